Source: an optimization exercise on an open RTL-to-GDS flow (aim: small area). Production flows keep margins and buffers that such runs may drop. RTL that was checked went through simulation tests only; none was proved equivalent to the original. Order is by start time. A run may have started before the one above it ended, and the first run may already hold edits. Not every run is shown, and edits may drop behaviour that the tests do not exercise. No functional check of the RTL was part of runs 4 to 6. No driver is modelled on the clock port, so clocking that relies on it looks cheaper here than on a real chip. Power is estimated from default activity; no workload was simulated.

File: design.v
`default_nettype none
module uart_down_counter(
        input clk,
        input rst,
        input effective,
        output ready
);
localparam bauds_per_clock = 104;
reg [$clog2(bauds_per_clock)-1:0] downcounter;
always @(posedge clk) begin
        if (rst) begin
                downcounter <= 0;
        end else if (effective) begin
                downcounter <= bauds_per_clock - 1;
        end else if (downcounter != 0) begin
                downcounter <= downcounter - 1;
        end
end
assign ready = (downcounter == 0);
endmodule
module uart_put(
        input clk,
        input rst,
        input [7:0] x,
        input effective,
        output uart,
        output ready
);
reg [3:0] state;
reg [7:0] chr;
assign ready = (state == 0);
wire [10:0] choice;
assign choice = {1'b1, chr, 2'b01};
wire counter_finish;
reg transit;
uart_down_counter counter(
        .clk(clk),
        .rst(rst),
        .effective(transit),
        .ready(counter_finish)
);
reg r_uart;
always @(posedge clk) begin
        if (rst) begin
                state <= 0;
                chr <= 0;
                transit <= 0;
                r_uart <= 1;
        end else if (effective & (state == 0)) begin
                state <= 1;
                chr <= x;
                transit <= 1;
                r_uart <= 1;
        end else if ((state != 0) & counter_finish & ~transit) begin
                if(state != 4'd11) begin
                        state <= state + 1;
                        transit <= 1;
                        r_uart <= choice[state];
                end else begin
                        state <= 0;
                        r_uart <= 1;
                end
        end else begin
                transit <= 0;
        end
end
assign uart = r_uart;
endmodule
module ffmul(
        input clk,
        input rst,
        input [63:0] x,
        input [63:0] y,
        input [63:0] pol,
        input effective,
        output [63:0] result,
        output ready
);
reg [63:0] rx;
reg [63:0] ry;
reg [63:0] rpol;
assign ready = (rx == 0);
reg [63:0] rresult;
assign result = rresult;
always @(posedge clk) begin
        if (rst) begin
                rx <= 0;
                ry <= 0;
                rpol <= 0;
                rresult <= 0;
        end else if (effective) begin
                rx <= x;
                ry <= y;
                rpol <= pol;
                rresult <= 0;
        end else if (rx != 0) begin
                if (rx[0]) begin
                        rresult <= rresult ^ ry;
                end
                rx <= rx[63:1];
                if (ry[63]) begin
                        ry <= {ry[62:0],1'b0} ^ rpol;
                end else begin
                        ry <= {ry[62:0],1'b0};
                end
        end
end
endmodule
module flagteller(
        input uart,
        input clk_12,
        input rst,
        output uart2
);
reg [7:0] my_memory [0:95];
initial begin
        $readmemh("flagteller_rom.hex", my_memory);
end
wire [63:0] target1;
wire [63:0] target2;
assign target1 = {my_memory[87],my_memory[86],my_memory[85],my_memory[84],my_memory[83],my_memory[82],my_memory[81],my_memory[80]};
assign target2 = {my_memory[95],my_memory[94],my_memory[93],my_memory[92],my_memory[91],my_memory[90],my_memory[89],my_memory[88]};
localparam bauds_per_clock = 104;
reg [31:0] state;
wire downcounter_start;
reg [$clog2(bauds_per_clock)-1:0] downcounter;
reg [3:0] bitn;
always @(posedge clk_12) begin
        if (rst) begin
                bitn <= 0;
                state <= 32'd0;
        end else begin
                case (state)
                        32'd0: begin
                                if (uart == 0) begin
                                        state <= 32'd1;
                                end
                        end
                        32'd1: begin
                                if (downcounter == 0) begin
                                        state <= 32'd2;
                                        bitn <= 7;
                                end
                        end
                        32'd2: begin
                                if (downcounter == 0) begin
                                        if (bitn == 0) begin
                                                state <= 32'd3;
                                        end else begin
                                                bitn <= bitn - 1;
                                        end
                                end
                        end
                        32'd3: begin
                                if (downcounter == 0) begin
                                        state <= 32'd0;
                                end
                        end
                endcase
        end
end
assign downcounter_start =      (state == 32'd0 && uart == 0) ? 1 : 
                                (state == 32'd1 && downcounter == 0) ? 1 :
                                (state == 32'd2 && downcounter == 0) ? 1 : 0;
always @(posedge clk_12) begin
        if (rst) begin
                downcounter <= 0;
        end else begin
                if (downcounter_start) begin
                        downcounter <= bauds_per_clock - 1;
                end else begin
                        if (downcounter != 0) begin
                                downcounter <= downcounter - 1;
                        end
                end
        end
end
wire sample_bit = (state == 32'd2 && downcounter == bauds_per_clock / 2);
reg [7:0] cur_byte;
always @(posedge clk_12) begin
        if (sample_bit) begin
                cur_byte[7-bitn] <= uart;
        end
end
wire byte_strobe = (state == 32'd3 && downcounter == bauds_per_clock / 2);
reg unlock_flag;
reg locked;
reg [3:0] char_counter;
reg [127:0] char_buf;
integer i;
always @(posedge clk_12) begin
        if (rst) begin
                char_counter <= 0;
                locked <= 0;
                char_buf <= 0;
        end else begin
                if (byte_strobe & ~locked) begin
                        if(char_counter == 4'd15) begin
                                locked <= 1;
                        end
                        char_counter <= char_counter + 1;
                        char_buf[char_counter*8 +: 8] <= cur_byte ^ 8'd42;
                end else if (locked & unlock_flag) begin
                        locked <= 0;
                end
        end
end
reg [3:0] stage;
always @(posedge clk_12) begin
        if (rst) begin
                stage <= 0;
        end else if (stage == 0) begin
                if (locked) begin
                        stage <= 1;
                end
        end else if (stage == 1) begin
                stage <= 2;
        end else if (stage == 2) begin
                if(ready1 & ready2)
                        stage <= 3;
        end else if (stage == 3) begin
                stage <= 4;
        end else if (stage == 4) begin
                if(ready1 & ready2 & ready3) begin
                        stage <= 5;
                end
        end else if (stage == 5) begin
                if((result1 == target1)
                &  (result2 == target2)) begin
                        stage <= 6;
                end else begin
                        stage <= 7;
                end
        end else if ((stage == 6)|(stage == 7)) begin
                stage <= 8;
        end else if (stage == 8) begin
                if(unlock_flag)
                        stage <= 0;
        end
end
wire ready1;
wire [63:0] result1;
wire ready2;
wire [63:0] result2;
wire ready3;
wire [63:0] result3;
reg [7:0] start_off;
reg [7:0] end_off;
reg sending;
reg [7:0] chr;
reg send_signal;
wire send_finish;
reg [63:0] enc_key;
reg enc_key_gen;
reg align_bound;
always @(posedge clk_12) begin
        if (rst) begin
                start_off <= 0;
                end_off <= 0;
                sending <= 0;
                chr <= 0;
                send_signal <= 0;
                unlock_flag <= 0;
                align_bound <= 0;
        end else if (~sending&((stage == 6)|(stage == 7))) begin
                sending <= 1;
                send_signal <= 0;
                if (stage == 6) begin
                        start_off <= 0;
                        end_off <= 8'h40;
                end else if (stage == 7) begin
                        start_off <= 8'h40;
                        end_off <= 8'h50;
                end
                align_bound <= 0;
        end else if (sending & send_finish) begin
                if (start_off == end_off) begin
                        send_signal <= 0;
                        sending <= 0;
                        unlock_flag <= 1;
                        start_off <= 0;
                        end_off <= 0;
                        chr <= 0;
                        align_bound <= 0;
                end else if (send_signal == 0) begin
                        send_signal <= 1;
                        chr <= enc_key[(start_off&7)*8 +: 8]^my_memory[start_off];
                        start_off <= start_off + 1;
                        if ((start_off&7) == 7) begin
                                align_bound <= 1;
                        end else begin
                                align_bound <= 0;
                        end
                end else begin
                        align_bound <= 0;
                end
        end else if (unlock_flag) begin
                unlock_flag <= 0;
        end else begin
                send_signal <= 0;
        end
end
reg last_ready3;
always @(posedge clk_12) begin
        if (rst) begin
                enc_key <= 0;
                enc_key_gen <= 0;
        end else if(stage == 1) begin
                enc_key_gen <= 1;
                enc_key <= char_buf[127:64]+char_buf[63:0];
        end else if(stage == 7) begin
                enc_key <= 64'hc456a1adda0b49cf;
        end else if(align_bound) begin
                enc_key_gen <= 1;
        end else begin
                enc_key_gen <= 0;
                if (ready3 & ~last_ready3) begin
                        enc_key <= result3;
                end
        end
        last_ready3 <= ready3;
end
ffmul ff1(
        .clk(clk_12),
        .rst(rst),
        .x((char_buf[63:0]&{64{stage==1}})|
                (result2&{64{stage==3}})),
        .y(64'h12345678deadc32f),
        .pol(64'h30410c084000aa3),
        .effective((stage==1)|(stage==3)),
        .result(result1),
        .ready(ready1)
);
ffmul ff2(
        .clk(clk_12),
        .rst(rst),
        .x((char_buf[127:64]&{64{stage==1}})|
                (result1&{64{stage==3}})),
        .y(64'h113355770044baef),
        .pol(64'h283),
        .effective((stage==1)|(stage==3)),
        .result(result2),
        .ready(ready2)
);
ffmul ff3(
        .clk(clk_12),
        .rst(rst),
        .x(enc_key),
        .y(64'hceba1234deaf2019),
        .pol(64'h80000000001005),
        .effective(enc_key_gen),
        .result(result3),
        .ready(ready3)
);
uart_put putter(
        .clk(clk_12),
        .rst(rst),
        .x(chr),
        .effective(send_signal),
        .uart(uart2),
        .ready(send_finish)
);
endmodule
File: flagteller_rom.hex
66
6c
61
67
7b
67
66
32
5f
36
34
5f
6d
75
6c
5f
6f
76
65
72
5f
75
61
72
74
5f
69
73
5f
73
74
69
6c
6c
5f
6a
75
73
74
5f
78
6f
72
5f
61
6e
64
5f
73
68
69
66
74
5f
30
31
32
33
34
35
36
7d
21
21
57
72
6f
6e
67
20
70
61
73
73
77
6f
72
64
21
0a
30
2b
d2
48
a0
43
9b
73
2d
a9
fb
d7
cb
e8
4f
be
File: run.sh
#!/bin/bash
# synth_recipe.tcl (not shown) runs the flow's synth.tcl, then flattens the netlist and writes it again
# the make line also repeats each setting of config.mk as NAME=value (left out here)
make -C /OpenROAD-flow-scripts/flow DESIGN_CONFIG=/design/flow/config.mk WORK_HOME=/design/flow/orfs CLKGATE_MAP_FILE= SYNTH_SCRIPT=/design/flow/synth_recipe.tcl finish
File: config.mk
export PLATFORM = sky130hd
export DESIGN_NAME = flagteller
export DESIGN_NICKNAME = flagteller
export VERILOG_FILES = /design/flow/design.v
export SDC_FILE = /design/flow/constraint.sdc
export NUM_CORES = 4
export LEC_CHECK = 0
export CAP_MARGIN = 20
export CORE_MARGIN = 2
export CORE_UTILIZATION = 40
export PLACE_DENSITY = 0.6
export SLEW_MARGIN = 20
File: constraint.sdc
create_clock -name core_clock -period 5.0 [get_ports {clk_12}]
set_input_delay 1.0000 -clock core_clock [delete_from_list [all_inputs] [get_ports {clk_12}]]
set_output_delay 1.0000 -clock core_clock [all_outputs]
set_load 0.01 [all_outputs]
==> summary.txt, run 1 <==
- Worst path arrival time: 4.48 ns
- Async set or reset register ratio after synthesis: 0%
- Count of different cell masters after synthesis: 87
- Setup ws final: 1.09 ns
- Post-Synth XOR/XNOR Area: 6.35%
- Core area: 98000 sq um
- Synth Flop Type: dfxtp_1
- Cell count after synthesis: 4441
- Fin Setup TNS: 0 ns
- Pre-CTS setup slack: 1.01 ns
- WP buf/inv: 4
- P_leak: 16.7 nW
- Rel. slew slack: 25.3%
- # nets final: 4370
- Worst-path cell chain: inv_1 -> ha_1 -> nand4bb_1 -> nand2b_1 -> nand3_1 -> o21a_1 -> buf_4 -> inv_1 -> buf_4 -> nor2_1 -> nor3_1 -> nor4b_1 -> nor4_1 -> a21o_1
- Top cell type's share of synthesized area: 42.9%
- Area leader, netlist: dfxtp_1
- Post-synthesis mux area share: 13.3%
- Maximum clock rate: 256 MHz
- Hold slack final: 0.455 ns
- WL per Instance: 20.8 um
- Die ar.: 101000 sq um
- Setup Buffers After CTS: 0
- PD cells: 348 nW/um^2
- Synth Cell Area: 39400 sq um
- Tightest Pin Transition: 1.12 ns
- Worst Path Max Fanout: 21
- Clock Sink Count: 853
- Total Power: 15.1 mW
- Final HPWL DP: 82900 um
- Clock buffer depth: 3
- Cell internal pwr: 11.3 mW
- WP data required: 5.57 ns
- TritonCTS clock tree: yes
- CTS Buf Count: 93
- Syn_nets: 4543
- Row cnt: 115
- RePlAce Congestion: 0.928
- Worst setup EP type: flop
- Largest family of logic cells by synthesized area: simple AND/OR/NAND/NOR gates
- Critical-path top delay cell: nand4bb_1
- Peak VDD IR: 0.286 mV
- First-pass GRT wire length: 180000 um
- Fillcell total: 9569
- Final min period: 3.91 ns
- Commonest non-fill, non-tap cell in the layout: dfxtp_1
- GRT Total Usage: 22.6%
- Final slew viol count: 0
- Most frequent cells in the layout: dfxtp_1, nor2_1, mux2i_1
- Hold WC Path Type: reg2reg
- Syn Area/Cell: 8.88 sq um
- Total of max-cap violations: 0
- Power share of the sequential group: 47.4%
- Final Cycle Share: 78.1%
- Initial Utilization: 40.2%
- RSZ-0062 raised after global routing: false
- Hold_buf cts: 0
- Clock Power Share: 44.8%
- Ys Warns: 4
- Worst clock skew: 0.0365 ns
- Status: timing/DRC/antenna clean
- Vias in the first global route: 29000
- Synth Area in Compound Gates: 13.2%
- Post-synthesis adder-cell area fraction: 3.16%
- Antenna-violating nets left: 0
- Antenna violations before repair: 1
- P_sw: 3.79 mW
- DR pass1 iterations: 6
- Clk slew on worst S/H paths: 0.06 ns
- Remaining DRCs: 0
- Share of cells above drive strength 1: 5.75%
- Antenna Cells: 0
- DRT Wirelength: 117000 um
- Synth top area cells: dfxtp_1, mux2i_1, nor2_1
- Final setup violation count: 0
- Worst path max stage delay: 0.44 ns
- Via/cell ratio: 5.54
- I/O pin count: 4
- Post-synth EDFFs: 8
- Cts repair resizes: 0
- Switching Share: 25.2%
- Vias after detailed routing: 31100
- Hold Violations, Final: 0
- Worst Setup Start Kind: flop
- Crit path max-delay family: simple AND/OR/NAND/NOR gates
- Clk latency of the worst-skew pair: 0.69 ns
- Clk root buf: clkbuf_16
- Congestion Overflow GR: 0
- 1st-iter DRT viols: 3000
- Area growth, synth to finish: 9.77%
- Die height: 318 um
- PortBufs: 3
- Post-synthesis sequential area ratio: 43.5%
- Comb power frac: 7.8%
- Synth Area in Simple Gates: 16.8%
- #FFs+latches synth: 853
- CTS HTree Levels: 3
- Largest net degree at the start of global routing: 221
- WS Path Type: reg2reg
- Die X-Extent: 318 um
## metrics by stage
step / area, sq um / cells / util [%]
3_5_place_dp: 40300 / 5460 / 41.2
2_1_floorplan: 39400 / 4441 / -
5_1_grt: 43300 / 5619 / 44.2
3_3_place_gp: 40300 / 5460 / 41.1
6_report: 43300 / 5619 / 44.2
4_1_cts: 43300 / 5619 / 44.2
## sequential cells by signal, indices dropped and copies added (netlist names), 4 cells and up, named ones only
| name | cells |
|---|---|
| ff3.ry | 64 |
| char_counter | 4 |
| bitn | 4 |
| enc_key | 64 |
| ff2.rx | 64 |
| ff1.rresult | 64 |
| putter.counter.downcounter | 7 |
| stage | 4 |
| ff2.rresult | 64 |
| char_buf | 128 |
| ff3.rresult | 64 |
| putter.chr | 8 |
| downcounter | 7 |
| cur_byte | 8 |
| ff1.ry | 64 |
| putter.state | 4 |
| ff2.ry | 64 |
| chr | 8 |
| start_off | 8 |
| ff1.rx | 64 |
| ff3.rx | 64 |
## kinds of logic after synthesis
logic type | count (synthesis)
fa+ha+maj | 99
simple gates | 1534
mux | 502
buf+inv | 366
flops | 853
xor+xnor | 286
compound gates | 801
## power by group through the flow
stage                     sequential, mW  clock (mW)  combinational (mW)
after global routing                7.15        7.13                1.31
after global placement              7.28           0                1.16
final                               7.13        6.75                1.18
after CTS                           7.13        6.87                1.18
after floorplan                     7.20           0               0.960
after detailed placement            7.28           0                1.18
## metal layers
metal	wire length (um)	GRT usage, %	vias to the layer above
met4	4690	8.78	0
li1	-	-	15200
met5	0	0	-
met1	54800	31.9	14900
met3	5510	2.71	194
met2	51900	35.4	820
## path summary, 6_finish.rpt
path	from	to	slack, ns	depth (start not counted)
max	putter.state[0]	flop	1.09	14
min	putter.chr[6]	putter.chr[6]	0.45	2
max reg2reg	putter.state[0]	flop	1.09	14
min reg2reg	putter.chr[6]	putter.chr[6]	0.45	2
## layout make-up
class	count	area (sq um)	share of cell area (%)
repair buffers	43	410	0.948
well taps	1287	1610	3.72
flip-flops and latches	853	17200	39.7
clock inverters	23	248	0.572
inverters	55	206	0.477
multi-input cells	3222	20900	48.4
clock buffers	136	2710	6.27
## cells in the mapped netlist (13+ instances only)
library cell	n
a221oi_1	21
o211ai_1	21
buf_1	44
and2_1	13
o21bai_1	19
buf_2	33
nor4_1	70
a22oi_1	19
dfxtp_1	845
nand3_1	46
clkbuf_1	233
inv_1	50
a21oi_1	291
o21ai_0	89
mux2i_1	475
xnor2_1	59
a21o_1	50
xor2_1	227
nand2b_1	15
and3_1	15
a211oi_1	174
nor2_1	784
nor3_1	65
ha_1	98
a31oi_1	13
nand2_1	402
a311oi_1	13
nand4_1	43
mux4_2	18
## worst reg2reg max path, delay by kind of cell, from the launching register on
kind | cells | cell delay [ns]
AO/OA/AOI/OAI | 2 | 0.29
adder cells (fa/ha/maj) | 1 | 0.21
buffers and inverters | 4 | 0.99
flip-flops | 1 | 0.38
AND/OR/NAND/NOR | 7 | 1.95
==> inputs of run 2 (changes only) <==
==> design.v (replaced) <==
`default_nettype none
module flagteller(
        input uart,
        input clk_12,
        input rst,
        output uart2
);
localparam [63:0] P1  = 64'h030410c084000aa3;
localparam [63:0] P2  = 64'h0000000000000283;
localparam [63:0] Y1P = 64'h07a5506c93a7b887;    
localparam [63:0] Y2P = 64'he62ad50cd5f292a6;    
localparam [63:0] R1S = 64'h23998629be97b578;    
localparam [63:0] R2S = 64'h61b607521904f69e;    
localparam [1023:0] MSG = 1024'hd86205bd025c8c2178e5e43a9cd2d023f81cb9869d37a6ca4b6d4bbe4fe6cfd9976c20bace36b7d91f508aa364ce298f3eaed134aa3e1cce0dcb08d0f2eaef8c2e08d19b7a630ff5a52681cab4643b982e08d19b7a630ff5a52681cab4643b982e08d19b7a630ff5a52681cab4643b982e08d19b7a630ff5a52681cab4643b98;
localparam RX_IDLE = 2'd0, RX_START = 2'd1, RX_DATA = 2'd2, RX_STOP = 2'd3;
reg [1:0] rxs;
reg [6:0] dc;
reg [2:0] bp;             
wire dc0 = (dc == 7'd0);
always @(posedge clk_12) begin
        if (rst) begin
                rxs <= RX_IDLE;
                bp <= 3'd0;
        end else begin
                case (rxs)
                RX_IDLE:  if (!uart) rxs <= RX_START;
                RX_START: if (dc0) begin rxs <= RX_DATA; bp <= 3'd0; end
                RX_DATA:  if (dc0) begin
                                if (bp == 3'd7) rxs <= RX_STOP;
                                else bp <= bp + 3'd1;
                          end
                RX_STOP:  if (dc0) rxs <= RX_IDLE;
                endcase
        end
end
wire dc_load = (rxs == RX_IDLE && !uart) || ((rxs == RX_START || rxs == RX_DATA) && dc0);
always @(posedge clk_12) begin
        if (rst) dc <= 7'd0;
        else if (dc_load) dc <= 7'd103;
        else if (!dc0) dc <= dc - 7'd1;
end
wire dc52 = (dc == 7'd52);
wire sample = (rxs == RX_DATA) && dc52;
wire strobe = (rxs == RX_STOP) && dc52;
localparam S_IDLE = 3'd0, S_MEAS = 3'd1, S_A = 3'd2, S_B = 3'd3, S_TX = 3'd4;
reg [2:0] st;
reg [3:0] cc;             
reg locked;
reg [63:0] R;
reg [6:0] na;             
reg [6:0] nb;             
reg match;
reg [6:0] bt;             
reg [3:0] ts;             
reg [5:0] bi;             
wire [5:0] j = {cc[2:0], bp};
wire first = (cc == 4'd0) && (bp == 3'd0);
wire hiph = cc[3];
wire last_lo = (cc == 4'd7) && (bp == 3'd7);
wire b = uart ^ (bp[0] && bp != 3'd7);    
wire rz = (R == 64'd0);
wire eq = (R == ((st == S_MEAS) ? R1S : R2S));
wire [63:0] pol = hiph ? P2 : P1;
wire [63:0] yp = hiph ? Y2P : Y1P;
wire [63:0] base = (sample && j == 6'd0) ? 64'd0 : R;
wire [63:0] hstep = {base[0], base[63:1] ^ (pol[63:1] & {63{base[0]}})} ^ (yp & {64{b}});
wire shift = (st == S_MEAS && !rz) || (st == S_B);
always @(posedge clk_12) begin
        if (sample) R <= hstep;
        else if (shift) R <= {1'b0, R[63:1]};
end
wire [6:0] jp = {1'b0, j} + 7'd3;
always @(posedge clk_12) begin
        if (sample) begin
                if (first) na <= b ? 7'd3 : 7'd2;
                else if (b && (!hiph || jp > na)) na <= jp;
        end else if (st == S_A) begin
                na <= na - 7'd1;
        end
end
always @(posedge clk_12) begin
        if (sample && last_lo) nb <= 7'd0;
        else if (st == S_MEAS && !rz) nb <= nb + 7'd1;
        else if (st == S_B && nb != 7'd0) nb <= nb - 7'd1;
end
always @(posedge clk_12) begin
        if (st == S_MEAS && nb == 7'd0) match <= eq;
        else if (st == S_IDLE && locked) match <= match & eq;
end
wire last_byte = match ? (bi == 6'd63) : (bi == 6'd15);
wire bt0 = (bt == 7'd0);
always @(posedge clk_12) begin
        if (rst) begin
                st <= S_IDLE;
                cc <= 4'd0;
                locked <= 1'b0;
                ts <= 4'd0;
        end else begin
                if (strobe && !locked) begin
                        cc <= cc + 4'd1;
                        if (cc == 4'd15) locked <= 1'b1;
                end else if (st == S_TX && ts == 4'd0 && bt == 7'd104 && last_byte) begin
                        locked <= 1'b0;
                end
                case (st)
                S_IDLE: begin
                        if (sample && last_lo) st <= S_MEAS;
                        else if (locked) st <= S_A;
                end
                S_MEAS: if (rz) st <= S_IDLE;
                S_A:    if (na == 7'd0) st <= S_B;
                S_B:    if (rz && nb == 7'd0) st <= S_TX;
                S_TX:   if (bt0) begin
                                case (ts)
                                4'd0: ts <= 4'd1;
                                4'd1: ts <= 4'd8;
                                4'd15: if (last_byte) begin
                                                st <= S_IDLE;
                                                ts <= 4'd0;
                                        end else ts <= 4'd2;
                                4'd2: ts <= 4'd0;
                                default: ts <= ts + 4'd1;
                                endcase
                        end
                default: st <= S_IDLE;
                endcase
        end
end
always @(posedge clk_12) begin
        if (st == S_B) begin
                bt <= 7'd108;
                bi <= 6'd0;
        end else if (bt0) begin
                bt <= (ts == 4'd15 || ts == 4'd2) ? 7'd105 : 7'd104;
                if (ts == 4'd2) bi <= bi + 6'd1;
        end else begin
                bt <= bt - 7'd1;
        end
end
wire msgbit = MSG[{match, bi, ts[2:0]}];
assign uart2 = (ts == 4'd1) ? 1'b0 : (ts[3] ? msgbit : 1'b1);
endmodule
removed: flagteller_rom.hex
==> summary.txt, run 2 <==
- Share of cells above drive strength 1: 7.29% (+1.5 points)
- Hold_buf cts: 0 (unchanged)
- Rel. slew slack: 36.8% (+11 points)
- DRT Wirelength: 19400 um (-83%)
- Die height: 144 um (-55%)
- WP data required: 4.00 ns (-1.57 ns)
- Tightest Pin Transition: 0.948 ns (-0.172 ns)
- Total of max-cap violations: 0 (unchanged)
- Async set or reset register ratio after synthesis: 0% (unchanged)
- Via/cell ratio: 5.68 (+2.6%)
- Initial Utilization: 40.6% (+0.38 points)
- Count leader, synth: nand2_1
- Synth top area cells: edfxtp_1, dfxtp_1, ha_1
- Final Cycle Share: 95.8% (+18 points)
- Antenna violations before repair: 0 (-1)
- Hold WC Path Type: reg2reg
- Congestion Overflow GR: 0 (unchanged)
- CTS HTree Levels: 4 (+1)
- Most frequent cells in the layout: nand2_1, edfxtp_1, nor2_1
- Antenna-violating nets left: 0 (unchanged)
- First-pass GRT wire length: 31600 um (-82%)
- WP buf/inv: 3 (-1)
- RSZ-0062 raised after global routing: false
- Fillcell total: 1906 (-80%)
- Worst clock skew: 0.0115 ns (-0.0250 ns)
- Worst Setup Start Kind: flop
- R2R Setup Slk: 1.36 ns (+0.27 ns)
- Cell count after synthesis: 899 (-80%)
- WL per Instance: 16.7 um (-20%)
- Core area: 19400 sq um (-80%)
- WS Path Type: reg2out
- Synth Cell Area: 7880 sq um (-80%)
- Critical-path top delay cell: clkdlybuf4s50_1
- #FFs+latches synth: 116 (-86%)
- Worst-path cell chain: buf_4 -> inv_1 -> ha_1 -> or2_1 -> a21boi_0 -> mux4_2 -> a211o_1 -> a41oi_1 -> o22ai_1 -> a31oi_1 -> clkdlybuf4s50_1
- RePlAce Congestion: 0.916 (-1.4%)
- Antenna Cells: 0 (unchanged)
- Maximum clock rate: 209 MHz (-19%)
- Commonest cells in the netlist: nand2_1, edfxtp_1, nor2_1
- Row cnt: 51 (-56%)
- Commonest non-fill, non-tap cell in the layout: nand2_1
- TritonCTS clock tree: yes
- Final slew viol count: 0 (unchanged)
- Area growth, synth to finish: 10.4%
- Worst path arrival time: 3.79 ns (-0.69 ns)
- Final HPWL DP: 13500 um (-84%)
- PortBufs: 3 (unchanged)
- Hold Violations, Final: 0 (unchanged)
- PD cells: 323 nW/um^2 (-7.1%)
- Die X-Extent: 144 um (-55%)
- Die ar.: 20800 sq um (-79%)
- Setup ws final: 0.208 ns (-0.887 ns)
- Final min period: 4.79 ns (+0.887 ns)
- Top cell type's share of synthesized area: 27.4% (-15 points)
- Clk latency of the worst-skew pair: 0.42 ns (-0.27 ns)
- Remaining DRCs: 0 (unchanged)
- Clock buffer depth: 2 (-1)
- Post-synthesis sequential area ratio: 38.6% (-4.9 points)
- Worst path max stage delay: 0.58 ns (+0.14 ns)
- I/O pin count: 4 (unchanged)
- Clk slew on worst S/H paths: 0.06 ns (about the same)
- P_leak: 3.07 nW (-82%)
- Setup Buffers After CTS: 0 (unchanged)
- Vias after detailed routing: 6572 (-79%)
- Crit path max-delay family: compound AO/OA/AOI/OAI gates
- GRT Total Usage: 19.3% (-3.3 points)
- Max reg flops: 64 (-50%)
- Peak VDD IR: 0.270 mV (-5.9%)
- Syn_nets: 943 (-79%)
- Ys Warns: 1 (-3)
- Final setup violation count: 0 (unchanged)
- Synth Flop Type: edfxtp_1
- Largest net degree at the start of global routing: 65 (-71%)
- Clock Sink Count: 116 (-86%)
- Fin Setup TNS: 0 ns (unchanged)
- 1st-iter DRT viols: 587 (-80%)
- Worst Path Max Fanout: 20 (-4.8%)
- Clk root buf: clkbuf_16
- CTS Buf Count: 17 (-82%)
- Area leader, netlist: edfxtp_1
- Cts repair resizes: 0 (unchanged)
- Biggest register: R
- DR pass1 iterations: 7 (+1)
- Worst setup EP type: primary output
- Post-synth EDFFs: 72 (+64)
- # nets final: 923 (-79%)
- Vias in the first global route: 6069 (-79%)
- Final Util: 44.8% (+0.65 points)
- Count of different cell masters after synthesis: 64 (-26%)
- Status: timing/DRC/antenna clean
- Syn Area/Cell: 8.77 sq um (-1.3%)
- Pre-CTS setup slack: 0.712 ns (-0.298 ns)
-- run 2: cell type report --
type,instances,area [sq um],area share (%)
multi-input cells,692,4490,51.6
flip-flops and latches,116,3050,35.0
clock buffers,17,425,4.89
well taps,265,332,3.81
clock inverters,15,143,1.64
inverters,36,135,1.55
repair buffers,16,128,1.47
-- run 2: per-layer routing --
layer	vias up	GRT usage (%)	part of all wire [%]
met3	38	2.98	4.5
met5	-	0	0
met4	0	6.80	2.1
li1	3232	-	-
met1	3108	27.9	48
met2	194	29.4	46
-- run 2: path summary, 6_finish.rpt --
path,from,to,cells past startpoint
setup reg to reg,R[56],nb[6],13
hold reg to reg,dc[3],dc[3],2
hold / removal,dc[3],dc[3],2
setup / recovery,ts[1],uart2,11
-- run 2: through the flow --
stage               cells  total power, mW  cell area, sq um  hold slack [ns]
floorplan             899             1.56              7880            0.454
global placement     1125             1.64              8130            0.483
detailed placement   1125             1.65              8130            0.481
CTS                  1157             2.82              8700            0.489
global route         1157             2.95              8700            0.515
finish               1157             2.81              8700            0.485
-- run 2: cells by family after synthesis --
kind of cell / synth area share [%]
adders and majority gates: 6.60
and+or+nand+nor: 21.6
DFF: 38.6
xor gates and xnor gates: 7.89
buffers and inverters: 4.62
AOI/OAI and AO/OA: 16.8
muxes: 3.79
-- run 2: worst register-to-register path: stages (launching register included) --
cell      delay (ns)
edfxtp_1        0.49
nor4_1          0.39
nand4_1         0.16
nor4_1          0.51
a21oi_1         0.28
inv_1           0.25
ha_1            0.31
a21o_1          0.19
a21oi_1         0.21
o21bai_1        0.09
a21oi_1         0.18
mux2i_1         0.23
xor2_1          0.16
nor2_1          0.05
-- run 2: report_power, final --
| part | switching, mW | internal [mW] | total, mW |
|---|---|---|---|
| registers | 0.0831 | 1.09 | 1.17 |
| clock network | 0.485 | 0.694 | 1.18 |
| logic | 0.248 | 0.213 | 0.460 |
==> inputs of run 3 (changes only) <==
--- a/design.v
+++ b/design.v
@@ -48,7 +48,6 @@
 reg locked;
 reg [63:0] R;
 reg [6:0] na;             
-reg [6:0] nb;             
 reg match;
 reg [6:0] bt;             
 reg [3:0] ts;             
@@ -59,12 +58,13 @@
 wire last_lo = (cc == 4'd7) && (bp == 3'd7);
 wire b = uart ^ (bp[0] && bp != 3'd7);    
 wire rz = (R == 64'd0);
+wire bt0 = (bt == 7'd0);
 wire eq = (R == ((st == S_MEAS) ? R1S : R2S));
 wire [63:0] pol = hiph ? P2 : P1;
 wire [63:0] yp = hiph ? Y2P : Y1P;
-wire [63:0] base = (sample && j == 6'd0) ? 64'd0 : R;
-wire [63:0] hstep = {base[0], base[63:1] ^ (pol[63:1] & {63{base[0]}})} ^ (yp & {64{b}});
-wire shift = (st == S_MEAS && !rz) || (st == S_B);
+wire [63:0] hstep = {R[0], R[63:1] ^ (pol[63:1] & {63{R[0]}})} ^ (yp & {64{b}});
+wire clr = (rxs == RX_START) && (cc[2:0] == 3'd0) && (st != S_A);
+wire shift = (st == S_MEAS) || (st == S_B) || clr;
 always @(posedge clk_12) begin
         if (sample) R <= hstep;
         else if (shift) R <= {1'b0, R[63:1]};
@@ -79,16 +79,10 @@
         end
 end
 always @(posedge clk_12) begin
-        if (sample && last_lo) nb <= 7'd0;
-        else if (st == S_MEAS && !rz) nb <= nb + 7'd1;
-        else if (st == S_B && nb != 7'd0) nb <= nb - 7'd1;
-end
-always @(posedge clk_12) begin
-        if (st == S_MEAS && nb == 7'd0) match <= eq;
+        if (st == S_MEAS && bt0) match <= eq;
         else if (st == S_IDLE && locked) match <= match & eq;
 end
 wire last_byte = match ? (bi == 6'd63) : (bi == 6'd15);
-wire bt0 = (bt == 7'd0);
 always @(posedge clk_12) begin
         if (rst) begin
                 st <= S_IDLE;
@@ -109,7 +103,7 @@
                 end
                 S_MEAS: if (rz) st <= S_IDLE;
                 S_A:    if (na == 7'd0) st <= S_B;
-                S_B:    if (rz && nb == 7'd0) st <= S_TX;
+                S_B:    if (rz && bt0) st <= S_TX;
                 S_TX:   if (bt0) begin
                                 case (ts)
                                 4'd0: ts <= 4'd1;
@@ -127,14 +121,19 @@
         end
 end
 always @(posedge clk_12) begin
-        if (st == S_B) begin
-                bt <= 7'd108;
-                bi <= 6'd0;
-        end else if (bt0) begin
-                bt <= (ts == 4'd15 || ts == 4'd2) ? 7'd105 : 7'd104;
-                if (ts == 4'd2) bi <= bi + 6'd1;
-        end else begin
-                bt <= bt - 7'd1;
+        if (sample && last_lo) begin
+                bt <= 7'd0;
+        end else if (st == S_MEAS) begin
+                if (!rz) bt <= bt + 7'd1;
+        end else if (st == S_B) begin
+                if (!bt0) bt <= bt - 7'd1;
+                else if (rz) begin bt <= 7'd108; bi <= 6'd0; end
+        end else if (st == S_TX) begin
+                if (!bt0) bt <= bt - 7'd1;
+                else begin
+                        bt <= (ts == 4'd15 || ts == 4'd2) ? 7'd105 : 7'd104;
+                        if (ts == 4'd2) bi <= bi + 6'd1;
+                end
         end
 end
 wire msgbit = MSG[{match, bi, ts[2:0]}];
==> summary.txt, run 3 <==
- Status: timing/DRC/antenna clean
- Antenna-violating nets left: 0 (unchanged)
- Max reg flops: 64 (unchanged)
- TritonCTS clock tree: yes
- PD cells: 367 nW/um^2 (+14%)
- Cell count after placement: 960 (-15%)
- Clk latency of the worst-skew pair: 0.36 ns (-0.06 ns)
- Cts repair resizes: 0 (unchanged)
- Worst Path Max Fanout: 12 (-40%)
- Row cnt: 48 (-5.9%)
- Vias after detailed routing: 5833 (-11%)
- Syn Area/Cell: 9.45 sq um (+7.8%)
- Syn_nets: 800 (-15%)
- Worst setup EP type: primary output
- Hold slack final: 0.468 ns (-0.0172 ns)
- Worst Setup Start Kind: flop
- Final HPWL DP: 13000 um (-3.6%)
- Congestion Overflow GR: 0 (unchanged)
- Synth top area cells: edfxtp_1, dfxtp_1, ha_1
- Setup Buffers After CTS: 0 (unchanged)
- Share of cells above drive strength 1: 7.46% (+0.17 points)
- Fin Setup TNS: 0 ns (unchanged)
- Synth Flop Type: edfxtp_1
- Final min period: 4.62 ns (-0.169 ns)
- Hold WC Path Type: reg2reg
- Clk slew on worst S/H paths: 0.08 ns (+0.02 ns)
- Final Cycle Share: 92.5% (-3.4 points)
- DRT Wirelength: 18000 um (-7.2%)
- I/O pin count: 4 (unchanged)
- Die X-Extent: 138 um (-4.5%)
- CTS HTree Levels: 3 (-1)
- Commonest non-fill, non-tap cell in the layout: edfxtp_1
- Hold_buf cts: 0 (unchanged)
- Post-synthesis sequential area ratio: 41.3% (+2.7 points)
- Die height: 138 um (-4.5%)
- #FFs+latches synth: 109 (-6.0%)
- Top cell type's share of synthesized area: 32.6% (+5.2 points)
- Synth Cell Area: 7170 sq um (-9.0%)
- Rel. slew slack: 29.0% (-7.8 points)
- Area leader, netlist: edfxtp_1
- Core area: 17400 sq um (-10%)
- Total Power: 2.84 mW (+1.2%)
- Initial Utilization: 41.2% (+0.56 points)
- Clock buffer depth: 2 (unchanged)
- # nets final: 787 (-15%)
- PortBufs: 3 (unchanged)
- Hold Violations, Final: 0 (unchanged)
- Final slew viol count: 0 (unchanged)
- 1st-iter DRT viols: 704 (+20%)
- Worst clock skew: 0.0134 ns (+0.00189 ns)
- Ys Warns: 1 (unchanged)
- Tightest Pin Transition: 1.06 ns (+0.109 ns)
- First-pass GRT wire length: 29000 um (-8.2%)
- Count leader, synth: edfxtp_1
- Clk root buf: clkbuf_16
- Largest net degree at the start of global routing: 57 (-12%)
- Antenna violations before repair: 0 (unchanged)
- Die ar.: 19000 sq um (-8.7%)
- Clock Sink Count: 109 (-6.0%)
- Biggest register: R
- WS Path Type: reg2out
- Async set or reset register ratio after synthesis: 0% (unchanged)
- Count of different cell masters after synthesis: 73 (+14%)
- WL per Instance: 18.4 um (+10%)
- Post-synth EDFFs: 78 (+8.3%)
- Peak VDD IR: 0.389 mV (+44%)
- Maximum clock rate: 216 MHz (+3.7%)
- RePlAce Congestion: 0.920 (+0.45%)
- CTS Buf Count: 9 (-8)
- Remaining DRCs: 0 (unchanged)
- WP data required: 4.00 ns (about the same)
- P_leak: 2.69 nW (-13%)
- Via/cell ratio: 5.98 (+5.2%)
- Most frequent cells in the layout: edfxtp_1, nor2_1, nand2_1, a21oi_1, xor2_1
- Final setup violation count: 0 (unchanged)
- GRT Total Usage: 19.6% (+0.31 points)
- Commonest cells in the netlist: edfxtp_1, nor2_1, nand2_1
- Cell count after synthesis: 759 (-16%)
- Worst path arrival time: 3.62 ns (-0.17 ns)
- Vias in the first global route: 5490 (-9.5%)
- Area growth, synth to finish: 8.02%
- Antenna Cells: 0 (unchanged)
- Post-route insts no fill: 976 (-16%)
- DR pass1 iterations: 5 (-2)
- Total of max-cap violations: 0 (unchanged)
- RSZ-0062 raised after global routing: false
-- run 3: cell type report --
| type | instances | area (sq um) |
|---|---|---|
| Fill cell | 1638 | 9670 |
| Sequential cell | 109 | 2960 |
| Tap cell | 225 | 282 |
| Timing Repair Buffer | 20 | 170 |
| Inverter | 35 | 131 |
| Multi-Input combinational cell | 571 | 3910 |
| Clock inverter | 6 | 65.1 |
| Clock buffer | 10 | 229 |
-- run 3: cells by family (layout without fill, tap and decap cells) --
| family | count (synthesis) | count (layout) | synth area share, % |
|---|---|---|---|
| flip-flops | 109 | 109 | 41.3 |
| AND/OR/NAND/NOR | 272 | 272 | 20.2 |
| multiplexers | 17 | 17 | 2.91 |
| AO/OA/AOI/OAI | 170 | 170 | 15.6 |
| buffers and inverters | 79 | 71 | 4.27 |
| adder cells (fa/ha/maj) | 38 | 38 | 6.63 |
| XOR/XNOR | 74 | 74 | 9.03 |
-- run 3: stage by stage --
stage / utilization (%) / instance area, sq um / worst slack, ns
5_1_grt: 44.5 / 7750 / 0.195
3_5_place_dp: 42.8 / 7460 / 0.814
3_3_place_gp: 42.8 / 7460 / 0.873
2_1_floorplan: - / 7170 / 1.15
4_1_cts: 44.5 / 7750 / 0.426
6_report: 44.5 / 7750 / 0.377
-- run 3: per-layer routing --
layer / up-vias / GRT usage, % / routed length, um
li1: 2765 / - / -
met1: 2834 / 26.5 / 8190
met2: 201 / 31.2 / 8390
met3: 33 / 3.58 / 915
met4: 0 / 7.82 / 477
met5: - / 0 / 0
-- run 3: power breakdown --
group | internal (mW) | switching, mW
Clock | 0.355 | 0.357
Sequential | 1.30 | 0.221
Combinational | 0.244 | 0.363
-- run 3: final timing paths --
path         startpoint    end  slack, ns  cells after the start
max               ts[0]  uart2       0.38                     10
min               R[60]  R[59]       0.47                      0
max reg2reg       R[23]  bi[2]       1.82                      5
min reg2reg       R[60]  R[59]       0.47                      0
-- run 3: critical path, stage by stage, from the launching register on --
cell and delay (ns):
dfxtp_1 0.58, inv_1 0.12, ha_1 0.47, nand2_1 0.17, nand3_1 0.09, o311a_1 0.15, or4b_2 0.67, a31oi_1 0.16
a311oi_1 0.07, o2bb2ai_1 0.21, clkdlybuf4s50_1 0.57
==> inputs of run 4 (changes only) <==
--- a/design.v
+++ b/design.v
@@ -9,8 +9,7 @@
 localparam [63:0] P2  = 64'h0000000000000283;
 localparam [63:0] Y1P = 64'h07a5506c93a7b887;    
 localparam [63:0] Y2P = 64'he62ad50cd5f292a6;    
-localparam [63:0] R1S = 64'h23998629be97b578;    
-localparam [63:0] R2S = 64'h61b607521904f69e;    
+localparam [127:0] PW = 128'h72336c6c33745f67346c665f41475046;   
 localparam [1023:0] MSG = 1024'hd86205bd025c8c2178e5e43a9cd2d023f81cb9869d37a6ca4b6d4bbe4fe6cfd9976c20bace36b7d91f508aa364ce298f3eaed134aa3e1cce0dcb08d0f2eaef8c2e08d19b7a630ff5a52681cab4643b982e08d19b7a630ff5a52681cab4643b982e08d19b7a630ff5a52681cab4643b982e08d19b7a630ff5a52681cab4643b98;
 localparam RX_IDLE = 2'd0, RX_START = 2'd1, RX_DATA = 2'd2, RX_STOP = 2'd3;
 reg [1:0] rxs;
@@ -47,7 +46,7 @@
 reg [3:0] cc;             
 reg locked;
 reg [63:0] R;
-reg [6:0] na;             
+reg [6:0] na;
 reg match;
 reg [6:0] bt;             
 reg [3:0] ts;             
@@ -59,7 +58,6 @@
 wire b = uart ^ (bp[0] && bp != 3'd7);    
 wire rz = (R == 64'd0);
 wire bt0 = (bt == 7'd0);
-wire eq = (R == ((st == S_MEAS) ? R1S : R2S));
 wire [63:0] pol = hiph ? P2 : P1;
 wire [63:0] yp = hiph ? Y2P : Y1P;
 wire [63:0] hstep = {R[0], R[63:1] ^ (pol[63:1] & {63{R[0]}})} ^ (yp & {64{b}});
@@ -69,18 +67,21 @@
         if (sample) R <= hstep;
         else if (shift) R <= {1'b0, R[63:1]};
 end
-wire [6:0] jp = {1'b0, j} + 7'd3;
 always @(posedge clk_12) begin
         if (sample) begin
-                if (first) na <= b ? 7'd3 : 7'd2;
-                else if (b && (!hiph || jp > na)) na <= jp;
+                if (first) na <= b ? 7'd0 : 7'd127;
+                else if (b && (!hiph || na[6] || j > na[5:0])) na <= {1'b0, j};
         end else if (st == S_A) begin
                 na <= na - 7'd1;
         end
 end
+reg mflag;
+wire pwok = (uart == PW[{cc, bp}]);
 always @(posedge clk_12) begin
-        if (st == S_MEAS && bt0) match <= eq;
-        else if (st == S_IDLE && locked) match <= match & eq;
+        if (sample) mflag <= pwok & (mflag | first);
+end
+always @(posedge clk_12) begin
+        if (st == S_IDLE && locked) match <= mflag;
 end
 wire last_byte = match ? (bi == 6'd63) : (bi == 6'd15);
 always @(posedge clk_12) begin
@@ -102,7 +103,7 @@
                         else if (locked) st <= S_A;
                 end
                 S_MEAS: if (rz) st <= S_IDLE;
-                S_A:    if (na == 7'd0) st <= S_B;
+                S_A:    if (na == 7'd125) st <= S_B;
                 S_B:    if (rz && bt0) st <= S_TX;
                 S_TX:   if (bt0) begin
                                 case (ts)
--- a/config.mk
+++ b/config.mk
@@ -7,6 +7,9 @@
 export LEC_CHECK = 0
 export CAP_MARGIN = 20
 export CORE_MARGIN = 2
-export CORE_UTILIZATION = 40
-export PLACE_DENSITY = 0.6
+export CORE_UTILIZATION = 60
+export CTS_BUF_LIST = sky130_fd_sc_hd__clkbuf_8
+export CTS_CLUSTER_DIAMETER = 60
+export CTS_CLUSTER_SIZE = 20
+export PLACE_DENSITY = 0.7
 export SLEW_MARGIN = 20
==> summary.txt, run 4 <==
- Final slew viol count: 0 (unchanged)
- TritonCTS clock tree: yes
- Total Power: 2.73 mW (-3.9%)
- Vias after detailed routing: 5677 (-2.7%)
- Via/cell ratio: 6.39 (+6.9%)
- Fillcell total: 1001 (-39%)
- Commonest non-fill, non-tap cell in the layout: edfxtp_1
- Area leader, netlist: edfxtp_1
- Final setup violation count: 0 (unchanged)
- # nets final: 778 (-1.1%)
- Core area: 11900 sq um (-32%)
- Final Cycle Share: 92.4% (about the same)
- Hold Startpoint: R[40]
- Post-Place Cell Area: 7290 sq um (-2.3%)
- Share of cells above drive strength 1: 7.14% (-0.31 points)
- PD cells: 366 nW/um^2 (-0.31%)
- Tightest Pin Transition: 1.04 ns (-0.0188 ns)
- Post-synth EDFFs: 79 (+1.3%)
- Hold Violations, Final: 0 (unchanged)
- Area growth, synth to finish: 3.63%
- 1st-iter DRT viols: 522 (-26%)
- Worst path arrival time: 3.62 ns (about the same)
- Synth top area cells: edfxtp_1, dfxtp_1, ha_1
- CTS Buf Count: 9 (unchanged)
- Synth Flop Type: edfxtp_1
- Antenna violations before repair: 0 (unchanged)
- Fin Setup TNS: 0 ns (unchanged)
- Critical Path Source: ts[0]
- Setup Buffers After CTS: 0 (unchanged)
- WS Path Type: reg2out
- Async set or reset register ratio after synthesis: 0% (unchanged)
- Clock buffer depth: 2 (unchanged)
- Ys Warns: 1 (unchanged)
- Row cnt: 40 (-17%)
- Synth Cell Area: 7210 sq um (+0.47%)
- Origin of the critical flop-to-flop path: dc[0]
- Antenna Cells: 0 (unchanged)
- Setup ws final: 0.380 ns (+0.00307 ns)
- Congestion Overflow GR: 0 (unchanged)
- First-pass GRT wire length: 27500 um (-5.0%)
- Syn Area/Cell: 9.53 sq um (+0.87%)
- Post-synthesis sequential area ratio: 41.5% (+0.22 points)
- Hold_buf cts: 0 (unchanged)
- RSZ-0062 raised after global routing: false
- Final Util: 63.0% (+18 points)
- Biggest register: R
- Max reg flops: 64 (unchanged)
- Die height: 114 um (-18%)
- Worst Path Max Fanout: 11 (-1)
- #FFs+latches synth: 110 (+0.92%)
- DR pass1 iterations: 6 (+1)
- P_leak: 2.73 nW (+1.7%)
- Die ar.: 12900 sq um (-32%)
- Vias in the first global route: 5411 (-1.4%)
- Antenna-violating nets left: 0 (unchanged)
- Largest net degree at the start of global routing: 33 (-42%)
- Clk root buf: clkbuf_8
- Critical-path top delay cell: clkdlybuf4s50_1
- Die X-Extent: 114 um (-18%)
- CTS HTree Levels: 3 (unchanged)
- Clock Sink Count: 110 (+0.92%)
- Commonest cells in the netlist: edfxtp_1, nor2_1, nand2_1
- WP data required: 4.00 ns (about the same)
- WL per Instance: 18.7 um (+1.6%)
- Top cell type's share of synthesized area: 32.9% (+0.26 points)
- I/O pin count: 4 (unchanged)
- Pre-CTS setup slack: 0.867 ns (+0.0526 ns)
- Worst Setup Start Kind: flop
- Final min period: 4.62 ns (-0.00307 ns)
- Clk slew on worst S/H paths: 0.12 ns (+0.04 ns)
- Cts repair resizes: 0 (unchanged)
- Count leader, synth: edfxtp_1
- Rel. slew slack: 30.5% (+1.6 points)
- Clk latency of the worst-skew pair: 0.40 ns (+0.04 ns)
- Final instance area: 7470 sq um (-3.6%)
- Count of different cell masters after synthesis: 74 (+1.4%)
- Initial Utilization: 60.8% (+20 points)
- Worst-path cell chain: inv_1 -> ha_1 -> nand2b_1 -> a21oi_1 -> a221oi_1 -> a21oi_1 -> o221ai_1 -> nand3_1 -> a211oi_1 -> clkdlybuf4s50_1
- DRT Wirelength: 16600 um (-7.4%)
- Cell count after synthesis: 756 (-0.40%)
- PortBufs: 3 (unchanged)
- Syn_nets: 797 (-0.38%)
- Worst path max stage delay: 0.60 ns (-0.07 ns)
- RePlAce Congestion: 0.987 (+7.3%)
- Status: timing/DRC/antenna clean
- Remaining DRCs: 0 (unchanged)
- Worst clock skew: 0.0252 ns (+0.0119 ns)
- Hold WC Path Type: reg2reg
- Maximum clock rate: 216 MHz (about the same)
- Cell mode on critical path: a21oi_1
- Most frequent cells in the layout: edfxtp_1, nor2_1, nand2_1
- GRT Total Usage: 26.8% (+7.2 points)
- Total of max-cap violations: 0 (unchanged)
- Peak VDD IR: 0.263 mV (-32%)
- Final HPWL DP: 11800 um (-8.9%)
- Worst setup EP type: primary output
## run 4: cell count changes in the layout (fill, tap and decap cells not counted), moves of 4 or more
cell,before,now
clkbuf_16,9,0
clkbuf_8,0,9
a21oi_1,52,44
nor2_1,58,63
o31ai_1,1,6
buf_4,16,12
mux2i_1,13,9
nand3_1,27,31
nand3b_1,4,0
nand4_1,13,17
nand4b_1,4,0
nor2b_1,16,12
nor3_1,22,26
## run 4: per-stage QoR
stage,cells,hold WS (ns)
6_report,889,0.446
2_1_floorplan,756,0.426
5_1_grt,889,0.470
3_3_place_gp,873,0.428
3_5_place_dp,873,0.438
4_1_cts,889,0.452
## run 4: cell type report
| class | count | area (sq um) | area share (%) |
|---|---|---|---|
| inverters | 32 | 120 | 1.61 |
| well taps | 147 | 184 | 2.46 |
| clock inverters | 7 | 60.1 | 0.804 |
| clock buffers | 9 | 124 | 1.66 |
| flip-flops and latches | 110 | 2990 | 40.1 |
| repair buffers | 15 | 120 | 1.61 |
| multi-input cells | 569 | 3870 | 51.8 |
## run 4: cell families (layout without fill, tap and decap cells)
| family | after synthesis | after routing | share of synthesized area [%] |
|---|---|---|---|
| flip-flops | 110 | 110 | 41.5 |
| AO/OA/AOI/OAI | 158 | 158 | 14.2 |
| buffers and inverters | 77 | 63 | 4.89 |
| AND/OR/NAND/NOR | 283 | 283 | 20.6 |
| XOR/XNOR | 73 | 73 | 8.97 |
| adder cells (fa/ha/maj) | 38 | 38 | 6.60 |
| multiplexers | 17 | 17 | 3.18 |
## run 4: worst max-delay path, delay by kind of cell (launching register included)
family          cells  cell delay, ns
fa+ha+maj           1            0.49
simple gates        2            0.41
compound gates      5            1.10
buf+inv             2            0.90
flops               1            0.33
## run 4: metal layers
metal	track usage [%]	wire (um)	share of wire, %	vias up
li1	-	-	-	2736
met1	36.6	7540	45	2707
met2	43.5	7860	47	208
met3	4.41	850	5.1	26
met4	9.84	381	2.3	0
met5	0	0	0	-
## run 4: where the power goes
group          switching (mW)  internal, mW  leakage (nW)  total (mW)
logic                   0.409         0.283          1.65       0.692
clock network           0.329         0.189        0.0938       0.518
registers               0.199          1.32         0.988        1.52
## run 4: worst paths after layout
kind | end | slack (ns) | cells past startpoint
setup / recovery | uart2 | 0.38 | 10
hold / removal | R[39] | 0.45 | 0
setup reg to reg | R[55] | 1.86 | 6
hold reg to reg | R[39] | 0.45 | 0
==> inputs of run 5 (changes only) <==
--- a/config.mk
+++ b/config.mk
@@ -5,11 +5,12 @@
 export SDC_FILE = /design/flow/constraint.sdc
 export NUM_CORES = 4
 export LEC_CHECK = 0
+export ABC_AREA = 1
 export CAP_MARGIN = 20
 export CORE_MARGIN = 2
 export CORE_UTILIZATION = 60
 export CTS_BUF_LIST = sky130_fd_sc_hd__clkbuf_8
-export CTS_CLUSTER_DIAMETER = 60
-export CTS_CLUSTER_SIZE = 20
+export CTS_CLUSTER_DIAMETER = 80
+export CTS_CLUSTER_SIZE = 30
 export PLACE_DENSITY = 0.7
 export SLEW_MARGIN = 20
==> summary.txt, run 5 <==
- Worst Setup Start Kind: flop
- Via/cell ratio: 5.93 (-7.1%)
- I/O pin count: 4 (unchanged)
- Most frequent cells in the layout: nand2_1, inv_1, nand3_1
- Area growth, synth to finish: 4.90%
- RSZ-0062 raised after global routing: false
- PortBufs: 3 (unchanged)
- Syn_nets: 953 (+20%)
- DRT Wirelength: 17700 um (+6.6%)
- Biggest register: R
- WL per Instance: 16.7 um (-11%)
- Commonest non-fill, non-tap cell in the layout: nand2_1
- Maximum clock rate: 220 MHz (+1.8%)
- Vias in the first global route: 5892 (+8.9%)
- Final instance area: 7640 sq um (+2.2%)
- Worst path arrival time: 3.54 ns (-0.08 ns)
- Congestion Overflow GR: 0 (unchanged)
- Worst-path cell chain: inv_1 -> ha_1 -> inv_1 -> nand2_1 -> nand3_1 -> nand3_1 -> nand2_1 -> nand2_1 -> nand2_1 -> inv_1 -> nand2_1 -> nand2_1 -> nand2_1 -> o21ai_1 -> a21oi_1 -> clkdlybuf4s50_1
- Row cnt: 40 (unchanged)
- Post-synth EDFFs: 79 (unchanged)
- CTS Buf Count: 9 (unchanged)
- Largest net degree at the start of global routing: 44 (+33%)
- Clock buffer depth: 2 (unchanged)
- Post-synthesis sequential area ratio: 41.1% (-0.41 points)
- Synth Cell Area: 7280 sq um (+1.0%)
- Tightest Pin Transition: 0.792 ns (-0.246 ns)
- Remaining DRCs: 0 (unchanged)
- Clk latency of the worst-skew pair: 0.40 ns (about the same)
- WP data required: 4.00 ns (about the same)
- Clock Sink Count: 110 (unchanged)
- Final setup violation count: 0 (unchanged)
- GRT Total Usage: 27.6% (+0.81 points)
- Ys Warns: 1 (unchanged)
- Clk root buf: clkbuf_8
- TritonCTS clock tree: yes
- PD cells: 437 nW/um^2 (+20%)
- Hold slack final: 0.462 ns (+0.0161 ns)
- P_leak: 3.23 nW (+18%)
- Commonest cells in the netlist: nand2_1, inv_1, nand3_1
- Rel. slew slack: 47.2% (+17 points)
- Synth top area cells: edfxtp_1, nand2_1, dfxtp_1
- Syn Area/Cell: 7.98 sq um (-16%)
- Die height: 114 um (+0.48%)
- Area of the multi-input gates: 3730 sq um (-3.6%)
- Cell mode on critical path: nand2_1
- Area leader, netlist: edfxtp_1
- Fin Setup TNS: 0 ns (unchanged)
- Seq. cell area: 2990 sq um (about the same)
- Setup ws final: 0.463 ns (+0.0825 ns)
- Final Cycle Share: 90.7% (-1.6 points)
- Final min period: 4.54 ns (-0.0825 ns)
- #FFs+latches synth: 110 (unchanged)
- Worst setup EP type: primary output
- Fillcell total: 1017 (+1.6%)
- Count leader, synth: nand2_1
- DR pass1 iterations: 5 (-1)
- Antenna violations before repair: 0 (unchanged)
- Final slew viol count: 0 (unchanged)
- Cts repair resizes: 0 (unchanged)
- # nets final: 948 (+22%)
- Share of cells above drive strength 1: 6.47% (-0.67 points)
- Clk slew on worst S/H paths: 0.10 ns (-0.02 ns)
- Hold Violations, Final: 0 (unchanged)
- Synth Flop Type: edfxtp_1
- WHS Path Cells: 0 (unchanged)
- GRT Max-Usage Layer: met2
- WS Path Type: reg2out
- Hold_buf cts: 0 (unchanged)
- Worst clock skew: 0.0187 ns (-0.00650 ns)
- Antenna-violating nets left: 0 (unchanged)
- Met3 Use GR: 4.71% (+0.30 points)
- Critical-path top delay cell: dfxtp_1
- Total Power: 3.34 mW (+22%)
- Status: timing/DRC/antenna clean
- Peak VDD IR: 0.313 mV (+19%)
- Die ar.: 13000 sq um (+0.97%)
- Async set or reset register ratio after synthesis: 0% (unchanged)
- Pre-CTS setup slack: 0.966 ns (+0.0997 ns)
- Final HPWL DP: 13000 um (+10%)
- RePlAce Congestion: 1.02 (+3.4%)
- FF-to-FF path depth: 9 (+3)
- CTS HTree Levels: 3 (unchanged)
- Total of max-cap violations: 0 (unchanged)
- Core area: 11900 sq um (+0.42%)
- Vias after detailed routing: 6284 (+11%)
- Met1 usage: 37.4% (+0.85 points)
- Max reg flops: 64 (unchanged)
- Setup Buffers After CTS: 0 (unchanged)
- First-pass GRT wire length: 28800 um (+4.5%)
- Met2 Usage GRT: 44.7% (+1.2 points)
- Initial Utilization: 61.1% (+0.35 points)
- 1st-iter DRT viols: 706 (+35%)
- Die X-Extent: 114 um (+0.48%)
- Post-Place Cell Area: 7420 sq um (+1.8%)
- Worst Path Max Fanout: 11 (unchanged)
- Count of different cell masters after synthesis: 43 (-42%)
- Hold WC Path Type: reg2reg
- Top cell type's share of synthesized area: 32.6% (-0.33 points)
- Worst path max stage delay: 0.62 ns (+0.02 ns)
- Cell count after synthesis: 912 (+21%)
- Antenna Cells: 0 (unchanged)
-- run 5: cell count changes after synthesis, moves of 13 or more --
cell	before	now
o21ai_0	29	42
nor4_1	20	7
nand3_1	32	105
nand2b_1	18	0
inv_1	31	111
xnor2_1	31	18
clkbuf_1	21	6
nand2_1	51	188
-- run 5: metrics by stage --
stage / cells / utilization (%)
global route: 1059 / 64.1
floorplan: 912 / -
detailed placement: 1043 / 62.3
finish: 1059 / 64.1
global placement: 1043 / 62.3
CTS: 1059 / 64.1
-- run 5: per-layer routing --
metal	wire length [um]	vias to the layer above
li1	-	3063
met1	7810	2934
met2	8300	253
met3	1190	34
met4	427	0
met5	0	-
-- run 5: cells by family after synthesis --
family          Yosys count  synth area share (%)
simple gates            417                  26.1
buf+inv                 145                  7.84
compound gates          141                  11.1
flops                   110                  41.1
xor+xnor                 61                  7.34
fa+ha+maj                38                  6.53
-- run 5: power by group --
group,internal (mW),switching (mW),total [mW],leakage (nW)
Sequential,1.35,0.197,1.55,0.982
Combinational,0.414,0.812,1.23,2.14
Clock,0.254,0.313,0.567,0.109
-- run 5: path summary, 6_finish.rpt --
path         slack (ns)     to   from
max                0.46  uart2  ts[0]
min                0.46  R[33]  R[34]
min reg2reg        0.46  R[33]  R[34]
max reg2reg        2.30  R[59]  dc[0]
-- run 5: cell type report --
cell class                      count  share of cell area [%]
Multi-Input combinational cell    657                    48.8
Sequential cell                   110                    39.2
Inverter                          123                    6.08
Tap cell                          147                    2.41
Clock buffer                       10                    1.80
Clock inverter                      6                   0.999
Timing Repair Buffer                6                   0.688
-- run 5: worst max-delay path, delay by kind of cell, from the launching register on --
kind / cells / cell delay, ns
simple gates: 9 / 0.85
fa+ha+maj: 1 / 0.41
compound gates: 2 / 0.25
flops: 1 / 0.62
buf+inv: 4 / 1.01
==> inputs of run 6 (changes only) <==
--- a/config.mk
+++ b/config.mk
@@ -10,7 +10,7 @@
 export CORE_MARGIN = 2
 export CORE_UTILIZATION = 60
 export CTS_BUF_LIST = sky130_fd_sc_hd__clkbuf_8
-export CTS_CLUSTER_DIAMETER = 80
-export CTS_CLUSTER_SIZE = 30
+export CTS_CLUSTER_DIAMETER = 60
+export CTS_CLUSTER_SIZE = 20
 export PLACE_DENSITY = 0.7
 export SLEW_MARGIN = 20
==> summary.txt, run 6 <==
- Peak VDD IR: 0.313 mV (unchanged)
- Die ar.: 13000 sq um (unchanged)
- Setup ws final: 0.463 ns (unchanged)
- I/O pin count: 4 (unchanged)
- Biggest register: R
- Remaining DRCs: 0 (unchanged)
- Count of different cell masters after synthesis: 43 (unchanged)
- Hold Startpoint: R[34]
- 1st-iter DRT viols: 706 (unchanged)
- Pre-CTS setup slack: 0.966 ns (unchanged)
- Antenna Cells: 0 (unchanged)
- Worst path arrival time: 3.54 ns (about the same)
- Area leader, netlist: edfxtp_1
- Worst clock skew: 0.0187 ns (unchanged)
- Commonest non-fill, non-tap cell in the layout: nand2_1
- Count leader, synth: nand2_1
- Worst Path Max Fanout: 11 (unchanged)
- Synth top area cells: edfxtp_1, nand2_1, dfxtp_1
- Hold slack final: 0.462 ns (unchanged)
- Row cnt: 40 (unchanged)
- Tightest Pin Transition: 0.792 ns (unchanged)
- Cell internal pwr: 2.02 mW (unchanged)
- Top cell type's share of synthesized area: 32.6% (unchanged)
- Switching Share: 39.6% (unchanged)
- Final HPWL DP: 13000 um (unchanged)
- Antenna violations before repair: 0 (unchanged)
- Setup Buffers After CTS: 0 (unchanged)
- Clk latency of the worst-skew pair: 0.40 ns (about the same)
- Syn Area/Cell: 7.98 sq um (unchanged)
- Worst setup EP type: primary output
- Clk root buf: clkbuf_8
- Maximum clock rate: 220 MHz (unchanged)
- Clock buffer depth: 2 (unchanged)
- #FFs+latches synth: 110 (unchanged)
- Final Cycle Share: 90.7% (unchanged)
- Final min period: 4.54 ns (unchanged)
- Post-synthesis sequential area ratio: 41.1% (unchanged)
- Share of cells above drive strength 1: 6.47% (unchanged)
- Post-synth EDFFs: 79 (unchanged)
- Worst Setup Start Kind: flop
- Hold_buf cts: 0 (unchanged)
- Via/cell ratio: 5.93 (unchanged)
- Clk slew on worst S/H paths: 0.10 ns (about the same)
- Origin of the critical flop-to-flop path: dc[0]
- Final setup violation count: 0 (unchanged)
- Clock Sink Count: 110 (unchanged)
- Hold WC Path Type: reg2reg
- TritonCTS clock tree: yes
- RSZ-0062 raised after global routing: false
- Comb power frac: 36.7% (about the same)
- Async set or reset register ratio after synthesis: 0% (unchanged)
- Fillcell total: 1017 (unchanged)
- Clock Power Share: 17.0% (about the same)
- Ys Warns: 1 (unchanged)
- Fin Setup TNS: 0 ns (unchanged)
- PortBufs: 3 (unchanged)
- Synth Flop Type: edfxtp_1
- Largest net degree at the start of global routing: 44 (unchanged)
- Vias in the first global route: 5892 (unchanged)
- DR pass1 iterations: 5 (unchanged)
- P_sw: 1.32 mW (unchanged)
- Die X-Extent: 114 um (unchanged)
- CTS HTree Levels: 3 (unchanged)
- PD cells: 437 nW/um^2 (unchanged)
- Final instance area: 7640 sq um (unchanged)
- Worst path max stage delay: 0.62 ns (about the same)
- Antenna-violating nets left: 0 (unchanged)
- Final slew viol count: 0 (unchanged)
- WL per Instance: 16.7 um (unchanged)
- Initial Utilization: 61.1% (unchanged)
- Worst-path cell chain: inv_1 -> ha_1 -> inv_1 -> nand2_1 -> nand3_1 -> nand3_1 -> nand2_1 -> nand2_1 -> nand2_1 -> inv_1 -> nand2_1 -> nand2_1 -> nand2_1 -> o21ai_1 -> a21oi_1 -> clkdlybuf4s50_1
- DRT Wirelength: 17700 um (unchanged)
- Critical-path top delay cell: dfxtp_1
- Most frequent cells in the layout: nand2_1, inv_1, nand3_1
- Total Power: 3.34 mW (unchanged)
- Die height: 114 um (unchanged)
- Commonest cells in the netlist: nand2_1, inv_1, nand3_1
- CTS Buf Count: 9 (unchanged)
- WS Path Type: reg2out
- Core area: 11900 sq um (unchanged)
- # nets final: 948 (unchanged)
- Cts repair resizes: 0 (unchanged)
- WP data required: 4.00 ns (about the same)
- Syn_nets: 953 (unchanged)
- Area growth, synth to finish: 4.90% (unchanged)
- Hold Violations, Final: 0 (unchanged)
- RePlAce Congestion: 1.02 (unchanged)
- GRT Total Usage: 27.6% (unchanged)
- Total of max-cap violations: 0 (unchanged)
- Rel. slew slack: 47.2% (unchanged)
- Vias after detailed routing: 6284 (unchanged)
- Cell count after synthesis: 912 (unchanged)
- Cell mode on critical path: nand2_1
- First-pass GRT wire length: 28800 um (unchanged)
- Power share of the sequential group: 46.3% (about the same)
- Critical Path Source: ts[0]
- Post-Place Cell Area: 7420 sq um (unchanged)
- P_leak: 3.23 nW (unchanged)
- Status: timing/DRC/antenna clean
- Max reg flops: 64 (unchanged)
- Synth Cell Area: 7280 sq um (unchanged)
- Congestion Overflow GR: 0 (unchanged)
[run 6: cell counts in the layout (fill, tap and decap cells not counted)]
Identical to the previous run, type by type.
[run 6: logic make-up after synthesis]
logic type / synth area share, %
XOR/XNOR: 7.34
AO/OA/AOI/OAI: 11.1
AND/OR/NAND/NOR: 26.1
adder cells (fa/ha/maj): 6.53
flip-flops: 41.1
buffers and inverters: 7.84
[run 6: per-layer routing]
metal / vias up / track usage, % / routed length (um)
met5: - / 0 / 0
met4: 0 / 10.2 / 427
met3: 34 / 4.71 / 1190
met2: 253 / 44.7 / 8300
met1: 2934 / 37.4 / 7810
li1: 3063 / - / -
[run 6: worst paths after layout]
check	end	slack (ns)	depth (start not counted)
min	R[33]	0.46	0
max	uart2	0.46	16
max reg2reg	R[59]	2.30	9
min reg2reg	R[33]	0.46	0
[run 6: final cells by class]
| class | instances | area (sq um) | area share (%) |
|---|---|---|---|
| multi-input combinational | 657 | 3730 | 48.8 |
| sequential | 110 | 2990 | 39.2 |
| inverter | 123 | 464 | 6.08 |
| tap | 147 | 184 | 2.41 |
| clock buffer | 10 | 138 | 1.80 |
| clock inverter | 6 | 76.3 | 0.999 |
| timing repair buffer | 6 | 52.6 | 0.688 |
[run 6: through the flow]
stage / util [%] / instances
final: 64.1 / 1059
after global routing: 64.1 / 1059
after detailed placement: 62.3 / 1043
after floorplan: - / 912
after CTS: 64.1 / 1059
after global placement: 62.3 / 1043
[run 6: power groups by stage]
stage	registers, mW	logic [mW]	clock network [mW]
floorplan	1.52	0.956	0
global placement	1.55	1.16	0
detailed placement	1.57	1.20	0
CTS	1.55	1.21	0.582
global route	1.57	1.38	0.608
finish	1.55	1.23	0.567
[run 6: worst max-delay path: cells and delay by family (launching register included)]
kind | cells | cell delay, ns
AO/OA/AOI/OAI | 2 | 0.25
adder cells (fa/ha/maj) | 1 | 0.41
buffers and inverters | 4 | 1.01
flip-flops | 1 | 0.62
AND/OR/NAND/NOR | 9 | 0.85
==> inputs of run 7 (changes only) <==
--- a/design.v
+++ b/design.v
@@ -10,12 +10,14 @@
 localparam [63:0] Y1P = 64'h07a5506c93a7b887;    
 localparam [63:0] Y2P = 64'he62ad50cd5f292a6;    
 localparam [127:0] PW = 128'h72336c6c33745f67346c665f41475046;   
-localparam [1023:0] MSG = 1024'hd86205bd025c8c2178e5e43a9cd2d023f81cb9869d37a6ca4b6d4bbe4fe6cfd9976c20bace36b7d91f508aa364ce298f3eaed134aa3e1cce0dcb08d0f2eaef8c2e08d19b7a630ff5a52681cab4643b982e08d19b7a630ff5a52681cab4643b982e08d19b7a630ff5a52681cab4643b982e08d19b7a630ff5a52681cab4643b98;
+localparam [1023:0] MSG = 1024'hd86205bd025c8c2178e5e43a9cd2d023f81cb9869d37a6ca4b6d4bbe4fe6cfd9976c20bace36b7d91f508aa364ce298f3eaed134aa3e1cce0dcb08d0f2eaef8cd86205bd025c8c2178e5e43a9cd2d023f81cb9869d37a6ca4b6d4bbe4fe6cfd9976c20bace36b7d91f508aa364ce298f2e08d19b7a630ff5a52681cab4643b98;
 localparam RX_IDLE = 2'd0, RX_START = 2'd1, RX_DATA = 2'd2, RX_STOP = 2'd3;
 reg [1:0] rxs;
-reg [6:0] dc;
+reg [6:0] dc;              
 reg [2:0] bp;             
-wire dc0 = (dc == 7'd0);
+localparam [6:0] DC0 = 7'h01, DC52 = 7'h6b, DC103 = 7'h79;
+wire dc0 = (dc == DC0);
+wire dc52 = (dc == DC52);
 always @(posedge clk_12) begin
         if (rst) begin
                 rxs <= RX_IDLE;
@@ -34,11 +36,10 @@
 end
 wire dc_load = (rxs == RX_IDLE && !uart) || ((rxs == RX_START || rxs == RX_DATA) && dc0);
 always @(posedge clk_12) begin
-        if (rst) dc <= 7'd0;
-        else if (dc_load) dc <= 7'd103;
-        else if (!dc0) dc <= dc - 7'd1;
+        if (rst) dc <= DC0;
+        else if (dc_load) dc <= DC103;
+        else if (!dc0) dc <= {dc[5:0], dc[6] ^ dc[5]};
 end
-wire dc52 = (dc == 7'd52);
 wire sample = (rxs == RX_DATA) && dc52;
 wire strobe = (rxs == RX_STOP) && dc52;
 localparam S_IDLE = 3'd0, S_MEAS = 3'd1, S_A = 3'd2, S_B = 3'd3, S_TX = 3'd4;
--- a/config.mk
+++ b/config.mk
@@ -5,7 +5,6 @@
 export SDC_FILE = /design/flow/constraint.sdc
 export NUM_CORES = 4
 export LEC_CHECK = 0
-export ABC_AREA = 1
 export CAP_MARGIN = 20
 export CORE_MARGIN = 2
 export CORE_UTILIZATION = 60
==> summary.txt, run 7 <==
- Status: timing/DRC/antenna clean
- Count of different cell masters after synthesis: 76 (+77%)
- GRT Total Usage: 26.4% (-1.3 points)
- Syn Area/Cell: 9.59 sq um (+20%)
- Post-Place Cell Area: 7230 sq um (-2.5%)
- Clock Sink Count: 110 (unchanged)
- WL per Instance: 18.6 um (+11%)
- Setup Buffers After CTS: 0 (unchanged)
- CTS HTree Levels: 3 (unchanged)
- Vias in the first global route: 5435 (-7.8%)
- Final slew viol count: 0 (unchanged)
- Final Cycle Share: 95.4% (+4.7 points)
- Hold_buf cts: 0 (unchanged)
- CTS Buf Count: 9 (unchanged)
- First-pass GRT wire length: 27000 um (-6.2%)
- # nets final: 762 (-20%)
- Commonest cells in the netlist: edfxtp_1, nand2_1, a21oi_1
- Largest net degree at the start of global routing: 35 (-20%)
- Die ar.: 12800 sq um (-1.7%)
- Tightest Pin Transition: 0.933 ns (+0.141 ns)
- DRT Wirelength: 16200 um (-8.4%)
- Count leader, synth: edfxtp_1
- Synth Flop Type: edfxtp_1
- Hold WC Path Type: reg2reg
- Peak VDD IR: 0.243 mV (-22%)
- Final instance area: 7450 sq um (-2.5%)
- Die X-Extent: 113 um (-0.85%)
- Most frequent cells in the layout: edfxtp_1, nand2_1, a21oi_1
- Area growth, synth to finish: 4.15%
- Final Util: 64.7% (+0.57 points)
- Clock buffer depth: 2 (unchanged)
- Async set or reset register ratio after synthesis: 0% (unchanged)
- Antenna-violating nets left: 0 (unchanged)
- Syn_nets: 784 (-18%)
- TritonCTS clock tree: yes
- Biggest register: R
- Congestion Overflow GR: 0 (unchanged)
- PortBufs: 3 (unchanged)
- Final HPWL DP: 11500 um (-12%)
- WS Path Type: reg2out
- PD cells: 430 nW/um^2 (-1.6%)
- Hold Violations, Final: 0 (unchanged)
- Via/cell ratio: 6.43 (+8.4%)
- Final setup violation count: 0 (unchanged)
- Synth top area cells: edfxtp_1, dfxtp_1, ha_1
- Post-synthesis sequential area ratio: 41.8% (+0.73 points)
- RePlAce Congestion: 0.897 (-12%)
- Share of cells above drive strength 1: 7.82% (+1.3 points)
- Cell count after synthesis: 746 (-18%)
- Die height: 113 um (-0.85%)
- Synth Cell Area: 7150 sq um (-1.8%)
- Final min period: 4.77 ns (+0.233 ns)
- Maximum clock rate: 210 MHz (-4.9%)
- RSZ-0062 raised after global routing: false
- Antenna violations before repair: 0 (unchanged)
- Worst Setup Start Kind: flop
- Worst clock skew: 0.0160 ns (-0.00270 ns)
- Core area: 11500 sq um (-3.3%)
- Antenna Cells: 0 (unchanged)
- Post-synthesis adder-cell area fraction: 6.12% (-0.41 points)
- Max reg flops: 64 (unchanged)
- WP data required: 4.00 ns (about the same)
- Area leader, netlist: edfxtp_1
- Vias after detailed routing: 5608 (-11%)
- Largest family of logic cells by synthesized area: simple AND/OR/NAND/NOR gates
- DR pass1 iterations: 5 (unchanged)
- Worst setup EP type: primary output
- Clk root buf: clkbuf_8
- Cts repair resizes: 0 (unchanged)
- Clk slew on worst S/H paths: 0.11 ns (about the same)
- Worst path arrival time: 3.77 ns (+0.23 ns)
- Fin Setup TNS: 0 ns (unchanged)
- Clk latency of the worst-skew pair: 0.39 ns (about the same)
- Initial Utilization: 62.1% (+0.99 points)
- 1st-iter DRT viols: 477 (-32%)
- Ys Warns: 1 (unchanged)
- I/O pin count: 4 (unchanged)
- Post-Synth XOR/XNOR Area: 8.33% (+0.99 points)
- Post-synthesis mux area share: 3.18% (+3.2 points)
- Commonest non-fill, non-tap cell in the layout: edfxtp_1
- Top cell type's share of synthesized area: 33.2% (+0.58 points)
- Rel. slew slack: 37.7% (-9.5 points)
- P_leak: 2.68 nW (-17%)
- Total Power: 3.21 mW (-4.0%)
- Row cnt: 39 (-2.5%)
- Post-synth EDFFs: 79 (unchanged)
- #FFs+latches synth: 110 (unchanged)
- Synth Area in Simple Gates: 18.9% (-7.2 points)
- Worst Path Max Fanout: 12 (+1)
- Synth Area in Compound Gates: 16.9% (+5.7 points)
- Remaining DRCs: 0 (unchanged)
- Total of max-cap violations: 0 (unchanged)
run 7: final cells by class:
cell class,count,area (sq um)
fill,942,4070
inverter,35,131
clock buffer,9,124
multi-input combinational,555,3820
timing repair buffer,13,105
clock inverter,7,95.1
tap,143,179
sequential,110,2990
run 7: worst paths after layout:
kind,from,endpoint,cells after the start,slack (ns)
setup / recovery,ts[0],uart2,10,0.23
hold / removal,dc[4],dc[5],2,0.46
setup reg to reg,rxs[0],R[10],5,1.79
hold reg to reg,dc[4],dc[5],2,0.46
run 7: where the power goes:
group | switching [mW] | internal (mW) | total, mW
logic | 0.500 | 0.349 | 0.849
registers | 0.278 | 1.49 | 1.77
clock network | 0.306 | 0.284 | 0.590
total | 1.08 | 2.12 | 3.21
run 7: kinds of logic (layout without fill, tap and decap cells):
group,Yosys count,count (layout)
AND/OR/NAND/NOR,255,255
flip-flops,110,110
XOR/XNOR,68,68
AO/OA/AOI/OAI,182,182
adder cells (fa/ha/maj),35,35
buffers and inverters,81,64
multiplexers,15,15
run 7: per-layer routing:
layer  vias to the layer above  part of all wire (%)  track usage [%]
met4                         0                   2.4             9.19
met2                       189                    47             42.5
met5                         -                     0                0
met1                      2683                    45             35.8
li1                       2699                     -                -
met3                        37                   6.0             5.20
run 7: worst max-delay path, cell delays in order (launching register included):
cell and delay, ns:
dfxtp_1 0.35, inv_1 0.11, ha_1 0.53, nor2_1 0.35
a21oi_1 0.07, mux4_2 0.48, o211a_1 0.22, o41ai_1 0.35
nand4_1 0.19, a32o_1 0.25, clkdlybuf4s50_1 0.47
run 7: per-stage QoR:
stage | setup WS (ns) | cells | hold WS [ns]
after global placement | 0.796 | 856 | 0.432
final | 0.229 | 872 | 0.456
after CTS | 0.272 | 872 | 0.460
after floorplan | 1.13 | 746 | 0.422
after detailed placement | 0.740 | 856 | 0.439
after global routing | 0.0499 | 872 | 0.467
==> inputs of run 8 (changes only) <==
--- a/design.v
+++ b/design.v
@@ -10,7 +10,6 @@
 localparam [63:0] Y1P = 64'h07a5506c93a7b887;    
 localparam [63:0] Y2P = 64'he62ad50cd5f292a6;    
 localparam [127:0] PW = 128'h72336c6c33745f67346c665f41475046;   
-localparam [1023:0] MSG = 1024'hd86205bd025c8c2178e5e43a9cd2d023f81cb9869d37a6ca4b6d4bbe4fe6cfd9976c20bace36b7d91f508aa364ce298f3eaed134aa3e1cce0dcb08d0f2eaef8cd86205bd025c8c2178e5e43a9cd2d023f81cb9869d37a6ca4b6d4bbe4fe6cfd9976c20bace36b7d91f508aa364ce298f2e08d19b7a630ff5a52681cab4643b98;
 localparam RX_IDLE = 2'd0, RX_START = 2'd1, RX_DATA = 2'd2, RX_STOP = 2'd3;
 reg [1:0] rxs;
 reg [6:0] dc;              
@@ -95,7 +94,7 @@
                 if (strobe && !locked) begin
                         cc <= cc + 4'd1;
                         if (cc == 4'd15) locked <= 1'b1;
-                end else if (st == S_TX && ts == 4'd0 && bt == 7'd104 && last_byte) begin
+                end else if (st == S_TX && ts == 4'd0 && bt == 7'd103 && last_byte) begin
                         locked <= 1'b0;
                 end
                 case (st)
@@ -129,7 +128,7 @@
                 if (!rz) bt <= bt + 7'd1;
         end else if (st == S_B) begin
                 if (!bt0) bt <= bt - 7'd1;
-                else if (rz) begin bt <= 7'd108; bi <= 6'd0; end
+                else if (rz) begin bt <= 7'd107; bi <= 6'd0; end
         end else if (st == S_TX) begin
                 if (!bt0) bt <= bt - 7'd1;
                 else begin
@@ -138,6 +137,298 @@
                 end
         end
 end
-wire msgbit = MSG[{match, bi, ts[2:0]}];
-assign uart2 = (ts == 4'd1) ? 1'b0 : (ts[3] ? msgbit : 1'b1);
+wire msgbit;
+flagteller_msg msg(.x0(match), .x1(bi[5]), .x2(bi[4]), .x3(bi[3]), .x4(bi[2]), .x5(bi[1]),
+        .x6(bi[0]), .x7(ts[2]), .x8(ts[1]), .x9(ts[0]), .z0(msgbit));
+reg txd;
+always @(posedge clk_12) txd <= rst | ((ts == 4'd1) ? 1'b0 : (ts[3] ? msgbit : 1'b1));
+assign uart2 = txd;
 endmodule
+module flagteller_msg ( 
+    x0, x1, x2, x3, x4, x5, x6, x7, x8, x9,
+    z0  );
+  input  x0, x1, x2, x3, x4, x5, x6, x7, x8, x9;
+  output z0;
+  wire new_n12, new_n13, new_n14, new_n15, new_n16, new_n17, new_n18,
+    new_n19, new_n20, new_n21, new_n22, new_n23, new_n24, new_n25, new_n26,
+    new_n27, new_n28, new_n29, new_n30, new_n31, new_n32, new_n33, new_n34,
+    new_n35, new_n36, new_n37, new_n38, new_n39, new_n40, new_n41, new_n42,
+    new_n43, new_n44, new_n45, new_n46, new_n47, new_n48, new_n49, new_n50,
+    new_n51, new_n52, new_n53, new_n54, new_n55, new_n56, new_n57, new_n58,
+    new_n59, new_n60, new_n61, new_n62, new_n63, new_n64, new_n65, new_n66,
+    new_n67, new_n68, new_n69, new_n70, new_n71, new_n72, new_n73, new_n74,
+    new_n75, new_n76, new_n77, new_n78, new_n79, new_n80, new_n81, new_n82,
+    new_n83, new_n84, new_n85, new_n86, new_n87, new_n88, new_n89, new_n90,
+    new_n91, new_n92, new_n93, new_n94, new_n95, new_n96, new_n97, new_n98,
+    new_n99, new_n100, new_n101, new_n102, new_n103, new_n104, new_n105,
+    new_n106, new_n107, new_n108, new_n109, new_n110, new_n111, new_n112,
+    new_n113, new_n114, new_n115, new_n116, new_n117, new_n118, new_n119,
+    new_n120, new_n121, new_n122, new_n123, new_n124, new_n125, new_n126,
+    new_n127, new_n128, new_n129, new_n130, new_n131, new_n132, new_n133,
+    new_n134, new_n135, new_n136, new_n137, new_n138, new_n139, new_n140,
+    new_n141, new_n142, new_n143, new_n144, new_n145, new_n146, new_n147,
+    new_n148, new_n149, new_n150, new_n151, new_n152, new_n153, new_n154,
+    new_n155, new_n156, new_n157, new_n158, new_n159, new_n160, new_n161,
+    new_n162, new_n163, new_n164, new_n165, new_n166, new_n167, new_n168,
+    new_n169, new_n170, new_n171, new_n172, new_n173, new_n174, new_n175,
+    new_n176, new_n177, new_n178, new_n179, new_n180, new_n181, new_n182,
+    new_n183, new_n184, new_n185, new_n186, new_n187, new_n188, new_n189,
+    new_n190, new_n191, new_n192, new_n193, new_n194, new_n195, new_n196,
+    new_n197, new_n198, new_n199, new_n200, new_n201, new_n202, new_n203,
+    new_n204, new_n205, new_n206, new_n207, new_n208, new_n209, new_n210,
+    new_n211, new_n212, new_n213, new_n214, new_n215, new_n216, new_n217,
+    new_n218, new_n219, new_n220, new_n221, new_n222, new_n223, new_n224,
+    new_n225, new_n226, new_n227, new_n228, new_n229, new_n230, new_n231,
+    new_n232, new_n233, new_n234, new_n235, new_n236, new_n237, new_n238,
+    new_n239, new_n240, new_n241, new_n242, new_n243, new_n244, new_n245,
+    new_n246, new_n247, new_n248, new_n249, new_n250, new_n251, new_n252,
+    new_n253, new_n254, new_n255, new_n256, new_n257, new_n258;
+  assign new_n12 = ~x0 & x7;
+  assign new_n13 = x5 & new_n12;
+  assign new_n14 = x5 & ~x7;
+  assign new_n15 = x0 & x7;
+  assign new_n16 = ~x1 & new_n15;
+  assign new_n17 = ~new_n14 & ~new_n16;
+  assign new_n18 = ~x3 & ~x4;
+  assign new_n19 = ~new_n17 & new_n18;
+  assign new_n20 = ~x2 & new_n15;
+  assign new_n21 = x1 & x7;
+  assign new_n22 = x6 & new_n21;
+  assign new_n23 = ~new_n20 & ~new_n22;
+  assign new_n24 = ~x2 & ~x3;
+  assign new_n25 = x5 & ~new_n24;
+  assign new_n26 = ~new_n23 & new_n25;
+  assign new_n27 = x1 & x2;
+  assign new_n28 = x4 & x5;
+  assign new_n29 = ~x6 & new_n24;
+  assign new_n30 = ~new_n28 & new_n29;
+  assign new_n31 = ~new_n27 & ~new_n30;
+  assign new_n32 = ~x7 & ~new_n31;
+  assign new_n33 = x4 & new_n12;
+  assign new_n34 = ~new_n32 & ~new_n33;
+  assign new_n35 = ~x6 & new_n28;
+  assign new_n36 = new_n21 & new_n35;
+  assign new_n37 = x0 & ~x7;
+  assign new_n38 = ~x5 & ~x6;
+  assign new_n39 = new_n37 & new_n38;
+  assign new_n40 = ~new_n36 & ~new_n39;
+  assign new_n41 = ~x2 & ~new_n40;
+  assign new_n42 = new_n34 & ~new_n41;
+  assign new_n43 = x5 & x6;
+  assign new_n44 = ~new_n38 & ~new_n43;
+  assign new_n45 = x1 & ~x4;
+  assign new_n46 = x2 & new_n45;
+  assign new_n47 = ~x2 & ~new_n45;
+  assign new_n48 = new_n44 & ~new_n46;
+  assign new_n49 = ~new_n47 & new_n48;
+  assign new_n50 = ~new_n34 & ~new_n49;
+  assign new_n51 = ~new_n42 & ~new_n50;
+  assign new_n52 = ~x0 & ~x3;
+  assign new_n53 = ~x4 & ~new_n52;
+  assign new_n54 = ~x3 & ~x7;
+  assign new_n55 = x0 & new_n54;
+  assign new_n56 = x5 & ~x6;
+  assign new_n57 = ~new_n55 & new_n56;
+  assign new_n58 = ~new_n53 & ~new_n57;
+  assign new_n59 = ~new_n51 & new_n58;
+  assign new_n60 = ~new_n26 & ~new_n59;
+  assign new_n61 = ~x6 & new_n60;
+  assign new_n62 = ~x3 & ~new_n34;
+  assign new_n63 = ~new_n61 & new_n62;
+  assign new_n64 = ~new_n19 & ~new_n63;
+  assign new_n65 = ~new_n13 & new_n64;
+  assign new_n66 = ~x2 & x5;
+  assign new_n67 = x6 & new_n66;
+  assign new_n68 = ~new_n65 & ~new_n67;
+  assign new_n69 = ~x1 & x4;
+  assign new_n70 = ~new_n46 & ~new_n69;
+  assign new_n71 = x0 & ~x3;
+  assign new_n72 = ~new_n20 & ~new_n71;
+  assign new_n73 = ~new_n46 & new_n72;
+  assign new_n74 = ~new_n70 & ~new_n73;
+  assign new_n75 = ~x4 & new_n38;
+  assign new_n76 = ~new_n22 & ~new_n75;
+  assign new_n77 = ~new_n74 & new_n76;
+  assign new_n78 = new_n24 & ~new_n77;
+  assign new_n79 = ~new_n14 & new_n78;
+  assign new_n80 = ~new_n38 & new_n79;
+  assign new_n81 = x2 & x6;
+  assign new_n82 = x3 & ~new_n81;
+  assign new_n83 = ~new_n57 & ~new_n82;
+  assign new_n84 = new_n14 & ~new_n83;
+  assign new_n85 = ~x1 & ~x5;
+  assign new_n86 = x2 & new_n85;
+  assign new_n87 = x3 & ~x7;
+  assign new_n88 = x3 & ~new_n44;
+  assign new_n89 = ~x6 & new_n54;
+  assign new_n90 = ~new_n66 & new_n89;
+  assign new_n91 = ~new_n88 & ~new_n90;
+  assign new_n92 = ~new_n87 & ~new_n91;
+  assign new_n93 = new_n86 & ~new_n92;
+  assign new_n94 = ~new_n84 & ~new_n93;
+  assign new_n95 = x4 & ~new_n94;
+  assign new_n96 = x0 & x5;
+  assign new_n97 = ~x2 & ~new_n96;
+  assign new_n98 = ~x1 & ~x3;
+  assign new_n99 = ~new_n97 & ~new_n98;
+  assign new_n100 = new_n15 & new_n69;
+  assign new_n101 = ~new_n15 & ~new_n28;
+  assign new_n102 = ~x6 & ~new_n24;
+  assign new_n103 = ~new_n100 & new_n102;
+  assign new_n104 = ~new_n101 & new_n103;
+  assign new_n105 = ~new_n99 & new_n104;
+  assign new_n106 = ~x8 & ~new_n105;
+  assign new_n107 = x7 & new_n85;
+  assign new_n108 = x2 & new_n38;
+  assign new_n109 = x1 & new_n66;
+  assign new_n110 = x4 & x6;
+  assign new_n111 = x0 & x3;
+  assign new_n112 = ~new_n110 & new_n111;
+  assign new_n113 = ~new_n86 & new_n112;
+  assign new_n114 = ~new_n107 & ~new_n108;
+  assign new_n115 = ~new_n109 & new_n114;
+  assign new_n116 = new_n113 & new_n115;
+  assign new_n117 = ~new_n104 & new_n116;
+  assign new_n118 = x2 & x4;
+  assign new_n119 = ~new_n24 & ~new_n118;
+  assign new_n120 = ~new_n44 & ~new_n119;
+  assign new_n121 = ~new_n38 & new_n119;
+  assign new_n122 = new_n21 & ~new_n120;
+  assign new_n123 = ~new_n121 & new_n122;
+  assign new_n124 = new_n106 & ~new_n123;
+  assign new_n125 = ~new_n117 & new_n124;
+  assign new_n126 = ~new_n95 & new_n125;
+  assign new_n127 = ~new_n80 & new_n126;
+  assign new_n128 = ~new_n68 & new_n127;
+  assign new_n129 = x3 & ~x6;
+  assign new_n130 = x2 & new_n129;
+  assign new_n131 = ~new_n29 & ~new_n130;
+  assign new_n132 = x1 & ~x7;
+  assign new_n133 = ~x4 & ~x5;
+  assign new_n134 = x0 & new_n133;
+  assign new_n135 = ~new_n45 & ~new_n132;
+  assign new_n136 = ~new_n134 & new_n135;
+  assign new_n137 = ~new_n51 & new_n136;
+  assign new_n138 = new_n51 & ~new_n136;
+  assign new_n139 = ~new_n137 & ~new_n138;
+  assign new_n140 = ~new_n131 & new_n139;
+  assign new_n141 = ~x1 & ~new_n14;
+  assign new_n142 = x6 & ~new_n141;
+  assign new_n143 = ~new_n139 & new_n142;
+  assign new_n144 = ~new_n60 & ~new_n143;
+  assign new_n145 = ~new_n140 & new_n144;
+  assign new_n146 = ~x3 & x6;
+  assign new_n147 = ~x5 & x7;
+  assign new_n148 = ~new_n129 & new_n147;
+  assign new_n149 = ~new_n146 & new_n148;
+  assign new_n150 = ~new_n145 & new_n149;
+  assign new_n151 = x1 & ~x6;
+  assign new_n152 = new_n150 & ~new_n151;
+  assign new_n153 = ~x2 & new_n69;
+  assign new_n154 = ~x5 & ~new_n27;
+  assign new_n155 = ~new_n153 & new_n154;
+  assign new_n156 = new_n149 & ~new_n155;
+  assign new_n157 = new_n145 & ~new_n156;
+  assign new_n158 = x3 & x6;
+  assign new_n159 = new_n93 & ~new_n158;
+  assign new_n160 = ~x1 & new_n38;
+  assign new_n161 = x7 & ~new_n66;
+  assign new_n162 = ~x1 & ~x4;
+  assign new_n163 = new_n82 & new_n162;
+  assign new_n164 = ~x3 & ~x5;
+  assign new_n165 = new_n23 & new_n164;
+  assign new_n166 = ~new_n163 & ~new_n165;
+  assign new_n167 = ~new_n110 & ~new_n160;
+  assign new_n168 = new_n161 & new_n167;
+  assign new_n169 = ~new_n166 & new_n168;
+  assign new_n170 = new_n74 & ~new_n91;
+  assign new_n171 = x8 & ~new_n169;
+  assign new_n172 = ~new_n170 & new_n171;
+  assign new_n173 = ~new_n159 & new_n172;
+  assign new_n174 = ~new_n157 & new_n173;
+  assign new_n175 = ~new_n152 & new_n174;
+  assign new_n176 = ~new_n128 & ~new_n175;
+  assign new_n177 = new_n27 & new_n87;
+  assign new_n178 = ~new_n12 & ~new_n177;
+  assign new_n179 = new_n28 & ~new_n178;
+  assign new_n180 = new_n67 & new_n162;
+  assign new_n181 = ~x2 & x6;
+  assign new_n182 = x8 & ~new_n181;
+  assign new_n183 = ~new_n96 & new_n182;
+  assign new_n184 = new_n178 & new_n183;
+  assign new_n185 = ~new_n180 & ~new_n184;
+  assign new_n186 = ~x7 & ~new_n185;
+  assign new_n187 = ~x1 & ~new_n34;
+  assign new_n188 = ~new_n186 & ~new_n187;
+  assign new_n189 = x5 & ~new_n52;
+  assign new_n190 = new_n54 & ~new_n69;
+  assign new_n191 = new_n81 & new_n190;
+  assign new_n192 = new_n106 & ~new_n191;
+  assign new_n193 = ~x4 & new_n192;
+  assign new_n194 = ~new_n45 & ~new_n189;
+  assign new_n195 = ~new_n193 & new_n194;
+  assign new_n196 = ~new_n188 & ~new_n195;
+  assign new_n197 = ~x9 & ~new_n179;
+  assign new_n198 = ~new_n196 & new_n197;
+  assign new_n199 = ~new_n176 & new_n198;
+  assign new_n200 = ~new_n44 & new_n70;
+  assign new_n201 = new_n44 & ~new_n70;
+  assign new_n202 = ~new_n47 & ~new_n200;
+  assign new_n203 = ~new_n201 & new_n202;
+  assign new_n204 = x3 & ~new_n203;
+  assign new_n205 = new_n139 & new_n204;
+  assign new_n206 = new_n35 & new_n190;
+  assign new_n207 = x0 & ~new_n158;
+  assign new_n208 = ~new_n155 & ~new_n207;
+  assign new_n209 = ~new_n38 & new_n74;
+  assign new_n210 = ~new_n208 & ~new_n209;
+  assign new_n211 = new_n161 & ~new_n210;
+  assign new_n212 = new_n192 & ~new_n206;
+  assign new_n213 = ~new_n79 & new_n212;
+  assign new_n214 = ~new_n211 & new_n213;
+  assign new_n215 = ~new_n205 & new_n214;
+  assign new_n216 = x3 & new_n13;
+  assign new_n217 = new_n51 & ~new_n133;
+  assign new_n218 = new_n172 & ~new_n216;
+  assign new_n219 = ~new_n217 & new_n218;
+  assign new_n220 = ~new_n215 & ~new_n219;
+  assign new_n221 = ~x2 & new_n132;
+  assign new_n222 = ~x5 & ~new_n158;
+  assign new_n223 = new_n182 & ~new_n222;
+  assign new_n224 = x7 & ~new_n223;
+  assign new_n225 = ~new_n78 & new_n224;
+  assign new_n226 = x3 & x4;
+  assign new_n227 = ~x5 & new_n226;
+  assign new_n228 = ~x8 & ~new_n85;
+  assign new_n229 = ~new_n18 & new_n37;
+  assign new_n230 = ~new_n227 & new_n229;
+  assign new_n231 = ~new_n228 & new_n230;
+  assign new_n232 = new_n49 & new_n69;
+  assign new_n233 = ~new_n25 & new_n110;
+  assign new_n234 = new_n146 & ~new_n155;
+  assign new_n235 = ~x4 & new_n129;
+  assign new_n236 = ~new_n234 & ~new_n235;
+  assign new_n237 = x6 & new_n46;
+  assign new_n238 = x8 & ~new_n237;
+  assign new_n239 = x5 & ~new_n238;
+  assign new_n240 = ~new_n236 & ~new_n239;
+  assign new_n241 = ~new_n232 & ~new_n233;
+  assign new_n242 = ~new_n240 & new_n241;
+  assign new_n243 = ~new_n221 & ~new_n231;
+  assign new_n244 = ~new_n242 & new_n243;
+  assign new_n245 = ~new_n225 & new_n244;
+  assign new_n246 = x0 & ~new_n87;
+  assign new_n247 = ~new_n129 & new_n246;
+  assign new_n248 = new_n64 & new_n214;
+  assign new_n249 = ~new_n204 & ~new_n247;
+  assign new_n250 = ~new_n144 & new_n249;
+  assign new_n251 = ~new_n248 & new_n250;
+  assign new_n252 = x9 & ~new_n245;
+  assign new_n253 = ~new_n220 & new_n252;
+  assign new_n254 = ~new_n251 & new_n253;
+  assign new_n255 = ~new_n199 & ~new_n254;
+  assign new_n256 = ~x1 & ~x2;
+  assign new_n257 = ~new_n150 & new_n256;
+  assign new_n258 = ~x0 & ~new_n257;
+  assign z0 = ~new_n255 & ~new_n258;
+endmodule
==> summary.txt, run 8 <==
- Worst-path cell chain: inv_1 -> ha_1 -> nand2_1 -> nand3_2 -> buf_4
- Setup Buffers After CTS: 0 (unchanged)
- Met3 Use GR: 5.06% (-0.14 points)
- Worst clock skew: 0.0193 ns (+0.00332 ns)
- 1st-iter DRT viols: 503 (+5.5%)
- Worst path max stage delay: 0.98 ns (+0.45 ns)
- Hold WC Path Type: reg2reg
- Hold Startpoint: dc[4]
- CTS HTree Levels: 3 (unchanged)
- Fillcell total: 845 (-10%)
- Most frequent cells in the layout: edfxtp_1, nor2_1, nand2_1, a21oi_1, xor2_1
- Worst Hold Endpoint: dc[5]
- Area growth, synth to finish: 4.09% (about the same)
- I/O pin count: 4 (unchanged)
- Post-Place Cell Area: 6830 sq um (-5.6%)
- Synth top area cells: edfxtp_1, dfxtp_1, ha_1
- Worst Path Max Fanout: 39 (+27)
- Commonest cells in the netlist: edfxtp_1, nor2_1, a21oi_1, nand2_1, xor2_1
- Status: timing/DRC/antenna clean
- Met1 usage: 35.1% (-0.69 points)
- Vias after detailed routing: 5288 (-5.7%)
- #FFs+latches synth: 111 (+0.91%)
- Tightest Pin Transition: 1.06 ns (+0.130 ns)
- First-pass GRT wire length: 24200 um (-10%)
- Maximum clock rate: 303 MHz (+44%)
- Critical-path top delay cell: nand3_2
- WL per Instance: 17.7 um (-4.9%)
- Vias in the first global route: 4889 (-10%)
- DR pass1 iterations: 5 (unchanged)
- GRT Total Usage: 25.9% (-0.47 points)
- Hold_buf cts: 0 (unchanged)
- Worst path arrival time: 3.42 ns (-0.35 ns)
- Post-route insts no fill: 833 (-4.5%)
- Row cnt: 38 (-2.6%)
- Met2 Usage GRT: 41.5% (-0.98 points)
- WP data required: 5.12 ns (+1.12 ns)
- Worst Setup Start Kind: flop
- TritonCTS clock tree: yes
- Syn Area/Cell: 9.47 sq um (-1.2%)
- Die ar.: 12100 sq um (-5.4%)
- Largest net degree at the start of global routing: 40 (+14%)
- Reg2reg end: R[29]
- Antenna Cells: 0 (unchanged)
- Count leader, synth: edfxtp_1
- Biggest register: R
- Ys Warns: 1 (unchanged)
- WHS Path Cells: 2 (unchanged)
- FF-to-FF path depth: 5 (unchanged)
- Share of cells above drive strength 1: 5.34% (-2.5 points)
- Total Power: 3.20 mW (-0.21%)
- RePlAce Congestion: 0.967 (+7.8%)
- Max reg flops: 64 (unchanged)
- Top cell type's share of synthesized area: 35.1% (+2.0 points)
- Commonest non-fill, non-tap cell in the layout: edfxtp_1
- Final HPWL DP: 10300 um (-11%)
- DRT Wirelength: 14700 um (-9.2%)
- Cell count after placement: 817 (-4.6%)
- Rel. slew slack: 28.6% (-9.1 points)
- RSZ-0062 raised after global routing: false
- Via/cell ratio: 6.35 (-1.3%)
- Final Cycle Share: 66.1% (-29 points)
- Worst setup EP type: flop
- Final Util: 64.6% (-0.12 points)
- PortBufs: 3 (unchanged)
- Clk slew on worst S/H paths: 0.10 ns (about the same)
- Async set or reset register ratio after synthesis: 0% (unchanged)
- Final min period: 3.30 ns (-1.47 ns)
- GRT Max-Usage Layer: met2
- Cts repair resizes: 0 (unchanged)
- P_leak: 2.50 nW (-6.7%)
- Total of max-cap violations: 0 (unchanged)
- Antenna violations before repair: 0 (unchanged)
- Final instance area: 7030 sq um (-5.6%)
- Clock Sink Count: 111 (+0.91%)
- Peak VDD IR: 0.311 mV (+28%)
- Core area: 10900 sq um (-5.5%)
- Final setup violation count: 0 (unchanged)
- Remaining DRCs: 0 (unchanged)
- CTS Buf Count: 9 (unchanged)
- Synth Flop Type: edfxtp_1
- Clock buffer depth: 2 (unchanged)
- Die X-Extent: 110 um (-2.7%)
- R2R Setup Slk: 1.70 ns (-0.09 ns)
- # nets final: 719 (-5.6%)
- Cell count after synthesis: 713 (-4.4%)
- Final slew viol count: 0 (unchanged)
- Antenna-violating nets left: 0 (unchanged)
- Clk root buf: clkbuf_8
- Origin of the critical flop-to-flop path: rxs[0]
- WS Path Type: reg2reg
- Area leader, netlist: edfxtp_1
- Count of different cell masters after synthesis: 71 (-6.6%)
- Syn_nets: 744 (-5.1%)
- Congestion Overflow GR: 0 (unchanged)
- PD cells: 455 nW/um^2 (+5.7%)
- Die height: 110 um (-2.7%)
- Fin Setup TNS: 0 ns (unchanged)
- Initial Utilization: 62.0% (-0.083 points)
- Synth Cell Area: 6750 sq um (-5.6%)
- Hold Violations, Final: 0 (unchanged)
- Clk latency of the worst-skew pair: 0.40 ns (about the same)
- Post-synth EDFFs: 79 (unchanged)
- Post-synthesis sequential area ratio: 44.6% (+2.8 points)
run 8: cell types whose count changed after synthesis, sizes merged, moves of 6 or more:
cell	before	now
nand2	61	55
nand3	20	14
nand2b	21	8
o21ai	44	38
ha	35	28
nor2	56	64
a211oi	15	9
run 8: worst max path at each step:
stage               startpoint    end  cells after the start  slack (ns)
floorplan               rxs[0]   R[0]                      7        1.17
finish                  rxs[0]  R[29]                      5        1.70
CTS                     rxs[0]  R[29]                      5        1.67
detailed placement      rxs[0]  R[34]                      5        1.67
global route            rxs[0]  R[28]                      5        1.41
global placement          uart  R[37]                      5        1.77
run 8: cell type report:
type                    count  area [sq um]  share of cell area (%)
repair buffers              9          75.1                    1.07
flip-flops and latches    111          3010                    42.9
multi-input cells         519          3420                    48.7
clock buffers               9           124                    1.76
clock inverters             7          78.8                    1.12
well taps                 140           175                    2.49
inverters                  38           143                    2.03
run 8: per-layer routing:
layer | part of all wire [%] | routed length (um)
met5 | 0 | 0
met4 | 1.9 | 274
met3 | 5.8 | 859
met2 | 47 | 6970
met1 | 45 | 6650
run 8: cell families (layout without fill, tap and decap cells):
family                     count (synthesis)  after routing  share of synthesized area (%)
DFF                                      111            111                           44.6
muxes                                      7              7                           1.22
adders and majority gates                 28             28                           5.19
xor gates and xnor gates                  71             71                           9.21
and+or+nand+nor                          242            242                           18.2
AOI/OAI and AO/OA                        171            171                           16.7
buffers and inverters                     83             63                           4.84
run 8: stage by stage:
step	hold WS (ns)	setup slack, ns
final	0.446	1.70
after global routing	0.476	1.41
after CTS	0.444	1.67
after detailed placement	0.437	1.67
after global placement	0.426	1.77
after floorplan	0.421	1.17
run 8: where the power goes:
part           switching [mW]  total [mW]  internal (mW)
logic                   0.508       0.831          0.322
registers               0.294        1.81           1.51
clock network           0.323       0.560          0.237
run 8: critical path, delay by kind of cell (launching register included):
| kind | cells | cell delay [ns] |
|---|---|---|
| flops | 1 | 0.40 |
| buf+inv | 2 | 0.66 |
| simple gates | 2 | 1.63 |
| fa+ha+maj | 1 | 0.30 |
==> inputs of run 9 (changes only) <==
==> flow/run.sh (new file) <==
#!/bin/bash
# Standard layout, except that clock tree synthesis inserts no dummy loads.
set -euo pipefail
export CTS_ARGS="-sink_clustering_enable -repair_clock_nets -dont_use_dummy_load -sink_clustering_size 20 -sink_clustering_max_diameter 60 -buf_list sky130_fd_sc_hd__clkbuf_8"
bash standard.sh > standard.log 2>&1
==> standard.sh (new file) <==
#!/bin/bash
# synth_recipe.tcl (not shown) runs the flow's synth.tcl, then flattens the netlist and writes it again
# the make line also repeats each setting of config.mk as NAME=value (left out here)
make -C /OpenROAD-flow-scripts/flow DESIGN_CONFIG=/design/flow/config.mk WORK_HOME=/design/flow/orfs CLKGATE_MAP_FILE= SYNTH_SCRIPT=/design/flow/synth_recipe.tcl "${@:-finish}"
removed: run.sh
==> summary.txt, run 9 <==
- Congestion Overflow GR: 0 (unchanged)
- Largest net degree at the start of global routing: 40 (unchanged)
- Hold WC Path Type: reg2reg
- Synth Cell Area: 6750 sq um (unchanged)
- Synth Flop Type: edfxtp_1
- DR pass1 iterations: 5 (unchanged)
- PD cells: 441 nW/um^2 (-3.1%)
- WS Path Type: reg2reg
- Top cell type's share of synthesized area: 35.1% (unchanged)
- Post-synthesis sequential area ratio: 44.6% (unchanged)
- Worst Path Max Fanout: 39 (unchanged)
- Clk latency of the worst-skew pair: 0.39 ns (about the same)
- Cell count after synthesis: 713 (unchanged)
- Hold_buf cts: 0 (unchanged)
- Worst path arrival time: 3.39 ns (-0.03 ns)
- Synth Area in Simple Gates: 18.2% (unchanged)
- Share of cells above drive strength 1: 4.37% (-0.97 points)
- Tightest Pin Transition: 1.07 ns (+0.00764 ns)
- Area growth, synth to finish: 2.93%
- Via/cell ratio: 6.35 (about the same)
- Vias in the first global route: 4844 (-0.92%)
- Final HPWL DP: 10300 um (unchanged)
- Worst clock skew: 0.0343 ns (+0.0150 ns)
- Core area: 10900 sq um (unchanged)
- Most frequent cells in the layout: edfxtp_1, nor2_1, nand2_1, a21oi_1, xor2_1
- Critical-path top delay cell: nand3_2
- Rel. slew slack: 28.1% (-0.51 points)
- Worst setup EP type: flop
- Fin Setup TNS: 0 ns (unchanged)
- Clock Sink Count: 111 (unchanged)
- Power share of the sequential group: 58.8% (+2.3 points)
- Post-synthesis adder-cell area fraction: 5.19% (unchanged)
- Worst Setup Start Kind: flop
- WP data required: 5.09 ns (-0.03 ns)
- I/O pin count: 4 (unchanged)
- P_leak: 2.46 nW (-1.6%)
- Hold Violations, Final: 0 (unchanged)
- CTS HTree Levels: 3 (unchanged)
- Commonest cells in the netlist: edfxtp_1, nor2_1, a21oi_1, nand2_1, xor2_1
- Die ar.: 12100 sq um (unchanged)
- Count of different cell masters after synthesis: 71 (unchanged)
- Final instance area: 6950 sq um (-1.1%)
- Post-Place Cell Area: 6830 sq um (unchanged)
- Clock buffer depth: 2 (unchanged)
- Final setup violation count: 0 (unchanged)
- Count leader, synth: edfxtp_1
- Commonest non-fill, non-tap cell in the layout: edfxtp_1
- TritonCTS clock tree: yes
- #FFs+latches synth: 111 (unchanged)
- Async set or reset register ratio after synthesis: 0% (unchanged)
- Comb power frac: 27.1% (+1.1 points)
- Total of max-cap violations: 0 (unchanged)
- GRT Total Usage: 25.7% (-0.18 points)
- Initial Utilization: 62.0% (unchanged)
- Remaining DRCs: 0 (unchanged)
- Total Power: 3.07 mW (-4.2%)
- Antenna violations before repair: 0 (unchanged)
- Final slew viol count: 0 (unchanged)
- Clk root buf: clkbuf_8
- DRT Wirelength: 14700 um (-0.57%)
- Status: timing/DRC/antenna clean
- Largest family of logic cells by synthesized area: simple AND/OR/NAND/NOR gates
- Syn_nets: 744 (unchanged)
- Biggest register: R
- Switching Share: 34.8% (-0.39 points)
- Row cnt: 38 (unchanged)
- P_sw: 1.07 mW (-5.2%)
- Final Cycle Share: 66.1% (about the same)
- Ys Warns: 1 (unchanged)
- Setup Buffers After CTS: 0 (unchanged)
- Cell internal pwr: 2.00 mW (-3.6%)
- Syn Area/Cell: 9.47 sq um (unchanged)
- Die X-Extent: 110 um (unchanged)
- Clk slew on worst S/H paths: 0.08 ns (-0.02 ns)
- Die height: 110 um (unchanged)
- Peak VDD IR: 0.309 mV (-0.59%)
- # nets final: 719 (unchanged)
- Vias after detailed routing: 5245 (-0.81%)
- Post-synth EDFFs: 79 (unchanged)
- First-pass GRT wire length: 24000 um (-0.68%)
- 1st-iter DRT viols: 467 (-7.2%)
- Antenna Cells: 0 (unchanged)
- Cts repair resizes: 0 (unchanged)
- Final min period: 3.31 ns (+0.00278 ns)
- Worst-path cell chain: inv_1 -> ha_1 -> nand2_1 -> nand3_2 -> buf_4
- RePlAce Congestion: 0.967 (unchanged)
- Area leader, netlist: edfxtp_1
- Synth top area cells: edfxtp_1, dfxtp_1, ha_1
- Clock Power Share: 14.1% (-3.4 points)
- RSZ-0062 raised after global routing: false
- Maximum clock rate: 302 MHz (about the same)
- CTS Buf Count: 9 (unchanged)
- Synth Area in Compound Gates: 16.7% (unchanged)
- Post-synthesis mux area share: 1.22% (unchanged)
- Post-Synth XOR/XNOR Area: 9.21% (unchanged)
- PortBufs: 3 (unchanged)
- Worst path max stage delay: 1.00 ns (+0.02 ns)
- Max reg flops: 64 (unchanged)
- Fillcell total: 850 (+0.59%)
- Antenna-violating nets left: 0 (unchanged)
- WL per Instance: 17.8 um (+0.27%)
[run 9: cell counts after synthesis]
Identical to the previous run, type by type.
[run 9: stage by stage]
| stage | hold WS, ns | setup WS, ns | util [%] | std cells |
|---|---|---|---|---|
| floorplan | 0.421 | 1.17 | - | 713 |
| global placement | 0.426 | 1.77 | 62.7 | 817 |
| detailed placement | 0.437 | 1.67 | 62.7 | 817 |
| CTS | 0.443 | 1.68 | 63.8 | 826 |
| global route | 0.474 | 1.40 | 63.8 | 826 |
| finish | 0.445 | 1.69 | 63.8 | 826 |
[run 9: power by group through the flow]
stage	logic (mW)	clock network, mW	registers, mW
after floorplan	0.670	0	1.73
after global placement	0.790	0	1.81
after detailed placement	0.831	0	1.82
after CTS	0.830	0.452	1.80
after global routing	0.941	0.478	1.85
final	0.830	0.432	1.80
[run 9: worst paths after layout]
path	start	to	slack [ns]	cells past startpoint
worst max-delay path	rxs[0]	R[29]	1.69	5
worst max register to register	rxs[0]	R[29]	1.69	5
worst min register to register	dc[4]	dc[5]	0.44	2
worst min-delay path	dc[4]	dc[5]	0.44	2
[run 9: cell families after synthesis]
kind of cell               after synthesis
buffers and inverters                   83
adders and majority gates               28
and+or+nand+nor                        242
xor gates and xnor gates                71
AOI/OAI and AO/OA                      171
muxes                                    7
DFF                                    111
[run 9: layout make-up]
class                   count  area (sq um)  share of cell area [%]
clock buffers               9           124                    1.78
flip-flops and latches    111          3010                    43.3
inverters                  38           143                    2.05
repair buffers              9          75.1                    1.08
multi-input cells         519          3420                    49.2
well taps                 140           175                    2.52
[run 9: critical path: cells and delay by family (launching register included)]
| family | cells | cell delay (ns) |
|---|---|---|
| fa+ha+maj | 1 | 0.29 |
| buf+inv | 2 | 0.66 |
| flops | 1 | 0.39 |
| simple gates | 2 | 1.66 |
[run 9: routing by layer]
metal	share of wire [%]	global-route usage (%)	routed length [um]
met5	0	0	0
met1	46	35.3	6690
met2	46	40.7	6800
met3	6.4	5.06	936
met4	1.7	9.29	246
==> inputs of run 10 (changes only) <==
==> flow/run.sh (replaced) <==
#!/bin/bash
# Standard layout, except that clock tree synthesis inserts no dummy loads.
set -euo pipefail
export CTS_ARGS="-sink_clustering_enable -repair_clock_nets -dont_use_dummy_load -sink_clustering_size 40 -sink_clustering_max_diameter 200 -buf_list sky130_fd_sc_hd__clkbuf_8"
bash standard.sh > standard.log 2>&1
==> summary.txt, run 10 <==
- Status: timing/DRC/antenna clean
- Peak VDD IR: 0.309 mV (unchanged)
- Area growth, synth to finish: 2.93% (unchanged)
- Post-synth EDFFs: 79 (unchanged)
- Worst-path cell chain: inv_1 -> ha_1 -> nand2_1 -> nand3_2 -> buf_4
- Synth Cell Area: 6750 sq um (unchanged)
- CTS Buf Count: 9 (unchanged)
- RePlAce Congestion: 0.967 (unchanged)
- Clk latency of the worst-skew pair: 0.39 ns (about the same)
- Final Cycle Share: 66.1% (unchanged)
- Congestion Overflow GR: 0 (unchanged)
- Worst clock skew: 0.0343 ns (unchanged)
- Syn_nets: 744 (unchanged)
- Most frequent cells in the layout: edfxtp_1, nor2_1, nand2_1, a21oi_1, xor2_1
- Antenna-violating nets left: 0 (unchanged)
- Max reg flops: 64 (unchanged)
- Antenna violations before repair: 0 (unchanged)
- Hold WC Path Type: reg2reg
- Core area: 10900 sq um (unchanged)
- Ys Warns: 1 (unchanged)
- Clk slew on worst S/H paths: 0.08 ns (about the same)
- Worst Setup Start Kind: flop
- Worst setup EP type: flop
- Async set or reset register ratio after synthesis: 0% (unchanged)
- PD cells: 441 nW/um^2 (unchanged)
- Die ar.: 12100 sq um (unchanged)
- Top cell type's share of synthesized area: 35.1% (unchanged)
- Maximum clock rate: 302 MHz (unchanged)
- I/O pin count: 4 (unchanged)
- Fin Setup TNS: 0 ns (unchanged)
- Antenna Cells: 0 (unchanged)
- Largest net degree at the start of global routing: 40 (unchanged)
- Final slew viol count: 0 (unchanged)
- Final setup violation count: 0 (unchanged)
- Critical-path top delay cell: nand3_2
- Rel. slew slack: 28.1% (unchanged)
- Hold_buf cts: 0 (unchanged)
- Cell count after synthesis: 713 (unchanged)
- Post-synthesis sequential area ratio: 44.6% (unchanged)
- PortBufs: 3 (unchanged)
- Area of the multi-input gates: 3420 sq um (unchanged)
- Biggest register: R
- Cts repair resizes: 0 (unchanged)
- Comb power frac: 27.1% (about the same)
- #FFs+latches synth: 111 (unchanged)
- DR pass1 iterations: 5 (unchanged)
- Initial Utilization: 62.0% (unchanged)
- Synth top area cells: edfxtp_1, dfxtp_1, ha_1
- CTS HTree Levels: 3 (unchanged)
- WS Path Type: reg2reg
- Count of different cell masters after synthesis: 71 (unchanged)
- Synth Flop Type: edfxtp_1
- Clk root buf: clkbuf_8
- Worst Path Max Fanout: 39 (unchanged)
- Clock Sink Count: 111 (unchanged)
- Seq. cell area: 3010 sq um (unchanged)
- WL per Instance: 17.8 um (unchanged)
- Final min period: 3.31 ns (unchanged)
- WP data required: 5.09 ns (about the same)
- Share of cells above drive strength 1: 4.37% (unchanged)
- Worst path arrival time: 3.39 ns (about the same)
- P_sw: 1.07 mW (unchanged)
- Via/cell ratio: 6.35 (unchanged)
- Vias in the first global route: 4844 (unchanged)
- Fillcell total: 850 (unchanged)
- First-pass GRT wire length: 24000 um (unchanged)
- Tightest Pin Transition: 1.07 ns (unchanged)
- Clock buffer depth: 2 (unchanged)
- Vias after detailed routing: 5245 (unchanged)
- Commonest cells in the netlist: edfxtp_1, nor2_1, a21oi_1, nand2_1, xor2_1
- Row cnt: 38 (unchanged)
- Syn Area/Cell: 9.47 sq um (unchanged)
- # nets final: 719 (unchanged)
- TritonCTS clock tree: yes
- Cell internal pwr: 2.00 mW (unchanged)
- Commonest non-fill, non-tap cell in the layout: edfxtp_1
- RSZ-0062 raised after global routing: false
- Remaining DRCs: 0 (unchanged)
- Clock Power Share: 14.1% (about the same)
- Setup Buffers After CTS: 0 (unchanged)
- DRT Wirelength: 14700 um (unchanged)
- GRT Total Usage: 25.7% (unchanged)
- Total of max-cap violations: 0 (unchanged)
- Hold Violations, Final: 0 (unchanged)
- Total Power: 3.07 mW (unchanged)
- 1st-iter DRT viols: 467 (unchanged)
- Area leader, netlist: edfxtp_1
- P_leak: 2.46 nW (unchanged)
- Power share of the sequential group: 58.8% (about the same)
- Die X-Extent: 110 um (unchanged)
- Worst path max stage delay: 1.00 ns (about the same)
- Final HPWL DP: 10300 um (unchanged)
- Count leader, synth: edfxtp_1
- Switching Share: 34.8% (unchanged)
- Die height: 110 um (unchanged)
[run 10: cell counts in the layout (fill, tap and decap cells not counted)]
No cell type changed its count.
[run 10: final timing paths]
| check | slack (ns) | startpoint | to | depth (start not counted) |
|---|---|---|---|---|
| setup / recovery | 1.69 | rxs[0] | R[29] | 5 |
| hold / removal | 0.44 | dc[4] | dc[5] | 2 |
| setup reg to reg | 1.69 | rxs[0] | R[29] | 5 |
| hold reg to reg | 0.44 | dc[4] | dc[5] | 2 |
[run 10: kinds of logic after synthesis]
family                     Yosys count  share of synthesized area [%]
muxes                                7                           1.22
buffers and inverters               83                           4.84
and+or+nand+nor                    242                           18.2
xor gates and xnor gates            71                           9.21
adders and majority gates           28                           5.19
DFF                                111                           44.6
AOI/OAI and AO/OA                  171                           16.7
[run 10: area by class of cell]
cell class / instances / share of cell area (%)
multi-input cells: 519 / 49.2
clock buffers: 9 / 1.78
inverters: 38 / 2.05
well taps: 140 / 2.52
flip-flops and latches: 111 / 43.3
repair buffers: 9 / 1.08
[run 10: power by group through the flow]
stage	clock network (mW)	logic (mW)	registers, mW
5_1_grt	0.478	0.941	1.85
3_5_place_dp	0	0.831	1.82
3_3_place_gp	0	0.790	1.81
2_1_floorplan	0	0.670	1.73
4_1_cts	0.452	0.830	1.80
6_report	0.432	0.830	1.80
[run 10: per-layer routing]
metal / track usage [%] / part of all wire, % / vias to the layer above
met2: 40.7 / 46 / 194
li1: - / - / 2549
met5: 0 / 0 / -
met3: 5.06 / 6.4 / 19
met1: 35.3 / 46 / 2483
met4: 9.29 / 1.7 / 0
[run 10: critical path, delay by kind of cell, from the launching register on]
kind                       cells  cell delay [ns]
DFF                            1             0.39
and+or+nand+nor                2             1.66
adders and majority gates      1             0.29
buffers and inverters          2             0.66
[run 10: stage by stage]
| stage | util (%) | hold slack (ns) | instance area, sq um | worst slack (ns) | instances |
|---|---|---|---|---|---|
| after CTS | 63.8 | 0.443 | 6950 | 1.68 | 826 |
| after detailed placement | 62.7 | 0.437 | 6830 | 1.67 | 817 |
| after global placement | 62.7 | 0.426 | 6830 | 1.77 | 817 |
| after floorplan | - | 0.421 | 6750 | 1.17 | 713 |
| final | 63.8 | 0.445 | 6950 | 1.69 | 826 |
| after global routing | 63.8 | 0.474 | 6950 | 1.40 | 826 |
==> inputs of run 11 (changes only) <==
==> flow/run.sh (replaced) <==
#!/bin/bash
# Standard layout, except that clock tree synthesis inserts no dummy loads.
set -euo pipefail
export CTS_ARGS="-sink_clustering_enable -repair_clock_nets -dont_use_dummy_load -sink_clustering_size 40 -sink_clustering_max_diameter 200 -buf_list sky130_fd_sc_hd__clkbuf_16"
bash standard.sh > standard.log 2>&1
==> summary.txt, run 11 <==
- Commonest cells in the netlist: edfxtp_1, nor2_1, a21oi_1, nand2_1, xor2_1
- Critical Path Source: rxs[0]
- Worst Setup Start Kind: flop
- Post-synth EDFFs: 79 (unchanged)
- DR pass1 iterations: 5 (unchanged)
- Final slew viol count: 0 (unchanged)
- Final Util: 64.8% (+0.93 points)
- Final min period: 3.31 ns (-0.00104 ns)
- Area leader, netlist: edfxtp_1
- WL per Instance: 17.7 um (-0.14%)
- Status: timing/DRC/antenna clean
- Cell count after synthesis: 713 (unchanged)
- CTS HTree Levels: 3 (unchanged)
- 1st-iter DRT viols: 474 (+1.5%)
- Clock buffer depth: 2 (unchanged)
- Peak VDD IR: 0.310 mV (+0.28%)
- Rel. slew slack: 28.4% (+0.32 points)
- Max reg flops: 64 (unchanged)
- TritonCTS clock tree: yes
- Synth Area in Compound Gates: 16.7% (unchanged)
- Final setup violation count: 0 (unchanged)
- Tightest Pin Transition: 1.07 ns (-0.00473 ns)
- Origin of the critical flop-to-flop path: rxs[0]
- Die height: 110 um (unchanged)
- Largest net degree at the start of global routing: 40 (unchanged)
- Post-synthesis mux area share: 1.22% (unchanged)
- Final HPWL DP: 10300 um (unchanged)
- GRT Total Usage: 25.8% (+0.10 points)
- Synth top area cells: edfxtp_1, dfxtp_1, ha_1
- Total Power: 3.25 mW (+5.8%)
- Post-synthesis sequential area ratio: 44.6% (unchanged)
- #FFs+latches synth: 111 (unchanged)
- Antenna Cells: 0 (unchanged)
- Count leader, synth: edfxtp_1
- Met3 wire len: 861 um (-8.0%)
- Ys Warns: 1 (unchanged)
- Largest family of logic cells by synthesized area: simple AND/OR/NAND/NOR gates
- Async set or reset register ratio after synthesis: 0% (unchanged)
- Vias in the first global route: 4880 (+0.74%)
- Worst Path Max Fanout: 39 (unchanged)
- Maximum clock rate: 302 MHz (about the same)
- Clock Sink Count: 111 (unchanged)
- M1 WL: 6670 um (-0.21%)
- Die ar.: 12100 sq um (unchanged)
- Post-Synth XOR/XNOR Area: 9.21% (unchanged)
- Fin Setup TNS: 0 ns (unchanged)
- PortBufs: 3 (unchanged)
- Syn_nets: 744 (unchanged)
- # nets final: 719 (unchanged)
- Clk latency of the worst-skew pair: 0.36 ns (-0.03 ns)
- Worst path arrival time: 3.37 ns (-0.02 ns)
- Die X-Extent: 110 um (unchanged)
- Biggest register: R
- Synth Cell Area: 6750 sq um (unchanged)
- Area growth, synth to finish: 4.43%
- Clk root buf: clkbuf_16
- Hold Violations, Final: 0 (unchanged)
- Syn Area/Cell: 9.47 sq um (unchanged)
- Post-route insts no fill: 826 (unchanged)
- Via/cell ratio: 6.33 (-0.34%)
- Remaining DRCs: 0 (unchanged)
- Max layer used: met4
- Worst clock skew: 0.0224 ns (-0.0119 ns)
- Worst setup EP type: flop
- Clk slew on worst S/H paths: 0.06 ns (-0.02 ns)
- Hold Startpoint: dc[4]
- I/O pin count: 4 (unchanged)
- WS Path Type: reg2reg
- First-pass GRT wire length: 24100 um (+0.26%)
- Cts repair resizes: 0 (unchanged)
- PD cells: 460 nW/um^2 (+4.3%)
- Synth Area in Simple Gates: 18.2% (unchanged)
- Vias after detailed routing: 5227 (-0.34%)
- Commonest non-fill, non-tap cell in the layout: edfxtp_1
- P_leak: 2.51 nW (+1.9%)
- Row cnt: 38 (unchanged)
- Top cell type's share of synthesized area: 35.1% (unchanged)
- Share of cells above drive strength 1: 4.37% (unchanged)
- WP data required: 5.06 ns (-0.03 ns)
- Most frequent cells in the layout: edfxtp_1, nor2_1, nand2_1, a21oi_1, xor2_1
- CTS Buf Count: 9 (unchanged)
- Setup Buffers After CTS: 0 (unchanged)
- RePlAce Congestion: 0.967 (unchanged)
- Hold_buf cts: 0 (unchanged)
- Initial Utilization: 62.0% (unchanged)
- Post-synthesis adder-cell area fraction: 5.19% (unchanged)
- Count of different cell masters after synthesis: 71 (unchanged)
- Antenna-violating nets left: 0 (unchanged)
- RSZ-0062 raised after global routing: false
- Total of max-cap violations: 0 (unchanged)
- R2R Setup Slk: 1.69 ns (about the same)
- Congestion Overflow GR: 0 (unchanged)
- Hold WC Path Type: reg2reg
- DRT Wirelength: 14600 um (-0.14%)
- Core area: 10900 sq um (unchanged)
- Wire length on met2: 6820 um (+0.32%)
- Final Cycle Share: 66.1% (about the same)
- Antenna violations before repair: 0 (unchanged)
- Cell count after placement: 817 (unchanged)
- Synth Flop Type: edfxtp_1
run 11: metrics by stage:
step	setup WS [ns]	cell area, sq um	hold slack, ns
2_1_floorplan	1.17	6750	0.421
6_report	1.69	7050	0.442
5_1_grt	1.41	7050	0.472
3_5_place_dp	1.67	6830	0.437
3_3_place_gp	1.77	6830	0.426
4_1_cts	1.68	7050	0.441
run 11: path summary, 6_finish.rpt:
| kind | endpoint | depth (start not counted) |
|---|---|---|
| max | R[29] | 5 |
| min | dc[5] | 2 |
| max reg2reg | R[29] | 5 |
| min reg2reg | dc[5] | 2 |
run 11: critical path, cell delays in order (launching register included):
cell,delay [ns]
dfxtp_1,0.38
inv_1,0.08
ha_1,0.30
nand2_1,0.67
nand3_2,1.00
buf_4,0.58
run 11: cells by family (layout without fill, tap and decap cells):
kind of cell	count (synthesis)	after routing
AND/OR/NAND/NOR	242	242
AO/OA/AOI/OAI	171	171
flip-flops	111	111
buffers and inverters	83	56
XOR/XNOR	71	71
adder cells (fa/ha/maj)	28	28
multiplexers	7	7
run 11: cell type report:
class                           instances  area (sq um)
Fill cell                             837          3830
Multi-Input combinational cell        519          3420
Sequential cell                       111          3010
Clock buffer                            9           225
Tap cell                              140           175
Inverter                               38           143
Timing Repair Buffer                    9          75.1
run 11: report_power, final:
part,internal [mW],switching [mW],total [mW]
combinational,0.322,0.507,0.829
sequential,1.52,0.290,1.81
clock,0.318,0.291,0.609
run 11: layer usage:
metal | up-vias | track usage [%]
li1 | 2546 | -
met1 | 2477 | 35.1
met2 | 177 | 40.4
met3 | 27 | 6.06
met4 | 0 | 9.46
met5 | - | 0
==> inputs of run 12 (changes only) <==
==> design.v (replaced) <==
`default_nettype none
module flagteller(
        input uart,
        input clk_12,
        input rst,
        output uart2
);
localparam [63:0] P1  = 64'h030410c084000aa3;
localparam [63:0] P2  = 64'h0000000000000283;
localparam [63:0] Y1P = 64'h07a5506c93a7b887;    
localparam [63:0] Y2P = 64'he62ad50cd5f292a6;    
localparam [127:0] PW = 128'h72336c6c33745f67346c665f41475046;   
function [6:0] dec7(input [6:0] x);
        integer k;
        reg bw;
        begin
                bw = 1'b1;
                for (k = 0; k < 7; k = k + 1) begin
                        dec7[k] = x[k] ^ bw;
                        bw = bw & ~x[k];
                end
        end
endfunction
function [3:0] inc4(input [3:0] x);
        integer k;
        reg c;
        begin
                c = 1'b1;
                for (k = 0; k < 4; k = k + 1) begin
                        inc4[k] = x[k] ^ c;
                        c = c & x[k];
                end
        end
endfunction
function gt6(input [5:0] a, input [5:0] b);
        integer k;
        reg g;
        begin
                g = 1'b0;
                for (k = 0; k < 6; k = k + 1)
                        g = (a[k] & ~b[k]) | (~(a[k] ^ b[k]) & g);
                gt6 = g;
        end
endfunction
reg [3:0] rp;
reg [6:0] dc;             
localparam [6:0] DC0 = 7'h01, DC52 = 7'h6b, DC103 = 7'h79;
wire dc0 = (dc == DC0);
wire dc52 = (dc == DC52);
wire [2:0] bp = rp[2:0];
always @(posedge clk_12) begin
        if (rst) begin
                rp <= 4'd0;
        end else if (rp == 4'd0) begin
                if (!uart) rp <= 4'd1;
        end else if (dc0) begin
                if (rp == 4'd1) rp <= 4'd8;
                else if (rp == 4'd15) rp <= 4'd2;
                else if (rp == 4'd2) rp <= 4'd0;
                else rp <= inc4(rp);
        end
end
wire dc_load = (rp == 4'd0) ? !uart : (dc0 && rp != 4'd2);
always @(posedge clk_12) begin
        if (rst) dc <= DC0;
        else if (dc_load) dc <= DC103;
        else if (!dc0) dc <= {dc[5:0], dc[6] ^ dc[5]};
end
wire sample = rp[3] && dc52;
wire strobe = (rp == 4'd2) && dc52;
localparam S_IDLE = 3'd0, S_MEAS = 3'd1, S_A = 3'd2, S_B = 3'd3, S_TX = 3'd4;
reg [2:0] st;
reg [3:0] cc;             
reg locked;
reg [63:0] R;
reg [6:0] na;
reg match;
localparam [6:0] BT0 = 7'h01, BT103 = 7'h5c, BT104 = 7'h39,
                 BT105 = 7'h73, BT107 = 7'h4c;
reg [6:0] bt;
reg [3:0] ts;             
localparam [5:0] BI0 = 6'h00, BI15 = 6'h0d, BI63 = 6'h01;
reg [5:0] bi;
wire [5:0] j = {cc[2:0], bp};
wire first = (cc == 4'd0) && (bp == 3'd0);
wire hiph = cc[3];
wire last_lo = (cc == 4'd7) && (bp == 3'd7);
wire b = uart ^ (bp[0] && bp != 3'd7);    
wire rz = (R == 64'd0);
wire bt0 = (bt == BT0);
wire [63:0] pol = hiph ? P2 : P1;
wire [63:0] yp = hiph ? Y2P : Y1P;
wire [63:0] hstep = {R[0], R[63:1] ^ (pol[63:1] & {63{R[0]}})} ^ (yp & {64{b}});
wire clr = (rp == 4'd1) && (cc[2:0] == 3'd0) && (st != S_A);
wire shift = (st == S_MEAS) || (st == S_B) || clr;
always @(posedge clk_12) begin
        if (sample) R <= hstep;
        else if (shift) R <= {1'b0, R[63:1]};
end
always @(posedge clk_12) begin
        if (sample) begin
                if (first) na <= b ? 7'd0 : 7'd127;
                else if (b && (!hiph || na[6] || gt6(j, na[5:0]))) na <= {1'b0, j};
        end else if (st == S_A) begin
                na <= dec7(na);
        end
end
reg mflag;
wire pwok = (uart == PW[{cc, bp}]);
always @(posedge clk_12) begin
        if (sample) mflag <= pwok & (mflag | first);
end
always @(posedge clk_12) begin
        if (st == S_IDLE && locked) match <= mflag;
end
wire last_byte = (bi == BI0);
always @(posedge clk_12) begin
        if (rst) begin
                st <= S_IDLE;
                cc <= 4'd0;
                locked <= 1'b0;
                ts <= 4'd0;
        end else begin
                if (strobe && !locked) begin
                        cc <= inc4(cc);
                        if (cc == 4'd15) locked <= 1'b1;
                end else if (st == S_TX && ts == 4'd0 && bt == BT103 && last_byte) begin
                        locked <= 1'b0;
                end
                case (st)
                S_IDLE: begin
                        if (sample && last_lo) st <= S_MEAS;
                        else if (locked) st <= S_A;
                end
                S_MEAS: if (rz) st <= S_IDLE;
                S_A:    if (na == 7'd125) st <= S_B;
                S_B:    if (rz && bt0) st <= S_TX;
                S_TX:   if (bt0) begin
                                case (ts)
                                4'd0: ts <= 4'd1;
                                4'd1: ts <= 4'd8;
                                4'd15: if (last_byte) begin
                                                st <= S_IDLE;
                                                ts <= 4'd0;
                                        end else ts <= 4'd2;
                                4'd2: ts <= 4'd0;
                                default: ts <= ts + 4'd1;
                                endcase
                        end
                default: st <= S_IDLE;
                endcase
        end
end
wire [6:0] bt_fwd = {bt[5:0], bt[6] ^ bt[5]};
wire [6:0] bt_back = {bt[0] ^ bt[6], bt[6:1]};
always @(posedge clk_12) begin
        if (sample && last_lo) begin
                bt <= BT0;
        end else if (st == S_MEAS) begin
                if (!rz) bt <= bt_fwd;
        end else if (st == S_B) begin
                if (!bt0) bt <= bt_back;
                else if (rz) begin
                        bt <= BT107;
                        bi <= match ? BI63 : BI15;
                end
        end else if (st == S_TX) begin
                if (!bt0) bt <= bt_back;
                else begin
                        bt <= (ts == 4'd15 || ts == 4'd2) ? BT105 : BT104;
                        if (ts == 4'd2) bi <= {bi[4:0], bi[5] ^ bi[4] ^ (bi[4:0] == 5'd0)};
                end
        end
end
wire msgbit;
flagteller_msg msg(.x0(match), .x1(bi[5]), .x2(bi[4]), .x3(bi[3]), .x4(bi[2]), .x5(bi[1]),
        .x6(bi[0]), .x7(ts[2]), .x8(ts[1]), .x9(ts[0]), .z0(msgbit));
reg txd;
always @(posedge clk_12) txd <= rst | ((ts == 4'd1) ? 1'b0 : (ts[3] ? msgbit : 1'b1));
assign uart2 = txd;
endmodule
module flagteller_msg ( 
    x0, x1, x2, x3, x4, x5, x6, x7, x8, x9,
    z0  );
  input  x0, x1, x2, x3, x4, x5, x6, x7, x8, x9;
  output z0;
  wire new_n12, new_n13, new_n14, new_n15, new_n16, new_n17, new_n18,
    new_n19, new_n20, new_n21, new_n22, new_n23, new_n24, new_n25, new_n26,
    new_n27, new_n28, new_n29, new_n30, new_n31, new_n32, new_n33, new_n34,
    new_n35, new_n36, new_n37, new_n38, new_n39, new_n40, new_n41, new_n42,
    new_n43, new_n44, new_n45, new_n46, new_n47, new_n48, new_n49, new_n50,
    new_n51, new_n52, new_n53, new_n54, new_n55, new_n56, new_n57, new_n58,
    new_n59, new_n60, new_n61, new_n62, new_n63, new_n64, new_n65, new_n66,
    new_n67, new_n68, new_n69, new_n70, new_n71, new_n72, new_n73, new_n74,
    new_n75, new_n76, new_n77, new_n78, new_n79, new_n80, new_n81, new_n82,
    new_n83, new_n84, new_n85, new_n86, new_n87, new_n88, new_n89, new_n90,
    new_n91, new_n92, new_n93, new_n94, new_n95, new_n96, new_n97, new_n98,
    new_n99, new_n100, new_n101, new_n102, new_n103, new_n104, new_n105,
    new_n106, new_n107, new_n108, new_n109, new_n110, new_n111, new_n112,
    new_n113, new_n114, new_n115, new_n116, new_n117, new_n118, new_n119,
    new_n120, new_n121, new_n122, new_n123, new_n124, new_n125, new_n126,
    new_n127, new_n128, new_n129, new_n130, new_n131, new_n132, new_n133,
    new_n134, new_n135, new_n136, new_n137, new_n138, new_n139, new_n140,
    new_n141, new_n142, new_n143, new_n144, new_n145, new_n146, new_n147,
    new_n148, new_n149, new_n150, new_n151, new_n152, new_n153, new_n154,
    new_n155, new_n156, new_n157, new_n158, new_n159, new_n160, new_n161,
    new_n162, new_n163, new_n164, new_n165, new_n166, new_n167, new_n168,
    new_n169, new_n170, new_n171, new_n172, new_n173, new_n174, new_n175,
    new_n176, new_n177, new_n178, new_n179, new_n180, new_n181, new_n182,
    new_n183, new_n184, new_n185, new_n186, new_n187, new_n188, new_n189,
    new_n190, new_n191, new_n192, new_n193, new_n194, new_n195, new_n196,
    new_n197, new_n198, new_n199, new_n200, new_n201, new_n202, new_n203,
    new_n204, new_n205, new_n206, new_n207, new_n208, new_n209, new_n210,
    new_n211, new_n212, new_n213, new_n214, new_n215, new_n216, new_n217,
    new_n218, new_n219, new_n220, new_n221, new_n222, new_n223, new_n224,
    new_n225, new_n226, new_n227, new_n228, new_n229, new_n230, new_n231,
    new_n232, new_n233, new_n234, new_n235, new_n236, new_n237, new_n238,
    new_n239, new_n240, new_n241, new_n242, new_n243, new_n244, new_n245,
    new_n246, new_n247, new_n248, new_n249, new_n250, new_n251, new_n252,
    new_n253, new_n254, new_n255, new_n256, new_n257, new_n258, new_n259,
    new_n260, new_n261, new_n262, new_n263, new_n264, new_n265, new_n266,
    new_n267, new_n268;
  assign new_n12 = ~x1 & ~x3;
  assign new_n13 = x1 & x6;
  assign new_n14 = x9 & new_n13;
  assign new_n15 = ~new_n12 & ~new_n14;
  assign new_n16 = ~x4 & ~new_n15;
  assign new_n17 = ~x5 & ~new_n16;
  assign new_n18 = ~x7 & x8;
  assign new_n19 = ~x4 & x6;
  assign new_n20 = ~x3 & ~x6;
  assign new_n21 = ~x1 & ~new_n20;
  assign new_n22 = x9 & ~new_n21;
  assign new_n23 = ~new_n19 & ~new_n22;
  assign new_n24 = new_n18 & ~new_n23;
  assign new_n25 = ~x4 & x7;
  assign new_n26 = ~x4 & ~x6;
  assign new_n27 = x1 & x9;
  assign new_n28 = x7 & ~new_n27;
  assign new_n29 = new_n26 & ~new_n28;
  assign new_n30 = x3 & x8;
  assign new_n31 = x1 & ~x9;
  assign new_n32 = ~new_n30 & ~new_n31;
  assign new_n33 = new_n29 & ~new_n32;
  assign new_n34 = ~x1 & ~x4;
  assign new_n35 = x1 & x4;
  assign new_n36 = ~new_n34 & ~new_n35;
  assign new_n37 = x7 & ~x8;
  assign new_n38 = ~new_n20 & new_n37;
  assign new_n39 = x3 & x6;
  assign new_n40 = new_n36 & ~new_n39;
  assign new_n41 = new_n38 & new_n40;
  assign new_n42 = ~new_n33 & ~new_n41;
  assign new_n43 = x4 & x9;
  assign new_n44 = ~new_n34 & ~new_n43;
  assign new_n45 = ~new_n18 & ~new_n37;
  assign new_n46 = new_n13 & new_n45;
  assign new_n47 = x7 & ~x9;
  assign new_n48 = ~new_n30 & new_n47;
  assign new_n49 = x7 & x9;
  assign new_n50 = new_n39 & new_n49;
  assign new_n51 = ~new_n48 & ~new_n50;
  assign new_n52 = ~new_n46 & new_n51;
  assign new_n53 = ~new_n44 & ~new_n52;
  assign new_n54 = new_n42 & ~new_n53;
  assign new_n55 = ~x1 & ~x6;
  assign new_n56 = ~new_n13 & ~new_n55;
  assign new_n57 = new_n25 & ~new_n56;
  assign new_n58 = ~new_n54 & new_n57;
  assign new_n59 = ~new_n24 & ~new_n58;
  assign new_n60 = ~new_n16 & ~new_n59;
  assign new_n61 = x7 & x8;
  assign new_n62 = ~new_n34 & new_n42;
  assign new_n63 = new_n52 & new_n61;
  assign new_n64 = ~new_n62 & new_n63;
  assign new_n65 = ~new_n60 & ~new_n64;
  assign new_n66 = ~new_n17 & ~new_n65;
  assign new_n67 = x1 & x7;
  assign new_n68 = ~x8 & ~new_n67;
  assign new_n69 = new_n19 & ~new_n68;
  assign new_n70 = ~x3 & ~x7;
  assign new_n71 = new_n68 & ~new_n70;
  assign new_n72 = ~new_n55 & ~new_n71;
  assign new_n73 = x4 & ~new_n72;
  assign new_n74 = ~new_n69 & ~new_n73;
  assign new_n75 = ~x9 & ~new_n46;
  assign new_n76 = x1 & x8;
  assign new_n77 = ~new_n70 & new_n76;
  assign new_n78 = ~x5 & ~new_n77;
  assign new_n79 = ~new_n75 & new_n78;
  assign new_n80 = new_n42 & new_n79;
  assign new_n81 = ~new_n74 & new_n80;
  assign new_n82 = x6 & ~x8;
  assign new_n83 = ~x9 & new_n82;
  assign new_n84 = x1 & ~new_n38;
  assign new_n85 = ~new_n83 & new_n84;
  assign new_n86 = ~new_n25 & ~new_n85;
  assign new_n87 = ~x8 & ~new_n86;
  assign new_n88 = ~x0 & new_n47;
  assign new_n89 = x6 & ~new_n88;
  assign new_n90 = ~new_n24 & new_n89;
  assign new_n91 = ~new_n29 & ~new_n90;
  assign new_n92 = ~new_n87 & ~new_n91;
  assign new_n93 = ~new_n41 & ~new_n92;
  assign new_n94 = x8 & x9;
  assign new_n95 = ~x3 & new_n94;
  assign new_n96 = new_n93 & new_n95;
  assign new_n97 = x4 & ~x6;
  assign new_n98 = ~new_n30 & new_n45;
  assign new_n99 = ~x9 & new_n97;
  assign new_n100 = ~new_n98 & new_n99;
  assign new_n101 = ~new_n19 & ~new_n97;
  assign new_n102 = ~x3 & ~x8;
  assign new_n103 = x6 & ~x7;
  assign new_n104 = new_n102 & ~new_n103;
  assign new_n105 = x0 & x3;
  assign new_n106 = ~x7 & x9;
  assign new_n107 = ~x1 & ~new_n106;
  assign new_n108 = ~new_n43 & new_n70;
  assign new_n109 = x1 & ~new_n49;
  assign new_n110 = ~new_n108 & new_n109;
  assign new_n111 = ~new_n107 & ~new_n110;
  assign new_n112 = ~new_n105 & ~new_n111;
  assign new_n113 = x3 & ~new_n47;
  assign new_n114 = new_n76 & new_n113;
  assign new_n115 = ~new_n112 & ~new_n114;
  assign new_n116 = new_n101 & ~new_n104;
  assign new_n117 = ~new_n115 & new_n116;
  assign new_n118 = ~new_n100 & ~new_n117;
  assign new_n119 = ~new_n96 & new_n118;
  assign new_n120 = new_n39 & ~new_n67;
  assign new_n121 = ~x0 & ~new_n120;
  assign new_n122 = new_n42 & ~new_n121;
  assign new_n123 = ~new_n119 & new_n122;
  assign new_n124 = ~new_n27 & ~new_n36;
  assign new_n125 = ~x1 & ~x8;
  assign new_n126 = x3 & new_n125;
  assign new_n127 = x7 & ~new_n126;
  assign new_n128 = new_n124 & ~new_n127;
  assign new_n129 = x8 & ~x9;
  assign new_n130 = x3 & ~x6;
  assign new_n131 = ~x0 & ~new_n130;
  assign new_n132 = ~new_n105 & ~new_n129;
  assign new_n133 = ~new_n131 & new_n132;
  assign new_n134 = new_n128 & new_n133;
  assign new_n135 = ~x7 & ~x9;
  assign new_n136 = ~x1 & new_n135;
  assign new_n137 = x6 & new_n136;
  assign new_n138 = ~new_n30 & ~new_n102;
  assign new_n139 = new_n137 & new_n138;
  assign new_n140 = ~new_n128 & new_n139;
  assign new_n141 = ~new_n134 & ~new_n140;
  assign new_n142 = ~new_n123 & new_n141;
  assign new_n143 = x5 & ~new_n142;
  assign new_n144 = x2 & ~new_n143;
  assign new_n145 = ~x3 & new_n67;
  assign new_n146 = new_n124 & new_n145;
  assign new_n147 = new_n54 & ~new_n146;
  assign new_n148 = ~x5 & ~new_n147;
  assign new_n149 = ~x4 & ~x8;
  assign new_n150 = x4 & x8;
  assign new_n151 = ~x6 & new_n47;
  assign new_n152 = ~new_n12 & ~new_n39;
  assign new_n153 = ~new_n106 & new_n150;
  assign new_n154 = new_n152 & new_n153;
  assign new_n155 = ~new_n151 & new_n154;
  assign new_n156 = x3 & new_n25;
  assign new_n157 = new_n76 & new_n156;
  assign new_n158 = x3 & x4;
  assign new_n159 = new_n135 & new_n158;
  assign new_n160 = ~x4 & new_n102;
  assign new_n161 = new_n26 & ~new_n70;
  assign new_n162 = x8 & ~new_n39;
  assign new_n163 = ~new_n161 & new_n162;
  assign new_n164 = ~new_n49 & ~new_n159;
  assign new_n165 = ~new_n160 & new_n164;
  assign new_n166 = ~new_n157 & ~new_n163;
  assign new_n167 = new_n165 & new_n166;
  assign new_n168 = ~new_n86 & new_n167;
  assign new_n169 = new_n55 & new_n61;
  assign new_n170 = ~x5 & ~new_n169;
  assign new_n171 = ~new_n139 & new_n170;
  assign new_n172 = ~new_n155 & new_n171;
  assign new_n173 = ~new_n168 & new_n172;
  assign new_n174 = new_n150 & new_n173;
  assign new_n175 = ~new_n149 & ~new_n174;
  assign new_n176 = x1 & x3;
  assign new_n177 = x5 & new_n176;
  assign new_n178 = ~new_n137 & ~new_n177;
  assign new_n179 = new_n54 & ~new_n178;
  assign new_n180 = ~new_n175 & new_n179;
  assign new_n181 = ~x8 & new_n26;
  assign new_n182 = new_n173 & ~new_n181;
  assign new_n183 = ~x5 & ~new_n182;
  assign new_n184 = ~x4 & new_n61;
  assign new_n185 = ~new_n82 & ~new_n184;
  assign new_n186 = new_n111 & ~new_n185;
  assign new_n187 = ~new_n20 & ~new_n149;
  assign new_n188 = ~new_n150 & new_n187;
  assign new_n189 = new_n136 & ~new_n188;
  assign new_n190 = ~x8 & ~x9;
  assign new_n191 = ~x3 & ~x4;
  assign new_n192 = ~new_n67 & ~new_n190;
  assign new_n193 = new_n191 & new_n192;
  assign new_n194 = x4 & new_n67;
  assign new_n195 = ~new_n158 & ~new_n194;
  assign new_n196 = ~new_n193 & new_n195;
  assign new_n197 = ~new_n13 & ~new_n135;
  assign new_n198 = ~new_n38 & new_n197;
  assign new_n199 = ~new_n196 & new_n198;
  assign new_n200 = ~new_n186 & ~new_n189;
  assign new_n201 = ~new_n199 & new_n200;
  assign new_n202 = ~new_n183 & new_n201;
  assign new_n203 = ~new_n24 & ~new_n201;
  assign new_n204 = ~x1 & ~new_n203;
  assign new_n205 = new_n173 & ~new_n204;
  assign new_n206 = ~new_n202 & ~new_n205;
  assign new_n207 = ~x3 & ~new_n26;
  assign new_n208 = new_n36 & new_n207;
  assign new_n209 = ~x5 & ~new_n208;
  assign new_n210 = x5 & ~new_n125;
  assign new_n211 = ~new_n191 & new_n210;
  assign new_n212 = ~x4 & ~new_n39;
  assign new_n213 = new_n125 & new_n212;
  assign new_n214 = ~new_n190 & ~new_n211;
  assign new_n215 = ~new_n213 & new_n214;
  assign new_n216 = ~new_n61 & ~new_n209;
  assign new_n217 = new_n215 & new_n216;
  assign new_n218 = ~new_n206 & new_n217;
  assign new_n219 = ~new_n148 & ~new_n180;
  assign new_n220 = ~new_n218 & new_n219;
  assign new_n221 = new_n144 & new_n220;
  assign new_n222 = ~x9 & ~new_n103;
  assign new_n223 = x0 & ~new_n222;
  assign new_n224 = ~new_n106 & new_n177;
  assign new_n225 = ~new_n223 & new_n224;
  assign new_n226 = ~new_n93 & new_n225;
  assign new_n227 = ~x2 & ~new_n226;
  assign new_n228 = ~new_n31 & ~new_n34;
  assign new_n229 = new_n101 & new_n228;
  assign new_n230 = new_n104 & new_n229;
  assign new_n231 = ~new_n206 & ~new_n230;
  assign new_n232 = new_n227 & new_n231;
  assign new_n233 = ~new_n221 & ~new_n232;
  assign new_n234 = x0 & ~new_n81;
  assign new_n235 = ~new_n66 & new_n234;
  assign new_n236 = ~new_n233 & new_n235;
  assign new_n237 = ~x3 & ~new_n25;
  assign new_n238 = ~new_n156 & ~new_n237;
  assign new_n239 = new_n42 & ~new_n238;
  assign new_n240 = ~x5 & ~new_n239;
  assign new_n241 = new_n27 & ~new_n37;
  assign new_n242 = new_n101 & ~new_n136;
  assign new_n243 = new_n207 & ~new_n241;
  assign new_n244 = new_n242 & new_n243;
  assign new_n245 = new_n215 & new_n244;
  assign new_n246 = ~new_n240 & new_n245;
  assign new_n247 = x4 & ~new_n94;
  assign new_n248 = ~new_n190 & new_n247;
  assign new_n249 = ~x5 & ~new_n49;
  assign new_n250 = ~new_n248 & ~new_n249;
  assign new_n251 = ~new_n135 & ~new_n250;
  assign new_n252 = ~x4 & ~x5;
  assign new_n253 = new_n45 & new_n252;
  assign new_n254 = ~new_n251 & ~new_n253;
  assign new_n255 = x1 & ~x6;
  assign new_n256 = ~new_n239 & new_n255;
  assign new_n257 = ~new_n254 & new_n256;
  assign new_n258 = ~new_n246 & ~new_n257;
  assign new_n259 = new_n144 & new_n258;
  assign new_n260 = new_n26 & new_n94;
  assign new_n261 = ~x1 & new_n101;
  assign new_n262 = ~new_n248 & new_n261;
  assign new_n263 = ~new_n260 & ~new_n262;
  assign new_n264 = new_n171 & ~new_n196;
  assign new_n265 = ~new_n263 & new_n264;
  assign new_n266 = new_n227 & ~new_n265;
  assign new_n267 = ~new_n259 & ~new_n266;
  assign new_n268 = ~x0 & ~new_n267;
  assign z0 = ~new_n236 & ~new_n268;
endmodule
==> flow/run.sh (replaced) <==
#!/bin/bash
# Standard layout, except that clock tree synthesis inserts no dummy loads.
set -euo pipefail
export CTS_ARGS="-sink_clustering_enable -repair_clock_nets -dont_use_dummy_load -sink_clustering_size 20 -sink_clustering_max_diameter 60 -buf_list sky130_fd_sc_hd__clkbuf_8"
bash standard.sh > standard.log 2>&1
==> summary.txt, run 12 <==
- Status: timing/DRC/antenna clean
- Post-route insts no fill: 791 (-4.2%)
- Ys Warns: 1 (unchanged)
- Count of different cell masters after synthesis: 82 (+15%)
- Commonest cells in the netlist: edfxtp_1, nor2_1, nand2_1
- Clk latency of the worst-skew pair: 0.38 ns (+0.02 ns)
- Final HPWL DP: 10600 um (+3.1%)
- Final setup violation count: 0 (unchanged)
- Cell mode on critical path: inv_1
- Fin Setup TNS: 0 ns (unchanged)
- GRT Total Usage: 26.2% (+0.41 points)
- Final min period: 3.16 ns (-0.150 ns)
- Syn Area/Cell: 10.0 sq um (+5.8%)
- Core area: 10900 sq um (+0.44%)
- Die height: 110 um (about the same)
- PD cells: 347 nW/um^2 (-25%)
- Post-synthesis adder-cell area fraction: 7.03% (+1.8 points)
- Synth Area in Simple Gates: 17.9% (-0.36 points)
- Initial Utilization: 61.9% (-0.18 points)
- Antenna-violating nets left: 0 (unchanged)
- Worst setup EP type: flop
- Post-Place Cell Area: 6800 sq um (-0.46%)
- Synth Area in Compound Gates: 17.0% (+0.29 points)
- Congestion Overflow GR: 0 (unchanged)
- Met2 Usage GRT: 41.8% (+1.3 points)
- TritonCTS clock tree: yes
- Final Cycle Share: 63.1% (-3.0 points)
- Worst path max stage delay: 0.68 ns (-0.32 ns)
- First-pass GRT wire length: 24300 um (+1.1%)
- Final Util: 63.4% (-1.4 points)
- Antenna Cells: 0 (unchanged)
- # nets final: 694 (-3.5%)
- Peak VDD IR: 0.247 mV (-20%)
- Area growth, synth to finish: 2.42%
- Post-synth EDFFs: 79 (unchanged)
- Tightest Pin Transition: 1.01 ns (-0.0562 ns)
- Area of the multi-input gates: 3480 sq um (+1.8%)
- Cell count after placement: 782 (-4.3%)
- Clock buffer depth: 2 (unchanged)
- Critical-path top delay cell: edfxtp_1
- #FFs+latches synth: 110 (-0.90%)
- Top cell type's share of synthesized area: 35.1% (-0.052 points)
- Worst Setup Start Kind: flop
- Area leader, netlist: edfxtp_1
- Met1 usage: 36.4% (+1.3 points)
- Synth Cell Area: 6760 sq um (+0.15%)
- Commonest non-fill, non-tap cell in the layout: edfxtp_1
- Count leader, synth: edfxtp_1
- Met3 Use GR: 4.82% (-1.2 points)
- Syn_nets: 716 (-3.8%)
- WL per Instance: 18.8 um (+6.0%)
- Post-synthesis sequential area ratio: 44.2% (-0.36 points)
- Max reg flops: 64 (unchanged)
- Hold_buf cts: 0 (unchanged)
- DRT Wirelength: 14900 um (+1.5%)
- Synth top area cells: edfxtp_1, dfxtp_1, ha_1
- P_leak: 2.52 nW (+0.45%)
- Largest net degree at the start of global routing: 44 (+10%)
- Setup Buffers After CTS: 0 (unchanged)
- Remaining DRCs: 0 (unchanged)
- RePlAce Congestion: 1.00 (+3.6%)
- Pre-CTS setup slack: 1.78 ns (+0.105 ns)
- Worst-path cell chain: inv_1 -> ha_1 -> inv_1 -> o311ai_4 -> o211ai_1 -> a21oi_1 -> nor4bb_1 -> o21a_1 -> a311oi_1
- Biggest register: R
- Async set or reset register ratio after synthesis: 0% (unchanged)
- Worst Path Max Fanout: 19 (-51%)
- Total of max-cap violations: 0 (unchanged)
- Worst path arrival time: 3.44 ns (+0.07 ns)
- Fillcell total: 925 (+11%)
- Hold WC Path Type: reg2reg
- Setup ws final: 1.84 ns (+0.150 ns)
- I/O pin count: 4 (unchanged)
- Hold Violations, Final: 0 (unchanged)
- 1st-iter DRT viols: 489 (+3.2%)
- CTS HTree Levels: 3 (unchanged)
- Share of cells above drive strength 1: 5.68% (+1.3 points)
- Final slew viol count: 0 (unchanged)
- WP data required: 5.29 ns (+0.23 ns)
- CTS Buf Count: 9 (unchanged)
- Most frequent cells in the layout: edfxtp_1, nor2_1, nand2_1
- PortBufs: 3 (unchanged)
- Synth Flop Type: edfxtp_1
- Vias after detailed routing: 5113 (-2.2%)
- Vias in the first global route: 4820 (-1.2%)
- Final instance area: 6930 sq um (-1.8%)
- Maximum clock rate: 317 MHz (+4.8%)
- Rel. slew slack: 32.5% (+4.1 points)
- Clk slew on worst S/H paths: 0.11 ns (+0.05 ns)
- Via/cell ratio: 6.46 (+2.1%)
- Clk root buf: clkbuf_8
- Clock Sink Count: 110 (-0.90%)
- Seq. cell area: 2990 sq um (-0.66%)
- Post-Synth XOR/XNOR Area: 8.03% (-1.2 points)
- Largest family of logic cells by synthesized area: simple AND/OR/NAND/NOR gates
- RSZ-0062 raised after global routing: false
- GRT Max-Usage Layer: met2
- Row cnt: 38 (unchanged)
- Post-synthesis mux area share: 1.33% (+0.11 points)
- Cell count after synthesis: 675 (-5.3%)
- DR pass1 iterations: 9 (+4)
- Cts repair resizes: 0 (unchanged)
- Die ar.: 12100 sq um (+0.15%)
- WS Path Type: reg2reg
- Die X-Extent: 110 um (about the same)
- Worst clock skew: 0.0371 ns (+0.0148 ns)
- Antenna violations before repair: 0 (unchanged)
run 12: cell count changes after synthesis, moves of 6 or more:
cell,delta
xnor2_1,-8
clkbuf_1,-10
buf_4,+6
ha_1,+10
inv_1,-7
nand2_1,-9
o21ai_0,-9
a21oi_1,-10
nor4_1,-7
nor2_1,-7
run 12: metrics by stage:
step | hold WS, ns | power [mW]
after floorplan | 0.420 | 1.85
after global placement | 0.431 | 1.98
after detailed placement | 0.436 | 2.00
after CTS | 0.454 | 2.42
after global routing | 0.470 | 2.55
final | 0.449 | 2.40
run 12: path summary, 6_finish.rpt:
kind                            startpoint  endpoint  slack, ns  cells after the start
worst max-delay path                 bi[2]       txd       1.84                      9
worst min-delay path                 dc[2]     dc[3]       0.45                      2
worst max register to register       bi[2]       txd       1.84                      9
worst min register to register       dc[2]     dc[3]       0.45                      2
run 12: cells by family after synthesis:
logic type / count (synthesis)
xor+xnor: 62
compound gates: 163
buf+inv: 67
fa+ha+maj: 38
simple gates: 226
flops: 110
mux: 9
run 12: cell type report:
type                    count  share of cell area (%)
multi-input cells         498                    50.3
flip-flops and latches    110                    43.2
well taps                 140                    2.53
clock buffers               9                    1.79
inverters                  29                    1.57
repair buffers              5                   0.650
run 12: routing by layer:
layer,share of wire (%),routed length [um]
met4,2.2,322
met5,0,0
met3,6.4,957
met1,44,6610
met2,47,6980
run 12: critical path, delay by kind of cell, from the launching register on:
family                     cells  cell delay, ns
AOI/OAI and AO/OA              5            1.27
adders and majority gates      1            0.41
buffers and inverters          2            0.61
DFF                            1            0.68
and+or+nand+nor                1            0.09
run 12: power by group:
group	total (mW)	internal, mW	switching (mW)
sequential	1.47	1.29	0.182
combinational	0.510	0.209	0.301
clock	0.427	0.163	0.264
total	2.40	1.66	0.747
==> inputs of run 13 (changes only) <==
--- a/design.v
+++ b/design.v
@@ -9,7 +9,6 @@
 localparam [63:0] P2  = 64'h0000000000000283;
 localparam [63:0] Y1P = 64'h07a5506c93a7b887;    
 localparam [63:0] Y2P = 64'he62ad50cd5f292a6;    
-localparam [127:0] PW = 128'h72336c6c33745f67346c665f41475046;   
 function [6:0] dec7(input [6:0] x);
         integer k;
         reg bw;
@@ -106,7 +105,10 @@
         end
 end
 reg mflag;
-wire pwok = (uart == PW[{cc, bp}]);
+wire pwbit;              
+flagteller_pw pwt(.x0(cc[3]), .x1(cc[2]), .x2(cc[1]), .x3(cc[0]), .x4(bp[2]), .x5(bp[1]),
+        .x6(bp[0]), .z0(pwbit));
+wire pwok = (uart == pwbit);
 always @(posedge clk_12) begin
         if (sample) mflag <= pwok & (mflag | first);
 end
@@ -479,3 +481,55 @@
   assign new_n268 = ~x0 & ~new_n267;
   assign z0 = ~new_n236 & ~new_n268;
 endmodule
+module flagteller_pw ( 
+    x0, x1, x2, x3, x4, x5, x6,
+    z0  );
+  input  x0, x1, x2, x3, x4, x5, x6;
+  output z0;
+  wire new_n9, new_n10, new_n11, new_n12, new_n13, new_n14, new_n15, new_n16,
+    new_n17, new_n18, new_n19, new_n20, new_n21, new_n22, new_n23, new_n24,
+    new_n25, new_n26, new_n27, new_n28, new_n29, new_n30, new_n31, new_n32,
+    new_n33, new_n34, new_n35, new_n36, new_n37, new_n38, new_n39, new_n40,
+    new_n41, new_n42, new_n43, new_n44, new_n45, new_n46, new_n47, new_n48;
+  assign new_n9 = ~x1 & ~x3;
+  assign new_n10 = ~x4 & ~new_n9;
+  assign new_n11 = x6 & ~new_n10;
+  assign new_n12 = x0 & x2;
+  assign new_n13 = x1 & x3;
+  assign new_n14 = ~new_n9 & ~new_n13;
+  assign new_n15 = x3 & x4;
+  assign new_n16 = x1 & ~new_n15;
+  assign new_n17 = ~new_n14 & ~new_n16;
+  assign new_n18 = new_n12 & ~new_n17;
+  assign new_n19 = ~new_n11 & ~new_n18;
+  assign new_n20 = ~x0 & ~x2;
+  assign new_n21 = new_n16 & ~new_n20;
+  assign new_n22 = new_n19 & new_n21;
+  assign new_n23 = ~x1 & ~x4;
+  assign new_n24 = ~x6 & ~new_n23;
+  assign new_n25 = x3 & x6;
+  assign new_n26 = ~x4 & x6;
+  assign new_n27 = new_n20 & ~new_n25;
+  assign new_n28 = ~new_n26 & new_n27;
+  assign new_n29 = ~new_n24 & new_n28;
+  assign new_n30 = ~new_n12 & ~new_n24;
+  assign new_n31 = x2 & x4;
+  assign new_n32 = ~new_n25 & ~new_n31;
+  assign new_n33 = ~new_n14 & new_n32;
+  assign new_n34 = ~new_n30 & new_n33;
+  assign new_n35 = ~x2 & x4;
+  assign new_n36 = x0 & ~new_n35;
+  assign new_n37 = ~x1 & ~new_n32;
+  assign new_n38 = ~new_n36 & new_n37;
+  assign new_n39 = ~x5 & ~new_n29;
+  assign new_n40 = ~new_n34 & ~new_n38;
+  assign new_n41 = new_n39 & new_n40;
+  assign new_n42 = ~new_n22 & new_n41;
+  assign new_n43 = x1 & new_n31;
+  assign new_n44 = new_n24 & ~new_n43;
+  assign new_n45 = ~x0 & x3;
+  assign new_n46 = ~new_n44 & new_n45;
+  assign new_n47 = x5 & ~new_n46;
+  assign new_n48 = new_n19 & new_n47;
+  assign z0 = new_n42 | new_n48;
+endmodule
==> summary.txt, run 13 <==
- WL per Instance: 19.0 um (+1.3%)
- Final setup violation count: 0 (unchanged)
- Maximum clock rate: 317 MHz (-0.11%)
- Clk latency of the worst-skew pair: 0.40 ns (+0.02 ns)
- Max reg flops: 64 (unchanged)
- GRT Total Usage: 27.0% (+0.75 points)
- Most frequent cells in the layout: edfxtp_1, nor2_1, nand2_1
- Worst clock skew: 0.0363 ns (-0.000809 ns)
- Status: timing/DRC/antenna clean
- Final min period: 3.16 ns (+0.00332 ns)
- Clk slew on worst S/H paths: 0.11 ns (about the same)
- Remaining DRCs: 0 (unchanged)
- Pre-CTS setup slack: 1.85 ns (+0.0718 ns)
- Final instance area: 6880 sq um (-0.70%)
- Die height: 109 um (-0.97%)
- RePlAce Congestion: 1.01 (+1.1%)
- Hold_buf cts: 0 (unchanged)
- Count of different cell masters after synthesis: 74 (-9.8%)
- Worst Path Max Fanout: 17 (-2)
- Final HPWL DP: 10700 um (+1.2%)
- Clk root buf: clkbuf_8
- CTS HTree Levels: 3 (unchanged)
- Rel. slew slack: 41.3% (+8.9 points)
- Post-synth EDFFs: 79 (unchanged)
- Worst path arrival time: 3.40 ns (-0.04 ns)
- DR pass1 iterations: 4 (-5)
- GRT Max-Usage Layer: met2
- Biggest register: R
- Cts repair resizes: 0 (unchanged)
- Fin Setup TNS: 0 ns (unchanged)
- Antenna-violating nets left: 0 (unchanged)
- Post-synthesis sequential area ratio: 45.1% (+0.90 points)
- Final slew viol count: 0 (unchanged)
- Count leader, synth: edfxtp_1
- Syn_nets: 716 (unchanged)
- Ys Warns: 1 (unchanged)
- Top cell type's share of synthesized area: 35.8% (+0.71 points)
- Congestion Overflow GR: 0 (unchanged)
- Antenna Cells: 0 (unchanged)
- Post-Place Cell Area: 6760 sq um (-0.61%)
- First-pass GRT wire length: 24800 um (+1.8%)
- Met2 Usage GRT: 41.5% (-0.28 points)
- Tightest Pin Transition: 0.879 ns (-0.131 ns)
- Die ar.: 11900 sq um (-1.9%)
- DRT Wirelength: 15300 um (+3.0%)
- Final Cycle Share: 63.2% (+0.066 points)
- Largest net degree at the start of global routing: 65 (+48%)
- Synth Flop Type: edfxtp_1
- Worst Setup Start Kind: flop
- Worst setup EP type: flop
- Hold Violations, Final: 0 (unchanged)
- #FFs+latches synth: 110 (unchanged)
- Syn Area/Cell: 9.78 sq um (-2.4%)
- Total of max-cap violations: 0 (unchanged)
- Share of cells above drive strength 1: 5.12% (-0.56 points)
- Vias after detailed routing: 5176 (+1.2%)
- Worst-path cell chain: inv_1 -> ha_1 -> a2111oi_2 -> o211ai_1 -> a31oi_1 -> o22ai_1 -> a2111oi_0 -> a211oi_1
- Cell count after synthesis: 678 (+0.44%)
- Critical-path top delay cell: dfxtp_1
- WS Path Type: reg2reg
- PortBufs: 3 (unchanged)
- I/O pin count: 4 (unchanged)
- Clock Sink Count: 110 (unchanged)
- Clock buffer depth: 2 (unchanged)
- Vias in the first global route: 4800 (-0.41%)
- Area leader, netlist: edfxtp_1
- TritonCTS clock tree: yes
- Commonest non-fill, non-tap cell in the layout: edfxtp_1
- Met3 Use GR: 3.71% (-1.1 points)
- Fillcell total: 865 (-6.5%)
- Setup ws final: 1.84 ns (-0.00332 ns)
- Commonest cells in the netlist: edfxtp_1, nor2_1, nand2_1
- Async set or reset register ratio after synthesis: 0% (unchanged)
- CTS Buf Count: 9 (unchanged)
- Synth Cell Area: 6630 sq um (-2.0%)
- 1st-iter DRT viols: 509 (+4.1%)
- Die X-Extent: 109 um (-0.97%)
- Met1 usage: 38.5% (+2.1 points)
- WP data required: 5.24 ns (-0.05 ns)
- Hold WC Path Type: reg2reg
- RSZ-0062 raised after global routing: false
- Row cnt: 38 (unchanged)
- Worst path max stage delay: 0.80 ns (+0.12 ns)
- Initial Utilization: 61.4% (-0.43 points)
- Synth top area cells: edfxtp_1, dfxtp_1, ha_1
- Core area: 10800 sq um (-1.3%)
- Via/cell ratio: 6.44 (-0.40%)
- P_leak: 2.60 nW (+3.3%)
- Peak VDD IR: 0.259 mV (+4.8%)
- Area growth, synth to finish: 3.78%
- PD cells: 325 nW/um^2 (-6.4%)
- Setup Buffers After CTS: 0 (unchanged)
- # nets final: 704 (+1.4%)
- Antenna violations before repair: 0 (unchanged)
[run 13: per-stage QoR]
stage,utilization [%],hold slack (ns),power [mW],cells
CTS,63.7,0.466,2.24,804
floorplan,-,0.426,1.70,678
global route,63.7,0.471,2.35,804
detailed placement,62.6,0.447,1.81,795
finish,63.7,0.469,2.23,804
global placement,62.6,0.435,1.79,795
[run 13: cells by family after synthesis]
| logic type | after synthesis | synth area share (%) |
|---|---|---|
| simple gates | 240 | 18.6 |
| flops | 110 | 45.1 |
| xor+xnor | 61 | 8.06 |
| buf+inv | 66 | 4.02 |
| compound gates | 154 | 15.7 |
| mux | 12 | 1.81 |
| fa+ha+maj | 35 | 6.61 |
[run 13: path summary, 6_finish.rpt]
| path | to | depth (start not counted) | slack (ns) | startpoint |
|---|---|---|---|---|
| setup / recovery | txd | 8 | 1.84 | ts[1] |
| hold / removal | R[36] | 0 | 0.47 | R[37] |
| setup reg to reg | txd | 8 | 1.84 | ts[1] |
| hold reg to reg | R[36] | 0 | 0.47 | R[37] |
[run 13: final cells by class]
type	count	area [sq um]	area share (%)
Multi-Input combinational cell	502	3380	49.1
Sequential cell	110	2990	43.5
Tap cell	140	175	2.55
Clock buffer	9	124	1.80
Inverter	32	120	1.75
Timing Repair Buffer	11	90.1	1.31
[run 13: layer usage]
layer  wire [um]  vias up
li1            -     2471
met1        7010     2471
met2        7030      204
met3         895       30
met4         362        0
met5           0        -
[run 13: power breakdown]
group	leakage (nW)	total, mW	switching, mW	internal (mW)
registers	0.990	1.38	0.163	1.22
clock network	0.0647	0.437	0.274	0.163
logic	1.55	0.414	0.243	0.171
[run 13: worst max-delay path, delay by kind of cell, from the launching register on]
family                   cells  cell delay, ns
flip-flops                   1            0.80
adder cells (fa/ha/maj)      1            0.37
AO/OA/AOI/OAI                6            1.44
buffers and inverters        1            0.39
==> run 14: too many edits to list; what changed since run 13 <==
design.v: 535 -> 1841 lines; modules unchanged: 0
  flagteller: edited, 182 -> 1841 lines, shown in part
  removed: flagteller_msg, flagteller_pw
  code outside the modules changed too, not shown
==> module flagteller as of run 14, first 117 of 1841 lines <==
module flagteller(uart, clk_12, rst, uart2);
  input uart;
  wire uart;
  input clk_12;
  wire clk_12;
  input rst;
  wire rst;
  output uart2;
  wire uart2;
  wire [63:0] _0000_;
  wire [6:0] _0001_;
  wire _0002_;
  wire _0003_;
  wire _0004_;
  wire _0005_;
  wire _0006_;
  wire _0007_;
  wire _0008_;
  wire _0009_;
  wire _0010_;
  wire _0011_;
  wire _0012_;
  wire _0013_;
  wire _0014_;
  wire _0015_;
  wire _0016_;
  wire _0017_;
  wire _0018_;
  wire _0019_;
  wire _0020_;
  wire _0021_;
  wire _0022_;
  wire _0023_;
  wire _0024_;
  wire _0025_;
  wire _0026_;
  wire _0027_;
  wire _0028_;
  wire _0029_;
  wire _0030_;
  wire _0031_;
  wire _0032_;
  wire _0033_;
  wire _0034_;
  wire _0035_;
  wire _0036_;
  wire _0037_;
  wire _0038_;
  wire _0039_;
  wire _0040_;
  wire _0041_;
  wire _0042_;
  wire _0043_;
  wire _0044_;
  wire _0045_;
  wire _0046_;
  wire _0047_;
  wire _0048_;
  wire _0049_;
  wire _0050_;
  wire _0051_;
  wire _0052_;
  wire _0053_;
  wire _0054_;
  wire _0055_;
  wire _0056_;
  wire _0057_;
  wire _0058_;
  wire _0059_;
  wire _0060_;
  wire _0061_;
  wire _0062_;
  wire _0063_;
  wire _0064_;
  wire _0065_;
  wire _0066_;
  wire _0067_;
  wire _0068_;
  wire _0069_;
  wire _0070_;
  wire _0071_;
  wire _0072_;
  wire _0073_;
  wire _0074_;
  wire _0075_;
  wire _0076_;
  wire _0077_;
  wire _0078_;
  wire _0079_;
  wire _0080_;
  wire _0081_;
  wire _0082_;
  wire _0083_;
  wire _0084_;
  wire _0085_;
  wire _0086_;
  wire _0087_;
  wire _0088_;
  wire _0089_;
  wire _0090_;
  wire _0091_;
  wire _0092_;
  wire _0093_;
  wire _0094_;
  wire _0095_;
  wire _0096_;
  wire _0097_;
  wire _0098_;
  wire _0099_;
  wire _0100_;
  wire _0101_;
  wire _0102_;
  wire _0103_;
  wire _0104_;
  wire _0105_;
  wire _0106_;
  wire _0107_;
==> summary.txt, run 14 <==
- Area growth, synth to finish: 3.12%
- Hold Violations, Final: 0 (unchanged)
- Initial Utilization: 62.4% (+0.96 points)
- Final setup violation count: 0 (unchanged)
- Final slew viol count: 0 (unchanged)
- TritonCTS clock tree: yes
- Worst Setup Start Kind: flop
- Tightest Pin Transition: 0.980 ns (+0.101 ns)
- Syn Area/Cell: 10.0 sq um (+2.2%)
- RSZ-0062 raised after global routing: false
- Via/cell ratio: 6.49 (+0.83%)
- Clock Sink Count: 110 (unchanged)
- Biggest register: R
- Die height: 108 um (-0.96%)
- PortBufs: 3 (unchanged)
- WL per Instance: 20.1 um (+5.3%)
- Syn_nets: 681 (-4.9%)
- Post-route insts no fill: 767 (-4.6%)
- # nets final: 664 (-5.7%)
- Hold WC Path Type: reg2reg
- DR pass1 iterations: 7 (+3)
- Synth Flop Type: edfxtp_1
- Worst setup EP type: flop
- P_sw: 938 uW (+38%)
- Share of cells above drive strength 1: 4.44% (-0.68 points)
- Maximum clock rate: 289 MHz (-8.8%)
- Worst path arrival time: 3.77 ns (+0.37 ns)
- Cell count after synthesis: 650 (-4.1%)
- CTS Buf Count: 9 (unchanged)
- Seq. cell area: 2990 sq um (unchanged)
- GRT Total Usage: 27.7% (+0.75 points)
- Switching Share: 33.6% (+3.2 points)
- Clk root buf: clkbuf_8
- Clock buffer depth: 2 (unchanged)
- Setup Buffers After CTS: 0 (unchanged)
- Count of different cell masters after synthesis: 77 (+4.1%)
- Area of the multi-input gates: 3230 sq um (-4.3%)
- WS Path Type: reg2reg
- Async set or reset register ratio after synthesis: 0% (unchanged)
- Fillcell total: 834 (-3.6%)
- Die ar.: 11700 sq um (-1.9%)
- P_leak: 2.40 nW (-7.9%)
- Antenna violations before repair: 0 (unchanged)
- RePlAce Congestion: 0.956 (-5.6%)
- Largest net degree at the start of global routing: 65 (unchanged)
- Fin Setup TNS: 0 ns (unchanged)
- Row cnt: 37 (-2.6%)
- WP data required: 5.31 ns (+0.07 ns)
- Rel. slew slack: 34.5% (-6.8 points)
- Status: timing/DRC/antenna clean
- Worst clock skew: 0.0427 ns (+0.00640 ns)
- Area leader, netlist: edfxtp_1
- Max reg flops: 64 (unchanged)
- Commonest cells in the netlist: edfxtp_1, nor2_1, nand2_1
- Post-synthesis sequential area ratio: 46.1% (+0.91 points)
- Count leader, synth: edfxtp_1
- Synth Cell Area: 6500 sq um (-2.0%)
- Clk slew on worst S/H paths: 0.09 ns (-0.02 ns)
- CTS HTree Levels: 3 (unchanged)
- R2R Setup Slk: 1.54 ns (-0.30 ns)
- Remaining DRCs: 0 (unchanged)
- Power share of the sequential group: 60.2% (-1.7 points)
- Antenna-violating nets left: 0 (unchanged)
- Most frequent cells in the layout: edfxtp_1, nor2_1, nand2_1
- Post-synth EDFFs: 79 (unchanged)
- Comb power frac: 24.5% (+6.0 points)
- #FFs+latches synth: 110 (unchanged)
- Final min period: 3.46 ns (+0.304 ns)
- First-pass GRT wire length: 25000 um (+0.75%)
- Commonest non-fill, non-tap cell in the layout: edfxtp_1
- Cell count after placement: 758 (-4.7%)
- I/O pin count: 4 (unchanged)
- Final HPWL DP: 11200 um (+4.7%)
- Total Power: 2.79 mW (+25%)
- Die X-Extent: 108 um (-0.96%)
- Final Cycle Share: 69.3% (+6.1 points)
- Antenna Cells: 0 (unchanged)
- Top cell type's share of synthesized area: 36.5% (+0.72 points)
- Synth top area cells: edfxtp_1, dfxtp_1, ha_1
- Peak VDD IR: 0.385 mV (+49%)
- Vias in the first global route: 4725 (-1.6%)
- Congestion Overflow GR: 0 (unchanged)
- Clock Power Share: 15.3% (-4.2 points)
- Final instance area: 6700 sq um (-2.6%)
- DRT Wirelength: 15400 um (+0.50%)
- Cell internal pwr: 1.85 mW (+19%)
- Hold_buf cts: 0 (unchanged)
- Ys Warns: 1 (unchanged)
- Vias after detailed routing: 4979 (-3.8%)
- Total of max-cap violations: 0 (unchanged)
- Cts repair resizes: 0 (unchanged)
- PD cells: 416 nW/um^2 (+28%)
- Worst Path Max Fanout: 28 (+11)
- Core area: 10400 sq um (-3.5%)
- 1st-iter DRT viols: 410 (-19%)
- Post-Place Cell Area: 6570 sq um (-2.7%)
- Clk latency of the worst-skew pair: 0.38 ns (-0.02 ns)
[run 14: kinds of logic (layout without fill, tap and decap cells)]
logic type / Yosys count / after routing / synth area share [%]
buf+inv: 68 / 49 / 4.31
compound gates: 149 / 149 / 15.7
fa+ha+maj: 33 / 33 / 6.24
mux: 13 / 13 / 2.02
flops: 110 / 110 / 46.1
simple gates: 214 / 214 / 17.2
xor+xnor: 63 / 63 / 8.49
[run 14: critical path: stages, from the launching register on]
cell and delay [ns]:
edfxtp_1 0.97, clkinv_1 0.50, ha_1 0.46, and4b_1 0.23, o21bai_1 0.19, o41ai_1 0.48
nand2_1 0.10, a221oi_1 0.29, a311o_1 0.19
[run 14: worst paths after layout]
check / start / endpoint / cells after the start
worst min register to register: dc[0] / dc[1] / 1
worst min-delay path: dc[0] / dc[1] / 1
worst max register to register: bi[5] / txd / 8
worst max-delay path: bi[5] / txd / 8
[run 14: through the flow]
step                hold slack, ns  util (%)  setup WS [ns]
finish                       0.470      64.3           1.54
global route                 0.472      64.3           1.24
CTS                          0.468      64.3           1.61
detailed placement           0.441      63.1           1.63
global placement             0.435      63.1           1.64
floorplan                    0.427         -          0.302
[run 14: metal layers]
metal,vias to the layer above,track usage [%],routed length [um]
li1,2356,-,-
met1,2377,38.4,6720
met2,201,43.5,7220
met3,45,5.12,920
met4,0,10.8,520
met5,-,0,0
[run 14: layout make-up]
cell class	count	area share, %
multi-input cells	472	48.3
flip-flops and latches	110	44.7
well taps	136	2.54
inverters	34	1.90
clock buffers	9	1.85
repair buffers	6	0.784
[run 14: power by group through the flow]
stage	Combinational, mW	Sequential, mW	Clock (mW)
after floorplan	0.581	1.60	0
after global placement	0.647	1.68	0
after detailed placement	0.682	1.69	0
after CTS	0.680	1.68	0.431
after global routing	0.767	1.72	0.462
final	0.683	1.68	0.426
==> inputs of run 15 (changes only) <==
==> design.v (replaced) <==
module flagteller(uart, clk_12, rst, uart2);
  input uart;
  wire uart;
  input clk_12;
  wire clk_12;
  input rst;
  wire rst;
  output uart2;
  wire uart2;
  wire [63:0] _0000_;
  wire [6:0] _0001_;
  wire _0002_;
  wire _0003_;
  wire _0004_;
  wire _0005_;
  wire _0006_;
  wire _0007_;
  wire _0008_;
  wire _0009_;
  wire _0010_;
  wire _0011_;
  wire _0012_;
  wire _0013_;
  wire _0014_;
  wire _0015_;
  wire _0016_;
  wire _0017_;
  wire _0018_;
  wire _0019_;
  wire _0020_;
  wire _0021_;
  wire _0022_;
  wire _0023_;
  wire _0024_;
  wire _0025_;
  wire _0026_;
  wire _0027_;
  wire _0028_;
  wire _0029_;
  wire _0030_;
  wire _0031_;
  wire _0032_;
  wire _0033_;
  wire _0034_;
  wire _0035_;
  wire _0036_;
  wire _0037_;
  wire _0038_;
  wire _0039_;
  wire _0040_;
  wire _0041_;
  wire _0042_;
  wire _0043_;
  wire _0044_;
  wire _0045_;
  wire _0046_;
  wire _0047_;
  wire _0048_;
  wire _0049_;
  wire _0050_;
  wire _0051_;
  wire _0052_;
  wire _0053_;
  wire _0054_;
  wire _0055_;
  wire _0056_;
  wire _0057_;
  wire _0058_;
  wire _0059_;
  wire _0060_;
  wire _0061_;
  wire _0062_;
  wire _0063_;
  wire _0064_;
  wire _0065_;
  wire _0066_;
  wire _0067_;
  wire _0068_;
  wire _0069_;
  wire _0070_;
  wire _0071_;
  wire _0072_;
  wire _0073_;
  wire _0074_;
  wire _0075_;
  wire _0076_;
  wire _0077_;
  wire _0078_;
  wire _0079_;
  wire _0080_;
  wire _0081_;
  wire _0082_;
  wire _0083_;
  wire _0084_;
  wire _0085_;
  wire _0086_;
  wire _0087_;
  wire _0088_;
  wire _0089_;
  wire _0090_;
  wire _0091_;
  wire _0092_;
  wire _0093_;
  wire _0094_;
  wire _0095_;
  wire _0096_;
  wire _0097_;
  wire _0098_;
  wire _0099_;
  wire _0100_;
  wire _0101_;
  wire _0102_;
  wire _0103_;
  wire _0104_;
  wire _0105_;
  wire _0106_;
  wire _0107_;
  wire _0108_;
  wire _0109_;
  wire _0110_;
  wire _0111_;
  wire _0112_;
  wire _0113_;
  wire _0114_;
  wire _0115_;
  wire _0116_;
  wire _0117_;
  wire _0118_;
  wire _0119_;
  wire _0120_;
  wire _0121_;
  wire _0122_;
  wire _0123_;
  wire _0124_;
  wire _0125_;
  wire _0126_;
  wire _0127_;
  wire _0128_;
  wire _0129_;
  wire _0130_;
  wire _0131_;
  wire _0132_;
  wire _0133_;
  wire _0134_;
  wire _0135_;
  wire _0136_;
  wire _0137_;
  wire _0138_;
  wire _0139_;
  wire _0140_;
  wire _0141_;
  wire _0142_;
  wire _0143_;
  wire _0144_;
  wire _0145_;
  wire _0146_;
  wire _0147_;
  wire _0148_;
  wire _0149_;
  wire _0150_;
  wire _0151_;
  wire _0152_;
  wire _0153_;
  wire _0154_;
  wire _0155_;
  wire _0156_;
  wire _0157_;
  wire _0158_;
  wire _0159_;
  wire _0160_;
  wire _0161_;
  wire _0162_;
  wire _0163_;
  wire _0164_;
  wire _0165_;
  wire _0166_;
  wire _0167_;
  wire _0168_;
  wire _0169_;
  wire _0170_;
  wire _0171_;
  wire _0172_;
  wire _0173_;
  wire _0174_;
  wire _0175_;
  wire _0176_;
  wire _0177_;
  wire _0178_;
  wire _0179_;
  wire _0180_;
  wire _0181_;
  wire _0182_;
  wire _0183_;
  wire _0184_;
  wire _0185_;
  wire _0186_;
  wire _0187_;
  wire _0188_;
  wire _0189_;
  wire _0190_;
  wire _0191_;
  wire _0192_;
  wire _0193_;
  wire _0194_;
  wire _0195_;
  wire _0196_;
  wire _0197_;
  wire _0198_;
  wire _0199_;
  wire _0200_;
  wire _0201_;
  wire _0202_;
  wire _0203_;
  wire _0204_;
  wire _0205_;
  wire _0206_;
  wire _0207_;
  wire _0208_;
  wire _0209_;
  wire _0210_;
  wire _0211_;
  wire _0212_;
  wire _0213_;
  wire _0214_;
  wire _0215_;
  wire _0216_;
  wire _0217_;
  wire _0218_;
  wire _0219_;
  wire _0220_;
  wire _0221_;
  wire _0222_;
  wire _0223_;
  wire _0224_;
  wire _0225_;
  wire _0226_;
  wire _0227_;
  wire _0228_;
  wire _0229_;
  wire _0230_;
  wire _0231_;
  wire _0232_;
  wire _0233_;
  wire _0234_;
  wire _0235_;
  wire _0236_;
  wire _0237_;
  wire _0238_;
  wire _0239_;
  wire _0240_;
  wire _0241_;
  wire _0242_;
  wire _0243_;
  wire _0244_;
  wire _0245_;
  wire _0246_;
  wire _0247_;
  wire _0248_;
  wire _0249_;
  wire _0250_;
  wire _0251_;
  wire _0252_;
  wire _0253_;
  wire _0254_;
  wire _0255_;
  wire _0256_;
  wire _0257_;
  wire _0258_;
  wire _0259_;
  wire _0260_;
  wire _0261_;
  wire _0262_;
  wire _0263_;
  wire _0264_;
  wire _0265_;
  wire _0266_;
  wire _0267_;
  wire _0268_;
  wire _0269_;
  wire _0270_;
  wire _0271_;
  wire _0272_;
  wire _0273_;
  wire _0274_;
  wire _0275_;
  wire _0276_;
  wire _0277_;
  wire _0278_;
  wire _0279_;
  wire _0280_;
  wire _0281_;
  wire _0282_;
  wire _0283_;
  wire _0284_;
  wire _0285_;
  wire _0286_;
  wire _0287_;
  wire _0288_;
  wire _0289_;
  wire _0290_;
  wire _0291_;
  wire _0292_;
  wire _0293_;
  wire _0294_;
  wire _0295_;
  wire _0296_;
  wire _0297_;
  wire _0298_;
  wire _0299_;
  wire _0300_;
  wire _0301_;
  wire _0302_;
  wire _0303_;
  wire _0304_;
  wire _0305_;
  wire _0306_;
  wire _0307_;
  wire _0308_;
  wire _0309_;
  wire _0310_;
  wire _0311_;
  wire _0312_;
  wire _0313_;
  wire _0314_;
  wire _0315_;
  wire _0316_;
  wire _0317_;
  wire _0318_;
  wire _0319_;
  wire _0320_;
  wire _0321_;
  wire _0322_;
  wire _0323_;
  wire _0324_;
  wire _0325_;
  wire _0326_;
  wire _0327_;
  wire _0328_;
  wire _0329_;
  wire _0330_;
  wire _0331_;
  wire _0332_;
  wire _0333_;
  wire _0334_;
  wire _0335_;
  wire _0336_;
  wire _0337_;
  wire _0338_;
  wire _0339_;
  wire _0340_;
  wire _0341_;
  wire _0342_;
  wire _0343_;
  wire _0344_;
  wire _0345_;
  wire _0346_;
  wire _0347_;
  wire _0348_;
  wire _0349_;
  wire _0350_;
  wire _0351_;
  wire _0352_;
  wire _0353_;
  wire _0354_;
  wire _0355_;
  wire _0356_;
  wire _0357_;
  wire _0358_;
  wire _0359_;
  wire _0360_;
  wire _0361_;
  wire _0362_;
  wire _0363_;
  wire _0364_;
  wire _0365_;
  wire _0366_;
  wire _0367_;
  wire _0368_;
  wire _0369_;
  wire _0370_;
  wire _0371_;
  wire _0372_;
  wire _0373_;
  wire _0374_;
  wire _0375_;
  wire _0376_;
  wire _0377_;
  wire _0378_;
  wire _0379_;
  wire _0380_;
  wire _0381_;
  wire _0382_;
  wire _0383_;
  wire _0384_;
  wire _0385_;
  wire _0386_;
  wire _0387_;
  wire _0388_;
  wire _0389_;
  wire _0390_;
  wire _0391_;
  wire _0392_;
  wire _0393_;
  wire _0394_;
  wire _0395_;
  wire _0396_;
  wire _0397_;
  wire _0398_;
  wire _0399_;
  wire _0400_;
  wire _0401_;
  wire _0402_;
  wire _0403_;
  wire _0404_;
  wire _0405_;
  wire _0406_;
  wire _0407_;
  wire _0408_;
  wire _0409_;
  wire _0410_;
  wire _0411_;
  wire _0412_;
  wire _0413_;
  wire _0414_;
  wire _0415_;
  wire _0416_;
  wire _0417_;
  wire _0418_;
  wire _0419_;
  wire _0420_;
  wire _0421_;
  wire _0422_;
  wire _0423_;
  wire _0424_;
  wire _0425_;
  wire _0426_;
  wire _0427_;
  wire _0428_;
  wire _0429_;
  wire _0430_;
  wire _0431_;
  wire _0432_;
  wire _0433_;
  wire _0434_;
  wire _0435_;
  wire _0436_;
  wire _0437_;
  wire _0438_;
  wire _0439_;
  wire _0440_;
  wire _0441_;
  wire _0442_;
  wire _0443_;
  wire _0444_;
  wire _0445_;
  wire _0446_;
  wire _0447_;
  wire _0448_;
  wire _0449_;
  wire _0450_;
  wire _0451_;
  wire _0452_;
  wire _0453_;
  wire _0454_;
  wire _0455_;
  wire _0456_;
  wire _0457_;
  wire _0458_;
  wire _0459_;
  wire _0460_;
  wire _0461_;
  wire _0462_;
  wire _0463_;
  wire _0464_;
  wire _0465_;
  wire _0466_;
  wire _0467_;
  wire _0468_;
  wire _0469_;
  wire _0470_;
  wire _0471_;
  wire _0472_;
  wire _0473_;
  wire _0474_;
  wire _0475_;
  wire _0476_;
  wire _0477_;
  wire _0478_;
  wire _0479_;
  wire _0480_;
  wire _0481_;
  wire _0482_;
  wire _0483_;
  wire _0484_;
  wire _0485_;
  wire _0486_;
  wire _0487_;
  wire _0488_;
  wire _0489_;
  wire _0490_;
  wire _0491_;
  wire _0492_;
  wire _0493_;
  wire _0494_;
  wire _0495_;
  wire _0496_;
  wire _0497_;
  wire _0498_;
  wire _0499_;
  wire _0500_;
  wire _0501_;
  wire _0502_;
  wire _0503_;
  wire _0504_;
  wire _0505_;
  wire _0506_;
  wire _0507_;
  wire _0508_;
  wire _0509_;
  wire _0510_;
  wire _0511_;
  wire _0512_;
  wire _0513_;
  wire _0514_;
  wire _0515_;
  wire _0516_;
  wire _0517_;
  wire _0518_;
  wire _0519_;
  wire _0520_;
  wire _0521_;
  wire _0522_;
  wire _0523_;
  wire _0524_;
  wire _0525_;
  wire _0526_;
  wire _0527_;
  wire _0528_;
  wire _0529_;
  wire _0530_;
  wire _0531_;
  wire _0532_;
  wire _0533_;
  wire _0534_;
  wire _0535_;
  wire _0536_;
  wire _0537_;
  wire _0538_;
  wire _0539_;
  wire _0540_;
  wire _0541_;
  wire _0542_;
  wire _0543_;
  wire _0544_;
  wire _0545_;
  wire _0546_;
  wire _0547_;
  wire _0548_;
  wire _0549_;
  wire _0550_;
  wire _0551_;
  wire _0552_;
  wire _0553_;
  wire _0554_;
  wire _0555_;
  wire _0556_;
  wire _0557_;
  wire _0558_;
  wire _0559_;
  wire _0560_;
  wire _0561_;
  wire _0562_;
  wire _0563_;
  wire _0564_;
  wire _0565_;
  wire _0566_;
  wire _0567_;
  wire _0568_;
  wire _0569_;
  wire _0570_;
  wire _0571_;
  wire _0572_;
  wire _0573_;
  wire _0574_;
  wire _0575_;
  wire _0576_;
  wire _0577_;
  wire _0578_;
  wire _0579_;
  wire _0580_;
  wire _0581_;
  wire _0582_;
  wire _0583_;
  wire _0584_;
  wire _0585_;
  wire _0586_;
  wire _0587_;
  wire _0588_;
  wire _0589_;
  wire _0590_;
  wire _0591_;
  wire _0592_;
  wire _0593_;
  wire _0594_;
  wire _0595_;
  wire _0596_;
  wire _0597_;
  wire _0598_;
  wire _0599_;
  wire _0600_;
  wire _0601_;
  wire _0602_;
  wire _0603_;
  wire _0604_;
  wire _0605_;
  wire _0606_;
  wire _0607_;
  wire _0608_;
  wire _0609_;
  wire _0610_;
  wire _0611_;
  wire _0612_;
  wire _0613_;
  wire _0614_;
  wire _0615_;
  wire _0616_;
  wire _0617_;
  wire _0618_;
  wire _0619_;
  wire _0620_;
  wire _0621_;
  wire _0622_;
  wire _0623_;
  wire _0624_;
  wire _0625_;
  wire _0626_;
  wire _0627_;
  wire _0628_;
  wire _0629_;
  wire _0630_;
  wire _0631_;
  wire _0632_;
  wire _0633_;
  wire _0634_;
  wire _0635_;
  wire _0636_;
  wire _0637_;
  wire _0638_;
  wire _0639_;
  wire _0640_;
  wire _0641_;
  wire _0642_;
  wire _0643_;
  wire _0644_;
  wire _0645_;
  wire _0646_;
  wire _0647_;
  wire _0648_;
  wire _0649_;
  wire _0650_;
  wire _0651_;
  wire _0652_;
  wire _0653_;
  wire _0654_;
  wire _0655_;
  wire _0656_;
  wire _0657_;
  wire _0658_;
  wire _0659_;
  wire _0660_;
  wire _0661_;
  wire _0662_;
  wire _0663_;
  wire _0664_;
  wire _0665_;
  wire _0666_;
  wire _0667_;
  wire _0668_;
  wire _0669_;
  wire _0670_;
  wire _0671_;
  wire _0672_;
  wire _0673_;
  wire _0674_;
  wire _0675_;
  wire _0676_;
  wire _0677_;
  wire _0678_;
  wire _0679_;
  wire _0680_;
  wire _0681_;
  wire _0682_;
  wire _0683_;
  wire [8:0] _0684_;
  wire [2:0] _0685_;
  wire [3:0] _0686_;
  reg [63:0] R;
  reg [5:0] bi;
  wire [2:0] bp;
  reg [6:0] bt;
  wire [6:0] bt_back;
  wire [6:0] bt_fwd;
  reg [3:0] cc;
  reg [6:0] dc;
  wire dc_load;
  wire hiph;
  wire [63:0] hstep;
  wire [5:0] j;
  reg locked;
  reg match;
  reg mflag;
  wire \msg.x0 ;
  wire \msg.x1 ;
  wire \msg.x2 ;
  wire \msg.x3 ;
  wire \msg.x4 ;
  wire \msg.x5 ;
  wire \msg.x6 ;
  wire \msg.x7 ;
  wire \msg.x8 ;
  wire \msg.x9 ;
  reg [6:0] na;
  wire [57:0] pol;
  wire \pwt.x0 ;
  wire \pwt.x1 ;
  wire \pwt.x2 ;
  wire \pwt.x3 ;
  wire \pwt.x4 ;
  wire \pwt.x5 ;
  wire \pwt.x6 ;
  reg [3:0] rp;
  wire sample;
  reg [2:0] st;
  reg [3:0] ts;
  reg txd;
  wire [63:0] yp;
  assign _0034_ = (~ts[2] & ~ts[3]);
  assign _0035_ = (ts[1] & ~ts[0]);
  assign _0036_ = (_0035_ & _0034_);
  assign _0686_[0] = (~_0036_ & ~ts[0]);
  assign _0037_ = (st[0] & ~st[2]);
  assign _0685_[2] = (_0037_ & st[1]);
  assign _0038_ = (~bt[6] & bt[0]);
  assign _0039_ = (~bt[2] & ~bt[1]);
  assign _0040_ = (~bt[5] & ~bt[3]);
  assign _0041_ = (_0040_ & ~bt[4]);
  assign _0042_ = (_0039_ & _0038_);
  assign _0043_ = (_0042_ & _0041_);
  assign _0044_ = (_0043_ & ~_0037_);
  assign _0045_ = (_0037_ & ~st[1]);
  assign _0046_ = (~_0045_ & ~_0044_);
  assign _0047_ = (_0046_ & ~bt[6]);
  assign _0048_ = (_0045_ & ~bt[4]);
  assign _0028_ = (~_0048_ & ~_0047_);
  assign _0049_ = (_0046_ & ~bt[5]);
  assign _0050_ = (_0045_ & ~bt[3]);
  assign _0027_ = (~_0050_ & ~_0049_);
  assign _0051_ = (_0043_ & _0037_);
  assign _0052_ = (ts[2] & ts[1]);
  assign _0053_ = (_0052_ & ts[3]);
  assign _0054_ = (_0053_ & ts[0]);
  assign _0055_ = (~_0054_ & ~_0036_);
  assign _0056_ = (_0055_ & _0044_);
  assign _0057_ = (~_0056_ & ~_0045_);
  assign _0058_ = (~_0051_ & ~bt[4]);
  assign _0059_ = (_0058_ & _0057_);
  assign _0060_ = (_0037_ & ~bt[2]);
  assign _0061_ = (_0060_ & ~_0057_);
  assign _0026_ = (~_0061_ & ~_0059_);
  assign _0062_ = (_0045_ & ~bt[1]);
  assign _0063_ = (~_0045_ & ~bt[3]);
  assign _0064_ = (_0063_ & ~_0051_);
  assign _0025_ = (~_0064_ & ~_0062_);
  assign _0065_ = (_0046_ & ~bt[2]);
  assign _0066_ = (~_0046_ & ~bt[0]);
  assign _0067_ = (~_0065_ & ~_0056_);
  assign _0024_ = (_0067_ & ~_0066_);
  assign _0068_ = (_0046_ & ~bt[1]);
  assign _0069_ = (~bt[6] & bt[5]);
  assign _0070_ = (bt[6] & ~bt[5]);
  assign _0071_ = (~_0070_ & ~_0069_);
  assign _0072_ = (_0071_ & _0045_);
  assign _0023_ = (~_0072_ & ~_0068_);
  assign _0073_ = (_0685_[2] & ~match);
  assign _0074_ = (~_0685_[2] & bi[2]);
  assign _0022_ = (_0074_ | _0073_);
  assign _0075_ = (~_0685_[2] & bi[1]);
  assign _0021_ = (_0075_ | _0073_);
  assign _0076_ = (dc[6] & dc[5]);
  assign _0077_ = (~dc[2] & dc[0]);
  assign _0078_ = (_0077_ & ~dc[4]);
  assign _0079_ = (dc[3] & dc[1]);
  assign _0080_ = (_0079_ & _0076_);
  assign _0081_ = (_0080_ & _0078_);
  assign sample = (_0081_ & rp[3]);
  assign _0082_ = (~rp[1] & rp[0]);
  assign _0083_ = (rp[1] & rp[0]);
  assign _0084_ = (_0083_ & ~rp[2]);
  assign _0085_ = (~_0084_ & ~_0082_);
  assign _0086_ = (_0085_ & ~uart);
  assign _0087_ = (~_0085_ & uart);
  assign _0088_ = (~_0087_ & ~_0086_);
  assign _0089_ = (_0088_ & sample);
  assign _0090_ = (_0089_ & cc[3]);
  assign _0091_ = (~_0090_ & R[43]);
  assign _0092_ = (_0090_ & ~R[43]);
  assign _0000_[42] = (_0092_ | _0091_);
  assign _0093_ = (_0088_ & R[0]);
  assign _0094_ = (sample & R[0]);
  assign _0095_ = (_0094_ & ~cc[3]);
  assign _0096_ = (_0089_ & ~cc[3]);
  assign _0097_ = (~_0096_ & ~_0095_);
  assign _0098_ = (~_0097_ & ~_0093_);
  assign _0099_ = (~_0098_ & R[39]);
  assign _0100_ = (_0098_ & ~R[39]);
  assign _0000_[38] = (_0100_ | _0099_);
  assign _0101_ = (~_0090_ & R[41]);
  assign _0102_ = (_0090_ & ~R[41]);
  assign _0000_[40] = (_0102_ | _0101_);
  assign _0103_ = (~_0098_ & R[38]);
  assign _0104_ = (_0098_ & ~R[38]);
  assign _0000_[37] = (_0104_ | _0103_);
  assign _0105_ = (~_0089_ & R[36]);
  assign _0106_ = (_0089_ & ~R[36]);
  assign _0000_[35] = (_0106_ | _0105_);
  assign _0107_ = (~_0089_ & R[35]);
  assign _0108_ = (_0089_ & ~R[35]);
  assign _0000_[34] = (_0108_ | _0107_);
  assign _0109_ = (~_0089_ & R[32]);
  assign _0110_ = (_0089_ & ~R[32]);
  assign _0000_[31] = (_0110_ | _0109_);
  assign _0111_ = (~_0095_ & ~_0090_);
  assign _0112_ = (~_0111_ & R[31]);
  assign _0113_ = (_0111_ & ~R[31]);
  assign _0000_[30] = (~_0113_ & ~_0112_);
  assign _0114_ = (~_0089_ & R[59]);
  assign _0115_ = (_0089_ & ~R[59]);
  assign _0000_[58] = (_0115_ | _0114_);
  assign _0116_ = (~_0089_ & R[58]);
  assign _0117_ = (_0089_ & ~R[58]);
  assign _0000_[57] = (_0117_ | _0116_);
  assign _0118_ = (~_0090_ & R[62]);
  assign _0119_ = (_0090_ & ~R[62]);
  assign _0000_[61] = (_0119_ | _0118_);
  assign _0120_ = (~_0111_ & R[50]);
  assign _0121_ = (_0111_ & ~R[50]);
  assign _0000_[49] = (~_0121_ & ~_0120_);
  assign _0122_ = (~_0096_ & R[49]);
  assign _0123_ = (_0096_ & ~R[49]);
  assign _0000_[48] = (_0123_ | _0122_);
  assign _0124_ = (~_0089_ & R[47]);
  assign _0125_ = (_0089_ & ~R[47]);
  assign _0000_[46] = (_0125_ | _0124_);
  assign _0126_ = (~_0089_ & R[45]);
  assign _0127_ = (_0089_ & ~R[45]);
  assign _0000_[44] = (_0127_ | _0126_);
  assign _0128_ = (~_0095_ & R[44]);
  assign _0129_ = (_0095_ & ~R[44]);
  assign _0000_[43] = (_0129_ | _0128_);
  assign _0130_ = (~_0090_ & R[48]);
  assign _0131_ = (_0090_ & ~R[48]);
  assign _0000_[47] = (_0131_ | _0130_);
  assign _0132_ = (~_0098_ & R[56]);
  assign _0133_ = (_0098_ & ~R[56]);
  assign _0000_[55] = (_0133_ | _0132_);
  assign _0134_ = (~_0089_ & R[54]);
  assign _0135_ = (_0089_ & ~R[54]);
  assign _0000_[53] = (_0135_ | _0134_);
  assign _0136_ = (cc[1] & cc[0]);
  assign _0137_ = (_0136_ & cc[2]);
  assign _0138_ = (sample & ~cc[3]);
  assign _0139_ = (~_0083_ & rp[2]);
  assign _0018_ = (_0139_ | _0084_);
  assign _0140_ = (~_0018_ & rp[0]);
  assign _0141_ = (~_0140_ & ~rp[3]);
  assign _0142_ = (~_0084_ & rp[3]);
  assign _0143_ = (_0142_ & _0083_);
  assign _0019_ = (~_0143_ & ~_0141_);
  assign _0144_ = (_0138_ & _0137_);
  assign _0684_[6] = (_0144_ & ~_0019_);
  assign _0145_ = (~_0090_ & R[63]);
  assign _0146_ = (_0090_ & ~R[63]);
  assign _0000_[62] = (_0146_ | _0145_);
  assign _0147_ = (~ts[2] & ts[1]);
  assign _0148_ = (ts[2] & ~ts[1]);
  assign _0149_ = (~_0148_ & ~_0147_);
  assign _0150_ = (_0149_ & ts[0]);
  assign _0151_ = (~_0150_ & ~ts[3]);
  assign _0686_[3] = (~_0151_ & ~_0054_);
  assign _0152_ = (~bi[0] & ~bi[2]);
  assign _0153_ = (~bi[3] & ~bi[1]);
  assign _0154_ = (_0153_ & _0152_);
  assign _0155_ = (~_0154_ & ~bi[4]);
  assign _0156_ = (~_0155_ & ~bi[5]);
  assign _0157_ = (_0156_ & ~bi[4]);
  assign _0158_ = (~_0157_ & _0053_);
  assign _0159_ = (~ts[1] & ts[0]);
  assign _0160_ = (~_0159_ & ~_0035_);
  assign _0161_ = (_0160_ & ~_0158_);
  assign _0686_[1] = (~_0161_ & ~_0034_);
  assign _0162_ = (~_0090_ & R[27]);
  assign _0163_ = (_0090_ & ~R[27]);
  assign _0000_[26] = (_0163_ | _0162_);
  assign _0164_ = (~_0098_ & R[26]);
  assign _0165_ = (_0098_ & ~R[26]);
  assign _0000_[25] = (_0165_ | _0164_);
  assign _0166_ = (~_0089_ & R[29]);
  assign _0167_ = (_0089_ & ~R[29]);
  assign _0000_[28] = (_0167_ | _0166_);
  assign _0168_ = (~rp[1] & ~rp[0]);
  assign _0169_ = (~_0142_ & ~_0139_);
  assign _0017_ = (~_0169_ & ~_0168_);
  assign _0170_ = (~ts[2] & ~ts[0]);
  assign _0686_[2] = (~_0170_ & ~_0150_);
  assign _0171_ = (~dc[6] & ~dc[5]);
  assign _0172_ = (~dc[3] & ~dc[1]);
  assign _0173_ = (_0172_ & _0171_);
  assign _0015_ = (_0173_ & _0078_);
  assign _0174_ = (~_0089_ & R[25]);
  assign _0175_ = (_0089_ & ~R[25]);
  assign _0000_[24] = (_0175_ | _0174_);
  assign _0176_ = (~_0089_ & R[24]);
  assign _0177_ = (_0089_ & ~R[24]);
  assign _0000_[23] = (_0177_ | _0176_);
  assign _0178_ = (~_0089_ & R[22]);
  assign _0179_ = (_0089_ & ~R[22]);
  assign _0000_[21] = (_0179_ | _0178_);
  assign _0180_ = (~_0090_ & R[21]);
  assign _0181_ = (_0090_ & ~R[21]);
  assign _0000_[20] = (_0181_ | _0180_);
  assign _0182_ = (~_0096_ & R[19]);
  assign _0183_ = (_0096_ & ~R[19]);
  assign _0000_[18] = (_0183_ | _0182_);
  assign _0184_ = (~_0684_[6] & ~st[1]);
  assign _0185_ = (~st[0] & ~st[2]);
  assign _0685_[0] = (_0185_ & ~_0184_);
  assign _0186_ = (~_0090_ & R[23]);
  assign _0187_ = (_0090_ & ~R[23]);
  assign _0000_[22] = (_0187_ | _0186_);
  assign _0188_ = (~_0096_ & R[17]);
  assign _0189_ = (_0096_ & ~R[17]);
  assign _0000_[16] = (_0189_ | _0188_);
  assign _0190_ = (~_0089_ & R[16]);
  assign _0191_ = (_0089_ & ~R[16]);
  assign _0000_[15] = (_0191_ | _0190_);
  assign _0192_ = (~_0089_ & R[18]);
  assign _0193_ = (_0089_ & ~R[18]);
  assign _0000_[17] = (_0193_ | _0192_);
  assign _0194_ = (~_0096_ & R[14]);
  assign _0195_ = (_0096_ & ~R[14]);
  assign _0000_[13] = (_0195_ | _0194_);
  assign _0196_ = (~_0089_ & R[13]);
  assign _0197_ = (_0089_ & ~R[13]);
  assign _0000_[12] = (_0197_ | _0196_);
  assign _0198_ = (~_0096_ & R[12]);
  assign _0199_ = (_0096_ & ~R[12]);
  assign _0000_[11] = (_0199_ | _0198_);
  assign _0200_ = (~_0095_ & R[11]);
  assign _0201_ = (_0095_ & ~R[11]);
  assign _0000_[10] = (_0201_ | _0200_);
  assign _0202_ = (~_0090_ & R[10]);
  assign _0203_ = (_0090_ & ~R[10]);
  assign _0000_[9] = (_0203_ | _0202_);
  assign _0204_ = (~_0089_ & R[8]);
  assign _0205_ = (_0089_ & ~R[8]);
  assign _0000_[7] = (_0205_ | _0204_);
  assign _0206_ = (~_0094_ & R[7]);
  assign _0207_ = (_0094_ & ~R[7]);
  assign _0000_[6] = (_0207_ | _0206_);
  assign _0208_ = (~_0090_ & R[6]);
  assign _0209_ = (_0090_ & ~R[6]);
  assign _0000_[5] = (_0209_ | _0208_);
  assign _0210_ = (_0089_ & na[6]);
  assign _0211_ = (~_0210_ & ~_0138_);
  assign _0212_ = (_0211_ & na[0]);
  assign _0213_ = (~cc[2] & ~cc[0]);
  assign _0214_ = (cc[1] & cc[3]);
  assign _0215_ = (~_0214_ & ~cc[2]);
  assign _0216_ = (cc[1] & rp[2]);
  assign _0217_ = (_0216_ & _0215_);
  assign _0218_ = (~cc[0] & rp[2]);
  assign _0219_ = (~cc[1] & ~cc[3]);
  assign _0220_ = (_0219_ & cc[2]);
  assign _0221_ = (_0218_ & ~_0214_);
  assign _0222_ = (_0221_ & ~_0220_);
  assign _0223_ = (cc[2] & cc[0]);
  assign _0224_ = (_0223_ & ~_0216_);
  assign _0225_ = (_0219_ & ~rp[2]);
  assign _0226_ = (_0225_ & _0215_);
  assign _0227_ = (~_0224_ & ~_0222_);
  assign _0228_ = (_0227_ & ~_0226_);
  assign _0229_ = (~_0228_ & ~rp[0]);
  assign _0230_ = (~_0213_ & cc[1]);
  assign _0231_ = (_0230_ & cc[3]);
  assign _0232_ = (~_0231_ & ~rp[2]);
  assign _0233_ = (~_0219_ & ~_0215_);
  assign _0234_ = (_0233_ & _0232_);
  assign _0235_ = (~_0234_ & ~_0217_);
  assign _0236_ = (_0235_ & ~_0229_);
  assign _0237_ = (~_0236_ & ~rp[1]);
  assign _0238_ = (_0219_ & _0218_);
  assign _0239_ = (_0232_ & ~_0213_);
  assign _0240_ = (~_0239_ & rp[1]);
  assign _0241_ = (~_0083_ & cc[2]);
  assign _0242_ = (~cc[1] & rp[2]);
  assign _0243_ = (~_0242_ & cc[3]);
  assign _0244_ = (~_0241_ & cc[0]);
  assign _0245_ = (_0244_ & ~_0243_);
  assign _0246_ = (~_0245_ & ~_0238_);
  assign _0247_ = (_0246_ & ~_0240_);
  assign _0248_ = (rp[1] & ~rp[2]);
  assign _0249_ = (_0248_ & cc[0]);
  assign _0250_ = (~_0137_ & ~cc[3]);
  assign _0251_ = (_0137_ & cc[3]);
  assign _0032_ = (~_0251_ & ~_0250_);
  assign _0252_ = (_0032_ & _0230_);
  assign _0253_ = (~_0249_ & ~rp[0]);
  assign _0254_ = (_0253_ & ~_0252_);
  assign _0255_ = (~_0254_ & ~_0247_);
  assign _0256_ = (~_0255_ & ~_0237_);
  assign _0257_ = (~_0256_ & ~uart);
  assign _0258_ = (~rp[0] & ~rp[2]);
  assign _0259_ = (_0258_ & _0213_);
  assign _0260_ = (_0259_ & _0257_);
  assign _0261_ = (~_0260_ & _0138_);
  assign _0262_ = (_0261_ & ~rp[0]);
  assign _0001_[0] = (~_0262_ & ~_0212_);
  assign _0263_ = (~_0095_ & R[5]);
  assign _0264_ = (_0095_ & ~R[5]);
  assign _0000_[4] = (_0264_ | _0263_);
  assign _0265_ = (_0261_ & ~rp[1]);
  assign _0266_ = (na[1] & na[0]);
  assign _0267_ = (~na[1] & ~na[0]);
  assign _0268_ = (~_0267_ & ~_0266_);
  assign _0269_ = (_0268_ & _0211_);
  assign _0001_[1] = (~_0269_ & ~_0265_);
  assign _0270_ = (_0261_ & ~rp[2]);
  assign _0271_ = (~_0267_ & na[2]);
  assign _0272_ = (_0267_ & ~na[2]);
  assign _0273_ = (~_0272_ & ~_0271_);
  assign _0274_ = (_0273_ & _0211_);
  assign _0001_[2] = (~_0274_ & ~_0270_);
  assign _0275_ = (~_0089_ & R[3]);
  assign _0276_ = (_0089_ & ~R[3]);
  assign _0000_[2] = (_0276_ | _0275_);
  assign _0277_ = (_0261_ & ~cc[0]);
  assign _0278_ = (~_0272_ & na[3]);
  assign _0279_ = (_0272_ & ~na[3]);
  assign _0280_ = (~_0279_ & ~_0278_);
  assign _0281_ = (_0280_ & _0211_);
  assign _0001_[3] = (~_0281_ & ~_0277_);
  assign _0282_ = (~_0089_ & R[2]);
  assign _0283_ = (_0089_ & ~R[2]);
  assign _0000_[1] = (_0283_ | _0282_);
  assign _0284_ = (_0261_ & ~cc[1]);
  assign _0285_ = (~_0279_ & na[4]);
  assign _0286_ = (_0279_ & ~na[4]);
  assign _0287_ = (~_0286_ & ~_0285_);
  assign _0288_ = (_0287_ & _0211_);
  assign _0001_[4] = (~_0288_ & ~_0284_);
  assign _0289_ = (~_0094_ & ~R[1]);
  assign _0290_ = (_0094_ & R[1]);
  assign _0291_ = (~_0290_ & ~_0289_);
  assign _0292_ = (_0291_ & ~_0096_);
  assign _0293_ = (~_0291_ & _0096_);
  assign _0000_[0] = (_0293_ | _0292_);
  assign _0294_ = (_0248_ & ~rp[3]);
  assign _0295_ = (_0294_ & ~rp[0]);
  assign _0296_ = (_0081_ & ~locked);
  assign _0014_ = (_0296_ & _0295_);
  assign _0297_ = (_0261_ & ~cc[2]);
  assign _0298_ = (_0286_ & ~na[5]);
  assign _0299_ = (~_0286_ & na[5]);
  assign _0300_ = (~_0299_ & ~_0298_);
  assign _0301_ = (_0300_ & _0211_);
  assign _0001_[5] = (~_0301_ & ~_0297_);
  assign _0302_ = (_0088_ & cc[3]);
  assign _0303_ = (~_0302_ & ~R[0]);
  assign _0304_ = (_0093_ & cc[3]);
  assign hstep[63] = (~_0304_ & ~_0303_);
  assign _0305_ = (~_0090_ & R[52]);
  assign _0306_ = (_0090_ & ~R[52]);
  assign _0000_[51] = (_0306_ | _0305_);
  assign _0307_ = (~_0096_ & R[51]);
  assign _0308_ = (_0096_ & ~R[51]);
  assign _0000_[50] = (_0308_ | _0307_);
  assign _0309_ = (~_0094_ & R[9]);
  assign _0310_ = (_0094_ & ~R[9]);
  assign _0000_[8] = (_0310_ | _0309_);
  assign _0311_ = (~R[0] & ~R[43]);
  assign _0312_ = (~R[41] & ~R[39]);
  assign _0313_ = (~R[36] & ~R[38]);
  assign _0314_ = (~R[32] & ~R[35]);
  assign _0315_ = (~R[59] & ~R[31]);
  assign _0316_ = (~R[62] & ~R[58]);
  assign _0317_ = (~R[49] & ~R[50]);
  assign _0318_ = (~R[45] & ~R[47]);
  assign _0319_ = (~R[48] & ~R[44]);
  assign _0320_ = (~R[54] & ~R[56]);
  assign _0321_ = (~R[27] & ~R[63]);
  assign _0322_ = (~R[29] & ~R[26]);
  assign _0323_ = (~R[24] & ~R[25]);
  assign _0324_ = (~R[21] & ~R[22]);
  assign _0325_ = (~R[23] & ~R[19]);
  assign _0326_ = (~R[16] & ~R[17]);
  assign _0327_ = (~R[14] & ~R[18]);
  assign _0328_ = (~R[12] & ~R[13]);
  assign _0329_ = (~R[10] & ~R[11]);
  assign _0330_ = (~R[7] & ~R[8]);
  assign _0331_ = (~R[5] & ~R[6]);
  assign _0332_ = (~R[2] & ~R[3]);
  assign _0333_ = (~R[52] & ~R[1]);
  assign _0334_ = (~R[9] & ~R[51]);
  assign _0335_ = (~R[15] & ~R[4]);
  assign _0336_ = (~R[28] & ~R[20]);
  assign _0337_ = (~R[33] & ~R[30]);
  assign _0338_ = (~R[37] & ~R[34]);
  assign _0339_ = (~R[42] & ~R[40]);
  assign _0340_ = (~R[53] & ~R[46]);
  assign _0341_ = (~R[57] & ~R[55]);
  assign _0342_ = (~R[60] & ~R[61]);
  assign _0343_ = (_0342_ & _0341_);
  assign _0344_ = (_0340_ & _0339_);
  assign _0345_ = (_0338_ & _0337_);
  assign _0346_ = (_0336_ & _0335_);
  assign _0347_ = (_0334_ & _0333_);
  assign _0348_ = (_0332_ & _0331_);
  assign _0349_ = (_0330_ & _0329_);
  assign _0350_ = (_0328_ & _0327_);
  assign _0351_ = (_0326_ & _0325_);
  assign _0352_ = (_0324_ & _0323_);
  assign _0353_ = (_0322_ & _0321_);
  assign _0354_ = (_0320_ & _0319_);
  assign _0355_ = (_0318_ & _0317_);
  assign _0356_ = (_0316_ & _0315_);
  assign _0357_ = (_0314_ & _0313_);
  assign _0358_ = (_0312_ & _0311_);
  assign _0359_ = (_0358_ & _0357_);
  assign _0360_ = (_0356_ & _0355_);
  assign _0361_ = (_0354_ & _0353_);
  assign _0362_ = (_0352_ & _0351_);
  assign _0363_ = (_0350_ & _0349_);
  assign _0364_ = (_0348_ & _0347_);
  assign _0365_ = (_0346_ & _0345_);
  assign _0366_ = (_0344_ & _0343_);
  assign _0367_ = (_0366_ & _0365_);
  assign _0368_ = (_0364_ & _0363_);
  assign _0369_ = (_0362_ & _0361_);
  assign _0370_ = (_0360_ & _0359_);
  assign _0371_ = (_0370_ & _0369_);
  assign _0372_ = (_0368_ & _0367_);
  assign _0373_ = (_0372_ & _0371_);
  assign _0374_ = (_0373_ & _0685_[2]);
  assign _0375_ = (~st[1] & st[2]);
  assign _0376_ = (_0375_ & ~st[0]);
  assign _0377_ = (_0376_ & _0036_);
  assign _0378_ = (~_0377_ & ~_0374_);
  assign _0379_ = (~_0684_[6] & _0043_);
  assign _0008_ = (_0379_ & ~_0378_);
  assign _0380_ = (_0298_ & ~na[6]);
  assign _0381_ = (~_0298_ & na[6]);
  assign _0382_ = (~_0381_ & ~_0380_);
  assign _0383_ = (_0382_ & _0211_);
  assign _0001_[6] = (~_0383_ & ~_0261_);
  assign _0384_ = (~rp[2] & ~rp[3]);
  assign _0385_ = (_0384_ & _0168_);
  assign _0386_ = (~_0385_ & _0015_);
  assign _0387_ = (_0385_ & ~uart);
  assign _0005_ = (_0387_ | _0386_);
  assign _0388_ = (st[1] & ~st[2]);
  assign _0389_ = (_0082_ & ~cc[1]);
  assign _0390_ = (_0384_ & _0213_);
  assign _0391_ = (_0390_ & ~_0388_);
  assign _0392_ = (_0391_ & _0389_);
  assign _0393_ = (~sample & ~_0037_);
  assign _0004_ = (~_0393_ | _0392_);
  assign _0394_ = (_0261_ & ~_0088_);
  assign _0395_ = (~_0685_[0] & ~sample);
  assign _0006_ = (~_0395_ & ~_0394_);
  assign _0396_ = (~_0376_ & ~_0685_[2]);
  assign _0397_ = (~_0396_ & ~_0043_);
  assign _0398_ = (~na[1] & st[1]);
  assign _0399_ = (na[4] & na[3]);
  assign _0400_ = (~na[6] & na[5]);
  assign _0401_ = (_0400_ & _0399_);
  assign _0402_ = (_0401_ & _0398_);
  assign _0403_ = (_0402_ & _0271_);
  assign _0404_ = (_0684_[6] & ~st[1]);
  assign _0685_[1] = (~_0404_ & _0185_);
  assign _0405_ = (locked & ~st[1]);
  assign _0406_ = (~_0405_ & ~_0403_);
  assign _0407_ = (_0406_ & _0685_[1]);
  assign _0408_ = (_0157_ & _0054_);
  assign _0409_ = (~_0408_ & _0376_);
  assign _0410_ = (~_0373_ & _0037_);
  assign _0411_ = (~_0409_ & ~_0397_);
  assign _0412_ = (_0411_ & ~_0410_);
  assign _0009_ = (_0412_ & ~_0407_);
  assign _0016_ = (~_0294_ & ~rp[0]);
  assign _0413_ = (~_0057_ & bt[5]);
  assign _0414_ = (bt[6] & ~bt[0]);
  assign _0415_ = (~_0414_ & ~_0038_);
  assign _0416_ = (~_0415_ & _0057_);
  assign _0029_ = (_0416_ | _0413_);
  assign _0417_ = (~_0410_ & _0396_);
  assign _0418_ = (_0043_ & st[1]);
  assign _0419_ = (_0418_ & ~_0373_);
  assign _0007_ = (~_0419_ & ~_0417_);
  assign _0420_ = (_0014_ & _0251_);
  assign _0421_ = (bt[2] & ~bt[1]);
  assign _0422_ = (~bt[5] & bt[3]);
  assign _0423_ = (_0422_ & bt[4]);
  assign _0424_ = (_0421_ & _0034_);
  assign _0425_ = (_0424_ & _0414_);
  assign _0426_ = (_0423_ & _0376_);
  assign _0427_ = (_0426_ & _0425_);
  assign _0428_ = (_0427_ & _0686_[0]);
  assign _0429_ = (_0428_ & _0157_);
  assign _0430_ = (_0429_ & ~_0014_);
  assign _0010_ = (_0430_ | _0420_);
  assign _0011_ = (_0376_ & _0043_);
  assign _0431_ = (_0159_ & _0034_);
  assign _0432_ = (bi[0] & bi[2]);
  assign _0433_ = (_0432_ & ~bi[5]);
  assign _0434_ = (bi[3] & ~bi[1]);
  assign _0435_ = (_0434_ & ~_0170_);
  assign _0436_ = (_0435_ & _0160_);
  assign _0437_ = (_0436_ & _0433_);
  assign _0438_ = (bi[5] & bi[1]);
  assign _0439_ = (bi[1] & ts[1]);
  assign _0440_ = (bi[5] & ~bi[0]);
  assign _0441_ = (~_0440_ & ~_0439_);
  assign _0442_ = (~_0441_ & ~_0438_);
  assign _0443_ = (~bi[3] & ts[1]);
  assign _0444_ = (_0443_ & ~ts[2]);
  assign _0445_ = (~_0444_ & ~_0159_);
  assign _0446_ = (~_0445_ & ~_0442_);
  assign _0447_ = (bi[0] & ~ts[1]);
  assign _0448_ = (bi[0] & ~bi[2]);
  assign _0449_ = (_0448_ & ~_0147_);
  assign _0450_ = (~_0449_ & ~_0447_);
  assign _0451_ = (bi[5] & ~ts[2]);
  assign _0452_ = (_0451_ & bi[3]);
  assign _0453_ = (~bi[5] & ~ts[0]);
  assign _0454_ = (~ts[2] & ts[0]);
  assign _0455_ = (bi[5] & bi[2]);
  assign _0456_ = (_0455_ & _0454_);
  assign _0457_ = (bi[5] & ts[0]);
  assign _0458_ = (~_0457_ & ts[2]);
  assign _0459_ = (~_0453_ & ~_0452_);
  assign _0460_ = (~_0458_ & ~_0456_);
  assign _0461_ = (_0460_ & _0459_);
  assign _0462_ = (_0461_ & ~_0450_);
  assign _0463_ = (_0443_ & bi[0]);
  assign _0464_ = (_0463_ & ts[2]);
  assign _0465_ = (bi[2] & ts[1]);
  assign _0466_ = (_0454_ & ~_0152_);
  assign _0467_ = (ts[2] & ~ts[0]);
  assign _0468_ = (~bi[3] & ~bi[0]);
  assign _0469_ = (~_0468_ & ts[0]);
  assign _0470_ = (~bi[2] & ~ts[1]);
  assign _0471_ = (~_0470_ & ~_0468_);
  assign _0472_ = (~_0469_ & ~_0467_);
  assign _0473_ = (_0472_ & ~_0471_);
  assign _0474_ = (~_0466_ & ~_0465_);
  assign _0475_ = (_0474_ & ~_0464_);
  assign _0476_ = (_0475_ & ~_0473_);
  assign _0477_ = (~_0170_ & ~bi[0]);
  assign _0478_ = (~_0477_ & bi[5]);
  assign _0479_ = (bi[5] & ts[2]);
  assign _0480_ = (~_0479_ & bi[2]);
  assign _0481_ = (~_0170_ & ~bi[3]);
  assign _0482_ = (_0481_ & _0480_);
  assign _0483_ = (~_0482_ & ~_0478_);
  assign _0484_ = (_0483_ & ~_0476_);
  assign _0485_ = (~_0484_ & ~_0462_);
  assign _0486_ = (~_0159_ & _0152_);
  assign _0487_ = (_0486_ & ~_0458_);
  assign _0488_ = (_0487_ & _0485_);
  assign _0489_ = (~_0488_ & ~_0147_);
  assign _0490_ = (~_0457_ & ~_0448_);
  assign _0491_ = (_0457_ & _0448_);
  assign _0492_ = (~_0491_ & ~_0490_);
  assign _0493_ = (_0492_ & ~_0489_);
  assign _0494_ = (~_0493_ & ~_0446_);
  assign _0495_ = (~_0494_ & _0154_);
  assign _0496_ = (~_0437_ & ~match);
  assign _0497_ = (_0496_ & ~_0495_);
  assign _0498_ = (~bi[3] & ~ts[2]);
  assign _0499_ = (~bi[5] & ~bi[2]);
  assign _0500_ = (~_0499_ & ~_0455_);
  assign _0501_ = (_0500_ & ~_0468_);
  assign _0502_ = (bi[3] & bi[0]);
  assign _0503_ = (~_0502_ & _0148_);
  assign _0504_ = (_0503_ & _0501_);
  assign _0505_ = (~_0504_ & ~_0488_);
  assign _0506_ = (_0505_ & ~bi[1]);
  assign _0507_ = (~_0506_ & ~_0498_);
  assign _0508_ = (_0035_ & bi[3]);
  assign _0509_ = (~_0508_ & ~ts[0]);
  assign _0510_ = (~bi[5] & ~bi[0]);
  assign _0511_ = (~bi[3] & ~ts[1]);
  assign _0512_ = (~_0511_ & _0510_);
  assign _0513_ = (_0512_ & ~_0509_);
  assign _0514_ = (_0513_ & ~_0507_);
  assign _0515_ = (_0485_ & bi[1]);
  assign _0516_ = (~_0467_ & ~_0451_);
  assign _0517_ = (~_0447_ & ~_0432_);
  assign _0518_ = (~_0517_ & _0170_);
  assign _0519_ = (~_0501_ & _0052_);
  assign _0520_ = (bi[2] & ~ts[2]);
  assign _0521_ = (~_0500_ & ~bi[0]);
  assign _0522_ = (~_0521_ & ~_0520_);
  assign _0523_ = (~_0522_ & _0511_);
  assign _0524_ = (~_0470_ & ~_0147_);
  assign _0525_ = (~_0524_ & bi[3]);
  assign _0526_ = (~_0525_ & ~_0519_);
  assign _0527_ = (_0526_ & ~_0523_);
  assign _0528_ = (~_0518_ & ~_0516_);
  assign _0529_ = (_0528_ & ~_0527_);
  assign _0530_ = (_0529_ & _0485_);
  assign _0531_ = (~_0511_ & bi[0]);
  assign _0532_ = (_0531_ & _0516_);
  assign _0533_ = (_0532_ & _0509_);
  assign _0534_ = (_0455_ & ts[1]);
  assign _0535_ = (_0534_ & ~_0502_);
  assign _0536_ = (_0535_ & ~_0686_[2]);
  assign _0537_ = (~_0533_ & ~bi[1]);
  assign _0538_ = (_0537_ & ~_0536_);
  assign _0539_ = (_0538_ & ~_0530_);
  assign _0540_ = (~_0539_ & ~_0515_);
  assign _0541_ = (~_0540_ & ~_0514_);
  assign _0542_ = (bi[3] & ~ts[1]);
  assign _0543_ = (~_0542_ & ~_0510_);
  assign _0544_ = (~_0543_ & _0480_);
  assign _0545_ = (~_0479_ & ~ts[1]);
  assign _0546_ = (_0479_ & ts[1]);
  assign _0547_ = (~_0545_ & _0448_);
  assign _0548_ = (_0547_ & ~_0546_);
  assign _0549_ = (_0548_ & ~_0452_);
  assign _0550_ = (~_0549_ & ~_0544_);
  assign _0551_ = (_0455_ & bi[0]);
  assign _0552_ = (~_0551_ & ~ts[0]);
  assign _0553_ = (~_0552_ & ~_0550_);
  assign _0554_ = (_0553_ & _0506_);
  assign _0555_ = (~bi[0] & ts[1]);
  assign _0556_ = (~_0555_ & ts[0]);
  assign _0557_ = (_0499_ & ~_0447_);
  assign _0558_ = (~_0432_ & ~_0152_);
  assign _0559_ = (_0558_ & _0511_);
  assign _0560_ = (~_0559_ & ~_0557_);
  assign _0561_ = (~_0556_ & ts[2]);
  assign _0562_ = (_0561_ & ~_0560_);
  assign _0563_ = (~_0562_ & ~_0493_);
  assign _0564_ = (~bi[5] & ~bi[3]);
  assign _0565_ = (_0564_ & ~_0555_);
  assign _0566_ = (~_0564_ & ~bi[1]);
  assign _0567_ = (~_0566_ & ~_0565_);
  assign _0568_ = (_0567_ & ~_0563_);
  assign _0569_ = (~_0554_ & match);
  assign _0570_ = (_0569_ & ~_0568_);
  assign _0571_ = (bi[0] & ~ts[2]);
  assign _0572_ = (bi[5] & ~ts[0]);
  assign _0573_ = (~_0571_ & _0511_);
  assign _0574_ = (_0573_ & ~_0572_);
  assign _0575_ = (_0574_ & _0560_);
  assign _0576_ = (~_0575_ & _0541_);
  assign _0577_ = (_0576_ & _0570_);
  assign _0578_ = (~_0577_ & ~_0497_);
  assign _0579_ = (bi[0] & ~match);
  assign _0580_ = (~_0579_ & ~_0555_);
  assign _0581_ = (~_0580_ & _0467_);
  assign _0582_ = (~bi[0] & bi[2]);
  assign _0583_ = (~_0582_ & ~_0548_);
  assign _0584_ = (~_0580_ & ~ts[0]);
  assign _0585_ = (~_0584_ & ~ts[2]);
  assign _0586_ = (_0438_ & bi[3]);
  assign _0587_ = (match & ts[0]);
  assign _0588_ = (~_0587_ & _0586_);
  assign _0589_ = (_0588_ & ~_0581_);
  assign _0590_ = (_0589_ & ~_0585_);
  assign _0591_ = (_0590_ & _0583_);
  assign _0592_ = (~_0591_ & ~_0578_);
  assign _0593_ = (~_0592_ & ~bi[4]);
  assign _0594_ = (~_0052_ & ~bi[1]);
  assign _0595_ = (_0594_ & ~_0454_);
  assign _0596_ = (~_0439_ & _0433_);
  assign _0597_ = (_0596_ & ~_0595_);
  assign _0598_ = (~_0448_ & ~bi[1]);
  assign _0599_ = (_0582_ & ~_0160_);
  assign _0600_ = (~_0599_ & ~_0598_);
  assign _0601_ = (~_0470_ & ~_0465_);
  assign _0602_ = (~_0601_ & ts[2]);
  assign _0603_ = (~_0602_ & ~_0498_);
  assign _0604_ = (~_0603_ & ts[0]);
  assign _0605_ = (~_0602_ & _0508_);
  assign _0606_ = (~_0605_ & ~_0604_);
  assign _0607_ = (~_0600_ & bi[5]);
  assign _0608_ = (_0607_ & _0606_);
  assign _0609_ = (~_0608_ & ~_0597_);
  assign _0610_ = (~_0502_ & _0469_);
  assign _0611_ = (bi[3] & ~bi[0]);
  assign _0612_ = (~_0611_ & bi[2]);
  assign _0613_ = (~_0612_ & ts[2]);
  assign _0614_ = (~_0470_ & ~_0463_);
  assign _0615_ = (_0614_ & ~_0610_);
  assign _0616_ = (_0615_ & ~_0613_);
  assign _0617_ = (~_0616_ & ~_0609_);
  assign _0618_ = (~_0617_ & ~match);
  assign _0619_ = (_0502_ & ts[2]);
  assign _0620_ = (_0500_ & ~_0479_);
  assign _0621_ = (~_0620_ & ~_0619_);
  assign _0622_ = (~_0621_ & _0446_);
  assign _0623_ = (_0622_ & _0541_);
  assign _0624_ = (~_0470_ & bi[3]);
  assign _0625_ = (~_0500_ & _0467_);
  assign _0626_ = (_0625_ & ~_0624_);
  assign _0627_ = (_0451_ & ts[1]);
  assign _0628_ = (~_0564_ & _0432_);
  assign _0629_ = (_0628_ & ~_0627_);
  assign _0630_ = (_0629_ & ~_0606_);
  assign _0631_ = (~_0630_ & ~_0626_);
  assign _0632_ = (_0631_ & _0505_);
  assign _0633_ = (~_0586_ & ~_0453_);
  assign _0634_ = (_0470_ & bi[0]);
  assign _0635_ = (_0634_ & ~_0633_);
  assign _0636_ = (_0635_ & _0632_);
  assign _0637_ = (~_0632_ & ~bi[1]);
  assign _0638_ = (~_0637_ & ~_0636_);
  assign _0639_ = (_0638_ & _0570_);
  assign _0640_ = (_0639_ & ~_0623_);
  assign _0641_ = (~_0640_ & ~_0618_);
  assign _0642_ = (~_0479_ & bi[3]);
  assign _0643_ = (~_0642_ & ~match);
  assign _0644_ = (_0643_ & ~_0533_);
  assign _0645_ = (~_0498_ & match);
  assign _0646_ = (~_0542_ & ~_0461_);
  assign _0647_ = (~_0531_ & ~_0500_);
  assign _0648_ = (_0647_ & ~_0645_);
  assign _0649_ = (_0648_ & ~_0646_);
  assign _0650_ = (_0533_ & match);
  assign _0651_ = (~_0443_ & ts[0]);
  assign _0652_ = (_0509_ & _0149_);
  assign _0653_ = (~_0652_ & ~_0651_);
  assign _0654_ = (~_0653_ & ~_0152_);
  assign _0655_ = (~_0654_ & match);
  assign _0656_ = (~_0655_ & ~_0432_);
  assign _0657_ = (~_0627_ & ~_0443_);
  assign _0658_ = (_0657_ & _0645_);
  assign _0659_ = (_0658_ & _0461_);
  assign _0660_ = (_0659_ & ~_0606_);
  assign _0661_ = (~_0658_ & ~_0461_);
  assign _0662_ = (~_0661_ & _0583_);
  assign _0663_ = (_0662_ & ~_0660_);
  assign _0664_ = (~_0663_ & ~_0656_);
  assign _0665_ = (_0664_ & _0505_);
  assign _0666_ = (~_0650_ & ~_0649_);
  assign _0667_ = (_0666_ & ~_0665_);
  assign _0668_ = (~_0644_ & bi[1]);
  assign _0669_ = (_0668_ & ~_0667_);
  assign _0670_ = (~_0669_ & ~_0641_);
  assign _0671_ = (~_0670_ & bi[4]);
  assign _0672_ = (~_0593_ & ts[3]);
  assign _0673_ = (_0672_ & ~_0671_);
  assign _0674_ = (~_0673_ & ~_0431_);
  assign _0002_ = (_0674_ | rst);
  assign _0675_ = (_0155_ & bi[5]);
  assign _0020_ = (_0675_ | _0156_);
  assign _0676_ = (~_0136_ & ~cc[2]);
  assign _0031_ = (~_0676_ & ~_0137_);
  assign _0677_ = (~cc[1] & ~cc[0]);
  assign _0030_ = (~_0677_ & ~_0136_);
  assign _0013_ = (_0405_ & _0185_);
  assign _0678_ = (_0256_ & uart);
  assign _0679_ = (~_0678_ & ~_0257_);
  assign _0680_ = (~_0679_ & mflag);
  assign _0681_ = (_0260_ & ~cc[1]);
  assign _0003_ = (_0681_ | _0680_);
  assign _0682_ = (~_0098_ & R[57]);
  assign _0683_ = (_0098_ & ~R[57]);
  assign _0000_[56] = (_0683_ | _0682_);
  assign _0033_ = (~_0171_ & ~_0076_);
  assign dc_load = (_0005_ & ~_0295_);
  assign _0012_ = ~cc[0];
  always @(posedge clk_12)
    if (_0008_) bi[2] <= _0021_;
  always @(posedge clk_12)
    if (_0008_) bi[3] <= _0022_;
  always @(posedge clk_12)
    if (_0008_)
      if (_0685_[2]) bi[0] <= 1'h1;
      else bi[0] <= _0020_;
  always @(posedge clk_12)
    if (_0008_)
      if (_0685_[2]) bi[1] <= 1'h0;
      else bi[1] <= bi[0];
  always @(posedge clk_12)
    if (_0008_)
      if (_0685_[2]) bi[4] <= 1'h0;
      else bi[4] <= bi[3];
  always @(posedge clk_12)
    if (_0008_)
      if (_0685_[2]) bi[5] <= 1'h0;
      else bi[5] <= bi[4];
  always @(posedge clk_12)
    if (_0004_) R[0] <= _0000_[0];
  always @(posedge clk_12)
    if (_0004_) R[1] <= _0000_[1];
  always @(posedge clk_12)
    if (_0004_) R[2] <= _0000_[2];
  always @(posedge clk_12)
    if (_0004_) R[3] <= R[4];
  always @(posedge clk_12)
    if (_0004_) R[4] <= _0000_[4];
  always @(posedge clk_12)
    if (_0004_) R[5] <= _0000_[5];
  always @(posedge clk_12)
    if (_0004_) R[6] <= _0000_[6];
  always @(posedge clk_12)
    if (_0004_) R[7] <= _0000_[7];
  always @(posedge clk_12)
    if (_0004_) R[8] <= _0000_[8];
  always @(posedge clk_12)
    if (_0004_) R[9] <= _0000_[9];
  always @(posedge clk_12)
    if (_0004_) R[10] <= _0000_[10];
  always @(posedge clk_12)
    if (_0004_) R[11] <= _0000_[11];
  always @(posedge clk_12)
    if (_0004_) R[12] <= _0000_[12];
  always @(posedge clk_12)
    if (_0004_) R[13] <= _0000_[13];
  always @(posedge clk_12)
    if (_0004_) R[14] <= R[15];
  always @(posedge clk_12)
    if (_0004_) R[15] <= _0000_[15];
  always @(posedge clk_12)
    if (_0004_) R[16] <= _0000_[16];
  always @(posedge clk_12)
    if (_0004_) R[17] <= _0000_[17];
  always @(posedge clk_12)
    if (_0004_) R[18] <= _0000_[18];
  always @(posedge clk_12)
    if (_0004_) R[19] <= R[20];
  always @(posedge clk_12)
    if (_0004_) R[20] <= _0000_[20];
  always @(posedge clk_12)
    if (_0004_) R[21] <= _0000_[21];
  always @(posedge clk_12)
    if (_0004_) R[22] <= _0000_[22];
  always @(posedge clk_12)
    if (_0004_) R[23] <= _0000_[23];
  always @(posedge clk_12)
    if (_0004_) R[24] <= _0000_[24];
  always @(posedge clk_12)
    if (_0004_) R[25] <= _0000_[25];
  always @(posedge clk_12)
    if (_0004_) R[26] <= _0000_[26];
  always @(posedge clk_12)
    if (_0004_) R[27] <= R[28];
  always @(posedge clk_12)
    if (_0004_) R[28] <= _0000_[28];
  always @(posedge clk_12)
    if (_0004_) R[29] <= R[30];
  always @(posedge clk_12)
    if (_0004_) R[30] <= _0000_[30];
  always @(posedge clk_12)
    if (_0004_) R[31] <= _0000_[31];
  always @(posedge clk_12)
    if (_0004_) R[32] <= R[33];
  always @(posedge clk_12)
    if (_0004_) R[33] <= R[34];
  always @(posedge clk_12)
    if (_0004_) R[34] <= _0000_[34];
  always @(posedge clk_12)
    if (_0004_) R[35] <= _0000_[35];
  always @(posedge clk_12)
    if (_0004_) R[36] <= R[37];
  always @(posedge clk_12)
    if (_0004_) R[37] <= _0000_[37];
  always @(posedge clk_12)
    if (_0004_) R[38] <= _0000_[38];
  always @(posedge clk_12)
    if (_0004_) R[39] <= R[40];
  always @(posedge clk_12)
    if (_0004_) R[40] <= _0000_[40];
  always @(posedge clk_12)
    if (_0004_) R[41] <= R[42];
  always @(posedge clk_12)
    if (_0004_) R[42] <= _0000_[42];
  always @(posedge clk_12)
    if (_0004_) R[43] <= _0000_[43];
  always @(posedge clk_12)
    if (_0004_) R[44] <= _0000_[44];
  always @(posedge clk_12)
    if (_0004_) R[45] <= R[46];
  always @(posedge clk_12)
    if (_0004_) R[46] <= _0000_[46];
  always @(posedge clk_12)
    if (_0004_) R[47] <= _0000_[47];
  always @(posedge clk_12)
    if (_0004_) R[48] <= _0000_[48];
  always @(posedge clk_12)
    if (_0004_) R[49] <= _0000_[49];
  always @(posedge clk_12)
    if (_0004_) R[50] <= _0000_[50];
  always @(posedge clk_12)
    if (_0004_) R[51] <= _0000_[51];
  always @(posedge clk_12)
    if (_0004_) R[52] <= R[53];
  always @(posedge clk_12)
    if (_0004_) R[53] <= _0000_[53];
  always @(posedge clk_12)
    if (_0004_) R[54] <= R[55];
  always @(posedge clk_12)
    if (_0004_) R[55] <= _0000_[55];
  always @(posedge clk_12)
    if (_0004_) R[56] <= _0000_[56];
  always @(posedge clk_12)
    if (_0004_) R[57] <= _0000_[57];
  always @(posedge clk_12)
    if (_0004_) R[58] <= _0000_[58];
  always @(posedge clk_12)
    if (_0004_) R[59] <= R[60];
  always @(posedge clk_12)
    if (_0004_) R[60] <= R[61];
  always @(posedge clk_12)
    if (_0004_) R[61] <= _0000_[61];
  always @(posedge clk_12)
    if (_0004_) R[62] <= _0000_[62];
  always @(posedge clk_12)
    if (_0004_)
      if (!sample) R[63] <= 1'h0;
      else R[63] <= hstep[63];
  always @(posedge clk_12)
    if (sample) mflag <= _0003_;
  always @(posedge clk_12)
    if (_0013_) match <= mflag;
  always @(posedge clk_12)
    if (rst) ts[0] <= 1'h0;
    else if (_0011_) ts[0] <= _0686_[0];
  always @(posedge clk_12)
    if (rst) ts[1] <= 1'h0;
    else if (_0011_) ts[1] <= _0686_[1];
  always @(posedge clk_12)
    if (rst) ts[2] <= 1'h0;
    else if (_0011_) ts[2] <= _0686_[2];
  always @(posedge clk_12)
    if (rst) ts[3] <= 1'h0;
    else if (_0011_) ts[3] <= _0686_[3];
  always @(posedge clk_12)
    if (rst) locked <= 1'h0;
    else if (_0010_) locked <= _0014_;
  always @(posedge clk_12)
    if (rst) cc[0] <= 1'h0;
    else if (_0014_) cc[0] <= _0012_;
  always @(posedge clk_12)
    if (rst) cc[1] <= 1'h0;
    else if (_0014_) cc[1] <= _0030_;
  always @(posedge clk_12)
    if (rst) cc[2] <= 1'h0;
    else if (_0014_) cc[2] <= _0031_;
  always @(posedge clk_12)
    if (rst) cc[3] <= 1'h0;
    else if (_0014_) cc[3] <= _0032_;
  always @(posedge clk_12)
    if (rst) st[0] <= 1'h0;
    else if (_0009_) st[0] <= _0685_[0];
  always @(posedge clk_12)
    if (rst) st[1] <= 1'h0;
    else if (_0009_) st[1] <= _0685_[1];
  always @(posedge clk_12)
    if (rst) st[2] <= 1'h0;
    else if (_0009_) st[2] <= _0685_[2];
  always @(posedge clk_12)
    if (_0684_[6]) bt[0] <= 1'h1;
    else if (_0007_) bt[0] <= _0023_;
  always @(posedge clk_12)
    if (_0684_[6]) bt[1] <= 1'h0;
    else if (_0007_) bt[1] <= _0024_;
  always @(posedge clk_12)
    if (_0684_[6]) bt[2] <= 1'h0;
    else if (_0007_) bt[2] <= _0025_;
  always @(posedge clk_12)
    if (_0684_[6]) bt[3] <= 1'h0;
    else if (_0007_) bt[3] <= _0026_;
  always @(posedge clk_12)
    if (_0684_[6]) bt[4] <= 1'h0;
    else if (_0007_) bt[4] <= _0027_;
  always @(posedge clk_12)
    if (_0684_[6]) bt[5] <= 1'h0;
    else if (_0007_) bt[5] <= _0028_;
  always @(posedge clk_12)
    if (_0684_[6]) bt[6] <= 1'h0;
    else if (_0007_) bt[6] <= _0029_;
  always @(posedge clk_12)
    if (_0006_) na[0] <= _0001_[0];
  always @(posedge clk_12)
    if (_0006_) na[1] <= _0001_[1];
  always @(posedge clk_12)
    if (_0006_) na[2] <= _0001_[2];
  always @(posedge clk_12)
    if (_0006_) na[3] <= _0001_[3];
  always @(posedge clk_12)
    if (_0006_) na[4] <= _0001_[4];
  always @(posedge clk_12)
    if (_0006_) na[5] <= _0001_[5];
  always @(posedge clk_12)
    if (_0006_) na[6] <= _0001_[6];
  always @(posedge clk_12)
    if (dc_load) dc[0] <= 1'h1;
    else if (!_0015_) dc[0] <= _0033_;
  always @(posedge clk_12)
    if (dc_load) dc[1] <= 1'h0;
    else if (!_0015_) dc[1] <= dc[0];
  always @(posedge clk_12)
    if (dc_load) dc[2] <= 1'h0;
    else if (!_0015_) dc[2] <= dc[1];
  always @(posedge clk_12)
    if (dc_load) dc[3] <= 1'h1;
    else if (!_0015_) dc[3] <= dc[2];
  always @(posedge clk_12)
    if (dc_load) dc[4] <= 1'h1;
    else if (!_0015_) dc[4] <= dc[3];
  always @(posedge clk_12)
    if (dc_load) dc[5] <= 1'h1;
    else if (!_0015_) dc[5] <= dc[4];
  always @(posedge clk_12)
    if (dc_load) dc[6] <= 1'h1;
    else if (!_0015_) dc[6] <= dc[5];
  always @(posedge clk_12)
    if (rst) rp[0] <= 1'h0;
    else if (_0005_) rp[0] <= _0016_;
  always @(posedge clk_12)
    if (rst) rp[1] <= 1'h0;
    else if (_0005_) rp[1] <= _0017_;
  always @(posedge clk_12)
    if (rst) rp[2] <= 1'h0;
    else if (_0005_) rp[2] <= _0018_;
  always @(posedge clk_12)
    if (rst) rp[3] <= 1'h0;
    else if (_0005_) rp[3] <= _0019_;
  always @(posedge clk_12)
    txd <= _0002_;
  assign \pwt.x0  = cc[3];
  assign \pwt.x1  = cc[2];
  assign \pwt.x2  = cc[1];
  assign \pwt.x3  = cc[0];
  assign \pwt.x4  = rp[2];
  assign \pwt.x5  = rp[1];
  assign \pwt.x6  = rp[0];
  assign { _0684_[8], _0684_[5:0] } = 7'h1c;
  assign { _0000_[60:59], _0000_[54], _0000_[52], _0000_[45], _0000_[41], _0000_[39], _0000_[36], _0000_[33:32], _0000_[29], _0000_[27], _0000_[19], _0000_[14], _0000_[3] } = { R[61:60], R[55], R[53], R[46], R[42], R[40], R[37], R[34:33], R[30], R[28], R[20], R[15], R[4] };
  assign \msg.x9  = ts[0];
  assign \msg.x8  = ts[1];
  assign \msg.x7  = ts[2];
  assign \msg.x6  = bi[0];
  assign \msg.x5  = bi[1];
  assign \msg.x4  = bi[2];
  assign \msg.x3  = bi[3];
  assign \msg.x2  = bi[4];
  assign \msg.x1  = bi[5];
  assign \msg.x0  = match;
  assign bt_back = { 1'hx, bt[6:1] };
  assign bt_fwd = { bt[5:0], 1'hx };
  assign hstep[62:0] = { 2'hx, R[61:60], 4'hx, R[55], 1'hx, R[53], 6'hxx, R[46], 3'hx, R[42], 1'hx, R[40], 2'hx, R[37], 2'hx, R[34:33], 2'hx, R[30], 1'hx, R[28], 7'hxx, R[20], 4'hx, R[15], 10'hxxx, R[4], 3'hx };
  assign yp = { cc[3], cc[3], cc[3], 9'b0011xx010, cc[3], 1'hx, cc[3], 1'hx, cc[3], 4'ha, cc[3], 1'h0, cc[3], 9'b0xx011001, cc[3], 3'h2, cc[3], 3'bx11, cc[3], 1'h1, cc[3], 10'b0x1x10x1x0, cc[3], 3'h2, cc[3], 5'b0011x };
  assign pol = 58'bxx00000x00000x0000xx000000x0000x00000000000000x01010x00011;
  assign hiph = cc[3];
  assign j = { cc[2:0], rp[2:0] };
  assign bp = rp[2:0];
  assign uart2 = txd;
endmodule
==> summary.txt, run 15 <==
- Status: timing/DRC/antenna clean
- Peak VDD IR: 0.254 mV (-34%)
- CTS HTree Levels: 3 (unchanged)
- Post-synthesis sequential area ratio: 47.3% (+1.2 points)
- Vias in the first global route: 4456 (-5.7%)
- Final HPWL DP: 9380 um (-16%)
- Area leader, netlist: edfxtp_1
- Die X-Extent: 107 um (-1.3%)
- Max reg flops: 64 (unchanged)
- Congestion Overflow GR: 0 (unchanged)
- Antenna Cells: 0 (unchanged)
- Clock Sink Count: 110 (unchanged)
- Biggest register: R
- Count of different cell masters after synthesis: 71 (-7.8%)
- Hold Violations, Final: 0 (unchanged)
- #FFs+latches synth: 110 (unchanged)
- Post-synth EDFFs: 79 (unchanged)
- Vias after detailed routing: 4671 (-6.2%)
- Clk slew on worst S/H paths: 0.11 ns (+0.02 ns)
- Final Util: 63.3% (-1.1 points)
- Commonest non-fill, non-tap cell in the layout: edfxtp_1
- Total of max-cap violations: 0 (unchanged)
- Via/cell ratio: 6.30 (-3.0%)
- RePlAce Congestion: 0.957 (+0.18%)
- Syn_nets: 656 (-3.7%)
- Final Cycle Share: 64.6% (-4.7 points)
- WL per Instance: 18.0 um (-10%)
- Syn Area/Cell: 10.2 sq um (+1.6%)
- Share of cells above drive strength 1: 5.12% (+0.68 points)
- 1st-iter DRT viols: 408 (-0.49%)
- Antenna-violating nets left: 0 (unchanged)
- FF-to-FF path depth: 9 (+1)
- R2R Setup Slk: 1.77 ns (+0.23 ns)
- PortBufs: 3 (unchanged)
- Synth top area cells: edfxtp_1, dfxtp_1, ha_1
- Worst Setup Start Kind: flop
- Die ar.: 11400 sq um (-2.5%)
- WS Path Type: reg2reg
- Tightest Pin Transition: 0.846 ns (-0.134 ns)
- Ys Warns: 1 (unchanged)
- Reg2reg end: txd
- I/O pin count: 4 (unchanged)
- RSZ-0062 raised after global routing: false
- GRT Total Usage: 24.7% (-3.1 points)
- Maximum clock rate: 310 MHz (+7.3%)
- Cell count after synthesis: 623 (-4.2%)
- Largest net degree at the start of global routing: 65 (unchanged)
- Row cnt: 37 (unchanged)
- Worst Path Max Fanout: 21 (-25%)
- Final setup violation count: 0 (unchanged)
- Commonest cells in the netlist: edfxtp_1, nor2_1, nand2_1
- Origin of the critical flop-to-flop path: ts[1]
- # nets final: 641 (-3.5%)
- Hold_buf cts: 0 (unchanged)
- DR pass1 iterations: 6 (-1)
- Cts repair resizes: 0 (unchanged)
- Most frequent cells in the layout: edfxtp_1, nor2_1, nand2_1
- Clk root buf: clkbuf_8
- Worst setup endpoint: txd
- CTS Buf Count: 9 (unchanged)
- Antenna violations before repair: 0 (unchanged)
- Synth Flop Type: edfxtp_1
- TritonCTS clock tree: yes
- Top cell type's share of synthesized area: 37.5% (+0.97 points)
- Die height: 107 um (-1.3%)
- Final instance area: 6500 sq um (-3.0%)
- DRT Wirelength: 13400 um (-13%)
- Rel. slew slack: 43.6% (+9.1 points)
- Hold WC Path Type: reg2reg
- Cell count after placement: 733 (-3.3%)
- WP data required: 5.24 ns (-0.07 ns)
- Async set or reset register ratio after synthesis: 0% (unchanged)
- Clock buffer depth: 2 (unchanged)
- Critical Path Source: ts[1]
- Remaining DRCs: 0 (unchanged)
- Area growth, synth to finish: 2.73%
- Worst clock skew: 0.0336 ns (-0.00914 ns)
- Post-route insts no fill: 742 (-3.3%)
- Core area: 10300 sq um (-1.3%)
- Setup Buffers After CTS: 0 (unchanged)
- PD cells: 341 nW/um^2 (-18%)
- Hold slack final: 0.435 ns (-0.0347 ns)
- Synth Cell Area: 6330 sq um (-2.6%)
- Clk latency of the worst-skew pair: 0.40 ns (+0.02 ns)
- Fin Setup TNS: 0 ns (unchanged)
- Worst path arrival time: 3.47 ns (-0.30 ns)
- Count leader, synth: edfxtp_1
- P_leak: 2.30 nW (-4.0%)
- Initial Utilization: 61.6% (-0.79 points)
- First-pass GRT wire length: 22100 um (-12%)
- Final min period: 3.23 ns (-0.234 ns)
- Post-Place Cell Area: 6380 sq um (-2.9%)
- Worst setup EP type: flop
- Final slew viol count: 0 (unchanged)
## run 15: changes by cell type after synthesis, sizes merged, moves of 5 or more
cell    delta
clkbuf     -5
maj3       -5
o22ai      +6
o41ai      -5
xnor2      +8
xor2      -11
## run 15: per-layer routing
layer | global-route usage [%] | vias to the layer above | wire length, um
met3 | 5.84 | 35 | 1090
met4 | 8.16 | 0 | 303
met5 | 0 | - | 0
met2 | 37.5 | 189 | 6100
li1 | - | 2232 | -
met1 | 35.0 | 2215 | 5880
## run 15: cells by family after synthesis
kind of cell	share of synthesized area, %
muxes	1.92
buffers and inverters	4.57
DFF	47.3
adders and majority gates	5.93
and+or+nand+nor	17.6
AOI/OAI and AO/OA	14.4
xor gates and xnor gates	8.30
## run 15: worst min-delay path by stage
| stage | startpoint | end | slack, ns | depth (start not counted) |
|---|---|---|---|---|
| 2_1_floorplan | dc[2] | dc[3] | 0.41 | 1 |
| 3_3_place_gp | dc[2] | dc[3] | 0.43 | 1 |
| 3_5_place_dp | R[55] | R[54] | 0.44 | 0 |
| 4_1_cts | R[34] | R[33] | 0.44 | 0 |
| 5_1_grt | R[34] | R[33] | 0.45 | 0 |
| 6_report | R[34] | R[33] | 0.43 | 0 |
## run 15: per-stage QoR
| step | setup WS [ns] | power [mW] |
|---|---|---|
| 6_report | 1.77 | 2.22 |
| 5_1_grt | 1.51 | 2.34 |
| 4_1_cts | 1.77 | 2.24 |
| 3_5_place_dp | 1.53 | 1.81 |
| 3_3_place_gp | 1.61 | 1.79 |
| 2_1_floorplan | 0.422 | 1.70 |
## run 15: worst max-delay path: stages (launching register included)
cell and delay, ns:
dfxtp_1 0.85, inv_1 0.35, ha_1 0.33, a21oi_1 0.20
o211ai_2 0.14, a211oi_2 0.37, nor4_1 0.11, or4_1 0.49
o22ai_1 0.16, a22oi_1 0.10
## run 15: final cells by class
cell class,instances,area [sq um]
clock buffer,9,124
inverter,28,105
tap,136,170
multi-input combinational,452,3050
fill,862,3770
timing repair buffer,7,60.1
sequential,110,2990
## run 15: power breakdown
group / switching [mW] / leakage, nW / internal (mW)
clock network: 0.265 / 0.0647 / 0.162
registers: 0.162 / 0.978 / 1.24
logic: 0.225 / 1.26 / 0.161
==> inputs of run 16 (changes only) <==
==> flow/run.sh (replaced) <==
#!/bin/bash
# Standard layout, except that clock tree synthesis inserts no dummy loads.
set -euo pipefail
export CTS_ARGS="-sink_clustering_enable -repair_clock_nets -dont_use_dummy_load -sink_clustering_size 50 -sink_clustering_max_diameter 300 -sink_clustering_levels 1 -buf_list sky130_fd_sc_hd__clkbuf_8"
bash standard.sh > standard.log 2>&1
==> summary.txt, run 16 <==
- Status: timing/DRC/antenna clean
- Post-Place Cell Area: 6380 sq um (unchanged)
- Largest net degree at the start of global routing: 65 (unchanged)
- Cell count after placement: 733 (unchanged)
- Final HPWL DP: 9380 um (unchanged)
- Hold WC Path Type: reg2reg
- PortBufs: 3 (unchanged)
- Post-synthesis sequential area ratio: 47.3% (unchanged)
- WP data required: 5.24 ns (about the same)
- WHS Path Cells: 0 (unchanged)
- Congestion Overflow GR: 0 (unchanged)
- CTS Buf Count: 9 (unchanged)
- Worst Setup Start Kind: flop
- Vias in the first global route: 4456 (unchanged)
- DRT Wirelength: 13400 um (unchanged)
- Cts repair resizes: 0 (unchanged)
- Hold Startpoint: R[34]
- Worst setup EP type: flop
- Post-synth EDFFs: 79 (unchanged)
- Max layer used: met4
- TritonCTS clock tree: yes
- RePlAce Congestion: 0.957 (unchanged)
- Clock Sink Count: 110 (unchanged)
- Final instance area: 6500 sq um (unchanged)
- P_leak: 2.30 nW (unchanged)
- Die ar.: 11400 sq um (unchanged)
- Top cell type's share of synthesized area: 37.5% (unchanged)
- Antenna-violating nets left: 0 (unchanged)
- Final Cycle Share: 64.6% (unchanged)
- Count of different cell masters after synthesis: 71 (unchanged)
- Hold_buf cts: 0 (unchanged)
- Maximum clock rate: 310 MHz (unchanged)
- Remaining DRCs: 0 (unchanged)
- Cell count after synthesis: 623 (unchanged)
- Total of max-cap violations: 0 (unchanged)
- R2R Setup Slk: 1.77 ns (about the same)
- I/O pin count: 4 (unchanged)
- Commonest non-fill, non-tap cell in the layout: edfxtp_1
- Reg2reg end: txd
- Synth top area cells: edfxtp_1, dfxtp_1, ha_1
- Final min period: 3.23 ns (unchanged)
- Peak VDD IR: 0.254 mV (unchanged)
- DR pass1 iterations: 6 (unchanged)
- Most frequent cells in the layout: edfxtp_1, nor2_1, nand2_1
- Commonest cells in the netlist: edfxtp_1, nor2_1, nand2_1
- Final setup violation count: 0 (unchanged)
- FF-to-FF path depth: 9 (unchanged)
- PD cells: 341 nW/um^2 (unchanged)
- Initial Utilization: 61.6% (unchanged)
- Count leader, synth: edfxtp_1
- Ys Warns: 1 (unchanged)
- Antenna violations before repair: 0 (unchanged)
- Via/cell ratio: 6.30 (unchanged)
- Worst Path Max Fanout: 21 (unchanged)
- Vias after detailed routing: 4671 (unchanged)
- #FFs+latches synth: 110 (unchanged)
- Wire length on met2: 6100 um (unchanged)
- Met3 wire len: 1090 um (unchanged)
- WL per Instance: 18.0 um (unchanged)
- Post-route insts no fill: 742 (unchanged)
- # nets final: 641 (unchanged)
- Share of cells above drive strength 1: 5.12% (unchanged)
- Clk slew on worst S/H paths: 0.11 ns (about the same)
- Syn_nets: 656 (unchanged)
- Fin Setup TNS: 0 ns (unchanged)
- M1 WL: 5880 um (unchanged)
- Area leader, netlist: edfxtp_1
- Core area: 10300 sq um (unchanged)
- 1st-iter DRT viols: 408 (unchanged)
- Row cnt: 37 (unchanged)
- Worst path arrival time: 3.47 ns (about the same)
- Biggest register: R
- Setup Buffers After CTS: 0 (unchanged)
- RSZ-0062 raised after global routing: false
- Clk latency of the worst-skew pair: 0.40 ns (about the same)
- Area growth, synth to finish: 2.73% (unchanged)
- Critical-path top delay cell: dfxtp_1
- Hold Violations, Final: 0 (unchanged)
- Synth Cell Area: 6330 sq um (unchanged)
- Die height: 107 um (unchanged)
- Pre-CTS setup slack: 1.53 ns (unchanged)
- Worst Hold Endpoint: R[33]
- Origin of the critical flop-to-flop path: ts[1]
- Worst-path cell chain: inv_1 -> ha_1 -> a21oi_1 -> o211ai_2 -> a211oi_2 -> nor4_1 -> or4_1 -> o22ai_1 -> a22oi_1
- GRT Total Usage: 24.7% (unchanged)
- First-pass GRT wire length: 22100 um (unchanged)
- Setup ws final: 1.77 ns (unchanged)
- Final Util: 63.3% (unchanged)
- WS Path Type: reg2reg
- Worst path max stage delay: 0.85 ns (about the same)
- Die X-Extent: 107 um (unchanged)
- Worst clock skew: 0.0336 ns (unchanged)
- Rel. slew slack: 43.6% (unchanged)
- Syn Area/Cell: 10.2 sq um (unchanged)
- Clk root buf: clkbuf_8
- Max reg flops: 64 (unchanged)
- Fillcell total: 862 (unchanged)
- Final slew viol count: 0 (unchanged)
- Antenna Cells: 0 (unchanged)
- Clock buffer depth: 2 (unchanged)
- Synth Flop Type: edfxtp_1
- Async set or reset register ratio after synthesis: 0% (unchanged)
- CTS HTree Levels: 3 (unchanged)
- Tightest Pin Transition: 0.846 ns (unchanged)
-- run 16: how the worst max path moves through the flow --
stage,from,endpoint,slack (ns),depth (start not counted)
global route,cc[1],na[0],1.51,12
finish,ts[1],txd,1.77,9
detailed placement,uart,R[30],1.53,7
floorplan,st[1],R[0],0.42,6
global placement,uart,R[30],1.61,7
CTS,cc[1],na[3],1.77,12
-- run 16: logic make-up (layout without fill, tap and decap cells) --
family / Yosys count / count (layout) / share of synthesized area (%)
AO/OA/AOI/OAI: 138 / 138 / 14.4
XOR/XNOR: 60 / 60 / 8.30
adder cells (fa/ha/maj): 30 / 30 / 5.93
buffers and inverters: 61 / 44 / 4.57
flip-flops: 110 / 110 / 47.3
multiplexers: 12 / 12 / 1.92
AND/OR/NAND/NOR: 212 / 212 / 17.6
-- run 16: critical path: cells and delay by family, from the launching register on --
family | cells | cell delay [ns]
compound gates | 5 | 0.97
fa+ha+maj | 1 | 0.33
buf+inv | 1 | 0.35
flops | 1 | 0.85
simple gates | 2 | 0.60
-- run 16: final cells by class --
class | count | area, sq um | area share (%)
timing repair buffer | 7 | 60.1 | 0.924
clock buffer | 9 | 124 | 1.90
inverter | 28 | 105 | 1.62
sequential | 110 | 2990 | 46.0
multi-input combinational | 452 | 3050 | 46.9
tap | 136 | 170 | 2.62
-- run 16: where the power goes --
part	internal (mW)	switching (mW)	leakage (nW)	total, mW
logic	0.161	0.225	1.26	0.386
clock network	0.162	0.265	0.0647	0.427
registers	1.24	0.162	0.978	1.40
total	1.57	0.652	2.30	2.22
-- run 16: layer usage --
layer	global-route usage (%)	vias to the layer above
li1	-	2232
met1	35.0	2215
met2	37.5	189
met3	5.84	35
met4	8.16	0
met5	0	-
-- run 16: metrics by stage --
step,total power [mW],hold slack (ns)
after floorplan,1.70,0.412
final,2.22,0.435
after CTS,2.24,0.444
after global routing,2.34,0.445
after global placement,1.79,0.433
after detailed placement,1.81,0.437
==> inputs of run 17 (changes only) <==
==> flow/run.sh (replaced) <==
#!/bin/bash
# Standard layout, except that clock tree synthesis inserts no dummy loads.
set -euo pipefail
export CTS_ARGS="-repair_clock_nets -dont_use_dummy_load -buf_list sky130_fd_sc_hd__clkbuf_8"
bash standard.sh > standard.log 2>&1
==> summary.txt, run 17 <==
- Worst Setup Start Kind: flop
- Final Cycle Share: 64.6% (unchanged)
- Final HPWL DP: 9380 um (unchanged)
- R2R Setup Slk: 1.77 ns (about the same)
- RePlAce Congestion: 0.957 (unchanged)
- Ys Warns: 1 (unchanged)
- PD cells: 341 nW/um^2 (unchanged)
- WL per Instance: 18.0 um (unchanged)
- First-pass GRT wire length: 22100 um (unchanged)
- WP data required: 5.24 ns (about the same)
- WS Path Type: reg2reg
- Fillcell total: 862 (unchanged)
- Synth top area cells: edfxtp_1, dfxtp_1, ha_1
- Die ar.: 11400 sq um (unchanged)
- Fin Setup TNS: 0 ns (unchanged)
- P_leak: 2.30 nW (unchanged)
- DRT Wirelength: 13400 um (unchanged)
- Row cnt: 37 (unchanged)
- Clk slew on worst S/H paths: 0.11 ns (about the same)
- I/O pin count: 4 (unchanged)
- TritonCTS clock tree: yes
- Wire length on met2: 6100 um (unchanged)
- PortBufs: 3 (unchanged)
- Origin of the critical flop-to-flop path: ts[1]
- Worst path arrival time: 3.47 ns (about the same)
- Core area: 10300 sq um (unchanged)
- Hold WC Path Type: reg2reg
- Max reg flops: 64 (unchanged)
- 1st-iter DRT viols: 408 (unchanged)
- Commonest non-fill, non-tap cell in the layout: edfxtp_1
- Critical-path top delay cell: dfxtp_1
- Count leader, synth: edfxtp_1
- Worst-path cell chain: inv_1 -> ha_1 -> a21oi_1 -> o211ai_2 -> a211oi_2 -> nor4_1 -> or4_1 -> o22ai_1 -> a22oi_1
- Post-synth EDFFs: 79 (unchanged)
- CTS HTree Levels: 3 (unchanged)
- Top cell type's share of synthesized area: 37.5% (unchanged)
- Worst path max stage delay: 0.85 ns (about the same)
- Worst clock skew: 0.0336 ns (unchanged)
- CTS Buf Count: 9 (unchanged)
- Remaining DRCs: 0 (unchanged)
- Synth Flop Type: edfxtp_1
- Worst Path Max Fanout: 21 (unchanged)
- Antenna violations before repair: 0 (unchanged)
- Clk latency of the worst-skew pair: 0.40 ns (about the same)
- Via/cell ratio: 6.30 (unchanged)
- Vias after detailed routing: 4671 (unchanged)
- Hold Violations, Final: 0 (unchanged)
- Post-synthesis sequential area ratio: 47.3% (unchanged)
- Share of cells above drive strength 1: 5.12% (unchanged)
- Syn Area/Cell: 10.2 sq um (unchanged)
- Die X-Extent: 107 um (unchanged)
- Area growth, synth to finish: 2.73% (unchanged)
- Hold Startpoint: R[34]
- Clock buffer depth: 2 (unchanged)
- Rel. slew slack: 43.6% (unchanged)
- Final setup violation count: 0 (unchanged)
- Synth Cell Area: 6330 sq um (unchanged)
- Congestion Overflow GR: 0 (unchanged)
- Hold_buf cts: 0 (unchanged)
- Vias in the first global route: 4456 (unchanged)
- Met3 wire len: 1090 um (unchanged)
- Die height: 107 um (unchanged)
- Commonest cells in the netlist: edfxtp_1, nor2_1, nand2_1
- Most frequent cells in the layout: edfxtp_1, nor2_1, nand2_1
- Antenna Cells: 0 (unchanged)
- Antenna-violating nets left: 0 (unchanged)
- Final slew viol count: 0 (unchanged)
- Worst Hold Endpoint: R[33]
- Largest net degree at the start of global routing: 65 (unchanged)
- Biggest register: R
- Peak VDD IR: 0.254 mV (unchanged)
- Maximum clock rate: 310 MHz (unchanged)
- Max layer used: met4
- M1 WL: 5880 um (unchanged)
- GRT Total Usage: 24.7% (unchanged)
- Seq. cell area: 2990 sq um (unchanged)
- Cts repair resizes: 0 (unchanged)
- Pre-CTS setup slack: 1.53 ns (unchanged)
- Async set or reset register ratio after synthesis: 0% (unchanged)
- # nets final: 641 (unchanged)
- Reg2reg end: txd
- WHS Path Cells: 0 (unchanged)
- Setup Buffers After CTS: 0 (unchanged)
- FF-to-FF path depth: 9 (unchanged)
- Clock Sink Count: 110 (unchanged)
- Tightest Pin Transition: 0.846 ns (unchanged)
- Initial Utilization: 61.6% (unchanged)
- RSZ-0062 raised after global routing: false
- #FFs+latches synth: 110 (unchanged)
- Worst setup EP type: flop
- Clk root buf: clkbuf_8
- DR pass1 iterations: 6 (unchanged)
- Area of the multi-input gates: 3050 sq um (unchanged)
- Final min period: 3.23 ns (unchanged)
- Setup ws final: 1.77 ns (unchanged)
- Cell count after synthesis: 623 (unchanged)
- Count of different cell masters after synthesis: 71 (unchanged)
- Total of max-cap violations: 0 (unchanged)
- Syn_nets: 656 (unchanged)
- Area leader, netlist: edfxtp_1
- Status: timing/DRC/antenna clean
==> run 17: layout make-up <==
type	count	share of cell area [%]
inverters	28	1.62
repair buffers	7	0.924
well taps	136	2.62
clock buffers	9	1.90
multi-input cells	452	46.9
flip-flops and latches	110	46.0
==> run 17: worst max-delay path by stage <==
stage | startpoint | end | slack, ns | cells after the start
final | ts[1] | txd | 1.77 | 9
after CTS | cc[1] | na[3] | 1.77 | 12
after global routing | cc[1] | na[0] | 1.51 | 12
after detailed placement | uart | R[30] | 1.53 | 7
after global placement | uart | R[30] | 1.61 | 7
after floorplan | st[1] | R[0] | 0.42 | 6
==> run 17: report_power, final <==
| part | internal, mW | switching (mW) | leakage [nW] |
|---|---|---|---|
| registers | 1.24 | 0.162 | 0.978 |
| logic | 0.161 | 0.225 | 1.26 |
| clock network | 0.162 | 0.265 | 0.0647 |
| total | 1.57 | 0.652 | 2.30 |
==> run 17: per-stage QoR <==
stage / util (%) / hold WS, ns / power [mW] / cell area [sq um] / cells
5_1_grt: 63.3 / 0.445 / 2.34 / 6500 / 742
3_3_place_gp: 62.1 / 0.433 / 1.79 / 6380 / 733
2_1_floorplan: - / 0.412 / 1.70 / 6330 / 623
3_5_place_dp: 62.1 / 0.437 / 1.81 / 6380 / 733
4_1_cts: 63.3 / 0.444 / 2.24 / 6500 / 742
6_report: 63.3 / 0.435 / 2.22 / 6500 / 742
==> run 17: kinds of logic after synthesis <==
kind of cell / count (synthesis) / synth area share [%]
simple gates: 212 / 17.6
compound gates: 138 / 14.4
flops: 110 / 47.3
buf+inv: 61 / 4.57
xor+xnor: 60 / 8.30
fa+ha+maj: 30 / 5.93
mux: 12 / 1.92
==> run 17: critical path: cells and delay by family, from the launching register on <==
kind                     cells  cell delay [ns]
AND/OR/NAND/NOR              2             0.60
buffers and inverters        1             0.35
AO/OA/AOI/OAI                5             0.97
adder cells (fa/ha/maj)      1             0.33
flip-flops                   1             0.85
==> run 17: metal layers <==
| metal | global-route usage (%) | vias up |
|---|---|---|
| li1 | - | 2232 |
| met4 | 8.16 | 0 |
| met2 | 37.5 | 189 |
| met3 | 5.84 | 35 |
| met5 | 0 | - |
| met1 | 35.0 | 2215 |
==> inputs of run 18 (changes only) <==
==> flow/run.sh (replaced) <==
#!/bin/bash
# Standard layout, except that clock tree synthesis inserts no dummy loads.
set -euo pipefail
export CTS_ARGS="-sink_clustering_enable -repair_clock_nets -dont_use_dummy_load -sink_clustering_size 20 -sink_clustering_max_diameter 60 -buf_list sky130_fd_sc_hd__clkbuf_8"
export PRE_CTS_TCL="$(pwd)/flow/pre_cts.tcl"
bash standard.sh > standard.log 2>&1
==> flow/pre_cts.tcl (new file) <==
configure_cts_characterization -max_cap 0.15
==> summary.txt, run 18 <==
- #FFs+latches synth: 110 (unchanged)
- Rel. slew slack: 43.6% (unchanged)
- Critical-path top delay cell: dfxtp_1
- Peak VDD IR: 0.254 mV (unchanged)
- Die X-Extent: 107 um (unchanged)
- Synth top area cells: edfxtp_1, dfxtp_1, ha_1
- Tightest Pin Transition: 0.846 ns (unchanged)
- Vias in the first global route: 4456 (unchanged)
- Final slew viol count: 0 (unchanged)
- WP data required: 5.24 ns (about the same)
- Final min period: 3.23 ns (unchanged)
- Largest net degree at the start of global routing: 65 (unchanged)
- Worst clock skew: 0.0336 ns (unchanged)
- Fin Setup TNS: 0 ns (unchanged)
- Setup Buffers After CTS: 0 (unchanged)
- Clk slew on worst S/H paths: 0.11 ns (about the same)
- Total Power: 2.22 mW (unchanged)
- Clock Sink Count: 110 (unchanged)
- Syn Area/Cell: 10.2 sq um (unchanged)
- P_leak: 2.30 nW (unchanged)
- Area growth, synth to finish: 2.73% (unchanged)
- Commonest non-fill, non-tap cell in the layout: edfxtp_1
- RSZ-0062 raised after global routing: false
- Top cell type's share of synthesized area: 37.5% (unchanged)
- Ys Warns: 1 (unchanged)
- Final Cycle Share: 64.6% (unchanged)
- Count leader, synth: edfxtp_1
- Worst-path cell chain: inv_1 -> ha_1 -> a21oi_1 -> o211ai_2 -> a211oi_2 -> nor4_1 -> or4_1 -> o22ai_1 -> a22oi_1
- Final instance area: 6500 sq um (unchanged)
- Post-Place Cell Area: 6380 sq um (unchanged)
- Commonest cells in the netlist: edfxtp_1, nor2_1, nand2_1
- PortBufs: 3 (unchanged)
- Remaining DRCs: 0 (unchanged)
- TritonCTS clock tree: yes
- Most frequent cells in the layout: edfxtp_1, nor2_1, nand2_1
- GRT Total Usage: 24.7% (unchanged)
- Maximum clock rate: 310 MHz (unchanged)
- Worst Path Max Fanout: 21 (unchanged)
- Via/cell ratio: 6.30 (unchanged)
- Clk latency of the worst-skew pair: 0.40 ns (about the same)
- 1st-iter DRT viols: 408 (unchanged)
- PD cells: 341 nW/um^2 (unchanged)
- Initial Utilization: 61.6% (unchanged)
- Worst path max stage delay: 0.85 ns (about the same)
- Worst setup EP type: flop
- CTS Buf Count: 9 (unchanged)
- Post-synth EDFFs: 79 (unchanged)
- Hold WC Path Type: reg2reg
- # nets final: 641 (unchanged)
- Antenna violations before repair: 0 (unchanged)
- Count of different cell masters after synthesis: 71 (unchanged)
- Share of cells above drive strength 1: 5.12% (unchanged)
- Worst Setup Start Kind: flop
- WHS Path Cells: 0 (unchanged)
- FF-to-FF path depth: 9 (unchanged)
- Area leader, netlist: edfxtp_1
- Antenna-violating nets left: 0 (unchanged)
- Status: timing/DRC/antenna clean
- Final Util: 63.3% (unchanged)
- Final HPWL DP: 9380 um (unchanged)
- WP buf/inv: 1 (unchanged)
- Post-synthesis sequential area ratio: 47.3% (unchanged)
- Die height: 107 um (unchanged)
- First-pass GRT wire length: 22100 um (unchanged)
- Biggest register: R
- Vias after detailed routing: 4671 (unchanged)
- Async set or reset register ratio after synthesis: 0% (unchanged)
- Synth Flop Type: edfxtp_1
- Total of max-cap violations: 0 (unchanged)
- Cts repair resizes: 0 (unchanged)
- Antenna Cells: 0 (unchanged)
- Syn_nets: 656 (unchanged)
- WS Path Type: reg2reg
- Congestion Overflow GR: 0 (unchanged)
- I/O pin count: 4 (unchanged)
- Hold_buf cts: 0 (unchanged)
- Hold Violations, Final: 0 (unchanged)
- RePlAce Congestion: 0.957 (unchanged)
- Crit path max-delay family: compound AO/OA/AOI/OAI gates
- DRT Wirelength: 13400 um (unchanged)
- Row cnt: 37 (unchanged)
- Worst path arrival time: 3.47 ns (about the same)
- Final setup violation count: 0 (unchanged)
- DR pass1 iterations: 6 (unchanged)
- Synth Cell Area: 6330 sq um (unchanged)
- Max reg flops: 64 (unchanged)
- Core area: 10300 sq um (unchanged)
- Critical path depth: 9 (unchanged)
- WL per Instance: 18.0 um (unchanged)
- Die ar.: 11400 sq um (unchanged)
- Cell count after synthesis: 623 (unchanged)
[run 18: report_power, final]
| group | internal (mW) | switching, mW |
|---|---|---|
| Clock | 0.162 | 0.265 |
| Combinational | 0.161 | 0.225 |
| Sequential | 1.24 | 0.162 |
[run 18: worst register-to-register path, cell delays in order, from the launching register on]
cell,delay [ns]
dfxtp_1,0.85
inv_1,0.35
ha_1,0.33
a21oi_1,0.20
o211ai_2,0.14
a211oi_2,0.37
nor4_1,0.11
or4_1,0.49
o22ai_1,0.16
a22oi_1,0.10
[run 18: kinds of logic (layout without fill, tap and decap cells)]
group                      Yosys count  count (layout)  synth area share (%)
and+or+nand+nor                    212             212                  17.6
AOI/OAI and AO/OA                  138             138                  14.4
DFF                                110             110                  47.3
buffers and inverters               61              44                  4.57
xor gates and xnor gates            60              60                  8.30
adders and majority gates           30              30                  5.93
muxes                               12              12                  1.92
[run 18: stage by stage]
stage,setup WS (ns),hold WS (ns),cells
after CTS,1.77,0.444,742
after global placement,1.61,0.433,733
after floorplan,0.422,0.412,623
after detailed placement,1.53,0.437,733
final,1.77,0.435,742
after global routing,1.51,0.445,742
[run 18: final cells by class]
class	instances	area [sq um]
timing repair buffer	7	60.1
tap	136	170
multi-input combinational	452	3050
inverter	28	105
sequential	110	2990
clock buffer	9	124
fill	862	3770
[run 18: path summary, 6_finish.rpt]
| path | startpoint | end | slack [ns] |
|---|---|---|---|
| max | ts[1] | txd | 1.77 |
| min | R[34] | R[33] | 0.43 |
| max reg2reg | ts[1] | txd | 1.77 |
| min reg2reg | R[34] | R[33] | 0.43 |
[run 18: routing by layer]
layer,share of wire (%),GRT usage [%]
met4,2.3,8.16
met2,46,37.5
met5,0,0
met1,44,35.0
met3,8.2,5.84
==> inputs of run 19 (changes only) <==
==> flow/pre_cts.tcl (replaced) <==
configure_cts_characterization -max_slew 0.2
==> summary.txt, run 19 <==
- Status: timing/DRC/antenna clean
- Final min period: 3.23 ns (unchanged)
- Initial Utilization: 61.6% (unchanged)
- Tightest Pin Transition: 0.846 ns (unchanged)
- DRT Wirelength: 13400 um (unchanged)
- Top cell type's share of synthesized area: 37.5% (unchanged)
- Reg2reg end: txd
- Final slew viol count: 0 (unchanged)
- Worst setup EP type: flop
- Maximum clock rate: 310 MHz (unchanged)
- Async set or reset register ratio after synthesis: 0% (unchanged)
- Worst clock skew: 0.0336 ns (unchanged)
- Largest net degree at the start of global routing: 65 (unchanged)
- First-pass GRT wire length: 22100 um (unchanged)
- Fin Setup TNS: 0 ns (unchanged)
- 1st-iter DRT viols: 408 (unchanged)
- Syn_nets: 656 (unchanged)
- Remaining DRCs: 0 (unchanged)
- Vias after detailed routing: 4671 (unchanged)
- Syn Area/Cell: 10.2 sq um (unchanged)
- Count of different cell masters after synthesis: 71 (unchanged)
- Die height: 107 um (unchanged)
- WP data required: 5.24 ns (about the same)
- Vias in the first global route: 4456 (unchanged)
- I/O pin count: 4 (unchanged)
- RSZ-0062 raised after global routing: false
- Core area: 10300 sq um (unchanged)
- Area growth, synth to finish: 2.73% (unchanged)
- Antenna-violating nets left: 0 (unchanged)
- Most frequent cells in the layout: edfxtp_1, nor2_1, nand2_1
- Rel. slew slack: 43.6% (unchanged)
- Hold slack final: 0.435 ns (unchanged)
- # nets final: 641 (unchanged)
- Count leader, synth: edfxtp_1
- Cell count after synthesis: 623 (unchanged)
- Hold_buf cts: 0 (unchanged)
- FF-to-FF path depth: 9 (unchanged)
- RePlAce Congestion: 0.957 (unchanged)
- Max reg flops: 64 (unchanged)
- Critical Path Source: ts[1]
- PD cells: 341 nW/um^2 (unchanged)
- Origin of the critical flop-to-flop path: ts[1]
- Synth top area cells: edfxtp_1, dfxtp_1, ha_1
- Via/cell ratio: 6.30 (unchanged)
- Worst Path Max Fanout: 21 (unchanged)
- Synth Flop Type: edfxtp_1
- Commonest cells in the netlist: edfxtp_1, nor2_1, nand2_1
- Peak VDD IR: 0.254 mV (unchanged)
- Antenna violations before repair: 0 (unchanged)
- CTS Buf Count: 9 (unchanged)
- Worst path arrival time: 3.47 ns (about the same)
- WS Path Type: reg2reg
- Congestion Overflow GR: 0 (unchanged)
- Post-synth EDFFs: 79 (unchanged)
- Final setup violation count: 0 (unchanged)
- Setup Buffers After CTS: 0 (unchanged)
- Row cnt: 37 (unchanged)
- GRT Total Usage: 24.7% (unchanged)
- Hold WC Path Type: reg2reg
- DR pass1 iterations: 6 (unchanged)
- Clock Sink Count: 110 (unchanged)
- Final HPWL DP: 9380 um (unchanged)
- Area leader, netlist: edfxtp_1
- Hold Violations, Final: 0 (unchanged)
- Total of max-cap violations: 0 (unchanged)
- Worst setup endpoint: txd
- Pre-CTS setup slack: 1.53 ns (unchanged)
- Worst Setup Start Kind: flop
- Clk slew on worst S/H paths: 0.11 ns (about the same)
- Die ar.: 11400 sq um (unchanged)
- PortBufs: 3 (unchanged)
- TritonCTS clock tree: yes
- WL per Instance: 18.0 um (unchanged)
- Setup ws final: 1.77 ns (unchanged)
- Cts repair resizes: 0 (unchanged)
- P_leak: 2.30 nW (unchanged)
- R2R Setup Slk: 1.77 ns (about the same)
- Synth Cell Area: 6330 sq um (unchanged)
- Ys Warns: 1 (unchanged)
- Fillcell total: 862 (unchanged)
- Antenna Cells: 0 (unchanged)
- Biggest register: R
- Die X-Extent: 107 um (unchanged)
- Clk latency of the worst-skew pair: 0.40 ns (about the same)
- Commonest non-fill, non-tap cell in the layout: edfxtp_1
- #FFs+latches synth: 110 (unchanged)
- Final Cycle Share: 64.6% (unchanged)
- Post-synthesis sequential area ratio: 47.3% (unchanged)
- Share of cells above drive strength 1: 5.12% (unchanged)
-- run 19: cell counts in the layout (fill, tap and decap cells not counted) --
Identical to the previous run, type by type.
-- run 19: worst min-delay path by stage --
stage          startpoint  depth (start not counted)  slack [ns]  endpoint
2_1_floorplan       dc[2]                          1        0.41     dc[3]
3_3_place_gp        dc[2]                          1        0.43     dc[3]
3_5_place_dp        R[55]                          0        0.44     R[54]
4_1_cts             R[34]                          0        0.44     R[33]
5_1_grt             R[34]                          0        0.45     R[33]
6_report            R[34]                          0        0.43     R[33]
-- run 19: stage by stage --
step	cell area, sq um	total power, mW	util, %	cells
2_1_floorplan	6330	1.70	-	623
3_3_place_gp	6380	1.79	62.1	733
3_5_place_dp	6380	1.81	62.1	733
4_1_cts	6500	2.24	63.3	742
5_1_grt	6500	2.34	63.3	742
6_report	6500	2.22	63.3	742
-- run 19: layer usage --
layer  routed length [um]  up-vias  share of wire (%)  GRT usage, %
met2                 6100      189                 46          37.5
met5                    0        -                  0             0
li1                     -     2232                  -             -
met3                 1090       35                8.2          5.84
met1                 5880     2215                 44          35.0
met4                  303        0                2.3          8.16
-- run 19: kinds of logic (layout without fill, tap and decap cells) --
logic type               count (synthesis)  after routing  share of synthesized area, %
AND/OR/NAND/NOR                        212            212                          17.6
buffers and inverters                   61             44                          4.57
adder cells (fa/ha/maj)                 30             30                          5.93
flip-flops                             110            110                          47.3
multiplexers                            12             12                          1.92
AO/OA/AOI/OAI                          138            138                          14.4
XOR/XNOR                                60             60                          8.30
-- run 19: layout make-up --
cell class                      instances  area, sq um  area share [%]
Clock buffer                            9          124            1.90
Inverter                               28          105            1.62
Multi-Input combinational cell        452         3050            46.9
Sequential cell                       110         2990            46.0
Tap cell                              136          170            2.62
Timing Repair Buffer                    7         60.1           0.924
-- run 19: where the power goes --
part | switching (mW) | total [mW] | internal, mW
Sequential | 0.162 | 1.40 | 1.24
Clock | 0.265 | 0.427 | 0.162
Combinational | 0.225 | 0.386 | 0.161
-- run 19: critical path, stage by stage, from the launching register on --
cell and delay, ns:
dfxtp_1 0.85, inv_1 0.35, ha_1 0.33, a21oi_1 0.20, o211ai_2 0.14, a211oi_2 0.37
nor4_1 0.11, or4_1 0.49, o22ai_1 0.16, a22oi_1 0.10
==> inputs of run 20 (changes only) <==
==> design.v (replaced) <==
module flagteller(uart, clk_12, rst, uart2);
  input uart;
  wire uart;
  input clk_12;
  wire clk_12;
  input rst;
  wire rst;
  output uart2;
  wire uart2;
  wire [63:0] _0000_;
  wire [6:0] _0001_;
  wire _0002_;
  wire _0003_;
  wire _0004_;
  wire _0005_;
  wire _0006_;
  wire _0007_;
  wire _0008_;
  wire _0009_;
  wire _0010_;
  wire _0011_;
  wire _0012_;
  wire _0013_;
  wire _0014_;
  wire _0015_;
  wire _0016_;
  wire _0017_;
  wire _0018_;
  wire _0019_;
  wire _0020_;
  wire _0021_;
  wire _0022_;
  wire _0023_;
  wire _0024_;
  wire _0025_;
  wire _0026_;
  wire _0027_;
  wire _0028_;
  wire _0029_;
  wire _0030_;
  wire _0031_;
  wire _0032_;
  wire _0033_;
  wire _0034_;
  wire _0035_;
  wire _0036_;
  wire _0037_;
  wire _0038_;
  wire _0039_;
  wire _0040_;
  wire _0041_;
  wire _0042_;
  wire _0043_;
  wire _0044_;
  wire _0045_;
  wire _0046_;
  wire _0047_;
  wire _0048_;
  wire _0049_;
  wire _0050_;
  wire _0051_;
  wire _0052_;
  wire _0053_;
  wire _0054_;
  wire _0055_;
  wire _0056_;
  wire _0057_;
  wire _0058_;
  wire _0059_;
  wire _0060_;
  wire _0061_;
  wire _0062_;
  wire _0063_;
  wire _0064_;
  wire _0065_;
  wire _0066_;
  wire _0067_;
  wire _0068_;
  wire _0069_;
  wire _0070_;
  wire _0071_;
  wire _0072_;
  wire _0073_;
  wire _0074_;
  wire _0075_;
  wire _0076_;
  wire _0077_;
  wire _0078_;
  wire _0079_;
  wire _0080_;
  wire _0081_;
  wire _0082_;
  wire _0083_;
  wire _0084_;
  wire _0085_;
  wire _0086_;
  wire _0087_;
  wire _0088_;
  wire _0089_;
  wire _0090_;
  wire _0091_;
  wire _0092_;
  wire _0093_;
  wire _0094_;
  wire _0095_;
  wire _0096_;
  wire _0097_;
  wire _0098_;
  wire _0099_;
  wire _0100_;
  wire _0101_;
  wire _0102_;
  wire _0103_;
  wire _0104_;
  wire _0105_;
  wire _0106_;
  wire _0107_;
  wire _0108_;
  wire _0109_;
  wire _0110_;
  wire _0111_;
  wire _0112_;
  wire _0113_;
  wire _0114_;
  wire _0115_;
  wire _0116_;
  wire _0117_;
  wire _0118_;
  wire _0119_;
  wire _0120_;
  wire _0121_;
  wire _0122_;
  wire _0123_;
  wire _0124_;
  wire _0125_;
  wire _0126_;
  wire _0127_;
  wire _0128_;
  wire _0129_;
  wire _0130_;
  wire _0131_;
  wire _0132_;
  wire _0133_;
  wire _0134_;
  wire _0135_;
  wire _0136_;
  wire _0137_;
  wire _0138_;
  wire _0139_;
  wire _0140_;
  wire _0141_;
  wire _0142_;
  wire _0143_;
  wire _0144_;
  wire _0145_;
  wire _0146_;
  wire _0147_;
  wire _0148_;
  wire _0149_;
  wire _0150_;
  wire _0151_;
  wire _0152_;
  wire _0153_;
  wire _0154_;
  wire _0155_;
  wire _0156_;
  wire _0157_;
  wire _0158_;
  wire _0159_;
  wire _0160_;
  wire _0161_;
  wire _0162_;
  wire _0163_;
  wire _0164_;
  wire _0165_;
  wire _0166_;
  wire _0167_;
  wire _0168_;
  wire _0169_;
  wire _0170_;
  wire _0171_;
  wire _0172_;
  wire _0173_;
  wire _0174_;
  wire _0175_;
  wire _0176_;
  wire _0177_;
  wire _0178_;
  wire _0179_;
  wire _0180_;
  wire _0181_;
  wire _0182_;
  wire _0183_;
  wire _0184_;
  wire _0185_;
  wire _0186_;
  wire _0187_;
  wire _0188_;
  wire _0189_;
  wire _0190_;
  wire _0191_;
  wire _0192_;
  wire _0193_;
  wire _0194_;
  wire _0195_;
  wire _0196_;
  wire _0197_;
  wire _0198_;
  wire _0199_;
  wire _0200_;
  wire _0201_;
  wire _0202_;
  wire _0203_;
  wire _0204_;
  wire _0205_;
  wire _0206_;
  wire _0207_;
  wire _0208_;
  wire _0209_;
  wire _0210_;
  wire _0211_;
  wire _0212_;
  wire _0213_;
  wire _0214_;
  wire _0215_;
  wire _0216_;
  wire _0217_;
  wire _0218_;
  wire _0219_;
  wire _0220_;
  wire _0221_;
  wire _0222_;
  wire _0223_;
  wire _0224_;
  wire _0225_;
  wire _0226_;
  wire _0227_;
  wire _0228_;
  wire _0229_;
  wire _0230_;
  wire _0231_;
  wire _0232_;
  wire _0233_;
  wire _0234_;
  wire _0235_;
  wire _0236_;
  wire _0237_;
  wire _0238_;
  wire _0239_;
  wire _0240_;
  wire _0241_;
  wire _0242_;
  wire _0243_;
  wire _0244_;
  wire _0245_;
  wire _0246_;
  wire _0247_;
  wire _0248_;
  wire _0249_;
  wire _0250_;
  wire _0251_;
  wire _0252_;
  wire _0253_;
  wire _0254_;
  wire _0255_;
  wire _0256_;
  wire _0257_;
  wire _0258_;
  wire _0259_;
  wire _0260_;
  wire _0261_;
  wire _0262_;
  wire _0263_;
  wire _0264_;
  wire _0265_;
  wire _0266_;
  wire _0267_;
  wire _0268_;
  wire _0269_;
  wire _0270_;
  wire _0271_;
  wire _0272_;
  wire _0273_;
  wire _0274_;
  wire _0275_;
  wire _0276_;
  wire _0277_;
  wire _0278_;
  wire _0279_;
  wire _0280_;
  wire _0281_;
  wire _0282_;
  wire _0283_;
  wire _0284_;
  wire _0285_;
  wire _0286_;
  wire _0287_;
  wire _0288_;
  wire _0289_;
  wire _0290_;
  wire _0291_;
  wire _0292_;
  wire _0293_;
  wire _0294_;
  wire _0295_;
  wire _0296_;
  wire _0297_;
  wire _0298_;
  wire _0299_;
  wire _0300_;
  wire _0301_;
  wire _0302_;
  wire _0303_;
  wire _0304_;
  wire _0305_;
  wire _0306_;
  wire _0307_;
  wire _0308_;
  wire _0309_;
  wire _0310_;
  wire _0311_;
  wire _0312_;
  wire _0313_;
  wire _0314_;
  wire _0315_;
  wire _0316_;
  wire _0317_;
  wire _0318_;
  wire _0319_;
  wire _0320_;
  wire _0321_;
  wire _0322_;
  wire _0323_;
  wire _0324_;
  wire _0325_;
  wire _0326_;
  wire _0327_;
  wire _0328_;
  wire _0329_;
  wire _0330_;
  wire _0331_;
  wire _0332_;
  wire _0333_;
  wire _0334_;
  wire _0335_;
  wire _0336_;
  wire _0337_;
  wire _0338_;
  wire _0339_;
  wire _0340_;
  wire _0341_;
  wire _0342_;
  wire _0343_;
  wire _0344_;
  wire _0345_;
  wire _0346_;
  wire _0347_;
  wire _0348_;
  wire _0349_;
  wire _0350_;
  wire _0351_;
  wire _0352_;
  wire _0353_;
  wire _0354_;
  wire _0355_;
  wire _0356_;
  wire _0357_;
  wire _0358_;
  wire _0359_;
  wire _0360_;
  wire _0361_;
  wire _0362_;
  wire _0363_;
  wire _0364_;
  wire _0365_;
  wire _0366_;
  wire _0367_;
  wire _0368_;
  wire _0369_;
  wire _0370_;
  wire _0371_;
  wire _0372_;
  wire _0373_;
  wire _0374_;
  wire _0375_;
  wire _0376_;
  wire _0377_;
  wire _0378_;
  wire _0379_;
  wire _0380_;
  wire _0381_;
  wire _0382_;
  wire _0383_;
  wire _0384_;
  wire _0385_;
  wire _0386_;
  wire _0387_;
  wire _0388_;
  wire _0389_;
  wire _0390_;
  wire _0391_;
  wire _0392_;
  wire _0393_;
  wire _0394_;
  wire _0395_;
  wire _0396_;
  wire _0397_;
  wire _0398_;
  wire _0399_;
  wire _0400_;
  wire _0401_;
  wire _0402_;
  wire _0403_;
  wire _0404_;
  wire _0405_;
  wire _0406_;
  wire _0407_;
  wire _0408_;
  wire _0409_;
  wire _0410_;
  wire _0411_;
  wire _0412_;
  wire _0413_;
  wire _0414_;
  wire _0415_;
  wire _0416_;
  wire _0417_;
  wire _0418_;
  wire _0419_;
  wire _0420_;
  wire _0421_;
  wire _0422_;
  wire _0423_;
  wire _0424_;
  wire _0425_;
  wire _0426_;
  wire _0427_;
  wire _0428_;
  wire _0429_;
  wire _0430_;
  wire _0431_;
  wire _0432_;
  wire _0433_;
  wire _0434_;
  wire _0435_;
  wire _0436_;
  wire _0437_;
  wire _0438_;
  wire _0439_;
  wire _0440_;
  wire _0441_;
  wire _0442_;
  wire _0443_;
  wire _0444_;
  wire _0445_;
  wire _0446_;
  wire _0447_;
  wire _0448_;
  wire _0449_;
  wire _0450_;
  wire _0451_;
  wire _0452_;
  wire _0453_;
  wire _0454_;
  wire _0455_;
  wire _0456_;
  wire _0457_;
  wire _0458_;
  wire _0459_;
  wire _0460_;
  wire _0461_;
  wire _0462_;
  wire _0463_;
  wire _0464_;
  wire _0465_;
  wire _0466_;
  wire _0467_;
  wire _0468_;
  wire _0469_;
  wire _0470_;
  wire _0471_;
  wire _0472_;
  wire _0473_;
  wire _0474_;
  wire _0475_;
  wire _0476_;
  wire _0477_;
  wire _0478_;
  wire _0479_;
  wire _0480_;
  wire _0481_;
  wire _0482_;
  wire _0483_;
  wire _0484_;
  wire _0485_;
  wire _0486_;
  wire _0487_;
  wire _0488_;
  wire _0489_;
  wire _0490_;
  wire _0491_;
  wire _0492_;
  wire _0493_;
  wire _0494_;
  wire _0495_;
  wire _0496_;
  wire _0497_;
  wire _0498_;
  wire _0499_;
  wire _0500_;
  wire _0501_;
  wire _0502_;
  wire _0503_;
  wire _0504_;
  wire _0505_;
  wire _0506_;
  wire _0507_;
  wire _0508_;
  wire _0509_;
  wire _0510_;
  wire _0511_;
  wire _0512_;
  wire _0513_;
  wire _0514_;
  wire _0515_;
  wire _0516_;
  wire _0517_;
  wire _0518_;
  wire _0519_;
  wire _0520_;
  wire _0521_;
  wire _0522_;
  wire _0523_;
  wire _0524_;
  wire _0525_;
  wire _0526_;
  wire _0527_;
  wire _0528_;
  wire _0529_;
  wire _0530_;
  wire _0531_;
  wire _0532_;
  wire _0533_;
  wire _0534_;
  wire _0535_;
  wire _0536_;
  wire _0537_;
  wire _0538_;
  wire _0539_;
  wire _0540_;
  wire _0541_;
  wire _0542_;
  wire _0543_;
  wire _0544_;
  wire _0545_;
  wire _0546_;
  wire _0547_;
  wire _0548_;
  wire _0549_;
  wire _0550_;
  wire _0551_;
  wire _0552_;
  wire _0553_;
  wire _0554_;
  wire _0555_;
  wire _0556_;
  wire _0557_;
  wire _0558_;
  wire _0559_;
  wire _0560_;
  wire _0561_;
  wire _0562_;
  wire _0563_;
  wire _0564_;
  wire _0565_;
  wire _0566_;
  wire _0567_;
  wire _0568_;
  wire _0569_;
  wire _0570_;
  wire _0571_;
  wire _0572_;
  wire _0573_;
  wire _0574_;
  wire _0575_;
  wire _0576_;
  wire _0577_;
  wire _0578_;
  wire _0579_;
  wire _0580_;
  wire _0581_;
  wire _0582_;
  wire _0583_;
  wire _0584_;
  wire _0585_;
  wire _0586_;
  wire _0587_;
  wire _0588_;
  wire _0589_;
  wire _0590_;
  wire _0591_;
  wire _0592_;
  wire _0593_;
  wire _0594_;
  wire _0595_;
  wire _0596_;
  wire _0597_;
  wire _0598_;
  wire _0599_;
  wire _0600_;
  wire _0601_;
  wire _0602_;
  wire _0603_;
  wire _0604_;
  wire _0605_;
  wire _0606_;
  wire _0607_;
  wire _0608_;
  wire _0609_;
  wire _0610_;
  wire _0611_;
  wire _0612_;
  wire _0613_;
  wire _0614_;
  wire _0615_;
  wire _0616_;
  wire _0617_;
  wire _0618_;
  wire _0619_;
  wire _0620_;
  wire _0621_;
  wire _0622_;
  wire _0623_;
  wire _0624_;
  wire _0625_;
  wire _0626_;
  wire _0627_;
  wire _0628_;
  wire _0629_;
  wire _0630_;
  wire _0631_;
  wire _0632_;
  wire _0633_;
  wire _0634_;
  wire _0635_;
  wire _0636_;
  wire _0637_;
  wire _0638_;
  wire _0639_;
  wire _0640_;
  wire _0641_;
  wire _0642_;
  wire _0643_;
  wire _0644_;
  wire _0645_;
  wire _0646_;
  wire _0647_;
  wire _0648_;
  wire _0649_;
  wire _0650_;
  wire _0651_;
  wire _0652_;
  wire _0653_;
  wire _0654_;
  wire _0655_;
  wire _0656_;
  wire _0657_;
  wire _0658_;
  wire _0659_;
  wire _0660_;
  wire _0661_;
  wire _0662_;
  wire _0663_;
  wire _0664_;
  wire _0665_;
  wire _0666_;
  wire _0667_;
  wire _0668_;
  wire _0669_;
  wire _0670_;
  wire _0671_;
  wire _0672_;
  wire _0673_;
  wire _0674_;
  wire [1:0] _0675_;
  wire [3:0] _0676_;
  reg [63:0] R;
  reg [5:0] bi;
  wire [2:0] bp;
  reg [6:0] bt;
  wire [6:0] bt_back;
  wire [6:0] bt_fwd;
  reg [3:0] cc;
  reg [6:0] dc;
  wire dc_load;
  wire hiph;
  wire [63:0] hstep;
  wire [5:0] j;
  reg locked;
  reg match;
  reg mflag;
  wire \msg.x0 ;
  wire \msg.x1 ;
  wire \msg.x2 ;
  wire \msg.x3 ;
  wire \msg.x4 ;
  wire \msg.x5 ;
  wire \msg.x6 ;
  wire \msg.x7 ;
  wire \msg.x8 ;
  wire \msg.x9 ;
  reg [6:0] na;
  wire [57:0] pol;
  wire \pwt.x0 ;
  wire \pwt.x1 ;
  wire \pwt.x2 ;
  wire \pwt.x3 ;
  wire \pwt.x4 ;
  wire \pwt.x5 ;
  wire \pwt.x6 ;
  reg [3:0] rp;
  wire sample;
  reg [1:0] st;
  reg [3:0] ts;
  reg txd;
  wire [63:0] yp;
  assign _0016_ = (~st[0] & st[1]);
  assign _0036_ = (st[0] & ~st[1]);
  assign _0037_ = (~cc[2] & ~rp[2]);
  assign _0038_ = (_0037_ & ~cc[0]);
  assign _0039_ = (_0038_ & ~rp[1]);
  assign _0040_ = (_0039_ & ~cc[1]);
  assign _0041_ = (~rp[3] & rp[0]);
  assign _0042_ = (_0041_ & ~_0036_);
  assign _0043_ = (_0042_ & _0040_);
  assign _0044_ = (_0043_ & cc[3]);
  assign _0045_ = (bt[0] & ~bt[6]);
  assign _0046_ = (~bt[3] & ~bt[2]);
  assign _0047_ = (~bt[5] & ~bt[4]);
  assign _0048_ = (_0047_ & ~bt[1]);
  assign _0049_ = (_0046_ & _0045_);
  assign _0050_ = (_0049_ & _0048_);
  assign _0051_ = (_0050_ & ~_0016_);
  assign _0052_ = (~_0051_ & ~_0044_);
  assign _0053_ = (~ts[2] & ~ts[3]);
  assign _0054_ = (_0053_ & ts[1]);
  assign _0055_ = (_0054_ & ~ts[0]);
  assign _0056_ = (ts[0] & ts[1]);
  assign _0057_ = (ts[2] & ts[3]);
  assign _0058_ = (_0057_ & _0056_);
  assign _0059_ = (~_0058_ & ~_0055_);
  assign _0060_ = (_0059_ & ~_0044_);
  assign _0061_ = (~_0060_ & ~_0052_);
  assign _0062_ = (~_0061_ & bt[2]);
  assign _0063_ = (_0061_ & bt[0]);
  assign _0026_ = (_0063_ | _0062_);
  assign _0064_ = (_0052_ & ~bt[1]);
  assign _0065_ = (~bt[6] & bt[5]);
  assign _0066_ = (bt[6] & ~bt[5]);
  assign _0067_ = (~_0066_ & ~_0065_);
  assign _0068_ = (_0067_ & _0044_);
  assign _0025_ = (~_0068_ & ~_0064_);
  assign _0069_ = (_0052_ & ~bt[6]);
  assign _0070_ = (_0044_ & ~bt[4]);
  assign _0030_ = (~_0070_ & ~_0069_);
  assign _0071_ = (_0016_ & match);
  assign _0072_ = (~_0016_ & ~bi[2]);
  assign _0024_ = (~_0072_ & ~_0071_);
  assign _0073_ = (~_0016_ & ~bi[1]);
  assign _0023_ = (~_0073_ & ~_0071_);
  assign _0074_ = (_0052_ & ~bt[5]);
  assign _0075_ = (_0044_ & ~bt[3]);
  assign _0029_ = (~_0075_ & ~_0074_);
  assign _0076_ = (_0061_ & ~bt[2]);
  assign _0077_ = (~_0050_ & ~bt[4]);
  assign _0078_ = (_0077_ & ~_0061_);
  assign _0028_ = (~_0078_ & ~_0076_);
  assign _0079_ = (dc[6] & dc[5]);
  assign _0080_ = (~dc[2] & dc[0]);
  assign _0081_ = (_0080_ & ~dc[4]);
  assign _0082_ = (dc[3] & dc[1]);
  assign _0083_ = (_0082_ & _0079_);
  assign _0084_ = (_0083_ & _0081_);
  assign sample = (_0084_ & rp[3]);
  assign _0085_ = (rp[2] & rp[1]);
  assign _0086_ = (~_0085_ & rp[0]);
  assign _0087_ = (~_0086_ & uart);
  assign _0088_ = (_0086_ & ~uart);
  assign _0089_ = (~_0088_ & ~_0087_);
  assign _0090_ = (~_0089_ & sample);
  assign _0091_ = (_0090_ & cc[3]);
  assign _0092_ = (~_0091_ & R[48]);
  assign _0093_ = (_0091_ & ~R[48]);
  assign _0000_[47] = (_0093_ | _0092_);
  assign _0094_ = (~_0091_ & R[43]);
  assign _0095_ = (_0091_ & ~R[43]);
  assign _0000_[42] = (_0095_ | _0094_);
  assign _0096_ = (sample & R[0]);
  assign _0097_ = (_0096_ & ~cc[3]);
  assign _0098_ = (~_0097_ & R[44]);
  assign _0099_ = (_0097_ & ~R[44]);
  assign _0000_[43] = (_0099_ | _0098_);
  assign _0100_ = (~_0091_ & R[41]);
  assign _0101_ = (_0091_ & ~R[41]);
  assign _0000_[40] = (_0101_ | _0100_);
  assign _0102_ = (~_0089_ & R[0]);
  assign _0103_ = (_0090_ & ~cc[3]);
  assign _0104_ = (~_0103_ & ~_0097_);
  assign _0105_ = (~_0104_ & ~_0102_);
  assign _0106_ = (~_0105_ & R[39]);
  assign _0107_ = (_0105_ & ~R[39]);
  assign _0000_[38] = (_0107_ | _0106_);
  assign _0108_ = (~_0105_ & R[38]);
  assign _0109_ = (_0105_ & ~R[38]);
  assign _0000_[37] = (_0109_ | _0108_);
  assign _0110_ = (~_0090_ & R[47]);
  assign _0111_ = (_0090_ & ~R[47]);
  assign _0000_[46] = (_0111_ | _0110_);
  assign _0112_ = (~_0091_ & R[63]);
  assign _0113_ = (_0091_ & ~R[63]);
  assign _0000_[62] = (_0113_ | _0112_);
  assign _0114_ = (~_0091_ & R[62]);
  assign _0115_ = (_0091_ & ~R[62]);
  assign _0000_[61] = (_0115_ | _0114_);
  assign _0116_ = (~_0105_ & R[56]);
  assign _0117_ = (_0105_ & ~R[56]);
  assign _0000_[55] = (_0117_ | _0116_);
  assign _0118_ = (~_0090_ & R[54]);
  assign _0119_ = (_0090_ & ~R[54]);
  assign _0000_[53] = (_0119_ | _0118_);
  assign _0120_ = (~_0103_ & R[51]);
  assign _0121_ = (_0103_ & ~R[51]);
  assign _0000_[50] = (_0121_ | _0120_);
  assign _0122_ = (~_0097_ & ~_0091_);
  assign _0123_ = (~_0122_ & R[50]);
  assign _0124_ = (_0122_ & ~R[50]);
  assign _0000_[49] = (~_0124_ & ~_0123_);
  assign _0125_ = (~_0103_ & R[49]);
  assign _0126_ = (_0103_ & ~R[49]);
  assign _0000_[48] = (_0126_ | _0125_);
  assign _0127_ = (~_0091_ & R[52]);
  assign _0128_ = (_0091_ & ~R[52]);
  assign _0000_[51] = (_0128_ | _0127_);
  assign _0129_ = (~_0090_ & R[45]);
  assign _0130_ = (_0090_ & ~R[45]);
  assign _0000_[44] = (_0130_ | _0129_);
  assign _0131_ = (~rp[1] & ~rp[0]);
  assign _0132_ = (rp[1] & rp[0]);
  assign _0133_ = (~_0132_ & rp[2]);
  assign _0134_ = (_0132_ & ~rp[2]);
  assign _0135_ = (~_0134_ & rp[3]);
  assign _0136_ = (~_0135_ & ~_0133_);
  assign _0019_ = (~_0136_ & ~_0131_);
  assign _0137_ = (~ts[0] & ~ts[1]);
  assign _0138_ = (~_0137_ & ~_0056_);
  assign _0139_ = (~_0138_ & ~_0058_);
  assign _0140_ = (~bi[5] & bi[2]);
  assign _0141_ = (bi[0] & ts[0]);
  assign _0142_ = (_0141_ & ~bi[2]);
  assign _0143_ = (~bi[5] & ~bi[3]);
  assign _0144_ = (~_0140_ & bi[1]);
  assign _0145_ = (_0144_ & ~_0143_);
  assign _0146_ = (_0145_ & ~_0142_);
  assign _0147_ = (bi[5] & bi[2]);
  assign _0148_ = (~bi[5] & ~bi[2]);
  assign _0149_ = (~_0148_ & ~_0147_);
  assign _0150_ = (~bi[3] & ~bi[0]);
  assign _0151_ = (bi[3] & bi[0]);
  assign _0152_ = (~_0151_ & ~_0150_);
  assign _0153_ = (ts[2] & ~ts[1]);
  assign _0154_ = (_0153_ & _0149_);
  assign _0155_ = (_0154_ & _0152_);
  assign _0156_ = (~bi[0] & ts[0]);
  assign _0157_ = (_0156_ & _0140_);
  assign _0158_ = (bi[5] & bi[3]);
  assign _0159_ = (~_0158_ & ts[1]);
  assign _0160_ = (_0159_ & _0142_);
  assign _0161_ = (bi[0] & ~ts[1]);
  assign _0162_ = (_0161_ & _0147_);
  assign _0163_ = (bi[5] & ts[2]);
  assign _0164_ = (ts[0] & ~ts[1]);
  assign _0165_ = (bi[3] & bi[2]);
  assign _0166_ = (_0165_ & _0164_);
  assign _0167_ = (~_0163_ & ~_0157_);
  assign _0168_ = (~_0166_ & ~_0162_);
  assign _0169_ = (_0168_ & _0167_);
  assign _0170_ = (_0169_ & ~_0160_);
  assign _0171_ = (~_0170_ & ~_0155_);
  assign _0172_ = (ts[2] & ts[1]);
  assign _0173_ = (~_0172_ & ~_0137_);
  assign _0174_ = (~bi[2] & ~ts[1]);
  assign _0175_ = (~bi[3] & ~bi[2]);
  assign _0176_ = (~_0175_ & ~_0174_);
  assign _0177_ = (~_0176_ & ~_0173_);
  assign _0178_ = (_0177_ & ts[0]);
  assign _0179_ = (~_0178_ & ~_0146_);
  assign _0180_ = (_0179_ & ~_0171_);
  assign _0181_ = (bi[3] & ~ts[2]);
  assign _0182_ = (~_0161_ & ~bi[2]);
  assign _0183_ = (~_0182_ & ~_0141_);
  assign _0184_ = (~_0183_ & _0181_);
  assign _0185_ = (_0184_ & bi[5]);
  assign _0186_ = (_0150_ & _0137_);
  assign _0187_ = (~_0056_ & ts[2]);
  assign _0188_ = (~ts[2] & ts[0]);
  assign _0189_ = (_0188_ & ts[1]);
  assign _0676_[2] = (_0189_ | _0187_);
  assign _0190_ = (~_0151_ & ~_0137_);
  assign _0191_ = (_0190_ & ~_0676_[2]);
  assign _0192_ = (~_0191_ & ~_0186_);
  assign _0193_ = (~_0143_ & bi[2]);
  assign _0194_ = (_0193_ & ~_0192_);
  assign _0195_ = (~_0194_ & ~_0185_);
  assign _0196_ = (~_0152_ & bi[1]);
  assign _0197_ = (_0138_ & bi[2]);
  assign _0198_ = (~_0150_ & ~bi[1]);
  assign _0199_ = (~_0198_ & ~_0197_);
  assign _0200_ = (~_0199_ & _0149_);
  assign _0201_ = (~_0200_ & ~_0196_);
  assign _0202_ = (~_0201_ & _0173_);
  assign _0203_ = (_0202_ & _0195_);
  assign _0204_ = (~_0181_ & bi[5]);
  assign _0205_ = (_0204_ & _0171_);
  assign _0206_ = (_0205_ & ~_0203_);
  assign _0207_ = (~_0206_ & ~_0180_);
  assign _0208_ = (~bi[4] & ~bi[1]);
  assign _0209_ = (~bi[0] & ~bi[2]);
  assign _0210_ = (_0208_ & ts[3]);
  assign _0211_ = (_0210_ & _0209_);
  assign _0212_ = (_0211_ & _0207_);
  assign _0213_ = (~_0139_ & ~_0053_);
  assign _0676_[1] = (_0213_ & ~_0212_);
  assign _0214_ = (~_0090_ & R[35]);
  assign _0215_ = (_0090_ & ~R[35]);
  assign _0000_[34] = (_0215_ | _0214_);
  assign _0216_ = (~_0090_ & R[32]);
  assign _0217_ = (_0090_ & ~R[32]);
  assign _0000_[31] = (_0217_ | _0216_);
  assign _0218_ = (~_0090_ & R[36]);
  assign _0219_ = (_0090_ & ~R[36]);
  assign _0000_[35] = (_0219_ | _0218_);
  assign _0675_[1] = (_0036_ | _0016_);
  assign _0220_ = (~rp[2] & ~rp[3]);
  assign _0221_ = (_0220_ & rp[1]);
  assign _0018_ = (~_0221_ & ~rp[0]);
  assign _0222_ = (~_0090_ & R[59]);
  assign _0223_ = (_0090_ & ~R[59]);
  assign _0000_[58] = (_0223_ | _0222_);
  assign _0224_ = (~_0090_ & R[58]);
  assign _0225_ = (_0090_ & ~R[58]);
  assign _0000_[57] = (_0225_ | _0224_);
  assign _0226_ = (~dc[6] & ~dc[5]);
  assign _0227_ = (~dc[3] & ~dc[1]);
  assign _0228_ = (_0227_ & _0226_);
  assign _0017_ = (_0228_ & _0081_);
  assign _0229_ = (~_0122_ & R[31]);
  assign _0230_ = (_0122_ & ~R[31]);
  assign _0000_[30] = (~_0230_ & ~_0229_);
  assign _0231_ = (~_0090_ & R[29]);
  assign _0232_ = (_0090_ & ~R[29]);
  assign _0000_[28] = (_0232_ | _0231_);
  assign _0233_ = (~_0105_ & R[26]);
  assign _0234_ = (_0105_ & ~R[26]);
  assign _0000_[25] = (_0234_ | _0233_);
  assign _0235_ = (~_0090_ & R[25]);
  assign _0236_ = (_0090_ & ~R[25]);
  assign _0000_[24] = (_0236_ | _0235_);
  assign _0237_ = (~_0090_ & R[24]);
  assign _0238_ = (_0090_ & ~R[24]);
  assign _0000_[23] = (_0238_ | _0237_);
  assign _0239_ = (~_0091_ & R[27]);
  assign _0240_ = (_0091_ & ~R[27]);
  assign _0000_[26] = (_0240_ | _0239_);
  assign _0241_ = (sample & ~cc[3]);
  assign _0242_ = (_0090_ & na[6]);
  assign _0243_ = (~_0242_ & ~_0241_);
  assign _0244_ = (_0243_ & na[0]);
  assign _0245_ = (cc[1] & cc[0]);
  assign _0246_ = (_0245_ & cc[2]);
  assign _0247_ = (_0246_ & rp[2]);
  assign _0248_ = (~cc[2] & ~cc[0]);
  assign _0249_ = (cc[3] & cc[1]);
  assign _0250_ = (_0249_ & ~_0248_);
  assign _0251_ = (~_0250_ & rp[1]);
  assign _0252_ = (_0251_ & _0247_);
  assign _0253_ = (~_0248_ & ~rp[2]);
  assign _0254_ = (~_0253_ & rp[0]);
  assign _0255_ = (~_0037_ & ~rp[0]);
  assign _0256_ = (~cc[3] & cc[0]);
  assign _0257_ = (_0256_ & ~_0255_);
  assign _0258_ = (~_0245_ & ~cc[2]);
  assign _0259_ = (_0258_ & cc[0]);
  assign _0260_ = (~_0251_ & ~_0247_);
  assign _0261_ = (_0260_ & ~_0259_);
  assign _0262_ = (~_0257_ & ~_0254_);
  assign _0263_ = (_0262_ & ~_0252_);
  assign _0264_ = (_0263_ & ~_0261_);
  assign _0265_ = (_0038_ & rp[0]);
  assign _0266_ = (~cc[3] & ~cc[1]);
  assign _0267_ = (~_0266_ & ~_0249_);
  assign _0268_ = (_0267_ & ~rp[2]);
  assign _0269_ = (_0268_ & ~rp[0]);
  assign _0270_ = (~_0269_ & ~cc[3]);
  assign _0271_ = (~_0270_ & ~cc[2]);
  assign _0272_ = (cc[0] & ~rp[0]);
  assign _0273_ = (~_0272_ & cc[2]);
  assign _0274_ = (_0273_ & ~_0268_);
  assign _0275_ = (~_0274_ & ~_0265_);
  assign _0276_ = (_0275_ & ~_0271_);
  assign _0277_ = (_0249_ & _0038_);
  assign _0278_ = (_0266_ & rp[0]);
  assign _0279_ = (_0267_ & ~rp[0]);
  assign _0280_ = (~_0279_ & ~_0278_);
  assign _0281_ = (~cc[0] & rp[2]);
  assign _0282_ = (_0281_ & ~_0280_);
  assign _0283_ = (~_0259_ & ~rp[1]);
  assign _0284_ = (_0283_ & ~_0277_);
  assign _0285_ = (_0284_ & ~_0282_);
  assign _0286_ = (_0285_ & ~_0276_);
  assign _0287_ = (~_0286_ & ~_0264_);
  assign _0288_ = (_0287_ & ~uart);
  assign _0289_ = (_0288_ & _0039_);
  assign _0290_ = (~_0289_ & _0241_);
  assign _0291_ = (_0290_ & ~rp[0]);
  assign _0001_[0] = (~_0291_ & ~_0244_);
  assign _0292_ = (~_0090_ & R[22]);
  assign _0293_ = (_0090_ & ~R[22]);
  assign _0000_[21] = (_0293_ | _0292_);
  assign _0294_ = (~_0091_ & R[21]);
  assign _0295_ = (_0091_ & ~R[21]);
  assign _0000_[20] = (_0295_ | _0294_);
  assign _0296_ = (~_0091_ & R[23]);
  assign _0297_ = (_0091_ & ~R[23]);
  assign _0000_[22] = (_0297_ | _0296_);
  assign _0298_ = (_0290_ & ~rp[1]);
  assign _0299_ = (~na[1] & ~na[0]);
  assign _0300_ = (na[1] & na[0]);
  assign _0301_ = (~_0300_ & ~_0299_);
  assign _0302_ = (_0301_ & _0243_);
  assign _0001_[1] = (~_0302_ & ~_0298_);
  assign _0303_ = (_0290_ & ~rp[2]);
  assign _0304_ = (~_0299_ & na[2]);
  assign _0305_ = (_0299_ & ~na[2]);
  assign _0306_ = (~_0305_ & ~_0304_);
  assign _0307_ = (_0306_ & _0243_);
  assign _0001_[2] = (~_0307_ & ~_0303_);
  assign _0308_ = (~_0090_ & R[18]);
  assign _0309_ = (_0090_ & ~R[18]);
  assign _0000_[17] = (_0309_ | _0308_);
  assign _0310_ = (~_0103_ & R[19]);
  assign _0311_ = (_0103_ & ~R[19]);
  assign _0000_[18] = (_0311_ | _0310_);
  assign _0312_ = (_0290_ & ~cc[0]);
  assign _0313_ = (_0305_ & ~na[3]);
  assign _0314_ = (~_0305_ & na[3]);
  assign _0315_ = (~_0314_ & ~_0313_);
  assign _0316_ = (_0315_ & _0243_);
  assign _0001_[3] = (~_0316_ & ~_0312_);
  assign _0317_ = (~_0103_ & R[17]);
  assign _0318_ = (_0103_ & ~R[17]);
  assign _0000_[16] = (_0318_ | _0317_);
  assign _0319_ = (_0290_ & ~cc[1]);
  assign _0320_ = (~_0313_ & na[4]);
  assign _0321_ = (_0313_ & ~na[4]);
  assign _0322_ = (~_0321_ & ~_0320_);
  assign _0323_ = (_0322_ & _0243_);
  assign _0001_[4] = (~_0323_ & ~_0319_);
  assign _0324_ = (~_0090_ & R[16]);
  assign _0325_ = (_0090_ & ~R[16]);
  assign _0000_[15] = (_0325_ | _0324_);
  assign _0326_ = (_0290_ & ~cc[2]);
  assign _0327_ = (~_0321_ & na[5]);
  assign _0328_ = (_0321_ & ~na[5]);
  assign _0329_ = (~_0328_ & ~_0327_);
  assign _0330_ = (_0329_ & _0243_);
  assign _0001_[5] = (~_0330_ & ~_0326_);
  assign _0331_ = (~_0103_ & R[14]);
  assign _0332_ = (_0103_ & ~R[14]);
  assign _0000_[13] = (_0332_ | _0331_);
  assign _0333_ = (~_0096_ & ~R[1]);
  assign _0334_ = (_0096_ & R[1]);
  assign _0335_ = (~_0334_ & ~_0333_);
  assign _0336_ = (_0335_ & ~_0103_);
  assign _0337_ = (~_0335_ & _0103_);
  assign _0000_[0] = (_0337_ | _0336_);
  assign _0338_ = (~_0090_ & R[13]);
  assign _0339_ = (_0090_ & ~R[13]);
  assign _0000_[12] = (_0339_ | _0338_);
  assign _0340_ = (~_0090_ & R[2]);
  assign _0341_ = (_0090_ & ~R[2]);
  assign _0000_[1] = (_0341_ | _0340_);
  assign _0342_ = (~_0103_ & R[12]);
  assign _0343_ = (_0103_ & ~R[12]);
  assign _0000_[11] = (_0343_ | _0342_);
  assign _0344_ = (~_0090_ & R[3]);
  assign _0345_ = (_0090_ & ~R[3]);
  assign _0000_[2] = (_0345_ | _0344_);
  assign _0346_ = (~_0097_ & R[5]);
  assign _0347_ = (_0097_ & ~R[5]);
  assign _0000_[4] = (_0347_ | _0346_);
  assign _0348_ = (~_0097_ & R[11]);
  assign _0349_ = (_0097_ & ~R[11]);
  assign _0000_[10] = (_0349_ | _0348_);
  assign _0350_ = (~_0091_ & R[6]);
  assign _0351_ = (_0091_ & ~R[6]);
  assign _0000_[5] = (_0351_ | _0350_);
  assign _0352_ = (~_0091_ & R[10]);
  assign _0353_ = (_0091_ & ~R[10]);
  assign _0000_[9] = (_0353_ | _0352_);
  assign _0354_ = (~_0096_ & R[7]);
  assign _0355_ = (_0096_ & ~R[7]);
  assign _0000_[6] = (_0355_ | _0354_);
  assign _0356_ = (~_0096_ & R[9]);
  assign _0357_ = (_0096_ & ~R[9]);
  assign _0000_[8] = (_0357_ | _0356_);
  assign _0358_ = (_0221_ & ~rp[0]);
  assign _0359_ = (_0084_ & ~locked);
  assign _0014_ = (_0359_ & _0358_);
  assign _0360_ = (~_0090_ & R[8]);
  assign _0361_ = (_0090_ & ~R[8]);
  assign _0000_[7] = (_0361_ | _0360_);
  assign _0362_ = (~_0089_ & cc[3]);
  assign _0363_ = (~_0362_ & R[0]);
  assign _0364_ = (_0362_ & ~R[0]);
  assign hstep[63] = (_0364_ | _0363_);
  assign _0020_ = (_0134_ | _0133_);
  assign _0365_ = (~_0020_ & rp[0]);
  assign _0366_ = (~_0365_ & ~rp[3]);
  assign _0367_ = (_0135_ & _0132_);
  assign _0021_ = (~_0367_ & ~_0366_);
  assign _0368_ = (_0246_ & _0241_);
  assign _0015_ = (_0368_ & ~_0021_);
  assign _0369_ = (~R[43] & ~R[48]);
  assign _0370_ = (~R[44] & ~R[0]);
  assign _0371_ = (~R[39] & ~R[41]);
  assign _0372_ = (~R[47] & ~R[38]);
  assign _0373_ = (~R[62] & ~R[63]);
  assign _0374_ = (~R[54] & ~R[56]);
  assign _0375_ = (~R[50] & ~R[51]);
  assign _0376_ = (~R[52] & ~R[49]);
  assign _0377_ = (~R[35] & ~R[45]);
  assign _0378_ = (~R[36] & ~R[32]);
  assign _0379_ = (~R[58] & ~R[59]);
  assign _0380_ = (~R[29] & ~R[31]);
  assign _0381_ = (~R[25] & ~R[26]);
  assign _0382_ = (~R[27] & ~R[24]);
  assign _0383_ = (~R[21] & ~R[22]);
  assign _0384_ = (~R[18] & ~R[23]);
  assign _0385_ = (~R[17] & ~R[19]);
  assign _0386_ = (~R[14] & ~R[16]);
  assign _0387_ = (~R[13] & ~R[1]);
  assign _0388_ = (~R[12] & ~R[2]);
  assign _0389_ = (~R[5] & ~R[3]);
  assign _0390_ = (~R[6] & ~R[11]);
  assign _0391_ = (~R[7] & ~R[10]);
  assign _0392_ = (~R[8] & ~R[9]);
  assign _0393_ = (~R[15] & ~R[4]);
  assign _0394_ = (~R[28] & ~R[20]);
  assign _0395_ = (~R[33] & ~R[30]);
  assign _0396_ = (~R[37] & ~R[34]);
  assign _0397_ = (~R[42] & ~R[40]);
  assign _0398_ = (~R[53] & ~R[46]);
  assign _0399_ = (~R[57] & ~R[55]);
  assign _0400_ = (~R[60] & ~R[61]);
  assign _0401_ = (_0400_ & _0399_);
  assign _0402_ = (_0398_ & _0397_);
  assign _0403_ = (_0396_ & _0395_);
  assign _0404_ = (_0394_ & _0393_);
  assign _0405_ = (_0392_ & _0391_);
  assign _0406_ = (_0390_ & _0389_);
  assign _0407_ = (_0388_ & _0387_);
  assign _0408_ = (_0386_ & _0385_);
  assign _0409_ = (_0384_ & _0383_);
  assign _0410_ = (_0382_ & _0381_);
  assign _0411_ = (_0380_ & _0379_);
  assign _0412_ = (_0378_ & _0377_);
  assign _0413_ = (_0376_ & _0375_);
  assign _0414_ = (_0374_ & _0373_);
  assign _0415_ = (_0372_ & _0371_);
  assign _0416_ = (_0370_ & _0369_);
  assign _0417_ = (_0416_ & _0415_);
  assign _0418_ = (_0414_ & _0413_);
  assign _0419_ = (_0412_ & _0411_);
  assign _0420_ = (_0410_ & _0409_);
  assign _0421_ = (_0408_ & _0407_);
  assign _0422_ = (_0406_ & _0405_);
  assign _0423_ = (_0404_ & _0403_);
  assign _0424_ = (_0402_ & _0401_);
  assign _0425_ = (_0424_ & _0423_);
  assign _0426_ = (_0422_ & _0421_);
  assign _0427_ = (_0420_ & _0419_);
  assign _0428_ = (_0418_ & _0417_);
  assign _0429_ = (_0428_ & _0427_);
  assign _0430_ = (_0426_ & _0425_);
  assign _0431_ = (_0430_ & _0429_);
  assign _0432_ = (~_0431_ & ~st[0]);
  assign _0433_ = (_0050_ & st[1]);
  assign _0434_ = (_0433_ & ~_0432_);
  assign _0435_ = (~_0055_ & st[0]);
  assign _0436_ = (~_0435_ & ~_0044_);
  assign _0437_ = (_0436_ & ~_0015_);
  assign _0008_ = (_0437_ & _0434_);
  assign _0438_ = (_0328_ & ~na[6]);
  assign _0439_ = (~_0328_ & na[6]);
  assign _0440_ = (~_0439_ & ~_0438_);
  assign _0441_ = (_0440_ & _0243_);
  assign _0001_[6] = (~_0441_ & ~_0290_);
  assign _0442_ = (_0220_ & _0131_);
  assign _0443_ = (~_0442_ & _0017_);
  assign _0444_ = (_0442_ & ~uart);
  assign _0005_ = (_0444_ | _0443_);
  assign _0445_ = (~sample & ~_0016_);
  assign _0004_ = (~_0445_ | _0043_);
  assign _0446_ = (_0290_ & _0089_);
  assign _0447_ = (~sample & ~_0036_);
  assign _0006_ = (~_0447_ & ~_0446_);
  assign _0448_ = (na[3] & ~na[1]);
  assign _0449_ = (na[5] & na[4]);
  assign _0450_ = (_0449_ & ~na[6]);
  assign _0451_ = (_0448_ & _0036_);
  assign _0452_ = (_0451_ & _0450_);
  assign _0453_ = (_0452_ & _0304_);
  assign _0454_ = (~_0212_ & st[0]);
  assign _0455_ = (~_0454_ & _0434_);
  assign _0456_ = (~st[0] & ~st[1]);
  assign _0013_ = (_0456_ & locked);
  assign _0457_ = (~_0013_ & ~_0453_);
  assign _0009_ = (~_0457_ | _0455_);
  assign _0458_ = (~bt[0] & bt[6]);
  assign _0459_ = (~_0458_ & ~_0045_);
  assign _0460_ = (~_0459_ & _0052_);
  assign _0461_ = (_0044_ & ~bt[5]);
  assign _0462_ = (~_0461_ & _0061_);
  assign _0031_ = (_0462_ | _0460_);
  assign _0463_ = (~_0431_ & _0044_);
  assign _0464_ = (_0432_ & _0050_);
  assign _0465_ = (~_0044_ & st[1]);
  assign _0466_ = (_0465_ & ~_0464_);
  assign _0007_ = (_0466_ | _0463_);
  assign _0467_ = (_0246_ & cc[3]);
  assign _0468_ = (_0467_ & _0014_);
  assign _0469_ = (st[0] & st[1]);
  assign _0470_ = (bt[3] & bt[2]);
  assign _0471_ = (~bt[5] & bt[4]);
  assign _0472_ = (_0471_ & ~bt[1]);
  assign _0473_ = (_0470_ & _0053_);
  assign _0474_ = (_0208_ & _0148_);
  assign _0475_ = (_0469_ & _0458_);
  assign _0476_ = (_0475_ & _0474_);
  assign _0477_ = (_0473_ & _0472_);
  assign _0478_ = (_0477_ & _0186_);
  assign _0479_ = (_0478_ & _0476_);
  assign _0480_ = (_0479_ & ~_0014_);
  assign _0010_ = (_0480_ | _0468_);
  assign _0011_ = (_0469_ & _0050_);
  assign _0676_[0] = (~_0054_ & ~ts[0]);
  assign _0481_ = (_0164_ & _0053_);
  assign _0482_ = (~_0197_ & bi[1]);
  assign _0483_ = (bi[5] & ~bi[0]);
  assign _0484_ = (_0676_[2] & _0165_);
  assign _0485_ = (bi[3] & ts[0]);
  assign _0486_ = (~bi[2] & ts[1]);
  assign _0487_ = (~_0486_ & ts[2]);
  assign _0488_ = (~_0487_ & _0485_);
  assign _0489_ = (~_0488_ & ~_0177_);
  assign _0490_ = (_0489_ & ~_0484_);
  assign _0491_ = (_0483_ & ~_0482_);
  assign _0492_ = (_0491_ & ~_0490_);
  assign _0493_ = (~bi[5] & bi[3]);
  assign _0494_ = (~_0493_ & ~_0165_);
  assign _0495_ = (~_0494_ & ts[2]);
  assign _0496_ = (~_0495_ & ~_0194_);
  assign _0497_ = (~_0496_ & _0141_);
  assign _0498_ = (~_0203_ & bi[1]);
  assign _0499_ = (~bi[3] & bi[0]);
  assign _0500_ = (~_0197_ & ~_0140_);
  assign _0501_ = (~_0500_ & _0499_);
  assign _0502_ = (~ts[2] & ~ts[0]);
  assign _0503_ = (~_0502_ & ~_0153_);
  assign _0504_ = (~bi[5] & ~bi[1]);
  assign _0505_ = (_0504_ & ~_0503_);
  assign _0506_ = (~_0505_ & _0501_);
  assign _0507_ = (_0506_ & ~_0497_);
  assign _0508_ = (_0507_ & ~_0498_);
  assign _0509_ = (~_0163_ & bi[3]);
  assign _0510_ = (~_0509_ & ~match);
  assign _0511_ = (~_0510_ & bi[1]);
  assign _0512_ = (~bi[3] & ~ts[2]);
  assign _0513_ = (_0512_ & ~_0197_);
  assign _0514_ = (_0188_ & ~bi[5]);
  assign _0515_ = (~_0514_ & ts[1]);
  assign _0516_ = (~bi[0] & ~match);
  assign _0517_ = (_0516_ & ~_0515_);
  assign _0518_ = (~_0517_ & ~_0513_);
  assign _0519_ = (~_0518_ & ~_0149_);
  assign _0520_ = (_0153_ & ~ts[0]);
  assign _0521_ = (~_0520_ & ~bi[0]);
  assign _0522_ = (~_0521_ & bi[2]);
  assign _0523_ = (ts[2] & ~ts[0]);
  assign _0524_ = (_0523_ & ~bi[3]);
  assign _0525_ = (~_0524_ & ~_0485_);
  assign _0526_ = (~_0525_ & ~_0209_);
  assign _0527_ = (~_0526_ & ts[1]);
  assign _0528_ = (_0527_ & match);
  assign _0529_ = (~_0528_ & ~_0522_);
  assign _0530_ = (~_0503_ & _0204_);
  assign _0531_ = (_0163_ & ts[0]);
  assign _0532_ = (_0531_ & ~bi[3]);
  assign _0533_ = (bi[3] & match);
  assign _0534_ = (_0533_ & ~_0531_);
  assign _0535_ = (~_0530_ & ~_0514_);
  assign _0536_ = (~_0534_ & ~_0532_);
  assign _0537_ = (_0536_ & _0535_);
  assign _0538_ = (~bi[0] & bi[2]);
  assign _0539_ = (bi[0] & ~ts[0]);
  assign _0540_ = (~_0150_ & ts[1]);
  assign _0541_ = (~_0156_ & bi[5]);
  assign _0542_ = (_0541_ & ~_0499_);
  assign _0543_ = (~_0542_ & ~_0540_);
  assign _0544_ = (_0539_ & _0181_);
  assign _0545_ = (_0544_ & _0543_);
  assign _0546_ = (~_0538_ & ~_0537_);
  assign _0547_ = (_0546_ & ~_0545_);
  assign _0548_ = (~_0547_ & ~_0529_);
  assign _0549_ = (~_0548_ & ~_0519_);
  assign _0550_ = (_0511_ & ~_0155_);
  assign _0551_ = (_0550_ & ~_0549_);
  assign _0552_ = (~_0551_ & bi[4]);
  assign _0553_ = (~_0508_ & ~_0492_);
  assign _0554_ = (_0553_ & _0552_);
  assign _0555_ = (_0158_ & bi[1]);
  assign _0556_ = (~_0174_ & bi[3]);
  assign _0557_ = (_0523_ & ~_0149_);
  assign _0558_ = (_0557_ & ~_0556_);
  assign _0559_ = (~_0531_ & ts[2]);
  assign _0560_ = (~_0559_ & _0209_);
  assign _0561_ = (_0560_ & ~_0543_);
  assign _0562_ = (~_0558_ & ~_0155_);
  assign _0563_ = (_0562_ & ~_0561_);
  assign _0564_ = (_0563_ & ~_0497_);
  assign _0565_ = (~_0564_ & bi[1]);
  assign _0566_ = (_0539_ & ~bi[5]);
  assign _0567_ = (~_0566_ & ~_0555_);
  assign _0568_ = (~_0567_ & _0174_);
  assign _0569_ = (~_0568_ & _0564_);
  assign _0570_ = (~_0569_ & ~_0565_);
  assign _0571_ = (~bi[0] & ~ts[1]);
  assign _0572_ = (bi[0] & match);
  assign _0573_ = (~_0572_ & ~_0571_);
  assign _0574_ = (_0573_ & _0523_);
  assign _0575_ = (~_0523_ & _0511_);
  assign _0576_ = (~_0575_ & ~_0574_);
  assign _0577_ = (_0576_ & ~_0570_);
  assign _0578_ = (_0564_ & _0486_);
  assign _0579_ = (_0573_ & _0502_);
  assign _0580_ = (_0579_ & ~_0578_);
  assign _0581_ = (~_0580_ & ~_0577_);
  assign _0582_ = (_0555_ & ~_0538_);
  assign _0583_ = (_0582_ & ~_0581_);
  assign _0584_ = (~_0583_ & ~bi[4]);
  assign _0585_ = (~bi[5] & ~bi[0]);
  assign _0586_ = (_0585_ & _0172_);
  assign _0587_ = (_0566_ & ~_0192_);
  assign _0588_ = (~_0586_ & ~bi[1]);
  assign _0589_ = (_0588_ & ~_0587_);
  assign _0590_ = (bi[3] & ~ts[0]);
  assign _0591_ = (~_0590_ & ~_0585_);
  assign _0592_ = (_0538_ & _0163_);
  assign _0593_ = (~_0175_ & ~_0165_);
  assign _0594_ = (~_0163_ & ~_0137_);
  assign _0595_ = (_0594_ & ~_0593_);
  assign _0596_ = (~_0592_ & ~_0502_);
  assign _0597_ = (_0596_ & ~_0595_);
  assign _0598_ = (_0597_ & ~_0591_);
  assign _0599_ = (~_0598_ & ~_0056_);
  assign _0600_ = (_0599_ & ~_0143_);
  assign _0601_ = (_0209_ & ~bi[3]);
  assign _0602_ = (_0601_ & _0173_);
  assign _0603_ = (_0151_ & _0140_);
  assign _0604_ = (~_0603_ & ~_0602_);
  assign _0605_ = (~_0604_ & _0589_);
  assign _0606_ = (_0605_ & ~_0600_);
  assign _0607_ = (~_0606_ & _0584_);
  assign _0608_ = (~_0607_ & ~_0554_);
  assign _0609_ = (~_0608_ & ~match);
  assign _0610_ = (~_0486_ & ~_0161_);
  assign _0611_ = (~_0610_ & _0531_);
  assign _0612_ = (~_0140_ & ~ts[2]);
  assign _0613_ = (_0612_ & ~_0543_);
  assign _0614_ = (~_0613_ & ~_0597_);
  assign _0615_ = (~_0150_ & ~ts[1]);
  assign _0616_ = (_0615_ & _0203_);
  assign _0617_ = (~_0616_ & ~_0614_);
  assign _0618_ = (~_0612_ & ~_0188_);
  assign _0619_ = (_0618_ & _0615_);
  assign _0620_ = (~_0619_ & ~_0617_);
  assign _0621_ = (~_0611_ & bi[1]);
  assign _0622_ = (_0621_ & ~_0620_);
  assign _0623_ = (~_0152_ & _0148_);
  assign _0624_ = (~_0623_ & ~_0174_);
  assign _0625_ = (~_0624_ & ~_0599_);
  assign _0626_ = (_0527_ & _0524_);
  assign _0627_ = (_0539_ & _0163_);
  assign _0628_ = (_0627_ & _0197_);
  assign _0629_ = (~_0628_ & ~_0545_);
  assign _0630_ = (_0629_ & ~_0626_);
  assign _0631_ = (_0630_ & _0195_);
  assign _0632_ = (~_0625_ & _0589_);
  assign _0633_ = (_0632_ & _0631_);
  assign _0634_ = (~_0633_ & ~_0622_);
  assign _0635_ = (_0501_ & _0153_);
  assign _0636_ = (_0175_ & _0164_);
  assign _0637_ = (_0636_ & _0483_);
  assign _0638_ = (~_0637_ & ~_0635_);
  assign _0639_ = (_0638_ & ~_0634_);
  assign _0640_ = (_0639_ & _0584_);
  assign _0641_ = (_0203_ & ~_0184_);
  assign _0642_ = (_0641_ & ~_0634_);
  assign _0643_ = (~_0570_ & _0552_);
  assign _0644_ = (_0643_ & ~_0642_);
  assign _0645_ = (~_0644_ & ~_0640_);
  assign _0646_ = (~_0493_ & _0189_);
  assign _0647_ = (_0585_ & _0523_);
  assign _0648_ = (~_0627_ & bi[1]);
  assign _0649_ = (_0648_ & ~_0647_);
  assign _0650_ = (_0649_ & ~_0646_);
  assign _0651_ = (_0650_ & ~_0578_);
  assign _0652_ = (~_0651_ & _0207_);
  assign _0653_ = (~_0652_ & match);
  assign _0654_ = (_0653_ & ~_0645_);
  assign _0655_ = (~_0654_ & ~_0609_);
  assign _0656_ = (~_0655_ & ts[3]);
  assign _0657_ = (~_0656_ & ~_0481_);
  assign _0002_ = (_0657_ | rst);
  assign _0658_ = (_0601_ & ~bi[1]);
  assign _0659_ = (~_0658_ & ~bi[4]);
  assign _0660_ = (~_0659_ & bi[5]);
  assign _0661_ = (_0659_ & ~bi[5]);
  assign _0022_ = (~_0661_ & ~_0660_);
  assign _0662_ = (~_0246_ & ~cc[3]);
  assign _0034_ = (~_0662_ & ~_0467_);
  assign _0033_ = (~_0258_ & ~_0246_);
  assign _0663_ = (~cc[1] & ~cc[0]);
  assign _0032_ = (~_0663_ & ~_0245_);
  assign _0664_ = (~_0040_ & ~mflag);
  assign _0665_ = (~_0664_ & _0288_);
  assign _0666_ = (mflag & uart);
  assign _0667_ = (_0666_ & ~_0287_);
  assign _0003_ = (_0667_ | _0665_);
  assign _0668_ = (~_0676_[2] & ts[0]);
  assign _0669_ = (~_0668_ & ~ts[3]);
  assign _0676_[3] = (~_0669_ & ~_0058_);
  assign _0670_ = (~_0105_ & R[57]);
  assign _0671_ = (_0105_ & ~R[57]);
  assign _0000_[56] = (_0671_ | _0670_);
  assign _0035_ = (~_0226_ & ~_0079_);
  assign dc_load = (_0005_ & ~_0358_);
  assign _0672_ = (~_0052_ & ~bt[1]);
  assign _0673_ = (~_0050_ & ~bt[3]);
  assign _0674_ = (_0673_ & ~_0044_);
  assign _0027_ = (~_0674_ & ~_0672_);
  assign _0012_ = ~cc[0];
  assign _0675_[0] = ~st[0];
  always @(posedge clk_12)
    if (_0008_) bi[2] <= _0023_;
  always @(posedge clk_12)
    if (_0008_) bi[3] <= _0024_;
  always @(posedge clk_12)
    if (_0008_)
      if (_0016_) bi[0] <= 1'h1;
      else bi[0] <= _0022_;
  always @(posedge clk_12)
    if (_0008_)
      if (_0016_) bi[1] <= 1'h0;
      else bi[1] <= bi[0];
  always @(posedge clk_12)
    if (_0008_)
      if (_0016_) bi[4] <= 1'h0;
      else bi[4] <= bi[3];
  always @(posedge clk_12)
    if (_0008_)
      if (_0016_) bi[5] <= 1'h0;
      else bi[5] <= bi[4];
  always @(posedge clk_12)
    if (_0004_) R[0] <= _0000_[0];
  always @(posedge clk_12)
    if (_0004_) R[1] <= _0000_[1];
  always @(posedge clk_12)
    if (_0004_) R[2] <= _0000_[2];
  always @(posedge clk_12)
    if (_0004_) R[3] <= R[4];
  always @(posedge clk_12)
    if (_0004_) R[4] <= _0000_[4];
  always @(posedge clk_12)
    if (_0004_) R[5] <= _0000_[5];
  always @(posedge clk_12)
    if (_0004_) R[6] <= _0000_[6];
  always @(posedge clk_12)
    if (_0004_) R[7] <= _0000_[7];
  always @(posedge clk_12)
    if (_0004_) R[8] <= _0000_[8];
  always @(posedge clk_12)
    if (_0004_) R[9] <= _0000_[9];
  always @(posedge clk_12)
    if (_0004_) R[10] <= _0000_[10];
  always @(posedge clk_12)
    if (_0004_) R[11] <= _0000_[11];
  always @(posedge clk_12)
    if (_0004_) R[12] <= _0000_[12];
  always @(posedge clk_12)
    if (_0004_) R[13] <= _0000_[13];
  always @(posedge clk_12)
    if (_0004_) R[14] <= R[15];
  always @(posedge clk_12)
    if (_0004_) R[15] <= _0000_[15];
  always @(posedge clk_12)
    if (_0004_) R[16] <= _0000_[16];
  always @(posedge clk_12)
    if (_0004_) R[17] <= _0000_[17];
  always @(posedge clk_12)
    if (_0004_) R[18] <= _0000_[18];
  always @(posedge clk_12)
    if (_0004_) R[19] <= R[20];
  always @(posedge clk_12)
    if (_0004_) R[20] <= _0000_[20];
  always @(posedge clk_12)
    if (_0004_) R[21] <= _0000_[21];
  always @(posedge clk_12)
    if (_0004_) R[22] <= _0000_[22];
  always @(posedge clk_12)
    if (_0004_) R[23] <= _0000_[23];
  always @(posedge clk_12)
    if (_0004_) R[24] <= _0000_[24];
  always @(posedge clk_12)
    if (_0004_) R[25] <= _0000_[25];
  always @(posedge clk_12)
    if (_0004_) R[26] <= _0000_[26];
  always @(posedge clk_12)
    if (_0004_) R[27] <= R[28];
  always @(posedge clk_12)
    if (_0004_) R[28] <= _0000_[28];
  always @(posedge clk_12)
    if (_0004_) R[29] <= R[30];
  always @(posedge clk_12)
    if (_0004_) R[30] <= _0000_[30];
  always @(posedge clk_12)
    if (_0004_) R[31] <= _0000_[31];
  always @(posedge clk_12)
    if (_0004_) R[32] <= R[33];
  always @(posedge clk_12)
    if (_0004_) R[33] <= R[34];
  always @(posedge clk_12)
    if (_0004_) R[34] <= _0000_[34];
  always @(posedge clk_12)
    if (_0004_) R[35] <= _0000_[35];
  always @(posedge clk_12)
    if (_0004_) R[36] <= R[37];
  always @(posedge clk_12)
    if (_0004_) R[37] <= _0000_[37];
  always @(posedge clk_12)
    if (_0004_) R[38] <= _0000_[38];
  always @(posedge clk_12)
    if (_0004_) R[39] <= R[40];
  always @(posedge clk_12)
    if (_0004_) R[40] <= _0000_[40];
  always @(posedge clk_12)
    if (_0004_) R[41] <= R[42];
  always @(posedge clk_12)
    if (_0004_) R[42] <= _0000_[42];
  always @(posedge clk_12)
    if (_0004_) R[43] <= _0000_[43];
  always @(posedge clk_12)
    if (_0004_) R[44] <= _0000_[44];
  always @(posedge clk_12)
    if (_0004_) R[45] <= R[46];
  always @(posedge clk_12)
    if (_0004_) R[46] <= _0000_[46];
  always @(posedge clk_12)
    if (_0004_) R[47] <= _0000_[47];
  always @(posedge clk_12)
    if (_0004_) R[48] <= _0000_[48];
  always @(posedge clk_12)
    if (_0004_) R[49] <= _0000_[49];
  always @(posedge clk_12)
    if (_0004_) R[50] <= _0000_[50];
  always @(posedge clk_12)
    if (_0004_) R[51] <= _0000_[51];
  always @(posedge clk_12)
    if (_0004_) R[52] <= R[53];
  always @(posedge clk_12)
    if (_0004_) R[53] <= _0000_[53];
  always @(posedge clk_12)
    if (_0004_) R[54] <= R[55];
  always @(posedge clk_12)
    if (_0004_) R[55] <= _0000_[55];
  always @(posedge clk_12)
    if (_0004_) R[56] <= _0000_[56];
  always @(posedge clk_12)
    if (_0004_) R[57] <= _0000_[57];
  always @(posedge clk_12)
    if (_0004_) R[58] <= _0000_[58];
  always @(posedge clk_12)
    if (_0004_) R[59] <= R[60];
  always @(posedge clk_12)
    if (_0004_) R[60] <= R[61];
  always @(posedge clk_12)
    if (_0004_) R[61] <= _0000_[61];
  always @(posedge clk_12)
    if (_0004_) R[62] <= _0000_[62];
  always @(posedge clk_12)
    if (_0004_)
      if (!sample) R[63] <= 1'h0;
      else R[63] <= hstep[63];
  always @(posedge clk_12)
    if (sample) mflag <= _0003_;
  always @(posedge clk_12)
    if (_0013_) match <= mflag;
  always @(posedge clk_12)
    if (rst) ts[0] <= 1'h0;
    else if (_0011_) ts[0] <= _0676_[0];
  always @(posedge clk_12)
    if (rst) ts[1] <= 1'h0;
    else if (_0011_) ts[1] <= _0676_[1];
  always @(posedge clk_12)
    if (rst) ts[2] <= 1'h0;
    else if (_0011_) ts[2] <= _0676_[2];
  always @(posedge clk_12)
    if (rst) ts[3] <= 1'h0;
    else if (_0011_) ts[3] <= _0676_[3];
  always @(posedge clk_12)
    if (rst) locked <= 1'h0;
    else if (_0010_) locked <= _0014_;
  always @(posedge clk_12)
    if (rst) cc[0] <= 1'h0;
    else if (_0014_) cc[0] <= _0012_;
  always @(posedge clk_12)
    if (rst) cc[1] <= 1'h0;
    else if (_0014_) cc[1] <= _0032_;
  always @(posedge clk_12)
    if (rst) cc[2] <= 1'h0;
    else if (_0014_) cc[2] <= _0033_;
  always @(posedge clk_12)
    if (rst) cc[3] <= 1'h0;
    else if (_0014_) cc[3] <= _0034_;
  always @(posedge clk_12)
    if (rst) st[0] <= 1'h0;
    else if (_0009_) st[0] <= _0675_[0];
  always @(posedge clk_12)
    if (rst) st[1] <= 1'h0;
    else if (_0009_) st[1] <= _0675_[1];
  always @(posedge clk_12)
    if (_0015_) bt[0] <= 1'h1;
    else if (_0007_) bt[0] <= _0025_;
  always @(posedge clk_12)
    if (_0015_) bt[1] <= 1'h0;
    else if (_0007_) bt[1] <= _0026_;
  always @(posedge clk_12)
    if (_0015_) bt[2] <= 1'h0;
    else if (_0007_) bt[2] <= _0027_;
  always @(posedge clk_12)
    if (_0015_) bt[3] <= 1'h0;
    else if (_0007_) bt[3] <= _0028_;
  always @(posedge clk_12)
    if (_0015_) bt[4] <= 1'h0;
    else if (_0007_) bt[4] <= _0029_;
  always @(posedge clk_12)
    if (_0015_) bt[5] <= 1'h0;
    else if (_0007_) bt[5] <= _0030_;
  always @(posedge clk_12)
    if (_0015_) bt[6] <= 1'h0;
    else if (_0007_) bt[6] <= _0031_;
  always @(posedge clk_12)
    if (_0006_) na[0] <= _0001_[0];
  always @(posedge clk_12)
    if (_0006_) na[1] <= _0001_[1];
  always @(posedge clk_12)
    if (_0006_) na[2] <= _0001_[2];
  always @(posedge clk_12)
    if (_0006_) na[3] <= _0001_[3];
  always @(posedge clk_12)
    if (_0006_) na[4] <= _0001_[4];
  always @(posedge clk_12)
    if (_0006_) na[5] <= _0001_[5];
  always @(posedge clk_12)
    if (_0006_) na[6] <= _0001_[6];
  always @(posedge clk_12)
    if (dc_load) dc[0] <= 1'h1;
    else if (!_0017_) dc[0] <= _0035_;
  always @(posedge clk_12)
    if (dc_load) dc[1] <= 1'h0;
    else if (!_0017_) dc[1] <= dc[0];
  always @(posedge clk_12)
    if (dc_load) dc[2] <= 1'h0;
    else if (!_0017_) dc[2] <= dc[1];
  always @(posedge clk_12)
    if (dc_load) dc[3] <= 1'h1;
    else if (!_0017_) dc[3] <= dc[2];
  always @(posedge clk_12)
    if (dc_load) dc[4] <= 1'h1;
    else if (!_0017_) dc[4] <= dc[3];
  always @(posedge clk_12)
    if (dc_load) dc[5] <= 1'h1;
    else if (!_0017_) dc[5] <= dc[4];
  always @(posedge clk_12)
    if (dc_load) dc[6] <= 1'h1;
    else if (!_0017_) dc[6] <= dc[5];
  always @(posedge clk_12)
    if (rst) rp[0] <= 1'h0;
    else if (_0005_) rp[0] <= _0018_;
  always @(posedge clk_12)
    if (rst) rp[1] <= 1'h0;
    else if (_0005_) rp[1] <= _0019_;
  always @(posedge clk_12)
    if (rst) rp[2] <= 1'h0;
    else if (_0005_) rp[2] <= _0020_;
  always @(posedge clk_12)
    if (rst) rp[3] <= 1'h0;
    else if (_0005_) rp[3] <= _0021_;
  always @(posedge clk_12)
    txd <= _0002_;
  assign \pwt.x0  = cc[3];
  assign \pwt.x1  = cc[2];
  assign \pwt.x2  = cc[1];
  assign \pwt.x3  = cc[0];
  assign \pwt.x4  = rp[2];
  assign \pwt.x5  = rp[1];
  assign \pwt.x6  = rp[0];
  assign { _0000_[60:59], _0000_[54], _0000_[52], _0000_[45], _0000_[41], _0000_[39], _0000_[36], _0000_[33:32], _0000_[29], _0000_[27], _0000_[19], _0000_[14], _0000_[3] } = { R[61:60], R[55], R[53], R[46], R[42], R[40], R[37], R[34:33], R[30], R[28], R[20], R[15], R[4] };
  assign \msg.x9  = ts[0];
  assign \msg.x8  = ts[1];
  assign \msg.x7  = ts[2];
  assign \msg.x6  = bi[0];
  assign \msg.x5  = bi[1];
  assign \msg.x4  = bi[2];
  assign \msg.x3  = bi[3];
  assign \msg.x2  = bi[4];
  assign \msg.x1  = bi[5];
  assign \msg.x0  = match;
  assign bt_back = { 1'hx, bt[6:1] };
  assign bt_fwd = { bt[5:0], 1'hx };
  assign hstep[62:0] = { 2'hx, R[61:60], 4'hx, R[55], 1'hx, R[53], 6'hxx, R[46], 3'hx, R[42], 1'hx, R[40], 2'hx, R[37], 2'hx, R[34:33], 2'hx, R[30], 1'hx, R[28], 7'hxx, R[20], 4'hx, R[15], 10'hxxx, R[4], 3'hx };
  assign yp = { cc[3], cc[3], cc[3], 9'b0011xx010, cc[3], 1'hx, cc[3], 1'hx, cc[3], 4'ha, cc[3], 1'h0, cc[3], 9'b0xx011001, cc[3], 3'h2, cc[3], 3'bx11, cc[3], 1'h1, cc[3], 10'b0x1x10x1x0, cc[3], 3'h2, cc[3], 5'b0011x };
  assign pol = 58'bxx00000x00000x0000xx000000x0000x00000000000000x01010x00011;
  assign hiph = cc[3];
  assign j = { cc[2:0], rp[2:0] };
  assign bp = rp[2:0];
  assign uart2 = txd;
endmodule
==> flow/run.sh (replaced) <==
#!/bin/bash
# Standard layout, except that clock tree synthesis inserts no dummy loads.
set -euo pipefail
export CTS_ARGS="-sink_clustering_enable -repair_clock_nets -dont_use_dummy_load -sink_clustering_size 20 -sink_clustering_max_diameter 60 -buf_list sky130_fd_sc_hd__clkbuf_8"
bash standard.sh > standard.log 2>&1
removed: flow/pre_cts.tcl
==> summary.txt, run 20 <==
- Status: timing/DRC/antenna clean
- Antenna violations before repair: 0 (unchanged)
- Fillcell total: 833 (-3.4%)
- Worst setup endpoint: st[0]
- I/O pin count: 4 (unchanged)
- Clock Sink Count: 109 (-0.91%)
- 1st-iter DRT viols: 469 (+15%)
- Final Cycle Share: 65.3% (+0.76 points)
- DRT Wirelength: 14600 um (+9.0%)
- P_leak: 2.43 nW (+5.6%)
- Antenna-violating nets left: 0 (unchanged)
- WL per Instance: 19.5 um (+8.1%)
- Die X-Extent: 107 um (+0.67%)
- Antenna Cells: 0 (unchanged)
- Core area: 10400 sq um (+0.90%)
- Worst path arrival time: 3.54 ns (+0.07 ns)
- Clk slew on worst S/H paths: 0.12 ns (about the same)
- Count of different cell masters after synthesis: 75 (+5.6%)
- Cell count after placement: 739 (+0.82%)
- Synth Cell Area: 6420 sq um (+1.4%)
- Largest net degree at the start of global routing: 39 (-40%)
- # nets final: 650 (+1.4%)
- Synth Flop Type: edfxtp_1
- Area leader, netlist: edfxtp_1
- Post-synthesis sequential area ratio: 46.3% (-0.96 points)
- Peak VDD IR: 0.286 mV (+13%)
- Die ar.: 11500 sq um (+1.3%)
- Commonest cells in the netlist: edfxtp_1, nor2_1, nand2_1
- WP data required: 5.27 ns (+0.03 ns)
- Area growth, synth to finish: 3.55%
- Max reg flops: 64 (unchanged)
- RePlAce Congestion: 0.978 (+2.1%)
- Syn Area/Cell: 10.3 sq um (+1.1%)
- #FFs+latches synth: 109 (-0.91%)
- Synth top area cells: edfxtp_1, dfxtp_1, ha_1
- Critical Path Source: bi[3]
- Final setup violation count: 0 (unchanged)
- Top cell type's share of synthesized area: 37.0% (-0.51 points)
- CTS HTree Levels: 3
- First-pass GRT wire length: 23800 um (+7.9%)
- Clk latency of the worst-skew pair: 0.40 ns (about the same)
- Worst Setup Start Kind: flop
- Via/cell ratio: 6.37 (+1.1%)
- Tightest Pin Transition: 0.871 ns (+0.0259 ns)
- DR pass1 iterations: 4 (-2)
- Rel. slew slack: 41.7% (-1.9 points)
- Cell count after synthesis: 625 (+0.32%)
- Vias in the first global route: 4572 (+2.6%)
- Vias after detailed routing: 4762 (+1.9%)
- Hold_buf cts: 0 (unchanged)
- TritonCTS clock tree: yes
- Worst setup EP type: flop
- Final slew viol count: 0 (unchanged)
- Final HPWL DP: 10500 um (+11%)
- Count leader, synth: edfxtp_1
- Async set or reset register ratio after synthesis: 0% (unchanged)
- WS Path Type: reg2reg
- Ys Warns: 1 (unchanged)
- Post-synth EDFFs: 79 (unchanged)
- FF-to-FF path depth: 8 (-1)
- Most frequent cells in the layout: edfxtp_1, nor2_1, nand2_1
- PD cells: 322 nW/um^2 (-5.7%)
- Maximum clock rate: 306 MHz (-1.2%)
- RSZ-0062 raised after global routing: false
- Share of cells above drive strength 1: 6.05% (+0.93 points)
- R2R Setup Slk: 1.73 ns (-0.04 ns)
- Clk root buf: clkbuf_8
- Biggest register: R
- Worst Path Max Fanout: 20 (-4.8%)
- Post-route insts no fill: 748 (+0.81%)
- Congestion Overflow GR: 0 (unchanged)
- Clock buffer depth: 2
- Setup Buffers After CTS: 0 (unchanged)
- Remaining DRCs: 0 (unchanged)
- Worst clock skew: 0.0316 ns (-0.00196 ns)
- Die height: 107 um (+0.67%)
- Final min period: 3.27 ns (+0.0379 ns)
- Origin of the critical flop-to-flop path: bi[3]
- Hold Violations, Final: 0 (unchanged)
- GRT Total Usage: 26.9% (+2.2 points)
- Area of the multi-input gates: 3180 sq um (+4.1%)
- CTS Buf Count: 9 (unchanged)
- Row cnt: 37 (unchanged)
- Hold WC Path Type: reg2reg
- PortBufs: 3 (unchanged)
- Total Power: 2.14 mW (-3.6%)
- Reg2reg end: st[0]
- Seq. cell area: 2970 sq um (-0.67%)
- Syn_nets: 661 (+0.76%)
- Commonest non-fill, non-tap cell in the layout: edfxtp_1
- Initial Utilization: 61.9% (+0.29 points)
- Fin Setup TNS: 0 ns (unchanged)
- Cts repair resizes: 0 (unchanged)
- Total of max-cap violations: 0 (unchanged)
## run 20: cell count changes after synthesis, moves of 4 or more
cell	previous run	this run
xor2_1	24	33
nand2_1	45	36
a31oi_1	3	7
a22oi_1	6	10
a21oi_1	44	27
nand2b_1	9	13
xnor2_1	36	23
nor4b_1	4	0
nor2_1	55	61
inv_1	27	32
o22ai_1	8	2
clkbuf_1	16	20
nand4_1	6	11
o21ai_0	21	17
## run 20: worst min path at each step
stage / cells after the start / slack, ns / start / endpoint
6_report: 0 / 0.44 / R[61] / R[60]
5_1_grt: 0 / 0.47 / R[61] / R[60]
4_1_cts: 1 / 0.45 / dc[2] / dc[3]
3_5_place_dp: 1 / 0.43 / dc[2] / dc[3]
3_3_place_gp: 1 / 0.43 / dc[2] / dc[3]
2_1_floorplan: 1 / 0.41 / dc[2] / dc[3]
## run 20: where the power goes
part	switching [mW]	internal (mW)	total [mW]
clock network	0.267	0.162	0.429
registers	0.138	1.20	1.34
logic	0.221	0.148	0.369
total	0.626	1.51	2.14
## run 20: per-layer routing
metal / vias up / GRT usage, % / routed length, um
met1: 2253 / 37.5 / 6440
met2: 209 / 40.9 / 6580
met5: - / 0 / 0
met3: 28 / 6.54 / 1180
li1: 2272 / - / -
met4: 0 / 9.80 / 362
## run 20: cell type report
| type | instances | share of cell area [%] |
|---|---|---|
| multi-input cells | 452 | 47.8 |
| well taps | 136 | 2.56 |
| flip-flops and latches | 109 | 44.7 |
| clock buffers | 9 | 1.86 |
| repair buffers | 10 | 1.24 |
| inverters | 32 | 1.81 |
## run 20: cells by family (layout without fill, tap and decap cells)
family,Yosys count,in the layout,synth area share [%]
AO/OA/AOI/OAI,129,129,14.4
buffers and inverters,64,51,4.25
XOR/XNOR,56,56,7.64
flip-flops,109,109,46.3
adder cells (fa/ha/maj),33,33,6.43
AND/OR/NAND/NOR,218,218,18.2
multiplexers,16,16,2.75
## run 20: through the flow
step           hold WS (ns)  area, sq um  setup slack [ns]  utilization, %
2_1_floorplan         0.412         6420              1.85               -
3_3_place_gp          0.431         6520              1.70            62.9
3_5_place_dp          0.426         6520              1.62            62.9
4_1_cts               0.448         6650              1.77            64.1
5_1_grt               0.470         6650              1.55            64.1
6_report              0.445         6650              1.73            64.1
## run 20: critical path: stages (launching register included)
cell      delay [ns]
edfxtp_1        0.78
inv_1           0.32
ha_1            0.41
mux2_2          0.27
a21oi_1         0.42
a211oi_1        0.14
nor3_1          0.36
o21ai_2         0.14
mux2_1          0.32
==> inputs of run 21 (changes only) <==
==> design.v (replaced) <==
`default_nettype none
module flagteller(
        input uart,
        input clk_12,
        input rst,
        output uart2
);
localparam [63:0] P1  = 64'h030410c084000aa3;
localparam [63:0] P2  = 64'h0000000000000283;
localparam [63:0] Y1P = 64'h07a5506c93a7b887;    
localparam [63:0] Y2P = 64'he62ad50cd5f292a6;    
function [6:0] dec7(input [6:0] x);
        integer k;
        reg bw;
        begin
                bw = 1'b1;
                for (k = 0; k < 7; k = k + 1) begin
                        dec7[k] = x[k] ^ bw;
                        bw = bw & ~x[k];
                end
        end
endfunction
function [3:0] inc4(input [3:0] x);
        integer k;
        reg c;
        begin
                c = 1'b1;
                for (k = 0; k < 4; k = k + 1) begin
                        inc4[k] = x[k] ^ c;
                        c = c & x[k];
                end
        end
endfunction
reg [3:0] rp;
reg [6:0] dc;             
localparam [6:0] DC0 = 7'h01, DC52 = 7'h6b, DC103 = 7'h79;
wire dc0 = (dc == DC0);
wire dc52 = (dc == DC52);
wire [2:0] bp = rp[2:0];
always @(posedge clk_12) begin
        if (rst) begin
                rp <= 4'd0;
        end else if (rp == 4'd0) begin
                if (!uart) rp <= 4'd1;
        end else if (dc0) begin
                if (rp == 4'd1) rp <= 4'd8;
                else if (rp == 4'd15) rp <= 4'd2;
                else if (rp == 4'd2) rp <= 4'd0;
                else rp <= inc4(rp);
        end
end
wire dc_load = (rp == 4'd0) ? !uart : (dc0 && rp != 4'd2);
always @(posedge clk_12) begin
        if (dc_load) dc <= DC103;
        else if (!dc0) dc <= {dc[5:0], dc[6] ^ dc[5]};
end
wire sample = rp[3] && dc52;
wire strobe = (rp == 4'd2) && dc52;
localparam S_IDLE = 2'd0, S_A = 2'd1, S_B = 2'd2, S_TX = 2'd3;
reg [1:0] st;
reg [3:0] cc;             
reg locked;
reg [63:0] R;
reg [6:0] na;
reg match;
localparam [6:0] BT0 = 7'h01, BT103 = 7'h5c, BT104 = 7'h39,
                 BT105 = 7'h73, BT107 = 7'h4c;
reg [6:0] bt;
reg [3:0] ts;             
localparam [5:0] BI0 = 6'h00, BI15 = 6'h0d, BI63 = 6'h01;
reg [5:0] bi;
wire first = (cc == 4'd0) && (bp == 3'd0);
wire hiph = cc[3];
wire last_lo = (cc == 4'd7) && (bp == 3'd7);
wire b = uart ^ (bp[0] && bp != 3'd7);    
wire rz = (R == 64'd0);
wire bt0 = (bt == BT0);
wire [63:0] pol = hiph ? P2 : P1;
wire [63:0] yp = hiph ? Y2P : Y1P;
wire [63:0] hstep = {R[0], R[63:1] ^ (pol[63:1] & {63{R[0]}})} ^ (yp & {64{b}});
wire clr = (rp == 4'd1) && (cc[2:0] == 3'd0) && (st != S_A);
wire shift = (st == S_B) || clr;
always @(posedge clk_12) begin
        if (sample) R <= hstep;
        else if (shift) R <= {1'b0, R[63:1]};
end
always @(posedge clk_12) begin
        if (sample) begin
                if (!hiph) na <= b ? 7'd63 : (first ? 7'd62 : dec7(na));
                else if (b && (na[6] || na == 7'd0)) na <= 7'd127;
                else na <= dec7(na);
        end else if (st == S_A) begin
                na <= dec7(na);
        end
end
reg mflag;
wire pwbit;              
flagteller_pw pwt(.x0(cc[3]), .x1(cc[2]), .x2(cc[1]), .x3(cc[0]), .x4(bp[2]), .x5(bp[1]),
        .x6(bp[0]), .z0(pwbit));
wire pwok = (uart == pwbit);
always @(posedge clk_12) begin
        if (sample) mflag <= pwok & (mflag | first);
end
always @(posedge clk_12) begin
        if (st == S_IDLE && locked) match <= mflag;
end
wire last_byte = (bi == BI0);
always @(posedge clk_12) begin
        if (rst) begin
                st <= S_IDLE;
                cc <= 4'd0;
                locked <= 1'b0;
                ts <= 4'd0;
        end else begin
                if (strobe && !locked) begin
                        cc <= inc4(cc);
                        if (cc == 4'd15) locked <= 1'b1;
                end else if (st == S_TX && ts == 4'd0 && bt == BT103 && last_byte) begin
                        locked <= 1'b0;
                end
                case (st)
                S_IDLE: if (locked) st <= S_A;
                S_A:    if (na == 7'd61) st <= S_B;
                S_B:    if (rz && bt0) st <= S_TX;
                S_TX:   if (bt0) begin
                                case (ts)
                                4'd0: ts <= 4'd1;
                                4'd1: ts <= 4'd8;
                                4'd15: if (last_byte) begin
                                                st <= S_IDLE;
                                                ts <= 4'd0;
                                        end else ts <= 4'd2;
                                4'd2: ts <= 4'd0;
                                default: ts <= ts + 4'd1;
                                endcase
                        end
                endcase
        end
end
wire [6:0] bt_fwd = {bt[5:0], bt[6] ^ bt[5]};
wire [6:0] bt_back = {bt[0] ^ bt[6], bt[6:1]};
always @(posedge clk_12) begin
        if (sample && last_lo) begin
                bt <= BT0;
        end else if (clr && hiph) begin
                if (!rz) bt <= bt_fwd;
        end else if (st == S_B) begin
                if (!bt0) bt <= bt_back;
                else if (rz) begin
                        bt <= BT107;
                        bi <= match ? BI63 : BI15;
                end
        end else if (st == S_TX) begin
                if (!bt0) bt <= bt_back;
                else begin
                        bt <= (ts == 4'd15 || ts == 4'd2) ? BT105 : BT104;
                        if (ts == 4'd2) bi <= {bi[4:0], bi[5] ^ bi[4] ^ (bi[4:0] == 5'd0)};
                end
        end
end
wire msgbit;
flagteller_msg msg(.x0(match), .x1(bi[5]), .x2(bi[4]), .x3(bi[3]), .x4(bi[2]), .x5(bi[1]),
        .x6(bi[0]), .x7(ts[2]), .x8(ts[1]), .x9(ts[0]), .z0(msgbit));
reg txd;
always @(posedge clk_12) txd <= rst | ((ts == 4'd1) ? 1'b0 : (ts[3] ? msgbit : 1'b1));
assign uart2 = txd;
endmodule
module flagteller_msg ( 
    x0, x1, x2, x3, x4, x5, x6, x7, x8, x9,
    z0  );
  input  x0, x1, x2, x3, x4, x5, x6, x7, x8, x9;
  output z0;
  wire new_n12, new_n13, new_n14, new_n15, new_n16, new_n17, new_n18,
    new_n19, new_n20, new_n21, new_n22, new_n23, new_n24, new_n25, new_n26,
    new_n27, new_n28, new_n29, new_n30, new_n31, new_n32, new_n33, new_n34,
    new_n35, new_n36, new_n37, new_n38, new_n39, new_n40, new_n41, new_n42,
    new_n43, new_n44, new_n45, new_n46, new_n47, new_n48, new_n49, new_n50,
    new_n51, new_n52, new_n53, new_n54, new_n55, new_n56, new_n57, new_n58,
    new_n59, new_n60, new_n61, new_n62, new_n63, new_n64, new_n65, new_n66,
    new_n67, new_n68, new_n69, new_n70, new_n71, new_n72, new_n73, new_n74,
    new_n75, new_n76, new_n77, new_n78, new_n79, new_n80, new_n81, new_n82,
    new_n83, new_n84, new_n85, new_n86, new_n87, new_n88, new_n89, new_n90,
    new_n91, new_n92, new_n93, new_n94, new_n95, new_n96, new_n97, new_n98,
    new_n99, new_n100, new_n101, new_n102, new_n103, new_n104, new_n105,
    new_n106, new_n107, new_n108, new_n109, new_n110, new_n111, new_n112,
    new_n113, new_n114, new_n115, new_n116, new_n117, new_n118, new_n119,
    new_n120, new_n121, new_n122, new_n123, new_n124, new_n125, new_n126,
    new_n127, new_n128, new_n129, new_n130, new_n131, new_n132, new_n133,
    new_n134, new_n135, new_n136, new_n137, new_n138, new_n139, new_n140,
    new_n141, new_n142, new_n143, new_n144, new_n145, new_n146, new_n147,
    new_n148, new_n149, new_n150, new_n151, new_n152, new_n153, new_n154,
    new_n155, new_n156, new_n157, new_n158, new_n159, new_n160, new_n161,
    new_n162, new_n163, new_n164, new_n165, new_n166, new_n167, new_n168,
    new_n169, new_n170, new_n171, new_n172, new_n173, new_n174, new_n175,
    new_n176, new_n177, new_n178, new_n179, new_n180, new_n181, new_n182,
    new_n183, new_n184, new_n185, new_n186, new_n187, new_n188, new_n189,
    new_n190, new_n191, new_n192, new_n193, new_n194, new_n195, new_n196,
    new_n197, new_n198, new_n199, new_n200, new_n201, new_n202, new_n203,
    new_n204, new_n205, new_n206, new_n207, new_n208, new_n209, new_n210,
    new_n211, new_n212, new_n213, new_n214, new_n215, new_n216, new_n217,
    new_n218, new_n219, new_n220, new_n221, new_n222, new_n223, new_n224,
    new_n225, new_n226, new_n227, new_n228, new_n229, new_n230, new_n231,
    new_n232, new_n233, new_n234, new_n235, new_n236, new_n237, new_n238,
    new_n239, new_n240, new_n241, new_n242, new_n243, new_n244, new_n245,
    new_n246, new_n247, new_n248, new_n249, new_n250, new_n251, new_n252,
    new_n253, new_n254, new_n255, new_n256, new_n257, new_n258, new_n259,
    new_n260, new_n261, new_n262, new_n263, new_n264, new_n265, new_n266,
    new_n267, new_n268;
  assign new_n12 = ~x1 & ~x3;
  assign new_n13 = x1 & x6;
  assign new_n14 = x9 & new_n13;
  assign new_n15 = ~new_n12 & ~new_n14;
  assign new_n16 = ~x4 & ~new_n15;
  assign new_n17 = ~x5 & ~new_n16;
  assign new_n18 = ~x7 & x8;
  assign new_n19 = ~x4 & x6;
  assign new_n20 = ~x3 & ~x6;
  assign new_n21 = ~x1 & ~new_n20;
  assign new_n22 = x9 & ~new_n21;
  assign new_n23 = ~new_n19 & ~new_n22;
  assign new_n24 = new_n18 & ~new_n23;
  assign new_n25 = ~x4 & x7;
  assign new_n26 = ~x4 & ~x6;
  assign new_n27 = x1 & x9;
  assign new_n28 = x7 & ~new_n27;
  assign new_n29 = new_n26 & ~new_n28;
  assign new_n30 = x3 & x8;
  assign new_n31 = x1 & ~x9;
  assign new_n32 = ~new_n30 & ~new_n31;
  assign new_n33 = new_n29 & ~new_n32;
  assign new_n34 = ~x1 & ~x4;
  assign new_n35 = x1 & x4;
  assign new_n36 = ~new_n34 & ~new_n35;
  assign new_n37 = x7 & ~x8;
  assign new_n38 = ~new_n20 & new_n37;
  assign new_n39 = x3 & x6;
  assign new_n40 = new_n36 & ~new_n39;
  assign new_n41 = new_n38 & new_n40;
  assign new_n42 = ~new_n33 & ~new_n41;
  assign new_n43 = x4 & x9;
  assign new_n44 = ~new_n34 & ~new_n43;
  assign new_n45 = ~new_n18 & ~new_n37;
  assign new_n46 = new_n13 & new_n45;
  assign new_n47 = x7 & ~x9;
  assign new_n48 = ~new_n30 & new_n47;
  assign new_n49 = x7 & x9;
  assign new_n50 = new_n39 & new_n49;
  assign new_n51 = ~new_n48 & ~new_n50;
  assign new_n52 = ~new_n46 & new_n51;
  assign new_n53 = ~new_n44 & ~new_n52;
  assign new_n54 = new_n42 & ~new_n53;
  assign new_n55 = ~x1 & ~x6;
  assign new_n56 = ~new_n13 & ~new_n55;
  assign new_n57 = new_n25 & ~new_n56;
  assign new_n58 = ~new_n54 & new_n57;
  assign new_n59 = ~new_n24 & ~new_n58;
  assign new_n60 = ~new_n16 & ~new_n59;
  assign new_n61 = x7 & x8;
  assign new_n62 = ~new_n34 & new_n42;
  assign new_n63 = new_n52 & new_n61;
  assign new_n64 = ~new_n62 & new_n63;
  assign new_n65 = ~new_n60 & ~new_n64;
  assign new_n66 = ~new_n17 & ~new_n65;
  assign new_n67 = x1 & x7;
  assign new_n68 = ~x8 & ~new_n67;
  assign new_n69 = new_n19 & ~new_n68;
  assign new_n70 = ~x3 & ~x7;
  assign new_n71 = new_n68 & ~new_n70;
  assign new_n72 = ~new_n55 & ~new_n71;
  assign new_n73 = x4 & ~new_n72;
  assign new_n74 = ~new_n69 & ~new_n73;
  assign new_n75 = ~x9 & ~new_n46;
  assign new_n76 = x1 & x8;
  assign new_n77 = ~new_n70 & new_n76;
  assign new_n78 = ~x5 & ~new_n77;
  assign new_n79 = ~new_n75 & new_n78;
  assign new_n80 = new_n42 & new_n79;
  assign new_n81 = ~new_n74 & new_n80;
  assign new_n82 = x6 & ~x8;
  assign new_n83 = ~x9 & new_n82;
  assign new_n84 = x1 & ~new_n38;
  assign new_n85 = ~new_n83 & new_n84;
  assign new_n86 = ~new_n25 & ~new_n85;
  assign new_n87 = ~x8 & ~new_n86;
  assign new_n88 = ~x0 & new_n47;
  assign new_n89 = x6 & ~new_n88;
  assign new_n90 = ~new_n24 & new_n89;
  assign new_n91 = ~new_n29 & ~new_n90;
  assign new_n92 = ~new_n87 & ~new_n91;
  assign new_n93 = ~new_n41 & ~new_n92;
  assign new_n94 = x8 & x9;
  assign new_n95 = ~x3 & new_n94;
  assign new_n96 = new_n93 & new_n95;
  assign new_n97 = x4 & ~x6;
  assign new_n98 = ~new_n30 & new_n45;
  assign new_n99 = ~x9 & new_n97;
  assign new_n100 = ~new_n98 & new_n99;
  assign new_n101 = ~new_n19 & ~new_n97;
  assign new_n102 = ~x3 & ~x8;
  assign new_n103 = x6 & ~x7;
  assign new_n104 = new_n102 & ~new_n103;
  assign new_n105 = x0 & x3;
  assign new_n106 = ~x7 & x9;
  assign new_n107 = ~x1 & ~new_n106;
  assign new_n108 = ~new_n43 & new_n70;
  assign new_n109 = x1 & ~new_n49;
  assign new_n110 = ~new_n108 & new_n109;
  assign new_n111 = ~new_n107 & ~new_n110;
  assign new_n112 = ~new_n105 & ~new_n111;
  assign new_n113 = x3 & ~new_n47;
  assign new_n114 = new_n76 & new_n113;
  assign new_n115 = ~new_n112 & ~new_n114;
  assign new_n116 = new_n101 & ~new_n104;
  assign new_n117 = ~new_n115 & new_n116;
  assign new_n118 = ~new_n100 & ~new_n117;
  assign new_n119 = ~new_n96 & new_n118;
  assign new_n120 = new_n39 & ~new_n67;
  assign new_n121 = ~x0 & ~new_n120;
  assign new_n122 = new_n42 & ~new_n121;
  assign new_n123 = ~new_n119 & new_n122;
  assign new_n124 = ~new_n27 & ~new_n36;
  assign new_n125 = ~x1 & ~x8;
  assign new_n126 = x3 & new_n125;
  assign new_n127 = x7 & ~new_n126;
  assign new_n128 = new_n124 & ~new_n127;
  assign new_n129 = x8 & ~x9;
  assign new_n130 = x3 & ~x6;
  assign new_n131 = ~x0 & ~new_n130;
  assign new_n132 = ~new_n105 & ~new_n129;
  assign new_n133 = ~new_n131 & new_n132;
  assign new_n134 = new_n128 & new_n133;
  assign new_n135 = ~x7 & ~x9;
  assign new_n136 = ~x1 & new_n135;
  assign new_n137 = x6 & new_n136;
  assign new_n138 = ~new_n30 & ~new_n102;
  assign new_n139 = new_n137 & new_n138;
  assign new_n140 = ~new_n128 & new_n139;
  assign new_n141 = ~new_n134 & ~new_n140;
  assign new_n142 = ~new_n123 & new_n141;
  assign new_n143 = x5 & ~new_n142;
  assign new_n144 = x2 & ~new_n143;
  assign new_n145 = ~x3 & new_n67;
  assign new_n146 = new_n124 & new_n145;
  assign new_n147 = new_n54 & ~new_n146;
  assign new_n148 = ~x5 & ~new_n147;
  assign new_n149 = ~x4 & ~x8;
  assign new_n150 = x4 & x8;
  assign new_n151 = ~x6 & new_n47;
  assign new_n152 = ~new_n12 & ~new_n39;
  assign new_n153 = ~new_n106 & new_n150;
  assign new_n154 = new_n152 & new_n153;
  assign new_n155 = ~new_n151 & new_n154;
  assign new_n156 = x3 & new_n25;
  assign new_n157 = new_n76 & new_n156;
  assign new_n158 = x3 & x4;
  assign new_n159 = new_n135 & new_n158;
  assign new_n160 = ~x4 & new_n102;
  assign new_n161 = new_n26 & ~new_n70;
  assign new_n162 = x8 & ~new_n39;
  assign new_n163 = ~new_n161 & new_n162;
  assign new_n164 = ~new_n49 & ~new_n159;
  assign new_n165 = ~new_n160 & new_n164;
  assign new_n166 = ~new_n157 & ~new_n163;
  assign new_n167 = new_n165 & new_n166;
  assign new_n168 = ~new_n86 & new_n167;
  assign new_n169 = new_n55 & new_n61;
  assign new_n170 = ~x5 & ~new_n169;
  assign new_n171 = ~new_n139 & new_n170;
  assign new_n172 = ~new_n155 & new_n171;
  assign new_n173 = ~new_n168 & new_n172;
  assign new_n174 = new_n150 & new_n173;
  assign new_n175 = ~new_n149 & ~new_n174;
  assign new_n176 = x1 & x3;
  assign new_n177 = x5 & new_n176;
  assign new_n178 = ~new_n137 & ~new_n177;
  assign new_n179 = new_n54 & ~new_n178;
  assign new_n180 = ~new_n175 & new_n179;
  assign new_n181 = ~x8 & new_n26;
  assign new_n182 = new_n173 & ~new_n181;
  assign new_n183 = ~x5 & ~new_n182;
  assign new_n184 = ~x4 & new_n61;
  assign new_n185 = ~new_n82 & ~new_n184;
  assign new_n186 = new_n111 & ~new_n185;
  assign new_n187 = ~new_n20 & ~new_n149;
  assign new_n188 = ~new_n150 & new_n187;
  assign new_n189 = new_n136 & ~new_n188;
  assign new_n190 = ~x8 & ~x9;
  assign new_n191 = ~x3 & ~x4;
  assign new_n192 = ~new_n67 & ~new_n190;
  assign new_n193 = new_n191 & new_n192;
  assign new_n194 = x4 & new_n67;
  assign new_n195 = ~new_n158 & ~new_n194;
  assign new_n196 = ~new_n193 & new_n195;
  assign new_n197 = ~new_n13 & ~new_n135;
  assign new_n198 = ~new_n38 & new_n197;
  assign new_n199 = ~new_n196 & new_n198;
  assign new_n200 = ~new_n186 & ~new_n189;
  assign new_n201 = ~new_n199 & new_n200;
  assign new_n202 = ~new_n183 & new_n201;
  assign new_n203 = ~new_n24 & ~new_n201;
  assign new_n204 = ~x1 & ~new_n203;
  assign new_n205 = new_n173 & ~new_n204;
  assign new_n206 = ~new_n202 & ~new_n205;
  assign new_n207 = ~x3 & ~new_n26;
  assign new_n208 = new_n36 & new_n207;
  assign new_n209 = ~x5 & ~new_n208;
  assign new_n210 = x5 & ~new_n125;
  assign new_n211 = ~new_n191 & new_n210;
  assign new_n212 = ~x4 & ~new_n39;
  assign new_n213 = new_n125 & new_n212;
  assign new_n214 = ~new_n190 & ~new_n211;
  assign new_n215 = ~new_n213 & new_n214;
  assign new_n216 = ~new_n61 & ~new_n209;
  assign new_n217 = new_n215 & new_n216;
  assign new_n218 = ~new_n206 & new_n217;
  assign new_n219 = ~new_n148 & ~new_n180;
  assign new_n220 = ~new_n218 & new_n219;
  assign new_n221 = new_n144 & new_n220;
  assign new_n222 = ~x9 & ~new_n103;
  assign new_n223 = x0 & ~new_n222;
  assign new_n224 = ~new_n106 & new_n177;
  assign new_n225 = ~new_n223 & new_n224;
  assign new_n226 = ~new_n93 & new_n225;
  assign new_n227 = ~x2 & ~new_n226;
  assign new_n228 = ~new_n31 & ~new_n34;
  assign new_n229 = new_n101 & new_n228;
  assign new_n230 = new_n104 & new_n229;
  assign new_n231 = ~new_n206 & ~new_n230;
  assign new_n232 = new_n227 & new_n231;
  assign new_n233 = ~new_n221 & ~new_n232;
  assign new_n234 = x0 & ~new_n81;
  assign new_n235 = ~new_n66 & new_n234;
  assign new_n236 = ~new_n233 & new_n235;
  assign new_n237 = ~x3 & ~new_n25;
  assign new_n238 = ~new_n156 & ~new_n237;
  assign new_n239 = new_n42 & ~new_n238;
  assign new_n240 = ~x5 & ~new_n239;
  assign new_n241 = new_n27 & ~new_n37;
  assign new_n242 = new_n101 & ~new_n136;
  assign new_n243 = new_n207 & ~new_n241;
  assign new_n244 = new_n242 & new_n243;
  assign new_n245 = new_n215 & new_n244;
  assign new_n246 = ~new_n240 & new_n245;
  assign new_n247 = x4 & ~new_n94;
  assign new_n248 = ~new_n190 & new_n247;
  assign new_n249 = ~x5 & ~new_n49;
  assign new_n250 = ~new_n248 & ~new_n249;
  assign new_n251 = ~new_n135 & ~new_n250;
  assign new_n252 = ~x4 & ~x5;
  assign new_n253 = new_n45 & new_n252;
  assign new_n254 = ~new_n251 & ~new_n253;
  assign new_n255 = x1 & ~x6;
  assign new_n256 = ~new_n239 & new_n255;
  assign new_n257 = ~new_n254 & new_n256;
  assign new_n258 = ~new_n246 & ~new_n257;
  assign new_n259 = new_n144 & new_n258;
  assign new_n260 = new_n26 & new_n94;
  assign new_n261 = ~x1 & new_n101;
  assign new_n262 = ~new_n248 & new_n261;
  assign new_n263 = ~new_n260 & ~new_n262;
  assign new_n264 = new_n171 & ~new_n196;
  assign new_n265 = ~new_n263 & new_n264;
  assign new_n266 = new_n227 & ~new_n265;
  assign new_n267 = ~new_n259 & ~new_n266;
  assign new_n268 = ~x0 & ~new_n267;
  assign z0 = ~new_n236 & ~new_n268;
endmodule
module flagteller_pw ( 
    x0, x1, x2, x3, x4, x5, x6,
    z0  );
  input  x0, x1, x2, x3, x4, x5, x6;
  output z0;
  wire new_n9, new_n10, new_n11, new_n12, new_n13, new_n14, new_n15, new_n16,
    new_n17, new_n18, new_n19, new_n20, new_n21, new_n22, new_n23, new_n24,
    new_n25, new_n26, new_n27, new_n28, new_n29, new_n30, new_n31, new_n32,
    new_n33, new_n34, new_n35, new_n36, new_n37, new_n38, new_n39, new_n40,
    new_n41, new_n42, new_n43, new_n44, new_n45, new_n46, new_n47, new_n48;
  assign new_n9 = ~x1 & ~x3;
  assign new_n10 = ~x4 & ~new_n9;
  assign new_n11 = x6 & ~new_n10;
  assign new_n12 = x0 & x2;
  assign new_n13 = x1 & x3;
  assign new_n14 = ~new_n9 & ~new_n13;
  assign new_n15 = x3 & x4;
  assign new_n16 = x1 & ~new_n15;
  assign new_n17 = ~new_n14 & ~new_n16;
  assign new_n18 = new_n12 & ~new_n17;
  assign new_n19 = ~new_n11 & ~new_n18;
  assign new_n20 = ~x0 & ~x2;
  assign new_n21 = new_n16 & ~new_n20;
  assign new_n22 = new_n19 & new_n21;
  assign new_n23 = ~x1 & ~x4;
  assign new_n24 = ~x6 & ~new_n23;
  assign new_n25 = x3 & x6;
  assign new_n26 = ~x4 & x6;
  assign new_n27 = new_n20 & ~new_n25;
  assign new_n28 = ~new_n26 & new_n27;
  assign new_n29 = ~new_n24 & new_n28;
  assign new_n30 = ~new_n12 & ~new_n24;
  assign new_n31 = x2 & x4;
  assign new_n32 = ~new_n25 & ~new_n31;
  assign new_n33 = ~new_n14 & new_n32;
  assign new_n34 = ~new_n30 & new_n33;
  assign new_n35 = ~x2 & x4;
  assign new_n36 = x0 & ~new_n35;
  assign new_n37 = ~x1 & ~new_n32;
  assign new_n38 = ~new_n36 & new_n37;
  assign new_n39 = ~x5 & ~new_n29;
  assign new_n40 = ~new_n34 & ~new_n38;
  assign new_n41 = new_n39 & new_n40;
  assign new_n42 = ~new_n22 & new_n41;
  assign new_n43 = x1 & new_n31;
  assign new_n44 = new_n24 & ~new_n43;
  assign new_n45 = ~x0 & x3;
  assign new_n46 = ~new_n44 & new_n45;
  assign new_n47 = x5 & ~new_n46;
  assign new_n48 = new_n19 & new_n47;
  assign z0 = new_n42 | new_n48;
endmodule
==> summary.txt, run 21 <==
- Status: timing/DRC/antenna clean
- Maximum clock rate: 296 MHz (-3.4%)
- Vias in the first global route: 4610 (+0.83%)
- Share of cells above drive strength 1: 5.66% (-0.38 points)
- Post-synth EDFFs: 79 (unchanged)
- Fin Setup TNS: 0 ns (unchanged)
- Post-synthesis sequential area ratio: 45.6% (-0.70 points)
- Antenna Cells: 0 (unchanged)
- Remaining DRCs: 0 (unchanged)
- Final instance area: 6650 sq um (+0.11%)
- Peak VDD IR: 0.232 mV (-19%)
- Cts repair resizes: 0 (unchanged)
- Post-Place Cell Area: 6530 sq um (+0.12%)
- Synth Flop Type: edfxtp_1
- PortBufs: 3 (unchanged)
- Count leader, synth: edfxtp_1
- First-pass GRT wire length: 23000 um (-3.6%)
- WP data required: 5.29 ns (+0.02 ns)
- Area growth, synth to finish: 2.09%
- Total of max-cap violations: 0 (unchanged)
- Hold Violations, Final: 0 (unchanged)
- Worst clock skew: 0.0256 ns (-0.00600 ns)
- Clock Sink Count: 109 (unchanged)
- CTS HTree Levels: 3 (unchanged)
- Cell count after synthesis: 642 (+2.7%)
- Vias after detailed routing: 4871 (+2.3%)
- Final min period: 3.38 ns (+0.116 ns)
- Worst Setup Start Kind: flop
- DR pass1 iterations: 5 (+1)
- P_leak: 2.36 nW (-3.0%)
- Final slew viol count: 0 (unchanged)
- Commonest cells in the netlist: edfxtp_1, nor2_1, nand2_1
- Synth Cell Area: 6520 sq um (+1.5%)
- Worst path arrival time: 3.67 ns (+0.13 ns)
- I/O pin count: 4 (unchanged)
- Synth top area cells: edfxtp_1, dfxtp_1, ha_1
- RePlAce Congestion: 0.984 (+0.68%)
- Syn_nets: 679 (+2.7%)
- Die X-Extent: 108 um (+0.74%)
- Clock buffer depth: 2 (unchanged)
- Congestion Overflow GR: 0 (unchanged)
- Tightest Pin Transition: 0.998 ns (+0.127 ns)
- Syn Area/Cell: 10.1 sq um (-1.1%)
- Row cnt: 38 (+2.7%)
- Hold_buf cts: 0 (unchanged)
- Initial Utilization: 60.9% (-0.97 points)
- Final HPWL DP: 9870 um (-5.6%)
- Commonest non-fill, non-tap cell in the layout: edfxtp_1
- Setup Buffers After CTS: 0 (unchanged)
- CTS Buf Count: 9 (unchanged)
- Core area: 10700 sq um (+3.2%)
- Antenna-violating nets left: 0 (unchanged)
- Final setup violation count: 0 (unchanged)
- GRT Total Usage: 25.6% (-1.3 points)
- Biggest register: R
- Die height: 108 um (+0.74%)
- Max reg flops: 64 (unchanged)
- Clk root buf: clkbuf_8
- Via/cell ratio: 6.43 (+0.94%)
- Die ar.: 11700 sq um (+1.5%)
- RSZ-0062 raised after global routing: false
- Largest net degree at the start of global routing: 42 (+7.7%)
- Top cell type's share of synthesized area: 36.4% (-0.56 points)
- Worst setup EP type: flop
- Ys Warns: 1 (unchanged)
- TritonCTS clock tree: yes
- WS Path Type: reg2reg
- WL per Instance: 18.4 um (-5.4%)
- Hold WC Path Type: reg2reg
- #FFs+latches synth: 109 (unchanged)
- # nets final: 657 (+1.1%)
- Final Cycle Share: 67.6% (+2.3 points)
- Async set or reset register ratio after synthesis: 0% (unchanged)
- Most frequent cells in the layout: edfxtp_1, nor2_1, nand2_1
- Clk slew on worst S/H paths: 0.10 ns (-0.02 ns)
- Count of different cell masters after synthesis: 80 (+6.7%)
- DRT Wirelength: 14000 um (-4.1%)
- PD cells: 325 nW/um^2 (+0.97%)
- Clk latency of the worst-skew pair: 0.38 ns (-0.02 ns)
- Rel. slew slack: 33.4% (-8.3 points)
- Worst Path Max Fanout: 18 (-10%)
- 1st-iter DRT viols: 442 (-5.8%)
- Area leader, netlist: edfxtp_1
- Antenna violations before repair: 0 (unchanged)
run 21: final timing paths:
kind                             from    end  slack (ns)  cells past startpoint
worst max-delay path            bi[2]    txd        1.62                      9
worst min register to register  dc[2]  dc[3]        0.45                      1
worst min-delay path            dc[2]  dc[3]        0.45                      1
worst max register to register  bi[2]    txd        1.62                      9
run 21: final cells by class:
class,instances,area [sq um]
timing repair buffer,4,37.5
clock buffer,9,124
tap,140,175
sequential,109,2970
inverter,32,120
multi-input combinational,464,3220
fill,906,4050
run 21: per-stage QoR:
| stage | utilization, % | instances | setup WS [ns] | power [mW] | hold WS, ns |
|---|---|---|---|---|---|
| final | 62.2 | 758 | 1.62 | 2.16 | 0.455 |
| after global routing | 62.2 | 758 | 1.37 | 2.28 | 0.466 |
| after CTS | 62.2 | 758 | 1.79 | 2.18 | 0.460 |
| after global placement | 61.0 | 749 | 1.62 | 1.74 | 0.427 |
| after floorplan | - | 642 | 1.80 | 1.65 | 0.418 |
| after detailed placement | 61.0 | 749 | 1.57 | 1.76 | 0.438 |
run 21: worst max-delay path, stage by stage, from the launching register on:
cell and delay [ns]:
edfxtp_1 0.87, clkinv_1 0.58, ha_1 0.50, a21oi_1 0.19, o21ai_0 0.12, nand4_1 0.18, nand4_1 0.11, a2111oi_0 0.44
o21ai_1 0.12, a31oi_1 0.18
run 21: logic make-up (layout without fill, tap and decap cells):
kind of cell    Yosys count  after routing  synth area share, %
xor+xnor                 61             61                 8.31
simple gates            210            210                 17.4
compound gates          150            150                 15.8
fa+ha+maj                34             34                 6.53
buf+inv                  69             45                 4.93
flops                   109            109                 45.6
mux                       9              9                 1.40
run 21: metal layers:
metal,global-route usage [%],part of all wire (%),up-vias,wire (um)
li1,-,-,2317,-
met3,5.61,6.7,35,931
met4,9.07,2.5,0,355
met2,40.1,46,180,6500
met1,35.3,44,2339,6190
met5,0,0,-,0
run 21: power by group:
group / total [mW] / switching [mW] / internal (mW)
clock: 0.418 / 0.256 / 0.162
combinational: 0.415 / 0.237 / 0.177
sequential: 1.33 / 0.145 / 1.18
==> inputs of run 22 (changes only) <==
==> design.v (replaced) <==
module flagteller(uart, clk_12, rst, uart2);
  input uart;
  wire uart;
  input clk_12;
  wire clk_12;
  input rst;
  wire rst;
  output uart2;
  wire uart2;
  wire [63:0] _0000_;
  wire [6:0] _0001_;
  wire _0002_;
  wire _0003_;
  wire _0004_;
  wire _0005_;
  wire _0006_;
  wire _0007_;
  wire _0008_;
  wire _0009_;
  wire _0010_;
  wire _0011_;
  wire _0012_;
  wire _0013_;
  wire _0014_;
  wire _0015_;
  wire _0016_;
  wire _0017_;
  wire _0018_;
  wire _0019_;
  wire _0020_;
  wire _0021_;
  wire _0022_;
  wire _0023_;
  wire _0024_;
  wire _0025_;
  wire _0026_;
  wire _0027_;
  wire _0028_;
  wire _0029_;
  wire _0030_;
  wire _0031_;
  wire _0032_;
  wire _0033_;
  wire _0034_;
  wire _0035_;
  wire _0036_;
  wire _0037_;
  wire _0038_;
  wire _0039_;
  wire _0040_;
  wire _0041_;
  wire _0042_;
  wire _0043_;
  wire _0044_;
  wire _0045_;
  wire _0046_;
  wire _0047_;
  wire _0048_;
  wire _0049_;
  wire _0050_;
  wire _0051_;
  wire _0052_;
  wire _0053_;
  wire _0054_;
  wire _0055_;
  wire _0056_;
  wire _0057_;
  wire _0058_;
  wire _0059_;
  wire _0060_;
  wire _0061_;
  wire _0062_;
  wire _0063_;
  wire _0064_;
  wire _0065_;
  wire _0066_;
  wire _0067_;
  wire _0068_;
  wire _0069_;
  wire _0070_;
  wire _0071_;
  wire _0072_;
  wire _0073_;
  wire _0074_;
  wire _0075_;
  wire _0076_;
  wire _0077_;
  wire _0078_;
  wire _0079_;
  wire _0080_;
  wire _0081_;
  wire _0082_;
  wire _0083_;
  wire _0084_;
  wire _0085_;
  wire _0086_;
  wire _0087_;
  wire _0088_;
  wire _0089_;
  wire _0090_;
  wire _0091_;
  wire _0092_;
  wire _0093_;
  wire _0094_;
  wire _0095_;
  wire _0096_;
  wire _0097_;
  wire _0098_;
  wire _0099_;
  wire _0100_;
  wire _0101_;
  wire _0102_;
  wire _0103_;
  wire _0104_;
  wire _0105_;
  wire _0106_;
  wire _0107_;
  wire _0108_;
  wire _0109_;
  wire _0110_;
  wire _0111_;
  wire _0112_;
  wire _0113_;
  wire _0114_;
  wire _0115_;
  wire _0116_;
  wire _0117_;
  wire _0118_;
  wire _0119_;
  wire _0120_;
  wire _0121_;
  wire _0122_;
  wire _0123_;
  wire _0124_;
  wire _0125_;
  wire _0126_;
  wire _0127_;
  wire _0128_;
  wire _0129_;
  wire _0130_;
  wire _0131_;
  wire _0132_;
  wire _0133_;
  wire _0134_;
  wire _0135_;
  wire _0136_;
  wire _0137_;
  wire _0138_;
  wire _0139_;
  wire _0140_;
  wire _0141_;
  wire _0142_;
  wire _0143_;
  wire _0144_;
  wire _0145_;
  wire _0146_;
  wire _0147_;
  wire _0148_;
  wire _0149_;
  wire _0150_;
  wire _0151_;
  wire _0152_;
  wire _0153_;
  wire _0154_;
  wire _0155_;
  wire _0156_;
  wire _0157_;
  wire _0158_;
  wire _0159_;
  wire _0160_;
  wire _0161_;
  wire _0162_;
  wire _0163_;
  wire _0164_;
  wire _0165_;
  wire _0166_;
  wire _0167_;
  wire _0168_;
  wire _0169_;
  wire _0170_;
  wire _0171_;
  wire _0172_;
  wire _0173_;
  wire _0174_;
  wire _0175_;
  wire _0176_;
  wire _0177_;
  wire _0178_;
  wire _0179_;
  wire _0180_;
  wire _0181_;
  wire _0182_;
  wire _0183_;
  wire _0184_;
  wire _0185_;
  wire _0186_;
  wire _0187_;
  wire _0188_;
  wire _0189_;
  wire _0190_;
  wire _0191_;
  wire _0192_;
  wire _0193_;
  wire _0194_;
  wire _0195_;
  wire _0196_;
  wire _0197_;
  wire _0198_;
  wire _0199_;
  wire _0200_;
  wire _0201_;
  wire _0202_;
  wire _0203_;
  wire _0204_;
  wire _0205_;
  wire _0206_;
  wire _0207_;
  wire _0208_;
  wire _0209_;
  wire _0210_;
  wire _0211_;
  wire _0212_;
  wire _0213_;
  wire _0214_;
  wire _0215_;
  wire _0216_;
  wire _0217_;
  wire _0218_;
  wire _0219_;
  wire _0220_;
  wire _0221_;
  wire _0222_;
  wire _0223_;
  wire _0224_;
  wire _0225_;
  wire _0226_;
  wire _0227_;
  wire _0228_;
  wire _0229_;
  wire _0230_;
  wire _0231_;
  wire _0232_;
  wire _0233_;
  wire _0234_;
  wire _0235_;
  wire _0236_;
  wire _0237_;
  wire _0238_;
  wire _0239_;
  wire _0240_;
  wire _0241_;
  wire _0242_;
  wire _0243_;
  wire _0244_;
  wire _0245_;
  wire _0246_;
  wire _0247_;
  wire _0248_;
  wire _0249_;
  wire _0250_;
  wire _0251_;
  wire _0252_;
  wire _0253_;
  wire _0254_;
  wire _0255_;
  wire _0256_;
  wire _0257_;
  wire _0258_;
  wire _0259_;
  wire _0260_;
  wire _0261_;
  wire _0262_;
  wire _0263_;
  wire _0264_;
  wire _0265_;
  wire _0266_;
  wire _0267_;
  wire _0268_;
  wire _0269_;
  wire _0270_;
  wire _0271_;
  wire _0272_;
  wire _0273_;
  wire _0274_;
  wire _0275_;
  wire _0276_;
  wire _0277_;
  wire _0278_;
  wire _0279_;
  wire _0280_;
  wire _0281_;
  wire _0282_;
  wire _0283_;
  wire _0284_;
  wire _0285_;
  wire _0286_;
  wire _0287_;
  wire _0288_;
  wire _0289_;
  wire _0290_;
  wire _0291_;
  wire _0292_;
  wire _0293_;
  wire _0294_;
  wire _0295_;
  wire _0296_;
  wire _0297_;
  wire _0298_;
  wire _0299_;
  wire _0300_;
  wire _0301_;
  wire _0302_;
  wire _0303_;
  wire _0304_;
  wire _0305_;
  wire _0306_;
  wire _0307_;
  wire _0308_;
  wire _0309_;
  wire _0310_;
  wire _0311_;
  wire _0312_;
  wire _0313_;
  wire _0314_;
  wire _0315_;
  wire _0316_;
  wire _0317_;
  wire _0318_;
  wire _0319_;
  wire _0320_;
  wire _0321_;
  wire _0322_;
  wire _0323_;
  wire _0324_;
  wire _0325_;
  wire _0326_;
  wire _0327_;
  wire _0328_;
  wire _0329_;
  wire _0330_;
  wire _0331_;
  wire _0332_;
  wire _0333_;
  wire _0334_;
  wire _0335_;
  wire _0336_;
  wire _0337_;
  wire _0338_;
  wire _0339_;
  wire _0340_;
  wire _0341_;
  wire _0342_;
  wire _0343_;
  wire _0344_;
  wire _0345_;
  wire _0346_;
  wire _0347_;
  wire _0348_;
  wire _0349_;
  wire _0350_;
  wire _0351_;
  wire _0352_;
  wire _0353_;
  wire _0354_;
  wire _0355_;
  wire _0356_;
  wire _0357_;
  wire _0358_;
  wire _0359_;
  wire _0360_;
  wire _0361_;
  wire _0362_;
  wire _0363_;
  wire _0364_;
  wire _0365_;
  wire _0366_;
  wire _0367_;
  wire _0368_;
  wire _0369_;
  wire _0370_;
  wire _0371_;
  wire _0372_;
  wire _0373_;
  wire _0374_;
  wire _0375_;
  wire _0376_;
  wire _0377_;
  wire _0378_;
  wire _0379_;
  wire _0380_;
  wire _0381_;
  wire _0382_;
  wire _0383_;
  wire _0384_;
  wire _0385_;
  wire _0386_;
  wire _0387_;
  wire _0388_;
  wire _0389_;
  wire _0390_;
  wire _0391_;
  wire _0392_;
  wire _0393_;
  wire _0394_;
  wire _0395_;
  wire _0396_;
  wire _0397_;
  wire _0398_;
  wire _0399_;
  wire _0400_;
  wire _0401_;
  wire _0402_;
  wire _0403_;
  wire _0404_;
  wire _0405_;
  wire _0406_;
  wire _0407_;
  wire _0408_;
  wire _0409_;
  wire _0410_;
  wire _0411_;
  wire _0412_;
  wire _0413_;
  wire _0414_;
  wire _0415_;
  wire _0416_;
  wire _0417_;
  wire _0418_;
  wire _0419_;
  wire _0420_;
  wire _0421_;
  wire _0422_;
  wire _0423_;
  wire _0424_;
  wire _0425_;
  wire _0426_;
  wire _0427_;
  wire _0428_;
  wire _0429_;
  wire _0430_;
  wire _0431_;
  wire _0432_;
  wire _0433_;
  wire _0434_;
  wire _0435_;
  wire _0436_;
  wire _0437_;
  wire _0438_;
  wire _0439_;
  wire _0440_;
  wire _0441_;
  wire _0442_;
  wire _0443_;
  wire _0444_;
  wire _0445_;
  wire _0446_;
  wire _0447_;
  wire _0448_;
  wire _0449_;
  wire _0450_;
  wire _0451_;
  wire _0452_;
  wire _0453_;
  wire _0454_;
  wire _0455_;
  wire _0456_;
  wire _0457_;
  wire _0458_;
  wire _0459_;
  wire _0460_;
  wire _0461_;
  wire _0462_;
  wire _0463_;
  wire _0464_;
  wire _0465_;
  wire _0466_;
  wire _0467_;
  wire _0468_;
  wire _0469_;
  wire _0470_;
  wire _0471_;
  wire _0472_;
  wire _0473_;
  wire _0474_;
  wire _0475_;
  wire _0476_;
  wire _0477_;
  wire _0478_;
  wire _0479_;
  wire _0480_;
  wire _0481_;
  wire _0482_;
  wire _0483_;
  wire _0484_;
  wire _0485_;
  wire _0486_;
  wire _0487_;
  wire _0488_;
  wire _0489_;
  wire _0490_;
  wire _0491_;
  wire _0492_;
  wire _0493_;
  wire _0494_;
  wire _0495_;
  wire _0496_;
  wire _0497_;
  wire _0498_;
  wire _0499_;
  wire _0500_;
  wire _0501_;
  wire _0502_;
  wire _0503_;
  wire _0504_;
  wire _0505_;
  wire _0506_;
  wire _0507_;
  wire _0508_;
  wire _0509_;
  wire _0510_;
  wire _0511_;
  wire _0512_;
  wire _0513_;
  wire _0514_;
  wire _0515_;
  wire _0516_;
  wire _0517_;
  wire _0518_;
  wire _0519_;
  wire _0520_;
  wire _0521_;
  wire _0522_;
  wire _0523_;
  wire _0524_;
  wire _0525_;
  wire _0526_;
  wire _0527_;
  wire _0528_;
  wire _0529_;
  wire _0530_;
  wire _0531_;
  wire _0532_;
  wire _0533_;
  wire _0534_;
  wire _0535_;
  wire _0536_;
  wire _0537_;
  wire _0538_;
  wire _0539_;
  wire _0540_;
  wire _0541_;
  wire _0542_;
  wire _0543_;
  wire _0544_;
  wire _0545_;
  wire _0546_;
  wire _0547_;
  wire _0548_;
  wire _0549_;
  wire _0550_;
  wire _0551_;
  wire _0552_;
  wire _0553_;
  wire _0554_;
  wire _0555_;
  wire _0556_;
  wire _0557_;
  wire _0558_;
  wire _0559_;
  wire _0560_;
  wire _0561_;
  wire _0562_;
  wire _0563_;
  wire _0564_;
  wire _0565_;
  wire _0566_;
  wire _0567_;
  wire _0568_;
  wire _0569_;
  wire _0570_;
  wire _0571_;
  wire _0572_;
  wire _0573_;
  wire _0574_;
  wire _0575_;
  wire _0576_;
  wire _0577_;
  wire _0578_;
  wire _0579_;
  wire _0580_;
  wire _0581_;
  wire _0582_;
  wire _0583_;
  wire _0584_;
  wire _0585_;
  wire _0586_;
  wire _0587_;
  wire _0588_;
  wire _0589_;
  wire _0590_;
  wire _0591_;
  wire _0592_;
  wire _0593_;
  wire _0594_;
  wire _0595_;
  wire _0596_;
  wire _0597_;
  wire _0598_;
  wire _0599_;
  wire _0600_;
  wire _0601_;
  wire _0602_;
  wire _0603_;
  wire _0604_;
  wire _0605_;
  wire _0606_;
  wire _0607_;
  wire _0608_;
  wire _0609_;
  wire _0610_;
  wire _0611_;
  wire _0612_;
  wire _0613_;
  wire _0614_;
  wire _0615_;
  wire _0616_;
  wire _0617_;
  wire _0618_;
  wire _0619_;
  wire _0620_;
  wire _0621_;
  wire _0622_;
  wire _0623_;
  wire _0624_;
  wire _0625_;
  wire _0626_;
  wire _0627_;
  wire _0628_;
  wire _0629_;
  wire _0630_;
  wire _0631_;
  wire _0632_;
  wire _0633_;
  wire _0634_;
  wire _0635_;
  wire _0636_;
  wire _0637_;
  wire _0638_;
  wire _0639_;
  wire _0640_;
  wire _0641_;
  wire _0642_;
  wire _0643_;
  wire _0644_;
  wire _0645_;
  wire _0646_;
  wire _0647_;
  wire _0648_;
  wire _0649_;
  wire _0650_;
  wire _0651_;
  wire _0652_;
  wire _0653_;
  wire _0654_;
  wire _0655_;
  wire _0656_;
  wire _0657_;
  wire _0658_;
  wire _0659_;
  wire _0660_;
  wire _0661_;
  wire _0662_;
  wire _0663_;
  wire _0664_;
  wire _0665_;
  wire _0666_;
  wire _0667_;
  wire _0668_;
  wire _0669_;
  wire _0670_;
  wire _0671_;
  wire _0672_;
  wire _0673_;
  wire _0674_;
  wire _0675_;
  wire _0676_;
  wire _0677_;
  wire _0678_;
  wire [3:0] _0679_;
  wire [1:0] _0680_;
  reg [63:0] R;
  reg [5:0] bi;
  wire [2:0] bp;
  reg [6:0] bt;
  wire [6:0] bt_back;
  wire [6:0] bt_fwd;
  reg [3:0] cc;
  reg [6:0] dc;
  wire dc_load;
  wire hiph;
  wire [63:0] hstep;
  reg locked;
  reg match;
  reg mflag;
  wire \msg.x0 ;
  wire \msg.x1 ;
  wire \msg.x2 ;
  wire \msg.x3 ;
  wire \msg.x4 ;
  wire \msg.x5 ;
  wire \msg.x6 ;
  wire \msg.x7 ;
  wire \msg.x8 ;
  wire \msg.x9 ;
  reg [6:0] na;
  wire [57:0] pol;
  wire \pwt.x0 ;
  wire \pwt.x1 ;
  wire \pwt.x2 ;
  wire \pwt.x3 ;
  wire \pwt.x4 ;
  wire \pwt.x5 ;
  wire \pwt.x6 ;
  reg [3:0] rp;
  wire sample;
  reg [1:0] st;
  reg [3:0] ts;
  reg txd;
  wire [63:0] yp;
  assign _0016_ = (st[1] & ~st[0]);
  assign _0036_ = (~cc[2] & ~rp[2]);
  assign _0037_ = (~st[1] & st[0]);
  assign _0038_ = (~rp[1] & rp[0]);
  assign _0039_ = (~cc[1] & ~cc[0]);
  assign _0040_ = (_0036_ & ~rp[3]);
  assign _0041_ = (_0038_ & ~_0037_);
  assign _0042_ = (_0041_ & _0039_);
  assign _0043_ = (_0042_ & _0040_);
  assign _0044_ = (_0043_ & cc[3]);
  assign _0045_ = (_0044_ & ~bt[1]);
  assign _0046_ = (~bt[5] & ~bt[1]);
  assign _0047_ = (~bt[6] & bt[0]);
  assign _0048_ = (~bt[3] & ~bt[2]);
  assign _0049_ = (_0048_ & ~bt[4]);
  assign _0050_ = (_0047_ & _0046_);
  assign _0051_ = (_0050_ & _0049_);
  assign _0052_ = (_0051_ & _0016_);
  assign _0053_ = (~_0052_ & ~bt[3]);
  assign _0054_ = (_0053_ & ~_0044_);
  assign _0027_ = (~_0054_ & ~_0045_);
  assign _0055_ = (_0016_ & match);
  assign _0056_ = (~_0016_ & ~bi[2]);
  assign _0024_ = (~_0056_ & ~_0055_);
  assign _0057_ = (~_0016_ & ~bi[1]);
  assign _0023_ = (~_0057_ & ~_0055_);
  assign _0058_ = (_0044_ & ~bt[0]);
  assign _0059_ = (_0051_ & ~_0016_);
  assign _0060_ = (~ts[2] & ~ts[3]);
  assign _0061_ = (~ts[0] & ts[1]);
  assign _0062_ = (_0061_ & _0060_);
  assign _0063_ = (ts[2] & ts[1]);
  assign _0064_ = (_0063_ & ts[0]);
  assign _0065_ = (_0064_ & ts[3]);
  assign _0066_ = (~_0065_ & ~_0062_);
  assign _0067_ = (~_0066_ & _0059_);
  assign _0068_ = (~_0044_ & ~bt[2]);
  assign _0069_ = (_0068_ & ~_0067_);
  assign _0026_ = (~_0069_ & ~_0058_);
  assign _0070_ = (~_0059_ & ~_0044_);
  assign _0071_ = (_0070_ & ~bt[1]);
  assign _0072_ = (~bt[6] & bt[5]);
  assign _0073_ = (bt[6] & ~bt[5]);
  assign _0074_ = (~_0073_ & ~_0072_);
  assign _0075_ = (_0074_ & _0044_);
  assign _0025_ = (~_0075_ & ~_0071_);
  assign _0076_ = (dc[6] & dc[5]);
  assign _0077_ = (~dc[2] & dc[0]);
  assign _0078_ = (dc[3] & dc[1]);
  assign _0079_ = (_0078_ & ~dc[4]);
  assign _0080_ = (_0077_ & _0076_);
  assign _0081_ = (_0080_ & _0079_);
  assign sample = (_0081_ & rp[3]);
  assign _0082_ = (~rp[2] & rp[0]);
  assign _0083_ = (~_0082_ & ~_0038_);
  assign _0084_ = (~_0083_ & uart);
  assign _0085_ = (_0083_ & ~uart);
  assign _0086_ = (~_0085_ & ~_0084_);
  assign _0087_ = (_0086_ & sample);
  assign _0088_ = (_0087_ & cc[3]);
  assign _0089_ = (~_0088_ & ~R[48]);
  assign _0090_ = (_0088_ & R[48]);
  assign _0000_[47] = (~_0090_ & ~_0089_);
  assign _0091_ = (~_0088_ & ~R[43]);
  assign _0092_ = (_0088_ & R[43]);
  assign _0000_[42] = (~_0092_ & ~_0091_);
  assign _0093_ = (sample & R[0]);
  assign _0094_ = (_0093_ & ~cc[3]);
  assign _0095_ = (~_0094_ & R[44]);
  assign _0096_ = (_0094_ & ~R[44]);
  assign _0000_[43] = (_0096_ | _0095_);
  assign _0097_ = (~_0088_ & ~R[41]);
  assign _0098_ = (_0088_ & R[41]);
  assign _0000_[40] = (~_0098_ & ~_0097_);
  assign _0099_ = (_0086_ & ~cc[3]);
  assign _0100_ = (~_0099_ & _0093_);
  assign _0101_ = (_0087_ & ~cc[3]);
  assign _0102_ = (_0101_ & ~R[0]);
  assign _0103_ = (~_0102_ & ~_0100_);
  assign _0104_ = (~_0103_ & ~cc[3]);
  assign _0105_ = (~_0104_ & R[39]);
  assign _0106_ = (_0104_ & ~R[39]);
  assign _0000_[38] = (_0106_ | _0105_);
  assign _0107_ = (~_0104_ & R[38]);
  assign _0108_ = (_0104_ & ~R[38]);
  assign _0000_[37] = (_0108_ | _0107_);
  assign _0109_ = (~_0087_ & R[47]);
  assign _0110_ = (_0087_ & ~R[47]);
  assign _0000_[46] = (_0110_ | _0109_);
  assign _0111_ = (~_0088_ & ~R[63]);
  assign _0112_ = (_0088_ & R[63]);
  assign _0000_[62] = (~_0112_ & ~_0111_);
  assign _0113_ = (~_0088_ & ~R[62]);
  assign _0114_ = (_0088_ & R[62]);
  assign _0000_[61] = (~_0114_ & ~_0113_);
  assign _0115_ = (~_0104_ & R[56]);
  assign _0116_ = (_0104_ & ~R[56]);
  assign _0000_[55] = (_0116_ | _0115_);
  assign _0117_ = (~_0087_ & R[54]);
  assign _0118_ = (_0087_ & ~R[54]);
  assign _0000_[53] = (_0118_ | _0117_);
  assign _0119_ = (~_0101_ & ~R[51]);
  assign _0120_ = (_0101_ & R[51]);
  assign _0000_[50] = (~_0120_ & ~_0119_);
  assign _0121_ = (~_0094_ & ~_0088_);
  assign _0122_ = (~_0121_ & R[50]);
  assign _0123_ = (_0121_ & ~R[50]);
  assign _0000_[49] = (~_0123_ & ~_0122_);
  assign _0124_ = (~_0101_ & ~R[49]);
  assign _0125_ = (_0101_ & R[49]);
  assign _0000_[48] = (~_0125_ & ~_0124_);
  assign _0126_ = (~_0088_ & ~R[52]);
  assign _0127_ = (_0088_ & R[52]);
  assign _0000_[51] = (~_0127_ & ~_0126_);
  assign _0128_ = (rp[2] & rp[3]);
  assign _0129_ = (rp[1] & rp[0]);
  assign _0130_ = (_0129_ & ~_0128_);
  assign _0131_ = (~rp[1] & ~rp[0]);
  assign _0132_ = (~rp[2] & ~rp[3]);
  assign _0133_ = (~_0132_ & ~_0131_);
  assign _0019_ = (_0133_ & ~_0130_);
  assign _0134_ = (~_0087_ & R[45]);
  assign _0135_ = (_0087_ & ~R[45]);
  assign _0000_[44] = (_0135_ | _0134_);
  assign _0136_ = (~st[1] & ~st[0]);
  assign _0137_ = (st[1] & st[0]);
  assign _0680_[1] = (~_0137_ & ~_0136_);
  assign _0138_ = (~_0129_ & ~rp[2]);
  assign _0139_ = (_0129_ & rp[2]);
  assign _0020_ = (~_0139_ & ~_0138_);
  assign _0140_ = (~_0087_ & R[35]);
  assign _0141_ = (_0087_ & ~R[35]);
  assign _0000_[34] = (_0141_ | _0140_);
  assign _0142_ = (~_0087_ & R[32]);
  assign _0143_ = (_0087_ & ~R[32]);
  assign _0000_[31] = (_0143_ | _0142_);
  assign _0144_ = (~_0087_ & R[36]);
  assign _0145_ = (_0087_ & ~R[36]);
  assign _0000_[35] = (_0145_ | _0144_);
  assign _0146_ = (_0132_ & rp[1]);
  assign _0018_ = (~_0146_ & ~rp[0]);
  assign _0147_ = (~_0087_ & R[59]);
  assign _0148_ = (_0087_ & ~R[59]);
  assign _0000_[58] = (_0148_ | _0147_);
  assign _0149_ = (~_0087_ & R[58]);
  assign _0150_ = (_0087_ & ~R[58]);
  assign _0000_[57] = (_0150_ | _0149_);
  assign _0151_ = (~dc[6] & ~dc[5]);
  assign _0152_ = (~dc[3] & ~dc[1]);
  assign _0153_ = (_0152_ & ~dc[4]);
  assign _0154_ = (_0151_ & _0077_);
  assign _0017_ = (_0154_ & _0153_);
  assign _0155_ = (~_0121_ & R[31]);
  assign _0156_ = (_0121_ & ~R[31]);
  assign _0000_[30] = (~_0156_ & ~_0155_);
  assign _0157_ = (~_0087_ & R[29]);
  assign _0158_ = (_0087_ & ~R[29]);
  assign _0000_[28] = (_0158_ | _0157_);
  assign _0159_ = (_0094_ & ~_0086_);
  assign _0160_ = (~_0159_ & ~_0102_);
  assign _0161_ = (~_0160_ & ~R[26]);
  assign _0162_ = (_0160_ & R[26]);
  assign _0000_[25] = (_0162_ | _0161_);
  assign _0163_ = (~_0087_ & R[25]);
  assign _0164_ = (_0087_ & ~R[25]);
  assign _0000_[24] = (_0164_ | _0163_);
  assign _0165_ = (~_0087_ & R[24]);
  assign _0166_ = (_0087_ & ~R[24]);
  assign _0000_[23] = (_0166_ | _0165_);
  assign _0167_ = (~na[1] & ~na[0]);
  assign _0168_ = (~_0167_ & na[2]);
  assign _0169_ = (_0167_ & ~na[2]);
  assign _0170_ = (~_0036_ & ~rp[0]);
  assign _0171_ = (~cc[3] & ~cc[1]);
  assign _0172_ = (_0171_ & ~_0082_);
  assign _0173_ = (_0172_ & ~_0170_);
  assign _0174_ = (_0131_ & ~cc[0]);
  assign _0175_ = (_0174_ & _0173_);
  assign _0176_ = (_0175_ & sample);
  assign _0177_ = (_0169_ & ~na[3]);
  assign _0178_ = (_0177_ & ~na[4]);
  assign _0179_ = (_0178_ & ~na[5]);
  assign _0180_ = (~_0179_ & ~na[6]);
  assign _0181_ = (_0180_ & cc[3]);
  assign _0182_ = (~_0181_ & _0087_);
  assign _0183_ = (~_0182_ & ~_0176_);
  assign _0184_ = (~_0169_ & ~_0168_);
  assign _0001_[2] = (~_0184_ | ~_0183_);
  assign _0185_ = (~_0088_ & ~R[27]);
  assign _0186_ = (_0088_ & R[27]);
  assign _0000_[26] = (~_0186_ & ~_0185_);
  assign _0187_ = (~_0169_ & na[3]);
  assign _0188_ = (~_0187_ & ~_0177_);
  assign _0001_[3] = (~_0188_ | ~_0183_);
  assign _0189_ = (~_0177_ & na[4]);
  assign _0190_ = (~_0189_ & ~_0178_);
  assign _0001_[4] = (~_0190_ | ~_0183_);
  assign _0191_ = (~_0178_ & na[5]);
  assign _0192_ = (~_0191_ & ~_0179_);
  assign _0001_[5] = (~_0192_ | ~_0183_);
  assign _0193_ = (~_0087_ & R[22]);
  assign _0194_ = (_0087_ & ~R[22]);
  assign _0000_[21] = (_0194_ | _0193_);
  assign _0195_ = (~_0088_ & ~R[23]);
  assign _0196_ = (_0088_ & R[23]);
  assign _0000_[22] = (~_0196_ & ~_0195_);
  assign _0197_ = (~_0103_ & R[1]);
  assign _0198_ = (_0103_ & ~R[1]);
  assign _0000_[0] = (~_0198_ & ~_0197_);
  assign _0199_ = (~na[1] & na[0]);
  assign _0200_ = (na[1] & ~na[0]);
  assign _0201_ = (~_0200_ & ~_0199_);
  assign _0001_[1] = (_0201_ | ~_0183_);
  assign _0202_ = (~_0088_ & ~R[21]);
  assign _0203_ = (_0088_ & R[21]);
  assign _0000_[20] = (~_0203_ & ~_0202_);
  assign _0204_ = (~_0087_ & R[2]);
  assign _0205_ = (_0087_ & ~R[2]);
  assign _0000_[1] = (_0205_ | _0204_);
  assign _0206_ = (~_0101_ & ~R[19]);
  assign _0207_ = (_0101_ & R[19]);
  assign _0000_[18] = (~_0207_ & ~_0206_);
  assign _0208_ = (~_0087_ & R[3]);
  assign _0209_ = (_0087_ & ~R[3]);
  assign _0000_[2] = (_0209_ | _0208_);
  assign _0210_ = (~_0087_ & R[18]);
  assign _0211_ = (_0087_ & ~R[18]);
  assign _0000_[17] = (_0211_ | _0210_);
  assign _0212_ = (~_0094_ & R[5]);
  assign _0213_ = (_0094_ & ~R[5]);
  assign _0000_[4] = (_0213_ | _0212_);
  assign _0214_ = (~_0101_ & ~R[17]);
  assign _0215_ = (_0101_ & R[17]);
  assign _0000_[16] = (~_0215_ & ~_0214_);
  assign _0216_ = (~_0088_ & ~R[6]);
  assign _0217_ = (_0088_ & R[6]);
  assign _0000_[5] = (~_0217_ & ~_0216_);
  assign _0218_ = (~_0087_ & R[16]);
  assign _0219_ = (_0087_ & ~R[16]);
  assign _0000_[15] = (_0219_ | _0218_);
  assign _0220_ = (~_0093_ & ~R[7]);
  assign _0221_ = (_0093_ & R[7]);
  assign _0000_[6] = (~_0221_ & ~_0220_);
  assign _0222_ = (~_0087_ & R[8]);
  assign _0223_ = (_0087_ & ~R[8]);
  assign _0000_[7] = (_0223_ | _0222_);
  assign _0224_ = (~_0101_ & ~R[14]);
  assign _0225_ = (_0101_ & R[14]);
  assign _0000_[13] = (~_0225_ & ~_0224_);
  assign _0226_ = (~_0093_ & ~R[9]);
  assign _0227_ = (_0093_ & R[9]);
  assign _0000_[8] = (~_0227_ & ~_0226_);
  assign _0228_ = (~_0087_ & R[13]);
  assign _0229_ = (_0087_ & ~R[13]);
  assign _0000_[12] = (_0229_ | _0228_);
  assign _0230_ = (~_0088_ & ~R[10]);
  assign _0231_ = (_0088_ & R[10]);
  assign _0000_[9] = (~_0231_ & ~_0230_);
  assign _0232_ = (~_0101_ & ~R[12]);
  assign _0233_ = (_0101_ & R[12]);
  assign _0000_[11] = (~_0233_ & ~_0232_);
  assign _0234_ = (_0146_ & ~rp[0]);
  assign _0235_ = (_0081_ & ~locked);
  assign _0014_ = (_0235_ & _0234_);
  assign _0236_ = (~_0094_ & R[11]);
  assign _0237_ = (_0094_ & ~R[11]);
  assign _0000_[10] = (_0237_ | _0236_);
  assign _0238_ = (_0086_ & cc[3]);
  assign _0239_ = (~_0238_ & ~R[0]);
  assign _0240_ = (_0238_ & R[0]);
  assign hstep[63] = (~_0240_ & ~_0239_);
  assign _0241_ = (~_0176_ & ~na[0]);
  assign _0001_[0] = (_0241_ | _0182_);
  assign _0242_ = (cc[1] & cc[0]);
  assign _0243_ = (_0242_ & cc[2]);
  assign _0244_ = (_0139_ & rp[3]);
  assign _0245_ = (_0243_ & ~cc[3]);
  assign _0246_ = (_0245_ & _0081_);
  assign _0015_ = (_0246_ & _0244_);
  assign _0247_ = (~_0082_ & ~rp[3]);
  assign _0248_ = (_0247_ & ~_0129_);
  assign _0249_ = (~_0244_ & ~_0146_);
  assign _0021_ = (_0249_ & ~_0248_);
  assign _0250_ = (~_0062_ & st[0]);
  assign _0251_ = (~R[43] & ~R[48]);
  assign _0252_ = (~R[44] & ~R[0]);
  assign _0253_ = (~R[39] & ~R[41]);
  assign _0254_ = (~R[47] & ~R[38]);
  assign _0255_ = (~R[62] & ~R[63]);
  assign _0256_ = (~R[54] & ~R[56]);
  assign _0257_ = (~R[50] & ~R[51]);
  assign _0258_ = (~R[52] & ~R[49]);
  assign _0259_ = (~R[35] & ~R[45]);
  assign _0260_ = (~R[36] & ~R[32]);
  assign _0261_ = (~R[58] & ~R[59]);
  assign _0262_ = (~R[29] & ~R[31]);
  assign _0263_ = (~R[25] & ~R[26]);
  assign _0264_ = (~R[27] & ~R[24]);
  assign _0265_ = (~R[23] & ~R[22]);
  assign _0266_ = (~R[21] & ~R[1]);
  assign _0267_ = (~R[19] & ~R[2]);
  assign _0268_ = (~R[18] & ~R[3]);
  assign _0269_ = (~R[17] & ~R[5]);
  assign _0270_ = (~R[16] & ~R[6]);
  assign _0271_ = (~R[8] & ~R[7]);
  assign _0272_ = (~R[9] & ~R[14]);
  assign _0273_ = (~R[10] & ~R[13]);
  assign _0274_ = (~R[11] & ~R[12]);
  assign _0275_ = (~R[15] & ~R[4]);
  assign _0276_ = (~R[28] & ~R[20]);
  assign _0277_ = (~R[33] & ~R[30]);
  assign _0278_ = (~R[37] & ~R[34]);
  assign _0279_ = (~R[42] & ~R[40]);
  assign _0280_ = (~R[53] & ~R[46]);
  assign _0281_ = (~R[57] & ~R[55]);
  assign _0282_ = (~R[60] & ~R[61]);
  assign _0283_ = (_0282_ & _0281_);
  assign _0284_ = (_0280_ & _0279_);
  assign _0285_ = (_0278_ & _0277_);
  assign _0286_ = (_0276_ & _0275_);
  assign _0287_ = (_0274_ & _0273_);
  assign _0288_ = (_0272_ & _0271_);
  assign _0289_ = (_0270_ & _0269_);
  assign _0290_ = (_0268_ & _0267_);
  assign _0291_ = (_0266_ & _0265_);
  assign _0292_ = (_0264_ & _0263_);
  assign _0293_ = (_0262_ & _0261_);
  assign _0294_ = (_0260_ & _0259_);
  assign _0295_ = (_0258_ & _0257_);
  assign _0296_ = (_0256_ & _0255_);
  assign _0297_ = (_0254_ & _0253_);
  assign _0298_ = (_0252_ & _0251_);
  assign _0299_ = (_0298_ & _0297_);
  assign _0300_ = (_0296_ & _0295_);
  assign _0301_ = (_0294_ & _0293_);
  assign _0302_ = (_0292_ & _0291_);
  assign _0303_ = (_0290_ & _0289_);
  assign _0304_ = (_0288_ & _0287_);
  assign _0305_ = (_0286_ & _0285_);
  assign _0306_ = (_0284_ & _0283_);
  assign _0307_ = (_0306_ & _0305_);
  assign _0308_ = (_0304_ & _0303_);
  assign _0309_ = (_0302_ & _0301_);
  assign _0310_ = (_0300_ & _0299_);
  assign _0311_ = (_0310_ & _0309_);
  assign _0312_ = (_0308_ & _0307_);
  assign _0313_ = (_0312_ & _0311_);
  assign _0314_ = (~_0313_ & _0016_);
  assign _0315_ = (~_0044_ & st[1]);
  assign _0316_ = (~_0250_ & _0051_);
  assign _0317_ = (_0316_ & ~_0015_);
  assign _0318_ = (_0317_ & _0315_);
  assign _0008_ = (_0318_ & ~_0314_);
  assign _0319_ = (_0070_ & ~bt[5]);
  assign _0320_ = (_0044_ & ~bt[3]);
  assign _0029_ = (~_0320_ & ~_0319_);
  assign _0321_ = (_0179_ & na[6]);
  assign _0322_ = (~_0321_ & ~_0176_);
  assign _0323_ = (~_0322_ & ~_0087_);
  assign _0324_ = (~_0180_ & ~_0101_);
  assign _0001_[6] = (_0324_ & ~_0323_);
  assign _0325_ = (_0132_ & _0131_);
  assign _0326_ = (~_0325_ & _0017_);
  assign _0327_ = (_0325_ & ~uart);
  assign _0006_ = (_0327_ | _0326_);
  assign _0328_ = (~_0043_ & ~_0016_);
  assign _0004_ = (~_0328_ | sample);
  assign _0005_ = (sample | _0037_);
  assign _0329_ = (~_0051_ & st[1]);
  assign _0330_ = (~bi[3] & ~bi[0]);
  assign _0331_ = (~bi[1] & ~bi[2]);
  assign _0332_ = (_0331_ & _0330_);
  assign _0333_ = (~_0332_ & ~bi[4]);
  assign _0334_ = (~_0333_ & ~bi[5]);
  assign _0335_ = (_0334_ & ~bi[4]);
  assign _0336_ = (_0335_ & _0065_);
  assign _0337_ = (~_0336_ & _0137_);
  assign _0338_ = (_0136_ & ~locked);
  assign _0339_ = (na[3] & na[2]);
  assign _0340_ = (na[5] & na[4]);
  assign _0341_ = (_0340_ & ~na[6]);
  assign _0342_ = (_0339_ & _0199_);
  assign _0343_ = (_0342_ & _0341_);
  assign _0344_ = (~_0343_ & _0037_);
  assign _0345_ = (~_0338_ & ~_0329_);
  assign _0346_ = (_0345_ & ~_0344_);
  assign _0347_ = (_0346_ & ~_0314_);
  assign _0009_ = (_0347_ & ~_0337_);
  assign _0348_ = (bt[6] & ~bt[0]);
  assign _0349_ = (~_0348_ & ~_0047_);
  assign _0350_ = (~_0066_ & ~_0044_);
  assign _0351_ = (~_0350_ & ~_0070_);
  assign _0352_ = (~_0351_ & ~_0349_);
  assign _0353_ = (_0044_ & bt[5]);
  assign _0031_ = (_0353_ | _0352_);
  assign _0354_ = (~_0313_ & _0044_);
  assign _0355_ = (~_0313_ & _0052_);
  assign _0356_ = (~_0355_ & _0315_);
  assign _0007_ = (_0356_ | _0354_);
  assign _0357_ = (cc[3] & cc[1]);
  assign _0358_ = (cc[2] & cc[0]);
  assign _0359_ = (_0358_ & _0357_);
  assign _0360_ = (_0359_ & _0014_);
  assign _0361_ = (~ts[2] & ~ts[0]);
  assign _0362_ = (~ts[3] & ~ts[1]);
  assign _0363_ = (bt[3] & bt[2]);
  assign _0364_ = (_0363_ & bt[4]);
  assign _0365_ = (_0137_ & _0046_);
  assign _0366_ = (_0361_ & _0348_);
  assign _0367_ = (_0366_ & _0362_);
  assign _0368_ = (_0365_ & _0364_);
  assign _0369_ = (_0368_ & _0367_);
  assign _0370_ = (_0369_ & ~_0014_);
  assign _0371_ = (_0370_ & _0335_);
  assign _0010_ = (_0371_ | _0360_);
  assign _0011_ = (_0137_ & _0051_);
  assign _0372_ = (_0044_ & ~bt[2]);
  assign _0373_ = (~_0052_ & ~bt[4]);
  assign _0374_ = (_0373_ & ~_0351_);
  assign _0028_ = (~_0374_ & ~_0372_);
  assign _0375_ = (~bi[0] & ~bi[2]);
  assign _0376_ = (bi[5] & ts[0]);
  assign _0377_ = (~_0376_ & ts[2]);
  assign _0378_ = (~_0377_ & _0375_);
  assign _0379_ = (~ts[2] & ts[1]);
  assign _0380_ = (_0330_ & ts[0]);
  assign _0381_ = (bi[0] & ~bi[2]);
  assign _0382_ = (~_0381_ & ~_0376_);
  assign _0383_ = (_0382_ & ~_0380_);
  assign _0384_ = (~_0383_ & _0379_);
  assign _0385_ = (ts[2] & ~ts[0]);
  assign _0386_ = (_0385_ & ~match);
  assign _0387_ = (~_0386_ & bi[0]);
  assign _0388_ = (_0387_ & ~_0384_);
  assign _0389_ = (~_0388_ & ~_0378_);
  assign _0390_ = (ts[2] & ~bi[2]);
  assign _0391_ = (~ts[0] & ~ts[1]);
  assign _0392_ = (_0391_ & bi[0]);
  assign _0393_ = (ts[2] & ~ts[1]);
  assign _0394_ = (_0393_ & ~_0330_);
  assign _0395_ = (~_0392_ & bi[5]);
  assign _0396_ = (_0395_ & ~_0394_);
  assign _0397_ = (~_0396_ & ~_0390_);
  assign _0398_ = (~_0397_ & ~ts[1]);
  assign _0399_ = (~_0398_ & ~_0389_);
  assign _0400_ = (bi[3] & bi[0]);
  assign _0401_ = (bi[5] & bi[2]);
  assign _0402_ = (~bi[5] & ~bi[2]);
  assign _0403_ = (~_0402_ & ~_0401_);
  assign _0404_ = (~_0400_ & _0394_);
  assign _0405_ = (_0404_ & _0403_);
  assign _0406_ = (~_0405_ & ~_0399_);
  assign _0407_ = (ts[0] & ts[1]);
  assign _0408_ = (_0407_ & ~bi[3]);
  assign _0409_ = (_0408_ & _0406_);
  assign _0410_ = (~bi[0] & bi[2]);
  assign _0411_ = (bi[3] & ts[1]);
  assign _0412_ = (~_0393_ & ~_0379_);
  assign _0413_ = (_0412_ & ~_0411_);
  assign _0414_ = (_0410_ & ~ts[0]);
  assign _0415_ = (_0414_ & ~_0413_);
  assign _0416_ = (~_0410_ & ~_0381_);
  assign _0417_ = (bi[0] & ~ts[2]);
  assign _0418_ = (~bi[3] & ~ts[1]);
  assign _0419_ = (_0418_ & ~_0417_);
  assign _0420_ = (bi[3] & match);
  assign _0421_ = (~ts[2] & ts[0]);
  assign _0422_ = (~_0421_ & ~bi[5]);
  assign _0423_ = (~bi[3] & ~ts[2]);
  assign _0424_ = (ts[0] & bi[2]);
  assign _0425_ = (~_0424_ & _0423_);
  assign _0426_ = (ts[2] & ts[0]);
  assign _0427_ = (~_0426_ & bi[5]);
  assign _0428_ = (_0427_ & ~_0425_);
  assign _0429_ = (~_0428_ & ~_0422_);
  assign _0430_ = (~_0429_ & ~_0420_);
  assign _0431_ = (bi[5] & ts[1]);
  assign _0432_ = (~_0385_ & bi[3]);
  assign _0433_ = (_0432_ & _0431_);
  assign _0434_ = (~_0433_ & ~_0430_);
  assign _0435_ = (~_0419_ & _0416_);
  assign _0436_ = (_0435_ & ~_0434_);
  assign _0437_ = (~_0436_ & ~_0415_);
  assign _0438_ = (_0437_ & ~_0409_);
  assign _0439_ = (bi[5] & ~ts[0]);
  assign _0440_ = (~_0439_ & ~_0411_);
  assign _0441_ = (~_0440_ & _0378_);
  assign _0442_ = (~_0441_ & ~_0405_);
  assign _0443_ = (bi[5] & ts[2]);
  assign _0444_ = (~_0443_ & _0400_);
  assign _0445_ = (~_0444_ & ~match);
  assign _0446_ = (~_0445_ & _0442_);
  assign _0447_ = (_0446_ & ~_0438_);
  assign _0448_ = (~bi[5] & ~ts[1]);
  assign _0449_ = (_0448_ & bi[3]);
  assign _0450_ = (~_0449_ & ts[2]);
  assign _0451_ = (~_0403_ & ~_0376_);
  assign _0452_ = (_0451_ & ~_0450_);
  assign _0453_ = (bi[3] & ~bi[0]);
  assign _0454_ = (~_0453_ & ~match);
  assign _0455_ = (~_0420_ & ~_0061_);
  assign _0456_ = (_0455_ & ~_0454_);
  assign _0457_ = (_0456_ & _0452_);
  assign _0458_ = (_0361_ & ~bi[5]);
  assign _0459_ = (_0458_ & bi[0]);
  assign _0460_ = (~_0418_ & ~_0411_);
  assign _0461_ = (_0460_ & _0459_);
  assign _0462_ = (_0461_ & ~_0452_);
  assign _0463_ = (~_0462_ & ~_0457_);
  assign _0464_ = (_0463_ & ~_0447_);
  assign _0465_ = (~_0464_ & bi[1]);
  assign _0466_ = (~_0465_ & bi[4]);
  assign _0467_ = (~_0375_ & ~bi[3]);
  assign _0468_ = (~bi[3] & ~bi[2]);
  assign _0469_ = (~_0448_ & bi[1]);
  assign _0470_ = (_0469_ & ~_0468_);
  assign _0471_ = (~_0400_ & ~bi[2]);
  assign _0472_ = (_0471_ & _0448_);
  assign _0473_ = (~_0470_ & ~_0391_);
  assign _0474_ = (_0473_ & ~_0472_);
  assign _0475_ = (_0390_ & bi[3]);
  assign _0476_ = (~_0390_ & ~bi[3]);
  assign _0477_ = (~_0476_ & ~_0475_);
  assign _0478_ = (~_0477_ & _0442_);
  assign _0479_ = (~_0478_ & ~bi[1]);
  assign _0480_ = (~_0393_ & _0376_);
  assign _0481_ = (~_0458_ & _0416_);
  assign _0482_ = (~_0480_ & _0467_);
  assign _0483_ = (_0482_ & _0481_);
  assign _0484_ = (_0483_ & _0474_);
  assign _0485_ = (_0484_ & ~_0479_);
  assign _0486_ = (~_0407_ & ~_0391_);
  assign _0487_ = (_0486_ & bi[2]);
  assign _0488_ = (~_0426_ & ~bi[1]);
  assign _0489_ = (~_0488_ & ~_0487_);
  assign _0490_ = (~_0489_ & ~_0361_);
  assign _0491_ = (_0412_ & _0331_);
  assign _0492_ = (~_0491_ & ~_0490_);
  assign _0493_ = (bi[5] & ~bi[0]);
  assign _0494_ = (_0493_ & ~_0478_);
  assign _0495_ = (_0494_ & ~_0492_);
  assign _0496_ = (~_0495_ & ~_0485_);
  assign _0497_ = (_0496_ & _0466_);
  assign _0498_ = (~_0417_ & ~ts[0]);
  assign _0499_ = (~_0498_ & match);
  assign _0500_ = (bi[3] & bi[1]);
  assign _0501_ = (_0500_ & bi[5]);
  assign _0502_ = (_0501_ & ~_0421_);
  assign _0503_ = (_0502_ & ~_0499_);
  assign _0504_ = (_0503_ & ~_0406_);
  assign _0505_ = (~_0504_ & ~bi[4]);
  assign _0506_ = (~bi[5] & ~bi[0]);
  assign _0507_ = (_0506_ & _0063_);
  assign _0508_ = (~_0507_ & ~bi[1]);
  assign _0509_ = (_0508_ & ~_0461_);
  assign _0510_ = (_0407_ & _0375_);
  assign _0511_ = (_0416_ & ~bi[5]);
  assign _0512_ = (_0511_ & ~_0487_);
  assign _0513_ = (~_0512_ & ~_0510_);
  assign _0514_ = (_0443_ & bi[2]);
  assign _0515_ = (bi[3] & bi[2]);
  assign _0516_ = (~_0443_ & ~_0391_);
  assign _0517_ = (_0516_ & _0468_);
  assign _0518_ = (~_0515_ & ~_0514_);
  assign _0519_ = (_0518_ & ~_0517_);
  assign _0520_ = (~_0519_ & _0509_);
  assign _0521_ = (_0520_ & ~_0513_);
  assign _0522_ = (~_0521_ & _0505_);
  assign _0523_ = (~_0522_ & ~_0497_);
  assign _0524_ = (~_0523_ & ~match);
  assign _0525_ = (~_0424_ & ~_0402_);
  assign _0526_ = (bi[5] & bi[0]);
  assign _0527_ = (_0526_ & _0412_);
  assign _0528_ = (_0426_ & _0400_);
  assign _0529_ = (~_0411_ & _0385_);
  assign _0530_ = (~_0529_ & ~_0528_);
  assign _0531_ = (_0530_ & ~_0527_);
  assign _0532_ = (~_0531_ & ~_0525_);
  assign _0533_ = (~_0532_ & _0442_);
  assign _0534_ = (~bi[3] & ~ts[0]);
  assign _0535_ = (_0534_ & _0514_);
  assign _0536_ = (~_0535_ & _0533_);
  assign _0537_ = (~_0536_ & ~bi[1]);
  assign _0538_ = (~ts[1] & ~bi[2]);
  assign _0539_ = (_0515_ & _0361_);
  assign _0540_ = (_0475_ & _0431_);
  assign _0541_ = (~_0400_ & ts[1]);
  assign _0542_ = (~_0423_ & _0375_);
  assign _0543_ = (~_0542_ & _0541_);
  assign _0544_ = (_0418_ & ~bi[2]);
  assign _0545_ = (~_0539_ & ~_0426_);
  assign _0546_ = (_0545_ & ~_0544_);
  assign _0547_ = (~_0543_ & ~_0540_);
  assign _0548_ = (_0547_ & _0546_);
  assign _0549_ = (_0548_ & ~_0397_);
  assign _0550_ = (_0385_ & ~bi[0]);
  assign _0551_ = (~_0515_ & ~_0401_);
  assign _0552_ = (_0541_ & ~_0421_);
  assign _0553_ = (~_0551_ & ~_0550_);
  assign _0554_ = (_0553_ & _0552_);
  assign _0555_ = (~_0554_ & _0509_);
  assign _0556_ = (_0555_ & ~_0549_);
  assign _0557_ = (ts[1] & bi[2]);
  assign _0558_ = (_0557_ & _0556_);
  assign _0559_ = (~_0558_ & ~_0538_);
  assign _0560_ = (~_0501_ & ~_0459_);
  assign _0561_ = (~_0560_ & _0533_);
  assign _0562_ = (_0561_ & ~_0559_);
  assign _0563_ = (bi[0] & ~ts[1]);
  assign _0564_ = (_0063_ & ~bi[2]);
  assign _0565_ = (~_0564_ & ~_0563_);
  assign _0566_ = (~_0565_ & _0429_);
  assign _0567_ = (~_0538_ & ~_0330_);
  assign _0568_ = (_0567_ & ~_0557_);
  assign _0569_ = (~_0568_ & _0458_);
  assign _0570_ = (~_0526_ & ~_0361_);
  assign _0571_ = (_0570_ & ~_0394_);
  assign _0572_ = (_0571_ & ~_0519_);
  assign _0573_ = (~_0569_ & ~_0566_);
  assign _0574_ = (_0573_ & ~_0572_);
  assign _0575_ = (~_0574_ & ~_0384_);
  assign _0576_ = (~_0575_ & ~bi[5]);
  assign _0577_ = (~_0576_ & _0556_);
  assign _0578_ = (_0375_ & ~ts[1]);
  assign _0579_ = (~_0578_ & _0556_);
  assign _0580_ = (~_0579_ & ~bi[1]);
  assign _0581_ = (~_0580_ & _0574_);
  assign _0582_ = (~_0581_ & ~_0577_);
  assign _0583_ = (_0467_ & _0403_);
  assign _0584_ = (~_0583_ & ~bi[1]);
  assign _0585_ = (~_0584_ & ~_0063_);
  assign _0586_ = (_0585_ & _0474_);
  assign _0587_ = (_0586_ & ~_0582_);
  assign _0588_ = (~_0562_ & ~_0537_);
  assign _0589_ = (_0588_ & ~_0587_);
  assign _0590_ = (_0589_ & _0466_);
  assign _0591_ = (~_0439_ & ~_0402_);
  assign _0592_ = (_0591_ & _0416_);
  assign _0593_ = (_0592_ & _0419_);
  assign _0594_ = (~_0593_ & _0505_);
  assign _0595_ = (_0594_ & ~_0582_);
  assign _0596_ = (~_0595_ & ~_0590_);
  assign _0597_ = (~_0443_ & ~ts[1]);
  assign _0598_ = (_0597_ & ~_0423_);
  assign _0599_ = (~_0598_ & ~_0506_);
  assign _0600_ = (~_0599_ & bi[2]);
  assign _0601_ = (~_0597_ & _0381_);
  assign _0602_ = (~_0601_ & ~_0600_);
  assign _0603_ = (~_0527_ & ~ts[0]);
  assign _0604_ = (_0431_ & ~_0423_);
  assign _0605_ = (~_0604_ & ~bi[1]);
  assign _0606_ = (_0605_ & ~_0603_);
  assign _0607_ = (_0606_ & _0442_);
  assign _0608_ = (_0607_ & ~_0602_);
  assign _0609_ = (_0381_ & _0376_);
  assign _0610_ = (_0468_ & ~bi[5]);
  assign _0611_ = (~_0610_ & ~_0609_);
  assign _0612_ = (_0611_ & ~bi[1]);
  assign _0613_ = (~_0526_ & ~_0506_);
  assign _0614_ = (~_0613_ & _0390_);
  assign _0615_ = (_0614_ & ~_0533_);
  assign _0616_ = (~_0615_ & ~_0384_);
  assign _0617_ = (~_0616_ & _0611_);
  assign _0618_ = (_0442_ & ~_0402_);
  assign _0619_ = (_0531_ & _0063_);
  assign _0620_ = (_0619_ & ~_0618_);
  assign _0621_ = (~_0620_ & ~_0617_);
  assign _0622_ = (~_0621_ & ~_0612_);
  assign _0623_ = (~_0608_ & match);
  assign _0624_ = (_0623_ & ~_0622_);
  assign _0625_ = (_0624_ & ~_0596_);
  assign _0626_ = (~_0625_ & ~_0524_);
  assign _0627_ = (~_0626_ & ts[3]);
  assign _0628_ = (_0421_ & _0362_);
  assign _0629_ = (~_0628_ & ~_0627_);
  assign _0002_ = (_0629_ | rst);
  assign _0630_ = (_0333_ & bi[5]);
  assign _0022_ = (_0630_ | _0334_);
  assign _0631_ = (_0070_ & ~bt[6]);
  assign _0632_ = (_0044_ & ~bt[4]);
  assign _0030_ = (~_0632_ & ~_0631_);
  assign _0633_ = (~_0243_ & ~cc[3]);
  assign _0034_ = (~_0633_ & ~_0359_);
  assign _0634_ = (~_0242_ & ~cc[2]);
  assign _0033_ = (~_0634_ & ~_0243_);
  assign _0032_ = (~_0242_ & ~_0039_);
  assign _0013_ = (_0136_ & locked);
  assign _0635_ = (~_0175_ & ~mflag);
  assign _0636_ = (cc[0] & rp[0]);
  assign _0637_ = (cc[1] & rp[2]);
  assign _0638_ = (~_0357_ & ~_0170_);
  assign _0639_ = (~cc[2] & ~cc[0]);
  assign _0640_ = (~_0639_ & ~_0358_);
  assign _0641_ = (~_0640_ & ~_0637_);
  assign _0642_ = (_0641_ & ~_0638_);
  assign _0643_ = (~_0642_ & ~_0173_);
  assign _0644_ = (~_0643_ & ~_0636_);
  assign _0645_ = (cc[3] & ~rp[2]);
  assign _0646_ = (~_0645_ & _0636_);
  assign _0647_ = (~_0646_ & ~_0637_);
  assign _0648_ = (~_0647_ & ~cc[2]);
  assign _0649_ = (~_0639_ & ~rp[2]);
  assign _0650_ = (~_0649_ & rp[0]);
  assign _0651_ = (_0358_ & rp[2]);
  assign _0652_ = (~_0651_ & ~_0639_);
  assign _0653_ = (~_0171_ & cc[2]);
  assign _0654_ = (_0653_ & ~_0650_);
  assign _0655_ = (_0654_ & _0652_);
  assign _0656_ = (~_0655_ & ~_0648_);
  assign _0657_ = (~_0656_ & ~_0357_);
  assign _0658_ = (~_0657_ & ~_0644_);
  assign _0659_ = (~_0658_ & ~rp[1]);
  assign _0660_ = (_0652_ & _0357_);
  assign _0661_ = (_0637_ & cc[2]);
  assign _0662_ = (~_0661_ & _0170_);
  assign _0663_ = (~cc[3] & cc[0]);
  assign _0664_ = (_0663_ & ~_0662_);
  assign _0665_ = (~_0660_ & ~_0650_);
  assign _0666_ = (_0665_ & ~_0664_);
  assign _0667_ = (~_0666_ & rp[1]);
  assign _0668_ = (~_0667_ & ~_0659_);
  assign _0669_ = (~_0668_ & ~uart);
  assign _0670_ = (_0668_ & uart);
  assign _0671_ = (~_0670_ & ~_0669_);
  assign _0003_ = (~_0671_ & ~_0635_);
  assign _0672_ = (_0412_ & ts[0]);
  assign _0673_ = (~_0672_ & ~ts[3]);
  assign _0679_[3] = (~_0673_ & ~_0065_);
  assign _0674_ = (~_0407_ & ~ts[2]);
  assign _0679_[2] = (~_0674_ & ~_0064_);
  assign _0679_[0] = (~_0062_ & ~ts[0]);
  assign _0675_ = (~_0160_ & ~R[57]);
  assign _0676_ = (_0160_ & R[57]);
  assign _0000_[56] = (_0676_ | _0675_);
  assign _0035_ = (~_0151_ & ~_0076_);
  assign dc_load = (_0006_ & ~_0234_);
  assign _0677_ = (_0486_ & ~_0060_);
  assign _0678_ = (~_0335_ & _0065_);
  assign _0679_[1] = (_0678_ | _0677_);
  assign _0012_ = ~cc[0];
  assign _0680_[0] = ~st[0];
  always @(posedge clk_12)
    if (_0008_) bi[2] <= _0023_;
  always @(posedge clk_12)
    if (_0008_) bi[3] <= _0024_;
  always @(posedge clk_12)
    if (_0008_)
      if (_0016_) bi[0] <= 1'h1;
      else bi[0] <= _0022_;
  always @(posedge clk_12)
    if (_0008_)
      if (_0016_) bi[1] <= 1'h0;
      else bi[1] <= bi[0];
  always @(posedge clk_12)
    if (_0008_)
      if (_0016_) bi[4] <= 1'h0;
      else bi[4] <= bi[3];
  always @(posedge clk_12)
    if (_0008_)
      if (_0016_) bi[5] <= 1'h0;
      else bi[5] <= bi[4];
  always @(posedge clk_12)
    if (_0004_) R[0] <= _0000_[0];
  always @(posedge clk_12)
    if (_0004_) R[1] <= _0000_[1];
  always @(posedge clk_12)
    if (_0004_) R[2] <= _0000_[2];
  always @(posedge clk_12)
    if (_0004_) R[3] <= R[4];
  always @(posedge clk_12)
    if (_0004_) R[4] <= _0000_[4];
  always @(posedge clk_12)
    if (_0004_) R[5] <= _0000_[5];
  always @(posedge clk_12)
    if (_0004_) R[6] <= _0000_[6];
  always @(posedge clk_12)
    if (_0004_) R[7] <= _0000_[7];
  always @(posedge clk_12)
    if (_0004_) R[8] <= _0000_[8];
  always @(posedge clk_12)
    if (_0004_) R[9] <= _0000_[9];
  always @(posedge clk_12)
    if (_0004_) R[10] <= _0000_[10];
  always @(posedge clk_12)
    if (_0004_) R[11] <= _0000_[11];
  always @(posedge clk_12)
    if (_0004_) R[12] <= _0000_[12];
  always @(posedge clk_12)
    if (_0004_) R[13] <= _0000_[13];
  always @(posedge clk_12)
    if (_0004_) R[14] <= R[15];
  always @(posedge clk_12)
    if (_0004_) R[15] <= _0000_[15];
  always @(posedge clk_12)
    if (_0004_) R[16] <= _0000_[16];
  always @(posedge clk_12)
    if (_0004_) R[17] <= _0000_[17];
  always @(posedge clk_12)
    if (_0004_) R[18] <= _0000_[18];
  always @(posedge clk_12)
    if (_0004_) R[19] <= R[20];
  always @(posedge clk_12)
    if (_0004_) R[20] <= _0000_[20];
  always @(posedge clk_12)
    if (_0004_) R[21] <= _0000_[21];
  always @(posedge clk_12)
    if (_0004_) R[22] <= _0000_[22];
  always @(posedge clk_12)
    if (_0004_) R[23] <= _0000_[23];
  always @(posedge clk_12)
    if (_0004_) R[24] <= _0000_[24];
  always @(posedge clk_12)
    if (_0004_) R[25] <= _0000_[25];
  always @(posedge clk_12)
    if (_0004_) R[26] <= _0000_[26];
  always @(posedge clk_12)
    if (_0004_) R[27] <= R[28];
  always @(posedge clk_12)
    if (_0004_) R[28] <= _0000_[28];
  always @(posedge clk_12)
    if (_0004_) R[29] <= R[30];
  always @(posedge clk_12)
    if (_0004_) R[30] <= _0000_[30];
  always @(posedge clk_12)
    if (_0004_) R[31] <= _0000_[31];
  always @(posedge clk_12)
    if (_0004_) R[32] <= R[33];
  always @(posedge clk_12)
    if (_0004_) R[33] <= R[34];
  always @(posedge clk_12)
    if (_0004_) R[34] <= _0000_[34];
  always @(posedge clk_12)
    if (_0004_) R[35] <= _0000_[35];
  always @(posedge clk_12)
    if (_0004_) R[36] <= R[37];
  always @(posedge clk_12)
    if (_0004_) R[37] <= _0000_[37];
  always @(posedge clk_12)
    if (_0004_) R[38] <= _0000_[38];
  always @(posedge clk_12)
    if (_0004_) R[39] <= R[40];
  always @(posedge clk_12)
    if (_0004_) R[40] <= _0000_[40];
  always @(posedge clk_12)
    if (_0004_) R[41] <= R[42];
  always @(posedge clk_12)
    if (_0004_) R[42] <= _0000_[42];
  always @(posedge clk_12)
    if (_0004_) R[43] <= _0000_[43];
  always @(posedge clk_12)
    if (_0004_) R[44] <= _0000_[44];
  always @(posedge clk_12)
    if (_0004_) R[45] <= R[46];
  always @(posedge clk_12)
    if (_0004_) R[46] <= _0000_[46];
  always @(posedge clk_12)
    if (_0004_) R[47] <= _0000_[47];
  always @(posedge clk_12)
    if (_0004_) R[48] <= _0000_[48];
  always @(posedge clk_12)
    if (_0004_) R[49] <= _0000_[49];
  always @(posedge clk_12)
    if (_0004_) R[50] <= _0000_[50];
  always @(posedge clk_12)
    if (_0004_) R[51] <= _0000_[51];
  always @(posedge clk_12)
    if (_0004_) R[52] <= R[53];
  always @(posedge clk_12)
    if (_0004_) R[53] <= _0000_[53];
  always @(posedge clk_12)
    if (_0004_) R[54] <= R[55];
  always @(posedge clk_12)
    if (_0004_) R[55] <= _0000_[55];
  always @(posedge clk_12)
    if (_0004_) R[56] <= _0000_[56];
  always @(posedge clk_12)
    if (_0004_) R[57] <= _0000_[57];
  always @(posedge clk_12)
    if (_0004_) R[58] <= _0000_[58];
  always @(posedge clk_12)
    if (_0004_) R[59] <= R[60];
  always @(posedge clk_12)
    if (_0004_) R[60] <= R[61];
  always @(posedge clk_12)
    if (_0004_) R[61] <= _0000_[61];
  always @(posedge clk_12)
    if (_0004_) R[62] <= _0000_[62];
  always @(posedge clk_12)
    if (_0004_)
      if (!sample) R[63] <= 1'h0;
      else R[63] <= hstep[63];
  always @(posedge clk_12)
    if (_0013_) match <= mflag;
  always @(posedge clk_12)
    if (rst) ts[0] <= 1'h0;
    else if (_0011_) ts[0] <= _0679_[0];
  always @(posedge clk_12)
    if (rst) ts[1] <= 1'h0;
    else if (_0011_) ts[1] <= _0679_[1];
  always @(posedge clk_12)
    if (rst) ts[2] <= 1'h0;
    else if (_0011_) ts[2] <= _0679_[2];
  always @(posedge clk_12)
    if (rst) ts[3] <= 1'h0;
    else if (_0011_) ts[3] <= _0679_[3];
  always @(posedge clk_12)
    if (rst) locked <= 1'h0;
    else if (_0010_) locked <= _0014_;
  always @(posedge clk_12)
    if (rst) cc[0] <= 1'h0;
    else if (_0014_) cc[0] <= _0012_;
  always @(posedge clk_12)
    if (rst) cc[1] <= 1'h0;
    else if (_0014_) cc[1] <= _0032_;
  always @(posedge clk_12)
    if (rst) cc[2] <= 1'h0;
    else if (_0014_) cc[2] <= _0033_;
  always @(posedge clk_12)
    if (rst) cc[3] <= 1'h0;
    else if (_0014_) cc[3] <= _0034_;
  always @(posedge clk_12)
    if (rst) st[0] <= 1'h0;
    else if (_0009_) st[0] <= _0680_[0];
  always @(posedge clk_12)
    if (rst) st[1] <= 1'h0;
    else if (_0009_) st[1] <= _0680_[1];
  always @(posedge clk_12)
    if (_0015_) bt[0] <= 1'h1;
    else if (_0007_) bt[0] <= _0025_;
  always @(posedge clk_12)
    if (_0015_) bt[1] <= 1'h0;
    else if (_0007_) bt[1] <= _0026_;
  always @(posedge clk_12)
    if (_0015_) bt[2] <= 1'h0;
    else if (_0007_) bt[2] <= _0027_;
  always @(posedge clk_12)
    if (_0015_) bt[3] <= 1'h0;
    else if (_0007_) bt[3] <= _0028_;
  always @(posedge clk_12)
    if (_0015_) bt[4] <= 1'h0;
    else if (_0007_) bt[4] <= _0029_;
  always @(posedge clk_12)
    if (_0015_) bt[5] <= 1'h0;
    else if (_0007_) bt[5] <= _0030_;
  always @(posedge clk_12)
    if (_0015_) bt[6] <= 1'h0;
    else if (_0007_) bt[6] <= _0031_;
  always @(posedge clk_12)
    if (sample) mflag <= _0003_;
  always @(posedge clk_12)
    if (_0005_) na[0] <= _0001_[0];
  always @(posedge clk_12)
    if (_0005_) na[1] <= _0001_[1];
  always @(posedge clk_12)
    if (_0005_) na[2] <= _0001_[2];
  always @(posedge clk_12)
    if (_0005_) na[3] <= _0001_[3];
  always @(posedge clk_12)
    if (_0005_) na[4] <= _0001_[4];
  always @(posedge clk_12)
    if (_0005_) na[5] <= _0001_[5];
  always @(posedge clk_12)
    if (_0005_) na[6] <= _0001_[6];
  always @(posedge clk_12)
    if (dc_load) dc[0] <= 1'h1;
    else if (!_0017_) dc[0] <= _0035_;
  always @(posedge clk_12)
    if (dc_load) dc[1] <= 1'h0;
    else if (!_0017_) dc[1] <= dc[0];
  always @(posedge clk_12)
    if (dc_load) dc[2] <= 1'h0;
    else if (!_0017_) dc[2] <= dc[1];
  always @(posedge clk_12)
    if (dc_load) dc[3] <= 1'h1;
    else if (!_0017_) dc[3] <= dc[2];
  always @(posedge clk_12)
    if (dc_load) dc[4] <= 1'h1;
    else if (!_0017_) dc[4] <= dc[3];
  always @(posedge clk_12)
    if (dc_load) dc[5] <= 1'h1;
    else if (!_0017_) dc[5] <= dc[4];
  always @(posedge clk_12)
    if (dc_load) dc[6] <= 1'h1;
    else if (!_0017_) dc[6] <= dc[5];
  always @(posedge clk_12)
    if (rst) rp[0] <= 1'h0;
    else if (_0006_) rp[0] <= _0018_;
  always @(posedge clk_12)
    if (rst) rp[1] <= 1'h0;
    else if (_0006_) rp[1] <= _0019_;
  always @(posedge clk_12)
    if (rst) rp[2] <= 1'h0;
    else if (_0006_) rp[2] <= _0020_;
  always @(posedge clk_12)
    if (rst) rp[3] <= 1'h0;
    else if (_0006_) rp[3] <= _0021_;
  always @(posedge clk_12)
    txd <= _0002_;
  assign \pwt.x0  = cc[3];
  assign \pwt.x1  = cc[2];
  assign \pwt.x2  = cc[1];
  assign \pwt.x3  = cc[0];
  assign \pwt.x4  = rp[2];
  assign \pwt.x5  = rp[1];
  assign \pwt.x6  = rp[0];
  assign { _0000_[60:59], _0000_[54], _0000_[52], _0000_[45], _0000_[41], _0000_[39], _0000_[36], _0000_[33:32], _0000_[29], _0000_[27], _0000_[19], _0000_[14], _0000_[3] } = { R[61:60], R[55], R[53], R[46], R[42], R[40], R[37], R[34:33], R[30], R[28], R[20], R[15], R[4] };
  assign \msg.x9  = ts[0];
  assign \msg.x8  = ts[1];
  assign \msg.x7  = ts[2];
  assign \msg.x6  = bi[0];
  assign \msg.x5  = bi[1];
  assign \msg.x4  = bi[2];
  assign \msg.x3  = bi[3];
  assign \msg.x2  = bi[4];
  assign \msg.x1  = bi[5];
  assign \msg.x0  = match;
  assign bt_back = { 1'hx, bt[6:1] };
  assign bt_fwd = { bt[5:0], 1'hx };
  assign hstep[62:0] = { 2'hx, R[61:60], 4'hx, R[55], 1'hx, R[53], 6'hxx, R[46], 3'hx, R[42], 1'hx, R[40], 2'hx, R[37], 2'hx, R[34:33], 2'hx, R[30], 1'hx, R[28], 7'hxx, R[20], 4'hx, R[15], 10'hxxx, R[4], 3'hx };
  assign yp = { cc[3], cc[3], cc[3], 9'b0011xx010, cc[3], 1'hx, cc[3], 1'hx, cc[3], 4'ha, cc[3], 1'h0, cc[3], 9'b0xx011001, cc[3], 3'h2, cc[3], 3'bx11, cc[3], 1'h1, cc[3], 10'b0x1x10x1x0, cc[3], 3'h2, cc[3], 5'b0011x };
  assign pol = 58'bxx00000x00000x0000xx000000x0000x00000000000000x01010x00011;
  assign hiph = cc[3];
  assign bp = rp[2:0];
  assign uart2 = txd;
endmodule
==> summary.txt, run 22 <==
- Biggest register: R
- Synth top area cells: edfxtp_1, dfxtp_1, ha_1
- Post-Synth XOR/XNOR Area: 7.79% (-0.52 points)
- Final slew viol count: 0 (unchanged)
- CTS HTree Levels: 3 (unchanged)
- Final min period: 3.21 ns (-0.175 ns)
- Vias after detailed routing: 4752 (-2.4%)
- DR pass1 iterations: 5 (unchanged)
- Synth Flop Type: edfxtp_1
- Die X-Extent: 107 um (-0.80%)
- Maximum clock rate: 312 MHz (+5.4%)
- Area growth, synth to finish: 3.94%
- Post-synthesis sequential area ratio: 46.4% (+0.77 points)
- Origin of the critical flop-to-flop path: bi[5]
- Clk root buf: clkbuf_8
- Final setup violation count: 0 (unchanged)
- Worst setup endpoint: txd
- Fin Setup TNS: 0 ns (unchanged)
- Clk latency of the worst-skew pair: 0.38 ns (about the same)
- Tightest Pin Transition: 0.904 ns (-0.0939 ns)
- TritonCTS clock tree: yes
- Count leader, synth: edfxtp_1
- Fillcell total: 832 (-8.2%)
- Total of max-cap violations: 0 (unchanged)
- Cell internal pwr: 1.42 mW (-6.6%)
- First-pass GRT wire length: 23700 um (+3.0%)
- Ys Warns: 1 (unchanged)
- Setup Buffers After CTS: 0 (unchanged)
- I/O pin count: 4 (unchanged)
- Die height: 107 um (-0.80%)
- RSZ-0062 raised after global routing: false
- Critical path depth: 8 (-1)
- Most frequent cells in the layout: edfxtp_1, nor2_1, nand2_1
- Setup ws final: 1.79 ns (+0.175 ns)
- RePlAce Congestion: 0.944 (-4.0%)
- Area leader, netlist: edfxtp_1
- Synth Cell Area: 6410 sq um (-1.7%)
- Congestion Overflow GR: 0 (unchanged)
- Final Cycle Share: 64.2% (-3.5 points)
- WP buf/inv: 1 (unchanged)
- Power share of the sequential group: 64.0% (+2.5 points)
- Top cell type's share of synthesized area: 37.0% (+0.61 points)
- WS Path Type: reg2reg
- # nets final: 663 (+0.91%)
- Critical-path top delay cell: edfxtp_1
- Seq. cell area: 2970 sq um (unchanged)
- Clock Power Share: 22.1% (+2.8 points)
- Antenna violations before repair: 0 (unchanged)
- Hold WC Path Type: reg2reg
- Crit path max-delay family: simple AND/OR/NAND/NOR gates
- GRT Total Usage: 26.8% (+1.2 points)
- Reg2reg end: txd
- Peak VDD IR: 0.221 mV (-4.5%)
- Syn Area/Cell: 10.2 sq um (+0.22%)
- P_sw: 548 uW (-14%)
- Largest family of logic cells by synthesized area: simple AND/OR/NAND/NOR gates
- Rel. slew slack: 39.6% (+6.3 points)
- Cts repair resizes: 0 (unchanged)
- Comb power frac: 13.9% (-5.3 points)
- DRT Wirelength: 14600 um (+4.3%)
- Synth Area in Compound Gates: 13.8% (-2.0 points)
- FF-to-FF path depth: 8 (-1)
- PortBufs: 3 (unchanged)
- Worst Path Max Fanout: 24 (+6)
- Critical Path Source: bi[5]
- Async set or reset register ratio after synthesis: 0% (unchanged)
- Count of different cell masters after synthesis: 75 (-6.3%)
- Die ar.: 11500 sq um (-1.6%)
- P_leak: 2.51 nW (+6.3%)
- Commonest non-fill, non-tap cell in the layout: edfxtp_1
- WL per Instance: 19.3 um (+4.6%)
- Pre-CTS setup slack: 1.69 ns (+0.120 ns)
- Worst path arrival time: 3.47 ns (-0.20 ns)
- Final HPWL DP: 10400 um (+5.1%)
- R2R Setup Slk: 1.79 ns (+0.17 ns)
- Worst setup EP type: flop
- Synth Area in Simple Gates: 18.3% (+0.90 points)
- Clock Sink Count: 109 (unchanged)
- Post-synthesis mux area share: 1.89% (+0.49 points)
- Area of the multi-input gates: 3150 sq um (-2.1%)
- Clk slew on worst S/H paths: 0.10 ns (about the same)
- Switching Share: 27.8% (-1.7 points)
- Initial Utilization: 61.8% (+0.89 points)
- Syn_nets: 671 (-1.2%)
- Largest net degree at the start of global routing: 40 (-4.8%)
- Via/cell ratio: 6.29 (-2.2%)
- Antenna-violating nets left: 0 (unchanged)
- Remaining DRCs: 0 (unchanged)
- PD cells: 296 nW/um^2 (-9.0%)
- Hold_buf cts: 0 (unchanged)
- Cell count after synthesis: 630 (-1.9%)
- Worst clock skew: 0.0264 ns (+0.000798 ns)
- #FFs+latches synth: 109 (unchanged)
- Row cnt: 37 (-2.6%)
- Max reg flops: 64 (unchanged)
- 1st-iter DRT viols: 399 (-9.7%)
- WP data required: 5.26 ns (-0.03 ns)
- Antenna Cells: 0 (unchanged)
- Hold Violations, Final: 0 (unchanged)
- Status: timing/DRC/antenna clean
- Post-synth EDFFs: 79 (unchanged)
- Worst Setup Start Kind: flop
- Core area: 10400 sq um (-3.1%)
- CTS Buf Count: 9 (unchanged)
- Worst path max stage delay: 0.92 ns (+0.05 ns)
- Vias in the first global route: 4602 (-0.17%)
- Commonest cells in the netlist: edfxtp_1, nor2_1, nand2_1
- Post-synthesis adder-cell area fraction: 7.42% (+0.89 points)
- Share of cells above drive strength 1: 5.97% (+0.30 points)
- Clock buffer depth: 2 (unchanged)
- Worst-path cell chain: inv_2 -> ha_1 -> and3_4 -> nor3_4 -> a21oi_1 -> or4b_4 -> o41ai_2 -> a31oi_1
==> run 22: cell families after synthesis <==
kind of cell / after synthesis
buffers and inverters: 69
DFF: 109
adders and majority gates: 38
muxes: 12
and+or+nand+nor: 215
xor gates and xnor gates: 57
AOI/OAI and AO/OA: 130
==> run 22: worst min path at each step <==
stage                     depth (start not counted)  endpoint   from  slack, ns
after floorplan                                   1     dc[3]  dc[2]       0.41
after global placement                            0     R[45]  R[46]       0.43
after detailed placement                          0     R[45]  R[46]       0.44
after CTS                                         0     R[45]  R[46]       0.47
after global routing                              0     R[45]  R[46]       0.49
final                                             0     R[45]  R[46]       0.47
==> run 22: metrics by stage <==
step	utilization, %	hold slack (ns)	power [mW]	area, sq um	instances
after global placement	63.0	0.433	1.54	6540	747
after detailed placement	63.0	0.445	1.56	6540	747
after floorplan	-	0.412	1.46	6410	630
final	64.2	0.468	1.97	6660	756
after global routing	64.2	0.489	2.07	6660	756
after CTS	64.2	0.469	1.99	6660	756
==> run 22: per-layer routing <==
| metal | vias to the layer above | GRT usage [%] | part of all wire, % |
|---|---|---|---|
| li1 | 2277 | - | - |
| met1 | 2268 | 36.8 | 45 |
| met2 | 176 | 42.9 | 47 |
| met3 | 31 | 4.48 | 5.9 |
| met4 | 0 | 9.89 | 2.2 |
| met5 | - | 0 | 0 |
==> run 22: cell type report <==
type                    instances  share of cell area, %
multi-input cells             452                   47.4
repair buffers                 12                   1.47
inverters                      38                   2.14
well taps                     136                   2.55
flip-flops and latches        109                   44.6
clock buffers                   9                   1.86
==> run 22: power by group through the flow <==
stage	Combinational (mW)	Clock, mW	Sequential [mW]
global placement	0.263	0	1.28
detailed placement	0.275	0	1.28
floorplan	0.227	0	1.24
global route	0.312	0.481	1.28
finish	0.273	0.436	1.26
CTS	0.276	0.447	1.26
==> inputs of run 23 (changes only) <==
==> design.v: back to that of run 15 <==
==> flow/run.sh (replaced) <==
#!/bin/bash
# Standard layout, except that clock tree synthesis inserts no dummy loads.
set -euo pipefail
export CTS_ARGS="-sink_clustering_enable -repair_clock_nets -dont_use_dummy_load -sink_clustering_size 20 -sink_clustering_max_diameter 60 -buf_list sky130_fd_sc_hd__clkbuf_8"
export RECOVER_POWER=100
bash standard.sh > standard.log 2>&1
==> summary.txt, run 23 <==
- RePlAce Congestion: 0.957 (+1.4%)
- Antenna violations before repair: 0 (unchanged)
- Seq. cell area: 2990 sq um (+0.67%)
- Critical-path top delay cell: o21ai_0
- Share of cells above drive strength 1: 4.62% (-1.3 points)
- WP data required: 5.29 ns (+0.03 ns)
- Clock buffer depth: 2 (unchanged)
- Die X-Extent: 107 um (-0.60%)
- Top cell type's share of synthesized area: 37.5% (+0.46 points)
- PD cells: 343 nW/um^2 (+16%)
- PortBufs: 3 (unchanged)
- Fin Setup TNS: 0 ns (unchanged)
- Final instance area: 6490 sq um (-2.6%)
- Hold slack final: 0.440 ns (-0.0274 ns)
- FF-to-FF path depth: 7 (-1)
- Most frequent cells in the layout: edfxtp_1, nor2_1, nand2_1
- I/O pin count: 4 (unchanged)
- #FFs+latches synth: 110 (+0.92%)
- WS Path Type: reg2reg
- Cell internal pwr: 1.57 mW (+10%)
- Async set or reset register ratio after synthesis: 0% (unchanged)
- Worst path arrival time: 4.01 ns (+0.54 ns)
- Final min period: 3.72 ns (+0.508 ns)
- Remaining DRCs: 0 (unchanged)
- Post-synth EDFFs: 79 (unchanged)
- Clock Power Share: 19.3% (-2.8 points)
- Area growth, synth to finish: 2.47%
- Peak VDD IR: 0.254 mV (+15%)
- Rel. slew slack: -3.88% (-44 points)
- Via/cell ratio: 6.27 (-0.28%)
- GRT Total Usage: 24.7% (-2.1 points)
- Ys Warns: 1 (unchanged)
- Synth Flop Type: edfxtp_1
- Area of the multi-input gates: 3040 sq um (-3.7%)
- Post-route insts no fill: 742 (-1.9%)
- CTS HTree Levels: 3 (unchanged)
- Comb power frac: 17.3% (+3.4 points)
- Worst-path cell chain: nor4_1 -> nand4_1 -> nor4_1 -> mux2i_1 -> o21ai_0 -> o221ai_1 -> o211ai_1
- First-pass GRT wire length: 22100 um (-6.8%)
- Worst Setup Start Kind: flop
- DRT Wirelength: 13400 um (-8.3%)
- Synth top area cells: edfxtp_1, dfxtp_1, ha_1
- Worst Hold Endpoint: R[33]
- R2R Setup Slk: 1.28 ns (-0.51 ns)
- Status: finished with violations
- Worst Path Max Fanout: 11 (-54%)
- Power share of the sequential group: 63.4% (-0.6 points)
- WHS Path Cells: 0 (unchanged)
- Worst setup EP type: flop
- Initial Utilization: 61.6% (-0.21 points)
- Clk slew on worst S/H paths: 0.11 ns (about the same)
- Syn Area/Cell: 10.2 sq um (-0.12%)
- Post-Place Cell Area: 6380 sq um (-2.4%)
- Vias in the first global route: 4456 (-3.2%)
- Cts repair resizes: 0 (unchanged)
- Die height: 107 um (-0.60%)
- Row cnt: 37 (unchanged)
- Largest net degree at the start of global routing: 65 (+63%)
- Count of different cell masters after synthesis: 71 (-5.3%)
- TritonCTS clock tree: yes
- Cell count after placement: 733 (-1.9%)
- Antenna Cells: 0 (unchanged)
- Worst clock skew: 0.0310 ns (+0.00457 ns)
- Synth Cell Area: 6330 sq um (-1.2%)
- Hold Startpoint: R[34]
- CTS Buf Count: 9 (unchanged)
- Post-synthesis sequential area ratio: 47.3% (+0.89 points)
- 1st-iter DRT viols: 420 (+5.3%)
- Worst path max stage delay: 1.00 ns (+0.08 ns)
- Die ar.: 11400 sq um (-1.2%)
- Syn_nets: 656 (-2.2%)
- Final setup violation count: 0 (unchanged)
- Hold WC Path Type: reg2reg
- Clock Sink Count: 110 (+0.92%)
- Setup Buffers After CTS: 0 (unchanged)
- Commonest cells in the netlist: edfxtp_1, nor2_1, nand2_1
- Vias after detailed routing: 4651 (-2.1%)
- Fillcell total: 867 (+4.2%)
- Max reg flops: 64 (unchanged)
- Commonest non-fill, non-tap cell in the layout: edfxtp_1
- Layout check faults: capacitance limit, slew limit
- Antenna-violating nets left: 0 (unchanged)
- Final Cycle Share: 74.3% (+10 points)
- RSZ-0062 raised after global routing: false
- Origin of the critical flop-to-flop path: R[30]
- P_sw: 654 uW (+19%)
- Maximum clock rate: 269 MHz (-14%)
- Total of max-cap violations: 1 (+1)
- DR pass1 iterations: 7 (+2)
- Cell mode on critical path: nor4_1
- Congestion Overflow GR: 0 (unchanged)
- Clk root buf: clkbuf_8
- Tightest Pin Transition: 1.56 ns (+0.654 ns)
- Hold_buf cts: 0 (unchanged)
- Cell count after synthesis: 623 (-1.1%)
- Final slew viol count: 65 (+65)
- Count leader, synth: edfxtp_1
- Hold Violations, Final: 0 (unchanged)
- Switching Share: 29.4% (+1.6 points)
- Final HPWL DP: 9380 um (-9.6%)
- Reg2reg end: bt[0]
- Clk latency of the worst-skew pair: 0.40 ns (+0.02 ns)
- WL per Instance: 18.0 um (-6.6%)
- P_leak: 2.30 nW (-8.4%)
- Total Power: 2.22 mW (+13%)
- Area leader, netlist: edfxtp_1
- Core area: 10300 sq um (-0.89%)
- # nets final: 641 (-3.3%)
- Biggest register: R
==> run 23: cell count changes after synthesis, sizes merged, moves of 7 or more <==
| cell | previous run | this run |
|---|---|---|
| ha | 38 | 30 |
| xnor2 | 23 | 36 |
| a21oi | 37 | 46 |
| nor2 | 48 | 55 |
| xor2 | 34 | 24 |
| inv | 38 | 28 |
==> run 23: logic make-up after synthesis <==
group,share of synthesized area (%)
and+or+nand+nor,17.6
DFF,47.3
buffers and inverters,4.57
muxes,1.92
AOI/OAI and AO/OA,14.4
xor gates and xnor gates,8.30
adders and majority gates,5.93
==> run 23: how the worst max path moves through the flow <==
stage	startpoint	end	slack, ns	depth (start not counted)
2_1_floorplan	st[1]	R[0]	0.42	6
3_3_place_gp	uart	R[30]	1.61	7
3_5_place_dp	uart	R[30]	1.53	7
4_1_cts	cc[1]	na[3]	1.77	12
5_1_grt	R[30]	bt[0]	1.09	7
6_report	R[30]	bt[0]	1.28	7
==> run 23: area by class of cell <==
| type | count | area share [%] |
|---|---|---|
| tap | 136 | 2.62 |
| clock buffer | 9 | 1.91 |
| sequential | 110 | 46.1 |
| inverter | 28 | 1.62 |
| multi-input combinational | 452 | 46.8 |
| timing repair buffer | 7 | 0.887 |
==> run 23: metal layers <==
layer | track usage (%) | routed length (um)
met5 | 0 | 0
met4 | 8.16 | 324
met3 | 5.84 | 1070
met2 | 37.5 | 6020
met1 | 35.0 | 5950
==> run 23: critical path, delay by kind of cell (launching register included) <==
family          cells  cell delay (ns)
flops               1             0.44
simple gates        3             1.53
compound gates      3             1.47
mux                 1             0.15
==> run 23: through the flow <==
step	setup slack (ns)	util, %
after floorplan	0.422	-
after global placement	1.61	62.1
after detailed placement	1.53	62.1
after CTS	1.77	63.3
after global routing	1.09	63.1
final	1.28	63.1
==> run 23: power by group through the flow <==
stage	clock, mW	combinational, mW	sequential (mW)
3_5_place_dp	0	0.388	1.42
4_1_cts	0.443	0.389	1.40
3_3_place_gp	0	0.370	1.42
2_1_floorplan	0	0.332	1.37
6_report	0.429	0.384	1.41
5_1_grt	0.468	0.441	1.44
==> inputs of run 24 (changes only) <==
==> design.v: back to that of run 21 <==
==> summary.txt, run 24 <==
- Status: timing/DRC/antenna clean
- Maximum clock rate: 280 MHz (+4.2%)
- P_sw: 635 uW (-2.9%)
- Syn Area/Cell: 10.1 sq um (-0.10%)
- DRT Wirelength: 13900 um (+4.3%)
- Die X-Extent: 108 um (+1.4%)
- Synth top area cells: edfxtp_1, dfxtp_1, ha_1
- Worst-path cell chain: nor2_1 -> nand2_1 -> nor2_1 -> nand2_1 -> inv_1 -> a311o_1 -> clkbuf_2
- Vias in the first global route: 4610 (+3.5%)
- Hold Startpoint: dc[2]
- Peak VDD IR: 0.231 mV (-9.0%)
- Tightest Pin Transition: 1.21 ns (-0.351 ns)
- Clock buffer depth: 2 (unchanged)
- Seq. cell area: 2970 sq um (-0.67%)
- P_leak: 2.33 nW (+1.5%)
- Syn_nets: 679 (+3.5%)
- Final HPWL DP: 9870 um (+5.3%)
- Setup Buffers After CTS: 0 (unchanged)
- Area leader, netlist: edfxtp_1
- Count of different cell masters after synthesis: 80 (+13%)
- RePlAce Congestion: 0.984 (+2.8%)
- WP data required: 4.98 ns (-0.31 ns)
- Final slew viol count: 0 (-100%)
- #FFs+latches synth: 109 (-0.91%)
- Worst path arrival time: 3.55 ns (-0.46 ns)
- Post-Place Cell Area: 6530 sq um (+2.4%)
- Final min period: 3.57 ns (-0.149 ns)
- CTS HTree Levels: 3 (unchanged)
- Async set or reset register ratio after synthesis: 0% (unchanged)
- First-pass GRT wire length: 23000 um (+4.1%)
- Final Cycle Share: 71.3% (-3.0 points)
- Clk slew on worst S/H paths: 0.07 ns (-0.04 ns)
- Largest net degree at the start of global routing: 42 (-35%)
- Reg2reg end: R[55]
- Cell internal pwr: 1.52 mW (-3.1%)
- Critical-path top delay cell: a311o_1
- Share of cells above drive strength 1: 4.53% (-0.090 points)
- Commonest non-fill, non-tap cell in the layout: edfxtp_1
- Die ar.: 11700 sq um (+2.8%)
- Power share of the sequential group: 61.7% (-1.7 points)
- TritonCTS clock tree: yes
- Clk root buf: clkbuf_8
- Area growth, synth to finish: 1.44%
- Origin of the critical flop-to-flop path: dc[2]
- Worst clock skew: 0.0264 ns (-0.00459 ns)
- Synth Cell Area: 6520 sq um (+2.9%)
- CTS Buf Count: 9 (unchanged)
- Top cell type's share of synthesized area: 36.4% (-1.1 points)
- Hold Violations, Final: 0 (unchanged)
- Post-synthesis sequential area ratio: 45.6% (-1.7 points)
- Final instance area: 6610 sq um (+1.9%)
- PortBufs: 3 (unchanged)
- Worst setup EP type: flop
- PD cells: 326 nW/um^2 (-4.8%)
- Hold WC Path Type: reg2reg
- Clock Power Share: 19.3% (about the same)
- Antenna Cells: 0 (unchanged)
- Ys Warns: 1 (unchanged)
- Core area: 10700 sq um (+4.1%)
- # nets final: 657 (+2.5%)
- Fillcell total: 910 (+5.0%)
- Worst Path Max Fanout: 41 (+30)
- Clock Sink Count: 109 (-0.91%)
- Clk latency of the worst-skew pair: 0.38 ns (-0.02 ns)
- WHS Path Cells: 1 (+1)
- Initial Utilization: 60.9% (-0.68 points)
- Comb power frac: 18.9% (+1.6 points)
- Cts repair resizes: 0 (unchanged)
- Biggest register: R
- FF-to-FF path depth: 7 (unchanged)
- Remaining DRCs: 0 (unchanged)
- 1st-iter DRT viols: 463 (+10%)
- GRT Total Usage: 25.6% (+0.91 points)
- Worst Hold Endpoint: dc[3]
- Worst path max stage delay: 0.97 ns (-0.03 ns)
- Antenna-violating nets left: 0 (unchanged)
- DR pass1 iterations: 5 (-2)
- Congestion Overflow GR: 0 (unchanged)
- Hold_buf cts: 0 (unchanged)
- RSZ-0062 raised after global routing: false
- Vias after detailed routing: 4847 (+4.2%)
- R2R Setup Slk: 1.43 ns (+0.15 ns)
- Row cnt: 38 (+2.7%)
- Die height: 108 um (+1.4%)
- Synth Flop Type: edfxtp_1
- Final setup violation count: 0 (unchanged)
- Via/cell ratio: 6.39 (+2.0%)
- WL per Instance: 18.4 um (+2.1%)
- Total Power: 2.16 mW (-3.0%)
- Post-synth EDFFs: 79 (unchanged)
- Commonest cells in the netlist: edfxtp_1, nor2_1, nand2_1
- Switching Share: 29.5% (+0.046 points)
- Fin Setup TNS: 0 ns (unchanged)
- Worst Setup Start Kind: flop
- Most frequent cells in the layout: edfxtp_1, nor2_1, nand2_1
- Count leader, synth: edfxtp_1
- Antenna violations before repair: 0 (unchanged)
- Cell count after synthesis: 642 (+3.0%)
- WS Path Type: reg2reg
- Area of the multi-input gates: 3180 sq um (+4.8%)
- I/O pin count: 4 (unchanged)
- Rel. slew slack: 19.5% (+23 points)
- Total of max-cap violations: 0 (-1)
- Max reg flops: 64 (unchanged)
==> run 24: changes by cell type after synthesis, sizes merged, moves of 4 or more <==
| cell | previous run | this run |
|---|---|---|
| a22oi | 6 | 0 |
| ha | 30 | 34 |
| nor2 | 55 | 63 |
| a21oi | 46 | 37 |
| xor2 | 24 | 28 |
| or2 | 1 | 7 |
| o41ai | 0 | 4 |
| nand2 | 45 | 41 |
| nand3b | 5 | 1 |
| nor2b | 11 | 5 |
| nand4 | 6 | 14 |
==> run 24: cell families after synthesis <==
family	count (synthesis)	synth area share (%)
AO/OA/AOI/OAI	150	15.8
flip-flops	109	45.6
XOR/XNOR	61	8.31
multiplexers	9	1.40
buffers and inverters	69	4.93
AND/OR/NAND/NOR	210	17.4
adder cells (fa/ha/maj)	34	6.53
==> run 24: worst max-delay path by stage <==
stage	from	endpoint	cells after the start
final	dc[2]	R[55]	7
after global routing	dc[2]	R[2]	7
after CTS	bi[2]	txd	8
after detailed placement	uart	R[9]	5
after global placement	uart	R[20]	5
after floorplan	rp[3]	R[0]	5
==> run 24: layout make-up <==
cell class | count | area share, %
sequential | 109 | 45.0
multi-input combinational | 464 | 48.2
clock buffer | 9 | 1.87
tap | 140 | 2.65
inverter | 32 | 1.82
timing repair buffer | 4 | 0.530
==> run 24: critical path, delay by kind of cell, from the launching register on <==
family                 cells  cell delay (ns)
AOI/OAI and AO/OA          1             0.97
and+or+nand+nor            4             0.66
DFF                        1             0.31
buffers and inverters      2             1.22
==> run 24: per-stage QoR <==
stage	hold WS [ns]	cells	util (%)	setup slack [ns]
after global routing	0.466	758	61.8	1.15
after CTS	0.460	758	62.2	1.79
after floorplan	0.418	642	-	1.80
final	0.455	758	61.8	1.43
after detailed placement	0.438	749	61.0	1.57
after global placement	0.427	749	61.0	1.62
==> run 24: routing by layer <==
metal / GRT usage [%] / share of wire, %
met5: 0 / 0
met4: 9.07 / 2.8
met3: 5.61 / 6.5
met2: 40.1 / 46
met1: 35.3 / 45
==> run 24: power by group through the flow <==
stage / clock network, mW / registers, mW / logic, mW
4_1_cts: 0.435 / 1.33 / 0.418
3_5_place_dp: 0 / 1.35 / 0.416
6_report: 0.417 / 1.33 / 0.408
2_1_floorplan: 0 / 1.29 / 0.353
5_1_grt: 0.464 / 1.35 / 0.465
3_3_place_gp: 0 / 1.34 / 0.397
==> inputs of run 25 (changes only) <==
==> design.v: back to that of run 15 <==
==> flow/run.sh (replaced) <==
#!/bin/bash
# Standard layout, except that clock tree synthesis inserts no dummy loads.
set -euo pipefail
export CTS_ARGS="-sink_clustering_enable -repair_clock_nets -dont_use_dummy_load -sink_clustering_size 20 -sink_clustering_max_diameter 60 -buf_list sky130_fd_sc_hd__clkbuf_8"
bash standard.sh > standard.log 2>&1
--- a/config.mk
+++ b/config.mk
@@ -5,6 +5,7 @@
 export SDC_FILE = /design/flow/constraint.sdc
 export NUM_CORES = 4
 export LEC_CHECK = 0
+export ABC_AREA = 1
 export CAP_MARGIN = 20
 export CORE_MARGIN = 2
 export CORE_UTILIZATION = 60
==> summary.txt, run 25 <==
- Top cell type's share of synthesized area: 37.9% (+1.5 points)
- Synth Cell Area: 6260 sq um (-3.9%)
- Setup ws final: 1.89 ns (+0.452 ns)
- Share of cells above drive strength 1: 6.84% (+2.3 points)
- Syn Area/Cell: 9.06 sq um (-11%)
- Final Cycle Share: 62.3% (-9.0 points)
- RePlAce Congestion: 0.989 (+0.46%)
- Synth top area cells: edfxtp_1, dfxtp_1, nand2_1
- Worst Hold Endpoint: R[27]
- Ys Warns: 1 (unchanged)
- Antenna-violating nets left: 0 (unchanged)
- I/O pin count: 4 (unchanged)
- Remaining DRCs: 0 (unchanged)
- Vias in the first global route: 4827 (+4.7%)
- Clock Sink Count: 110 (+0.92%)
- Reg2reg end: na[1]
- Antenna violations before repair: 0 (unchanged)
- Area growth, synth to finish: 4.16%
- Max reg flops: 64 (unchanged)
- WP data required: 5.00 ns (+0.02 ns)
- Syn_nets: 724 (+6.6%)
- Worst setup EP type: flop
- Status: timing/DRC/antenna clean
- Final slew viol count: 0 (unchanged)
- Total of max-cap violations: 0 (unchanged)
- Met3 wire len: 831 um (-7.9%)
- WL per Instance: 17.5 um (-4.9%)
- Biggest register: R
- M1 WL: 6350 um (+1.9%)
- Vias after detailed routing: 4875 (+0.58%)
- # nets final: 722 (+9.9%)
- WS Path Type: reg2reg
- WHS Path Cells: 0 (-1)
- #FFs+latches synth: 110 (+0.92%)
- Clock buffer depth: 2 (unchanged)
- Hold Startpoint: R[28]
- Post-synth EDFFs: 79 (unchanged)
- Fin Setup TNS: 0 ns (unchanged)
- Clk root buf: clkbuf_8
- Synth Flop Type: edfxtp_1
- Clk slew on worst S/H paths: 0.08 ns (about the same)
- Commonest cells in the netlist: nand2_1, inv_1, edfxtp_1
- Peak VDD IR: 0.297 mV (+28%)
- Antenna Cells: 0 (unchanged)
- Clk latency of the worst-skew pair: 0.38 ns (about the same)
- Via/cell ratio: 5.92 (-7.4%)
- Hold Violations, Final: 0 (unchanged)
- Worst clock skew: 0.0273 ns (+0.000876 ns)
- Final setup violation count: 0 (unchanged)
- Hold WC Path Type: reg2reg
- Die ar.: 11300 sq um (-3.7%)
- RSZ-0062 raised after global routing: false
- DRT Wirelength: 14400 um (+3.3%)
- Worst path arrival time: 3.12 ns (-0.43 ns)
- 1st-iter DRT viols: 344 (-26%)
- TritonCTS clock tree: yes
- Pre-CTS setup slack: 1.81 ns (+0.239 ns)
- Count leader, synth: nand2_1
- Commonest non-fill, non-tap cell in the layout: nand2_1
- PortBufs: 3 (unchanged)
- FF-to-FF path depth: 12 (+5)
- Total Power: 2.54 mW (+18%)
- First-pass GRT wire length: 23800 um (+3.6%)
- GRT Total Usage: 27.2% (+1.7 points)
- Largest net degree at the start of global routing: 65 (+55%)
- Worst Path Max Fanout: 9 (-78%)
- P_leak: 2.60 nW (+12%)
- Final min period: 3.11 ns (-0.452 ns)
- Cell count after synthesis: 691 (+7.6%)
- CTS HTree Levels: 3 (unchanged)
- Max layer used: met4
- Origin of the critical flop-to-flop path: cc[1]
- Wire length on met2: 6790 um (+5.9%)
- DR pass1 iterations: 5 (unchanged)
- R2R Setup Slk: 1.89 ns (+0.45 ns)
- Tightest Pin Transition: 0.911 ns (-0.297 ns)
- Final HPWL DP: 10600 um (+7.6%)
- Hold_buf cts: 0 (unchanged)
- PD cells: 389 nW/um^2 (+19%)
- CTS Buf Count: 9 (unchanged)
- Die X-Extent: 106 um (-1.9%)
- Async set or reset register ratio after synthesis: 0% (unchanged)
- Congestion Overflow GR: 0 (unchanged)
- Post-synthesis sequential area ratio: 47.8% (+2.2 points)
- Most frequent cells in the layout: nand2_1, inv_1, edfxtp_1
- Count of different cell masters after synthesis: 49 (-39%)
- Die height: 106 um (-1.9%)
- Area leader, netlist: edfxtp_1
- Rel. slew slack: 38.9% (+19 points)
- Row cnt: 37 (-2.6%)
- Setup Buffers After CTS: 0 (unchanged)
- Cts repair resizes: 0 (unchanged)
- Maximum clock rate: 321 MHz (+15%)
- Core area: 10200 sq um (-4.4%)
- Final Util: 63.8% (+2.0 points)
- Fillcell total: 888 (-2.4%)
- Initial Utilization: 61.2% (+0.31 points)
- Worst Setup Start Kind: flop
-- run 25: cell types whose count changed in the layout (fill, tap and decap cells not counted), sizes merged, moves of 8 or more --
cell	previous run	this run
xor2	28	13
mux2i	8	0
nand2b	9	0
nand3	11	35
nand2	41	118
o21ai	29	50
inv	31	92
-- run 25: per-layer routing --
metal  up-vias  GRT usage, %
met5         -             0
met4         0          11.6
met3        35          5.52
met2       154          42.8
met1      2306          36.9
li1       2380             -
-- run 25: worst max path at each step --
stage          startpoint     to  slack (ns)  cells past startpoint
6_report            cc[1]  na[1]        1.89                     12
5_1_grt             cc[1]  na[0]        1.62                     12
4_1_cts             cc[1]  na[6]        1.90                     12
3_5_place_dp         uart  R[30]        1.81                      5
3_3_place_gp         uart  R[30]        1.89                      5
2_1_floorplan       cc[0]   R[0]        1.02                      4
-- run 25: power breakdown --
group | total [mW] | internal, mW | leakage [nW] | switching (mW)
Sequential | 1.55 | 1.34 | 0.985 | 0.210
Clock | 0.428 | 0.162 | 0.0647 | 0.266
Combinational | 0.562 | 0.217 | 1.55 | 0.344
Total | 2.54 | 1.72 | 2.60 | 0.820
-- run 25: layout make-up --
| cell class | count | area, sq um | area share, % |
|---|---|---|---|
| timing repair buffer | 6 | 52.6 | 0.806 |
| tap | 136 | 170 | 2.61 |
| multi-input combinational | 467 | 2820 | 43.2 |
| sequential | 110 | 2990 | 45.9 |
| clock buffer | 9 | 124 | 1.90 |
| inverter | 95 | 364 | 5.58 |
-- run 25: critical path, stage by stage (launching register included) --
cell,delay (ns)
dfxtp_1,0.41
ha_1,0.26
ha_1,0.23
ha_1,0.29
inv_1,0.05
o21ai_0,0.20
o32ai_1,0.11
o21ai_1,0.10
ha_1,0.16
nand4_1,0.14
nand2_1,0.22
nor2_1,0.06
a21oi_1,0.53
-- run 25: logic make-up (layout without fill, tap and decap cells) --
logic type / Yosys count / after routing / share of synthesized area (%)
AND/OR/NAND/NOR: 257 / 257 / 19.3
AO/OA/AOI/OAI: 127 / 127 / 12.0
buffers and inverters: 114 / 110 / 7.47
flip-flops: 110 / 110 / 47.8
XOR/XNOR: 53 / 53 / 7.53
adder cells (fa/ha/maj): 30 / 30 / 5.99
-- run 25: per-stage QoR --
step | instances | hold slack [ns] | cell area [sq um]
after floorplan | 691 | 0.426 | 6270
after global placement | 814 | 0.431 | 6400
after detailed placement | 814 | 0.443 | 6400
after CTS | 823 | 0.459 | 6520
after global routing | 823 | 0.470 | 6520
final | 823 | 0.457 | 6520

static timing again, ports no longer ideal:
In the flow no input, the clock included, has a driving cell. The finished layouts below were timed again as built, in two steps. Step 1: set_driving_cell puts a clkbuf_16 on clk_12 and a buf_2 on each other input, an assumption about the parent block. Step 2 times the ports against the registers' clock, not the clock port: input delays grow and output delays shrink by t, the midpoint of the rising clock arrivals with the driver on. a / b / c = ideal ports / drivers / drivers and shift; a / b = the first two.
| run | shift t [ns] | slack for setup (ns) | worst hold slack (ns) |
|---|---|---|---|
| run 1 | 0.738 | 1.095 / 1.095 / 0.924 | 0.455 / 0.455 / 0.455 |
| run 2 | 0.461 | 0.208 / 0.165 / 0.626 | 0.485 / 0.485 / 0.485 |
| run 3 | 0.394 | 0.377 / 0.335 / 0.729 | 0.468 / 0.468 / 0.468 |
| run 4 | 0.425 | 0.380 / 0.344 / 0.770 | 0.446 / 0.446 / 0.446 |
| run 5 | 0.422 | 0.463 / 0.426 / 0.848 | 0.462 / 0.462 / 0.462 |
| run 6 | 0.422 | 0.463 / 0.426 / 0.848 | 0.462 / 0.462 / 0.462 |
| run 7 | 0.423 | 0.229 / 0.191 / 0.614 | 0.456 / 0.456 / 0.456 |
| run 8 | 0.430 | 1.696 / 1.696 / 1.696 | 0.446 / 0.446 / 0.446 |
| run 9 | 0.415 | 1.693 / 1.693 / 1.668 | 0.445 / 0.445 / 0.445 |
| run 10 | 0.415 | 1.693 / 1.693 / 1.668 | 0.445 / 0.445 / 0.445 |
| run 11 | 0.392 | 1.694 / 1.694 / 1.694 | 0.442 / 0.442 / 0.442 |
| run 12 | 0.393 | 1.844 / 1.844 / 1.801 | 0.449 / 0.449 / 0.449 |
| run 13 | 0.412 | 1.841 / 1.841 / 1.840 | 0.469 / 0.469 / 0.469 |
| run 14 | 0.394 | 1.537 / 1.537 / 1.537 | 0.470 / 0.470 / 0.470 |
| run 15 | 0.413 | 1.771 / 1.771 / 1.554 | 0.435 / 0.435 / 0.435 |
| run 16 | 0.413 | 1.771 / 1.771 / 1.554 | 0.435 / 0.435 / 0.435 |
| run 17 | 0.413 | 1.771 / 1.771 / 1.554 | 0.435 / 0.435 / 0.435 |
| run 18 | 0.413 | 1.771 / 1.771 / 1.554 | 0.435 / 0.435 / 0.435 |
| run 19 | 0.413 | 1.771 / 1.771 / 1.554 | 0.435 / 0.435 / 0.435 |
| run 20 | 0.416 | 1.734 / 1.734 / 1.591 | 0.445 / 0.445 / 0.445 |
| run 21 | 0.404 | 1.618 / 1.618 / 1.566 | 0.455 / 0.455 / 0.455 |
| run 22 | 0.397 | 1.792 / 1.792 / 1.738 | 0.468 / 0.468 / 0.468 |
| run 23 | 0.414 | 1.284 / 1.284 / 1.284 | 0.440 / 0.440 / 0.440 |
| run 24 | 0.402 | 1.433 / 1.433 / 1.251 | 0.455 / 0.455 / 0.455 |
| run 25 | 0.401 | 1.885 / 1.885 / 1.840 | 0.457 / 0.457 / 0.457 |
